What follows belongs to an exercise in optimizing a design on an open flow for small area, a short achievable clock period and few clock cycles; a production flow would make more cautious choices. Function was checked by simulation only, so behaviour that the tests miss may differ from the original. Runs are listed by start time; runs that overlapped did not see each other's results, and the first one shown may already differ from the original design. Some runs may be left out. An edit can pass the tests and still lose a function that they never use.

===== flow/config.mk =====
export PLATFORM = sky130hd
export DESIGN_NAME = MyDesign
export DESIGN_NICKNAME = MyDesign
export VERILOG_FILES = /design/flow/design.v
export SDC_FILE = /design/flow/constraint.sdc
export NUM_CORES = 8
export LEC_CHECK = 0
export CAP_MARGIN = 20
export CORE_MARGIN = 2
export CORE_UTILIZATION = 20
export PLACE_DENSITY = 0.28
export SLEW_MARGIN = 20

===== flow/constraint.sdc =====
create_clock -name core_clock -period 30.0 [get_ports {clock}]
set_input_delay 6.0000 -clock core_clock [delete_from_list [all_inputs] [get_ports {clock}]]
set_output_delay 6.0000 -clock core_clock [all_outputs]
set_load 0.01 [all_outputs]

===== flow/design.v =====
module fp_mult (a, b, z);
input  [31:0] a;
input  [31:0] b;
output reg [31:0] z;
wire        sa = a[31], sb = b[31];
wire [7:0]  ea = a[30:23], eb = b[30:23];
wire        za = (ea == 8'd0), zb = (eb == 8'd0);
wire        ia = (ea == 8'hff), ib = (eb == 8'hff);
wire        na = ia & (a[22:0] != 23'd0), nb = ib & (b[22:0] != 23'd0);
wire        sz = sa ^ sb;
wire [47:0] p = {1'b1, a[22:0]} * {1'b1, b[22:0]};
wire [23:0] m0 = p[47] ? p[47:24] : p[46:23];
wire        g  = p[47] ? p[23] : p[22];
wire        st = p[47] ? (p[22:0] != 23'd0) : (p[21:0] != 22'd0);
wire        up = g & (st | m0[0]);
wire [24:0] mr = {1'b0, m0} + {24'd0, up};
wire [9:0]  e0 = {2'b0, ea} + {2'b0, eb} - 10'd127 + {9'd0, p[47]} + {9'd0, mr[24]};
wire [22:0] mf = mr[24] ? mr[23:1] : mr[22:0];
always @(*) begin
	if (na | nb | (ia & zb) | (ib & za))
		z = 32'h7fc00000;
	else if (ia | ib)
		z = {sz, 8'hff, 23'd0};
	else if (za | zb)
		z = {sz, 31'd0};
	else if (e0[9])
		z = {sz, 31'd0};
	else if (e0[8] | (e0[7:0] == 8'hff))
		z = {sz, 8'hff, 23'd0};
	else if (e0[7:0] == 8'd0)
		z = {sz, 31'd0};
	else
		z = {sz, e0[7:0], mf};
end
endmodule
module fp_addsub (a, b, op, z);
input  [31:0] a;
input  [31:0] b;
input         op;
output reg [31:0] z;
wire        sa = a[31], sb = b[31] ^ op;
wire [7:0]  ea = a[30:23], eb = b[30:23];
wire        za = (ea == 8'd0), zb = (eb == 8'd0);
wire        ia = (ea == 8'hff), ib = (eb == 8'hff);
wire        na = ia & (a[22:0] != 23'd0), nb = ib & (b[22:0] != 23'd0);
wire        swap = {eb, b[22:0]} > {ea, a[22:0]};
wire        sl = swap ? sb : sa;
wire [7:0]  el = swap ? eb : ea;
wire [7:0]  es = swap ? ea : eb;
wire [23:0] ml = swap ? {1'b1, b[22:0]} : {1'b1, a[22:0]};
wire [23:0] ms = swap ? {1'b1, a[22:0]} : {1'b1, b[22:0]};
wire        sub = sa ^ sb;
wire [7:0]  d  = el - es;
wire [4:0]  dc = (d > 8'd27) ? 5'd27 : d[4:0];
wire [53:0] sh = {ms, 3'b000, 27'd0} >> dc;
wire [26:0] ax = {sh[53:28], sh[27] | (sh[26:0] != 27'd0)};
wire [26:0] lx = {ml, 3'b000};
wire [27:0] sum = sub ? ({1'b0, lx} - {1'b0, ax}) : ({1'b0, lx} + {1'b0, ax});
reg  [4:0]  lz;
integer     i;
always @(*) begin
	lz = 5'd27;
	for (i = 0; i <= 26; i = i + 1)
		if (sum[i]) lz = 26 - i;
end
wire [26:0] nl = sum[26:0] << lz;
wire [26:0] nr = {sum[27:2], sum[1] | sum[0]};
wire [26:0] nm = sum[27] ? nr : nl;
wire [9:0]  e1 = sum[27] ? ({2'b0, el} + 10'd1) : ({2'b0, el} - {5'd0, lz});
wire        up = nm[2] & (nm[1] | nm[0] | nm[3]);
wire [24:0] mr = {1'b0, nm[26:3]} + {24'd0, up};
wire [9:0]  e2 = e1 + {9'd0, mr[24]};
wire [22:0] mf = mr[24] ? mr[23:1] : mr[22:0];
always @(*) begin
	if (na | nb | (ia & ib & (sa ^ sb)))
		z = 32'h7fc00000;
	else if (ia)
		z = {sa, 8'hff, 23'd0};
	else if (ib)
		z = {sb, 8'hff, 23'd0};
	else if (za & zb)
		z = {sa & sb, 31'd0};
	else if (za)
		z = {sb, b[30:0]};
	else if (zb)
		z = a;
	else if (sum == 28'd0)
		z = 32'd0;
	else if (e2[9] | (e2[8:0] == 9'd0))
		z = {sl, 31'd0};
	else if (e2[8] | (e2[7:0] == 8'hff))
		z = {sl, 8'hff, 23'd0};
	else
		z = {sl, e2[7:0], mf};
end
endmodule
module div_step (r_in, d, r_out, q);
input  [25:0] r_in;
input  [23:0] d;
output [25:0] r_out;
output        q;
wire   [26:0] t = {1'b0, r_in} - {3'b000, d};
assign q = ~t[26];
assign r_out = q ? t[25:0] : r_in;
endmodule
module div_pipe (inst_a, inst_b, div_go, z6, overflow, clock);
input  [31:0] inst_a;
input  [31:0] inst_b;
input         div_go;
input         clock;
output [31:0] z6;
output reg    overflow;
reg [25:0] r1, r2, r3, r4, r5;
reg [23:0] d1, d2, d3, d4, d5;
reg [24:0] q1, q2, q3, q4, q5;
reg [9:0]  x1, x2, x3, x4, x5;
reg        s1, s2, s3, s4, s5;
reg [1:0]  c1, c2, c3, c4, c5;
reg [31:0] z6;
wire        sa = inst_a[31], sb = inst_b[31];
wire [7:0]  ea = inst_a[30:23], eb = inst_b[30:23];
wire        za = (ea == 8'd0), zb = (eb == 8'd0);
wire        ia = (ea == 8'hff), ib = (eb == 8'hff);
wire        na = ia & (inst_a[22:0] != 23'd0), nb = ib & (inst_b[22:0] != 23'd0);
wire [23:0] ma = {1'b1, inst_a[22:0]};
wire [23:0] mb = {1'b1, inst_b[22:0]};
wire        lt = ma < mb;
wire [25:0] r0 = lt ? {1'b0, ma, 1'b0} : {2'b00, ma};
wire [9:0]  x0 = {2'b0, ea} - {2'b0, eb} + 10'd127 - {9'd0, lt};
wire [1:0]  c0 = (na | nb | (za & zb) | (ia & ib)) ? 2'd3 :
                 (ia | zb) ? 2'd2 :
                 (za | ib) ? 2'd1 : 2'd0;
wire [25:0] ra0, ra1, ra2;
wire        qa0, qa1, qa2;
div_step sa_0 (r0, mb, ra0, qa0);
div_step sa_1 ({ra0[24:0], 1'b0}, mb, ra1, qa1);
div_step sa_2 ({ra1[24:0], 1'b0}, mb, ra2, qa2);
always @(posedge clock) begin
	r1 <= ra2; d1 <= mb; q1 <= {22'd0, qa0, qa1, qa2};
	x1 <= x0; s1 <= sa ^ sb; c1 <= c0;
	overflow <= div_go & zb;
end
wire [25:0] rb0, rb1, rb2, rb3, rb4;
wire        qb0, qb1, qb2, qb3, qb4;
div_step sb_0 ({r1[24:0], 1'b0}, d1, rb0, qb0);
div_step sb_1 ({rb0[24:0], 1'b0}, d1, rb1, qb1);
div_step sb_2 ({rb1[24:0], 1'b0}, d1, rb2, qb2);
div_step sb_3 ({rb2[24:0], 1'b0}, d1, rb3, qb3);
div_step sb_4 ({rb3[24:0], 1'b0}, d1, rb4, qb4);
always @(posedge clock) begin
	r2 <= rb4; d2 <= d1; q2 <= {q1[19:0], qb0, qb1, qb2, qb3, qb4};
	x2 <= x1; s2 <= s1; c2 <= c1;
end
wire [25:0] rc0, rc1, rc2, rc3, rc4;
wire        qc0, qc1, qc2, qc3, qc4;
div_step sc_0 ({r2[24:0], 1'b0}, d2, rc0, qc0);
div_step sc_1 ({rc0[24:0], 1'b0}, d2, rc1, qc1);
div_step sc_2 ({rc1[24:0], 1'b0}, d2, rc2, qc2);
div_step sc_3 ({rc2[24:0], 1'b0}, d2, rc3, qc3);
div_step sc_4 ({rc3[24:0], 1'b0}, d2, rc4, qc4);
always @(posedge clock) begin
	r3 <= rc4; d3 <= d2; q3 <= {q2[19:0], qc0, qc1, qc2, qc3, qc4};
	x3 <= x2; s3 <= s2; c3 <= c2;
end
wire [25:0] rd0, rd1, rd2, rd3, rd4;
wire        qd0, qd1, qd2, qd3, qd4;
div_step sd_0 ({r3[24:0], 1'b0}, d3, rd0, qd0);
div_step sd_1 ({rd0[24:0], 1'b0}, d3, rd1, qd1);
div_step sd_2 ({rd1[24:0], 1'b0}, d3, rd2, qd2);
div_step sd_3 ({rd2[24:0], 1'b0}, d3, rd3, qd3);
div_step sd_4 ({rd3[24:0], 1'b0}, d3, rd4, qd4);
always @(posedge clock) begin
	r4 <= rd4; d4 <= d3; q4 <= {q3[19:0], qd0, qd1, qd2, qd3, qd4};
	x4 <= x3; s4 <= s3; c4 <= c3;
end
wire [25:0] re0, re1, re2, re3, re4;
wire        qe0, qe1, qe2, qe3, qe4;
div_step se_0 ({r4[24:0], 1'b0}, d4, re0, qe0);
div_step se_1 ({re0[24:0], 1'b0}, d4, re1, qe1);
div_step se_2 ({re1[24:0], 1'b0}, d4, re2, qe2);
div_step se_3 ({re2[24:0], 1'b0}, d4, re3, qe3);
div_step se_4 ({re3[24:0], 1'b0}, d4, re4, qe4);
always @(posedge clock) begin
	r5 <= re4; d5 <= d4; q5 <= {q4[19:0], qe0, qe1, qe2, qe3, qe4};
	x5 <= x4; s5 <= s4; c5 <= c4;
end
wire [25:0] rf0, rf1;
wire        qf0, qf1;
div_step sf_0 ({r5[24:0], 1'b0}, d5, rf0, qf0);
div_step sf_1 ({rf0[24:0], 1'b0}, d5, rf1, qf1);
wire [24:0] q  = {q5[22:0], qf0, qf1};
wire        st = (rf1 != 26'd0);
wire        up = q[0] & (st | q[1]);
wire [24:0] mr = {1'b0, q[24:1]} + {24'd0, up};
wire [9:0]  xr = x5 + {9'd0, mr[24]};
wire [22:0] mf = mr[24] ? mr[23:1] : mr[22:0];
always @(posedge clock) begin
	if (c5 == 2'd3)
		z6 <= 32'h7fc00000;
	else if (c5 == 2'd2)
		z6 <= {s5, 8'hff, 23'd0};
	else if (c5 == 2'd1)
		z6 <= {s5, 31'd0};
	else if (xr[9] | (xr[8:0] == 9'd0))
		z6 <= {s5, 31'd0};
	else if (xr[8] | (xr[7:0] == 8'hff))
		z6 <= {s5, 8'hff, 23'd0};
	else
		z6 <= {s5, xr[7:0], mf};
end
endmodule
module MyDesign (clock, reset,go,rdAddress, wrAddress,WE,readbus,writebus,overflow,finished);
	input 		        clock;
	input				reset; 
    input               go;
	input 	 [31:0] 	readbus;   
  	output 	 [31:0]		writebus;   
	output   [6:0] 		rdAddress;  
	output   [6:0]		wrAddress;  
    output              overflow;
    output				finished;
    output              WE;
	reg [6:0]      	rdAddress;
	reg [6:0]		wrAddress;
	reg [31:0] 		a [9:0];  
	reg [31:0] 		b [8:0];  
	reg [31:0] 		c [8:0];  
	reg [5:0]  		Counter;  
	reg [8:0]		cycle;
	reg 			Enable;
	reg    			finished;
	reg				WE;
	reg [31:0]			mul_1_in1;
	reg [31:0]			mul_1_in2;
	wire [31:0]			mul_1_out;
	reg [31:0]			mul_2_in1;
	reg [31:0]			mul_2_in2;
	wire [31:0]			mul_2_out;
	reg [31:0]			div_in1;
	reg [31:0]			div_in2;
	wire [31:0]			div_out;
	reg [31:0]			sub_in_1;
	reg [31:0]			sub_in_2;
	wire [31:0]			sub_out;
	reg [31:0]			R1_mul1;
	reg [31:0]			R2_mul1;
	reg [31:0]			R1_mul2;
	reg [31:0]			R2_mul2;
	reg [31:0]			BC [6:2];
	reg [31:0]			theta[10:2];
	reg [31:0]			phi[9:2];
	reg [31:0]			T_out;
	reg [31:0]			theta_1_10;
	reg [31:0]			theta_0_10;
	wire 				go;	
    wire    		    overflow;
    wire [31:0] 		readbus;
    wire [31:0] 		writebus;
	reg 				div_go;
	wire	inst_op = 1;
always @(posedge clock) begin
	if(!reset) begin
		Counter <= 7'b001_1100;
		finished <= 1'b0;
		Enable <= 1'b0;
	end
	else begin
		if(go) begin
			Enable <= 1'b1;
			Counter <= 7'b001_1100;
			finished <= 1'b0;
		end
		else begin
			if(Counter == 4'b0000) 
			begin
				if(Counter == 4'b0000) 
				begin
				Enable <= 1'b0;
				Counter <= Counter;
				end
			end
			else 
			begin
				Enable <= Enable;
				Counter <= Counter - 1;
			end
			if(cycle==108)
				finished <= 1;
		end
	end	
end
always@(*) 
begin
	if (!reset)
	begin
    	rdAddress = 7'b0;
	end
	else
	begin
		if(Enable == 1)
		begin
			if(Counter == 28)
			begin	
				rdAddress = 7'd0;
			end
			else if(Counter == 27)
			begin	
				rdAddress = 7'd1;
			end
			else if(Counter == 26)
			begin	
				rdAddress = 7'd2;
			end
			else if(Counter == 25)
				begin
				rdAddress = 7'd3;
				end
			else if(Counter == 24)
				begin
					rdAddress = 7'd4;
				end
			else if(Counter == 23)
				begin		
					rdAddress = 7'd5;
				end
			else if(Counter == 22)
				begin		
					rdAddress = 7'd6;
				end
			else if(Counter == 21)
				begin		
					rdAddress = 7'd7;
				end
			else if(Counter == 20)
				begin		
					rdAddress = 7'd8;
				end
			else if(Counter == 19)
				begin		
					rdAddress = 7'd9;
				end
			else if(Counter == 18)
				begin		
					rdAddress = 7'd10;
				end
			else if(Counter == 17)
				begin		
					rdAddress = 7'd11;
				end
			else if(Counter == 16)
				begin		
					rdAddress = 7'd12;
				end
			else if(Counter == 15)
				begin		
					rdAddress = 7'd13;
				end
			else if(Counter == 14)
				begin		
					rdAddress = 7'd14;
				end
			else if(Counter == 13)
				begin		
					rdAddress = 7'd15;
				end
			else if(Counter == 12)
				begin		
					rdAddress = 7'd16;
				end
			else if(Counter == 11)
				begin		
					rdAddress = 7'd17;
				end
			else if(Counter == 10)
				begin		
					rdAddress = 7'd18;
				end
			else if(Counter == 9)
				begin		
					rdAddress = 7'd19;
				end
			else if(Counter == 8)
				begin		
					rdAddress = 7'd20;
				end
			else if(Counter == 7)
				begin		
					rdAddress = 7'd21;
				end
			else if(Counter == 6)
				begin		
					rdAddress = 7'd22;
				end
			else if(Counter == 5)
				begin		
					rdAddress = 7'd23;
				end
			else if(Counter == 4)
				begin		
					rdAddress = 7'd24;
				end
			else if(Counter == 3)
				begin		
					rdAddress = 7'd25;
				end
			else if(Counter == 2)
				begin		
					rdAddress = 7'd26;
				end
			else if(Counter == 1)
				begin		
					rdAddress = 7'd27;
				end
			else if(Counter == 0)
				begin		
					rdAddress = 7'd28;
				end
			else rdAddress = 7'b0;
		end
		else
		begin
			if(cycle == 1)
			begin
				rdAddress = 7'd27;
			end
			else if(cycle == 2)
			begin
				rdAddress = 7'd21;
			end
			else if(cycle == 4)
			begin
				rdAddress = 7'd18;
			end
			else if(cycle == 9)
			begin
				rdAddress = 7'd27;
			end
			else if(cycle == 13)
			begin
				rdAddress = 7'd27;
			end
			else if(cycle == 15)
			begin
				rdAddress = 7'd27;
			end
			else if(cycle == 18)
			begin
				rdAddress = 7'd27;
			end
			else if(cycle == 22)
			begin
				rdAddress = 7'd27;
			end
			else if(cycle == 23)
			begin
				rdAddress = 7'd15;
			end
			else if(cycle == 24)
			begin
				rdAddress = 7'd17;
			end
			else if(cycle == 27)
			begin
				rdAddress = 7'd27;
			end
			else if(cycle == 31)
			begin
				rdAddress = 7'd27;
			end
			else if(cycle == 32)
			begin
				rdAddress = 7'd12;
			end
			else if(cycle == 33)
			begin
				rdAddress = 7'd14;
			end
			else if(cycle == 34)
			begin
				rdAddress = 7'd17;
			end
			else if(cycle == 37)
			begin
				rdAddress = 7'd27;
			end
			else if(cycle == 42)
			begin
				rdAddress = 7'd27;
			end
			else if(cycle == 43)
			begin
				rdAddress = 7'd9;
			end
			else if(cycle == 44)
			begin
				rdAddress = 7'd11;
			end
			else if(cycle == 45)
			begin
				rdAddress = 7'd14;
			end
			else if(cycle == 46)
			begin
				rdAddress = 7'd17;
			end
			else if(cycle == 49)
			begin
				rdAddress = 7'd27;
			end
			else if(cycle == 55)
			begin
				rdAddress = 7'd27;
			end
			else if(cycle == 56)
			begin
				rdAddress = 7'd6;
			end
			else if(cycle == 57)
			begin
				rdAddress = 7'd8;
			end
			else if(cycle == 58)
			begin
				rdAddress = 7'd11;
			end
			else if(cycle == 59)
			begin
				rdAddress = 7'd14;
			end
			else if(cycle == 60)
			begin
				rdAddress = 7'd17;
			end
			else if(cycle == 63)
			begin
				rdAddress = 7'd27;
			end
			else if(cycle == 70)
			begin
				rdAddress = 7'd27;
			end
			else if(cycle == 71)
			begin
				rdAddress = 7'd3;
			end
			else if(cycle == 72)
			begin
				rdAddress = 7'd5;
			end
			else if(cycle == 73)
			begin
				rdAddress = 7'd8;
			end
			else if(cycle == 74)
			begin
				rdAddress = 7'd11;
			end
			else if(cycle == 75)
			begin
				rdAddress = 7'd14;
			end
			else if(cycle == 76)
			begin
				rdAddress = 7'd17;
			end
			else if(cycle == 79)
			begin
				rdAddress = 7'd27;
			end
			else if(cycle == 87)
			begin
				rdAddress = 7'd27;
			end
			else if(cycle == 89)
			begin
				rdAddress = 7'd2;
			end
			else if(cycle == 90)
			begin
				rdAddress = 7'd5;
			end
			else if(cycle == 91)
			begin
				rdAddress = 7'd8;
			end
			else if(cycle == 92)
			begin
				rdAddress = 7'd11;
			end
			else if(cycle == 93)
			begin
				rdAddress = 7'd14;
			end
			else if(cycle == 94)
			begin
				rdAddress = 7'd17;
			end
			else if(cycle == 97)
			begin
				rdAddress = 7'd27;
			end
			else if(cycle == 106)
			begin
				rdAddress = 7'd27;
			end
			else rdAddress = 7'b0;
		end
	end
end
always@(posedge clock) 
begin
	if (!reset)
	begin
		a[0] <= 32'b0;
	end
	else
	begin
		if(Enable == 1 && Counter == 28)
		begin
			a[0]   <= readbus[31:0];
		end
		else
		begin
			a[0] <= a[0];
		end
	end
end
always@(posedge clock) 
begin
	if (!reset)
	begin
		b[0] <= 32'b0;
	end
	else
	begin
		if(Enable == 1 && Counter == 27)
		begin
			b[0]   <= readbus[31:0];
		end
		else
		begin
			b[0] <= b[0];
		end
	end
end
always@(*)
begin
		sub_in_1 = 32'b0;
		sub_in_2 = 32'b0;
		mul_1_in1 = 32'b0;
		mul_1_in2 = 32'b0;
		mul_2_in1 = 32'b0;
		mul_2_in2 = 32'b0;
		div_in1 = 32'b0;
		div_in2 = 32'b0;
		div_go = 1'b0;
	case ({Enable, Counter, cycle})
	{1'b1, 6'd26, 9'd0}:
		begin	
			mul_1_in1 = readbus[31:0];
			mul_1_in2 = b[0];
		end
	{1'b1, 6'd25, 9'd0}:
		begin
			mul_1_in1 = readbus[31:0];
			mul_1_in2 = a[0];
		end
	{1'b1, 6'd24, 9'd0}:
		begin
			sub_in_1 = R1_mul1;
			sub_in_2 = R2_mul1;
			mul_1_in1 = readbus[31:0];
			mul_1_in2 = a[0];
		end
	{1'b1, 6'd23, 9'd0}:
		begin		
			mul_1_in1 = readbus[31:0];
			mul_1_in2 = R1_mul1;
			mul_2_in1 = readbus[31:0];
			mul_2_in2 = b[1];
		end
	{1'b1, 6'd22, 9'd0}:
		begin		
			mul_1_in1 = readbus[31:0];
			mul_1_in2 = theta[2];
		end
	{1'b1, 6'd21, 9'd0}:
		begin		
			sub_in_1 = R1_mul1;
			sub_in_2 = R2_mul1;
			mul_1_in1 = readbus[31:0];
			mul_1_in2 = theta[2];
		end
	{1'b1, 6'd20, 9'd0}:
		begin		
			mul_1_in1 = readbus[31:0];
			mul_1_in2 = R1_mul1;
			mul_2_in1 = readbus[31:0];
			mul_2_in2 = b[2];
		end
	{1'b1, 6'd19, 9'd0}:
		begin		
			mul_1_in1 = readbus[31:0];
			mul_1_in2 = theta[3];
		end
	{1'b1, 6'd18, 9'd0}:
		begin		
			sub_in_1 = R1_mul1;
			sub_in_2 = R2_mul1;
			mul_1_in1 = readbus[31:0];
			mul_1_in2 = theta[3];
		end
	{1'b1, 6'd17, 9'd0}:
		begin		
			mul_1_in1 = readbus[31:0];
			mul_1_in2 = R1_mul1;
			mul_2_in1 = readbus[31:0];
			mul_2_in2 = b[3];
		end
	{1'b1, 6'd16, 9'd0}:
		begin		
			mul_1_in1 = readbus[31:0];
			mul_1_in2 = theta[4];
		end
	{1'b1, 6'd15, 9'd0}:
		begin		
			sub_in_1 = R1_mul1;
			sub_in_2 = R2_mul1;
			mul_1_in1 = readbus[31:0];
			mul_1_in2 = theta[4];
		end
	{1'b1, 6'd14, 9'd0}:
		begin		
			mul_1_in1 = readbus[31:0];
			mul_1_in2 = R1_mul1;
			mul_2_in1 = readbus[31:0];
			mul_2_in2 = b[4];
		end
	{1'b1, 6'd13, 9'd0}:
		begin		
			mul_1_in1 = readbus[31:0];
			mul_1_in2 = theta[5];
		end
	{1'b1, 6'd12, 9'd0}:
		begin		
			sub_in_1 = R1_mul1;
			sub_in_2 = R2_mul1;
			mul_1_in1 = readbus[31:0];
			mul_1_in2 = theta[5];
		end
	{1'b1, 6'd11, 9'd0}:
		begin		
			mul_1_in1 = readbus[31:0];
			mul_1_in2 = R1_mul1;
			mul_2_in1 = readbus[31:0];
			mul_2_in2 = b[5];
		end
	{1'b1, 6'd10, 9'd0}:
		begin		
			mul_1_in1 = readbus[31:0];
			mul_1_in2 = theta[6];
		end
	{1'b1, 6'd9, 9'd0}:
		begin		
			sub_in_1 = R1_mul1;
			sub_in_2 = R2_mul1;
			mul_1_in1 = readbus[31:0];
			mul_1_in2 = theta[6];
		end
	{1'b1, 6'd8, 9'd0}:
		begin		
			mul_1_in1 = readbus[31:0];
			mul_1_in2 = R1_mul1;
		end
	{1'b1, 6'd7, 9'd0}:
		begin		
			mul_1_in1 = readbus[31:0];
			mul_1_in2 = theta[7];
		end
	{1'b1, 6'd6, 9'd0}:
		begin		
			sub_in_1 = R1_mul1;
			sub_in_2 = R2_mul1;
			mul_1_in1 = readbus[31:0];
			mul_1_in2 = theta[7];
		end
	{1'b1, 6'd5, 9'd0}:
		begin		
			mul_1_in1 = readbus[31:0];
			mul_1_in2 = R1_mul1;
		end
	{1'b1, 6'd4, 9'd0}:
		begin		
			mul_1_in1 = readbus[31:0];
			mul_1_in2 = theta[8];
		end
	{1'b1, 6'd3, 9'd0}:
		begin		
			sub_in_1 = R1_mul1;
			sub_in_2 = R2_mul1;
			mul_1_in1 = readbus[31:0];
			mul_1_in2 = theta[8];
		end
	{1'b1, 6'd2, 9'd0}:
		begin		
			mul_1_in1 = readbus[31:0];
			mul_1_in2 = R1_mul1;
		end
	{1'b1, 6'd1, 9'd0}:
		begin		
			mul_1_in1 = readbus[31:0];
			mul_1_in2 = theta[9];
			mul_2_in1 = a[8];
			mul_2_in2 = readbus[31:0];
		end
	{1'b1, 6'd0, 9'd0}:
		begin		
			sub_in_1 = R1_mul1;
			sub_in_2 = R2_mul1;
			mul_1_in1 = b[8];
			mul_1_in2 = c[8];
			mul_2_in1 = b[7];
			mul_2_in2 = c[7];
		end	
	{1'b0, 6'd0, 9'd1}:
	begin
		div_in1 = theta[9];
		div_in2 = theta[10];
		div_go = 1'b1;
		sub_in_1 = R2_mul2;
		sub_in_2 = R1_mul1;
		mul_1_in1 = b[6];
		mul_1_in2 = c[6];
		mul_2_in1 = R1_mul2;
		mul_2_in2 = readbus[31:0];	
	end
	{1'b0, 6'd0, 9'd2}:
	begin
		div_in1 = theta[8];
		div_in2 = theta[10];
		div_go = 1'b1;
		mul_1_in1 = readbus[31:0];
		mul_1_in2 = phi[9];
	end
	{1'b0, 6'd0, 9'd3}:
	begin
		div_in1 = theta[7];
		div_in2 = theta[10];
		div_go = 1'b1;
		sub_in_1 = R1_mul1;
		sub_in_2 = R2_mul2;
		mul_2_in1 = R2_mul1;
		mul_2_in2 = phi[9];		
	end
	{1'b0, 6'd0, 9'd4}:
	begin
		div_in1 = theta[6];
		div_in2 = theta[10];
		div_go = 1'b1;
		mul_2_in1 = readbus[31:0];
		mul_2_in2 = phi[8];		
	end
	{1'b0, 6'd0, 9'd5}:
	begin
		div_in1 = theta[5];
		div_in2 = theta[10];
		div_go = 1'b1;
		sub_in_1 = R1_mul2;
		sub_in_2 = R2_mul2;
	end
	{1'b0, 6'd0, 9'd6}:
	begin
		div_in1 = theta[4];
		div_in2 = theta[10];
		div_go = 1'b1;
	end
	{1'b0, 6'd0, 9'd7}:
	begin
		div_in1 = theta[3];
		div_in2 = theta[10];
		div_go = 1'b1;
	end
	{1'b0, 6'd0, 9'd8}:
	begin
		div_in1 = theta[2];
		div_in2 = theta[10];
		div_go = 1'b1;
	end
	{1'b0, 6'd0, 9'd9}:
	begin
		div_in1 = a[0];
		div_in2 = theta[10];
		div_go = 1'b1;
		mul_1_in1 = readbus[31:0];
		mul_1_in2 = theta[8];
	end
	{1'b0, 6'd0, 9'd10}:
	begin	
		div_in1 = 32'b0011_1111_1000_0000_0000_0000_0000_0000;
		div_in2 = theta[10];
		div_go = 1'b1;
		mul_1_in1 = c[8];
		mul_1_in2 = theta[8];	
	end
	{1'b0, 6'd0, 9'd11}:
	begin
		mul_1_in1 = b[8];
		mul_1_in2 = theta[8];
	end
	{1'b0, 6'd0, 9'd12}:
	begin
		mul_1_in1 = phi[9];
		mul_1_in2 = theta[7];
		mul_2_in1 = theta[7];
		mul_2_in2 = c[7];
	end
	{1'b0, 6'd0, 9'd13}:
	begin
		mul_1_in1 = readbus[31:0];
		mul_1_in2 = R1_mul2;
	end
	{1'b0, 6'd0, 9'd14}:
	begin
		mul_1_in1 = c[8];
		mul_1_in2 = R2_mul2;
		mul_2_in1 = theta[7];
		mul_2_in2 = b[7];
	end
	{1'b0, 6'd0, 9'd15}:
	begin
		mul_1_in1 = readbus[31:0];
		mul_1_in2 = R1_mul2;
	end
	{1'b0, 6'd0, 9'd16}:
	begin
		mul_1_in1 = b[8];
		mul_1_in2 = R2_mul2;
		mul_2_in1 = phi[9];
		mul_2_in2 = c[6];
	end
	{1'b0, 6'd0, 9'd17}:
	begin
		mul_1_in1 = phi[8];
		mul_1_in2 = theta[6];
		mul_2_in1 = c[7];
		mul_2_in2 = c[6];
	end
	{1'b0, 6'd0, 9'd18}:
	begin
		mul_1_in1 = R2_mul2;
		mul_1_in2 = theta[6];
		mul_2_in1 = readbus[31:0];
		mul_2_in2 = R1_mul2;
	end
	{1'b0, 6'd0, 9'd19}:
	begin
		mul_1_in1 = R1_mul2;
		mul_1_in2 = theta[6];
		mul_2_in1 = R2_mul2;
		mul_2_in2 = c[8];
	end
	{1'b0, 6'd0, 9'd20}:
	begin
		mul_1_in1 = R1_mul2;
		mul_1_in2 = theta[6];
		mul_2_in1 = theta[6];
		mul_2_in2 = b[6];
	end
	{1'b0, 6'd0, 9'd21}:
	begin
		mul_1_in1 = R1_mul2;
		mul_1_in2 = phi[9];
		mul_2_in1 = b[7];
		mul_2_in2 = R1_mul2;
	end
	{1'b0, 6'd0, 9'd22}:
	begin
		mul_1_in1 = R1_mul2;
		mul_1_in2 = readbus[31:0];
		mul_2_in1 = BC[6];
		mul_2_in2 = phi[8];
	end
	{1'b0, 6'd0, 9'd23}:
	begin
		mul_1_in1 = R2_mul2;
		mul_1_in2 = b[8];
		mul_2_in1 = phi[7];
		mul_2_in2 = readbus[31:0];
	end
	{1'b0, 6'd0, 9'd24}:
	begin
		sub_in_1 = R1_mul2;
		sub_in_2 = R2_mul2;
		mul_1_in1 = theta[5];
		mul_1_in2 = phi[7];
		mul_2_in1 = theta[5];
		mul_2_in2 = readbus[31:0];
	end
	{1'b0, 6'd0, 9'd25}:
	begin
		mul_1_in1 = R1_mul2;
		mul_1_in2 = phi[8];
		mul_2_in1 = R1_mul2;
		mul_2_in2 = c[6];
	end
	{1'b0, 6'd0, 9'd26}:
	begin
		mul_1_in1 = R1_mul2;
		mul_1_in2 = phi[9];
		mul_2_in1 = R1_mul2;
		mul_2_in2 = c[7];
	end
	{1'b0, 6'd0, 9'd27}:
	begin
		mul_1_in1 = R1_mul2;
		mul_1_in2 = readbus[31:0];
	end
	{1'b0, 6'd0, 9'd28}:
	begin
		mul_1_in1 = R2_mul2;
		mul_1_in2 = c[8];
		mul_2_in1 = theta[5];
		mul_2_in2 = b[5];
	end
	{1'b0, 6'd0, 9'd29}:
	begin
		mul_1_in1 = R1_mul2;
		mul_1_in2 = phi[8];
		mul_2_in1 = R1_mul2;
		mul_2_in2 = b[6];
	end
	{1'b0, 6'd0, 9'd30}:
	begin
		mul_1_in1 = R1_mul2;
		mul_1_in2 = phi[9];
		mul_2_in1 = R1_mul2;
		mul_2_in2 = b[7];
	end
	{1'b0, 6'd0, 9'd31}:
	begin
		mul_1_in1 = R1_mul2;
		mul_1_in2 = readbus[31:0];
		mul_2_in1 = BC[5];
		mul_2_in2 = phi[7];
	end
	{1'b0, 6'd0, 9'd32}:
	begin
		mul_1_in1 = R2_mul2;
		mul_1_in2 = b[8];
		mul_2_in1 = readbus[31:0];
		mul_2_in2 = theta[6];
	end
	{1'b0, 6'd0, 9'd33}:
	begin
		sub_in_1 = R1_mul2;
		sub_in_2 = R2_mul2;
		mul_1_in1 = theta[4];
		mul_1_in2 = theta[6];
		mul_2_in1 = theta[4];
		mul_2_in2 = readbus[31:0];
	end
	{1'b0, 6'd0, 9'd34}:
	begin
		mul_1_in1 = R1_mul2;
		mul_1_in2 = phi[7];
		mul_2_in1 = R1_mul2;
		mul_2_in2 = readbus[31:0];
	end
	{1'b0, 6'd0, 9'd35}:
	begin
		mul_1_in1 = R1_mul2;
		mul_1_in2 = phi[8];
		mul_2_in1 = R1_mul2;
		mul_2_in2 = c[6];
	end
	{1'b0, 6'd0, 9'd36}:
	begin
		mul_1_in1 = R1_mul2;
		mul_1_in2 = phi[9];
		mul_2_in1 = R1_mul2;
		mul_2_in2 = c[7];
	end
	{1'b0, 6'd0, 9'd37}:
	begin
		mul_1_in1 = R1_mul2;
		mul_1_in2 = readbus[31:0];
	end
	{1'b0, 6'd0, 9'd38}:
	begin
		mul_1_in1 = R2_mul2;
		mul_1_in2 = c[8];
		mul_2_in1 = theta[4];
		mul_2_in2 = b[4];
	end
	{1'b0, 6'd0, 9'd39}:
	begin
		mul_1_in1 = R1_mul2;
		mul_1_in2 = phi[7];
		mul_2_in1 = R1_mul2;
		mul_2_in2 = b[5];
	end
	{1'b0, 6'd0, 9'd40}:
	begin
		mul_1_in1 = R1_mul2;
		mul_1_in2 = phi[8];
		mul_2_in1 = R1_mul2;
		mul_2_in2 = b[6];
	end
	{1'b0, 6'd0, 9'd41}:
	begin
		mul_1_in1 = R1_mul2;
		mul_1_in2 = phi[9];
		mul_2_in1 = R1_mul2;
		mul_2_in2 = b[7];
	end
	{1'b0, 6'd0, 9'd42}:
	begin
		mul_1_in1 = R1_mul2;
		mul_1_in2 = readbus[31:0];
		mul_2_in1 = theta[6];
		mul_2_in2 = BC[4];
	end
	{1'b0, 6'd0, 9'd43}:
	begin
		mul_1_in1 = R2_mul2;
		mul_1_in2 = b[8];
		mul_2_in1 = theta[5];
		mul_2_in2 = readbus[31:0];
	end
	{1'b0, 6'd0, 9'd44}:
	begin
		sub_in_1 = R1_mul2;
		sub_in_2 = R2_mul2;
		mul_1_in1 = theta[3];
		mul_1_in2 = theta[5];
		mul_2_in1 = theta[3];
		mul_2_in2 = readbus[31:0];
	end
	{1'b0, 6'd0, 9'd45}:
	begin
		mul_1_in1 = R1_mul2;
		mul_1_in2 = theta[6];
		mul_2_in1 = R1_mul2;
		mul_2_in2 = readbus[31:0];
	end
	{1'b0, 6'd0, 9'd46}:
	begin
		mul_1_in1 = R1_mul2;
		mul_1_in2 = phi[7];
		mul_2_in1 = R1_mul2;
		mul_2_in2 = readbus[31:0];
	end
	{1'b0, 6'd0, 9'd47}:
	begin
		mul_1_in1 = R1_mul2;
		mul_1_in2 = phi[8];
		mul_2_in1 = R1_mul2;
		mul_2_in2 = c[6];
	end
	{1'b0, 6'd0, 9'd48}:
	begin
		mul_1_in1 = R1_mul2;
		mul_1_in2 = phi[9];
		mul_2_in1 = R1_mul2;
		mul_2_in2 = c[7];
	end
	{1'b0, 6'd0, 9'd49}:
	begin
		mul_1_in1 = R1_mul2;
		mul_1_in2 = readbus[31:0];
	end
	{1'b0, 6'd0, 9'd50}:
	begin
		mul_1_in1 = R2_mul2;
		mul_1_in2 = c[8];
		mul_2_in1 = theta[3];
		mul_2_in2 = b[3];
	end
	{1'b0, 6'd0, 9'd51}:
	begin
		mul_1_in1 = R1_mul2;
		mul_1_in2 = theta[6];
		mul_2_in1 = R1_mul2;
		mul_2_in2 = b[4];
	end
	{1'b0, 6'd0, 9'd52}:
	begin
		mul_1_in1 = R1_mul2;
		mul_1_in2 = phi[7];
		mul_2_in1 = R1_mul2;
		mul_2_in2 = b[5];
	end
	{1'b0, 6'd0, 9'd53}:
	begin
		mul_1_in1 = R1_mul2;
		mul_1_in2 = phi[8];
		mul_2_in1 = R1_mul2;
		mul_2_in2 = b[6];
	end
	{1'b0, 6'd0, 9'd54}:
	begin
		mul_1_in1 = R1_mul2;
		mul_1_in2 = phi[9];
		mul_2_in1 = R1_mul2;
		mul_2_in2 = b[7];
	end
	{1'b0, 6'd0, 9'd55}:
	begin
		mul_1_in1 = R1_mul2;
		mul_1_in2 = readbus[31:0];
		mul_2_in1 = BC[3];
		mul_2_in2 = theta[5];
	end
	{1'b0, 6'd0, 9'd56}:
	begin
		mul_1_in1 = R2_mul2;
		mul_1_in2 = b[8];
		mul_2_in1 = readbus[31:0];
		mul_2_in2 = theta[4];
	end
	{1'b0, 6'd0, 9'd57}:
	begin
		sub_in_1 = R1_mul2;
		sub_in_2 = R2_mul2;
		mul_1_in1 = theta[2];
		mul_1_in2 = theta[4];
		mul_2_in1 = theta[2];
		mul_2_in2 = readbus[31:0];
	end
	{1'b0, 6'd0, 9'd58}:
	begin
		mul_1_in1 = R1_mul2;
		mul_1_in2 = theta[5];
		mul_2_in1 = R1_mul2;
		mul_2_in2 = readbus[31:0];
	end
	{1'b0, 6'd0, 9'd59}:
	begin
		mul_1_in1 = R1_mul2;
		mul_1_in2 = theta[6];
		mul_2_in1 = R1_mul2;
		mul_2_in2 = readbus[31:0];
	end
	{1'b0, 6'd0, 9'd60}:
	begin
		mul_1_in1 = R1_mul2;
		mul_1_in2 = phi[7];
		mul_2_in1 = R1_mul2;
		mul_2_in2 = readbus[31:0];
	end
	{1'b0, 6'd0, 9'd61}:
	begin
		mul_1_in1 = R1_mul2;
		mul_1_in2 = phi[8];
		mul_2_in1 = R1_mul2;
		mul_2_in2 = c[6];
	end
	{1'b0, 6'd0, 9'd62}:
	begin
		mul_1_in1 = R1_mul2;
		mul_1_in2 = phi[9];
		mul_2_in1 = R1_mul2;
		mul_2_in2 = c[7];
	end
	{1'b0, 6'd0, 9'd63}:
	begin
		mul_1_in1 = R1_mul2;
		mul_1_in2 = readbus[31:0];
	end
	{1'b0, 6'd0, 9'd64}:
	begin
		mul_1_in1 = R2_mul2;
		mul_1_in2 = c[8];
		mul_2_in1 = theta[2];
		mul_2_in2 = b[2];
	end
	{1'b0, 6'd0, 9'd65}:
	begin
		mul_1_in1 = R1_mul2;
		mul_1_in2 = theta[5];
		mul_2_in1 = R1_mul2;
		mul_2_in2 = b[3];
	end
	{1'b0, 6'd0, 9'd66}:
	begin
		mul_1_in1 = R1_mul2;
		mul_1_in2 = theta[6];
		mul_2_in1 = R1_mul2;
		mul_2_in2 = b[4];
	end
	{1'b0, 6'd0, 9'd67}:
	begin
		mul_1_in1 = R1_mul2;
		mul_1_in2 = phi[7];
		mul_2_in1 = R1_mul2;
		mul_2_in2 = b[5];
	end
	{1'b0, 6'd0, 9'd68}:
	begin
		mul_1_in1 = R1_mul2;
		mul_1_in2 = phi[8];
		mul_2_in1 = R1_mul2;
		mul_2_in2 = b[6];
	end
	{1'b0, 6'd0, 9'd69}:
	begin
		mul_1_in1 = R1_mul2;
		mul_1_in2 = phi[9];
		mul_2_in1 = R1_mul2;
		mul_2_in2 = b[7];
	end
	{1'b0, 6'd0, 9'd70}:
	begin
		mul_1_in1 = R1_mul2;
		mul_1_in2 = readbus[31:0];
		mul_2_in1 = BC[2];
		mul_2_in2 = theta[4];
	end
	{1'b0, 6'd0, 9'd71}:
	begin
		mul_1_in1 = R2_mul2;
		mul_1_in2 = b[8];
		mul_2_in1 = readbus[31:0];
		mul_2_in2 = theta[3];
	end
	{1'b0, 6'd0, 9'd72}:
	begin
		sub_in_1 = R1_mul2;
		sub_in_2 = R2_mul2;
		mul_1_in1 = theta_1_10;
		mul_1_in2 = theta[3];
		mul_2_in1 = theta_1_10;
		mul_2_in2 = readbus[31:0];
	end
	{1'b0, 6'd0, 9'd73}:
	begin
		mul_1_in1 = R1_mul2;
		mul_1_in2 = theta[4];
		mul_2_in1 = R1_mul2;
		mul_2_in2 = readbus[31:0];
	end
	{1'b0, 6'd0, 9'd74}:
	begin
		mul_1_in1 = R1_mul2;
		mul_1_in2 = theta[5];
		mul_2_in1 = R1_mul2;
		mul_2_in2 = readbus[31:0];
	end
	{1'b0, 6'd0, 9'd75}:
	begin
		mul_1_in1 = R1_mul2;
		mul_1_in2 = theta[6];
		mul_2_in1 = R1_mul2;
		mul_2_in2 = readbus[31:0];
	end
	{1'b0, 6'd0, 9'd76}:
	begin
		mul_1_in1 = R1_mul2;
		mul_1_in2 = phi[7];
		mul_2_in1 = R1_mul2;
		mul_2_in2 = readbus[31:0];
	end
	{1'b0, 6'd0, 9'd77}:
	begin
		mul_1_in1 = R1_mul2;
		mul_1_in2 = phi[8];
		mul_2_in1 = R1_mul2;
		mul_2_in2 = c[6];
	end
	{1'b0, 6'd0, 9'd78}:
	begin
		mul_1_in1 = R1_mul2;
		mul_1_in2 = phi[9];
		mul_2_in1 = R1_mul2;
		mul_2_in2 = c[7];
	end
	{1'b0, 6'd0, 9'd79}:
	begin
		mul_1_in1 = R1_mul2;
		mul_1_in2 = readbus[31:0];
	end
	{1'b0, 6'd0, 9'd80}:
	begin
		mul_1_in1 = R2_mul2;
		mul_1_in2 = c[8];
		mul_2_in1 = theta_1_10;
		mul_2_in2 = b[1];
	end
	{1'b0, 6'd0, 9'd81}:
	begin
		mul_1_in1 = R1_mul2;
		mul_1_in2 = theta[4];
		mul_2_in1 = R1_mul2;
		mul_2_in2 = b[2];
	end
	{1'b0, 6'd0, 9'd82}:
	begin
		mul_1_in1 = R1_mul2;
		mul_1_in2 = theta[5];
		mul_2_in1 = R1_mul2;
		mul_2_in2 = b[3];
	end
	{1'b0, 6'd0, 9'd83}:
	begin
		mul_1_in1 = R1_mul2;
		mul_1_in2 = theta[6];
		mul_2_in1 = R1_mul2;
		mul_2_in2 = b[4];
	end
	{1'b0, 6'd0, 9'd84}:
	begin
		mul_1_in1 = R1_mul2;
		mul_1_in2 = phi[7];
		mul_2_in1 = R1_mul2;
		mul_2_in2 = b[5];
	end
	{1'b0, 6'd0, 9'd85}:
	begin
		mul_1_in1 = R1_mul2;
		mul_1_in2 = phi[8];
		mul_2_in1 = R1_mul2;
		mul_2_in2 = b[6];
	end
	{1'b0, 6'd0, 9'd86}:
	begin
		mul_1_in1 = R1_mul2;
		mul_1_in2 = phi[9];
		mul_2_in1 = R1_mul2;
		mul_2_in2 = b[7];
	end
	{1'b0, 6'd0, 9'd87}:
	begin
		mul_1_in1 = R1_mul2;
		mul_1_in2 = readbus[31:0];
	end
	{1'b0, 6'd0, 9'd88}:
	begin
		mul_1_in1 = R2_mul2;
		mul_1_in2 = b[8];
	end
	{1'b0, 6'd0, 9'd89}:
	begin
		mul_1_in1 = theta_0_10;
		mul_1_in2 = theta[2];
		mul_2_in1 = theta_0_10;
		mul_2_in2 = readbus[31:0];
	end
	{1'b0, 6'd0, 9'd90}:
	begin
		mul_1_in1 = R1_mul2;
		mul_1_in2 = theta[3];
		mul_2_in1 = R1_mul2;
		mul_2_in2 = readbus[31:0];
	end
	{1'b0, 6'd0, 9'd91}:
	begin
		mul_1_in1 = R1_mul2;
		mul_1_in2 = theta[4];
		mul_2_in1 = R1_mul2;
		mul_2_in2 = readbus[31:0];
	end
	{1'b0, 6'd0, 9'd92}:
	begin
		mul_1_in1 = R1_mul2;
		mul_1_in2 = theta[5];
		mul_2_in1 = R1_mul2;
		mul_2_in2 = readbus[31:0];
	end
	{1'b0, 6'd0, 9'd93}:
	begin
		mul_1_in1 = R1_mul2;
		mul_1_in2 = theta[6];
		mul_2_in1 = R1_mul2;
		mul_2_in2 = readbus[31:0];
	end
	{1'b0, 6'd0, 9'd94}:
	begin
		mul_1_in1 = R1_mul2;
		mul_1_in2 = phi[7];
		mul_2_in1 = R1_mul2;
		mul_2_in2 = readbus[31:0];
	end
	{1'b0, 6'd0, 9'd95}:
	begin
		mul_1_in1 = R1_mul2;
		mul_1_in2 = phi[8];
		mul_2_in1 = R1_mul2;
		mul_2_in2 = c[6];
	end
	{1'b0, 6'd0, 9'd96}:
	begin
		mul_1_in1 = R1_mul2;
		mul_1_in2 = phi[9];
		mul_2_in1 = R1_mul2;
		mul_2_in2 = c[7];
	end
	{1'b0, 6'd0, 9'd97}:
	begin
		mul_1_in1 = R1_mul2;
		mul_1_in2 = readbus[31:0];
	end
	{1'b0, 6'd0, 9'd98}:
	begin
		mul_1_in1 = R2_mul2;
		mul_1_in2 = c[8];
		mul_2_in1 = theta_0_10;
		mul_2_in2 = b[0];
	end
	{1'b0, 6'd0, 9'd99}:
	begin
		mul_1_in1 = R1_mul2;
		mul_1_in2 = theta[3];
		mul_2_in1 = R1_mul2;
		mul_2_in2 = b[1];
	end
	{1'b0, 6'd0, 9'd100}:
	begin
		mul_1_in1 = R1_mul2;
		mul_1_in2 = theta[4];
		mul_2_in1 = R1_mul2;
		mul_2_in2 = b[2];
	end
	{1'b0, 6'd0, 9'd101}:
	begin
		mul_1_in1 = R1_mul2;
		mul_1_in2 = theta[5];
		mul_2_in1 = R1_mul2;
		mul_2_in2 = b[3];
	end
	{1'b0, 6'd0, 9'd102}:
	begin
		mul_1_in1 = R1_mul2;
		mul_1_in2 = theta[6];
		mul_2_in1 = R1_mul2;
		mul_2_in2 = b[4];
	end
	{1'b0, 6'd0, 9'd103}:
	begin
		mul_1_in1 = R1_mul2;
		mul_1_in2 = phi[7];
		mul_2_in1 = R1_mul2;
		mul_2_in2 = b[5];
	end
	{1'b0, 6'd0, 9'd104}:
	begin
		mul_1_in1 = R1_mul2;
		mul_1_in2 = phi[8];
		mul_2_in1 = R1_mul2;
		mul_2_in2 = b[6];
	end
	{1'b0, 6'd0, 9'd105}:
	begin
		mul_1_in1 = R1_mul2;
		mul_1_in2 = phi[9];
		mul_2_in1 = R1_mul2;
		mul_2_in2 = b[7];
	end
	{1'b0, 6'd0, 9'd106}:
	begin
		mul_1_in1 = R1_mul2;
		mul_1_in2 = readbus[31:0];
	end
	{1'b0, 6'd0, 9'd107}:
	begin
		mul_1_in1 = R2_mul2;
		mul_1_in2 = b[8];
	end
	default: ;
	endcase
end
always@(posedge clock) 
begin
	case ({Enable, Counter, cycle})
	{1'b1, 6'd26, 9'd0}:
		begin
			R1_mul1 <= mul_1_out;
		end
	{1'b1, 6'd25, 9'd0}:
		begin
			R2_mul1 <= R1_mul1;
			R1_mul1 <= mul_1_out;
		end
	{1'b1, 6'd24, 9'd0}:
		begin		
			theta[2] <= sub_out;
			R2_mul1 <= R1_mul1;
			R1_mul1 <= mul_1_out;
		end
	{1'b1, 6'd23, 9'd0}:
		begin		
			R2_mul1 <= R1_mul1;
			R1_mul1 <= mul_1_out;
			BC[2] <= mul_2_out;
		end
	{1'b1, 6'd22, 9'd0}:
		begin	
			R2_mul1 <= R1_mul1;
			R1_mul1 <= mul_1_out;
		end
	{1'b1, 6'd21, 9'd0}:
		begin	
			theta[3] <= sub_out;
			R2_mul1 <= R1_mul1;
			R1_mul1 <= mul_1_out;
		end
	{1'b1, 6'd20, 9'd0}:
		begin		
			R2_mul1 <= R1_mul1;
			R1_mul1 <= mul_1_out;
			BC[3] <= mul_2_out;
		end
	{1'b1, 6'd19, 9'd0}:
		begin	
			R2_mul1 <= R1_mul1;
			R1_mul1 <= mul_1_out;
		end
	{1'b1, 6'd18, 9'd0}:
		begin	
			theta[4] <= sub_out;
			R2_mul1 <= R1_mul1;
			R1_mul1 <= mul_1_out;
		end
	{1'b1, 6'd17, 9'd0}:
		begin		
			R2_mul1 <= R1_mul1;
			R1_mul1 <= mul_1_out;
			BC[4] <= mul_2_out;
		end
	{1'b1, 6'd16, 9'd0}:
		begin	
			R2_mul1 <= R1_mul1;
			R1_mul1 <= mul_1_out;
		end
	{1'b1, 6'd15, 9'd0}:
		begin	
			theta[5] <= sub_out;
			R2_mul1 <= R1_mul1;
			R1_mul1 <= mul_1_out;
		end
	{1'b1, 6'd14, 9'd0}:
		begin		
			R2_mul1 <= R1_mul1;
			R1_mul1 <= mul_1_out;
			BC[5] <= mul_2_out;
		end
	{1'b1, 6'd13, 9'd0}:
		begin	
			R2_mul1 <= R1_mul1;
			R1_mul1 <= mul_1_out;
		end
	{1'b1, 6'd12, 9'd0}:
		begin	
			theta[6] <= sub_out;
			R2_mul1 <= R1_mul1;
			R1_mul1 <= mul_1_out;
		end
	{1'b1, 6'd11, 9'd0}:
		begin		
			R2_mul1 <= R1_mul1;
			R1_mul1 <= mul_1_out;
			BC[6] <= mul_2_out;
		end
	{1'b1, 6'd10, 9'd0}:
		begin	
			R2_mul1 <= R1_mul1;
			R1_mul1 <= mul_1_out;
		end
	{1'b1, 6'd9, 9'd0}:
		begin	
			theta[7] <= sub_out;
			R2_mul1 <= R1_mul1;
			R1_mul1 <= mul_1_out;
		end
	{1'b1, 6'd8, 9'd0}:
		begin		
			R2_mul1 <= R1_mul1;
			R1_mul1 <= mul_1_out;
		end
	{1'b1, 6'd7, 9'd0}:
		begin	
			R2_mul1 <= R1_mul1;
			R1_mul1 <= mul_1_out;
		end
	{1'b1, 6'd6, 9'd0}:
		begin	
			theta[8] <= sub_out;
			R2_mul1 <= R1_mul1;
			R1_mul1 <= mul_1_out;
		end
	{1'b1, 6'd5, 9'd0}:
		begin		
			R2_mul1 <= R1_mul1;
			R1_mul1 <= mul_1_out;
		end
	{1'b1, 6'd4, 9'd0}:
		begin	
			R2_mul1 <= R1_mul1;
			R1_mul1 <= mul_1_out;
		end
	{1'b1, 6'd3, 9'd0}:
		begin	
			theta[9] <= sub_out;
			R2_mul1 <= R1_mul1;
			R1_mul1 <= mul_1_out;
		end
	{1'b1, 6'd2, 9'd0}:
		begin		
			R2_mul1 <= R1_mul1;
			R1_mul1 <= mul_1_out;
		end
	{1'b1, 6'd1, 9'd0}:
		begin	
			R2_mul1 <= R1_mul1;
			R1_mul1 <= mul_1_out;
			R2_mul2 <= R1_mul2;
			R1_mul2 <= mul_2_out;
		end
	{1'b1, 6'd0, 9'd0}:
		begin	
			theta[10] <= sub_out;
			R2_mul1 <= R1_mul1;
			R1_mul1 <= mul_1_out;
			R2_mul2 <= R1_mul2;
			R1_mul2 <= mul_2_out;
			cycle <= 1;
		end
	{1'b0, 6'd0, 9'd1}:
		begin
			phi[9] <= sub_out;
			R2_mul1 <= R1_mul1;
			R1_mul1 <= mul_1_out;
			R2_mul2 <= R1_mul2;
			R1_mul2 <= mul_2_out;
			cycle <= cycle + 1;
		end
	{1'b0, 6'd0, 9'd2}:
		begin		
			R2_mul1 <= R1_mul1;
			R1_mul1 <= mul_1_out;
			R2_mul2 <= R1_mul2;
			cycle <= cycle + 1;			
		end
	{1'b0, 6'd0, 9'd3}:
		begin
			phi[8] <= sub_out;
			R2_mul1 <= R1_mul1;
			R2_mul2 <= R1_mul2;
			R1_mul2 <= mul_2_out;
			cycle <= cycle + 1;
		end
	{1'b0, 6'd0, 9'd4}:
		begin
			R2_mul1 <= R1_mul1;
			R2_mul2 <= R1_mul2;
			R1_mul2 <= mul_2_out;
			cycle <= cycle + 1;
		end
	{1'b0, 6'd0, 9'd5}:
		begin
			phi[7] <= sub_out;
			cycle <= cycle + 1;
		end
	{1'b0, 6'd0, 9'd6}:
		begin
			cycle <= cycle + 1;
		end
	{1'b0, 6'd0, 9'd7}:
		begin
		theta[9] <= div_out;
		cycle <= cycle + 1;
	end
	{1'b0, 6'd0, 9'd8}:
		begin		
			theta[8] <= div_out;
			cycle <= cycle + 1;
		end
	{1'b0, 6'd0, 9'd9}:
		begin
			WE <= 1;			
			wrAddress <= 127;  
			T_out <= theta[9];
			theta[7] <= div_out;
			R2_mul1 <= R1_mul1;
			R1_mul1 <= mul_1_out;
			cycle <= cycle + 1;
		end
	{1'b0, 6'd0, 9'd10}:
		begin
			WE <= 1;			
			wrAddress <= 116;  
			T_out <= R1_mul1;
			theta[6] <= div_out;
			R2_mul1 <= R1_mul1;
			R1_mul1 <= mul_1_out;
			cycle <= cycle + 1;
		end
	{1'b0, 6'd0, 9'd11}:
		begin
			WE <= 1;			
			wrAddress <= 126;  
			T_out <= {~R1_mul1[31],R1_mul1[30:0]};
			theta[5] <= div_out;
			R2_mul1 <= R1_mul1;
			R1_mul1 <= mul_1_out;
			cycle <= cycle + 1;
		end
	{1'b0, 6'd0, 9'd12}:
		begin
			WE <= 1;			
			wrAddress <= 117;  
			T_out <= {~R1_mul1[31],R1_mul1[30:0]};
			theta[4] <= div_out;
			R2_mul1 <= R1_mul1;
			R1_mul1 <= mul_1_out;
			R1_mul2 <= mul_2_out;
			cycle <= cycle + 1;
		end
	{1'b0, 6'd0, 9'd13}:
		begin
			WE <= 1;			
			wrAddress <= 105;  
			T_out <= R1_mul1;
			theta[3] <= div_out;
			R2_mul1 <= R1_mul1;
			R1_mul1 <= mul_1_out;
			R2_mul2 <= R1_mul2;
			cycle <= cycle + 1;
		end
	{1'b0, 6'd0, 9'd14}:
		begin
			WE <= 1;			
			wrAddress <= 115;  
			T_out <= {~R1_mul1[31],R1_mul1[30:0]};
			theta[2] <= div_out;
			R2_mul1 <= R1_mul1;
			R1_mul1 <= mul_1_out;
			R2_mul2 <= R1_mul2;
			R1_mul2 <= mul_2_out;
			cycle <= cycle + 1;
		end
	{1'b0, 6'd0, 9'd15}:
		begin
			WE <= 1;			
			wrAddress <= 125;  
			theta_1_10 <= div_out;
			T_out <= R1_mul1;
			R2_mul1 <= R1_mul1;
			R1_mul1 <= mul_1_out;
			R2_mul2 <= R1_mul2;
			cycle <= cycle + 1;
		end
	{1'b0, 6'd0, 9'd16}:
		begin
			WE <= 1;			
			wrAddress <= 106;  
			theta_0_10 <= div_out;
			T_out <= {~R1_mul1[31],R1_mul1[30:0]};
			R2_mul1 <= R1_mul1;
			R1_mul1 <= mul_1_out;
			R2_mul2 <= R1_mul2;
			R1_mul2 <= mul_2_out;
			cycle <= cycle + 1;
		end
	{1'b0, 6'd0, 9'd17}:
		begin
			WE <= 1;			
			wrAddress <= 107;  
			T_out <= R1_mul1;
			R2_mul1 <= R1_mul1;
			R1_mul1 <= mul_1_out;
			R2_mul2 <= R1_mul2;
			R1_mul2 <= mul_2_out;
			cycle <= cycle + 1;
		end
	{1'b0, 6'd0, 9'd18}:
		begin
			WE <= 1;			
			wrAddress <= 94;  
			T_out <= R1_mul1;
			R2_mul1 <= R1_mul1;
			R1_mul1 <= mul_1_out;
			R2_mul2 <= R1_mul2;
			R1_mul2 <= mul_2_out;
			cycle <= cycle + 1;
		end
	{1'b0, 6'd0, 9'd19}:
		begin
			WE <= 1;			
			wrAddress <= 104;  
			T_out <= {~R1_mul1[31],R1_mul1[30:0]};			
			R2_mul1 <= R1_mul1;
			R1_mul1 <= mul_1_out;
			R2_mul2 <= R1_mul2;
			R1_mul2 <= mul_2_out;
			cycle <= cycle + 1;
		end
	{1'b0, 6'd0, 9'd20}:
		begin
			WE <= 1;			
			wrAddress <= 114;  
			T_out <= R1_mul1;
			R2_mul1 <= R1_mul1;
			R1_mul1 <= mul_1_out;
			R2_mul2 <= R1_mul2;
			R1_mul2 <= mul_2_out;
			cycle <= cycle + 1;
		end
	{1'b0, 6'd0, 9'd21}:
		begin
			WE <= 1;			
			wrAddress <= 124;  
			T_out <= {~R1_mul1[31],R1_mul1[30:0]};
			R2_mul1 <= R1_mul1;
			R1_mul1 <= mul_1_out;
			R2_mul2 <= R1_mul2;
			R1_mul2 <= mul_2_out;
			cycle <= cycle + 1;
		end
	{1'b0, 6'd0, 9'd22}:
		begin
			WE <= 1;			
			wrAddress <= 95;  
			T_out <= {~R1_mul1[31],R1_mul1[30:0]};
			R2_mul1 <= R1_mul1;
			R1_mul1 <= mul_1_out;
			R2_mul2 <= R1_mul2;
			R1_mul2 <= mul_2_out;
			cycle <= cycle + 1;
		end
	{1'b0, 6'd0, 9'd23}:
		begin
			WE <= 1;			
			wrAddress <= 96;  
			T_out <= R1_mul1;
			R2_mul1 <= R1_mul1;
			R1_mul1 <= mul_1_out;
			R2_mul2 <= R1_mul2;
			R1_mul2 <= mul_2_out;
			cycle <= cycle + 1;
		end
	{1'b0, 6'd0, 9'd24}:
		begin
			WE <= 1;			
			wrAddress <= 97;  
			T_out <= {~R1_mul1[31],R1_mul1[30:0]};
			theta[6] <= sub_out;
			R2_mul1 <= R1_mul1;
			R1_mul1 <= mul_1_out;
			R2_mul2 <= R1_mul2;
			R1_mul2 <= mul_2_out;
			cycle <= cycle + 1;
		end
	{1'b0, 6'd0, 9'd25}:
		begin
			WE <= 1;			
			wrAddress <= 83;  
			T_out <= R1_mul1;
			R2_mul1 <= R1_mul1;
			R1_mul1 <= mul_1_out;
			R2_mul2 <= R1_mul2;
			R1_mul2 <= mul_2_out;
			cycle <= cycle + 1;
		end
	{1'b0, 6'd0, 9'd26}:
		begin
			WE <= 1;			
			wrAddress <= 93;  
			T_out <= {~R1_mul1[31],R1_mul1[30:0]};
			R2_mul1 <= R1_mul1;
			R1_mul1 <= mul_1_out;
			R2_mul2 <= R1_mul2;
			R1_mul2 <= mul_2_out;
			cycle <= cycle + 1;
		end
	{1'b0, 6'd0, 9'd27}:
		begin
			WE <= 1;			
			wrAddress <= 103;  
			T_out <= R1_mul1;
			R2_mul1 <= R1_mul1;
			R1_mul1 <= mul_1_out;
			R2_mul2 <= R1_mul2;
			cycle <= cycle + 1;
		end
	{1'b0, 6'd0, 9'd28}:
		begin
			WE <= 1;			
			wrAddress <= 113;  
			T_out <= {~R1_mul1[31],R1_mul1[30:0]};
			R2_mul1 <= R1_mul1;
			R1_mul1 <= mul_1_out;
			R2_mul2 <= R1_mul2;
			R1_mul2 <= mul_2_out;
			cycle <= cycle + 1;
		end
	{1'b0, 6'd0, 9'd29}:
		begin
			WE <= 1;			
			wrAddress <= 123;  
			T_out <= R1_mul1;
			R2_mul1 <= R1_mul1;
			R1_mul1 <= mul_1_out;
			R2_mul2 <= R1_mul2;
			R1_mul2 <= mul_2_out;
			cycle <= cycle + 1;
		end
	{1'b0, 6'd0, 9'd30}:
		begin
			WE <= 1;			
			wrAddress <= 84;  
			T_out <= {~R1_mul1[31],R1_mul1[30:0]};
			R2_mul1 <= R1_mul1;
			R1_mul1 <= mul_1_out;
			R2_mul2 <= R1_mul2;
			R1_mul2 <= mul_2_out;
			cycle <= cycle + 1;
		end
	{1'b0, 6'd0, 9'd31}:
		begin
			WE <= 1;			
			wrAddress <= 85;  
			T_out <= R1_mul1;
			R2_mul1 <= R1_mul1;
			R1_mul1 <= mul_1_out;
			R2_mul2 <= R1_mul2;
			R1_mul2 <= mul_2_out;
			cycle <= cycle + 1;
		end
	{1'b0, 6'd0, 9'd32}:
		begin
			WE <= 1;			
			wrAddress <= 86;  
			T_out <= {~R1_mul1[31],R1_mul1[30:0]};
			R2_mul1 <= R1_mul1;
			R1_mul1 <= mul_1_out;
			R2_mul2 <= R1_mul2;
			R1_mul2 <= mul_2_out;
			cycle <= cycle + 1;
		end
	{1'b0, 6'd0, 9'd33}:
		begin
			WE <= 1;			
			wrAddress <= 87;  
			T_out <= R1_mul1;
			theta[5] <= sub_out;
			R2_mul1 <= R1_mul1;
			R1_mul1 <= mul_1_out;
			R2_mul2 <= R1_mul2;
			R1_mul2 <= mul_2_out;
			cycle <= cycle + 1;
		end
	{1'b0, 6'd0, 9'd34}:
		begin
			WE <= 1;			
			wrAddress <= 72;  
			T_out <= R1_mul1;
			R2_mul1 <= R1_mul1;
			R1_mul1 <= mul_1_out;
			R2_mul2 <= R1_mul2;
			R1_mul2 <= mul_2_out;
			cycle <= cycle + 1;
		end
	{1'b0, 6'd0, 9'd35}:
		begin
			WE <= 1;			
			wrAddress <= 82;  
			T_out <= {~R1_mul1[31],R1_mul1[30:0]};
			R2_mul1 <= R1_mul1;
			R1_mul1 <= mul_1_out;
			R2_mul2 <= R1_mul2;
			R1_mul2 <= mul_2_out;
			cycle <= cycle + 1;
		end
	{1'b0, 6'd0, 9'd36}:
		begin
			WE <= 1;			
			wrAddress <= 92;  
			T_out <= R1_mul1;
			R2_mul1 <= R1_mul1;
			R1_mul1 <= mul_1_out;
			R2_mul2 <= R1_mul2;
			R1_mul2 <= mul_2_out;
			cycle <= cycle + 1;
		end
	{1'b0, 6'd0, 9'd37}:
		begin
			WE <= 1;			
			wrAddress <= 102;  
			T_out <= {~R1_mul1[31],R1_mul1[30:0]};
			R2_mul1 <= R1_mul1;
			R1_mul1 <= mul_1_out;
			R2_mul2 <= R1_mul2;
			cycle <= cycle + 1;
		end
	{1'b0, 6'd0, 9'd38}:
		begin
			WE <= 1;			
			wrAddress <= 112;  
			T_out <= R1_mul1;
			R2_mul1 <= R1_mul1;
			R1_mul1 <= mul_1_out;
			R2_mul2 <= R1_mul2;
			R1_mul2 <= mul_2_out;
			cycle <= cycle + 1;
		end
	{1'b0, 6'd0, 9'd39}:
		begin
			WE <= 1;			
			wrAddress <= 122;  
			T_out <= {~R1_mul1[31],R1_mul1[30:0]};
			R2_mul1 <= R1_mul1;
			R1_mul1 <= mul_1_out;
			R2_mul2 <= R1_mul2;
			R1_mul2 <= mul_2_out;
			cycle <= cycle + 1;
		end
	{1'b0, 6'd0, 9'd40}:
		begin
			WE <= 1;			
			wrAddress <= 73;  
			T_out <= {~R1_mul1[31],R1_mul1[30:0]};
			R2_mul1 <= R1_mul1;
			R1_mul1 <= mul_1_out;
			R2_mul2 <= R1_mul2;
			R1_mul2 <= mul_2_out;
			cycle <= cycle + 1;
		end
	{1'b0, 6'd0, 9'd41}:
		begin
			WE <= 1;			
			wrAddress <= 74;  
			T_out <= R1_mul1;
			R2_mul1 <= R1_mul1;
			R1_mul1 <= mul_1_out;
			R2_mul2 <= R1_mul2;
			R1_mul2 <= mul_2_out;
			cycle <= cycle + 1;
		end
	{1'b0, 6'd0, 9'd42}:
		begin
			WE <= 1;			
			wrAddress <= 75;  
			T_out <= {~R1_mul1[31],R1_mul1[30:0]};
			R2_mul1 <= R1_mul1;
			R1_mul1 <= mul_1_out;
			R2_mul2 <= R1_mul2;
			R1_mul2 <= mul_2_out;
			cycle <= cycle + 1;
		end
	{1'b0, 6'd0, 9'd43}:
		begin
			WE <= 1;			
			wrAddress <= 76;  
			T_out <= R1_mul1;
			R2_mul1 <= R1_mul1;
			R1_mul1 <= mul_1_out;
			R2_mul2 <= R1_mul2;
			R1_mul2 <= mul_2_out;
			cycle <= cycle + 1;
		end
	{1'b0, 6'd0, 9'd44}:
		begin
			WE <= 1;			
			wrAddress <= 77;  
			T_out <= {~R1_mul1[31],R1_mul1[30:0]};
			theta[4] <= sub_out;
			R2_mul1 <= R1_mul1;
			R1_mul1 <= mul_1_out;
			R2_mul2 <= R1_mul2;
			R1_mul2 <= mul_2_out;
			cycle <= cycle + 1;
		end
	{1'b0, 6'd0, 9'd45}:
		begin
			WE <= 1;			
			wrAddress <= 61;  
			T_out <= R1_mul1;
			R2_mul1 <= R1_mul1;
			R1_mul1 <= mul_1_out;
			R2_mul2 <= R1_mul2;
			R1_mul2 <= mul_2_out;
			cycle <= cycle + 1;
		end
	{1'b0, 6'd0, 9'd46}:
		begin
			WE <= 1;			
			wrAddress <= 71;  
			T_out <= {~R1_mul1[31],R1_mul1[30:0]};
			R2_mul1 <= R1_mul1;
			R1_mul1 <= mul_1_out;
			R2_mul2 <= R1_mul2;
			R1_mul2 <= mul_2_out;
			cycle <= cycle + 1;
		end
	{1'b0, 6'd0, 9'd47}:
		begin
			WE <= 1;			
			wrAddress <= 81;  
			T_out <= R1_mul1;
			R2_mul1 <= R1_mul1;
			R1_mul1 <= mul_1_out;
			R2_mul2 <= R1_mul2;
			R1_mul2 <= mul_2_out;
			cycle <= cycle + 1;
		end
	{1'b0, 6'd0, 9'd48}:
		begin
			WE <= 1;			
			wrAddress <= 91;  
			T_out <= {~R1_mul1[31],R1_mul1[30:0]};
			R2_mul1 <= R1_mul1;
			R1_mul1 <= mul_1_out;
			R2_mul2 <= R1_mul2;
			R1_mul2 <= mul_2_out;
			cycle <= cycle + 1;
		end
	{1'b0, 6'd0, 9'd49}:
		begin
			WE <= 1;			
			wrAddress <= 101;  
			T_out <= R1_mul1;
			R2_mul1 <= R1_mul1;
			R1_mul1 <= mul_1_out;
			R2_mul2 <= R1_mul2;
			cycle <= cycle + 1;
		end
	{1'b0, 6'd0, 9'd50}:
		begin
			WE <= 1;			
			wrAddress <= 111;  
			T_out <= {~R1_mul1[31],R1_mul1[30:0]};
			R2_mul1 <= R1_mul1;
			R1_mul1 <= mul_1_out;
			R2_mul2 <= R1_mul2;
			R1_mul2 <= mul_2_out;
			cycle <= cycle + 1;
		end
	{1'b0, 6'd0, 9'd51}:
		begin
			WE <= 1;			
			wrAddress <= 121;  
			T_out <= R1_mul1;
			R2_mul1 <= R1_mul1;
			R1_mul1 <= mul_1_out;
			R2_mul2 <= R1_mul2;
			R1_mul2 <= mul_2_out;
			cycle <= cycle + 1;
		end
	{1'b0, 6'd0, 9'd52}:
		begin
			WE <= 1;			
			wrAddress <= 62;  
			T_out <= {~R1_mul1[31],R1_mul1[30:0]};
			R2_mul1 <= R1_mul1;
			R1_mul1 <= mul_1_out;
			R2_mul2 <= R1_mul2;
			R1_mul2 <= mul_2_out;
			cycle <= cycle + 1;
		end
	{1'b0, 6'd0, 9'd53}:
		begin
			WE <= 1;			
			wrAddress <= 63;  
			T_out <= R1_mul1;
			R2_mul1 <= R1_mul1;
			R1_mul1 <= mul_1_out;
			R2_mul2 <= R1_mul2;
			R1_mul2 <= mul_2_out;
			cycle <= cycle + 1;
		end
	{1'b0, 6'd0, 9'd54}:
		begin
			WE <= 1;			
			wrAddress <= 64;  
			T_out <= {~R1_mul1[31],R1_mul1[30:0]};
			R2_mul1 <= R1_mul1;
			R1_mul1 <= mul_1_out;
			R2_mul2 <= R1_mul2;
			R1_mul2 <= mul_2_out;
			cycle <= cycle + 1;
		end
	{1'b0, 6'd0, 9'd55}:
		begin
			WE <= 1;			
			wrAddress <= 65;  
			T_out <= R1_mul1;
			R2_mul1 <= R1_mul1;
			R1_mul1 <= mul_1_out;
			R2_mul2 <= R1_mul2;
			R1_mul2 <= mul_2_out;
			cycle <= cycle + 1;
		end
	{1'b0, 6'd0, 9'd56}:
		begin
			WE <= 1;			
			wrAddress <= 66;  
			T_out <= {~R1_mul1[31],R1_mul1[30:0]};
			R2_mul1 <= R1_mul1;
			R1_mul1 <= mul_1_out;
			R2_mul2 <= R1_mul2;
			R1_mul2 <= mul_2_out;
			cycle <= cycle + 1;
		end
	{1'b0, 6'd0, 9'd57}:
		begin
			WE <= 1;			
			wrAddress <= 67;  
			T_out <= R1_mul1;
			theta[3] <= sub_out;
			R2_mul1 <= R1_mul1;
			R1_mul1 <= mul_1_out;
			R2_mul2 <= R1_mul2;
			R1_mul2 <= mul_2_out;
			cycle <= cycle + 1;
		end
	{1'b0, 6'd0, 9'd58}:
		begin
			WE <= 1;			
			wrAddress <= 50;  
			T_out <= R1_mul1;
			R2_mul1 <= R1_mul1;
			R1_mul1 <= mul_1_out;
			R2_mul2 <= R1_mul2;
			R1_mul2 <= mul_2_out;
			cycle <= cycle + 1;
		end
	{1'b0, 6'd0, 9'd59}:
		begin
			WE <= 1;			
			wrAddress <= 60;  
			T_out <= {~R1_mul1[31],R1_mul1[30:0]};
			R2_mul1 <= R1_mul1;
			R1_mul1 <= mul_1_out;
			R2_mul2 <= R1_mul2;
			R1_mul2 <= mul_2_out;
			cycle <= cycle + 1;
		end
	{1'b0, 6'd0, 9'd60}:
		begin
			WE <= 1;			
			wrAddress <= 70;  
			T_out <= R1_mul1;
			R2_mul1 <= R1_mul1;
			R1_mul1 <= mul_1_out;
			R2_mul2 <= R1_mul2;
			R1_mul2 <= mul_2_out;
			cycle <= cycle + 1;
		end
	{1'b0, 6'd0, 9'd61}:
		begin
			WE <= 1;			
			wrAddress <= 80;  
			T_out <= {~R1_mul1[31],R1_mul1[30:0]};
			R2_mul1 <= R1_mul1;
			R1_mul1 <= mul_1_out;
			R2_mul2 <= R1_mul2;
			R1_mul2 <= mul_2_out;
			cycle <= cycle + 1;
		end
	{1'b0, 6'd0, 9'd62}:
		begin
			WE <= 1;			
			wrAddress <= 90;  
			T_out <= R1_mul1;
			R2_mul1 <= R1_mul1;
			R1_mul1 <= mul_1_out;
			R2_mul2 <= R1_mul2;
			R1_mul2 <= mul_2_out;
			cycle <= cycle + 1;
		end
	{1'b0, 6'd0, 9'd63}:
		begin
			WE <= 1;			
			wrAddress <= 100;  
			T_out <= {~R1_mul1[31],R1_mul1[30:0]};
			R2_mul1 <= R1_mul1;
			R1_mul1 <= mul_1_out;
			R2_mul2 <= R1_mul2;
			cycle <= cycle + 1;
		end
	{1'b0, 6'd0, 9'd64}:
		begin
			WE <= 1;			
			wrAddress <= 110;  
			T_out <= R1_mul1;
			R2_mul1 <= R1_mul1;
			R1_mul1 <= mul_1_out;
			R2_mul2 <= R1_mul2;
			R1_mul2 <= mul_2_out;
			cycle <= cycle + 1;
		end
	{1'b0, 6'd0, 9'd65}:
		begin
			WE <= 1;			
			wrAddress <= 120;  
			T_out <= {~R1_mul1[31],R1_mul1[30:0]};
			R2_mul1 <= R1_mul1;
			R1_mul1 <= mul_1_out;
			R2_mul2 <= R1_mul2;
			R1_mul2 <= mul_2_out;
			cycle <= cycle + 1;
		end
	{1'b0, 6'd0, 9'd66}:
		begin
			WE <= 1;			
			wrAddress <= 51;  
			T_out <= {~R1_mul1[31],R1_mul1[30:0]};
			R2_mul1 <= R1_mul1;
			R1_mul1 <= mul_1_out;
			R2_mul2 <= R1_mul2;
			R1_mul2 <= mul_2_out;
			cycle <= cycle + 1;
		end
	{1'b0, 6'd0, 9'd67}:
		begin
			WE <= 1;			
			wrAddress <= 52;  
			T_out <= R1_mul1;
			R2_mul1 <= R1_mul1;
			R1_mul1 <= mul_1_out;
			R2_mul2 <= R1_mul2;
			R1_mul2 <= mul_2_out;
			cycle <= cycle + 1;
		end
	{1'b0, 6'd0, 9'd68}:
		begin
			WE <= 1;			
			wrAddress <= 53;  
			T_out <= {~R1_mul1[31],R1_mul1[30:0]};
			R2_mul1 <= R1_mul1;
			R1_mul1 <= mul_1_out;
			R2_mul2 <= R1_mul2;
			R1_mul2 <= mul_2_out;
			cycle <= cycle + 1;
		end
	{1'b0, 6'd0, 9'd69}:
		begin
			WE <= 1;			
			wrAddress <= 54;  
			T_out <= R1_mul1;
			R2_mul1 <= R1_mul1;
			R1_mul1 <= mul_1_out;
			R2_mul2 <= R1_mul2;
			R1_mul2 <= mul_2_out;
			cycle <= cycle + 1;
		end
	{1'b0, 6'd0, 9'd70}:
		begin
			WE <= 1;			
			wrAddress <= 55;  
			T_out <= {~R1_mul1[31],R1_mul1[30:0]};
			R2_mul1 <= R1_mul1;
			R1_mul1 <= mul_1_out;
			R2_mul2 <= R1_mul2;
			R1_mul2 <= mul_2_out;
			cycle <= cycle + 1;
		end
	{1'b0, 6'd0, 9'd71}:
		begin
			WE <= 1;			
			wrAddress <= 56;  
			T_out <= R1_mul1;
			R2_mul1 <= R1_mul1;
			R1_mul1 <= mul_1_out;
			R2_mul2 <= R1_mul2;
			R1_mul2 <= mul_2_out;
			cycle <= cycle + 1;
		end
	{1'b0, 6'd0, 9'd72}:
		begin
			WE <= 1;			
			wrAddress <= 57;  
			T_out <= {~R1_mul1[31],R1_mul1[30:0]};
			theta[2] <= sub_out;
			R2_mul1 <= R1_mul1;
			R1_mul1 <= mul_1_out;
			R2_mul2 <= R1_mul2;
			R1_mul2 <= mul_2_out;
			cycle <= cycle + 1;
		end
	{1'b0, 6'd0, 9'd73}:
		begin
			WE <= 1;			
			wrAddress <= 39;  
			T_out <= R1_mul1;
			R2_mul1 <= R1_mul1;
			R1_mul1 <= mul_1_out;
			R2_mul2 <= R1_mul2;
			R1_mul2 <= mul_2_out;
			cycle <= cycle + 1;
		end
	{1'b0, 6'd0, 9'd74}:
		begin
			WE <= 1;			
			wrAddress <= 49;  
			T_out <= {~R1_mul1[31],R1_mul1[30:0]};
			R2_mul1 <= R1_mul1;
			R1_mul1 <= mul_1_out;
			R2_mul2 <= R1_mul2;
			R1_mul2 <= mul_2_out;
			cycle <= cycle + 1;
		end
	{1'b0, 6'd0, 9'd75}:
		begin
			WE <= 1;			
			wrAddress <= 59;  
			T_out <= R1_mul1;
			R2_mul1 <= R1_mul1;
			R1_mul1 <= mul_1_out;
			R2_mul2 <= R1_mul2;
			R1_mul2 <= mul_2_out;
			cycle <= cycle + 1;
		end
	{1'b0, 6'd0, 9'd76}:
		begin
			WE <= 1;			
			wrAddress <=  69;  
			T_out <= {~R1_mul1[31],R1_mul1[30:0]};
			R2_mul1 <= R1_mul1;
			R1_mul1 <= mul_1_out;
			R2_mul2 <= R1_mul2;
			R1_mul2 <= mul_2_out;
			cycle <= cycle + 1;
		end
	{1'b0, 6'd0, 9'd77}:
		begin
			WE <= 1;			
			wrAddress <= 79;  
			T_out <= R1_mul1;
			R2_mul1 <= R1_mul1;
			R1_mul1 <= mul_1_out;
			R2_mul2 <= R1_mul2;
			R1_mul2 <= mul_2_out;
			cycle <= cycle + 1;
		end
	{1'b0, 6'd0, 9'd78}:
		begin
			WE <= 1;			
			wrAddress <= 89;  
			T_out <= {~R1_mul1[31],R1_mul1[30:0]};
			R2_mul1 <= R1_mul1;
			R1_mul1 <= mul_1_out;
			R2_mul2 <= R1_mul2;
			R1_mul2 <= mul_2_out;
			cycle <= cycle + 1;
		end
	{1'b0, 6'd0, 9'd79}:
		begin
			WE <= 1;			
			wrAddress <= 99;  
			T_out <= R1_mul1;
			R2_mul1 <= R1_mul1;
			R1_mul1 <= mul_1_out;
			R2_mul2 <= R1_mul2;
			cycle <= cycle + 1;
		end
	{1'b0, 6'd0, 9'd80}:
		begin
			WE <= 1;			
			wrAddress <= 109;  
			T_out <= {~R1_mul1[31],R1_mul1[30:0]};
			R2_mul1 <= R1_mul1;
			R1_mul1 <= mul_1_out;
			R2_mul2 <= R1_mul2;
			R1_mul2 <= mul_2_out;
			cycle <= cycle + 1;
		end
	{1'b0, 6'd0, 9'd81}:
		begin
			WE <= 1;			
			wrAddress <= 119;  
			T_out <= R1_mul1;
			R2_mul1 <= R1_mul1;
			R1_mul1 <= mul_1_out;
			R2_mul2 <= R1_mul2;
			R1_mul2 <= mul_2_out;
			cycle <= cycle + 1;
		end
	{1'b0, 6'd0, 9'd82}:
		begin
			WE <= 1;			
			wrAddress <= 40;  
			T_out <= {~R1_mul1[31],R1_mul1[30:0]};
			R2_mul1 <= R1_mul1;
			R1_mul1 <= mul_1_out;
			R2_mul2 <= R1_mul2;
			R1_mul2 <= mul_2_out;
			cycle <= cycle + 1;
		end
	{1'b0, 6'd0, 9'd83}:
		begin
			WE <= 1;			
			wrAddress <= 41;  
			T_out <= R1_mul1;
			R2_mul1 <= R1_mul1;
			R1_mul1 <= mul_1_out;
			R2_mul2 <= R1_mul2;
			R1_mul2 <= mul_2_out;
			cycle <= cycle + 1;
		end
	{1'b0, 6'd0, 9'd84}:
		begin
			WE <= 1;			
			wrAddress <= 42;  
			T_out <= {~R1_mul1[31],R1_mul1[30:0]};
			R2_mul1 <= R1_mul1;
			R1_mul1 <= mul_1_out;
			R2_mul2 <= R1_mul2;
			R1_mul2 <= mul_2_out;
			cycle <= cycle + 1;
		end
	{1'b0, 6'd0, 9'd85}:
		begin
			WE <= 1;			
			wrAddress <= 43;  
			T_out <= R1_mul1;
			R2_mul1 <= R1_mul1;
			R1_mul1 <= mul_1_out;
			R2_mul2 <= R1_mul2;
			R1_mul2 <= mul_2_out;
			cycle <= cycle + 1;
		end
	{1'b0, 6'd0, 9'd86}:
		begin
			WE <= 1;			
			wrAddress <= 44;  
			T_out <= {~R1_mul1[31],R1_mul1[30:0]};
			R2_mul1 <= R1_mul1;
			R1_mul1 <= mul_1_out;
			R2_mul2 <= R1_mul2;
			R1_mul2 <= mul_2_out;
			cycle <= cycle + 1;
		end
	{1'b0, 6'd0, 9'd87}:
		begin
			WE <= 1;			
			wrAddress <= 45;  
			T_out <= R1_mul1;
			R2_mul1 <= R1_mul1;
			R1_mul1 <= mul_1_out;
			R2_mul2 <= R1_mul2;
			cycle <= cycle + 1;
		end
	{1'b0, 6'd0, 9'd88}:
		begin
			WE <= 1;			
			wrAddress <= 46;  
			T_out <= {~R1_mul1[31],R1_mul1[30:0]};
			R2_mul1 <= R1_mul1;
			R1_mul1 <= mul_1_out;
			R2_mul2 <= R2_mul2;
			cycle <= cycle + 1;
		end
	{1'b0, 6'd0, 9'd89}:
		begin
			WE <= 1;			
			wrAddress <= 47;  
			T_out <= R1_mul1;
			R2_mul1 <= R1_mul1;
			R1_mul1 <= mul_1_out;
			R2_mul2 <= R1_mul2;
			R1_mul2 <= mul_2_out;
			cycle <= cycle + 1;
		end
	{1'b0, 6'd0, 9'd90}:
		begin
			WE <= 1;			
			wrAddress <= 7'b001_1100;  
			T_out <= R1_mul1;
			R2_mul1 <= R1_mul1;
			R1_mul1 <= mul_1_out;
			R2_mul2 <= R1_mul2;
			R1_mul2 <= mul_2_out;
			cycle <= cycle + 1;
		end
	{1'b0, 6'd0, 9'd91}:
		begin
			WE <= 1;			
			wrAddress <= 38;  
			T_out <= {~R1_mul1[31],R1_mul1[30:0]};
			R2_mul1 <= R1_mul1;
			R1_mul1 <= mul_1_out;
			R2_mul2 <= R1_mul2;
			R1_mul2 <= mul_2_out;
			cycle <= cycle + 1;
		end
	{1'b0, 6'd0, 9'd92}:
		begin
			WE <= 1;			
			wrAddress <= 48;  
			T_out <= R1_mul1;
			R2_mul1 <= R1_mul1;
			R1_mul1 <= mul_1_out;
			R2_mul2 <= R1_mul2;
			R1_mul2 <= mul_2_out;
			cycle <= cycle + 1;
		end
	{1'b0, 6'd0, 9'd93}:
		begin
			WE <= 1;			
			wrAddress <= 58;  
			T_out <= {~R1_mul1[31],R1_mul1[30:0]};
			R2_mul1 <= R1_mul1;
			R1_mul1 <= mul_1_out;
			R2_mul2 <= R1_mul2;
			R1_mul2 <= mul_2_out;
			cycle <= cycle + 1;
		end
	{1'b0, 6'd0, 9'd94}:
		begin
			WE <= 1;			
			wrAddress <= 68;  
			T_out <= R1_mul1;
			R2_mul1 <= R1_mul1;
			R1_mul1 <= mul_1_out;
			R2_mul2 <= R1_mul2;
			R1_mul2 <= mul_2_out;
			cycle <= cycle + 1;
		end
	{1'b0, 6'd0, 9'd95}:
		begin
			WE <= 1;			
			wrAddress <= 78;  
			T_out <= {~R1_mul1[31],R1_mul1[30:0]};
			R2_mul1 <= R1_mul1;
			R1_mul1 <= mul_1_out;
			R2_mul2 <= R1_mul2;
			R1_mul2 <= mul_2_out;
			cycle <= cycle + 1;
		end
	{1'b0, 6'd0, 9'd96}:
		begin
			WE <= 1;			
			wrAddress <= 88;  
			T_out <= R1_mul1;
			R2_mul1 <= R1_mul1;
			R1_mul1 <= mul_1_out;
			R2_mul2 <= R1_mul2;
			R1_mul2 <= mul_2_out;
			cycle <= cycle + 1;
		end
	{1'b0, 6'd0, 9'd97}:
		begin
			WE <= 1;			
			wrAddress <= 98;  
			T_out <= {~R1_mul1[31],R1_mul1[30:0]};
			R2_mul1 <= R1_mul1;
			R1_mul1 <= mul_1_out;
			R2_mul2 <= R1_mul2;
			cycle <= cycle + 1;
		end
	{1'b0, 6'd0, 9'd98}:
		begin
			WE <= 1;			
			wrAddress <= 108;  
			T_out <= R1_mul1;
			R2_mul1 <= R1_mul1;
			R1_mul1 <= mul_1_out;
			R2_mul2 <= R1_mul2;
			R1_mul2 <= mul_2_out;
			cycle <= cycle + 1;
		end
	{1'b0, 6'd0, 9'd99}:
		begin
			WE <= 1;			
			wrAddress <= 118;  
			T_out <= {~R1_mul1[31],R1_mul1[30:0]};
			R2_mul1 <= R1_mul1;
			R1_mul1 <= mul_1_out;
			R2_mul2 <= R1_mul2;
			R1_mul2 <= mul_2_out;
			cycle <= cycle + 1;
		end
	{1'b0, 6'd0, 9'd100}:
		begin
			WE <= 1;			
			wrAddress <= 29;  
			T_out <= {~R1_mul1[31],R1_mul1[30:0]};
			R2_mul1 <= R1_mul1;
			R1_mul1 <= mul_1_out;
			R2_mul2 <= R1_mul2;
			R1_mul2 <= mul_2_out;
			cycle <= cycle + 1;
		end
	{1'b0, 6'd0, 9'd101}:
		begin
			WE <= 1;			
			wrAddress <= 30;  
			T_out <= R1_mul1;
			R2_mul1 <= R1_mul1;
			R1_mul1 <= mul_1_out;
			R2_mul2 <= R1_mul2;
			R1_mul2 <= mul_2_out;
			cycle <= cycle + 1;
		end
	{1'b0, 6'd0, 9'd102}:
		begin
			WE <= 1;			
			wrAddress <= 31;  
			T_out <= {~R1_mul1[31],R1_mul1[30:0]};
			R2_mul1 <= R1_mul1;
			R1_mul1 <= mul_1_out;
			R2_mul2 <= R1_mul2;
			R1_mul2 <= mul_2_out;
			cycle <= cycle + 1;
		end
	{1'b0, 6'd0, 9'd103}:
		begin
			WE <= 1;			
			wrAddress <= 32;  
			T_out <= R1_mul1;
			R2_mul1 <= R1_mul1;
			R1_mul1 <= mul_1_out;
			R2_mul2 <= R1_mul2;
			R1_mul2 <= mul_2_out;
			cycle <= cycle + 1;
		end
	{1'b0, 6'd0, 9'd104}:
		begin
			WE <= 1;			
			wrAddress <= 33;  
			T_out <= {~R1_mul1[31],R1_mul1[30:0]};
			R2_mul1 <= R1_mul1;
			R1_mul1 <= mul_1_out;
			R2_mul2 <= R1_mul2;
			R1_mul2 <= mul_2_out;
			cycle <= cycle + 1;
		end
	{1'b0, 6'd0, 9'd105}:
		begin
			WE <= 1;			
			wrAddress <= 34;  
			T_out <= R1_mul1;
			R2_mul1 <= R1_mul1;
			R1_mul1 <= mul_1_out;
			R2_mul2 <= R1_mul2;
			R1_mul2 <= mul_2_out;
			cycle <= cycle + 1;
		end
	{1'b0, 6'd0, 9'd106}:
		begin
			WE <= 1;			
			wrAddress <= 35;  
			T_out <= {~R1_mul1[31],R1_mul1[30:0]};
			R2_mul1 <= R1_mul1;
			R1_mul1 <= mul_1_out;
			R2_mul2 <= R1_mul2;
			cycle <= cycle + 1;
		end
	{1'b0, 6'd0, 9'd107}:
		begin
			WE <= 1;			
			wrAddress <= 36;  
			T_out <= R1_mul1;
			R2_mul1 <= R1_mul1;
			R1_mul1 <= mul_1_out;
			R2_mul2 <= R2_mul2;
			cycle <= cycle + 1;
		end
	{1'b0, 6'd0, 9'd108}:
		begin
			WE <= 1;			
			wrAddress <= 37;  
			T_out <= {~R1_mul1[31],R1_mul1[30:0]};
			cycle <= cycle;
		end
	default: ;
	endcase
	if(!reset || (go == 1))
	begin
		cycle <= 0;
		WE <= 0;
	end
end
always@(posedge clock) 
begin
	if (!reset)
	begin
		b[1] <= 32'b0;
	end
	else
	begin
		if(Enable == 1 && Counter == 24)
		begin
			b[1]  <= readbus[31:0];
		end
		else
		begin
			b[1] <= b[1];
		end
	end
end
always@(posedge clock) 
begin
	if (!reset)
	begin
		b[2] <= 32'b0;
	end
	else
		if(Enable == 1 && Counter == 21)
		begin
			b[2]  <= readbus[31:0];
		end
		else
		begin
			b[2] <= b[2];
		end
end
always@(posedge clock) 
begin
	if (!reset)
	begin
		b[3] <= 32'b0;
	end
	else
		if(Enable == 1 && Counter == 18)
		begin
			b[3]  <= readbus[31:0];
		end
		else
		begin
			b[3] <= b[3];
		end
end
always@(posedge clock) 
begin
	if (!reset)
	begin
		b[4] <= 32'b0;
	end
	else
		if(Enable == 1 && Counter == 15)
		begin
			b[4]  <= readbus[31:0];
		end
		else
		begin
			b[4] <= b[4];
		end
end
always@(posedge clock) 
begin
	if (!reset)
	begin
		b[5] <= 32'b0;
	end
	else
		if(Enable == 1 && Counter == 12)
		begin
			b[5]  <= readbus[31:0];
		end
		else
		begin
			b[5] <= b[5];
		end
end
always@(posedge clock) 
begin
	if (!reset)
	begin
		b[6] <= 32'b0;
	end
	else
		if(Enable == 1 && Counter == 9)
		begin
			b[6]  <= readbus[31:0];
		end
		else
		begin
			b[6] <= b[6];
		end
end
always@(posedge clock) 
begin
	if (!reset)
	begin
		c[6] <= 32'b0;
	end
	else
		if(Enable == 1 && Counter == 8)
		begin
			c[6]   <= readbus[31:0];
		end
		else
		begin
			c[6] <= c[6];
		end
end
always@(posedge clock) 
begin
	if (!reset)
	begin
		b[7] <= 32'b0;
	end
	else
		if(Enable == 1 && Counter == 6)
		begin
			b[7]  <= readbus[31:0];
		end
		else
		begin
			b[7] <= b[7];
		end
end
always@(posedge clock) 
begin
	if (!reset)
	begin
		c[7] <= 32'b0;
	end
	else
		if(Enable == 1 && Counter == 5)
		begin
			c[7]   <= readbus[31:0];
		end
		else
		begin
			c[7] <= c[7];
		end
end
always@(posedge clock) 
begin
	if (!reset)
	begin
		a[8] <= 32'b0;
	end
	else
		if(Enable == 1 && Counter == 4)
		begin
			a[8]   <= readbus[31:0];
		end		
		else
		begin
			a[8] <= a[8];
		end
end
always@(posedge clock) 
begin
	if (!reset)
	begin
		b[8] <= 32'b0;
	end
	else
		if(Enable == 1 && Counter == 3)
		begin
			b[8]  <= readbus[31:0];
		end
		else
		begin
			b[8] <= b[8];
		end
end
always@(posedge clock) 
begin
	if (!reset)
	begin
		c[8] <= 32'b0;
	end
	else
		if(Enable == 1 && Counter == 2)
		begin
			c[8]   <= readbus[31:0];
		end
		else
		begin
			c[8] <= c[8];
		end
end
assign writebus = (WE) ? (T_out) : 32'b0;  
div_pipe U1 (.inst_a(div_in1), .inst_b(div_in2), .div_go(div_go), .z6(div_out) , .overflow(overflow), .clock(clock));
fp_addsub U2 ( .a(sub_in_1), .b(sub_in_2), .op(inst_op), .z(sub_out));
fp_mult U3 (.a(mul_1_in1), .b(mul_1_in2),.z(mul_1_out));
fp_mult U4 (.a(mul_2_in1), .b(mul_2_in2),.z(mul_2_out));
endmodule

===== flow/run.sh =====
#!/bin/bash
# synth_recipe.tcl (not shown) runs the flow's synth.tcl, then flattens the netlist and writes it again
# the make line also repeats each setting of config.mk as NAME=value (left out here)
make -C /OpenROAD-flow-scripts/flow DESIGN_CONFIG=/design/flow/config.mk WORK_HOME=/design/flow/orfs CLKGATE_MAP_FILE= SYNTH_SCRIPT=/design/flow/synth_recipe.tcl finish

==> results.toml, run 1 <==
[outcome]
status = "no timing/DRC/antenna violations"

[drt]
viasPerCell = 5.16
wl_um = 979000
firstDrtPassIters = 14
drtAntennaViolNets = 0
routedWlPerCell_um = 34.4
vias = 146675
drt-initial-drc-count = 16615
route.detailed.drc = 0

[timing]
max_slew_margin = 0.130
rsz0062_at_grt = "false"
drv_slew = 0
fmax_ghz = 0.0362
finalCriticalPeriod_ns = 27.61
tns_ns = 0
tightestPinTransition_ns = 1.30
min_period_over_period = 0.920
hold_viol_final = 0
finalSetupViolCount = 0
finClkSkew_ns = 0.182

[floorplanning]
dieHeight_um = 878
coreArea_um2 = 763000
rows = 321
start_util = 0.200
fp.dieW_um = 878
top_level_ports = 84
dieArea_um2 = 772000

[cells_and_area]
postLayoutCoreUtil = 0.232
drive_gt1_frac = 0.0921
final_cell_mix = "nand2_1 (2927), inv_1 (1658), nor2_1 (1190)"
final_nets = 19973
multiInputGateArea_um2 = 103000
fin_area_um2 = 177000
layout-area-overhead-vs-synth_pct = 15.6
register_area_um2 = 40700
nFillCells = 83779
layout_commonest_cell = "nand2_1"

[synth]
ys_seq_area_frac = 0.266
yosys_warnings = 10
syn_area_per_cell_um2 = 8.49
async_flop_share = 0
synth_ff_type = "dfxtp_1"
netlist_area_um2 = 153000
synth_edf_count = 775
synth.distinct_cells = 133
synthCells = 18004
synth-seq-cells = 1644

[global_routing]
grt_pass1_vias = 144438
grt_use_total = 0.244
grt_pass1_wl_um = 1310000
grt-ovfl-total = 0
antenna_found_initial = 129
grt_max_degree = 177

[run]
max-cap-violations = 0

[worst_setup_path]
critPathSlowestCell = "o211a_1"
crit_fanout = 45
start_kind = "flop"
crit_path_max_incr_delay_ns = 0.79
setup.worst_path.end_class = "flop"
path_class = "flop to flop"
worst_path_most_repeated_cell = "o21a_1"
crit_arrival_ns = 28.42
required_ns = 30.81

[worst_hold_path]
hold_class = "flop to flop"

[placed_design]
place.port_buffers = 81
place_area_um2 = 169000
place_hpwl_um = 726000
place_congestion = 0.925

[clock_network]
postCtsResizedCells = 0
numCtsBuffers = 220
cts.sinks = 1644
h-tree-depth = 4
root_buffer = "clkbuf_16"
clkLatencyLatePin_ns = 1.05
holdBufCountCts = 0
clock_path_buffers = 4
path_clk_slew_ns = 0.06
cts_tree = "done"
post-cts-setup-buffer-count = 0
[synth_stat cells, types with 158 or more instances]
| cell | n | share of area |
|---|---|---|
| nand2_1 | 2948 | 0.072 |
| inv_1 | 1660 | 0.041 |
| nor2_1 | 1239 | 0.030 |
| ha_1 | 1067 | 0.087 |
| fa_1 | 979 | 0.13 |
| clkbuf_1 | 869 | 0.021 |
| dfxtp_1 | 869 | 0.11 |
| edfxtp_1 | 775 | 0.15 |
| a21oi_1 | 773 | 0.025 |
| a21boi_0 | 596 | 0.029 |
| o21ai_0 | 586 | 0.019 |
| a22oi_1 | 521 | 0.026 |
| o21a_1 | 364 | 0.018 |
| xnor2_1 | 320 | 0.018 |
| nor3_1 | 315 | 0.010 |
| a21o_1 | 306 | 0.015 |
| a221oi_1 | 295 | 0.017 |
| nand3_1 | 288 | 0.0094 |
| mux2_2 | 272 | 0.020 |
| a222oi_1 | 247 | 0.016 |
| nand4_1 | 242 | 0.0099 |
| o31ai_1 | 233 | 0.011 |
| and2_1 | 176 | 0.0072 |
| buf_1 | 160 | 0.0039 |
| xor2_1 | 158 | 0.0090 |
[sequential cells by signal, summed over array words and instances, names as in the netlist, 32 cells and up]
name	count
R2_mul2	32
phi	96
theta	288
a	64
c	96
U1.z6	32
R1_mul2	32
theta_1_10	32
R1_mul1	32
T_out	32
b	288
R2_mul1	32
BC	160
theta_0_10	32
[worst max-delay path: cells and delay by family (launching register included)]
kind | cells | cell delay (ns)
AND/OR/NAND/NOR | 7 | 1.35
adder cells (fa/ha/maj) | 5 | 1.83
buffers and inverters | 4 | 1.14
multiplexers | 2 | 0.72
flip-flops | 1 | 0.66
AO/OA/AOI/OAI | 112 | 21.70
[metrics by stage]
step                worst slack (ns)  hold WS (ns)  cells
global route                   0.221         0.318  28365
detailed placement              2.21         0.312  27844
floorplan                       4.34         0.310  18005
global placement                2.39         0.310  27844
CTS                             2.22         0.299  28255
finish                          2.39         0.270  28429
[cell families (layout without fill, tap and decap cells)]
logic type	Yosys count	count (layout)	share of synthesized area
simple gates	5894	5894	0.171
fa+ha+maj	2046	2046	0.215
xor+xnor	483	483	0.0280
compound gates	4801	4801	0.224
other cells	1	176	0.0000245
mux	371	371	0.0267
flops	1644	1644	0.266
buf+inv	2764	2840	0.0687
[cell type report]
type / instances / share of cell area
timing repair buffer: 756 / 0.0345
clock inverter: 105 / 0.00568
clock buffer: 306 / 0.0356
sequential: 1644 / 0.230
tap: 10174 / 0.0720
antenna: 174 / 0.00246
inverter: 1673 / 0.0356
multi-input combinational: 13597 / 0.584
[per-layer routing]
| layer | share of wire | track usage | vias up |
|---|---|---|---|
| met5 | 0.00028 | 0 | - |
| met4 | 0.062 | 0.131 | 34 |
| met3 | 0.071 | 0.0508 | 1912 |
| met2 | 0.45 | 0.387 | 6550 |
| met1 | 0.42 | 0.310 | 74480 |
| li1 | - | - | 63699 |
[worst paths after layout]
path / endpoint / slack, ns / cells after the start / from
worst max-delay path: U1.r3[4] / 2.39 / 130 / U1.d2[0]
worst min register to register: U1.d5[2] / 0.27 / 0 / U1.d4[2]
worst max register to register: U1.r3[4] / 2.39 / 130 / U1.d2[0]
worst min-delay path: U1.d5[2] / 0.27 / 0 / U1.d4[2]
Testbench counts, summed over its fixed seeds: cycles 8,840.
Power of run 1 is not shown: the default activity estimate is doubtful for this run.
==> run 2: too many edits to list; what changed since run 1 <==
flow/design.v: 3074 -> 1764 lines; modules unchanged: 0
  fmul2: new, 43 lines, not shown
  fsub2: new, 67 lines, not shown
  mant_mul_and: new, 1110 lines, not shown
  dstep4: new, 14 lines
  fdiv_it: new, 56 lines, not shown
  MyDesign: edited, 2863 -> 474 lines, not shown
  removed: fp_mult, fp_addsub, div_step, div_pipe
==> module dstep4 as of run 2 <==
module dstep4 (r_in, d1, d2, d3, r_out, q);
input  [23:0] r_in;       
input  [23:0] d1;
input  [24:0] d2;
input  [25:0] d3;
output [23:0] r_out;
output [1:0]  q;
wire   [25:0] x = {r_in, 2'b00};
wire   [26:0] t1 = {1'b0, x} - {3'b000, d1};
wire   [26:0] t2 = {1'b0, x} - {2'b00, d2};
wire   [26:0] t3 = {1'b0, x} - {1'b0, d3};
assign q = ~t3[26] ? 2'd3 : ~t2[26] ? 2'd2 : ~t1[26] ? 2'd1 : 2'd0;
assign r_out = ~t3[26] ? t3[23:0] : ~t2[26] ? t2[23:0] : ~t1[26] ? t1[23:0] : x[23:0];
endmodule
==> run 2 against run 1 <==
- sequential share of layout area increased by 2.6 points
- utilization increased by 0.12 points
- critical path type unchanged
- still clean on timing, DRC and antenna
- non-clock buffer count decreased by 189
- synthesized cell count decreased by 27%
- first-iteration DRC count decreased by 47%
- critical path depth decreased by 88
- via count decreased by 30%
- clock-buffer cell count decreased by 46
- die area decreased by 21%
- design area decreased by 21%
- routed wire length decreased by 32%
==> results.toml, run 2 <==
[timing]
finClkSkew_ns = 0.110
finalSetupViolCount = 0
tightestPinTransition_ns = 1.22
hold_viol_final = 0
rsz0062_at_grt = "false"
fmax_ghz = 0.0862
max_slew_margin = 0.187
finalCriticalPeriod_ns = 11.60
tns_ns = 0
drv_slew = 0
min_period_over_period = 0.387

[global_routing]
antenna_found_initial = 62
gr-usage-met1 = 0.302
grt_pass1_vias = 105915
grt_max_degree = 71
top_usage_layer = "met2"
use_met3 = 0.0258
grt_use_total = 0.213
use_met2 = 0.347
grt_pass1_wl_um = 913000
grt-ovfl-total = 0

[cells_and_area]
reg.largest.list = "u_m1.s1 x47, u_m2.s1 x47"
nFillCells = 65381
register_area_um2 = 35700
drive_gt1_frac = 0.123
layout-area-overhead-vs-synth_pct = 15.9
multiInputGateArea_um2 = 76700
final_cell_mix = "inv_1 (1578), nor2_1 (1513), fa_1 (981)"
layout_commonest_cell = "inv_1"
final_nets = 14579

[synth]
netlist_area_um2 = 120000
synth_ff_type = "edfxtp_1"
synth_edf_count = 853
yosys_warnings = 4
yosys-top-cells-count = "inv_1 (1578), nor2_1 (1531), fa_1 (981)"
synthCells = 13088
synth.distinct_cells = 131
synth_most_common_cell = "inv_1"
async_flop_share = 0
yosysTopAreaCell = "edfxtp_1"
netlist.area_leader.share = 0.213
syn_area_per_cell_um2 = 9.19
synth-seq-cells = 1349
ys_seq_area_frac = 0.296
synthTopCellsByArea = "edfxtp_1 (21%), fa_1 (16%), dfxtp_1 (8.3%)"

[floorplanning]
fp.dieW_um = 779
dieHeight_um = 779
top_level_ports = 84
coreArea_um2 = 599000
dieArea_um2 = 608000
start_util = 0.201
rows = 284

[worst_hold_path]
min_from = "c_wa[1]"
hold_class = "flop to flop"
whs_endpoint = "wrAddress[1]"
min_delay_path_depth = 0

[worst_setup_path]
worst_path_most_repeated_cell = "a21oi_1"
crit_path_max_incr_delay_ns = 0.76
crit_arrival_ns = 12.45
cp.buffers_inverters = 6
setup.worst_path.end_class = "flop"
rrSetupSlack_ns = 18.40
rr_startpoint = "c_sel_S_b[3]"
ff2ff_path_depth = 42
cp_top_family = "compound AO/OA/AOI/OAI gates"
rr_endpoint = "u_s.sum1[25]"
start_kind = "flop"
crit_fanout = 41
critPathSlowestCell = "nand2b_1"
required_ns = 30.86
path_class = "flop to flop"

[placed_design]
place.port_buffers = 81
place_hpwl_um = 485000
place_congestion = 0.908

[run]
max-cap-violations = 0

[drt]
vias = 102749
wl_um = 661000
route.detailed.drc = 0
firstDrtPassIters = 6
drt-initial-drc-count = 8786
drtAntennaViolNets = 0
viasPerCell = 4.83
routedWlPerCell_um = 31.1

[clock_network]
h-tree-depth = 4
numCtsBuffers = 196
holdBufCountCts = 0
clock_path_buffers = 4
path_clk_slew_ns = 0.06
cts_tree = "done"
root_buffer = "clkbuf_16"
postCtsResizedCells = 0
clkLatencyLatePin_ns = 1.00
post-cts-setup-buffer-count = 0
cts.sinks = 1349

[outcome]
status = "no timing/DRC/antenna violations"
run 2: cell types whose count changed after synthesis, sizes merged, moves of 299 or more:
cell    before  now
ha        1067  507
nand2     2948  868
mux2i       96  398
o21a       365   64
dfxtp      869  496
a22oi      522  223
a21boi     596   36
run 2: per-stage QoR:
stage / setup WS, ns / instances / hold WS [ns] / area [um2] / util
floorplan: 21.24 / 13089 / 0.310 / 120000 / -
global placement: 18.58 / 20863 / 0.313 / 133000 / 0.222
detailed placement: 18.62 / 20863 / 0.312 / 133000 / 0.222
CTS: 18.55 / 21229 / 0.327 / 139000 / 0.233
global route: 17.77 / 21257 / 0.335 / 139000 / 0.233
finish: 18.40 / 21267 / 0.326 / 139000 / 0.233
run 2: kinds of logic (layout without fill, tap and decap cells):
group,count (synthesis),after routing,share of synthesized area
buf+inv,2392,2527,0.0762
simple gates,3819,3819,0.148
other cells,1,37,0.0000312
mux,817,817,0.0795
fa+ha+maj,1488,1488,0.216
compound gates,2838,2838,0.156
flops,1349,1349,0.296
xor+xnor,384,384,0.0281
run 2: layout make-up:
class	count	area share
tap	8008	0.0719
sequential	1349	0.256
clock buffer	260	0.0390
multi-input combinational	9348	0.550
timing repair buffer	567	0.0322
antenna	35	0.000628
clock inverter	106	0.00771
inverter	1594	0.0429
run 2: worst max path at each step:
stage / start / to / slack [ns] / cells past startpoint
2_1_floorplan: go / c_en_M1 / 21.24 / 14
3_3_place_gp: c_sel_S_b[3] / u_s.sum1[25] / 18.58 / 43
3_5_place_dp: c_sel_S_b[3] / u_s.sum1[25] / 18.62 / 42
4_1_cts: c_sel_S_b[3] / u_s.sum1[25] / 18.55 / 42
5_1_grt: c_sel_S_b[3] / u_s.sum1[25] / 17.77 / 43
6_report: c_sel_S_b[3] / u_s.sum1[25] / 18.40 / 42
run 2: routing by layer:
metal | wire (um) | vias to the layer above | share of wire
li1 | - | 45401 | -
met1 | 309000 | 53751 | 0.47
met2 | 304000 | 2990 | 0.46
met3 | 32500 | 601 | 0.049
met4 | 15100 | 6 | 0.023
met5 | 36 | - | 0.000054
run 2: worst reg2reg max path: cells and delay by family (launching register included):
family | cells | cell delay [ns]
muxes | 3 | 0.69
and+or+nand+nor | 9 | 2.64
adders and majority gates | 3 | 0.99
buffers and inverters | 6 | 2.19
xor gates and xnor gates | 1 | 0.15
AOI/OAI and AO/OA | 20 | 4.15
DFF | 1 | 0.66
Testbench counts for the RTL of run 2, summed over its fixed seeds: cycles 9,672.
Power of run 2 is not shown: the default activity estimate is doubtful for this run.
==> run 3: too many edits to list; what changed since run 2 <==
flow/design.v: 1764 -> 1812 lines; modules unchanged: 2
  fmul2: edited, 43 -> 54 lines, not shown
  fsub2: edited, 67 -> 75 lines, not shown
  ksadd: new, 26 lines, not shown
  ksinc: new, 22 lines, not shown
  dstep2: new, 10 lines
  fdiv_it: edited, 56 -> 57 lines, not shown
  MyDesign: edited, 474 -> 444 lines, not shown
==> module dstep2 as of run 3 <==
module dstep2 (r_in, d1, r_out, q);
input  [23:0] r_in;       
input  [23:0] d1;
output [23:0] r_out;
output        q;
wire   [24:0] x = {r_in, 1'b0};
wire   [25:0] t1 = {1'b0, x} - {2'b00, d1};
assign q = ~t1[25];
assign r_out = q ? t1[23:0] : x[23:0];
endmodule
--- a/flow/config.mk
+++ b/flow/config.mk
@@ -8,5 +8,5 @@
 export CAP_MARGIN = 20
 export CORE_MARGIN = 2
-export CORE_UTILIZATION = 20
-export PLACE_DENSITY = 0.28
+export CORE_UTILIZATION = 35
+export PLACE_DENSITY = 0.45
 export SLEW_MARGIN = 20
==> run 3 against run 2 <==
- worst setup slack better by 1.6 ns
- largest cell class unchanged
- utilization is 16 points higher
- clock skew down 0.014 ns
- global-route usage is 11 points higher
- design area shrank 18%
- critical endpoint is now u_d.r[1]
- flip-flop and latch count decreased by 249
- critical path depth shrank 4
==> results.toml, run 3 <==
[clock_network]
root_buffer = "clkbuf_16"
cts_tree = "done"
path_clk_slew_ns = 0.05
numCtsBuffers = 151
cts.sinks = 1100
clock_path_buffers = 4
h-tree-depth = 4
post-cts-setup-buffer-count = 0
postCtsResizedCells = 0
clkLatencyLatePin_ns = 0.88
holdBufCountCts = 0

[timing]
hold_viol_final = 0
tightestPinTransition_ns = 1.18
tns_ns = 0
finalSetupViolCount = 0
finClkSkew_ns = 0.0961
fmax_ghz = 0.0999
rsz0062_at_grt = "false"
drv_slew = 0
finalCriticalPeriod_ns = 10.01
min_period_over_period = 0.334
max_slew_margin = 0.194

[drt]
drt-initial-drc-count = 11522
wirelength_met1_um = 195000
wl_um = 485000
vias = 92049
viasPerCell = 6.00
route.detailed.drc = 0
routedWlPerCell_um = 31.6
drtAntennaViolNets = 0
top_layer = "met5"
wl_met2_um = 209000
firstDrtPassIters = 11
wl_met3_um = 49100

[run]
max-cap-violations = 0

[synth]
synth_most_common_cell = "inv_1"
yosys.area_share.simple = 0.142
yosys-top-cells-count = "inv_1 (1677), nor2_1 (1311), fa_1 (982)"
synthCells = 11412
syn_area_per_cell_um2 = 9.01
ys_seq_area_frac = 0.279
async_flop_share = 0
yosys_warnings = 7
synth.distinct_cells = 107
synthTopCellsByArea = "edfxtp_1 (19%), fa_1 (19%), dfxtp_1 (8.6%)"
synth_compound_area_frac = 0.186
netlist.area_leader.share = 0.193
synth-adder-area-share = 0.254
yosysTopAreaCell = "edfxtp_1"
synth_ff_type = "edfxtp_1"
netlist_area_um2 = 103000
synth_top_family_by_area = "adder cells"
synthMuxAreaShare = 0.0147
synth_edf_count = 661
synth_xor_area_frac = 0.0336
synth-seq-cells = 1100

[floorplanning]
dieArea_um2 = 298000
coreArea_um2 = 292000
start_util = 0.352
fp.dieW_um = 546
rows = 198
dieHeight_um = 546
top_level_ports = 84

[global_routing]
grt_pass1_wl_um = 689000
grt_max_degree = 65
grt_use_total = 0.318
grt_pass1_vias = 93081
antenna_found_initial = 38
grt-ovfl-total = 0

[cells_and_area]
postLayoutCoreUtil = 0.391
final_cell_mix = "inv_1 (1677), nor2_1 (1303), fa_1 (982)"
drive_gt1_frac = 0.0762
final_nets = 12818
fin_cells = 15334
layout-area-overhead-vs-synth_pct = 10.9
layout_commonest_cell = "inv_1"
nFillCells = 29268

[worst_setup_path]
start_kind = "flop"
critPathLaunch = "u_d.d3[0]"
required_ns = 30.59
rrSetupSlack_ns = 19.99
path_class = "flop to flop"
worst_path_most_repeated_cell = "o21ai_0"
setup.worst_path.end_class = "flop"
crit_arrival_ns = 10.60
crit_path_max_incr_delay_ns = 0.61
critPathSlowestCell = "edfxtp_1"
rr_startpoint = "u_d.d3[0]"
crit_fanout = 44

[outcome]
status = "no timing/DRC/antenna violations"

[placed_design]
place_hpwl_um = 339000
place_congestion = 0.970
dpl.cell_count = 15028
place.port_buffers = 83

[worst_hold_path]
hold_class = "flop to flop"
min_from = "c_wa[5]"
## run 3: cell count changes after synthesis, sizes merged, moves of 67 or more
cell    delta
nor2     -222
a22oi    +219
a21oi    -164
mux4      -68
edfxtp   -192
mux2     -333
inv       +96
o21ai    -287
a22o     +313
buf       -67
mux2i    -275
nand2    -232
a222oi   +116
## run 3: per-layer routing
metal,vias to the layer above,GRT usage
met1,46530,0.419
met4,24,0.176
met5,-,0
li1,38959,-
met2,5276,0.481
met3,1260,0.0725
## run 3: kinds of logic after synthesis
logic type / Yosys count
buf+inv: 2449
xor+xnor: 393
flops: 1100
simple gates: 3140
mux: 141
compound gates: 2688
fa+ha+maj: 1501
## run 3: area by class of cell
| type | count | area (um2) | share of cell area |
|---|---|---|---|
| antenna | 29 | 72.6 | 0.000637 |
| multi-input combinational | 7863 | 65300 | 0.572 |
| clock buffer | 205 | 4310 | 0.0378 |
| clock inverter | 71 | 649 | 0.00570 |
| timing repair buffer | 470 | 3760 | 0.0330 |
| sequential | 1100 | 28700 | 0.252 |
| tap | 3900 | 4880 | 0.0428 |
| inverter | 1696 | 6370 | 0.0558 |
## run 3: stage by stage
stage / area [um2] / setup slack, ns / hold WS [ns]
detailed placement: 109000 / 20.33 / 0.316
CTS: 114000 / 20.22 / 0.336
floorplan: 103000 / 21.48 / 0.310
global route: 114000 / 19.16 / 0.349
finish: 114000 / 19.99 / 0.334
global placement: 109000 / 20.11 / 0.321
## run 3: worst paths after layout
check        cells past startpoint           end
max reg2reg                     38      u_d.r[1]
min reg2reg                      0  wrAddress[5]
max                             38      u_d.r[1]
min                              0  wrAddress[5]
## run 3: critical path, delay by kind of cell (launching register included)
kind	cells	cell delay [ns]
buffers and inverters	4	1.01
AND/OR/NAND/NOR	5	0.98
AO/OA/AOI/OAI	26	6.24
adder cells (fa/ha/maj)	2	0.55
multiplexers	1	0.32
flip-flops	1	0.61
Testbench counts for the RTL of run 3, summed over its fixed seeds: cycles 9,928.
Power of run 3 is not shown: the default activity estimate is doubtful for this run.
## Run 4: large edit since run 3, in outline
flow/design.v: 1812 -> 1901 lines; modules unchanged: 5
  dstep4: edited, 14 -> 16 lines, not shown
  fdiv_it: edited, 57 -> 61 lines, not shown
  MyDesign: edited, 444 -> 537 lines, not shown
  removed: dstep2
--- a/flow/config.mk
+++ b/flow/config.mk
@@ -6,4 +6,5 @@
 export NUM_CORES = 8
 export LEC_CHECK = 0
+export ABC_AREA = 1
 export CAP_MARGIN = 20
 export CORE_MARGIN = 2
==> run 4 against run 3 <==
- synthesized cell count increased by 32%
- routed wire length increased by 19%
- clock-buffer cell count decreased by 6
- synthesized area increased by 9.3%
- critical path depth increased by 4
- maximum frequency increased by 8.8%
- utilization about the same
- worst setup slack improved by 0.81 ns
- design area increased by 9.2%
- critical path type unchanged
- critical endpoint is now u_d.r[0]
==> results.toml, run 4 <==
[outcome]
status = "no timing/DRC/antenna violations"

[clock_network]
numCtsBuffers = 151
holdBufCountCts = 0
clock_path_buffers = 4
h-tree-depth = 4
cts_tree = "done"
cts.sinks = 1139
postCtsResizedCells = 0
clkLatencyLatePin_ns = 0.93
path_clk_slew_ns = 0.06
root_buffer = "clkbuf_16"
post-cts-setup-buffer-count = 0

[synth]
synth.distinct_cells = 83
netlist.area_leader.share = 0.177
yosys-top-cells-count = "inv_1 (3486), nand2_1 (3129), nor2_1 (1051)"
syn_area_per_cell_um2 = 7.48
ys_seq_area_frac = 0.262
synthTopCellsByArea = "edfxtp_1 (18%), fa_1 (17%), inv_1 (12%)"
netlist_area_um2 = 112000
synthCells = 15021
async_flop_share = 0
synth_ff_type = "edfxtp_1"
yosysTopAreaCell = "edfxtp_1"
synth_edf_count = 661
yosys_warnings = 9
synth-seq-cells = 1139
synth_most_common_cell = "inv_1"

[cells_and_area]
register_area_um2 = 29400
drive_gt1_frac = 0.0563
multiInputGateArea_um2 = 67700
fin_area_um2 = 125000
final_cell_mix = "inv_1 (3472), nand2_1 (3128), nor2_1 (1036)"
nFillCells = 34002
layout-area-overhead-vs-synth_pct = 10.9
final_nets = 16640
layout_commonest_cell = "inv_1"

[placed_design]
place.port_buffers = 83
place_hpwl_um = 447000
place_area_um2 = 119000
place_congestion = 1.05

[global_routing]
antenna_found_initial = 29
grt_use_total = 0.349
grt_pass1_vias = 104380
grt_max_degree = 101
grt_pass1_wl_um = 805000
grt-ovfl-total = 0

[floorplanning]
rows = 207
top_level_ports = 84
coreArea_um2 = 319000
dieArea_um2 = 325000
fp.dieW_um = 570
dieHeight_um = 570
start_util = 0.353

[run]
max-cap-violations = 0

[worst_setup_path]
setup.worst_path.end_class = "flop"
critPathSlowestCell = "edfxtp_1"
crit_fanout = 40
crit_arrival_ns = 9.87
crit_path_max_incr_delay_ns = 0.51
start_kind = "flop"
required_ns = 30.67
rrSetupSlack_ns = 20.80
path_class = "flop to flop"

[timing]
finClkSkew_ns = 0.101
hold_viol_final = 0
fmax_ghz = 0.109
finalCriticalPeriod_ns = 9.20
tightestPinTransition_ns = 1.34
drv_slew = 0
finalSetupViolCount = 0
max_slew_margin = 0.110
min_period_over_period = 0.307
rsz0062_at_grt = "false"
tns_ns = 0

[drt]
routedWlPerCell_um = 29.9
drt-initial-drc-count = 11898
drtAntennaViolNets = 0
wirelength_met1_um = 240000
vias = 106774
top_layer = "met5"
route.detailed.drc = 0
viasPerCell = 5.51
wl_met3_um = 49400
wl_um = 579000
firstDrtPassIters = 7
wl_met2_um = 252000

[worst_hold_path]
hold_class = "flop to flop"
[run 4: worst max-delay path, delay by kind of cell (launching register included)]
family | cells | cell delay (ns)
AO/OA/AOI/OAI | 21 | 4.54
adder cells (fa/ha/maj) | 2 | 0.73
buffers and inverters | 6 | 1.64
flip-flops | 1 | 0.51
AND/OR/NAND/NOR | 13 | 1.57
[run 4: worst paths after layout]
check / from / to / cells past startpoint
worst min register to register: c_wa[4] / wrAddress[4] / 0
worst max register to register: u_d.d3[0] / u_d.r[0] / 42
worst max-delay path: u_d.d3[0] / u_d.r[0] / 42
worst min-delay path: c_wa[4] / wrAddress[4] / 0
[run 4: area by class of cell]
cell class,count,share of cell area
Clock buffer,199,0.0335
Inverter,3544,0.107
Timing Repair Buffer,487,0.0311
Multi-Input combinational cell,9734,0.543
Tap cell,4180,0.0420
Antenna cell,32,0.000643
Sequential cell,1139,0.236
Clock inverter,76,0.00601
[run 4: layer usage]
layer | up-vias | track usage
met1 | 52652 | 0.458
met5 | - | 0
met2 | 4948 | 0.536
met4 | 18 | 0.189
met3 | 1326 | 0.0726
li1 | 47830 | -
[run 4: metrics by stage]
| step | hold slack, ns | setup slack, ns | std cells | util |
|---|---|---|---|---|
| finish | 0.327 | 20.80 | 19391 | 0.391 |
| global route | 0.333 | 20.10 | 19370 | 0.391 |
| CTS | 0.329 | 20.75 | 19357 | 0.390 |
| detailed placement | 0.316 | 20.82 | 19082 | 0.375 |
| global placement | 0.313 | 20.91 | 19081 | 0.375 |
| floorplan | 0.310 | 23.28 | 15021 | - |
[run 4: kinds of logic (layout without fill, tap and decap cells)]
logic type | Yosys count | in the layout | share of synthesized area
flops | 1139 | 1139 | 0.262
fa+ha+maj | 1548 | 1548 | 0.238
buf+inv | 4148 | 4306 | 0.140
xor+xnor | 360 | 360 | 0.0281
other cells | 0 | 32 | 0
compound gates | 2309 | 2309 | 0.124
mux | 12 | 12 | 0.00107
simple gates | 5505 | 5505 | 0.207
Testbench counts for the RTL of run 4, summed over its fixed seeds: cycles 9,672.
Power of run 4 is not shown: the default activity estimate is doubtful for this run.
==> run 5, diff against run 4 <==
--- a/flow/config.mk
+++ b/flow/config.mk
@@ -9,5 +9,5 @@
 export CAP_MARGIN = 20
 export CORE_MARGIN = 2
-export CORE_UTILIZATION = 35
-export PLACE_DENSITY = 0.45
+export CORE_UTILIZATION = 50
+export PLACE_DENSITY = 0.6
 export SLEW_MARGIN = 20
==> run 5 against run 4 <==
- die area is 30% lower
- utilization is 16 points higher
- first-iteration DRC count is 63% higher
- synthesized area stayed put
- maximum frequency is 1.8% higher
- synthesized cell count stayed put
- register-to-register slack better by 0.16 ns
- global-route usage is 13 points higher
- sequential share of layout area is 0.49 points higher
- clock skew is 0.048 ns lower
- critical endpoint is now u_d.r[13]
==> results.toml, run 5 <==
[drt]
wl_um = 560000
routedWlPerCell_um = 31.0
vias = 115044
drt-initial-drc-count = 19371
drtAntennaViolNets = 0
route.detailed.drc = 0
viasPerCell = 6.36
firstDrtPassIters = 22

[timing]
finClkSkew_ns = 0.0532
tightestPinTransition_ns = 1.32
hold_viol_final = 0
min_period_over_period = 0.301
finalSetupViolCount = 0
max_slew_margin = 0.112
drv_slew = 0
fmax_ghz = 0.111
rsz0062_at_grt = "false"
tns_ns = 0
finalCriticalPeriod_ns = 9.04

[floorplanning]
rows = 173
dieHeight_um = 478
dieArea_um2 = 228000
coreArea_um2 = 223000
top_level_ports = 84
start_util = 0.504
fp.dieW_um = 478

[synth]
yosys.area_share.simple = 0.207
ys_seq_area_frac = 0.262
synth_most_common_cell = "inv_1"
synth-seq-cells = 1139
synth_xor_area_frac = 0.0281
synth_top_family_by_area = "adder cells"
yosys-top-cells-count = "inv_1 (3486), nand2_1 (3129), nor2_1 (1051)"
synthTopCellsByArea = "edfxtp_1 (18%), fa_1 (17%), inv_1 (12%)"
netlist_area_um2 = 112000
synthMuxAreaShare = 0.00107
synth_ff_type = "edfxtp_1"
syn_area_per_cell_um2 = 7.48
yosysTopAreaCell = "edfxtp_1"
synthCells = 15021
netlist.area_leader.share = 0.177
synth.distinct_cells = 83
synth-adder-area-share = 0.238
synth_compound_area_frac = 0.124
synth_edf_count = 661
yosys_warnings = 9
async_flop_share = 0

[clock_network]
root_buffer = "clkbuf_16"
cts_tree = "done"
clock_path_buffers = 3
path_clk_slew_ns = 0.06
postCtsResizedCells = 0
numCtsBuffers = 137
holdBufCountCts = 0
post-cts-setup-buffer-count = 0
h-tree-depth = 4
clkLatencyLatePin_ns = 0.85
cts.sinks = 1139

[outcome]
status = "no timing/DRC/antenna violations"

[placed_design]
place_hpwl_um = 426000
place.port_buffers = 83
place_congestion = 1.09

[cells_and_area]
final_nets = 16557
drive_gt1_frac = 0.0511
layout-area-overhead-vs-synth_pct = 8.62
nFillCells = 20000
final_cell_mix = "inv_1 (3470), nand2_1 (3128), nor2_1 (1037)"
layout_commonest_cell = "inv_1"

[global_routing]
antenna_found_initial = 30
grt_max_degree = 100
grt-ovfl-total = 0
grt_pass1_vias = 113500
grt_use_total = 0.476
grt_pass1_wl_um = 787000

[worst_setup_path]
ff2ff_path_depth = 53
setup.worst_path.end_class = "flop"
rrSetupSlack_ns = 20.96
start_kind = "flop"
critPathSlowestCell = "edfxtp_1"
worst_path_most_repeated_cell = "nand2_1"
crit_fanout = 40
crit_arrival_ns = 9.59
crit_path_max_incr_delay_ns = 0.54
rr_startpoint = "u_d.d3[0]"
rr_endpoint = "u_d.r[13]"
required_ns = 30.55
path_class = "flop to flop"

[run]
max-cap-violations = 0

[worst_hold_path]
min_delay_path_depth = 0
min_from = "c_wa[4]"
hold_class = "flop to flop"
whs_endpoint = "wrAddress[4]"
[run 5: cell count changes in the layout (fill, tap and decap cells not counted), moves of 4 or more]
cell and change:
buf_4 -73, clkbuf_16 -14, diode_2 -14, clkinv_1 -8, clkinv_2 -8, o2111ai_2 +6, o2111ai_4 -6, clkbuf_8 +5
o221ai_2 +5, o221ai_4 -5, clkinv_4 -4, clkinvlp_4 +4
[run 5: cell families (layout without fill, tap and decap cells)]
| logic type | after synthesis | after routing |
|---|---|---|
| and+or+nand+nor | 5505 | 5505 |
| buffers and inverters | 4148 | 4215 |
| AOI/OAI and AO/OA | 2309 | 2309 |
| adders and majority gates | 1548 | 1548 |
| DFF | 1139 | 1139 |
| xor gates and xnor gates | 360 | 360 |
| muxes | 12 | 12 |
| other | 0 | 18 |
[run 5: metal layers]
layer / track usage / share of wire / vias up
met3: 0.177 / 0.15 / 2804
met2: 0.682 / 0.41 / 10082
met1: 0.597 / 0.36 / 54506
met5: 0 / 0.00056 / -
li1: - / - / 47640
met4: 0.315 / 0.085 / 12
[run 5: through the flow]
step | util | worst slack [ns] | instance area (um2) | hold slack, ns | std cells
final | 0.548 | 20.96 | 122000 | 0.326 | 18081
after global routing | 0.547 | 20.27 | 122000 | 0.343 | 18064
after CTS | 0.547 | 21.21 | 122000 | 0.329 | 18057
after detailed placement | 0.526 | 21.27 | 117000 | 0.315 | 17804
after global placement | 0.526 | 21.17 | 117000 | 0.312 | 17804
after floorplan | - | 23.28 | 112000 | 0.310 | 15021
[run 5: how the worst max path moves through the flow]
stage / start / endpoint / slack (ns) / cells after the start
2_1_floorplan: c_sel_D_b[0] / u_d.r[23] / 23.28 / 43
3_3_place_gp: u_d.d3[0] / u_d.r[13] / 21.17 / 53
3_5_place_dp: u_d.d3[0] / u_d.r[13] / 21.27 / 53
4_1_cts: u_d.d3[0] / u_d.r[22] / 21.21 / 43
5_1_grt: u_d.d3[0] / u_d.r[13] / 20.27 / 53
6_report: u_d.d3[0] / u_d.r[13] / 20.96 / 53
[run 5: layout make-up]
cell class              count  area, um2  share of cell area
clock inverters            63        668             0.00548
diodes                     18       45.0            0.000369
well taps                2975       3720              0.0305
clock buffers             190       3890              0.0319
flip-flops and latches   1139      29400               0.241
inverters                3544      13300               0.109
repair buffers            418       3390              0.0278
multi-input cells        9734      67500               0.553
[run 5: critical path, delay by kind of cell, from the launching register on]
family | cells | cell delay, ns
compound gates | 19 | 3.49
simple gates | 24 | 2.10
buf+inv | 8 | 1.82
fa+ha+maj | 2 | 0.74
flops | 1 | 0.54
Power of run 5 is not shown: the default activity estimate is doubtful for this run.
==> run 6: too many edits to list; what changed since run 5 <==
flow/design.v: 1901 -> 1499 lines; modules unchanged: 4
  fmul2: edited, 54 -> 54 lines
  mant_mul: new, 789 lines, not shown
  dstep2: new, 10 lines, not shown
  fdiv_it: edited, 61 -> 63 lines, not shown
  MyDesign: edited, 537 -> 444 lines, shown in part
  removed: mant_mul_and
==> module fmul2, changes in run 6 <==
@@ -11,5 +11,5 @@
                   (ia | ib) ? 2'd2 : (za | zb) ? 2'd1 : 2'd0;
 wire [47:0] ps, pc;
-mant_mul_and mm (.a({1'b1, a[22:0]}), .b({1'b1, b[22:0]}), .s(ps), .c(pc));
+mant_mul mm (.a({1'b1, a[22:0]}), .b({1'b1, b[22:0]}), .s(ps), .c(pc));
 wire [21:0] lsum;
 wire        lco;
==> module MyDesign as of run 6, first 15 of 444 lines <==
module MyDesign (clock, reset, go, rdAddress, wrAddress, WE, readbus, writebus, overflow, finished);
input         clock, reset, go;
input  [31:0] readbus;
output [6:0]  rdAddress, wrAddress;
output        WE, overflow, finished;
output [31:0] writebus;
reg  [7:0] t;
reg         run, finished, overflow, WE;
reg  [6:0]  rdAddress, wrAddress;
reg  [31:0] writebus;
wire [7:0] tn = go ? 8'd1 : run ? t + 8'd1 : 8'd0;
reg  [7:0] c_sel_M1_a;
wire [7:0] n_sel_M1_a;
reg  [7:0] c_sel_M1_b;
wire [7:0] n_sel_M1_b;
--- a/flow/config.mk
+++ b/flow/config.mk
@@ -7,7 +7,7 @@
 export LEC_CHECK = 0
 export ABC_AREA = 1
-export CAP_MARGIN = 20
+export CAP_MARGIN = 30
 export CORE_MARGIN = 2
-export CORE_UTILIZATION = 50
-export PLACE_DENSITY = 0.6
-export SLEW_MARGIN = 20
+export CORE_UTILIZATION = 35
+export PLACE_DENSITY = 0.45
+export SLEW_MARGIN = 30
==> run 6 against run 5 <==
- still clean
- via count shrank 15%
- sequential share of layout area grew 2.0 points
- non-clock buffer count grew 33
- clock-buffer cell count shrank 7
- hold slack gained 0.0048 ns
- flip-flop and latch count shrank 33
- critical path type unchanged
- largest cell class unchanged
- highest routed layer unchanged
==> results.toml, run 6 <==
[outcome]
status = "no timing/DRC/antenna violations"

[timing]
finClkSkew_ns = 0.0569
max_slew_margin = 0.232
tightestPinTransition_ns = 1.15
finalCriticalPeriod_ns = 9.38
tns_ns = 0
layout_setup_ws_ns = 20.62
rsz0062_at_grt = "false"
hold_viol_final = 0
fmax_ghz = 0.107
finalSetupViolCount = 0
drv_slew = 0
min_period_over_period = 0.313

[worst_setup_path]
cp_top_family = "adder cells"
setup.worst_path.end_class = "flop"
crit_fanout = 34
path_class = "flop to flop"
crit_path_cell_trace = "buf_4 -> inv_2 -> buf_4 -> buf_4 -> o21ai_0 -> nor4_4 -> buf_4 -> inv_1 -> o21ai_0 -> nand2_1 -> o22ai_1 -> xor2_1 -> fa_1 -> fa_1 -> fa_1 -> fa_1 -> inv_1 -> fa_1 -> ha_1 -> inv_1 -> or2_2 -> a2111oi_0 -> o2111ai_1 -> a221oi_1"
start_kind = "flop"
required_ns = 30.78
critPathSlowestCell = "a2111oi_0"
crit_path_max_incr_delay_ns = 0.68
cp.buffers_inverters = 8
worst_path_most_repeated_cell = "fa_1"
crit_arrival_ns = 10.16

[drt]
wl_um = 532000
drt-initial-drc-count = 13010
drtAntennaViolNets = 0
routedWlPerCell_um = 32.1
vias = 98338
route.detailed.drc = 0
viasPerCell = 5.93
firstDrtPassIters = 8

[synth]
netlist_area_um2 = 98900
synthTopCellsByArea = "edfxtp_1 (20%), fa_1 (10%), dfxtp_1 (9.0%)"
ys_seq_area_frac = 0.291
synth_most_common_cell = "nand2_1"
async_flop_share = 0
netlist.area_leader.share = 0.201
syn_area_per_cell_um2 = 7.75
yosys-top-cells-count = "nand2_1 (2167), inv_1 (2095), o22ai_1 (919)"
synth_edf_count = 661
synth-seq-cells = 1106
yosys_warnings = 9
synth_ff_type = "edfxtp_1"
yosysTopAreaCell = "edfxtp_1"
synthCells = 12771
synth.distinct_cells = 80

[floorplanning]
top_level_ports = 84
fp.dieW_um = 536
coreArea_um2 = 282000
rows = 195
start_util = 0.351
dieArea_um2 = 287000
dieHeight_um = 536

[global_routing]
grt_max_degree = 96
antenna_found_initial = 44
grt-ovfl-total = 0
grt_use_total = 0.361
grt_pass1_wl_um = 738000
grt_pass1_vias = 94952

[clock_network]
cts.sinks = 1106
clkLatencyLatePin_ns = 0.88
h-tree-depth = 4
postCtsResizedCells = 0
post-cts-setup-buffer-count = 0
holdBufCountCts = 0
numCtsBuffers = 147
clock_path_buffers = 4
cts_tree = "done"
path_clk_slew_ns = 0.06
root_buffer = "clkbuf_16"

[worst_hold_path]
hold_class = "flop to flop"

[cells_and_area]
final_cell_mix = "nand2_1 (2165), inv_1 (2089), o22ai_1 (915)"
fin_cells = 16596
layout_commonest_cell = "nand2_1"
final_nets = 13819
layout-area-overhead-vs-synth_pct = 11.6
drive_gt1_frac = 0.0675

[placed_design]
place.port_buffers = 83
place_hpwl_um = 399000
place_congestion = 1.03
dpl.cell_count = 16308
pre_cts_ws_ns = 20.87

[run]
max-cap-violations = 0
[run 6: worst paths after layout]
path / from / end / slack (ns) / cells past startpoint
hold / removal: c_wa[3] / wrAddress[3] / 0.33 / 0
hold reg to reg: c_wa[3] / wrAddress[3] / 0.33 / 0
setup reg to reg: c_sel_M1_b[3] / u_m1.lz1 / 20.62 / 24
setup / recovery: c_sel_M1_b[3] / u_m1.lz1 / 20.62 / 24
[run 6: area by class of cell]
| class | instances | area [um2] |
|---|---|---|
| Tap cell | 3743 | 4680 |
| Antenna cell | 19 | 47.5 |
| Inverter | 2163 | 8120 |
| Multi-Input combinational cell | 8849 | 60100 |
| Sequential cell | 1106 | 28800 |
| Fill cell | 29269 | 171000 |
| Clock inverter | 82 | 967 |
| Clock buffer | 183 | 4030 |
| Timing Repair Buffer | 451 | 3630 |
[run 6: cells by family (layout without fill, tap and decap cells)]
kind of cell	count (synthesis)	in the layout	share of synthesized area
compound gates	2749	2749	0.170
xor+xnor	860	860	0.0762
fa+ha+maj	1066	1066	0.173
buf+inv	2816	2879	0.109
flops	1106	1106	0.291
mux	14	14	0.00142
other cells	0	19	0
simple gates	4160	4160	0.180
[run 6: through the flow]
step                hold WS, ns  cell area (um2)   util
global placement          0.322           105000  0.373
CTS                       0.337           110000  0.391
floorplan                 0.310            98900      -
global route              0.340           110000  0.392
finish                    0.331           110000  0.392
detailed placement        0.317           105000  0.374
[run 6: worst register-to-register path, stage by stage, from the launching register on]
cell and delay (ns):
dfxtp_1 0.30, buf_4 0.28, inv_2 0.50, buf_4 0.41, buf_4 0.51, o21ai_0 0.30, nor4_4 0.28, buf_4 0.34
inv_1 0.45, o21ai_0 0.30, nand2_1 0.56, o22ai_1 0.42, xor2_1 0.25, fa_1 0.47, fa_1 0.53, fa_1 0.43
fa_1 0.52, inv_1 0.06, fa_1 0.52, ha_1 0.37, inv_1 0.06, or2_2 0.26, a2111oi_0 0.68, o2111ai_1 0.24
a221oi_1 0.27
[run 6: routing by layer]
metal  GRT usage  vias to the layer above  routed length, um
met5           0                        -                268
met4       0.194                       38              33500
met3       0.104                     1411              57400
met2       0.532                     5670             222000
met1       0.474                    48275             219000
li1            -                    42944                  -
Testbench counts for the RTL of run 6, summed over its fixed seeds: cycles 9,928.
Power of run 6 is not shown: the default activity estimate is doubtful for this run.
==> run 7, diff against run 6 <==
--- a/flow/design.v
+++ b/flow/design.v
@@ -1,7 +1,8 @@
-module fmul2 (clock, a, b, en2, z);
+module fmul2 (clock, a, b, en2, z, zn);
 input         clock;
 input  [31:0] a, b;
 input         en2;
 output reg [31:0] z;
+output     [31:0] zn;       
 wire [7:0]  ea = a[30:23], eb = b[30:23];
 wire        za = (ea == 8'd0), zb = (eb == 8'd0);
@@ -51,11 +52,13 @@
 	else                                   zr = {sz1, e0[7:0], mf};
 end
+assign zn = zr;
 always @(posedge clock) if (en2) z <= zr;
 endmodule
-module fsub2 (clock, a, b, en2, z);
+module fsub2 (clock, a, b, en2, z, zn);
 input         clock;
 input  [31:0] a, b;
 input         en2;
 output reg [31:0] z;
+output     [31:0] zn;       
 wire        sa = a[31], sb = ~b[31];
 wire [7:0]  ea = a[30:23], eb = b[30:23];
@@ -77,6 +80,9 @@
 wire        big = (d > 8'd26);
 wire [4:0]  dc = d[4:0];
-wire [49:0] shx = {my, 26'd0} >> dc;
-wire [26:0] ay = big ? 27'd1 : {shx[49:24], shx[23:0] != 24'd0};
+wire [26:0] yx = {my, 3'b000};
+wire [26:0] ysh = yx >> dc;
+wire [26:0] ymask = ~(27'h7ffffff << dc);
+wire        ystk = (yx & ymask) != 27'd0;
+wire [26:0] ay = big ? 27'd1 : {ysh[26:1], ysh[0] | ystk};
 wire [26:0] lx = {mx, 3'b000};
 wire [27:0] sumf = sub ? ({1'b0, lx} - {1'b0, ay}) : ({1'b0, lx} + {1'b0, ay});
@@ -126,4 +132,5 @@
 	else                                   zr = {sl1, e2[7:0], mf};
 end
+assign zn = zr;
 always @(posedge clock) if (en2) z <= zr;
 endmodule
@@ -1065,6 +1072,6 @@
 reg  [31:0] writebus;
 wire [7:0] tn = go ? 8'd1 : run ? t + 8'd1 : 8'd0;
-reg  [7:0] c_sel_M1_a;
-wire [7:0] n_sel_M1_a;
+reg  [8:0] c_sel_M1_a;
+wire [8:0] n_sel_M1_a;
 reg  [7:0] c_sel_M1_b;
 wire [7:0] n_sel_M1_b;
@@ -1075,10 +1082,10 @@
 reg  [0:0] c_sel_S_a;
 wire [0:0] n_sel_S_a;
-reg  [1:0] c_sel_S_b;
-wire [1:0] n_sel_S_b;
+reg  [0:0] c_sel_S_b;
+wire [0:0] n_sel_S_b;
 reg  [3:0] c_sel_D_a;
 wire [3:0] n_sel_D_a;
-reg  [1:0] c_sel_D_b;
-wire [1:0] n_sel_D_b;
+reg  [0:0] c_sel_D_b;
+wire [0:0] n_sel_D_b;
 reg  [0:0] c_ld_B9;
 wire [0:0] n_ld_B9;
@@ -1147,16 +1154,17 @@
 reg  [0:0] c_ovck;
 wire [0:0] n_ovck;
-wire [7:0] r_sel_M1_a;
-assign r_sel_M1_a[0] = (t == 8'd50) | (t == 8'd58) | (t == 8'd59) | (t == 8'd67) | (t == 8'd68) | (t == 8'd78) | (t == 8'd79) | (t == 8'd91) | (t == 8'd92) | (t == 8'd106) | (t == 8'd107) | (t == 8'd123) | (t == 8'd124) | (t == 8'd142) | (t == 8'd143) | (t == 8'd147) | (t == 8'd148);
-assign r_sel_M1_a[1] = (t == 8'd49) | (t == 8'd52) | (t == 8'd54) | (t == 8'd60) | (t == 8'd61) | (t == 8'd62) | (t == 8'd63) | (t == 8'd64) | (t == 8'd65) | (t == 8'd69) | (t == 8'd70) | (t == 8'd71) | (t == 8'd72) | (t == 8'd73) | (t == 8'd74) | (t == 8'd75) | (t == 8'd76) | (t == 8'd80) | (t == 8'd81) | (t == 8'd82) | (t == 8'd83) | (t == 8'd84) | (t == 8'd85) | (t == 8'd86) | (t == 8'd87) | (t == 8'd88) | (t == 8'd89) | (t == 8'd93) | (t == 8'd94) | (t == 8'd95) | (t == 8'd96) | (t == 8'd97) | (t == 8'd98) | (t == 8'd99) | (t == 8'd100) | (t == 8'd101) | (t == 8'd102) | (t == 8'd103) | (t == 8'd104) | (t == 8'd108) | (t == 8'd109) | (t == 8'd110) | (t == 8'd111) | (t == 8'd112) | (t == 8'd113) | (t == 8'd114) | (t == 8'd115) | (t == 8'd116) | (t == 8'd117) | (t == 8'd118) | (t == 8'd119) | (t == 8'd120) | (t == 8'd121) | (t == 8'd125) | (t == 8'd126) | (t == 8'd127) | (t == 8'd128) | (t == 8'd129) | (t == 8'd130) | (t == 8'd131) | (t == 8'd132) | (t == 8'd133) | (t == 8'd134) | (t == 8'd135) | (t == 8'd136) | (t == 8'd137) | (t == 8'd138) | (t == 8'd139) | (t == 8'd140) | (t == 8'd144) | (t == 8'd145);
-assign r_sel_M1_a[2] = (t == 8'd51) | (t == 8'd53);
-assign r_sel_M1_a[3] = (t == 8'd41);
-assign r_sel_M1_a[4] = (t == 8'd37);
-assign r_sel_M1_a[5] = (t == 8'd47);
-assign r_sel_M1_a[6] = (t == 8'd3) | (t == 8'd5) | (t == 8'd9) | (t == 8'd13) | (t == 8'd17) | (t == 8'd21) | (t == 8'd25) | (t == 8'd29) | (t == 8'd33);
-assign r_sel_M1_a[7] = (t == 8'd7) | (t == 8'd11) | (t == 8'd15) | (t == 8'd19) | (t == 8'd23) | (t == 8'd27) | (t == 8'd31) | (t == 8'd35);
-assign n_sel_M1_a = run ? r_sel_M1_a : 8'd0;
+wire [8:0] r_sel_M1_a;
+assign r_sel_M1_a[0] = (t == 8'd36);
+assign r_sel_M1_a[1] = (t == 8'd50) | (t == 8'd58) | (t == 8'd59) | (t == 8'd67) | (t == 8'd68) | (t == 8'd78) | (t == 8'd79) | (t == 8'd91) | (t == 8'd92) | (t == 8'd106) | (t == 8'd107) | (t == 8'd123) | (t == 8'd124) | (t == 8'd142) | (t == 8'd143) | (t == 8'd147) | (t == 8'd148);
+assign r_sel_M1_a[2] = (t == 8'd49) | (t == 8'd52) | (t == 8'd54) | (t == 8'd60) | (t == 8'd61) | (t == 8'd62) | (t == 8'd63) | (t == 8'd64) | (t == 8'd65) | (t == 8'd69) | (t == 8'd70) | (t == 8'd71) | (t == 8'd72) | (t == 8'd73) | (t == 8'd74) | (t == 8'd75) | (t == 8'd76) | (t == 8'd80) | (t == 8'd81) | (t == 8'd82) | (t == 8'd83) | (t == 8'd84) | (t == 8'd85) | (t == 8'd86) | (t == 8'd87) | (t == 8'd88) | (t == 8'd89) | (t == 8'd93) | (t == 8'd94) | (t == 8'd95) | (t == 8'd96) | (t == 8'd97) | (t == 8'd98) | (t == 8'd99) | (t == 8'd100) | (t == 8'd101) | (t == 8'd102) | (t == 8'd103) | (t == 8'd104) | (t == 8'd108) | (t == 8'd109) | (t == 8'd110) | (t == 8'd111) | (t == 8'd112) | (t == 8'd113) | (t == 8'd114) | (t == 8'd115) | (t == 8'd116) | (t == 8'd117) | (t == 8'd118) | (t == 8'd119) | (t == 8'd120) | (t == 8'd121) | (t == 8'd125) | (t == 8'd126) | (t == 8'd127) | (t == 8'd128) | (t == 8'd129) | (t == 8'd130) | (t == 8'd131) | (t == 8'd132) | (t == 8'd133) | (t == 8'd134) | (t == 8'd135) | (t == 8'd136) | (t == 8'd137) | (t == 8'd138) | (t == 8'd139) | (t == 8'd140) | (t == 8'd144) | (t == 8'd145);
+assign r_sel_M1_a[3] = (t == 8'd51) | (t == 8'd53);
+assign r_sel_M1_a[4] = (t == 8'd41);
+assign r_sel_M1_a[5] = (t == 8'd37);
+assign r_sel_M1_a[6] = (t == 8'd47);
+assign r_sel_M1_a[7] = (t == 8'd3) | (t == 8'd5) | (t == 8'd9) | (t == 8'd13) | (t == 8'd17) | (t == 8'd21) | (t == 8'd25) | (t == 8'd29) | (t == 8'd33);
+assign r_sel_M1_a[8] = (t == 8'd7) | (t == 8'd11) | (t == 8'd15) | (t == 8'd19) | (t == 8'd23) | (t == 8'd27) | (t == 8'd31) | (t == 8'd35);
+assign n_sel_M1_a = run ? r_sel_M1_a : 9'd0;
 wire [7:0] r_sel_M1_b;
-assign r_sel_M1_b[0] = (t == 8'd54) | (t == 8'd65) | (t == 8'd76) | (t == 8'd89) | (t == 8'd104) | (t == 8'd121) | (t == 8'd140) | (t == 8'd145) | (t == 8'd148);
+assign r_sel_M1_b[0] = (t == 8'd36) | (t == 8'd54) | (t == 8'd65) | (t == 8'd76) | (t == 8'd89) | (t == 8'd104) | (t == 8'd121) | (t == 8'd140) | (t == 8'd145) | (t == 8'd148);
 assign r_sel_M1_b[1] = (t == 8'd64) | (t == 8'd75) | (t == 8'd88) | (t == 8'd103) | (t == 8'd120) | (t == 8'd139) | (t == 8'd144) | (t == 8'd147);
 assign r_sel_M1_b[2] = (t == 8'd49) | (t == 8'd51) | (t == 8'd53);
@@ -1175,5 +1183,5 @@
 assign r_sel_M2_a[5] = (t == 8'd66) | (t == 8'd90);
 assign r_sel_M2_a[6] = (t == 8'd46) | (t == 8'd77);
-assign r_sel_M2_a[7] = (t == 8'd1) | (t == 8'd6) | (t == 8'd7) | (t == 8'd10) | (t == 8'd11) | (t == 8'd14) | (t == 8'd15) | (t == 8'd18) | (t == 8'd19) | (t == 8'd22) | (t == 8'd23) | (t == 8'd26) | (t == 8'd27) | (t == 8'd30) | (t == 8'd31) | (t == 8'd34) | (t == 8'd35) | (t == 8'd36) | (t == 8'd40) | (t == 8'd47) | (t == 8'd53);
+assign r_sel_M2_a[7] = (t == 8'd1) | (t == 8'd6) | (t == 8'd7) | (t == 8'd10) | (t == 8'd11) | (t == 8'd14) | (t == 8'd15) | (t == 8'd18) | (t == 8'd19) | (t == 8'd22) | (t == 8'd23) | (t == 8'd26) | (t == 8'd27) | (t == 8'd30) | (t == 8'd31) | (t == 8'd35) | (t == 8'd36) | (t == 8'd40) | (t == 8'd47) | (t == 8'd53);
 assign r_sel_M2_a[8] = (t == 8'd44) | (t == 8'd67) | (t == 8'd78) | (t == 8'd91) | (t == 8'd106);
 assign n_sel_M2_a = run ? r_sel_M2_a : 9'd0;
@@ -1188,5 +1196,5 @@
 assign r_sel_M2_b[7] = (t == 8'd50) | (t == 8'd60) | (t == 8'd61) | (t == 8'd71) | (t == 8'd72) | (t == 8'd84) | (t == 8'd85) | (t == 8'd99) | (t == 8'd100) | (t == 8'd116) | (t == 8'd117) | (t == 8'd135) | (t == 8'd136);
 assign r_sel_M2_b[8] = (t == 8'd52) | (t == 8'd62) | (t == 8'd63) | (t == 8'd73) | (t == 8'd74) | (t == 8'd86) | (t == 8'd87) | (t == 8'd101) | (t == 8'd102) | (t == 8'd118) | (t == 8'd119) | (t == 8'd137) | (t == 8'd138) | (t == 8'd143);
-assign r_sel_M2_b[9] = (t == 8'd1) | (t == 8'd6) | (t == 8'd10) | (t == 8'd14) | (t == 8'd18) | (t == 8'd22) | (t == 8'd26) | (t == 8'd30) | (t == 8'd34) | (t == 8'd47);
+assign r_sel_M2_b[9] = (t == 8'd1) | (t == 8'd6) | (t == 8'd10) | (t == 8'd14) | (t == 8'd18) | (t == 8'd22) | (t == 8'd26) | (t == 8'd30) | (t == 8'd47);
 assign r_sel_M2_b[10] = (t == 8'd7) | (t == 8'd11) | (t == 8'd15) | (t == 8'd19) | (t == 8'd23) | (t == 8'd27) | (t == 8'd31) | (t == 8'd35) | (t == 8'd40) | (t == 8'd44) | (t == 8'd46) | (t == 8'd53) | (t == 8'd67) | (t == 8'd68) | (t == 8'd78) | (t == 8'd79) | (t == 8'd91) | (t == 8'd92) | (t == 8'd106) | (t == 8'd107) | (t == 8'd124);
 assign n_sel_M2_b = run ? r_sel_M2_b : 11'd0;
@@ -1194,8 +1202,7 @@
 assign r_sel_S_a[0] = (t == 8'd5) | (t == 8'd9) | (t == 8'd13) | (t == 8'd17) | (t == 8'd21) | (t == 8'd25) | (t == 8'd29) | (t == 8'd33) | (t == 8'd37) | (t == 8'd38) | (t == 8'd42) | (t == 8'd46) | (t == 8'd55) | (t == 8'd69) | (t == 8'd80) | (t == 8'd93) | (t == 8'd108);
 assign n_sel_S_a = run ? r_sel_S_a : 1'd0;
-wire [1:0] r_sel_S_b;
-assign r_sel_S_b[0] = (t == 8'd5) | (t == 8'd9) | (t == 8'd13) | (t == 8'd17) | (t == 8'd21) | (t == 8'd25) | (t == 8'd29) | (t == 8'd33) | (t == 8'd37) | (t == 8'd42) | (t == 8'd46);
-assign r_sel_S_b[1] = (t == 8'd38) | (t == 8'd55) | (t == 8'd69) | (t == 8'd80) | (t == 8'd93) | (t == 8'd108);
-assign n_sel_S_b = run ? r_sel_S_b : 2'd0;
+wire [0:0] r_sel_S_b;
+assign r_sel_S_b[0] = (t == 8'd5) | (t == 8'd9) | (t == 8'd13) | (t == 8'd17) | (t == 8'd21) | (t == 8'd25) | (t == 8'd29) | (t == 8'd33) | (t == 8'd37) | (t == 8'd38) | (t == 8'd42) | (t == 8'd46) | (t == 8'd55) | (t == 8'd69) | (t == 8'd80) | (t == 8'd93) | (t == 8'd108);
+assign n_sel_S_b = run ? r_sel_S_b : 1'd0;
 wire [3:0] r_sel_D_a;
 assign r_sel_D_a[0] = (t == 8'd113);
@@ -1204,8 +1211,7 @@
 assign r_sel_D_a[3] = (t == 8'd134) | (t == 8'd143);
 assign n_sel_D_a = run ? r_sel_D_a : 4'd0;
-wire [1:0] r_sel_D_b;
-assign r_sel_D_b[0] = (t == 8'd39);
-assign r_sel_D_b[1] = (t == 8'd48) | (t == 8'd57) | (t == 8'd66) | (t == 8'd77) | (t == 8'd90) | (t == 8'd113) | (t == 8'd123) | (t == 8'd134) | (t == 8'd143);
-assign n_sel_D_b = run ? r_sel_D_b : 2'd0;
+wire [0:0] r_sel_D_b;
+assign r_sel_D_b[0] = (t == 8'd39) | (t == 8'd48) | (t == 8'd57) | (t == 8'd66) | (t == 8'd77) | (t == 8'd90) | (t == 8'd113) | (t == 8'd123) | (t == 8'd134) | (t == 8'd143);
+assign n_sel_D_b = run ? r_sel_D_b : 1'd0;
 wire [0:0] r_ld_B9;
 assign r_ld_B9[0] = (t == 8'd33);
@@ -1277,19 +1283,19 @@
 assign n_ld_PH9 = run ? r_ld_PH9 : 1'd0;
 wire [0:0] r_ld_TH10;
-assign r_ld_TH10[0] = (t == 8'd39);
+assign r_ld_TH10[0] = (t == 8'd38);
 assign n_ld_TH10 = run ? r_ld_TH10 : 1'd0;
 wire [0:0] r_ld_XR;
-assign r_ld_XR[0] = (t == 8'd36) | (t == 8'd39) | (t == 8'd43) | (t == 8'd48) | (t == 8'd68) | (t == 8'd79) | (t == 8'd92) | (t == 8'd107) | (t == 8'd121) | (t == 8'd141);
+assign r_ld_XR[0] = (t == 8'd4) | (t == 8'd8) | (t == 8'd12) | (t == 8'd16) | (t == 8'd20) | (t == 8'd24) | (t == 8'd28) | (t == 8'd32) | (t == 8'd36) | (t == 8'd37) | (t == 8'd38) | (t == 8'd42) | (t == 8'd47) | (t == 8'd67) | (t == 8'd78) | (t == 8'd91) | (t == 8'd106) | (t == 8'd121) | (t == 8'd141);
 assign n_ld_XR = run ? r_ld_XR : 1'd0;
 wire [2:0] r_sel_XR;
-assign r_sel_XR[0] = (t == 8'd39) | (t == 8'd43);
-assign r_sel_XR[1] = (t == 8'd36) | (t == 8'd48) | (t == 8'd68) | (t == 8'd79) | (t == 8'd92) | (t == 8'd107);
+assign r_sel_XR[0] = (t == 8'd4) | (t == 8'd8) | (t == 8'd12) | (t == 8'd16) | (t == 8'd20) | (t == 8'd24) | (t == 8'd28) | (t == 8'd32) | (t == 8'd36) | (t == 8'd37) | (t == 8'd38) | (t == 8'd42);
+assign r_sel_XR[1] = (t == 8'd47) | (t == 8'd67) | (t == 8'd78) | (t == 8'd91) | (t == 8'd106);
 assign r_sel_XR[2] = (t == 8'd121) | (t == 8'd141);
 assign n_sel_XR = run ? r_sel_XR : 3'd0;
 wire [0:0] r_en_M1;
-assign r_en_M1[0] = (t == 8'd4) | (t == 8'd6) | (t == 8'd8) | (t == 8'd10) | (t == 8'd12) | (t == 8'd14) | (t == 8'd16) | (t == 8'd18) | (t == 8'd20) | (t == 8'd22) | (t == 8'd24) | (t == 8'd26) | (t == 8'd28) | (t == 8'd30) | (t == 8'd32) | (t == 8'd34) | (t == 8'd36) | (t == 8'd38) | (t == 8'd42) | (t == 8'd48) | (t == 8'd50) | (t == 8'd51) | (t == 8'd52) | (t == 8'd53) | (t == 8'd54) | (t == 8'd55) | (t == 8'd59) | (t == 8'd60) | (t == 8'd61) | (t == 8'd62) | (t == 8'd63) | (t == 8'd64) | (t == 8'd65) | (t == 8'd66) | (t == 8'd68) | (t == 8'd69) | (t == 8'd70) | (t == 8'd71) | (t == 8'd72) | (t == 8'd73) | (t == 8'd74) | (t == 8'd75) | (t == 8'd76) | (t == 8'd77) | (t == 8'd79) | (t == 8'd80) | (t == 8'd81) | (t == 8'd82) | (t == 8'd83) | (t == 8'd84) | (t == 8'd85) | (t == 8'd86) | (t == 8'd87) | (t == 8'd88) | (t == 8'd89) | (t == 8'd90) | (t == 8'd92) | (t == 8'd93) | (t == 8'd94) | (t == 8'd95) | (t == 8'd96) | (t == 8'd97) | (t == 8'd98) | (t == 8'd99) | (t == 8'd100) | (t == 8'd101) | (t == 8'd102) | (t == 8'd103) | (t == 8'd104) | (t == 8'd105) | (t == 8'd107) | (t == 8'd108) | (t == 8'd109) | (t == 8'd110) | (t == 8'd111) | (t == 8'd112) | (t == 8'd113) | (t == 8'd114) | (t == 8'd115) | (t == 8'd116) | (t == 8'd117) | (t == 8'd118) | (t == 8'd119) | (t == 8'd120) | (t == 8'd121) | (t == 8'd122) | (t == 8'd124) | (t == 8'd125) | (t == 8'd126) | (t == 8'd127) | (t == 8'd128) | (t == 8'd129) | (t == 8'd130) | (t == 8'd131) | (t == 8'd132) | (t == 8'd133) | (t == 8'd134) | (t == 8'd135) | (t == 8'd136) | (t == 8'd137) | (t == 8'd138) | (t == 8'd139) | (t == 8'd140) | (t == 8'd141) | (t == 8'd143) | (t == 8'd144) | (t == 8'd145) | (t == 8'd146) | (t == 8'd148) | (t == 8'd149);
+assign r_en_M1[0] = (t == 8'd4) | (t == 8'd6) | (t == 8'd8) | (t == 8'd10) | (t == 8'd12) | (t == 8'd14) | (t == 8'd16) | (t == 8'd18) | (t == 8'd20) | (t == 8'd22) | (t == 8'd24) | (t == 8'd26) | (t == 8'd28) | (t == 8'd30) | (t == 8'd32) | (t == 8'd34) | (t == 8'd36) | (t == 8'd37) | (t == 8'd38) | (t == 8'd42) | (t == 8'd48) | (t == 8'd50) | (t == 8'd51) | (t == 8'd52) | (t == 8'd53) | (t == 8'd54) | (t == 8'd55) | (t == 8'd59) | (t == 8'd60) | (t == 8'd61) | (t == 8'd62) | (t == 8'd63) | (t == 8'd64) | (t == 8'd65) | (t == 8'd66) | (t == 8'd68) | (t == 8'd69) | (t == 8'd70) | (t == 8'd71) | (t == 8'd72) | (t == 8'd73) | (t == 8'd74) | (t == 8'd75) | (t == 8'd76) | (t == 8'd77) | (t == 8'd79) | (t == 8'd80) | (t == 8'd81) | (t == 8'd82) | (t == 8'd83) | (t == 8'd84) | (t == 8'd85) | (t == 8'd86) | (t == 8'd87) | (t == 8'd88) | (t == 8'd89) | (t == 8'd90) | (t == 8'd92) | (t == 8'd93) | (t == 8'd94) | (t == 8'd95) | (t == 8'd96) | (t == 8'd97) | (t == 8'd98) | (t == 8'd99) | (t == 8'd100) | (t == 8'd101) | (t == 8'd102) | (t == 8'd103) | (t == 8'd104) | (t == 8'd105) | (t == 8'd107) | (t == 8'd108) | (t == 8'd109) | (t == 8'd110) | (t == 8'd111) | (t == 8'd112) | (t == 8'd113) | (t == 8'd114) | (t == 8'd115) | (t == 8'd116) | (t == 8'd117) | (t == 8'd118) | (t == 8'd119) | (t == 8'd120) | (t == 8'd121) | (t == 8'd122) | (t == 8'd124) | (t == 8'd125) | (t == 8'd126) | (t == 8'd127) | (t == 8'd128) | (t == 8'd129) | (t == 8'd130) | (t == 8'd131) | (t == 8'd132) | (t == 8'd133) | (t == 8'd134) | (t == 8'd135) | (t == 8'd136) | (t == 8'd137) | (t == 8'd138) | (t == 8'd139) | (t == 8'd140) | (t == 8'd141) | (t == 8'd143) | (t == 8'd144) | (t == 8'd145) | (t == 8'd146) | (t == 8'd148) | (t == 8'd149);
 assign n_en_M1 = run ? r_en_M1 : 1'd0;
 wire [0:0] r_en_M2;
-assign r_en_M2[0] = (t == 8'd2) | (t == 8'd7) | (t == 8'd8) | (t == 8'd11) | (t == 8'd12) | (t == 8'd15) | (t == 8'd16) | (t == 8'd19) | (t == 8'd20) | (t == 8'd23) | (t == 8'd24) | (t == 8'd27) | (t == 8'd28) | (t == 8'd31) | (t == 8'd32) | (t == 8'd35) | (t == 8'd36) | (t == 8'd37) | (t == 8'd41) | (t == 8'd45) | (t == 8'd47) | (t == 8'd48) | (t == 8'd50) | (t == 8'd51) | (t == 8'd52) | (t == 8'd53) | (t == 8'd54) | (t == 8'd55) | (t == 8'd60) | (t == 8'd61) | (t == 8'd62) | (t == 8'd63) | (t == 8'd64) | (t == 8'd65) | (t == 8'd66) | (t == 8'd67) | (t == 8'd68) | (t == 8'd69) | (t == 8'd70) | (t == 8'd71) | (t == 8'd72) | (t == 8'd73) | (t == 8'd74) | (t == 8'd75) | (t == 8'd76) | (t == 8'd77) | (t == 8'd78) | (t == 8'd79) | (t == 8'd80) | (t == 8'd81) | (t == 8'd82) | (t == 8'd83) | (t == 8'd84) | (t == 8'd85) | (t == 8'd86) | (t == 8'd87) | (t == 8'd88) | (t == 8'd89) | (t == 8'd90) | (t == 8'd91) | (t == 8'd92) | (t == 8'd93) | (t == 8'd94) | (t == 8'd95) | (t == 8'd96) | (t == 8'd97) | (t == 8'd98) | (t == 8'd99) | (t == 8'd100) | (t == 8'd101) | (t == 8'd102) | (t == 8'd103) | (t == 8'd104) | (t == 8'd105) | (t == 8'd106) | (t == 8'd107) | (t == 8'd108) | (t == 8'd109) | (t == 8'd110) | (t == 8'd111) | (t == 8'd112) | (t == 8'd113) | (t == 8'd114) | (t == 8'd115) | (t == 8'd116) | (t == 8'd117) | (t == 8'd118) | (t == 8'd119) | (t == 8'd120) | (t == 8'd121) | (t == 8'd122) | (t == 8'd125) | (t == 8'd126) | (t == 8'd127) | (t == 8'd128) | (t == 8'd129) | (t == 8'd130) | (t == 8'd131) | (t == 8'd132) | (t == 8'd133) | (t == 8'd134) | (t == 8'd135) | (t == 8'd136) | (t == 8'd137) | (t == 8'd138) | (t == 8'd139) | (t == 8'd140) | (t == 8'd141) | (t == 8'd144) | (t == 8'd145) | (t == 8'd146) | (t == 8'd149);
+assign r_en_M2[0] = (t == 8'd2) | (t == 8'd7) | (t == 8'd8) | (t == 8'd11) | (t == 8'd12) | (t == 8'd15) | (t == 8'd16) | (t == 8'd19) | (t == 8'd20) | (t == 8'd23) | (t == 8'd24) | (t == 8'd27) | (t == 8'd28) | (t == 8'd31) | (t == 8'd32) | (t == 8'd36) | (t == 8'd37) | (t == 8'd41) | (t == 8'd45) | (t == 8'd47) | (t == 8'd48) | (t == 8'd50) | (t == 8'd51) | (t == 8'd52) | (t == 8'd53) | (t == 8'd54) | (t == 8'd55) | (t == 8'd60) | (t == 8'd61) | (t == 8'd62) | (t == 8'd63) | (t == 8'd64) | (t == 8'd65) | (t == 8'd66) | (t == 8'd67) | (t == 8'd68) | (t == 8'd69) | (t == 8'd70) | (t == 8'd71) | (t == 8'd72) | (t == 8'd73) | (t == 8'd74) | (t == 8'd75) | (t == 8'd76) | (t == 8'd77) | (t == 8'd78) | (t == 8'd79) | (t == 8'd80) | (t == 8'd81) | (t == 8'd82) | (t == 8'd83) | (t == 8'd84) | (t == 8'd85) | (t == 8'd86) | (t == 8'd87) | (t == 8'd88) | (t == 8'd89) | (t == 8'd90) | (t == 8'd91) | (t == 8'd92) | (t == 8'd93) | (t == 8'd94) | (t == 8'd95) | (t == 8'd96) | (t == 8'd97) | (t == 8'd98) | (t == 8'd99) | (t == 8'd100) | (t == 8'd101) | (t == 8'd102) | (t == 8'd103) | (t == 8'd104) | (t == 8'd105) | (t == 8'd106) | (t == 8'd107) | (t == 8'd108) | (t == 8'd109) | (t == 8'd110) | (t == 8'd111) | (t == 8'd112) | (t == 8'd113) | (t == 8'd114) | (t == 8'd115) | (t == 8'd116) | (t == 8'd117) | (t == 8'd118) | (t == 8'd119) | (t == 8'd120) | (t == 8'd121) | (t == 8'd122) | (t == 8'd125) | (t == 8'd126) | (t == 8'd127) | (t == 8'd128) | (t == 8'd129) | (t == 8'd130) | (t == 8'd131) | (t == 8'd132) | (t == 8'd133) | (t == 8'd134) | (t == 8'd135) | (t == 8'd136) | (t == 8'd137) | (t == 8'd138) | (t == 8'd139) | (t == 8'd140) | (t == 8'd141) | (t == 8'd144) | (t == 8'd145) | (t == 8'd146) | (t == 8'd149);
 assign n_en_M2 = run ? r_en_M2 : 1'd0;
 wire [0:0] r_en_S;
@@ -1337,12 +1343,12 @@
 always @(posedge clock) begin
 	if (!reset_q) begin
-		c_sel_M1_a <= 8'd0;
+		c_sel_M1_a <= 9'd0;
 		c_sel_M1_b <= 8'd0;
 		c_sel_M2_a <= 9'd0;
 		c_sel_M2_b <= 11'd0;
 		c_sel_S_a <= 1'd0;
-		c_sel_S_b <= 2'd0;
+		c_sel_S_b <= 1'd0;
 		c_sel_D_a <= 4'd0;
-		c_sel_D_b <= 2'd0;
+		c_sel_D_b <= 1'd0;
 		c_ld_B9 <= 1'd0;
 		c_ld_C9 <= 1'd0;
@@ -1434,5 +1440,5 @@
 always @(posedge clock) begin RB <= readbus; RB2 <= RB; end
 always @(posedge clock) rdAddress <= reset ? n_rd : 7'd0;
-wire [31:0] M1, M2, S, D;
+wire [31:0] M1, M2, S, D, M1n, M2n, Sn;
 reg  [31:0] in_M1_a;
 reg  [31:0] in_M1_b;
@@ -1458,15 +1464,15 @@
 reg  [31:0] XR;
 wire [31:0] ONE = 32'h3f800000;
-always @(*) in_M1_a = (D & {32{c_sel_M1_a[0]}}) | (M1 & {32{c_sel_M1_a[1]}}) | (M2 & {32{c_sel_M1_a[2]}}) | (PH7 & {32{c_sel_M1_a[3]}}) | (PH8 & {32{c_sel_M1_a[4]}}) | (PH9 & {32{c_sel_M1_a[5]}}) | (RB & {32{c_sel_M1_a[6]}}) | (RB2 & {32{c_sel_M1_a[7]}});
+always @(*) in_M1_a = (C9 & {32{c_sel_M1_a[0]}}) | (D & {32{c_sel_M1_a[1]}}) | (M1 & {32{c_sel_M1_a[2]}}) | (M2 & {32{c_sel_M1_a[3]}}) | (PH7 & {32{c_sel_M1_a[4]}}) | (PH8 & {32{c_sel_M1_a[5]}}) | (PH9 & {32{c_sel_M1_a[6]}}) | (RB & {32{c_sel_M1_a[7]}}) | (RB2 & {32{c_sel_M1_a[8]}});
 always @(*) in_M1_b = (B9 & {32{c_sel_M1_b[0]}}) | (C9 & {32{c_sel_M1_b[1]}}) | (D & {32{c_sel_M1_b[2]}}) | (M1 & {32{c_sel_M1_b[3]}}) | (PH10 & {32{c_sel_M1_b[4]}}) | (RB & {32{c_sel_M1_b[5]}}) | (RB2 & {32{c_sel_M1_b[6]}}) | (S & {32{c_sel_M1_b[7]}});
 always @(*) in_M2_a = (D & {32{c_sel_M2_a[0]}}) | (H & {32{c_sel_M2_a[1]}}) | (M1 & {32{c_sel_M2_a[2]}}) | (M2 & {32{c_sel_M2_a[3]}}) | (PH2 & {32{c_sel_M2_a[4]}}) | (PH5 & {32{c_sel_M2_a[5]}}) | (PH6 & {32{c_sel_M2_a[6]}}) | (RB & {32{c_sel_M2_a[7]}}) | (RB2 & {32{c_sel_M2_a[8]}});
 always @(*) in_M2_b = (C9 & {32{c_sel_M2_b[0]}}) | (PH10 & {32{c_sel_M2_b[1]}}) | (PH3 & {32{c_sel_M2_b[2]}}) | (PH4 & {32{c_sel_M2_b[3]}}) | (PH5 & {32{c_sel_M2_b[4]}}) | (PH6 & {32{c_sel_M2_b[5]}}) | (PH7 & {32{c_sel_M2_b[6]}}) | (PH8 & {32{c_sel_M2_b[7]}}) | (PH9 & {32{c_sel_M2_b[8]}}) | (RB2 & {32{c_sel_M2_b[9]}}) | (S & {32{c_sel_M2_b[10]}});
 always @(*) in_S_a = M2;
-always @(*) in_S_b = (M1 & {32{c_sel_S_b[0]}}) | (XR & {32{c_sel_S_b[1]}});
+always @(*) in_S_b = XR;
 always @(*) in_D_a = (ONE & {32{c_sel_D_a[0]}}) | (RB & {32{c_sel_D_a[1]}}) | (RB2 & {32{c_sel_D_a[2]}}) | (XR & {32{c_sel_D_a[3]}});
-always @(*) in_D_b = (S & {32{c_sel_D_b[0]}}) | (TH10 & {32{c_sel_D_b[1]}});
-fmul2 u_m1 (.clock(clock), .a(in_M1_a), .b(in_M1_b), .en2(c_en_M1), .z(M1));
-fmul2 u_m2 (.clock(clock), .a(in_M2_a), .b(in_M2_b), .en2(c_en_M2), .z(M2));
-fsub2 u_s (.clock(clock), .a(in_S_a), .b(in_S_b), .en2(c_en_S), .z(S));
+always @(*) in_D_b = TH10;
+fmul2 u_m1 (.clock(clock), .a(in_M1_a), .b(in_M1_b), .en2(c_en_M1), .z(M1), .zn(M1n));
+fmul2 u_m2 (.clock(clock), .a(in_M2_a), .b(in_M2_b), .en2(c_en_M2), .z(M2), .zn(M2n));
+fsub2 u_s (.clock(clock), .a(in_S_a), .b(in_S_b), .en2(c_en_S), .z(S), .zn(Sn));
 fdiv_it u_d (.clock(clock), .go(c_dgo), .a(in_D_a), .b(in_D_b), .z(D));
 always @(posedge clock) begin
@@ -1483,6 +1489,6 @@
 	if (c_ld_PH8) PH8 <= (M2 & {32{c_sel_PH8[0]}}) | (S & {32{c_sel_PH8[1]}});
 	if (c_ld_PH9) PH9 <= S;
-	if (c_ld_TH10) TH10 <= S;
-	if (c_ld_XR) XR <= (M1 & {32{c_sel_XR[0]}}) | (M2 & {32{c_sel_XR[1]}}) | (RB & {32{c_sel_XR[2]}});
+	if (c_ld_TH10) TH10 <= Sn;
+	if (c_ld_XR) XR <= (M1n & {32{c_sel_XR[0]}}) | (M2n & {32{c_sel_XR[1]}}) | (RB & {32{c_sel_XR[2]}});
 end
 reg [31:0] wv;
==> run 7 against run 6 <==
- design area decreased by 0.83%
- largest cell class unchanged
- synthesized area decreased by 0.88%
- critical path type unchanged
- sequential share of layout area grew 0.21 points
==> results.toml, run 7 <==
[worst_setup_path]
required_ns = 30.71
rrSetupSlack_ns = 20.75
crit_fanout = 23
setup.worst_path.end_class = "flop"
critPathSlowestCell = "inv_1"
start_kind = "flop"
worst_path_most_repeated_cell = "fa_1"
crit_arrival_ns = 9.96
crit_path_max_incr_delay_ns = 0.70
path_class = "flop to flop"
rr_startpoint = "c_sel_M1_b[6]"
ff2ff_path_depth = 25
rr_endpoint = "u_m1.lz1"

[global_routing]
grt_max_degree = 70
grt_use_total = 0.394
grt_pass1_vias = 95940
top_usage_layer = "met2"
grt_pass1_wl_um = 786000
grt-ovfl-total = 0
use_met2 = 0.582
antenna_found_initial = 53
use_met3 = 0.108
gr-usage-met1 = 0.498

[cells_and_area]
layout-area-overhead-vs-synth_pct = 11.6
final_nets = 13665
final_cell_mix = "nand2_1 (2259), inv_1 (1868), nor2_1 (876)"
nFillCells = 28848
layout_commonest_cell = "nand2_1"
fin_cells = 16467
drive_gt1_frac = 0.0659

[placed_design]
dpl.cell_count = 16138
place_hpwl_um = 434000
place.port_buffers = 83
place_congestion = 1.04
pre_cts_ws_ns = 21.04

[floorplanning]
fp.dieW_um = 533
dieHeight_um = 533
rows = 194
dieArea_um2 = 284000
coreArea_um2 = 279000
top_level_ports = 84
start_util = 0.352

[worst_hold_path]
whs_endpoint = "wrAddress[6]"
hold_class = "flop to flop"
min_delay_path_depth = 0
min_from = "c_wa[6]"

[timing]
finalSetupViolCount = 0
finalCriticalPeriod_ns = 9.25
fmax_ghz = 0.108
max_slew_margin = 0.223
drv_slew = 0
hold_viol_final = 0
tightestPinTransition_ns = 1.17
rsz0062_at_grt = "false"
min_period_over_period = 0.308
finClkSkew_ns = 0.0880
layout_setup_ws_ns = 20.75
tns_ns = 0

[clock_network]
clock_path_buffers = 4
cts.sinks = 1105
post-cts-setup-buffer-count = 0
root_buffer = "clkbuf_16"
holdBufCountCts = 0
clkLatencyLatePin_ns = 0.89
numCtsBuffers = 152
path_clk_slew_ns = 0.06
h-tree-depth = 4
postCtsResizedCells = 0
cts_tree = "done"

[synth]
yosys-top-cells-count = "nand2_1 (2264), inv_1 (1887), nor2_1 (889)"
async_flop_share = 0
yosysTopAreaCell = "edfxtp_1"
synth_most_common_cell = "nand2_1"
synthTopCellsByArea = "edfxtp_1 (20%), fa_1 (10%), dfxtp_1 (9.1%)"
synth_edf_count = 661
syn_area_per_cell_um2 = 7.78
synthCells = 12603
synth-seq-cells = 1105
synth_ff_type = "edfxtp_1"
ys_seq_area_frac = 0.293
synth.distinct_cells = 83
netlist.area_leader.share = 0.202
netlist_area_um2 = 98000
yosys_warnings = 9

[drt]
route.detailed.drc = 0
firstDrtPassIters = 9
vias = 99374
drt-initial-drc-count = 13613
routedWlPerCell_um = 35.1
drtAntennaViolNets = 0
wl_um = 578000
viasPerCell = 6.03

[run]
max-cap-violations = 0

[outcome]
status = "no timing/DRC/antenna violations"
## run 7: stage by stage
step                hold slack, ns  area, um2  utilization
detailed placement           0.313     104000        0.374
floorplan                    0.310      98000            -
finish                       0.323     109000        0.392
global placement             0.318     104000        0.373
CTS                          0.325     109000        0.392
global route                 0.334     109000        0.392
## run 7: kinds of logic (layout without fill, tap and decap cells)
family | count (synthesis) | in the layout | synth area share
AO/OA/AOI/OAI | 2712 | 2712 | 0.169
XOR/XNOR | 871 | 871 | 0.0778
adder cells (fa/ha/maj) | 1061 | 1061 | 0.174
buffers and inverters | 2605 | 2694 | 0.101
flip-flops | 1105 | 1105 | 0.293
multiplexers | 10 | 10 | 0.00102
other | 0 | 51 | 0
AND/OR/NAND/NOR | 4239 | 4239 | 0.184
## run 7: cell type report
class,count,area (um2),share of cell area
antenna,51,128,0.00117
clock buffer,225,4470,0.0408
sequential,1105,28800,0.263
multi-input combinational,8893,59900,0.548
tap,3724,4660,0.0426
timing repair buffer,422,3430,0.0313
inverter,1996,7520,0.0687
clock inverter,51,537,0.00490
## run 7: layer usage
layer,part of all wire,vias to the layer above
met3,0.10,1585
met5,0.00040,-
met4,0.082,34
met1,0.39,49029
li1,-,42535
met2,0.42,6191
## run 7: worst max path at each step
| stage | slack, ns | from | end |
|---|---|---|---|
| 3_3_place_gp | 20.98 | u_s.sum1[1] | TH10[14] |
| 3_5_place_dp | 21.04 | c_sel_M2_a[1] | u_m2.lz1 |
| 6_report | 20.75 | c_sel_M1_b[6] | u_m1.lz1 |
| 2_1_floorplan | 23.29 | PH5[9] | u_m2.lz1 |
| 4_1_cts | 21.02 | c_sel_M2_a[1] | u_m2.lz1 |
| 5_1_grt | 20.52 | c_sel_M2_a[1] | u_m2.lz1 |
## run 7: critical path: cells and delay by family (launching register included)
family,cells,cell delay [ns]
buffers and inverters,8,3.41
xor gates and xnor gates,1,0.24
AOI/OAI and AO/OA,7,1.90
adders and majority gates,6,2.83
and+or+nand+nor,3,0.39
DFF,1,0.31
Testbench counts for the RTL of run 7, summed over its fixed seeds: cycles 9,928.
Power of run 7 is not shown: the default activity estimate is doubtful for this run.
==> run 8, diff against run 7 <==
--- a/flow/design.v
+++ b/flow/design.v
@@ -13,23 +13,22 @@
 wire [47:0] ps, pc;
 mant_mul mm (.a({1'b1, a[22:0]}), .b({1'b1, b[22:0]}), .s(ps), .c(pc));
-wire [21:0] lsum;
-wire        lco;
-ksadd #(.N(22)) lo (.a(ps[21:0]), .b(pc[21:0]), .ci(1'b0), .s(lsum), .co(lco));
-wire [21:0] zx = (ps[21:0] ^ pc[21:0]) ^ {(ps[20:0] | pc[20:0]), 1'b0};
-wire        lz = (zx == 22'd0);
-reg [25:0] s1, c1;
-reg        co1, lz1;
+reg [47:0] s1, c1;
 reg [9:0]  e1;
 reg        sz1;
 reg [1:0]  cl1;
 always @(posedge clock) begin
-	s1 <= ps[47:22]; c1 <= pc[47:22]; co1 <= lco; lz1 <= lz;
+	s1 <= ps; c1 <= pc;
 	e1 <= {2'b0, ea} + {2'b0, eb} - 10'd127;
 	sz1 <= a[31] ^ b[31];
 	cl1 <= cls;
 end
+wire [21:0] lsum;
+wire        co1;
+ksadd #(.N(22)) lo (.a(s1[21:0]), .b(c1[21:0]), .ci(1'b0), .s(lsum), .co(co1));
+wire [21:0] zx = (s1[21:0] ^ c1[21:0]) ^ {(s1[20:0] | c1[20:0]), 1'b0};
+wire        lz1 = (zx == 22'd0);
 wire [25:0] p;
 wire        pco;
-ksadd #(.N(26)) hi (.a(s1), .b(c1), .ci(co1), .s(p), .co(pco));
+ksadd #(.N(26)) hi (.a(s1[47:22]), .b(c1[47:22]), .ci(co1), .s(p), .co(pco));
 wire        n1 = p[25];
 wire [23:0] m0 = n1 ? p[25:2] : p[24:1];
@@ -109,11 +108,27 @@
 	sum1 <= sum; el1 <= el; sl1 <= sl; spf1 <= spf; spv1 <= spv;
 end
-reg  [4:0]  lz;
-integer     i;
-always @(*) begin
-	lz = 5'd27;
-	for (i = 0; i <= 26; i = i + 1)
-		if (sum1[i]) lz = 26 - i;
+wire [31:0] lzx = {sum1[26:0], 1'b1, 4'b0000};
+wire [15:0] z1;  wire [15:0] c1z;           
+wire [7:0]  z2;  wire [15:0] c2z;           
+wire [3:0]  z3;  wire [11:0] c3z;           
+wire [1:0]  z4;  wire [7:0]  c4z;           
+genvar gi;
+generate for (gi = 0; gi < 16; gi = gi + 1) begin : l1
+	assign z1[gi]  = ~(lzx[2*gi+1] | lzx[2*gi]);
+	assign c1z[gi] = ~lzx[2*gi+1];
+end
+for (gi = 0; gi < 8; gi = gi + 1) begin : l2
+	assign z2[gi] = z1[2*gi+1] & z1[2*gi];
+	assign c2z[2*gi+1:2*gi] = z1[2*gi+1] ? {1'b1, c1z[2*gi]} : {1'b0, c1z[2*gi+1]};
+end
+for (gi = 0; gi < 4; gi = gi + 1) begin : l3
+	assign z3[gi] = z2[2*gi+1] & z2[2*gi];
+	assign c3z[3*gi+2:3*gi] = z2[2*gi+1] ? {1'b1, c2z[4*gi+1:4*gi]} : {1'b0, c2z[4*gi+3:4*gi+2]};
 end
+for (gi = 0; gi < 2; gi = gi + 1) begin : l4
+	assign z4[gi] = z3[2*gi+1] & z3[2*gi];
+	assign c4z[4*gi+3:4*gi] = z3[2*gi+1] ? {1'b1, c3z[6*gi+2:6*gi]} : {1'b0, c3z[6*gi+5:6*gi+3]};
+end endgenerate
+wire [4:0]  lz = z4[1] ? {1'b1, c4z[3:0]} : {1'b0, c4z[7:4]};
 wire [26:0] nl = sum1[26:0] << lz;
 wire [26:0] nr = {sum1[27:2], sum1[1] | sum1[0]};
==> run 8 against run 7 <==
- highest routed layer unchanged
- routed wire length shrank 1.0%
- global-route usage decreased by 2.5 points
- die area increased by 5.6%
- maximum frequency rose by 11%
- first-iteration DRC count up 12%
- via count grew 6.5%
==> results.toml, run 8 <==
[worst_setup_path]
crit_path_max_incr_delay_ns = 0.74
crit_arrival_ns = 9.13
required_ns = 30.76
worst_path_most_repeated_cell = "nand2_1"
crit_fanout = 31
critPathSlowestCell = "fa_1"
start_kind = "flop"
setup.worst_path.end_class = "flop"
path_class = "flop to flop"

[timing]
max_slew_margin = 0.234
layout_setup_ws_ns = 21.64
hold_slack_ns = 0.330
rsz0062_at_grt = "false"
min_period_over_period = 0.279
finalCriticalPeriod_ns = 8.36
tightestPinTransition_ns = 1.15
fmax_ghz = 0.120
drv_slew = 0
finClkSkew_ns = 0.0557
hold_viol_final = 0
finalSetupViolCount = 0
tns_ns = 0

[placed_design]
place_area_um2 = 110000
place.port_buffers = 83
place_hpwl_um = 429000
place_congestion = 1.02
pre_cts_ws_ns = 21.70

[outcome]
status = "no timing/DRC/antenna violations"

[run]
max-cap-violations = 0

[global_routing]
grt-ovfl-total = 0
grt_max_degree = 78
grt_use_total = 0.369
grt_pass1_vias = 101756
grt_pass1_wl_um = 792000
antenna_found_initial = 51

[drt]
routedWlPerCell_um = 32.1
drtAntennaViolNets = 0
wl_um = 572000
viasPerCell = 5.95
firstDrtPassIters = 10
drt-initial-drc-count = 15300
route.detailed.drc = 0
vias = 105797

[synth]
synth_edf_count = 661
netlist_area_um2 = 104000
syn_area_per_cell_um2 = 7.53
synthCells = 13757
synth-seq-cells = 1187
synth.distinct_cells = 75
async_flop_share = 0
netlist.area_leader.share = 0.192
synth_ff_type = "edfxtp_1"
ys_seq_area_frac = 0.293
yosys-top-cells-count = "nand2_1 (2897), inv_1 (2075), nor2_1 (984)"
synth_most_common_cell = "nand2_1"
synthTopCellsByArea = "edfxtp_1 (19%), nand2_1 (10%), dfxtp_1 (10%)"
yosysTopAreaCell = "edfxtp_1"
yosys_warnings = 9

[clock_network]
clkLatencyLatePin_ns = 0.91
postCtsResizedCells = 0
cts.sinks = 1187
h-tree-depth = 4
holdBufCountCts = 0
path_clk_slew_ns = 0.06
post-cts-setup-buffer-count = 0
cts_tree = "done"
clock_path_buffers = 4
root_buffer = "clkbuf_16"
numCtsBuffers = 153

[cells_and_area]
fin_area_um2 = 115000
layout-area-overhead-vs-synth_pct = 11.0
final_cell_mix = "nand2_1 (2894), inv_1 (2063), nor2_1 (975)"
final_nets = 14812
nFillCells = 31076
drive_gt1_frac = 0.0614
layout_commonest_cell = "nand2_1"
reg.largest.list = "u_m1.s1 x48, u_m2.s1 x48"

[floorplanning]
rows = 199
top_level_ports = 84
fp.dieW_um = 548
start_util = 0.352
dieArea_um2 = 300000
coreArea_um2 = 294000
dieHeight_um = 548

[worst_hold_path]
hold_class = "flop to flop"
[run 8: routing by layer]
layer | GRT usage | part of all wire | vias up
li1 | - | - | 45979
met1 | 0.486 | 0.40 | 51730
met2 | 0.551 | 0.42 | 6587
met3 | 0.101 | 0.11 | 1481
met4 | 0.190 | 0.062 | 20
met5 | 0 | 0.00024 | -
[run 8: layout make-up]
class | instances | area, um2 | area share
Inverter | 2169 | 8150 | 0.0709
Clock inverter | 77 | 633 | 0.00551
Sequential cell | 1187 | 30500 | 0.265
Clock buffer | 200 | 4290 | 0.0373
Tap cell | 3919 | 4900 | 0.0427
Timing Repair Buffer | 416 | 3360 | 0.0292
Multi-Input combinational cell | 9786 | 63100 | 0.549
Antenna cell | 40 | 100 | 0.000871
[run 8: final timing paths]
path	startpoint	slack [ns]	depth (start not counted)	end
min	c_wa[6]	0.33	0	wrAddress[6]
max reg2reg	u_m2.s1[8]	21.64	38	XR[1]
max	u_m2.s1[8]	21.64	38	XR[1]
min reg2reg	c_wa[6]	0.33	0	wrAddress[6]
[run 8: per-stage QoR]
step	cells	util
2_1_floorplan	13757	-
3_3_place_gp	17470	0.373
3_5_place_dp	17474	0.373
4_1_cts	17751	0.390
5_1_grt	17776	0.390
6_report	17794	0.391
[run 8: cell families after synthesis]
group                      Yosys count  share of synthesized area
muxes                                3                   0.000302
DFF                               1187                      0.293
AOI/OAI and AO/OA                 2581                      0.152
and+or+nand+nor                   5359                      0.222
xor gates and xnor gates           779                     0.0659
adders and majority gates         1064                      0.165
buffers and inverters             2784                      0.102
[run 8: worst max-delay path: cells and delay by family, from the launching register on]
kind	cells	cell delay, ns
buf+inv	5	0.44
flops	1	0.35
fa+ha+maj	4	1.65
simple gates	26	4.87
compound gates	2	0.75
xor+xnor	1	0.18
Testbench counts for the RTL of run 8, summed over its fixed seeds: cycles 9,928.
Power of run 8 is not shown: the default activity estimate is doubtful for this run.
==> run 9, diff against run 8 <==
--- a/flow/design.v
+++ b/flow/design.v
@@ -1103,70 +1103,7 @@
 reg  [0:0] c_sel_D_b;
 wire [0:0] n_sel_D_b;
-reg  [0:0] c_ld_B9;
-wire [0:0] n_ld_B9;
-reg  [0:0] c_ld_C9;
-wire [0:0] n_ld_C9;
-reg  [0:0] c_ld_H;
-wire [0:0] n_ld_H;
-reg  [1:0] c_sel_H;
-wire [1:0] n_sel_H;
-reg  [0:0] c_ld_PH10;
-wire [0:0] n_ld_PH10;
-reg  [0:0] c_ld_PH2;
-wire [0:0] n_ld_PH2;
-reg  [1:0] c_sel_PH2;
-wire [1:0] n_sel_PH2;
-reg  [0:0] c_ld_PH3;
-wire [0:0] n_ld_PH3;
-reg  [1:0] c_sel_PH3;
-wire [1:0] n_sel_PH3;
-reg  [0:0] c_ld_PH4;
-wire [0:0] n_ld_PH4;
-reg  [1:0] c_sel_PH4;
-wire [1:0] n_sel_PH4;
-reg  [0:0] c_ld_PH5;
-wire [0:0] n_ld_PH5;
-reg  [1:0] c_sel_PH5;
-wire [1:0] n_sel_PH5;
-reg  [0:0] c_ld_PH6;
-wire [0:0] n_ld_PH6;
-reg  [1:0] c_sel_PH6;
-wire [1:0] n_sel_PH6;
-reg  [0:0] c_ld_PH7;
-wire [0:0] n_ld_PH7;
-reg  [1:0] c_sel_PH7;
-wire [1:0] n_sel_PH7;
-reg  [0:0] c_ld_PH8;
-wire [0:0] n_ld_PH8;
-reg  [1:0] c_sel_PH8;
-wire [1:0] n_sel_PH8;
-reg  [0:0] c_ld_PH9;
-wire [0:0] n_ld_PH9;
-reg  [0:0] c_ld_TH10;
-wire [0:0] n_ld_TH10;
-reg  [0:0] c_ld_XR;
-wire [0:0] n_ld_XR;
-reg  [2:0] c_sel_XR;
-wire [2:0] n_sel_XR;
-reg  [0:0] c_en_M1;
-wire [0:0] n_en_M1;
-reg  [0:0] c_en_M2;
-wire [0:0] n_en_M2;
-reg  [0:0] c_en_S;
-wire [0:0] n_en_S;
 reg  [0:0] c_dgo;
 wire [0:0] n_dgo;
-reg  [6:0] c_rd;
 wire [6:0] n_rd;
-reg  [0:0] c_we;
-wire [0:0] n_we;
-reg  [6:0] c_wa;
-wire [6:0] n_wa;
-reg  [0:0] c_neg;
-wire [0:0] n_neg;
-reg  [4:0] c_sel_W;
-wire [4:0] n_sel_W;
-reg  [0:0] c_ovck;
-wire [0:0] n_ovck;
 wire [8:0] r_sel_M1_a;
 assign r_sel_M1_a[0] = (t == 8'd36);
@@ -1229,92 +1166,4 @@
 assign r_sel_D_b[0] = (t == 8'd39) | (t == 8'd48) | (t == 8'd57) | (t == 8'd66) | (t == 8'd77) | (t == 8'd90) | (t == 8'd113) | (t == 8'd123) | (t == 8'd134) | (t == 8'd143);
 assign n_sel_D_b = run ? r_sel_D_b : 1'd0;
-wire [0:0] r_ld_B9;
-assign r_ld_B9[0] = (t == 8'd33);
-assign n_ld_B9 = run ? r_ld_B9 : 1'd0;
-wire [0:0] r_ld_C9;
-assign r_ld_C9[0] = (t == 8'd34);
-assign n_ld_C9 = run ? r_ld_C9 : 1'd0;
-wire [0:0] r_ld_H;
-assign r_ld_H[0] = (t == 8'd49) | (t == 8'd66) | (t == 8'd77) | (t == 8'd90) | (t == 8'd105) | (t == 8'd122) | (t == 8'd141) | (t == 8'd146) | (t == 8'd149);
-assign n_ld_H = run ? r_ld_H : 1'd0;
-wire [1:0] r_sel_H;
-assign r_sel_H[0] = (t == 8'd66) | (t == 8'd77) | (t == 8'd90) | (t == 8'd105) | (t == 8'd122) | (t == 8'd141) | (t == 8'd146) | (t == 8'd149);
-assign r_sel_H[1] = (t == 8'd49);
-assign n_sel_H = run ? r_sel_H : 2'd0;
-wire [0:0] r_ld_PH10;
-assign r_ld_PH10[0] = (t == 8'd35);
-assign n_ld_PH10 = run ? r_ld_PH10 : 1'd0;
-wire [0:0] r_ld_PH2;
-assign r_ld_PH2[0] = (t == 8'd8) | (t == 8'd110);
-assign n_ld_PH2 = run ? r_ld_PH2 : 1'd0;
-wire [1:0] r_sel_PH2;
-assign r_sel_PH2[0] = (t == 8'd8);
-assign r_sel_PH2[1] = (t == 8'd110);
-assign n_sel_PH2 = run ? r_sel_PH2 : 2'd0;
-wire [0:0] r_ld_PH3;
-assign r_ld_PH3[0] = (t == 8'd12) | (t == 8'd95);
-assign n_ld_PH3 = run ? r_ld_PH3 : 1'd0;
-wire [1:0] r_sel_PH3;
-assign r_sel_PH3[0] = (t == 8'd12);
-assign r_sel_PH3[1] = (t == 8'd95);
-assign n_sel_PH3 = run ? r_sel_PH3 : 2'd0;
-wire [0:0] r_ld_PH4;
-assign r_ld_PH4[0] = (t == 8'd16) | (t == 8'd82);
-assign n_ld_PH4 = run ? r_ld_PH4 : 1'd0;
-wire [1:0] r_sel_PH4;
-assign r_sel_PH4[0] = (t == 8'd16);
-assign r_sel_PH4[1] = (t == 8'd82);
-assign n_sel_PH4 = run ? r_sel_PH4 : 2'd0;
-wire [0:0] r_ld_PH5;
-assign r_ld_PH5[0] = (t == 8'd20) | (t == 8'd71);
-assign n_ld_PH5 = run ? r_ld_PH5 : 1'd0;
-wire [1:0] r_sel_PH5;
-assign r_sel_PH5[0] = (t == 8'd20);
-assign r_sel_PH5[1] = (t == 8'd71);
-assign n_sel_PH5 = run ? r_sel_PH5 : 2'd0;
-wire [0:0] r_ld_PH6;
-assign r_ld_PH6[0] = (t == 8'd24) | (t == 8'd57);
-assign n_ld_PH6 = run ? r_ld_PH6 : 1'd0;
-wire [1:0] r_sel_PH6;
-assign r_sel_PH6[0] = (t == 8'd24);
-assign r_sel_PH6[1] = (t == 8'd57);
-assign n_sel_PH6 = run ? r_sel_PH6 : 2'd0;
-wire [0:0] r_ld_PH7;
-assign r_ld_PH7[0] = (t == 8'd28) | (t == 8'd48);
-assign n_ld_PH7 = run ? r_ld_PH7 : 1'd0;
-wire [1:0] r_sel_PH7;
-assign r_sel_PH7[0] = (t == 8'd28);
-assign r_sel_PH7[1] = (t == 8'd48);
-assign n_sel_PH7 = run ? r_sel_PH7 : 2'd0;
-wire [0:0] r_ld_PH8;
-assign r_ld_PH8[0] = (t == 8'd32) | (t == 8'd44);
-assign n_ld_PH8 = run ? r_ld_PH8 : 1'd0;
-wire [1:0] r_sel_PH8;
-assign r_sel_PH8[0] = (t == 8'd32);
-assign r_sel_PH8[1] = (t == 8'd44);
-assign n_sel_PH8 = run ? r_sel_PH8 : 2'd0;
-wire [0:0] r_ld_PH9;
-assign r_ld_PH9[0] = (t == 8'd40);
-assign n_ld_PH9 = run ? r_ld_PH9 : 1'd0;
-wire [0:0] r_ld_TH10;
-assign r_ld_TH10[0] = (t == 8'd38);
-assign n_ld_TH10 = run ? r_ld_TH10 : 1'd0;
-wire [0:0] r_ld_XR;
-assign r_ld_XR[0] = (t == 8'd4) | (t == 8'd8) | (t == 8'd12) | (t == 8'd16) | (t == 8'd20) | (t == 8'd24) | (t == 8'd28) | (t == 8'd32) | (t == 8'd36) | (t == 8'd37) | (t == 8'd38) | (t == 8'd42) | (t == 8'd47) | (t == 8'd67) | (t == 8'd78) | (t == 8'd91) | (t == 8'd106) | (t == 8'd121) | (t == 8'd141);
-assign n_ld_XR = run ? r_ld_XR : 1'd0;
-wire [2:0] r_sel_XR;
-assign r_sel_XR[0] = (t == 8'd4) | (t == 8'd8) | (t == 8'd12) | (t == 8'd16) | (t == 8'd20) | (t == 8'd24) | (t == 8'd28) | (t == 8'd32) | (t == 8'd36) | (t == 8'd37) | (t == 8'd38) | (t == 8'd42);
-assign r_sel_XR[1] = (t == 8'd47) | (t == 8'd67) | (t == 8'd78) | (t == 8'd91) | (t == 8'd106);
-assign r_sel_XR[2] = (t == 8'd121) | (t == 8'd141);
-assign n_sel_XR = run ? r_sel_XR : 3'd0;
-wire [0:0] r_en_M1;
-assign r_en_M1[0] = (t == 8'd4) | (t == 8'd6) | (t == 8'd8) | (t == 8'd10) | (t == 8'd12) | (t == 8'd14) | (t == 8'd16) | (t == 8'd18) | (t == 8'd20) | (t == 8'd22) | (t == 8'd24) | (t == 8'd26) | (t == 8'd28) | (t == 8'd30) | (t == 8'd32) | (t == 8'd34) | (t == 8'd36) | (t == 8'd37) | (t == 8'd38) | (t == 8'd42) | (t == 8'd48) | (t == 8'd50) | (t == 8'd51) | (t == 8'd52) | (t == 8'd53) | (t == 8'd54) | (t == 8'd55) | (t == 8'd59) | (t == 8'd60) | (t == 8'd61) | (t == 8'd62) | (t == 8'd63) | (t == 8'd64) | (t == 8'd65) | (t == 8'd66) | (t == 8'd68) | (t == 8'd69) | (t == 8'd70) | (t == 8'd71) | (t == 8'd72) | (t == 8'd73) | (t == 8'd74) | (t == 8'd75) | (t == 8'd76) | (t == 8'd77) | (t == 8'd79) | (t == 8'd80) | (t == 8'd81) | (t == 8'd82) | (t == 8'd83) | (t == 8'd84) | (t == 8'd85) | (t == 8'd86) | (t == 8'd87) | (t == 8'd88) | (t == 8'd89) | (t == 8'd90) | (t == 8'd92) | (t == 8'd93) | (t == 8'd94) | (t == 8'd95) | (t == 8'd96) | (t == 8'd97) | (t == 8'd98) | (t == 8'd99) | (t == 8'd100) | (t == 8'd101) | (t == 8'd102) | (t == 8'd103) | (t == 8'd104) | (t == 8'd105) | (t == 8'd107) | (t == 8'd108) | (t == 8'd109) | (t == 8'd110) | (t == 8'd111) | (t == 8'd112) | (t == 8'd113) | (t == 8'd114) | (t == 8'd115) | (t == 8'd116) | (t == 8'd117) | (t == 8'd118) | (t == 8'd119) | (t == 8'd120) | (t == 8'd121) | (t == 8'd122) | (t == 8'd124) | (t == 8'd125) | (t == 8'd126) | (t == 8'd127) | (t == 8'd128) | (t == 8'd129) | (t == 8'd130) | (t == 8'd131) | (t == 8'd132) | (t == 8'd133) | (t == 8'd134) | (t == 8'd135) | (t == 8'd136) | (t == 8'd137) | (t == 8'd138) | (t == 8'd139) | (t == 8'd140) | (t == 8'd141) | (t == 8'd143) | (t == 8'd144) | (t == 8'd145) | (t == 8'd146) | (t == 8'd148) | (t == 8'd149);
-assign n_en_M1 = run ? r_en_M1 : 1'd0;
-wire [0:0] r_en_M2;
-assign r_en_M2[0] = (t == 8'd2) | (t == 8'd7) | (t == 8'd8) | (t == 8'd11) | (t == 8'd12) | (t == 8'd15) | (t == 8'd16) | (t == 8'd19) | (t == 8'd20) | (t == 8'd23) | (t == 8'd24) | (t == 8'd27) | (t == 8'd28) | (t == 8'd31) | (t == 8'd32) | (t == 8'd36) | (t == 8'd37) | (t == 8'd41) | (t == 8'd45) | (t == 8'd47) | (t == 8'd48) | (t == 8'd50) | (t == 8'd51) | (t == 8'd52) | (t == 8'd53) | (t == 8'd54) | (t == 8'd55) | (t == 8'd60) | (t == 8'd61) | (t == 8'd62) | (t == 8'd63) | (t == 8'd64) | (t == 8'd65) | (t == 8'd66) | (t == 8'd67) | (t == 8'd68) | (t == 8'd69) | (t == 8'd70) | (t == 8'd71) | (t == 8'd72) | (t == 8'd73) | (t == 8'd74) | (t == 8'd75) | (t == 8'd76) | (t == 8'd77) | (t == 8'd78) | (t == 8'd79) | (t == 8'd80) | (t == 8'd81) | (t == 8'd82) | (t == 8'd83) | (t == 8'd84) | (t == 8'd85) | (t == 8'd86) | (t == 8'd87) | (t == 8'd88) | (t == 8'd89) | (t == 8'd90) | (t == 8'd91) | (t == 8'd92) | (t == 8'd93) | (t == 8'd94) | (t == 8'd95) | (t == 8'd96) | (t == 8'd97) | (t == 8'd98) | (t == 8'd99) | (t == 8'd100) | (t == 8'd101) | (t == 8'd102) | (t == 8'd103) | (t == 8'd104) | (t == 8'd105) | (t == 8'd106) | (t == 8'd107) | (t == 8'd108) | (t == 8'd109) | (t == 8'd110) | (t == 8'd111) | (t == 8'd112) | (t == 8'd113) | (t == 8'd114) | (t == 8'd115) | (t == 8'd116) | (t == 8'd117) | (t == 8'd118) | (t == 8'd119) | (t == 8'd120) | (t == 8'd121) | (t == 8'd122) | (t == 8'd125) | (t == 8'd126) | (t == 8'd127) | (t == 8'd128) | (t == 8'd129) | (t == 8'd130) | (t == 8'd131) | (t == 8'd132) | (t == 8'd133) | (t == 8'd134) | (t == 8'd135) | (t == 8'd136) | (t == 8'd137) | (t == 8'd138) | (t == 8'd139) | (t == 8'd140) | (t == 8'd141) | (t == 8'd144) | (t == 8'd145) | (t == 8'd146) | (t == 8'd149);
-assign n_en_M2 = run ? r_en_M2 : 1'd0;
-wire [0:0] r_en_S;
-assign r_en_S[0] = (t == 8'd6) | (t == 8'd10) | (t == 8'd14) | (t == 8'd18) | (t == 8'd22) | (t == 8'd26) | (t == 8'd30) | (t == 8'd34) | (t == 8'd38) | (t == 8'd39) | (t == 8'd43) | (t == 8'd47) | (t == 8'd56) | (t == 8'd70) | (t == 8'd81) | (t == 8'd94) | (t == 8'd109);
-assign n_en_S = run ? r_en_S : 1'd0;
 wire [0:0] r_dgo;
 assign r_dgo[0] = (t == 8'd39) | (t == 8'd48) | (t == 8'd57) | (t == 8'd66) | (t == 8'd77) | (t == 8'd90) | (t == 8'd113) | (t == 8'd123) | (t == 8'd134) | (t == 8'd143);
@@ -1329,29 +1178,86 @@
 assign r_rd[6] = (t == 8'd38) | (t == 8'd47) | (t == 8'd56) | (t == 8'd64) | (t == 8'd75) | (t == 8'd120) | (t == 8'd121) | (t == 8'd140);
 assign n_rd = go ? 7'd3 : run ? r_rd : 7'd0;
-wire [0:0] r_we;
-assign r_we[0] = (t == 8'd7) | (t == 8'd11) | (t == 8'd15) | (t == 8'd19) | (t == 8'd23) | (t == 8'd27) | (t == 8'd31) | (t == 8'd35) | (t == 8'd51) | (t == 8'd52) | (t == 8'd53) | (t == 8'd54) | (t == 8'd55) | (t == 8'd56) | (t == 8'd57) | (t == 8'd61) | (t == 8'd62) | (t == 8'd63) | (t == 8'd64) | (t == 8'd65) | (t == 8'd66) | (t == 8'd67) | (t == 8'd68) | (t == 8'd69) | (t == 8'd70) | (t == 8'd71) | (t == 8'd72) | (t == 8'd73) | (t == 8'd74) | (t == 8'd75) | (t == 8'd76) | (t == 8'd77) | (t == 8'd78) | (t == 8'd79) | (t == 8'd80) | (t == 8'd81) | (t == 8'd82) | (t == 8'd83) | (t == 8'd84) | (t == 8'd85) | (t == 8'd86) | (t == 8'd87) | (t == 8'd88) | (t == 8'd89) | (t == 8'd90) | (t == 8'd91) | (t == 8'd92) | (t == 8'd93) | (t == 8'd94) | (t == 8'd95) | (t == 8'd96) | (t == 8'd97) | (t == 8'd98) | (t == 8'd99) | (t == 8'd100) | (t == 8'd101) | (t == 8'd102) | (t == 8'd103) | (t == 8'd104) | (t == 8'd105) | (t == 8'd106) | (t == 8'd107) | (t == 8'd108) | (t == 8'd109) | (t == 8'd110) | (t == 8'd111) | (t == 8'd112) | (t == 8'd113) | (t == 8'd114) | (t == 8'd115) | (t == 8'd116) | (t == 8'd117) | (t == 8'd118) | (t == 8'd119) | (t == 8'd120) | (t == 8'd121) | (t == 8'd122) | (t == 8'd123) | (t == 8'd124) | (t == 8'd125) | (t == 8'd126) | (t == 8'd127) | (t == 8'd128) | (t == 8'd129) | (t == 8'd130) | (t == 8'd131) | (t == 8'd132) | (t == 8'd133) | (t == 8'd134) | (t == 8'd135) | (t == 8'd136) | (t == 8'd137) | (t == 8'd138) | (t == 8'd139) | (t == 8'd140) | (t == 8'd141) | (t == 8'd142) | (t == 8'd143) | (t == 8'd144) | (t == 8'd145) | (t == 8'd146) | (t == 8'd147) | (t == 8'd148) | (t == 8'd149) | (t == 8'd150) | (t == 8'd151) | (t == 8'd152) | (t == 8'd153);
-assign n_we = run ? r_we : 1'd0;
-wire [6:0] r_wa;
-assign r_wa[0] = (t == 8'd7) | (t == 8'd15) | (t == 8'd19) | (t == 8'd27) | (t == 8'd31) | (t == 8'd54) | (t == 8'd57) | (t == 8'd61) | (t == 8'd62) | (t == 8'd64) | (t == 8'd65) | (t == 8'd66) | (t == 8'd68) | (t == 8'd69) | (t == 8'd72) | (t == 8'd76) | (t == 8'd79) | (t == 8'd81) | (t == 8'd82) | (t == 8'd84) | (t == 8'd85) | (t == 8'd86) | (t == 8'd88) | (t == 8'd89) | (t == 8'd90) | (t == 8'd92) | (t == 8'd93) | (t == 8'd96) | (t == 8'd100) | (t == 8'd104) | (t == 8'd107) | (t == 8'd109) | (t == 8'd110) | (t == 8'd112) | (t == 8'd113) | (t == 8'd114) | (t == 8'd116) | (t == 8'd117) | (t == 8'd118) | (t == 8'd120) | (t == 8'd121) | (t == 8'd122) | (t == 8'd124) | (t == 8'd125) | (t == 8'd128) | (t == 8'd132) | (t == 8'd136) | (t == 8'd140) | (t == 8'd143) | (t == 8'd145) | (t == 8'd146) | (t == 8'd148) | (t == 8'd149) | (t == 8'd151) | (t == 8'd153);
-assign r_wa[1] = (t == 8'd11) | (t == 8'd15) | (t == 8'd19) | (t == 8'd35) | (t == 8'd52) | (t == 8'd53) | (t == 8'd54) | (t == 8'd61) | (t == 8'd64) | (t == 8'd67) | (t == 8'd68) | (t == 8'd69) | (t == 8'd71) | (t == 8'd74) | (t == 8'd75) | (t == 8'd76) | (t == 8'd80) | (t == 8'd82) | (t == 8'd83) | (t == 8'd85) | (t == 8'd86) | (t == 8'd90) | (t == 8'd91) | (t == 8'd92) | (t == 8'd94) | (t == 8'd96) | (t == 8'd97) | (t == 8'd101) | (t == 8'd102) | (t == 8'd104) | (t == 8'd105) | (t == 8'd109) | (t == 8'd112) | (t == 8'd115) | (t == 8'd116) | (t == 8'd117) | (t == 8'd120) | (t == 8'd123) | (t == 8'd124) | (t == 8'd125) | (t == 8'd127) | (t == 8'd130) | (t == 8'd131) | (t == 8'd132) | (t == 8'd135) | (t == 8'd138) | (t == 8'd139) | (t == 8'd140) | (t == 8'd144) | (t == 8'd146) | (t == 8'd147) | (t == 8'd148) | (t == 8'd152) | (t == 8'd153);
-assign r_wa[2] = (t == 8'd23) | (t == 8'd27) | (t == 8'd31) | (t == 8'd35) | (t == 8'd52) | (t == 8'd54) | (t == 8'd55) | (t == 8'd62) | (t == 8'd63) | (t == 8'd64) | (t == 8'd65) | (t == 8'd67) | (t == 8'd68) | (t == 8'd73) | (t == 8'd75) | (t == 8'd78) | (t == 8'd79) | (t == 8'd81) | (t == 8'd82) | (t == 8'd83) | (t == 8'd85) | (t == 8'd88) | (t == 8'd90) | (t == 8'd95) | (t == 8'd97) | (t == 8'd98) | (t == 8'd100) | (t == 8'd102) | (t == 8'd103) | (t == 8'd104) | (t == 8'd105) | (t == 8'd109) | (t == 8'd114) | (t == 8'd116) | (t == 8'd119) | (t == 8'd121) | (t == 8'd122) | (t == 8'd123) | (t == 8'd124) | (t == 8'd125) | (t == 8'd126) | (t == 8'd127) | (t == 8'd128) | (t == 8'd130) | (t == 8'd132) | (t == 8'd133) | (t == 8'd135) | (t == 8'd141) | (t == 8'd142) | (t == 8'd143) | (t == 8'd144) | (t == 8'd149) | (t == 8'd150) | (t == 8'd151) | (t == 8'd152) | (t == 8'd153);
-assign r_wa[3] = (t == 8'd7) | (t == 8'd11) | (t == 8'd15) | (t == 8'd31) | (t == 8'd35) | (t == 8'd51) | (t == 8'd52) | (t == 8'd54) | (t == 8'd55) | (t == 8'd62) | (t == 8'd69) | (t == 8'd70) | (t == 8'd72) | (t == 8'd73) | (t == 8'd74) | (t == 8'd76) | (t == 8'd78) | (t == 8'd79) | (t == 8'd80) | (t == 8'd81) | (t == 8'd83) | (t == 8'd85) | (t == 8'd86) | (t == 8'd90) | (t == 8'd93) | (t == 8'd95) | (t == 8'd101) | (t == 8'd105) | (t == 8'd106) | (t == 8'd107) | (t == 8'd108) | (t == 8'd111) | (t == 8'd112) | (t == 8'd113) | (t == 8'd115) | (t == 8'd116) | (t == 8'd117) | (t == 8'd118) | (t == 8'd119) | (t == 8'd121) | (t == 8'd122) | (t == 8'd123) | (t == 8'd124) | (t == 8'd126) | (t == 8'd128) | (t == 8'd130) | (t == 8'd131) | (t == 8'd132) | (t == 8'd135) | (t == 8'd137) | (t == 8'd141) | (t == 8'd145) | (t == 8'd147) | (t == 8'd148) | (t == 8'd149) | (t == 8'd152) | (t == 8'd153);
-assign r_wa[4] = (t == 8'd19) | (t == 8'd23) | (t == 8'd27) | (t == 8'd31) | (t == 8'd35) | (t == 8'd52) | (t == 8'd53) | (t == 8'd54) | (t == 8'd55) | (t == 8'd61) | (t == 8'd62) | (t == 8'd63) | (t == 8'd65) | (t == 8'd66) | (t == 8'd67) | (t == 8'd68) | (t == 8'd69) | (t == 8'd71) | (t == 8'd73) | (t == 8'd77) | (t == 8'd80) | (t == 8'd81) | (t == 8'd83) | (t == 8'd84) | (t == 8'd85) | (t == 8'd86) | (t == 8'd93) | (t == 8'd94) | (t == 8'd95) | (t == 8'd96) | (t == 8'd98) | (t == 8'd99) | (t == 8'd100) | (t == 8'd101) | (t == 8'd102) | (t == 8'd104) | (t == 8'd106) | (t == 8'd107) | (t == 8'd108) | (t == 8'd110) | (t == 8'd112) | (t == 8'd118) | (t == 8'd125) | (t == 8'd126) | (t == 8'd128) | (t == 8'd129) | (t == 8'd130) | (t == 8'd131) | (t == 8'd132) | (t == 8'd137) | (t == 8'd144) | (t == 8'd146) | (t == 8'd149) | (t == 8'd150) | (t == 8'd151) | (t == 8'd152) | (t == 8'd153);
-assign r_wa[5] = (t == 8'd7) | (t == 8'd11) | (t == 8'd15) | (t == 8'd19) | (t == 8'd23) | (t == 8'd27) | (t == 8'd31) | (t == 8'd35) | (t == 8'd51) | (t == 8'd53) | (t == 8'd55) | (t == 8'd56) | (t == 8'd57) | (t == 8'd64) | (t == 8'd66) | (t == 8'd69) | (t == 8'd75) | (t == 8'd77) | (t == 8'd80) | (t == 8'd81) | (t == 8'd83) | (t == 8'd85) | (t == 8'd88) | (t == 8'd90) | (t == 8'd93) | (t == 8'd94) | (t == 8'd95) | (t == 8'd96) | (t == 8'd98) | (t == 8'd100) | (t == 8'd102) | (t == 8'd103) | (t == 8'd104) | (t == 8'd105) | (t == 8'd106) | (t == 8'd107) | (t == 8'd108) | (t == 8'd109) | (t == 8'd110) | (t == 8'd111) | (t == 8'd112) | (t == 8'd113) | (t == 8'd115) | (t == 8'd117) | (t == 8'd119) | (t == 8'd120) | (t == 8'd121) | (t == 8'd122) | (t == 8'd123) | (t == 8'd124) | (t == 8'd125) | (t == 8'd127) | (t == 8'd129) | (t == 8'd131) | (t == 8'd134) | (t == 8'd136) | (t == 8'd138) | (t == 8'd139) | (t == 8'd140) | (t == 8'd141) | (t == 8'd142) | (t == 8'd143) | (t == 8'd144) | (t == 8'd145) | (t == 8'd146) | (t == 8'd147) | (t == 8'd148) | (t == 8'd149) | (t == 8'd150) | (t == 8'd151) | (t == 8'd152) | (t == 8'd153);
-assign r_wa[6] = (t == 8'd7) | (t == 8'd11) | (t == 8'd15) | (t == 8'd19) | (t == 8'd23) | (t == 8'd27) | (t == 8'd31) | (t == 8'd35) | (t == 8'd51) | (t == 8'd52) | (t == 8'd53) | (t == 8'd54) | (t == 8'd55) | (t == 8'd56) | (t == 8'd57) | (t == 8'd61) | (t == 8'd62) | (t == 8'd63) | (t == 8'd64) | (t == 8'd65) | (t == 8'd66) | (t == 8'd67) | (t == 8'd68) | (t == 8'd69) | (t == 8'd70) | (t == 8'd71) | (t == 8'd72) | (t == 8'd73) | (t == 8'd74) | (t == 8'd75) | (t == 8'd76) | (t == 8'd77) | (t == 8'd78) | (t == 8'd79) | (t == 8'd80) | (t == 8'd82) | (t == 8'd84) | (t == 8'd86) | (t == 8'd87) | (t == 8'd88) | (t == 8'd89) | (t == 8'd90) | (t == 8'd91) | (t == 8'd92) | (t == 8'd93) | (t == 8'd97) | (t == 8'd99) | (t == 8'd101) | (t == 8'd103) | (t == 8'd105) | (t == 8'd108) | (t == 8'd114) | (t == 8'd116) | (t == 8'd118) | (t == 8'd120) | (t == 8'd122) | (t == 8'd125) | (t == 8'd133) | (t == 8'd135) | (t == 8'd137) | (t == 8'd139) | (t == 8'd141) | (t == 8'd144) | (t == 8'd145) | (t == 8'd146) | (t == 8'd147) | (t == 8'd148) | (t == 8'd149) | (t == 8'd150) | (t == 8'd151) | (t == 8'd152) | (t == 8'd153);
-assign n_wa = run ? r_wa : 7'd0;
-wire [0:0] r_neg;
-assign r_neg[0] = (t == 8'd51) | (t == 8'd54) | (t == 8'd55) | (t == 8'd57) | (t == 8'd62) | (t == 8'd63) | (t == 8'd66) | (t == 8'd67) | (t == 8'd71) | (t == 8'd72) | (t == 8'd75) | (t == 8'd76) | (t == 8'd79) | (t == 8'd80) | (t == 8'd82) | (t == 8'd83) | (t == 8'd86) | (t == 8'd87) | (t == 8'd90) | (t == 8'd91) | (t == 8'd95) | (t == 8'd96) | (t == 8'd99) | (t == 8'd100) | (t == 8'd103) | (t == 8'd104) | (t == 8'd107) | (t == 8'd108) | (t == 8'd110) | (t == 8'd111) | (t == 8'd114) | (t == 8'd115) | (t == 8'd118) | (t == 8'd119) | (t == 8'd122) | (t == 8'd123) | (t == 8'd127) | (t == 8'd128) | (t == 8'd131) | (t == 8'd132) | (t == 8'd135) | (t == 8'd136) | (t == 8'd139) | (t == 8'd140) | (t == 8'd143) | (t == 8'd144) | (t == 8'd146) | (t == 8'd147) | (t == 8'd151) | (t == 8'd152);
-assign n_neg = run ? r_neg : 1'd0;
-wire [4:0] r_sel_W;
-assign r_sel_W[0] = (t == 8'd153);
-assign r_sel_W[1] = (t == 8'd69) | (t == 8'd80) | (t == 8'd93) | (t == 8'd108) | (t == 8'd125) | (t == 8'd144) | (t == 8'd149) | (t == 8'd152);
-assign r_sel_W[2] = (t == 8'd51) | (t == 8'd53) | (t == 8'd55) | (t == 8'd57) | (t == 8'd68) | (t == 8'd79) | (t == 8'd92) | (t == 8'd107) | (t == 8'd124) | (t == 8'd143) | (t == 8'd148) | (t == 8'd151);
-assign r_sel_W[3] = (t == 8'd52) | (t == 8'd54) | (t == 8'd56) | (t == 8'd61) | (t == 8'd62) | (t == 8'd63) | (t == 8'd64) | (t == 8'd65) | (t == 8'd66) | (t == 8'd67) | (t == 8'd70) | (t == 8'd71) | (t == 8'd72) | (t == 8'd73) | (t == 8'd74) | (t == 8'd75) | (t == 8'd76) | (t == 8'd77) | (t == 8'd78) | (t == 8'd81) | (t == 8'd82) | (t == 8'd83) | (t == 8'd84) | (t == 8'd85) | (t == 8'd86) | (t == 8'd87) | (t == 8'd88) | (t == 8'd89) | (t == 8'd90) | (t == 8'd91) | (t == 8'd94) | (t == 8'd95) | (t == 8'd96) | (t == 8'd97) | (t == 8'd98) | (t == 8'd99) | (t == 8'd100) | (t == 8'd101) | (t == 8'd102) | (t == 8'd103) | (t == 8'd104) | (t == 8'd105) | (t == 8'd106) | (t == 8'd109) | (t == 8'd110) | (t == 8'd111) | (t == 8'd112) | (t == 8'd113) | (t == 8'd114) | (t == 8'd115) | (t == 8'd116) | (t == 8'd117) | (t == 8'd118) | (t == 8'd119) | (t == 8'd120) | (t == 8'd121) | (t == 8'd122) | (t == 8'd123) | (t == 8'd126) | (t == 8'd127) | (t == 8'd128) | (t == 8'd129) | (t == 8'd130) | (t == 8'd131) | (t == 8'd132) | (t == 8'd133) | (t == 8'd134) | (t == 8'd135) | (t == 8'd136) | (t == 8'd137) | (t == 8'd138) | (t == 8'd139) | (t == 8'd140) | (t == 8'd141) | (t == 8'd142) | (t == 8'd145) | (t == 8'd146) | (t == 8'd147) | (t == 8'd150);
-assign r_sel_W[4] = (t == 8'd7) | (t == 8'd11) | (t == 8'd15) | (t == 8'd19) | (t == 8'd23) | (t == 8'd27) | (t == 8'd31) | (t == 8'd35);
-assign n_sel_W = run ? r_sel_W : 5'd0;
-wire [0:0] r_ovck;
-assign r_ovck[0] = (t == 8'd39);
-assign n_ovck = run ? r_ovck : 1'd0;
+wire [0:0] c_ld_B9;
+assign c_ld_B9[0] = run & ((t == 8'd34));
+wire [0:0] c_ld_C9;
+assign c_ld_C9[0] = run & ((t == 8'd35));
+wire [0:0] c_ld_H;
+assign c_ld_H[0] = run & ((t == 8'd50) | (t == 8'd67) | (t == 8'd78) | (t == 8'd91) | (t == 8'd106) | (t == 8'd123) | (t == 8'd142) | (t == 8'd147) | (t == 8'd150));
+wire [1:0] c_sel_H;
+assign c_sel_H[0] = run & ((t == 8'd67) | (t == 8'd78) | (t == 8'd91) | (t == 8'd106) | (t == 8'd123) | (t == 8'd142) | (t == 8'd147) | (t == 8'd150));
+assign c_sel_H[1] = run & ((t == 8'd50));
+wire [0:0] c_ld_PH10;
+assign c_ld_PH10[0] = run & ((t == 8'd36));
+wire [0:0] c_ld_PH2;
+assign c_ld_PH2[0] = run & ((t == 8'd9) | (t == 8'd111));
+wire [1:0] c_sel_PH2;
+assign c_sel_PH2[0] = run & ((t == 8'd9));
+assign c_sel_PH2[1] = run & ((t == 8'd111));
+wire [0:0] c_ld_PH3;
+assign c_ld_PH3[0] = run & ((t == 8'd13) | (t == 8'd96));
+wire [1:0] c_sel_PH3;
+assign c_sel_PH3[0] = run & ((t == 8'd13));
+assign c_sel_PH3[1] = run & ((t == 8'd96));
+wire [0:0] c_ld_PH4;
+assign c_ld_PH4[0] = run & ((t == 8'd17) | (t == 8'd83));
+wire [1:0] c_sel_PH4;
+assign c_sel_PH4[0] = run & ((t == 8'd17));
+assign c_sel_PH4[1] = run & ((t == 8'd83));
+wire [0:0] c_ld_PH5;
+assign c_ld_PH5[0] = run & ((t == 8'd21) | (t == 8'd72));
+wire [1:0] c_sel_PH5;
+assign c_sel_PH5[0] = run & ((t == 8'd21));
+assign c_sel_PH5[1] = run & ((t == 8'd72));
+wire [0:0] c_ld_PH6;
+assign c_ld_PH6[0] = run & ((t == 8'd25) | (t == 8'd58));
+wire [1:0] c_sel_PH6;
+assign c_sel_PH6[0] = run & ((t == 8'd25));
+assign c_sel_PH6[1] = run & ((t == 8'd58));
+wire [0:0] c_ld_PH7;
+assign c_ld_PH7[0] = run & ((t == 8'd29) | (t == 8'd49));
+wire [1:0] c_sel_PH7;
+assign c_sel_PH7[0] = run & ((t == 8'd29));
+assign c_sel_PH7[1] = run & ((t == 8'd49));
+wire [0:0] c_ld_PH8;
+assign c_ld_PH8[0] = run & ((t == 8'd33) | (t == 8'd45));
+wire [1:0] c_sel_PH8;
+assign c_sel_PH8[0] = run & ((t == 8'd33));
+assign c_sel_PH8[1] = run & ((t == 8'd45));
+wire [0:0] c_ld_PH9;
+assign c_ld_PH9[0] = run & ((t == 8'd41));
+wire [0:0] c_ld_TH10;
+assign c_ld_TH10[0] = run & ((t == 8'd39));
+wire [0:0] c_ld_XR;
+assign c_ld_XR[0] = run & ((t == 8'd5) | (t == 8'd9) | (t == 8'd13) | (t == 8'd17) | (t == 8'd21) | (t == 8'd25) | (t == 8'd29) | (t == 8'd33) | (t == 8'd37) | (t == 8'd38) | (t == 8'd39) | (t == 8'd43) | (t == 8'd48) | (t == 8'd68) | (t == 8'd79) | (t == 8'd92) | (t == 8'd107) | (t == 8'd122) | (t == 8'd142));
+wire [2:0] c_sel_XR;
+assign c_sel_XR[0] = run & ((t == 8'd5) | (t == 8'd9) | (t == 8'd13) | (t == 8'd17) | (t == 8'd21) | (t == 8'd25) | (t == 8'd29) | (t == 8'd33) | (t == 8'd37) | (t == 8'd38) | (t == 8'd39) | (t == 8'd43));
+assign c_sel_XR[1] = run & ((t == 8'd48) | (t == 8'd68) | (t == 8'd79) | (t == 8'd92) | (t == 8'd107));
+assign c_sel_XR[2] = run & ((t == 8'd122) | (t == 8'd142));
+wire [0:0] c_en_M1;
+assign c_en_M1[0] = run & ((t == 8'd5) | (t == 8'd7) | (t == 8'd9) | (t == 8'd11) | (t == 8'd13) | (t == 8'd15) | (t == 8'd17) | (t == 8'd19) | (t == 8'd21) | (t == 8'd23) | (t == 8'd25) | (t == 8'd27) | (t == 8'd29) | (t == 8'd31) | (t == 8'd33) | (t == 8'd35) | (t == 8'd37) | (t == 8'd38) | (t == 8'd39) | (t == 8'd43) | (t == 8'd49) | (t == 8'd51) | (t == 8'd52) | (t == 8'd53) | (t == 8'd54) | (t == 8'd55) | (t == 8'd56) | (t == 8'd60) | (t == 8'd61) | (t == 8'd62) | (t == 8'd63) | (t == 8'd64) | (t == 8'd65) | (t == 8'd66) | (t == 8'd67) | (t == 8'd69) | (t == 8'd70) | (t == 8'd71) | (t == 8'd72) | (t == 8'd73) | (t == 8'd74) | (t == 8'd75) | (t == 8'd76) | (t == 8'd77) | (t == 8'd78) | (t == 8'd80) | (t == 8'd81) | (t == 8'd82) | (t == 8'd83) | (t == 8'd84) | (t == 8'd85) | (t == 8'd86) | (t == 8'd87) | (t == 8'd88) | (t == 8'd89) | (t == 8'd90) | (t == 8'd91) | (t == 8'd93) | (t == 8'd94) | (t == 8'd95) | (t == 8'd96) | (t == 8'd97) | (t == 8'd98) | (t == 8'd99) | (t == 8'd100) | (t == 8'd101) | (t == 8'd102) | (t == 8'd103) | (t == 8'd104) | (t == 8'd105) | (t == 8'd106) | (t == 8'd108) | (t == 8'd109) | (t == 8'd110) | (t == 8'd111) | (t == 8'd112) | (t == 8'd113) | (t == 8'd114) | (t == 8'd115) | (t == 8'd116) | (t == 8'd117) | (t == 8'd118) | (t == 8'd119) | (t == 8'd120) | (t == 8'd121) | (t == 8'd122) | (t == 8'd123) | (t == 8'd125) | (t == 8'd126) | (t == 8'd127) | (t == 8'd128) | (t == 8'd129) | (t == 8'd130) | (t == 8'd131) | (t == 8'd132) | (t == 8'd133) | (t == 8'd134) | (t == 8'd135) | (t == 8'd136) | (t == 8'd137) | (t == 8'd138) | (t == 8'd139) | (t == 8'd140) | (t == 8'd141) | (t == 8'd142) | (t == 8'd144) | (t == 8'd145) | (t == 8'd146) | (t == 8'd147) | (t == 8'd149) | (t == 8'd150));
+wire [0:0] c_en_M2;
+assign c_en_M2[0] = run & ((t == 8'd3) | (t == 8'd8) | (t == 8'd9) | (t == 8'd12) | (t == 8'd13) | (t == 8'd16) | (t == 8'd17) | (t == 8'd20) | (t == 8'd21) | (t == 8'd24) | (t == 8'd25) | (t == 8'd28) | (t == 8'd29) | (t == 8'd32) | (t == 8'd33) | (t == 8'd37) | (t == 8'd38) | (t == 8'd42) | (t == 8'd46) | (t == 8'd48) | (t == 8'd49) | (t == 8'd51) | (t == 8'd52) | (t == 8'd53) | (t == 8'd54) | (t == 8'd55) | (t == 8'd56) | (t == 8'd61) | (t == 8'd62) | (t == 8'd63) | (t == 8'd64) | (t == 8'd65) | (t == 8'd66) | (t == 8'd67) | (t == 8'd68) | (t == 8'd69) | (t == 8'd70) | (t == 8'd71) | (t == 8'd72) | (t == 8'd73) | (t == 8'd74) | (t == 8'd75) | (t == 8'd76) | (t == 8'd77) | (t == 8'd78) | (t == 8'd79) | (t == 8'd80) | (t == 8'd81) | (t == 8'd82) | (t == 8'd83) | (t == 8'd84) | (t == 8'd85) | (t == 8'd86) | (t == 8'd87) | (t == 8'd88) | (t == 8'd89) | (t == 8'd90) | (t == 8'd91) | (t == 8'd92) | (t == 8'd93) | (t == 8'd94) | (t == 8'd95) | (t == 8'd96) | (t == 8'd97) | (t == 8'd98) | (t == 8'd99) | (t == 8'd100) | (t == 8'd101) | (t == 8'd102) | (t == 8'd103) | (t == 8'd104) | (t == 8'd105) | (t == 8'd106) | (t == 8'd107) | (t == 8'd108) | (t == 8'd109) | (t == 8'd110) | (t == 8'd111) | (t == 8'd112) | (t == 8'd113) | (t == 8'd114) | (t == 8'd115) | (t == 8'd116) | (t == 8'd117) | (t == 8'd118) | (t == 8'd119) | (t == 8'd120) | (t == 8'd121) | (t == 8'd122) | (t == 8'd123) | (t == 8'd126) | (t == 8'd127) | (t == 8'd128) | (t == 8'd129) | (t == 8'd130) | (t == 8'd131) | (t == 8'd132) | (t == 8'd133) | (t == 8'd134) | (t == 8'd135) | (t == 8'd136) | (t == 8'd137) | (t == 8'd138) | (t == 8'd139) | (t == 8'd140) | (t == 8'd141) | (t == 8'd142) | (t == 8'd145) | (t == 8'd146) | (t == 8'd147) | (t == 8'd150));
+wire [0:0] c_en_S;
+assign c_en_S[0] = run & ((t == 8'd7) | (t == 8'd11) | (t == 8'd15) | (t == 8'd19) | (t == 8'd23) | (t == 8'd27) | (t == 8'd31) | (t == 8'd35) | (t == 8'd39) | (t == 8'd40) | (t == 8'd44) | (t == 8'd48) | (t == 8'd57) | (t == 8'd71) | (t == 8'd82) | (t == 8'd95) | (t == 8'd110));
+wire [0:0] c_we;
+assign c_we[0] = run & ((t == 8'd8) | (t == 8'd12) | (t == 8'd16) | (t == 8'd20) | (t == 8'd24) | (t == 8'd28) | (t == 8'd32) | (t == 8'd36) | (t == 8'd52) | (t == 8'd53) | (t == 8'd54) | (t == 8'd55) | (t == 8'd56) | (t == 8'd57) | (t == 8'd58) | (t == 8'd62) | (t == 8'd63) | (t == 8'd64) | (t == 8'd65) | (t == 8'd66) | (t == 8'd67) | (t == 8'd68) | (t == 8'd69) | (t == 8'd70) | (t == 8'd71) | (t == 8'd72) | (t == 8'd73) | (t == 8'd74) | (t == 8'd75) | (t == 8'd76) | (t == 8'd77) | (t == 8'd78) | (t == 8'd79) | (t == 8'd80) | (t == 8'd81) | (t == 8'd82) | (t == 8'd83) | (t == 8'd84) | (t == 8'd85) | (t == 8'd86) | (t == 8'd87) | (t == 8'd88) | (t == 8'd89) | (t == 8'd90) | (t == 8'd91) | (t == 8'd92) | (t == 8'd93) | (t == 8'd94) | (t == 8'd95) | (t == 8'd96) | (t == 8'd97) | (t == 8'd98) | (t == 8'd99) | (t == 8'd100) | (t == 8'd101) | (t == 8'd102) | (t == 8'd103) | (t == 8'd104) | (t == 8'd105) | (t == 8'd106) | (t == 8'd107) | (t == 8'd108) | (t == 8'd109) | (t == 8'd110) | (t == 8'd111) | (t == 8'd112) | (t == 8'd113) | (t == 8'd114) | (t == 8'd115) | (t == 8'd116) | (t == 8'd117) | (t == 8'd118) | (t == 8'd119) | (t == 8'd120) | (t == 8'd121) | (t == 8'd122) | (t == 8'd123) | (t == 8'd124) | (t == 8'd125) | (t == 8'd126) | (t == 8'd127) | (t == 8'd128) | (t == 8'd129) | (t == 8'd130) | (t == 8'd131) | (t == 8'd132) | (t == 8'd133) | (t == 8'd134) | (t == 8'd135) | (t == 8'd136) | (t == 8'd137) | (t == 8'd138) | (t == 8'd139) | (t == 8'd140) | (t == 8'd141) | (t == 8'd142) | (t == 8'd143) | (t == 8'd144) | (t == 8'd145) | (t == 8'd146) | (t == 8'd147) | (t == 8'd148) | (t == 8'd149) | (t == 8'd150) | (t == 8'd151) | (t == 8'd152) | (t == 8'd153) | (t == 8'd154));
+wire [6:0] c_wa;
+assign c_wa[0] = run & ((t == 8'd8) | (t == 8'd16) | (t == 8'd20) | (t == 8'd28) | (t == 8'd32) | (t == 8'd55) | (t == 8'd58) | (t == 8'd62) | (t == 8'd63) | (t == 8'd65) | (t == 8'd66) | (t == 8'd67) | (t == 8'd69) | (t == 8'd70) | (t == 8'd73) | (t == 8'd77) | (t == 8'd80) | (t == 8'd82) | (t == 8'd83) | (t == 8'd85) | (t == 8'd86) | (t == 8'd87) | (t == 8'd89) | (t == 8'd90) | (t == 8'd91) | (t == 8'd93) | (t == 8'd94) | (t == 8'd97) | (t == 8'd101) | (t == 8'd105) | (t == 8'd108) | (t == 8'd110) | (t == 8'd111) | (t == 8'd113) | (t == 8'd114) | (t == 8'd115) | (t == 8'd117) | (t == 8'd118) | (t == 8'd119) | (t == 8'd121) | (t == 8'd122) | (t == 8'd123) | (t == 8'd125) | (t == 8'd126) | (t == 8'd129) | (t == 8'd133) | (t == 8'd137) | (t == 8'd141) | (t == 8'd144) | (t == 8'd146) | (t == 8'd147) | (t == 8'd149) | (t == 8'd150) | (t == 8'd152) | (t == 8'd154));
+assign c_wa[1] = run & ((t == 8'd12) | (t == 8'd16) | (t == 8'd20) | (t == 8'd36) | (t == 8'd53) | (t == 8'd54) | (t == 8'd55) | (t == 8'd62) | (t == 8'd65) | (t == 8'd68) | (t == 8'd69) | (t == 8'd70) | (t == 8'd72) | (t == 8'd75) | (t == 8'd76) | (t == 8'd77) | (t == 8'd81) | (t == 8'd83) | (t == 8'd84) | (t == 8'd86) | (t == 8'd87) | (t == 8'd91) | (t == 8'd92) | (t == 8'd93) | (t == 8'd95) | (t == 8'd97) | (t == 8'd98) | (t == 8'd102) | (t == 8'd103) | (t == 8'd105) | (t == 8'd106) | (t == 8'd110) | (t == 8'd113) | (t == 8'd116) | (t == 8'd117) | (t == 8'd118) | (t == 8'd121) | (t == 8'd124) | (t == 8'd125) | (t == 8'd126) | (t == 8'd128) | (t == 8'd131) | (t == 8'd132) | (t == 8'd133) | (t == 8'd136) | (t == 8'd139) | (t == 8'd140) | (t == 8'd141) | (t == 8'd145) | (t == 8'd147) | (t == 8'd148) | (t == 8'd149) | (t == 8'd153) | (t == 8'd154));
+assign c_wa[2] = run & ((t == 8'd24) | (t == 8'd28) | (t == 8'd32) | (t == 8'd36) | (t == 8'd53) | (t == 8'd55) | (t == 8'd56) | (t == 8'd63) | (t == 8'd64) | (t == 8'd65) | (t == 8'd66) | (t == 8'd68) | (t == 8'd69) | (t == 8'd74) | (t == 8'd76) | (t == 8'd79) | (t == 8'd80) | (t == 8'd82) | (t == 8'd83) | (t == 8'd84) | (t == 8'd86) | (t == 8'd89) | (t == 8'd91) | (t == 8'd96) | (t == 8'd98) | (t == 8'd99) | (t == 8'd101) | (t == 8'd103) | (t == 8'd104) | (t == 8'd105) | (t == 8'd106) | (t == 8'd110) | (t == 8'd115) | (t == 8'd117) | (t == 8'd120) | (t == 8'd122) | (t == 8'd123) | (t == 8'd124) | (t == 8'd125) | (t == 8'd126) | (t == 8'd127) | (t == 8'd128) | (t == 8'd129) | (t == 8'd131) | (t == 8'd133) | (t == 8'd134) | (t == 8'd136) | (t == 8'd142) | (t == 8'd143) | (t == 8'd144) | (t == 8'd145) | (t == 8'd150) | (t == 8'd151) | (t == 8'd152) | (t == 8'd153) | (t == 8'd154));
+assign c_wa[3] = run & ((t == 8'd8) | (t == 8'd12) | (t == 8'd16) | (t == 8'd32) | (t == 8'd36) | (t == 8'd52) | (t == 8'd53) | (t == 8'd55) | (t == 8'd56) | (t == 8'd63) | (t == 8'd70) | (t == 8'd71) | (t == 8'd73) | (t == 8'd74) | (t == 8'd75) | (t == 8'd77) | (t == 8'd79) | (t == 8'd80) | (t == 8'd81) | (t == 8'd82) | (t == 8'd84) | (t == 8'd86) | (t == 8'd87) | (t == 8'd91) | (t == 8'd94) | (t == 8'd96) | (t == 8'd102) | (t == 8'd106) | (t == 8'd107) | (t == 8'd108) | (t == 8'd109) | (t == 8'd112) | (t == 8'd113) | (t == 8'd114) | (t == 8'd116) | (t == 8'd117) | (t == 8'd118) | (t == 8'd119) | (t == 8'd120) | (t == 8'd122) | (t == 8'd123) | (t == 8'd124) | (t == 8'd125) | (t == 8'd127) | (t == 8'd129) | (t == 8'd131) | (t == 8'd132) | (t == 8'd133) | (t == 8'd136) | (t == 8'd138) | (t == 8'd142) | (t == 8'd146) | (t == 8'd148) | (t == 8'd149) | (t == 8'd150) | (t == 8'd153) | (t == 8'd154));
+assign c_wa[4] = run & ((t == 8'd20) | (t == 8'd24) | (t == 8'd28) | (t == 8'd32) | (t == 8'd36) | (t == 8'd53) | (t == 8'd54) | (t == 8'd55) | (t == 8'd56) | (t == 8'd62) | (t == 8'd63) | (t == 8'd64) | (t == 8'd66) | (t == 8'd67) | (t == 8'd68) | (t == 8'd69) | (t == 8'd70) | (t == 8'd72) | (t == 8'd74) | (t == 8'd78) | (t == 8'd81) | (t == 8'd82) | (t == 8'd84) | (t == 8'd85) | (t == 8'd86) | (t == 8'd87) | (t == 8'd94) | (t == 8'd95) | (t == 8'd96) | (t == 8'd97) | (t == 8'd99) | (t == 8'd100) | (t == 8'd101) | (t == 8'd102) | (t == 8'd103) | (t == 8'd105) | (t == 8'd107) | (t == 8'd108) | (t == 8'd109) | (t == 8'd111) | (t == 8'd113) | (t == 8'd119) | (t == 8'd126) | (t == 8'd127) | (t == 8'd129) | (t == 8'd130) | (t == 8'd131) | (t == 8'd132) | (t == 8'd133) | (t == 8'd138) | (t == 8'd145) | (t == 8'd147) | (t == 8'd150) | (t == 8'd151) | (t == 8'd152) | (t == 8'd153) | (t == 8'd154));
+assign c_wa[5] = run & ((t == 8'd8) | (t == 8'd12) | (t == 8'd16) | (t == 8'd20) | (t == 8'd24) | (t == 8'd28) | (t == 8'd32) | (t == 8'd36) | (t == 8'd52) | (t == 8'd54) | (t == 8'd56) | (t == 8'd57) | (t == 8'd58) | (t == 8'd65) | (t == 8'd67) | (t == 8'd70) | (t == 8'd76) | (t == 8'd78) | (t == 8'd81) | (t == 8'd82) | (t == 8'd84) | (t == 8'd86) | (t == 8'd89) | (t == 8'd91) | (t == 8'd94) | (t == 8'd95) | (t == 8'd96) | (t == 8'd97) | (t == 8'd99) | (t == 8'd101) | (t == 8'd103) | (t == 8'd104) | (t == 8'd105) | (t == 8'd106) | (t == 8'd107) | (t == 8'd108) | (t == 8'd109) | (t == 8'd110) | (t == 8'd111) | (t == 8'd112) | (t == 8'd113) | (t == 8'd114) | (t == 8'd116) | (t == 8'd118) | (t == 8'd120) | (t == 8'd121) | (t == 8'd122) | (t == 8'd123) | (t == 8'd124) | (t == 8'd125) | (t == 8'd126) | (t == 8'd128) | (t == 8'd130) | (t == 8'd132) | (t == 8'd135) | (t == 8'd137) | (t == 8'd139) | (t == 8'd140) | (t == 8'd141) | (t == 8'd142) | (t == 8'd143) | (t == 8'd144) | (t == 8'd145) | (t == 8'd146) | (t == 8'd147) | (t == 8'd148) | (t == 8'd149) | (t == 8'd150) | (t == 8'd151) | (t == 8'd152) | (t == 8'd153) | (t == 8'd154));
+assign c_wa[6] = run & ((t == 8'd8) | (t == 8'd12) | (t == 8'd16) | (t == 8'd20) | (t == 8'd24) | (t == 8'd28) | (t == 8'd32) | (t == 8'd36) | (t == 8'd52) | (t == 8'd53) | (t == 8'd54) | (t == 8'd55) | (t == 8'd56) | (t == 8'd57) | (t == 8'd58) | (t == 8'd62) | (t == 8'd63) | (t == 8'd64) | (t == 8'd65) | (t == 8'd66) | (t == 8'd67) | (t == 8'd68) | (t == 8'd69) | (t == 8'd70) | (t == 8'd71) | (t == 8'd72) | (t == 8'd73) | (t == 8'd74) | (t == 8'd75) | (t == 8'd76) | (t == 8'd77) | (t == 8'd78) | (t == 8'd79) | (t == 8'd80) | (t == 8'd81) | (t == 8'd83) | (t == 8'd85) | (t == 8'd87) | (t == 8'd88) | (t == 8'd89) | (t == 8'd90) | (t == 8'd91) | (t == 8'd92) | (t == 8'd93) | (t == 8'd94) | (t == 8'd98) | (t == 8'd100) | (t == 8'd102) | (t == 8'd104) | (t == 8'd106) | (t == 8'd109) | (t == 8'd115) | (t == 8'd117) | (t == 8'd119) | (t == 8'd121) | (t == 8'd123) | (t == 8'd126) | (t == 8'd134) | (t == 8'd136) | (t == 8'd138) | (t == 8'd140) | (t == 8'd142) | (t == 8'd145) | (t == 8'd146) | (t == 8'd147) | (t == 8'd148) | (t == 8'd149) | (t == 8'd150) | (t == 8'd151) | (t == 8'd152) | (t == 8'd153) | (t == 8'd154));
+wire [0:0] c_neg;
+assign c_neg[0] = run & ((t == 8'd52) | (t == 8'd55) | (t == 8'd56) | (t == 8'd58) | (t == 8'd63) | (t == 8'd64) | (t == 8'd67) | (t == 8'd68) | (t == 8'd72) | (t == 8'd73) | (t == 8'd76) | (t == 8'd77) | (t == 8'd80) | (t == 8'd81) | (t == 8'd83) | (t == 8'd84) | (t == 8'd87) | (t == 8'd88) | (t == 8'd91) | (t == 8'd92) | (t == 8'd96) | (t == 8'd97) | (t == 8'd100) | (t == 8'd101) | (t == 8'd104) | (t == 8'd105) | (t == 8'd108) | (t == 8'd109) | (t == 8'd111) | (t == 8'd112) | (t == 8'd115) | (t == 8'd116) | (t == 8'd119) | (t == 8'd120) | (t == 8'd123) | (t == 8'd124) | (t == 8'd128) | (t == 8'd129) | (t == 8'd132) | (t == 8'd133) | (t == 8'd136) | (t == 8'd137) | (t == 8'd140) | (t == 8'd141) | (t == 8'd144) | (t == 8'd145) | (t == 8'd147) | (t == 8'd148) | (t == 8'd152) | (t == 8'd153));
+wire [4:0] c_sel_W;
+assign c_sel_W[0] = run & ((t == 8'd154));
+assign c_sel_W[1] = run & ((t == 8'd70) | (t == 8'd81) | (t == 8'd94) | (t == 8'd109) | (t == 8'd126) | (t == 8'd145) | (t == 8'd150) | (t == 8'd153));
+assign c_sel_W[2] = run & ((t == 8'd52) | (t == 8'd54) | (t == 8'd56) | (t == 8'd58) | (t == 8'd69) | (t == 8'd80) | (t == 8'd93) | (t == 8'd108) | (t == 8'd125) | (t == 8'd144) | (t == 8'd149) | (t == 8'd152));
+assign c_sel_W[3] = run & ((t == 8'd53) | (t == 8'd55) | (t == 8'd57) | (t == 8'd62) | (t == 8'd63) | (t == 8'd64) | (t == 8'd65) | (t == 8'd66) | (t == 8'd67) | (t == 8'd68) | (t == 8'd71) | (t == 8'd72) | (t == 8'd73) | (t == 8'd74) | (t == 8'd75) | (t == 8'd76) | (t == 8'd77) | (t == 8'd78) | (t == 8'd79) | (t == 8'd82) | (t == 8'd83) | (t == 8'd84) | (t == 8'd85) | (t == 8'd86) | (t == 8'd87) | (t == 8'd88) | (t == 8'd89) | (t == 8'd90) | (t == 8'd91) | (t == 8'd92) | (t == 8'd95) | (t == 8'd96) | (t == 8'd97) | (t == 8'd98) | (t == 8'd99) | (t == 8'd100) | (t == 8'd101) | (t == 8'd102) | (t == 8'd103) | (t == 8'd104) | (t == 8'd105) | (t == 8'd106) | (t == 8'd107) | (t == 8'd110) | (t == 8'd111) | (t == 8'd112) | (t == 8'd113) | (t == 8'd114) | (t == 8'd115) | (t == 8'd116) | (t == 8'd117) | (t == 8'd118) | (t == 8'd119) | (t == 8'd120) | (t == 8'd121) | (t == 8'd122) | (t == 8'd123) | (t == 8'd124) | (t == 8'd127) | (t == 8'd128) | (t == 8'd129) | (t == 8'd130) | (t == 8'd131) | (t == 8'd132) | (t == 8'd133) | (t == 8'd134) | (t == 8'd135) | (t == 8'd136) | (t == 8'd137) | (t == 8'd138) | (t == 8'd139) | (t == 8'd140) | (t == 8'd141) | (t == 8'd142) | (t == 8'd143) | (t == 8'd146) | (t == 8'd147) | (t == 8'd148) | (t == 8'd151));
+assign c_sel_W[4] = run & ((t == 8'd8) | (t == 8'd12) | (t == 8'd16) | (t == 8'd20) | (t == 8'd24) | (t == 8'd28) | (t == 8'd32) | (t == 8'd36));
+wire [0:0] c_ovck;
+assign c_ovck[0] = run & ((t == 8'd40));
 reg reset_q;
 always @(posedge clock) reset_q <= reset;
@@ -1366,37 +1272,5 @@
 		c_sel_D_a <= 4'd0;
 		c_sel_D_b <= 1'd0;
-		c_ld_B9 <= 1'd0;
-		c_ld_C9 <= 1'd0;
-		c_ld_H <= 1'd0;
-		c_sel_H <= 2'd0;
-		c_ld_PH10 <= 1'd0;
-		c_ld_PH2 <= 1'd0;
-		c_sel_PH2 <= 2'd0;
-		c_ld_PH3 <= 1'd0;
-		c_sel_PH3 <= 2'd0;
-		c_ld_PH4 <= 1'd0;
-		c_sel_PH4 <= 2'd0;
-		c_ld_PH5 <= 1'd0;
-		c_sel_PH5 <= 2'd0;
-		c_ld_PH6 <= 1'd0;
-		c_sel_PH6 <= 2'd0;
-		c_ld_PH7 <= 1'd0;
-		c_sel_PH7 <= 2'd0;
-		c_ld_PH8 <= 1'd0;
-		c_sel_PH8 <= 2'd0;
-		c_ld_PH9 <= 1'd0;
-		c_ld_TH10 <= 1'd0;
-		c_ld_XR <= 1'd0;
-		c_sel_XR <= 3'd0;
-		c_en_M1 <= 1'd0;
-		c_en_M2 <= 1'd0;
-		c_en_S <= 1'd0;
 		c_dgo <= 1'd0;
-		c_rd <= 7'd0;
-		c_we <= 1'd0;
-		c_wa <= 7'd0;
-		c_neg <= 1'd0;
-		c_sel_W <= 5'd0;
-		c_ovck <= 1'd0;
 	end else begin
 		c_sel_M1_a <= n_sel_M1_a;
@@ -1408,37 +1282,5 @@
 		c_sel_D_a <= n_sel_D_a;
 		c_sel_D_b <= n_sel_D_b;
-		c_ld_B9 <= n_ld_B9;
-		c_ld_C9 <= n_ld_C9;
-		c_ld_H <= n_ld_H;
-		c_sel_H <= n_sel_H;
-		c_ld_PH10 <= n_ld_PH10;
-		c_ld_PH2 <= n_ld_PH2;
-		c_sel_PH2 <= n_sel_PH2;
-		c_ld_PH3 <= n_ld_PH3;
-		c_sel_PH3 <= n_sel_PH3;
-		c_ld_PH4 <= n_ld_PH4;
-		c_sel_PH4 <= n_sel_PH4;
-		c_ld_PH5 <= n_ld_PH5;
-		c_sel_PH5 <= n_sel_PH5;
-		c_ld_PH6 <= n_ld_PH6;
-		c_sel_PH6 <= n_sel_PH6;
-		c_ld_PH7 <= n_ld_PH7;
-		c_sel_PH7 <= n_sel_PH7;
-		c_ld_PH8 <= n_ld_PH8;
-		c_sel_PH8 <= n_sel_PH8;
-		c_ld_PH9 <= n_ld_PH9;
-		c_ld_TH10 <= n_ld_TH10;
-		c_ld_XR <= n_ld_XR;
-		c_sel_XR <= n_sel_XR;
-		c_en_M1 <= n_en_M1;
-		c_en_M2 <= n_en_M2;
-		c_en_S <= n_en_S;
 		c_dgo <= n_dgo;
-		c_rd <= n_rd;
-		c_we <= n_we;
-		c_wa <= n_wa;
-		c_neg <= n_neg;
-		c_sel_W <= n_sel_W;
-		c_ovck <= n_ovck;
 	end
 end
==> run 9 against run 8 <==
- clock-buffer cell count is 3 lower
- routed wire length up 3.2%
- hold slack better by 0.13 ns
- design area fell by 1.7%
- sequential share of layout area shrank 0.47 points
- register-to-register slack got worse by 0.40 ns
- non-clock buffer count up 44
- critical path type unchanged
- highest routed layer unchanged
==> results.toml, run 9 <==
[global_routing]
grt_pass1_vias = 101417
grt_max_degree = 73
antenna_found_initial = 57
grt_use_total = 0.389
grt_pass1_wl_um = 810000
grt-ovfl-total = 0

[worst_setup_path]
worst_path_most_repeated_cell = "nand2_1"
path_class = "flop to flop"
critPathLaunch = "u_m2.s1[15]"
crit_path_max_incr_delay_ns = 0.69
crit_arrival_ns = 9.49
critPathSlowestCell = "fa_1"
start_kind = "flop"
required_ns = 30.73
rr_startpoint = "u_m2.s1[15]"
setup.worst_path.end_class = "flop"
rrSetupSlack_ns = 21.23
worstSetupEndpoint = "XR[22]"
ff2ff_path_depth = 37
rr_endpoint = "XR[22]"
crit_fanout = 30

[worst_hold_path]
hold_class = "flop to flop"
min_delay_path_depth = 0

[synth]
synth-seq-cells = 1138
netlist_area_um2 = 102000
synth.distinct_cells = 83
async_flop_share = 0
yosysTopAreaCell = "edfxtp_1"
yosys_warnings = 9
synthTopCellsByArea = "edfxtp_1 (20%), fa_1 (9.9%), nand2_1 (9.7%)"
syn_area_per_cell_um2 = 7.63
yosys-top-cells-count = "nand2_1 (2632), inv_1 (1988), nor2_1 (939)"
netlist.area_leader.share = 0.195
ys_seq_area_frac = 0.289
synth_most_common_cell = "nand2_1"
synthCells = 13315
synth_edf_count = 661
synth_ff_type = "edfxtp_1"

[placed_design]
place_hpwl_um = 437000
place_congestion = 1.05
place.port_buffers = 83

[run]
max-cap-violations = 0

[timing]
drv_slew = 0
tns_ns = 0
rsz0062_at_grt = "false"
min_period_over_period = 0.292
finalSetupViolCount = 0
max_slew_margin = 0.165
hold_viol_final = 0
tightestPinTransition_ns = 1.24
finClkSkew_ns = 0.0556
finalCriticalPeriod_ns = 8.77
fmax_ghz = 0.114

[drt]
wl_met2_um = 249000
routedWlPerCell_um = 34.2
wl_met3_um = 65200
drt-initial-drc-count = 14886
wirelength_met1_um = 233000
viasPerCell = 6.13
wl_um = 590000
vias = 105600
route.detailed.drc = 0
firstDrtPassIters = 7
drtAntennaViolNets = 0
top_layer = "met5"

[floorplanning]
start_util = 0.352
coreArea_um2 = 288000
fp.dieW_um = 543
rows = 197
dieHeight_um = 543
top_level_ports = 84
dieArea_um2 = 294000

[clock_network]
clkLatencyLatePin_ns = 0.88
holdBufCountCts = 0
clock_path_buffers = 4
post-cts-setup-buffer-count = 0
cts_tree = "done"
h-tree-depth = 4
cts.sinks = 1138
numCtsBuffers = 151
postCtsResizedCells = 0
root_buffer = "clkbuf_16"
path_clk_slew_ns = 0.07

[cells_and_area]
final_cell_mix = "nand2_1 (2620), inv_1 (1981), nor2_1 (931)"
reg.largest.list = "u_m1.s1 x48, u_m2.s1 x48"
drive_gt1_frac = 0.0646
final_nets = 14397
layout_commonest_cell = "nand2_1"
layout-area-overhead-vs-synth_pct = 11.3
nFillCells = 30083

[outcome]
status = "no timing/DRC/antenna violations"
## run 9: area by class of cell
class	instances	area, um2	area share
diodes	35	87.6	0.000775
clock buffers	197	4230	0.0374
clock inverters	77	691	0.00611
inverters	2093	7870	0.0696
multi-input cells	9454	62300	0.551
flip-flops and latches	1138	29400	0.260
well taps	3781	4730	0.0419
repair buffers	460	3690	0.0326
## run 9: per-layer routing
metal	up-vias	GRT usage
met1	51857	0.500
met4	42	0.236
li1	44913	-
met3	1775	0.103
met5	-	0.000658
met2	7013	0.580
## run 9: kinds of logic (layout without fill, tap and decap cells)
logic type / count (synthesis) / after routing / share of synthesized area
XOR/XNOR: 788 / 788 / 0.0680
AND/OR/NAND/NOR: 4884 / 4884 / 0.206
multiplexers: 3 / 3 / 0.000308
flip-flops: 1138 / 1138 / 0.289
other: 0 / 35 / 0
adder cells (fa/ha/maj): 1064 / 1064 / 0.168
AO/OA/AOI/OAI: 2715 / 2715 / 0.166
buffers and inverters: 2723 / 2827 / 0.102
## run 9: worst max-delay path: cells and delay by family, from the launching register on
| kind | cells | cell delay [ns] |
|---|---|---|
| simple gates | 23 | 4.28 |
| flops | 1 | 0.33 |
| fa+ha+maj | 4 | 1.91 |
| compound gates | 4 | 1.12 |
| xor+xnor | 1 | 0.17 |
| buf+inv | 5 | 0.81 |
## run 9: per-stage QoR
step	std cells	cell area, um2	hold WS, ns	utilization	worst slack [ns]
finish	17235	113000	0.457	0.392	21.23
global route	17213	113000	0.472	0.392	20.73
CTS	17198	113000	0.457	0.391	21.22
detailed placement	16924	108000	0.444	0.374	21.26
global placement	16920	108000	0.445	0.374	21.24
floorplan	13315	102000	0.391	-	23.30
## run 9: worst min-delay path by stage
stage	from	slack, ns	endpoint
5_1_grt	u_s.z[10]	0.47	PH9[10]
2_1_floorplan	RB[12]	0.39	RB2[12]
6_report	u_s.z[10]	0.46	PH9[10]
3_3_place_gp	u_s.z[31]	0.45	PH9[31]
4_1_cts	overflow	0.46	overflow
3_5_place_dp	overflow	0.44	overflow
Testbench counts for the RTL of run 9, summed over its fixed seeds: cycles 9,928.
Power of run 9 is not shown: the default activity estimate is doubtful for this run.
--- run 10: outline of the changes from run 9 ---
flow/design.v: 1362 -> 1360 lines; modules unchanged: 8
  MyDesign: edited, 285 -> 283 lines, shown in part
==> module MyDesign as of run 10, first 33 of 283 lines <==
module MyDesign (clock, reset, go, rdAddress, wrAddress, WE, readbus, writebus, overflow, finished);
input         clock, reset, go;
input  [31:0] readbus;
output [6:0]  rdAddress, wrAddress;
output        WE, overflow, finished;
output [31:0] writebus;
reg  [7:0] t;
reg         run, finished, overflow, WE;
reg  [6:0]  rdAddress, wrAddress;
reg  [31:0] writebus;
wire [7:0] tn = go ? 8'd1 : run ? t + 8'd1 : 8'd0;
reg  [8:0] c_sel_M1_a;
wire [8:0] n_sel_M1_a;
reg  [7:0] c_sel_M1_b;
wire [7:0] n_sel_M1_b;
reg  [8:0] c_sel_M2_a;
wire [8:0] n_sel_M2_a;
reg  [10:0] c_sel_M2_b;
wire [10:0] n_sel_M2_b;
reg  [0:0] c_sel_S_a;
wire [0:0] n_sel_S_a;
reg  [0:0] c_sel_S_b;
wire [0:0] n_sel_S_b;
reg  [3:0] c_sel_D_a;
wire [3:0] n_sel_D_a;
reg  [0:0] c_sel_D_b;
wire [0:0] n_sel_D_b;
reg  [0:0] c_dgo;
wire [0:0] n_dgo;
wire [6:0] n_rd;
wire [8:0] r_sel_M1_a;
assign r_sel_M1_a[0] = (t == 8'd36);
assign r_sel_M1_a[1] = (t == 8'd49) | (t == 8'd50) | (t == 8'd58) | (t == 8'd59) | (t == 8'd69) | (t == 8'd70) | (t == 8'd82) | (t == 8'd83) | (t == 8'd97) | (t == 8'd98) | (t == 8'd117) | (t == 8'd122) | (t == 8'd123) | (t == 8'd141) | (t == 8'd142) | (t == 8'd146) | (t == 8'd147);
==> run 10 against run 9 <==
- utilization is essentially flat
- critical path type unchanged
- synthesized area is essentially flat
- clock-buffer cell count shrank 7
- die area is essentially flat
- non-clock buffer count shrank 9
- sequential share of layout area is essentially flat
==> results.toml, run 10 <==
[floorplanning]
fp.dieW_um = 542
rows = 197
top_level_ports = 84
dieArea_um2 = 294000
start_util = 0.352
dieHeight_um = 542
coreArea_um2 = 288000

[placed_design]
place.port_buffers = 83
place_hpwl_um = 419000
place_congestion = 1.02

[global_routing]
grt-ovfl-total = 0
grt_use_total = 0.371
grt_pass1_vias = 99807
grt_max_degree = 69
antenna_found_initial = 50
grt_pass1_wl_um = 779000

[cells_and_area]
layout-area-overhead-vs-synth_pct = 11.2
register_area_um2 = 29400
multiInputGateArea_um2 = 62200
drive_gt1_frac = 0.0615
final_nets = 14400
final_cell_mix = "nand2_1 (2609), inv_1 (1990), nor2_1 (944)"
reg.largest.list = "u_m1.s1 x48, u_m2.s1 x48"
layout_commonest_cell = "nand2_1"
nFillCells = 29961

[timing]
rsz0062_at_grt = "false"
max_slew_margin = 0.234
finalSetupViolCount = 0
drv_slew = 0
fmax_ghz = 0.116
hold_viol_final = 0
tns_ns = 0
min_period_over_period = 0.287
finClkSkew_ns = 0.0643
finalCriticalPeriod_ns = 8.60
tightestPinTransition_ns = 1.15

[synth]
synth_edf_count = 661
syn_area_per_cell_um2 = 7.62
netlist.area_leader.share = 0.196
synth_most_common_cell = "nand2_1"
synthCells = 13318
synth_ff_type = "edfxtp_1"
yosys_warnings = 9
ys_seq_area_frac = 0.290
synthTopCellsByArea = "edfxtp_1 (20%), fa_1 (9.9%), nand2_1 (9.7%)"
synth.distinct_cells = 77
yosysTopAreaCell = "edfxtp_1"
netlist_area_um2 = 101000
synth-seq-cells = 1138
async_flop_share = 0
yosys-top-cells-count = "nand2_1 (2618), inv_1 (2006), nor2_1 (958)"

[drt]
firstDrtPassIters = 11
drtAntennaViolNets = 0
drt-initial-drc-count = 14038
viasPerCell = 6.01
routedWlPerCell_um = 32.6
route.detailed.drc = 0
vias = 103439
wl_um = 562000

[worst_setup_path]
start_kind = "flop"
worst_path_most_repeated_cell = "nand2_1"
setup.worst_path.end_class = "flop"
crit_fanout = 30
crit_path_max_incr_delay_ns = 0.72
path_class = "flop to flop"
required_ns = 30.72
crit_arrival_ns = 9.32
critPathSlowestCell = "fa_1"

[clock_network]
numCtsBuffers = 151
postCtsResizedCells = 0
cts_tree = "done"
clock_path_buffers = 4
cts.sinks = 1138
path_clk_slew_ns = 0.06
holdBufCountCts = 0
h-tree-depth = 4
clkLatencyLatePin_ns = 0.87
root_buffer = "clkbuf_16"
post-cts-setup-buffer-count = 0

[outcome]
status = "no timing/DRC/antenna violations"

[run]
max-cap-violations = 0

[worst_hold_path]
hold_class = "flop to flop"
==> run 10: critical path: cells and delay by family, from the launching register on <==
kind | cells | cell delay [ns]
AND/OR/NAND/NOR | 28 | 5.32
adder cells (fa/ha/maj) | 4 | 1.56
buffers and inverters | 6 | 0.72
AO/OA/AOI/OAI | 3 | 0.41
flip-flops | 1 | 0.34
XOR/XNOR | 1 | 0.12
==> run 10: cells by family after synthesis <==
logic type               after synthesis  synth area share
adder cells (fa/ha/maj)             1066             0.168
buffers and inverters               2710             0.102
flip-flops                          1138             0.290
AND/OR/NAND/NOR                     4934             0.209
multiplexers                           2          0.000210
AO/OA/AOI/OAI                       2669             0.161
XOR/XNOR                             799            0.0690
==> run 10: metrics by stage <==
stage / util / std cells / worst slack [ns] / hold slack, ns / area [um2]
global route: 0.392 / 17201 / 20.66 / 0.518 / 113000
finish: 0.392 / 17221 / 21.40 / 0.496 / 113000
floorplan: - / 13318 / 23.30 / 0.391 / 101000
detailed placement: 0.374 / 16925 / 21.55 / 0.483 / 108000
CTS: 0.391 / 17194 / 21.53 / 0.496 / 113000
global placement: 0.374 / 16923 / 21.33 / 0.473 / 108000
==> run 10: routing by layer <==
layer  GRT usage  part of all wire
met1       0.480              0.40
met2       0.560              0.42
met3       0.103              0.11
met4       0.196             0.065
met5           0           0.00049
==> run 10: layout make-up <==
type	instances	area share
multi-input cells	9470	0.551
flip-flops and latches	1138	0.261
inverters	2088	0.0695
well taps	3781	0.0419
clock buffers	190	0.0364
repair buffers	451	0.0320
clock inverters	79	0.00783
diodes	24	0.000532
==> run 10: worst paths after layout <==
path	from	endpoint	slack, ns	depth (start not counted)
hold / removal	u_s.z[11]	PH9[11]	0.50	0
setup reg to reg	u_m1.s1[15]	XR[22]	21.40	42
setup / recovery	u_m1.s1[15]	XR[22]	21.40	42
hold reg to reg	u_s.z[11]	PH9[11]	0.50	0
Testbench counts for the RTL of run 10, summed over its fixed seeds: cycles 9,864.
Power of run 10 is not shown: the default activity estimate is doubtful for this run.
==> run 11, diff against run 10 <==
--- a/flow/design.v
+++ b/flow/design.v
@@ -1037,5 +1037,6 @@
 ksadd #(.N(25)) sub1b (.a({ma, 1'b0}), .b(~{1'b0, mb}), .ci(1'b1), .s(r1b), .co(r1bc));
 wire [24:0] r1 = lt ? r1b : r1a;
-reg [23:0] r, d1;
+reg [23:0] r;
+wire [23:0] d1 = mb;    
 reg [25:0] d3;
 reg [24:0] q;
@@ -1052,5 +1053,5 @@
 always @(posedge clock) begin
 	if (go) begin
-		r <= r1[23:0]; d1 <= mb; d3 <= {1'b0, mb, 1'b0} + {2'b00, mb};
+		r <= r1[23:0]; d3 <= {1'b0, mb, 1'b0} + {2'b00, mb};
 		q <= 25'd1;
 		x <= x0; s <= sa ^ sb; c <= c0;
--- a/flow/config.mk
+++ b/flow/config.mk
@@ -10,4 +10,5 @@
 export CORE_MARGIN = 2
 export CORE_UTILIZATION = 35
+export CTS_BUF_LIST = sky130_fd_sc_hd__clkbuf_8
 export PLACE_DENSITY = 0.45
 export SLEW_MARGIN = 30
==> run 11 against run 10 <==
- non-clock buffer count is 25 higher
- via count about the same
- sequential share of layout area is 0.40 points lower
- die area decreased by 1.0%
- flip-flop and latch count is 22 lower
- utilization up 0.12 points
- critical path depth down 3
- critical path type unchanged
- maximum frequency is 4.7% lower
- first-iteration DRC count fell by 3.2%
- clock-buffer cell count increased by 82
- highest routed layer unchanged
- synthesized area decreased by 1.0%
- register-to-register slack lost 0.43 ns
==> results.toml, run 11 <==
[floorplanning]
start_util = 0.352
dieHeight_um = 540
rows = 196
top_level_ports = 84
dieArea_um2 = 291000
fp.dieW_um = 540
coreArea_um2 = 285000

[cells_and_area]
fin_area_um2 = 112000
multiInputGateArea_um2 = 61900
layout-area-overhead-vs-synth_pct = 11.6
layout_commonest_cell = "nand2_1"
reg.largest.list = "u_m1.s1 x48, u_m2.s1 x48"
nFillCells = 29864
drive_gt1_frac = 0.0753
final_nets = 14338
final_cell_mix = "nand2_1 (2559), inv_1 (2033), nor2_1 (940)"
register_area_um2 = 28700

[drt]
vias = 103378
wl_um = 575000
firstDrtPassIters = 9
viasPerCell = 6.00
drtAntennaViolNets = 0
routedWlPerCell_um = 33.3
drt-initial-drc-count = 13592
route.detailed.drc = 0

[clock_network]
clock_path_buffers = 4
clkLatencyLatePin_ns = 1.10
h-tree-depth = 4
postCtsResizedCells = 0
path_clk_slew_ns = 0.06
post-cts-setup-buffer-count = 0
cts.sinks = 1116
numCtsBuffers = 223
root_buffer = "clkbuf_8"
cts_tree = "done"
holdBufCountCts = 0

[synth]
syn_area_per_cell_um2 = 7.64
yosys.area_share.simple = 0.205
synth_ff_type = "edfxtp_1"
synthTopCellsByArea = "edfxtp_1 (19%), fa_1 (10%), nand2_1 (9.6%)"
synthMuxAreaShare = 0.000399
netlist.area_leader.share = 0.191
synth_xor_area_frac = 0.0707
yosysTopAreaCell = "edfxtp_1"
async_flop_share = 0
synth_edf_count = 639
ys_seq_area_frac = 0.286
synth_compound_area_frac = 0.164
synth-adder-area-share = 0.170
yosys_warnings = 9
yosys-top-cells-count = "nand2_1 (2569), inv_1 (1986), nor2_1 (951)"
synth_top_family_by_area = "simple AND/OR/NAND/NOR gates"
synthCells = 13154
netlist_area_um2 = 100000
synth-seq-cells = 1116
synth.distinct_cells = 76
synth_most_common_cell = "nand2_1"

[placed_design]
place.port_buffers = 83
place_congestion = 1.07
pre_cts_ws_ns = 21.11
place_hpwl_um = 427000
place_area_um2 = 107000

[worst_setup_path]
worst_path_most_repeated_cell = "nand2_1"
ff2ff_path_depth = 39
cp_num_cells = 39
required_ns = 30.95
rr_startpoint = "u_m1.s1[9]"
rrSetupSlack_ns = 20.97
crit_arrival_ns = 9.98
rr_endpoint = "XR[22]"
cp_top_family = "simple AND/OR/NAND/NOR gates"
critPathSlowestCell = "a2111oi_1"
crit_path_max_incr_delay_ns = 0.85
start_kind = "flop"
crit_fanout = 32
cp.buffers_inverters = 4
setup.worst_path.end_class = "flop"
path_class = "flop to flop"

[timing]
finClkSkew_ns = 0.0978
finalSetupViolCount = 0
fmax_ghz = 0.111
min_period_over_period = 0.301
finalCriticalPeriod_ns = 9.03
tns_ns = 0
layout_setup_ws_ns = 20.97
drv_slew = 0
rsz0062_at_grt = "false"
tightestPinTransition_ns = 1.14
hold_viol_final = 0
max_slew_margin = 0.231

[worst_hold_path]
whs_endpoint = "PH9[2]"
min_from = "u_s.z[2]"
min_delay_path_depth = 0
hold_class = "flop to flop"

[run]
max-cap-violations = 0

[global_routing]
grt-ovfl-total = 0
antenna_found_initial = 44
grt_use_total = 0.383
grt_pass1_wl_um = 792000
grt_max_degree = 66
grt_pass1_vias = 99764

[outcome]
status = "no timing/DRC/antenna violations"
[run 11: worst max-delay path by stage]
stage	start	endpoint	slack (ns)
2_1_floorplan	go	t[5]	23.30
3_3_place_gp	u_m1.s1[7]	XR[22]	21.26
3_5_place_dp	u_m1.s1[7]	XR[22]	21.11
4_1_cts	u_m1.s1[7]	XR[22]	21.08
5_1_grt	u_m1.s1[7]	XR[22]	20.32
6_report	u_m1.s1[9]	XR[22]	20.97
[run 11: final cells by class]
| class | count | area share |
|---|---|---|
| clock buffer | 272 | 0.0334 |
| tap | 3762 | 0.0420 |
| timing repair buffer | 476 | 0.0343 |
| inverter | 2074 | 0.0695 |
| multi-input combinational | 9346 | 0.553 |
| antenna | 48 | 0.00107 |
| clock inverter | 145 | 0.0106 |
| sequential | 1116 | 0.257 |
[run 11: per-layer routing]
metal  vias up  part of all wire  global-route usage
met5         -           0.00040             0.00230
met1     50730              0.39               0.482
met4        24             0.079               0.250
met2      6437              0.42               0.568
li1      44535                 -                   -
met3      1652              0.11               0.112
[run 11: kinds of logic (layout without fill, tap and decap cells)]
group	Yosys count	after routing
other	0	48
adder cells (fa/ha/maj)	1066	1066
multiplexers	4	4
AO/OA/AOI/OAI	2676	2676
flip-flops	1116	1116
buffers and inverters	2692	2967
AND/OR/NAND/NOR	4789	4789
XOR/XNOR	811	811
[run 11: per-stage QoR]
stage,utilization,std cells,hold WS (ns)
final,0.393,17239,0.396
after global routing,0.393,17212,0.437
after CTS,0.392,17186,0.430
after detailed placement,0.375,16769,0.443
after global placement,0.374,16766,0.438
after floorplan,-,13154,0.391
Testbench counts for the RTL of run 11, summed over its fixed seeds: cycles 9,864.
Power of run 11 is not shown: the default activity estimate is doubtful for this run.
==> run 12, diff against run 11 <==
--- a/flow/design.v
+++ b/flow/design.v
@@ -28,7 +28,7 @@
 wire [21:0] zx = (s1[21:0] ^ c1[21:0]) ^ {(s1[20:0] | c1[20:0]), 1'b0};
 wire        lz1 = (zx == 22'd0);
-wire [25:0] p;
-wire        pco;
-ksadd #(.N(26)) hi (.a(s1[47:22]), .b(c1[47:22]), .ci(co1), .s(p), .co(pco));
+wire [25:0] p0, p1;
+ksadd2 #(.N(26)) hi (.a(s1[47:22]), .b(c1[47:22]), .s0(p0), .s1(p1));
+wire [25:0] p = co1 ? p1 : p0;
 wire        n1 = p[25];
 wire [23:0] m0 = n1 ? p[25:2] : p[24:1];
@@ -36,7 +36,10 @@
 wire        st = n1 ? (p[0] | ~lz1) : ~lz1;
 wire        up = g & (st | m0[0]);
-wire [23:0] mi;
-wire        mco;
-ksinc #(.N(24)) inc (.a(m0), .ci(up), .s(mi), .co(mco));
+wire [23:0] i2, i1;
+wire        c2, c1i;
+ksinc #(.N(24)) inc2 (.a(p[25:2]), .ci(1'b1), .s(i2), .co(c2));
+ksinc #(.N(24)) inc1 (.a(p[24:1]), .ci(1'b1), .s(i1), .co(c1i));
+wire [23:0] mi = up ? (n1 ? i2 : i1) : m0;
+wire        mco = up & (n1 ? c2 : c1i);
 wire [9:0]  e0 = e1 + {9'd0, n1} + {9'd0, mco};
 wire [22:0] mf = mco ? 23'd0 : mi[22:0];
@@ -198,4 +201,28 @@
 assign co = p[LV][N];
 endmodule
+module ksadd2 (a, b, s0, s1);
+parameter N = 8;
+input  [N-1:0] a, b;
+output [N-1:0] s0, s1;
+localparam LV = 6;     
+wire [N-1:0] g [0:LV];
+wire [N-1:0] p [0:LV];
+assign g[0] = a & b;
+assign p[0] = a ^ b;
+genvar l, i;
+generate for (l = 0; l < LV; l = l + 1) begin : lv
+	for (i = 0; i < N; i = i + 1) begin : bt
+		if (i >= (1 << l)) begin : c
+			assign g[l+1][i] = g[l][i] | (p[l][i] & g[l][i - (1 << l)]);
+			assign p[l+1][i] = p[l][i] & p[l][i - (1 << l)];
+		end else begin : n
+			assign g[l+1][i] = g[l][i];
+			assign p[l+1][i] = p[l][i];
+		end
+	end
+end endgenerate
+assign s0 = (a ^ b) ^ {g[LV][N-2:0], 1'b0};
+assign s1 = (a ^ b) ^ {g[LV][N-2:0] | p[LV][N-2:0], 1'b1};
+endmodule
 module mant_mul (input [23:0] a, input [23:0] b, output [47:0] s, output [47:0] c);
 wire [25:0] bb = {2'b00, b};
--- a/flow/config.mk
+++ b/flow/config.mk
@@ -10,5 +10,4 @@
 export CORE_MARGIN = 2
 export CORE_UTILIZATION = 35
-export CTS_BUF_LIST = sky130_fd_sc_hd__clkbuf_8
 export PLACE_DENSITY = 0.45
 export SLEW_MARGIN = 30
==> run 12 against run 11 <==
- cell count grew 5.9%
- non-clock buffer count shrank 3
- flip-flop and latch count is the same
- design area grew 3.8%
- utilization shrank 0.12 points
- die area grew 4.0%
- still clean on timing, DRC and antenna
- largest cell class unchanged
==> results.toml, run 12 <==
[clock_network]
h-tree-depth = 4
clkLatencyLatePin_ns = 0.91
path_clk_slew_ns = 0.06
postCtsResizedCells = 0
cts.sinks = 1116
post-cts-setup-buffer-count = 0
cts_tree = "done"
holdBufCountCts = 0
clock_path_buffers = 4
numCtsBuffers = 149
root_buffer = "clkbuf_16"

[drt]
viasPerCell = 6.02
wl_um = 596000
drt-initial-drc-count = 14907
firstDrtPassIters = 9
drtAntennaViolNets = 0
routedWlPerCell_um = 32.6
route.detailed.drc = 0
vias = 109930

[synth]
synth.distinct_cells = 80
synth-seq-cells = 1116
yosysTopAreaCell = "edfxtp_1"
synth_xor_area_frac = 0.0654
yosys-top-cells-count = "nand2_1 (2925), inv_1 (2068), nor2_1 (1162)"
yosys.area_share.simple = 0.232
syn_area_per_cell_um2 = 7.36
synth_top_family_by_area = "simple AND/OR/NAND/NOR gates"
synthTopCellsByArea = "edfxtp_1 (18%), nand2_1 (11%), fa_1 (9.6%)"
synth_edf_count = 639
synthMuxAreaShare = 0
ys_seq_area_frac = 0.275
synth_compound_area_frac = 0.161
synth_ff_type = "edfxtp_1"
synth_most_common_cell = "nand2_1"
async_flop_share = 0
synth-adder-area-share = 0.164
synthCells = 14194
netlist_area_um2 = 104000
yosys_warnings = 10
netlist.area_leader.share = 0.184

[floorplanning]
coreArea_um2 = 297000
dieHeight_um = 550
dieArea_um2 = 303000
top_level_ports = 84
fp.dieW_um = 550
rows = 200
start_util = 0.352

[worst_setup_path]
ff2ff_path_depth = 31
worstSetupEndpoint = "XR[18]"
setup.worst_path.end_class = "flop"
crit_fanout = 50
crit_path_max_incr_delay_ns = 0.59
crit_arrival_ns = 9.08
rr_endpoint = "XR[18]"
rrSetupSlack_ns = 21.64
rr_startpoint = "u_m1.s1[15]"
critPathSlowestCell = "a21oi_2"
critPathLaunch = "u_m1.s1[15]"
required_ns = 30.71
start_kind = "flop"
path_class = "flop to flop"

[placed_design]
place_hpwl_um = 445000
place_congestion = 1.05
place.port_buffers = 83

[cells_and_area]
postLayoutCoreUtil = 0.392
layout-area-overhead-vs-synth_pct = 11.4
final_nets = 15275
drive_gt1_frac = 0.0620
nFillCells = 31245
final_cell_mix = "nand2_1 (2917), inv_1 (2060), nor2_1 (1140)"
reg.largest.list = "u_m1.s1 x48, u_m2.s1 x48"
layout_commonest_cell = "nand2_1"

[global_routing]
grt_pass1_wl_um = 821000
grt-ovfl-total = 0
grt_max_degree = 66
grt_pass1_vias = 105658
antenna_found_initial = 48
grt_use_total = 0.381

[timing]
tightestPinTransition_ns = 1.18
drv_slew = 0
finalCriticalPeriod_ns = 8.36
max_slew_margin = 0.213
finClkSkew_ns = 0.0713
min_period_over_period = 0.279
rsz0062_at_grt = "false"
tns_ns = 0
fmax_ghz = 0.120
finalSetupViolCount = 0
hold_viol_final = 0

[outcome]
status = "no timing/DRC/antenna violations"

[run]
max-cap-violations = 0

[worst_hold_path]
hold_class = "flop to flop"
min_from = "u_s.z[7]"
==> run 12: changes by cell type after synthesis, moves of 27 or more <==
cell	before	now
a21oi_1	555	656
clkbuf_1	422	495
inv_1	1986	2068
nand2_1	2569	2925
nand3_1	562	800
nand4_1	211	244
nor2_1	951	1162
o2111ai_1	88	61
o21ai_0	583	629
o22ai_1	814	842
==> run 12: logic make-up after synthesis <==
kind of cell,after synthesis
compound gates,2765
buf+inv,2806
flops,1116
simple gates,5658
xor+xnor,779
fa+ha+maj,1070
==> run 12: worst min-delay path by stage <==
stage	end	slack, ns	cells past startpoint
final	PH9[7]	0.46	0
after global routing	PH9[1]	0.48	0
after CTS	PH9[21]	0.47	0
after detailed placement	PH9[21]	0.45	0
after global placement	PH9[1]	0.44	0
after floorplan	RB2[29]	0.39	0
==> run 12: worst max-delay path, delay by kind of cell (launching register included) <==
| kind | cells | cell delay, ns |
|---|---|---|
| AOI/OAI and AO/OA | 5 | 1.50 |
| xor gates and xnor gates | 1 | 0.18 |
| adders and majority gates | 3 | 1.10 |
| buffers and inverters | 7 | 1.79 |
| DFF | 1 | 0.34 |
| and+or+nand+nor | 15 | 3.21 |
==> run 12: per-layer routing <==
layer | vias up | GRT usage | share of wire
met5 | - | 0.00782 | 0.00081
met4 | 44 | 0.206 | 0.065
met3 | 1684 | 0.128 | 0.12
met2 | 6953 | 0.564 | 0.42
met1 | 53640 | 0.487 | 0.40
li1 | 47609 | - | -
==> run 12: final cells by class <==
cell class,count,area [um2],share of cell area
Antenna cell,25,62.6,0.000538
Clock buffer,203,4280,0.0368
Clock inverter,68,887,0.00762
Inverter,2158,8110,0.0697
Multi-Input combinational cell,10272,65600,0.564
Sequential cell,1116,28700,0.247
Tap cell,3939,4930,0.0424
Timing Repair Buffer,473,3760,0.0323
==> run 12: per-stage QoR <==
step | std cells | hold slack [ns] | setup WS [ns] | instance area (um2)
4_1_cts | 18229 | 0.466 | 21.72 | 116000
3_3_place_gp | 17956 | 0.443 | 21.60 | 111000
3_5_place_dp | 17958 | 0.450 | 21.76 | 111000
5_1_grt | 18234 | 0.478 | 21.06 | 116000
6_report | 18254 | 0.459 | 21.64 | 116000
2_1_floorplan | 14194 | 0.391 | 23.24 | 104000
Testbench counts for the RTL of run 12, summed over its fixed seeds: cycles 9,864.
Power of run 12 is not shown: the default activity estimate is doubtful for this run.
==> run 13, diff against run 12 <==
--- a/flow/design.v
+++ b/flow/design.v
@@ -14,10 +14,16 @@
 mant_mul mm (.a({1'b1, a[22:0]}), .b({1'b1, b[22:0]}), .s(ps), .c(pc));
 reg [47:0] s1, c1;
-reg [9:0]  e1;
+wire [9:0]  ek0 = {2'b0, ea} + {2'b0, eb} - 10'd127;
+wire [9:0]  ek1 = {2'b0, ea} + {2'b0, eb} - 10'd126;
+wire [9:0]  ek2 = {2'b0, ea} + {2'b0, eb} - 10'd125;
+wire [2:0]  zk = {ek2[9] | (~ek2[8] & (ek2[7:0] == 8'd0)), ek1[9] | (~ek1[8] & (ek1[7:0] == 8'd0)), ek0[9] | (~ek0[8] & (ek0[7:0] == 8'd0))};
+wire [2:0]  ik = {~ek2[9] & (ek2[8] | (ek2[7:0] == 8'hff)), ~ek1[9] & (ek1[8] | (ek1[7:0] == 8'hff)), ~ek0[9] & (ek0[8] | (ek0[7:0] == 8'hff))};
+reg [7:0]  x0, x1, x2;
+reg [2:0]  zk1, ik1;
 reg        sz1;
 reg [1:0]  cl1;
 always @(posedge clock) begin
 	s1 <= ps; c1 <= pc;
-	e1 <= {2'b0, ea} + {2'b0, eb} - 10'd127;
+	x0 <= ek0[7:0]; x1 <= ek1[7:0]; x2 <= ek2[7:0]; zk1 <= zk; ik1 <= ik;
 	sz1 <= a[31] ^ b[31];
 	cl1 <= cls;
@@ -28,7 +34,7 @@
 wire [21:0] zx = (s1[21:0] ^ c1[21:0]) ^ {(s1[20:0] | c1[20:0]), 1'b0};
 wire        lz1 = (zx == 22'd0);
-wire [25:0] p0, p1;
-ksadd2 #(.N(26)) hi (.a(s1[47:22]), .b(c1[47:22]), .s0(p0), .s1(p1));
-wire [25:0] p = co1 ? p1 : p0;
+wire [25:0] p;
+wire        pco;
+ksadd #(.N(26)) hi (.a(s1[47:22]), .b(c1[47:22]), .ci(co1), .s(p), .co(pco));
 wire        n1 = p[25];
 wire [23:0] m0 = n1 ? p[25:2] : p[24:1];
@@ -36,12 +42,12 @@
 wire        st = n1 ? (p[0] | ~lz1) : ~lz1;
 wire        up = g & (st | m0[0]);
-wire [23:0] i2, i1;
-wire        c2, c1i;
-ksinc #(.N(24)) inc2 (.a(p[25:2]), .ci(1'b1), .s(i2), .co(c2));
-ksinc #(.N(24)) inc1 (.a(p[24:1]), .ci(1'b1), .s(i1), .co(c1i));
-wire [23:0] mi = up ? (n1 ? i2 : i1) : m0;
-wire        mco = up & (n1 ? c2 : c1i);
-wire [9:0]  e0 = e1 + {9'd0, n1} + {9'd0, mco};
+wire [23:0] mi;
+wire        mco;
+ksinc #(.N(24)) inc (.a(m0), .ci(up), .s(mi), .co(mco));
 wire [22:0] mf = mco ? 23'd0 : mi[22:0];
+wire        k2 = n1 & mco, k0 = ~n1 & ~mco, k1 = ~k2 & ~k0;
+wire        ez = (k0 & zk1[0]) | (k1 & zk1[1]) | (k2 & zk1[2]);
+wire        ei = (k0 & ik1[0]) | (k1 & ik1[1]) | (k2 & ik1[2]);
+wire [7:0]  ex = ({8{k0}} & x0) | ({8{k1}} & x1) | ({8{k2}} & x2);
 reg  [31:0] zr;
 always @(*) begin
@@ -49,8 +55,7 @@
 	else if (cl1 == 2'd2)                  zr = {sz1, 8'hff, 23'd0};
 	else if (cl1 == 2'd1)                  zr = {sz1, 31'd0};
-	else if (e0[9])                        zr = {sz1, 31'd0};
-	else if (e0[8] | (e0[7:0] == 8'hff))   zr = {sz1, 8'hff, 23'd0};
-	else if (e0[7:0] == 8'd0)              zr = {sz1, 31'd0};
-	else                                   zr = {sz1, e0[7:0], mf};
+	else if (ez)                           zr = {sz1, 31'd0};
+	else if (ei)                           zr = {sz1, 8'hff, 23'd0};
+	else                                   zr = {sz1, ex, mf};
 end
 assign zn = zr;
==> run 13 against run 12 <==
- first-iteration DRC count fell by 4.0%
- worst setup slack improved by 0.40 ns
- design area fell by 2.5%
- critical endpoint is now rdAddress[2]
- synthesized area fell by 2.7%
- register-to-register slack improved by 0.72 ns
- non-clock buffer count fell by 7
- cell count fell by 5.2%
- highest routed layer unchanged
- critical path depth fell by 30
==> results.toml, run 13 <==
[global_routing]
grt_max_degree = 61
grt_pass1_wl_um = 775000
grt_pass1_vias = 100778
antenna_found_initial = 41
grt-ovfl-total = 0
grt_use_total = 0.368

[drt]
drtAntennaViolNets = 0
firstDrtPassIters = 9
viasPerCell = 5.97
route.detailed.drc = 0
wl_um = 557000
routedWlPerCell_um = 32.2
vias = 103284
drt-initial-drc-count = 14306

[synth]
yosys-top-cells-count = "nand2_1 (2556), inv_1 (1945), nor2_1 (986)"
synthCells = 13272
netlist_area_um2 = 102000
synth_edf_count = 639
synth_most_common_cell = "nand2_1"
yosysTopAreaCell = "edfxtp_1"
syn_area_per_cell_um2 = 7.66
async_flop_share = 0
netlist.area_leader.share = 0.189
synth-seq-cells = 1154
yosys_warnings = 9
ys_seq_area_frac = 0.290
synth_ff_type = "edfxtp_1"
synth.distinct_cells = 80
synthTopCellsByArea = "edfxtp_1 (19%), dfxtp_1 (10%), fa_1 (9.8%)"

[run]
max-cap-violations = 0

[cells_and_area]
fin_cells = 17301
nFillCells = 29999
layout_commonest_cell = "nand2_1"
final_nets = 14393
drive_gt1_frac = 0.0644
layout-area-overhead-vs-synth_pct = 11.6
postLayoutCoreUtil = 0.393
final_cell_mix = "nand2_1 (2551), inv_1 (1937), nor2_1 (972)"
reg.largest.list = "u_m1.s1 x48, u_m2.s1 x48"

[worst_setup_path]
start_kind = "flop"
critPathSlowestCell = "clkdlybuf4s50_1"
crit_path_max_incr_delay_ns = 0.64
setup.worst_path.end_class = "output pin"
cp_top_family = "buffers and inverters"
crit_fanout = 1
cp.buffers_inverters = 1
crit_path_cell_trace = "clkdlybuf4s50_1"
required_ns = 24.00
path_class = "flop to output pin"
crit_arrival_ns = 1.96

[clock_network]
path_clk_slew_ns = 0.06
clkLatencyLatePin_ns = 0.89
cts_tree = "done"
h-tree-depth = 4
post-cts-setup-buffer-count = 0
cts.sinks = 1154
clock_path_buffers = 4
holdBufCountCts = 0
root_buffer = "clkbuf_16"
numCtsBuffers = 155
postCtsResizedCells = 0

[timing]
min_period_over_period = 0.265
rsz0062_at_grt = "false"
fmax_ghz = 0.126
tightestPinTransition_ns = 1.19
finClkSkew_ns = 0.0769
max_slew_margin = 0.207
drv_slew = 0
hold_viol_final = 0
finalCriticalPeriod_ns = 7.96
tns_ns = 0
finalSetupViolCount = 0

[floorplanning]
dieArea_um2 = 295000
top_level_ports = 84
start_util = 0.352
fp.dieW_um = 543
coreArea_um2 = 289000
dieHeight_um = 543
rows = 197

[placed_design]
place_hpwl_um = 420000
place.port_buffers = 83
dpl.cell_count = 16996
place_congestion = 1.03

[outcome]
status = "no timing/DRC/antenna violations"

[worst_hold_path]
hold_class = "flop to flop"
[run 13: changes by cell type after synthesis, sizes merged, moves of 42 or more]
cell / previous run / this run
nand2: 2965 / 2582
o211ai: 61 / 110
inv: 2100 / 1975
a21oi: 660 / 589
xor2: 654 / 696
nand3: 815 / 575
nor2: 1185 / 1004
[run 13: cells by family (layout without fill, tap and decap cells)]
kind of cell,after synthesis,count (layout),share of synthesized area
xor+xnor,812,812,0.0699
buf+inv,2653,2785,0.0997
flops,1154,1154,0.290
fa+ha+maj,1082,1082,0.170
other cells,0,17,0
simple gates,4812,4812,0.203
mux,6,6,0.000615
compound gates,2753,2753,0.166
[run 13: path summary, 6_finish.rpt]
check / start / end / slack (ns) / depth (start not counted)
max: rdAddress[2] / rdAddress[2] / 22.04 / 1
min: overflow / overflow / 0.47 / 2
max reg2reg: c_sel_M1_b[1] / u_m1.c1[26] / 22.36 / 23
min reg2reg: overflow / overflow / 0.47 / 2
[run 13: metal layers]
layer | vias to the layer above | global-route usage | wire length (um)
met1 | 50583 | 0.475 | 223000
met2 | 6355 | 0.553 | 237000
li1 | 44825 | - | -
met5 | - | 0 | 127
met3 | 1503 | 0.0995 | 60600
met4 | 18 | 0.202 | 36400
[run 13: cell type report]
type                    instances  area [um2]  share of cell area
multi-input cells            9465       62600               0.552
flip-flops and latches       1154       29500               0.260
inverters                    2034        7640              0.0673
well taps                    3880        4850              0.0428
clock buffers                 216        4380              0.0386
repair buffers                466        3730              0.0328
clock inverters                69         692             0.00610
diodes                         17        42.5            0.000375
[run 13: metrics by stage]
stage | setup WS (ns) | area, um2 | hold slack (ns)
final | 22.04 | 113000 | 0.468
after global routing | 21.60 | 113000 | 0.496
after CTS | 21.94 | 113000 | 0.471
after detailed placement | 22.19 | 108000 | 0.452
after global placement | 22.25 | 108000 | 0.457
after floorplan | 23.08 | 102000 | 0.391
Testbench counts for the RTL of run 13, summed over its fixed seeds: cycles 9,864.
Power of run 13 is not shown: the default activity estimate is doubtful for this run.
==> run 14, diff against run 13 <==
--- a/flow/config.mk
+++ b/flow/config.mk
@@ -7,7 +7,7 @@
 export LEC_CHECK = 0
 export ABC_AREA = 1
-export CAP_MARGIN = 30
+export CAP_MARGIN = 20
 export CORE_MARGIN = 2
-export CORE_UTILIZATION = 35
-export PLACE_DENSITY = 0.45
-export SLEW_MARGIN = 30
+export CORE_UTILIZATION = 45
+export PLACE_DENSITY = 0.55
+export SLEW_MARGIN = 20
==> run 14 against run 13 <==
- routed wire length down 4.1%
- still clean
- first-iteration DRC count up 15%
- sequential share of layout area up 0.33 points
- global-route usage up 8.3 points
- non-clock buffer count down 31
- design area down 1.3%
==> results.toml, run 14 <==
[worst_setup_path]
cp.buffers_inverters = 3
critPathSlowestCell = "nor3_1"
required_ns = 30.74
crit_fanout = 32
start_kind = "flop"
rrSetupSlack_ns = 21.44
crit_path_max_incr_delay_ns = 1.17
crit_arrival_ns = 9.31
cp_top_family = "simple AND/OR/NAND/NOR gates"
setup.worst_path.end_class = "flop"
worst_path_most_repeated_cell = "nand2_1"
path_class = "flop to flop"

[cells_and_area]
layout_commonest_cell = "nand2_1"
fin_cells = 16387
drive_gt1_frac = 0.0602
final_nets = 14352
nFillCells = 22164
layout-area-overhead-vs-synth_pct = 10.2
final_cell_mix = "nand2_1 (2549), inv_1 (1944), nor2_1 (973)"
reg.largest.list = "u_m1.s1 x48, u_m2.s1 x48"

[synth]
yosys-top-cells-count = "nand2_1 (2556), inv_1 (1945), nor2_1 (986)"
async_flop_share = 0
synth.distinct_cells = 80
yosysTopAreaCell = "edfxtp_1"
synth_edf_count = 639
synth-adder-area-share = 0.170
synthCells = 13272
ys_seq_area_frac = 0.290
synth_most_common_cell = "nand2_1"
synth_xor_area_frac = 0.0699
synth_top_family_by_area = "simple AND/OR/NAND/NOR gates"
netlist.area_leader.share = 0.189
syn_area_per_cell_um2 = 7.66
yosys.area_share.simple = 0.203
synth_ff_type = "edfxtp_1"
synthTopCellsByArea = "edfxtp_1 (19%), dfxtp_1 (10%), fa_1 (9.8%)"
synth-seq-cells = 1154
yosys_warnings = 9
synthMuxAreaShare = 0.000615
synth_compound_area_frac = 0.166
netlist_area_um2 = 102000

[placed_design]
place_hpwl_um = 387000
pre_cts_ws_ns = 21.92
place_congestion = 1.13
dpl.cell_count = 16078
place.port_buffers = 83

[clock_network]
post-cts-setup-buffer-count = 0
h-tree-depth = 4
clock_path_buffers = 3
postCtsResizedCells = 0
holdBufCountCts = 0
cts.sinks = 1154
numCtsBuffers = 145
root_buffer = "clkbuf_16"
clkLatencyLatePin_ns = 0.90
path_clk_slew_ns = 0.06
cts_tree = "done"

[timing]
finClkSkew_ns = 0.0642
drv_slew = 0
hold_viol_final = 0
rsz0062_at_grt = "false"
hold_slack_ns = 0.458
tns_ns = 0
layout_setup_ws_ns = 21.44
finalSetupViolCount = 0
min_period_over_period = 0.285
tightestPinTransition_ns = 1.37
fmax_ghz = 0.117
max_slew_margin = 0.0791
finalCriticalPeriod_ns = 8.56

[drt]
drt-initial-drc-count = 16468
drtAntennaViolNets = 0
firstDrtPassIters = 17
wl_um = 534000
viasPerCell = 6.51
route.detailed.drc = 0
vias = 106661
routedWlPerCell_um = 32.6

[floorplanning]
fp.dieW_um = 479
rows = 174
start_util = 0.453
dieHeight_um = 479
dieArea_um2 = 230000
top_level_ports = 84
coreArea_um2 = 225000

[global_routing]
grt-ovfl-total = 0
grt_max_degree = 109
grt_pass1_vias = 101577
grt_use_total = 0.451
antenna_found_initial = 47
grt_pass1_wl_um = 746000

[run]
max-cap-violations = 0

[outcome]
status = "no timing/DRC/antenna violations"

[worst_hold_path]
hold_class = "flop to flop"
==> run 14: cell types whose count changed in the layout (fill, tap and decap cells not counted), moves of 6 or more <==
cell and change:
diode_2 +23, clkbuf_1 -10, inv_1 +7, clkinv_2 -7
buf_4 -31, nor4_1 +8, inv_2 -6
==> run 14: final cells by class <==
cell class / instances / area [um2] / share of cell area
multi-input cells: 9465 / 62500 / 0.558
flip-flops and latches: 1154 / 29500 / 0.263
inverters: 2034 / 7640 / 0.0682
clock buffers: 198 / 4180 / 0.0373
well taps: 2992 / 3740 / 0.0334
repair buffers: 435 / 3550 / 0.0316
clock inverters: 69 / 817 / 0.00729
diodes: 40 / 100 / 0.000893
==> run 14: path summary, 6_finish.rpt <==
path / endpoint / startpoint / cells after the start
worst min-delay path: overflow / overflow / 2
worst max register to register: XR[16] / u_m2.c1[9] / 33
worst min register to register: overflow / overflow / 2
worst max-delay path: XR[16] / u_m2.c1[9] / 33
==> run 14: cell families (layout without fill, tap and decap cells) <==
logic type | Yosys count | count (layout)
flip-flops | 1154 | 1154
XOR/XNOR | 812 | 812
adder cells (fa/ha/maj) | 1082 | 1082
buffers and inverters | 2653 | 2736
other | 0 | 40
AO/OA/AOI/OAI | 2753 | 2753
multiplexers | 6 | 6
AND/OR/NAND/NOR | 4812 | 4812
==> run 14: stage by stage <==
stage / util / cell area, um2
after CTS: 0.498 / 112000
after global routing: 0.498 / 112000
final: 0.499 / 112000
after global placement: 0.475 / 107000
after floorplan: - / 102000
after detailed placement: 0.476 / 107000
==> run 14: per-layer routing <==
| metal | vias to the layer above | GRT usage | share of wire |
|---|---|---|---|
| met1 | 50966 | 0.544 | 0.36 |
| met3 | 2386 | 0.190 | 0.14 |
| met2 | 8509 | 0.647 | 0.40 |
| met5 | - | 0.0201 | 0.0015 |
| li1 | 44756 | - | - |
| met4 | 44 | 0.312 | 0.090 |
==> run 14: worst min-delay path: stages (launching register included) <==
cell	delay, ns
dfxtp_1	0.30
inv_1	0.05
a21oi_1	0.05
Power of run 14 is not shown: the default activity estimate is doubtful for this run.
==> run 15, diff against run 14 <==
--- a/flow/design.v
+++ b/flow/design.v
@@ -82,6 +82,9 @@
 wire [7:0]  el = elt ? eb : ea;
 wire [7:0]  d  = elt ? dba : dab[7:0];
-wire [23:0] mx = elt ? {1'b1, b[22:0]} : {1'b1, a[22:0]};
-wire [23:0] my = elt ? {1'b1, a[22:0]} : {1'b1, b[22:0]};
+wire [23:0] ma = za ? 24'd0 : {1'b1, a[22:0]};
+wire [23:0] mb = zb ? 24'd0 : {1'b1, b[22:0]};
+wire [23:0] mx = elt ? mb : ma;
+wire [23:0] my = elt ? ma : mb;
+wire        zy = elt ? za : zb;
 wire        sub = sa ^ sb;
 wire        big = (d > 8'd26);
@@ -91,5 +94,5 @@
 wire [26:0] ymask = ~(27'h7ffffff << dc);
 wire        ystk = (yx & ymask) != 27'd0;
-wire [26:0] ay = big ? 27'd1 : {ysh[26:1], ysh[0] | ystk};
+wire [26:0] ay = big ? {26'd0, ~zy} : {ysh[26:1], ysh[0] | ystk};
 wire [26:0] lx = {mx, 3'b000};
 wire [27:0] sumf = sub ? ({1'b0, lx} - {1'b0, ay}) : ({1'b0, lx} + {1'b0, ay});
@@ -97,22 +100,13 @@
 wire        rev = ~egt & ~elt & sub & mlt;
 wire [27:0] sum = rev ? {1'b0, mdr, 3'b000} : sumf;
-reg  [31:0] spv;
-reg         spf;
-always @(*) begin
-	spf = 1'b1;
-	if (na | nb | (ia & ib & (sa ^ sb))) spv = 32'h7fc00000;
-	else if (ia)        spv = {sa, 8'hff, 23'd0};
-	else if (ib)        spv = {sb, 8'hff, 23'd0};
-	else if (za & zb)   spv = {sa & sb, 31'd0};
-	else if (za)        spv = {sb, b[30:0]};
-	else if (zb)        spv = a;
-	else begin          spv = 32'd0; spf = 1'b0; end
-end
+wire        spn = na | nb | (ia & ib & (sa ^ sb));
+wire        spf = spn | ia | ib | (za & zb);
+wire        spi = ia | ib;
+wire        sps = ia ? sa : ib ? sb : (sa & sb);
 reg [27:0] sum1;
 reg [7:0]  el1;
-reg        sl1, spf1;
-reg [31:0] spv1;
+reg        sl1, spf1, spn1, spi1, sps1;
 always @(posedge clock) begin
-	sum1 <= sum; el1 <= el; sl1 <= sl; spf1 <= spf; spv1 <= spv;
+	sum1 <= sum; el1 <= el; sl1 <= sl; spf1 <= spf; spn1 <= spn; spi1 <= spi; sps1 <= sps;
 end
 wire [31:0] lzx = {sum1[26:0], 1'b1, 4'b0000};
@@ -149,5 +143,5 @@
 reg  [31:0] zr;
 always @(*) begin
-	if (spf1)                              zr = spv1;
+	if (spf1)                              zr = spn1 ? 32'h7fc00000 : {sps1, {8{spi1}}, 23'd0};
 	else if (sum1 == 28'd0)                zr = 32'd0;
 	else if (e2[9] | (e2[8:0] == 9'd0))    zr = {sl1, 31'd0};
--- a/flow/config.mk
+++ b/flow/config.mk
@@ -7,7 +7,7 @@
 export LEC_CHECK = 0
 export ABC_AREA = 1
-export CAP_MARGIN = 20
+export CAP_MARGIN = 30
 export CORE_MARGIN = 2
-export CORE_UTILIZATION = 45
-export PLACE_DENSITY = 0.55
-export SLEW_MARGIN = 20
+export CORE_UTILIZATION = 35
+export PLACE_DENSITY = 0.45
+export SLEW_MARGIN = 30
==> run 15 against run 14 <==
- flip-flop and latch count fell by 29
- critical path depth down 2
- via count shrank 1.5%
- non-clock buffer count grew 24
- worst setup slack gained 0.17 ns
- critical endpoint is now XR[10]
==> results.toml, run 15 <==
[outcome]
status = "no timing/DRC/antenna violations"

[global_routing]
grt_pass1_vias = 101309
antenna_found_initial = 45
grt_max_degree = 72
grt_use_total = 0.379
grt_pass1_wl_um = 793000
grt-ovfl-total = 0

[drt]
routedWlPerCell_um = 33.2
route.detailed.drc = 0
wl_um = 574000
viasPerCell = 6.07
firstDrtPassIters = 9
drtAntennaViolNets = 0
drt-initial-drc-count = 15013
vias = 105016

[floorplanning]
top_level_ports = 84
start_util = 0.352
rows = 197
dieArea_um2 = 295000
dieHeight_um = 543
fp.dieW_um = 543
coreArea_um2 = 288000

[clock_network]
path_clk_slew_ns = 0.06
post-cts-setup-buffer-count = 0
clkLatencyLatePin_ns = 0.89
cts.sinks = 1125
clock_path_buffers = 4
postCtsResizedCells = 0
h-tree-depth = 4
holdBufCountCts = 0
root_buffer = "clkbuf_16"
cts_tree = "done"
numCtsBuffers = 150

[worst_setup_path]
crit_arrival_ns = 9.12
setup.worst_path.end_class = "flop"
rrSetupSlack_ns = 21.61
critPathSlowestCell = "nand2_1"
cp_top_family = "simple AND/OR/NAND/NOR gates"
worst_path_most_repeated_cell = "nand2_1"
crit_fanout = 31
crit_path_max_incr_delay_ns = 0.83
start_kind = "flop"
cp.buffers_inverters = 3
required_ns = 30.72
path_class = "flop to flop"

[worst_hold_path]
hold_class = "flop to flop"

[run]
max-cap-violations = 0

[synth]
syn_area_per_cell_um2 = 7.60
yosys-top-cells-count = "nand2_1 (2622), inv_1 (2014), nor2_1 (1013)"
synthTopCellsByArea = "edfxtp_1 (19%), fa_1 (9.8%), nand2_1 (9.7%)"
netlist_area_um2 = 102000
synthCells = 13371
netlist.area_leader.share = 0.189
yosys_warnings = 9
synth_most_common_cell = "nand2_1"
async_flop_share = 0
ys_seq_area_frac = 0.285
yosysTopAreaCell = "edfxtp_1"
synth.distinct_cells = 79
synth_ff_type = "edfxtp_1"
synth_edf_count = 639
synth-seq-cells = 1125

[cells_and_area]
final_cell_mix = "nand2_1 (2613), inv_1 (2006), nor2_1 (991)"
register_area_um2 = 28900
nFillCells = 29967
final_nets = 14488
drive_gt1_frac = 0.0638
layout_commonest_cell = "nand2_1"
multiInputGateArea_um2 = 62800
postLayoutCoreUtil = 0.393
reg.largest.list = "u_m1.s1 x48, u_m2.s1 x48"
layout-area-overhead-vs-synth_pct = 11.5

[placed_design]
place_congestion = 1.05
place.port_buffers = 83
place_hpwl_um = 441000

[timing]
finClkSkew_ns = 0.0537
drv_slew = 0
min_period_over_period = 0.280
finalCriticalPeriod_ns = 8.39
hold_viol_final = 0
tightestPinTransition_ns = 1.20
fmax_ghz = 0.119
rsz0062_at_grt = "false"
max_slew_margin = 0.192
finalSetupViolCount = 0
tns_ns = 0
run 15: worst reg2reg max path, delay by kind of cell (launching register included):
| kind | cells | cell delay [ns] |
|---|---|---|
| flip-flops | 1 | 0.34 |
| AND/OR/NAND/NOR | 21 | 5.10 |
| adder cells (fa/ha/maj) | 3 | 1.49 |
| AO/OA/AOI/OAI | 4 | 1.11 |
| buffers and inverters | 3 | 0.24 |
run 15: routing by layer:
metal | global-route usage | routed length, um
met1 | 0.509 | 236000
met4 | 0.196 | 36200
met5 | 0 | 445
met2 | 0.557 | 238000
met3 | 0.0965 | 63600
run 15: kinds of logic after synthesis:
| kind of cell | after synthesis | synth area share |
|---|---|---|
| AO/OA/AOI/OAI | 2693 | 0.165 |
| XOR/XNOR | 808 | 0.0697 |
| adder cells (fa/ha/maj) | 1084 | 0.170 |
| buffers and inverters | 2707 | 0.102 |
| flip-flops | 1125 | 0.285 |
| AND/OR/NAND/NOR | 4954 | 0.209 |
run 15: per-stage QoR:
step                      area (um2)  instances  hold WS, ns  setup slack (ns)
after floorplan               102000      13371        0.391             23.24
after global placement        108000      16980        0.446             21.71
after detailed placement      108000      16990        0.453             21.67
after CTS                     113000      17262        0.460             21.62
after global routing          113000      17272        0.473             21.28
final                         113000      17293        0.465             21.61
run 15: final cells by class:
cell class / instances / share of cell area
Tap cell: 3781 / 0.0418
Timing Repair Buffer: 459 / 0.0333
Clock inverter: 59 / 0.00535
Inverter: 2094 / 0.0695
Multi-Input combinational cell: 9539 / 0.555
Clock buffer: 213 / 0.0395
Sequential cell: 1125 / 0.255
Antenna cell: 23 / 0.000508
run 15: worst paths after layout:
check	from	to	cells past startpoint
worst max-delay path	u_m1.s1[19]	XR[10]	31
worst min register to register	overflow	overflow	2
worst max register to register	u_m1.s1[19]	XR[10]	31
worst min-delay path	overflow	overflow	2
Testbench counts for the RTL of run 15, summed over its fixed seeds: cycles 9,864.
Power of run 15 is not shown: the default activity estimate is doubtful for this run.
==> run 16, diff against run 15 <==
--- a/flow/design.v
+++ b/flow/design.v
@@ -34,7 +34,7 @@
 wire [21:0] zx = (s1[21:0] ^ c1[21:0]) ^ {(s1[20:0] | c1[20:0]), 1'b0};
 wire        lz1 = (zx == 22'd0);
-wire [25:0] p;
-wire        pco;
-ksadd #(.N(26)) hi (.a(s1[47:22]), .b(c1[47:22]), .ci(co1), .s(p), .co(pco));
+wire [25:0] p0, p1;
+ksadd2 #(.N(26)) hi (.a(s1[47:22]), .b(c1[47:22]), .s0(p0), .s1(p1));
+wire [25:0] p = co1 ? p1 : p0;
 wire        n1 = p[25];
 wire [23:0] m0 = n1 ? p[25:2] : p[24:1];
==> run 16 against run 15 <==
- maximum frequency is 4.9% higher
- utilization hardly changed
- design area is 0.88% higher
- worst setup slack better by 0.39 ns
==> results.toml, run 16 <==
[outcome]
status = "no timing/DRC/antenna violations"

[clock_network]
cts_tree = "done"
cts.sinks = 1125
post-cts-setup-buffer-count = 0
numCtsBuffers = 153
clkLatencyLatePin_ns = 0.91
h-tree-depth = 4
root_buffer = "clkbuf_16"
holdBufCountCts = 0
clock_path_buffers = 4
path_clk_slew_ns = 0.07
postCtsResizedCells = 0

[worst_setup_path]
worstSetupEndpoint = "XR[14]"
start_kind = "flop"
rr_endpoint = "XR[14]"
rrSetupSlack_ns = 22.00
required_ns = 30.76
worst_path_most_repeated_cell = "nand2_1"
rr_startpoint = "u_m2.c1[19]"
ff2ff_path_depth = 34
setup.worst_path.end_class = "flop"
critPathLaunch = "u_m2.c1[19]"
crit_arrival_ns = 8.76
crit_fanout = 36
critPathSlowestCell = "nor3_2"
path_class = "flop to flop"
crit_path_max_incr_delay_ns = 0.65

[floorplanning]
start_util = 0.352
dieArea_um2 = 297000
fp.dieW_um = 545
coreArea_um2 = 291000
dieHeight_um = 545
top_level_ports = 84
rows = 198

[timing]
finalCriticalPeriod_ns = 8.00
hold_viol_final = 0
min_period_over_period = 0.267
drv_slew = 0
fmax_ghz = 0.125
finalSetupViolCount = 0
tns_ns = 0
layout_setup_ws_ns = 22.00
rsz0062_at_grt = "false"
tightestPinTransition_ns = 1.20
max_slew_margin = 0.193
finClkSkew_ns = 0.101

[placed_design]
place_hpwl_um = 433000
pre_cts_ws_ns = 22.05
place_congestion = 1.05
place_area_um2 = 109000
place.port_buffers = 83

[synth]
synth_ff_type = "edfxtp_1"
yosysTopAreaCell = "edfxtp_1"
ys_seq_area_frac = 0.282
synth.distinct_cells = 76
synth_edf_count = 639
synth-seq-cells = 1125
yosys_warnings = 10
async_flop_share = 0
netlist.area_leader.share = 0.187
synthCells = 13627
syn_area_per_cell_um2 = 7.52
yosys-top-cells-count = "nand2_1 (2780), inv_1 (2072), nor2_1 (1017)"
netlist_area_um2 = 102000
synth_most_common_cell = "nand2_1"
synthTopCellsByArea = "edfxtp_1 (19%), nand2_1 (10%), fa_1 (9.7%)"

[cells_and_area]
register_area_um2 = 28900
final_nets = 14733
postLayoutCoreUtil = 0.392
layout-area-overhead-vs-synth_pct = 11.5
nFillCells = 30397
drive_gt1_frac = 0.0665
fin_area_um2 = 114000
final_cell_mix = "nand2_1 (2753), inv_1 (2061), nor2_1 (1005)"
multiInputGateArea_um2 = 63500
reg.largest.list = "u_m1.s1 x48, u_m2.s1 x48"
layout_commonest_cell = "nand2_1"

[run]
max-cap-violations = 0

[global_routing]
grt_pass1_wl_um = 802000
grt_use_total = 0.382
antenna_found_initial = 48
grt-ovfl-total = 0
grt_max_degree = 84
grt_pass1_vias = 101779

[drt]
viasPerCell = 5.97
routedWlPerCell_um = 32.9
firstDrtPassIters = 9
wl_um = 582000
route.detailed.drc = 0
vias = 105494
drt-initial-drc-count = 13839
drtAntennaViolNets = 0

[worst_hold_path]
hold_class = "flop to flop"
run 16: cell types whose count changed after synthesis, moves of 23 or more:
cell,change
o21ai_1,+23
o211ai_1,-44
clkbuf_1,-41
a21oi_1,+41
o21ai_0,+54
nand2_1,+158
nand3_1,-42
inv_1,+58
o221ai_1,+28
xor2_1,-29
run 16: kinds of logic (layout without fill, tap and decap cells):
logic type                 count (synthesis)  count (layout)  synth area share
and+or+nand+nor                         5122            5122             0.214
buffers and inverters                   2782            2889             0.104
AOI/OAI and AO/OA                       2730            2730             0.163
DFF                                     1125            1125             0.282
adders and majority gates               1085            1085             0.169
xor gates and xnor gates                 780             780            0.0667
muxes                                      3               3          0.000293
other                                      0              40                 0
run 16: how the worst min path moves through the flow:
stage | from | to | slack, ns | depth (start not counted)
after CTS | RB[31] | RB2[31] | 0.45 | 0
after detailed placement | u_s.z[21] | PH9[21] | 0.45 | 0
after global routing | u_s.z[0] | PH9[0] | 0.47 | 0
final | RB[31] | RB2[31] | 0.46 | 0
after floorplan | RB[31] | RB2[31] | 0.39 | 0
after global placement | u_s.z[31] | PH9[31] | 0.44 | 0
run 16: per-layer routing:
| layer | track usage | share of wire |
|---|---|---|
| met1 | 0.466 | 0.38 |
| met2 | 0.590 | 0.43 |
| met3 | 0.107 | 0.11 |
| met4 | 0.250 | 0.080 |
| met5 | 0.00503 | 0.00063 |
run 16: cell type report:
cell class                      instances  share of cell area
Timing Repair Buffer                  444              0.0314
Inverter                             2170              0.0714
Antenna cell                           40            0.000876
Clock buffer                          213              0.0382
Multi-Input combinational cell       9720               0.556
Clock inverter                         62             0.00617
Tap cell                             3900              0.0427
Sequential cell                      1125               0.253
run 16: worst max-delay path: cells and delay by family, from the launching register on:
kind / cells / cell delay, ns
AO/OA/AOI/OAI: 1 / 0.13
adder cells (fa/ha/maj): 2 / 0.86
buffers and inverters: 7 / 1.91
flip-flops: 1 / 0.44
AND/OR/NAND/NOR: 24 / 4.45
run 16: metrics by stage:
stage	instances	hold slack [ns]
2_1_floorplan	13627	0.391
3_3_place_gp	17351	0.442
3_5_place_dp	17356	0.448
4_1_cts	17631	0.454
5_1_grt	17642	0.467
6_report	17674	0.458
Testbench counts for the RTL of run 16, summed over its fixed seeds: cycles 9,864.
Power of run 16 is not shown: the default activity estimate is doubtful for this run.
==> run 17, diff against run 16 <==
--- a/flow/config.mk
+++ b/flow/config.mk
@@ -10,4 +10,6 @@
 export CORE_MARGIN = 2
 export CORE_UTILIZATION = 35
+export CTS_CLUSTER_DIAMETER = 105
+export CTS_CLUSTER_SIZE = 20
 export PLACE_DENSITY = 0.45
 export SLEW_MARGIN = 30
==> run 17 against run 16 <==
- still clean on timing, DRC and antenna
- register-to-register slack better by 0.10 ns
- worst setup slack better by 0.048 ns
- critical path depth is 33 lower
- clock-buffer cell count is 95 lower
- sequential share of layout area is 0.44 points higher
- flip-flop and latch count stayed put
- design area is 1.7% lower
- maximum frequency is 0.60% higher
- die area stayed put
- first-iteration DRC count is 1.1% lower
- utilization is 0.68 points lower
- cell count is 0.68% lower
- critical endpoint is now overflow
==> results.toml, run 17 <==
[synth]
synth-seq-cells = 1125
netlist.area_leader.share = 0.187
synth_edf_count = 639
netlist_area_um2 = 102000
yosys-top-cells-count = "nand2_1 (2780), inv_1 (2072), nor2_1 (1017)"
synthCells = 13627
synth_ff_type = "edfxtp_1"
yosys_warnings = 10
ys_seq_area_frac = 0.282
yosysTopAreaCell = "edfxtp_1"
async_flop_share = 0
synthTopCellsByArea = "edfxtp_1 (19%), nand2_1 (10%), fa_1 (9.7%)"
synth.distinct_cells = 76
synth_most_common_cell = "nand2_1"
syn_area_per_cell_um2 = 7.52

[global_routing]
grt_use_total = 0.381
grt-ovfl-total = 0
antenna_found_initial = 49
grt_pass1_wl_um = 799000
grt_pass1_vias = 101321
grt_max_degree = 84

[clock_network]
cts.sinks = 1125
path_clk_slew_ns = 0.09
clkLatencyLatePin_ns = 0.92
postCtsResizedCells = 0
post-cts-setup-buffer-count = 0
holdBufCountCts = 0
root_buffer = "clkbuf_16"
h-tree-depth = 3
cts_tree = "done"
clock_path_buffers = 4
numCtsBuffers = 92

[cells_and_area]
layout_commonest_cell = "nand2_1"
reg.largest.list = "u_m1.s1 x48, u_m2.s1 x48"
layout-area-overhead-vs-synth_pct = 9.63
drive_gt1_frac = 0.0609
final_cell_mix = "nand2_1 (2753), inv_1 (2060), nor2_1 (1005)"
final_nets = 14670

[timing]
finClkSkew_ns = 0.0886
drv_slew = 0
hold_viol_final = 0
max_slew_margin = 0.208
tns_ns = 0
tightestPinTransition_ns = 1.18
hold_slack_ns = 0.466
min_period_over_period = 0.265
finalSetupViolCount = 0
finalCriticalPeriod_ns = 7.95
rsz0062_at_grt = "false"
fmax_ghz = 0.126

[drt]
firstDrtPassIters = 6
top_layer = "met5"
drtAntennaViolNets = 0
drt-initial-drc-count = 13683
vias = 105116
routedWlPerCell_um = 33.0
route.detailed.drc = 0
wl_met3_um = 60500
wirelength_met1_um = 222000
wl_met2_um = 251000
wl_um = 580000
viasPerCell = 5.99

[worst_setup_path]
start_kind = "flop"
crit_fanout = 2
setup.worst_path.end_class = "output pin"
path_class = "flop to output pin"
crit_path_cell_trace = "clkdlybuf4s50_1"
critPathSlowestCell = "clkdlybuf4s50_1"
crit_arrival_ns = 1.95
crit_path_max_incr_delay_ns = 0.60
cp_top_family = "buffers and inverters"
cp.buffers_inverters = 1
required_ns = 24.00

[placed_design]
place_hpwl_um = 433000
place.port_buffers = 83
place_congestion = 1.05

[floorplanning]
fp.dieW_um = 545
dieArea_um2 = 297000
coreArea_um2 = 291000
start_util = 0.352
dieHeight_um = 545
rows = 198
top_level_ports = 84

[run]
max-cap-violations = 0

[worst_hold_path]
hold_class = "flop to flop"

[outcome]
status = "no timing/DRC/antenna violations"
==> run 17: cell counts after synthesis <==
Identical to the previous run, type by type.
==> run 17: cell type report <==
| cell class | count | area [um2] |
|---|---|---|
| fill | 30546 | 179000 |
| multi-input combinational | 9720 | 63500 |
| sequential | 1125 | 28900 |
| inverter | 2170 | 8150 |
| tap | 3900 | 4880 |
| timing repair buffer | 442 | 3570 |
| clock buffer | 118 | 2510 |
| clock inverter | 46 | 632 |
| antenna | 32 | 80.1 |
==> run 17: metrics by stage <==
| step | util | setup WS [ns] | area [um2] | std cells |
|---|---|---|---|---|
| 3_5_place_dp | 0.374 | 22.05 | 109000 | 17356 |
| 4_1_cts | 0.385 | 21.99 | 112000 | 17520 |
| 2_1_floorplan | - | 23.24 | 102000 | 13627 |
| 5_1_grt | 0.386 | 21.60 | 112000 | 17526 |
| 6_report | 0.386 | 22.05 | 112000 | 17553 |
| 3_3_place_gp | 0.374 | 20.79 | 109000 | 17351 |
==> run 17: cells by family (layout without fill, tap and decap cells) <==
group                    after synthesis  after routing  share of synthesized area
XOR/XNOR                             780            780                     0.0667
flip-flops                          1125           1125                      0.282
other                                  0             32                          0
AND/OR/NAND/NOR                     5122           5122                      0.214
AO/OA/AOI/OAI                       2730           2730                      0.163
buffers and inverters               2782           2776                      0.104
multiplexers                           3              3                   0.000293
adder cells (fa/ha/maj)             1085           1085                      0.169
==> run 17: metal layers <==
layer / global-route usage / up-vias
li1: - / 45541
met1: 0.465 / 51581
met2: 0.588 / 6329
met3: 0.106 / 1631
met4: 0.246 / 34
met5: 0.00455 / -
==> run 17: path summary, 6_finish.rpt <==
kind	start	endpoint	slack (ns)	cells past startpoint
worst max-delay path	overflow	overflow	22.05	1
worst min-delay path	RB[31]	RB2[31]	0.47	0
worst max register to register	u_m2.c1[19]	XR[14]	22.10	34
worst min register to register	RB[31]	RB2[31]	0.47	0
Power of run 17 is not shown: the default activity estimate is doubtful for this run.
==> run 18, diff against run 17 <==
--- a/flow/design.v
+++ b/flow/design.v
@@ -38,11 +38,15 @@
 wire [25:0] p = co1 ? p1 : p0;
 wire        n1 = p[25];
-wire [23:0] m0 = n1 ? p[25:2] : p[24:1];
-wire        g  = n1 ? p[1] : p[0];
-wire        st = n1 ? (p[0] | ~lz1) : ~lz1;
-wire        up = g & (st | m0[0]);
-wire [23:0] mi;
-wire        mco;
-ksinc #(.N(24)) inc (.a(m0), .ci(up), .s(mi), .co(mco));
+wire        up1 = p[0] & (~lz1 | p[1]);                
+wire        up2 = p[1] & (p[0] | ~lz1 | p[2]);         
+wire [23:0] i2, i1;
+wire        c2, c1i;
+ksinc #(.N(24)) inc2 (.a(p[25:2]), .ci(1'b1), .s(i2), .co(c2));
+ksinc #(.N(24)) inc1 (.a(p[24:1]), .ci(1'b1), .s(i1), .co(c1i));
+wire [23:0] r1m = up1 ? i1 : p[24:1];
+wire [23:0] r2m = up2 ? i2 : p[25:2];
+wire        mc1 = up1 & c1i, mc2 = up2 & c2;
+wire [23:0] mi = n1 ? r2m : r1m;
+wire        mco = n1 ? mc2 : mc1;
 wire [22:0] mf = mco ? 23'd0 : mi[22:0];
 wire        k2 = n1 & mco, k0 = ~n1 & ~mco, k1 = ~k2 & ~k0;
==> run 18 against run 17 <==
- still clean on timing, DRC and antenna
- synthesized cell count is 4.2% higher
- critical path depth increased by 34
- clock skew is 0.025 ns lower
- synthesized area rose by 2.7%
==> results.toml, run 18 <==
[worst_setup_path]
rr_endpoint = "u_d.r[17]"
required_ns = 30.59
start_kind = "flop"
cp.buffers_inverters = 7
cp_num_cells = 35
crit_fanout = 26
crit_path_max_incr_delay_ns = 0.64
rr_startpoint = "TH10[0]"
ff2ff_path_depth = 35
crit_arrival_ns = 8.69
cp_top_family = "compound AO/OA/AOI/OAI gates"
rrSetupSlack_ns = 21.90
setup.worst_path.end_class = "flop"
worst_path_most_repeated_cell = "nand2_1"
path_class = "flop to flop"
critPathSlowestCell = "edfxtp_1"

[timing]
fmax_ghz = 0.123
hold_viol_final = 0
drv_slew = 0
tightestPinTransition_ns = 1.22
max_slew_margin = 0.180
min_period_over_period = 0.270
finClkSkew_ns = 0.0636
finalSetupViolCount = 0
finalCriticalPeriod_ns = 8.10
tns_ns = 0
rsz0062_at_grt = "false"

[synth]
netlist_area_um2 = 105000
synthCells = 14195
synth_edf_count = 639
synth-seq-cells = 1125
yosys-top-cells-count = "nand2_1 (2845), inv_1 (2163), nor2_1 (1108)"
netlist.area_leader.share = 0.182
yosys_warnings = 10
yosysTopAreaCell = "edfxtp_1"
synth_ff_type = "edfxtp_1"
async_flop_share = 0
synth.distinct_cells = 79
synthTopCellsByArea = "edfxtp_1 (18%), nand2_1 (10%), fa_1 (9.5%)"
syn_area_per_cell_um2 = 7.41
synth_most_common_cell = "nand2_1"
ys_seq_area_frac = 0.275

[global_routing]
grt_use_total = 0.379
antenna_found_initial = 44
grt_pass1_vias = 104769
grt_pass1_wl_um = 827000
grt-ovfl-total = 0
grt_max_degree = 80

[worst_hold_path]
hold_class = "flop to flop"
min_delay_path_depth = 2
min_from = "overflow"
whs_endpoint = "overflow"

[placed_design]
place.port_buffers = 83
place_congestion = 1.05
place_hpwl_um = 454000

[clock_network]
cts_tree = "done"
holdBufCountCts = 0
clock_path_buffers = 4
h-tree-depth = 3
postCtsResizedCells = 0
clkLatencyLatePin_ns = 0.89
post-cts-setup-buffer-count = 0
cts.sinks = 1125
root_buffer = "clkbuf_16"
numCtsBuffers = 87
path_clk_slew_ns = 0.10

[floorplanning]
fp.dieW_um = 552
top_level_ports = 84
rows = 201
start_util = 0.351
dieHeight_um = 552
coreArea_um2 = 300000
dieArea_um2 = 305000

[cells_and_area]
final_nets = 15240
register_area_um2 = 28900
nFillCells = 31576
final_cell_mix = "nand2_1 (2841), inv_1 (2153), nor2_1 (1095)"
layout_commonest_cell = "nand2_1"
drive_gt1_frac = 0.0632
multiInputGateArea_um2 = 65800
layout-area-overhead-vs-synth_pct = 9.20
reg.largest.list = "u_m1.s1 x48, u_m2.s1 x48"

[drt]
drt-initial-drc-count = 13711
routedWlPerCell_um = 33.0
viasPerCell = 6.03
firstDrtPassIters = 9
vias = 109543
wl_um = 600000
drtAntennaViolNets = 0
route.detailed.drc = 0

[run]
max-cap-violations = 0

[outcome]
status = "no timing/DRC/antenna violations"
run 18: cell types whose count changed after synthesis, sizes merged, moves of 39 or more:
cell,change
nand3,+183
inv,+77
o21ai,+46
clkbuf,+39
nor2,+108
nor3,+40
nand2,+101
nand4,+82
run 18: worst max path at each step:
stage          startpoint   endpoint
2_1_floorplan          go       t[5]
5_1_grt           TH10[0]  u_d.r[23]
3_3_place_gp      TH10[0]  u_d.r[23]
3_5_place_dp      TH10[0]  u_d.r[12]
6_report          TH10[0]  u_d.r[17]
4_1_cts           TH10[0]  u_d.r[17]
run 18: stage by stage:
stage               utilization  instance area, um2  setup WS [ns]  std cells  hold WS, ns
floorplan                     -              105000          23.24      14195        0.391
global placement          0.373              112000          21.54      17985        0.456
detailed placement        0.373              112000          21.71      17986        0.450
CTS                       0.383              115000          21.67      18140        0.467
global route              0.383              115000          21.17      18146        0.499
finish                    0.384              115000          21.90      18171        0.465
run 18: area by class of cell:
cell class,count,share of cell area
well taps,3958,0.0431
flip-flops and latches,1125,0.252
clock inverters,43,0.00452
diodes,27,0.000588
repair buffers,474,0.0334
clock buffers,111,0.0208
inverters,2235,0.0731
multi-input cells,10198,0.573
run 18: kinds of logic after synthesis:
| family | share of synthesized area |
|---|---|
| compound gates | 0.154 |
| xor+xnor | 0.0632 |
| fa+ha+maj | 0.164 |
| buf+inv | 0.105 |
| flops | 0.275 |
| mux | 0.000381 |
| simple gates | 0.239 |
run 18: worst register-to-register path: cells and delay by family (launching register included):
kind	cells	cell delay (ns)
buffers and inverters	7	1.78
AOI/OAI and AO/OA	10	2.60
adders and majority gates	2	0.80
and+or+nand+nor	16	2.01
DFF	1	0.64
run 18: routing by layer:
layer  share of wire  global-route usage  routed length (um)  vias to the layer above
li1                -                   -                   -                    47412
met1            0.39               0.475              234000                    53564
met2            0.43               0.583              259000                     6913
met3            0.10              0.0903               60400                     1624
met4           0.077               0.239               46100                       30
met5         0.00069             0.00547                 411                        -
Testbench counts for the RTL of run 18, summed over its fixed seeds: cycles 9,864.
Power of run 18 is not shown: the default activity estimate is doubtful for this run.
==> run 19, diff against run 18 <==
--- a/flow/config.mk
+++ b/flow/config.mk
@@ -10,6 +10,4 @@
 export CORE_MARGIN = 2
 export CORE_UTILIZATION = 35
-export CTS_CLUSTER_DIAMETER = 105
-export CTS_CLUSTER_SIZE = 20
 export PLACE_DENSITY = 0.45
 export SLEW_MARGIN = 30
==> run 19 against run 18 <==
- register-to-register slack gained 0.04 ns
- global-route usage grew 0.14 points
- critical path depth is the same
- worst setup slack gained 0.040 ns
- critical endpoint is now u_d.r[12]
- cell count grew 0.70%
- clock skew shrank 0.0013 ns
- critical path type unchanged
- non-clock buffer count grew 1
==> results.toml, run 19 <==
[synth]
synthCells = 14195
synth.distinct_cells = 79
async_flop_share = 0
synth-seq-cells = 1125
synth_ff_type = "edfxtp_1"
yosys_warnings = 10
synth_edf_count = 639
yosysTopAreaCell = "edfxtp_1"
yosys-top-cells-count = "nand2_1 (2845), inv_1 (2163), nor2_1 (1108)"
netlist.area_leader.share = 0.182
syn_area_per_cell_um2 = 7.41
synthTopCellsByArea = "edfxtp_1 (18%), nand2_1 (10%), fa_1 (9.5%)"
ys_seq_area_frac = 0.275
synth_most_common_cell = "nand2_1"
netlist_area_um2 = 105000

[drt]
viasPerCell = 6.03
vias = 110256
routedWlPerCell_um = 32.9
firstDrtPassIters = 9
drt-initial-drc-count = 14239
drtAntennaViolNets = 0
wl_um = 602000
route.detailed.drc = 0

[clock_network]
cts_tree = "done"
numCtsBuffers = 151
post-cts-setup-buffer-count = 0
root_buffer = "clkbuf_16"
path_clk_slew_ns = 0.06
cts.sinks = 1125
postCtsResizedCells = 0
clkLatencyLatePin_ns = 0.89
holdBufCountCts = 0
h-tree-depth = 4
clock_path_buffers = 4

[timing]
max_slew_margin = 0.215
fmax_ghz = 0.124
finClkSkew_ns = 0.0623
finalSetupViolCount = 0
hold_viol_final = 0
min_period_over_period = 0.269
drv_slew = 0
rsz0062_at_grt = "false"
tns_ns = 0
finalCriticalPeriod_ns = 8.06
tightestPinTransition_ns = 1.17

[floorplanning]
dieArea_um2 = 305000
coreArea_um2 = 300000
start_util = 0.351
dieHeight_um = 552
fp.dieW_um = 552
rows = 201
top_level_ports = 84

[outcome]
status = "no timing/DRC/antenna violations"

[cells_and_area]
layout-area-overhead-vs-synth_pct = 11.2
final_nets = 15305
nFillCells = 31445
reg.largest.list = "u_m1.s1 x48, u_m2.s1 x48"
layout_commonest_cell = "nand2_1"
multiInputGateArea_um2 = 65800
drive_gt1_frac = 0.0692
final_cell_mix = "nand2_1 (2841), inv_1 (2152), nor2_1 (1096)"
register_area_um2 = 28900
fin_cells = 18299

[worst_setup_path]
rr_startpoint = "TH10[0]"
setup.worst_path.end_class = "flop"
crit_path_max_incr_delay_ns = 0.64
path_class = "flop to flop"
critPathSlowestCell = "clkinv_1"
start_kind = "flop"
rrSetupSlack_ns = 21.94
worst_path_most_repeated_cell = "nand2_1"
required_ns = 30.61
crit_arrival_ns = 8.66
ff2ff_path_depth = 35
rr_endpoint = "u_d.r[12]"
crit_fanout = 26

[global_routing]
grt-ovfl-total = 0
grt_pass1_wl_um = 830000
grt_use_total = 0.380
grt_max_degree = 80
grt_pass1_vias = 105692
antenna_found_initial = 45

[worst_hold_path]
min_from = "overflow"
hold_class = "flop to flop"
min_delay_path_depth = 2
whs_endpoint = "overflow"

[placed_design]
dpl.cell_count = 17986
place_congestion = 1.05
place.port_buffers = 83
place_hpwl_um = 454000

[run]
max-cap-violations = 0
-- run 19: cell counts after synthesis --
Identical to the previous run, type by type.
-- run 19: routing by layer --
layer,share of wire,track usage,vias up
met5,0.00073,0.00297,-
met4,0.078,0.245,24
met3,0.10,0.0951,1719
met2,0.43,0.582,6995
met1,0.39,0.475,53898
li1,-,-,47620
-- run 19: cell families after synthesis --
group | share of synthesized area
multiplexers | 0.000381
flip-flops | 0.275
AO/OA/AOI/OAI | 0.154
buffers and inverters | 0.105
adder cells (fa/ha/maj) | 0.164
AND/OR/NAND/NOR | 0.239
XOR/XNOR | 0.0632
-- run 19: worst max path at each step --
stage	from	end	slack, ns	depth (start not counted)
final	TH10[0]	u_d.r[12]	21.94	35
after global routing	TH10[0]	u_d.r[23]	21.20	35
after CTS	TH10[0]	u_d.r[12]	21.70	35
after detailed placement	TH10[0]	u_d.r[12]	21.71	35
after global placement	TH10[0]	u_d.r[23]	21.54	36
after floorplan	go	t[5]	23.24	5
-- run 19: final cells by class --
cell class,count,share of cell area
sequential,1125,0.247
antenna,35,0.000748
clock buffer,208,0.0362
inverter,2235,0.0718
multi-input combinational,10198,0.562
timing repair buffer,475,0.0329
tap,3958,0.0423
clock inverter,65,0.00659
-- run 19: metrics by stage --
stage               utilization  hold slack [ns]  setup slack, ns  instance area, um2
floorplan                     -            0.391            23.24              105000
global placement          0.373            0.456            21.54              112000
detailed placement        0.373            0.450            21.71              112000
CTS                       0.390            0.464            21.70              117000
global route              0.390            0.495            21.20              117000
finish                    0.391            0.463            21.94              117000
-- run 19: worst max-delay path, delay by kind of cell, from the launching register on --
family / cells / cell delay [ns]
AO/OA/AOI/OAI: 10 / 2.59
adder cells (fa/ha/maj): 2 / 0.80
buffers and inverters: 7 / 1.75
flip-flops: 1 / 0.61
AND/OR/NAND/NOR: 16 / 2.03
Power of run 19 is not shown: the default activity estimate is doubtful for this run.
==> run 20, diff against run 19 <==
--- a/flow/design.v
+++ b/flow/design.v
@@ -11,7 +11,7 @@
 wire [1:0]  cls = (na | nb | (ia & zb) | (ib & za)) ? 2'd3 :
                   (ia | ib) ? 2'd2 : (za | zb) ? 2'd1 : 2'd0;
-wire [47:0] ps, pc;
-mant_mul mm (.a({1'b1, a[22:0]}), .b({1'b1, b[22:0]}), .s(ps), .c(pc));
-reg [47:0] s1, c1;
+wire [47:0] ps, pc, pe;
+mant_mul3 mm (.a({1'b1, a[22:0]}), .b({1'b1, b[22:0]}), .s(ps), .c(pc), .e(pe));
+reg [47:0] s0, c0, e0r;
 wire [9:0]  ek0 = {2'b0, ea} + {2'b0, eb} - 10'd127;
 wire [9:0]  ek1 = {2'b0, ea} + {2'b0, eb} - 10'd126;
@@ -24,9 +24,11 @@
 reg [1:0]  cl1;
 always @(posedge clock) begin
-	s1 <= ps; c1 <= pc;
+	s0 <= ps; c0 <= pc; e0r <= pe;
 	x0 <= ek0[7:0]; x1 <= ek1[7:0]; x2 <= ek2[7:0]; zk1 <= zk; ik1 <= ik;
 	sz1 <= a[31] ^ b[31];
 	cl1 <= cls;
 end
+wire [47:0] s1 = s0 ^ c0 ^ e0r;
+wire [47:0] c1 = {(s0[46:0] & c0[46:0]) | (s0[46:0] & e0r[46:0]) | (c0[46:0] & e0r[46:0]), 1'b0};
 wire [21:0] lsum;
 wire        co1;
@@ -77,6 +79,9 @@
 wire        ia = (ea == 8'hff), ib = (eb == 8'hff);
 wire        na = ia & (a[22:0] != 23'd0), nb = ib & (b[22:0] != 23'd0);
-wire [8:0]  dab = {1'b0, ea} - {1'b0, eb};
-wire [7:0]  dba = eb - ea;
+wire [8:0]  dab;
+wire [7:0]  dba;
+wire        dco, dco2;
+ksadd #(.N(9)) xab (.a({1'b0, ea}), .b(~{1'b0, eb}), .ci(1'b1), .s(dab), .co(dco));
+ksadd #(.N(8)) xba (.a(eb), .b(~ea), .ci(1'b1), .s(dba), .co(dco2));
 wire        egt = ~dab[8] & (dab[7:0] != 8'd0);      
 wire        elt = dab[8];                             
@@ -85,20 +90,23 @@
 wire        sl = swap ? sb : sa;
 wire [7:0]  el = elt ? eb : ea;
-wire [7:0]  d  = elt ? dba : dab[7:0];
 wire [23:0] ma = za ? 24'd0 : {1'b1, a[22:0]};
 wire [23:0] mb = zb ? 24'd0 : {1'b1, b[22:0]};
 wire [23:0] mx = elt ? mb : ma;
-wire [23:0] my = elt ? ma : mb;
-wire        zy = elt ? za : zb;
 wire        sub = sa ^ sb;
-wire        big = (d > 8'd26);
-wire [4:0]  dc = d[4:0];
-wire [26:0] yx = {my, 3'b000};
-wire [26:0] ysh = yx >> dc;
-wire [26:0] ymask = ~(27'h7ffffff << dc);
-wire        ystk = (yx & ymask) != 27'd0;
-wire [26:0] ay = big ? {26'd0, ~zy} : {ysh[26:1], ysh[0] | ystk};
+wire [26:0] bx = {mb, 3'b000};
+wire [26:0] ax = {ma, 3'b000};
+wire [4:0]  dcb = dab[4:0], dca = dba[4:0];
+wire        bigb = (dab[7:0] > 8'd26), biga = (dba > 8'd26);
+wire [26:0] bsh = bx >> dcb;
+wire [26:0] ash = ax >> dca;
+wire        bstk = (bx & ~(27'h7ffffff << dcb)) != 27'd0;
+wire        astk = (ax & ~(27'h7ffffff << dca)) != 27'd0;
+wire [26:0] ayb = bigb ? {26'd0, ~zb} : {bsh[26:1], bsh[0] | bstk};
+wire [26:0] aya = biga ? {26'd0, ~za} : {ash[26:1], ash[0] | astk};
+wire [26:0] ay = elt ? aya : ayb;
 wire [26:0] lx = {mx, 3'b000};
-wire [27:0] sumf = sub ? ({1'b0, lx} - {1'b0, ay}) : ({1'b0, lx} + {1'b0, ay});
+wire [27:0] sumf;
+wire        sco;
+ksadd #(.N(28)) sadd (.a({1'b0, lx}), .b(sub ? ~{1'b0, ay} : {1'b0, ay}), .ci(sub), .s(sumf), .co(sco));
 wire [23:0] mdr = {1'b1, b[22:0]} - {1'b1, a[22:0]};
 wire        rev = ~egt & ~elt & sub & mlt;
@@ -228,5 +236,5 @@
 assign s1 = (a ^ b) ^ {g[LV][N-2:0] | p[LV][N-2:0], 1'b1};
 endmodule
-module mant_mul (input [23:0] a, input [23:0] b, output [47:0] s, output [47:0] c);
+module mant_mul3 (input [23:0] a, input [23:0] b, output [47:0] s, output [47:0] c, output [47:0] e);
 wire [25:0] bb = {2'b00, b};
 wire [26:0] bx = {bb, 1'b0};
@@ -828,192 +836,148 @@
 wire w505 = pp11[24] ^ pp12[22];
 wire w506 = pp11[24] & pp12[22];
-wire w507 = pp0[2] ^ pp1[0];
-wire w508 = pp0[2] & pp1[0];
-wire w509 = pp0[3] ^ pp1[1];
-wire w510 = pp0[3] & pp1[1];
-wire w511 = w421 ^ pp2[0] ^ neg2;
-wire w512 = (w421 & pp2[0]) | (w421 & neg2) | (pp2[0] & neg2);
-wire w513 = w422 ^ w423 ^ pp2[1];
-wire w514 = (w422 & w423) | (w422 & pp2[1]) | (w423 & pp2[1]);
-wire w515 = w424 ^ w425 ^ neg3;
-wire w516 = (w424 & w425) | (w424 & neg3) | (w425 & neg3);
-wire w517 = w426 ^ w427 ^ pp3[1];
-wire w518 = (w426 & w427) | (w426 & pp3[1]) | (w427 & pp3[1]);
-wire w519 = w428 ^ w429 ^ neg4;
-wire w520 = (w428 & w429) | (w428 & neg4) | (w429 & neg4);
-wire w521 = w430 ^ w431 ^ w283;
-wire w522 = (w430 & w431) | (w430 & w283) | (w431 & w283);
-wire w523 = w432 ^ w433 ^ w287;
-wire w524 = (w432 & w433) | (w432 & w287) | (w433 & w287);
-wire w525 = w434 ^ w435 ^ w291;
-wire w526 = (w434 & w435) | (w434 & w291) | (w435 & w291);
-wire w527 = w436 ^ w437 ^ w295;
-wire w528 = (w436 & w437) | (w436 & w295) | (w437 & w295);
-wire w529 = w438 ^ w439 ^ w299;
-wire w530 = (w438 & w439) | (w438 & w299) | (w439 & w299);
-wire w531 = w440 ^ w441 ^ w303;
-wire w532 = (w440 & w441) | (w440 & w303) | (w441 & w303);
-wire w533 = w442 ^ w443 ^ w307;
-wire w534 = (w442 & w443) | (w442 & w307) | (w443 & w307);
-wire w535 = w444 ^ w445 ^ w311;
-wire w536 = (w444 & w445) | (w444 & w311) | (w445 & w311);
-wire w537 = w446 ^ w447 ^ w315;
-wire w538 = (w446 & w447) | (w446 & w315) | (w447 & w315);
-wire w539 = w448 ^ w449 ^ w319;
-wire w540 = (w448 & w449) | (w448 & w319) | (w449 & w319);
-wire w541 = w450 ^ w451 ^ w323;
-wire w542 = (w450 & w451) | (w450 & w323) | (w451 & w323);
-wire w543 = w452 ^ w453 ^ w327;
-wire w544 = (w452 & w453) | (w452 & w327) | (w453 & w327);
-wire w545 = w454 ^ w455 ^ w331;
-wire w546 = (w454 & w455) | (w454 & w331) | (w455 & w331);
-wire w547 = w456 ^ w457 ^ w335;
-wire w548 = (w456 & w457) | (w456 & w335) | (w457 & w335);
-wire w549 = w458 ^ w459 ^ w339;
-wire w550 = (w458 & w459) | (w458 & w339) | (w459 & w339);
-wire w551 = w460 ^ w461 ^ w343;
-wire w552 = (w460 & w461) | (w460 & w343) | (w461 & w343);
-wire w553 = w462 ^ w463 ^ w347;
-wire w554 = (w462 & w463) | (w462 & w347) | (w463 & w347);
-wire w555 = w464 ^ w465 ^ w351;
-wire w556 = (w464 & w465) | (w464 & w351) | (w465 & w351);
-wire w557 = w466 ^ w467 ^ w355;
-wire w558 = (w466 & w467) | (w466 & w355) | (w467 & w355);
-wire w559 = w468 ^ w469 ^ w359;
-wire w560 = (w468 & w469) | (w468 & w359) | (w469 & w359);
-wire w561 = w470 ^ w471 ^ w363;
-wire w562 = (w470 & w471) | (w470 & w363) | (w471 & w363);
-wire w563 = w472 ^ w473 ^ w367;
-wire w564 = (w472 & w473) | (w472 & w367) | (w473 & w367);
-wire w565 = w474 ^ w475 ^ w371;
-wire w566 = (w474 & w475) | (w474 & w371) | (w475 & w371);
-wire w567 = w476 ^ w477 ^ w375;
-wire w568 = (w476 & w477) | (w476 & w375) | (w477 & w375);
-wire w569 = w478 ^ w479 ^ w379;
-wire w570 = (w478 & w479) | (w478 & w379) | (w479 & w379);
-wire w571 = w480 ^ w481 ^ w383;
-wire w572 = (w480 & w481) | (w480 & w383) | (w481 & w383);
-wire w573 = w482 ^ w483 ^ w387;
-wire w574 = (w482 & w483) | (w482 & w387) | (w483 & w387);
-wire w575 = w484 ^ w485 ^ w391;
-wire w576 = (w484 & w485) | (w484 & w391) | (w485 & w391);
-wire w577 = w486 ^ w487 ^ w395;
-wire w578 = (w486 & w487) | (w486 & w395) | (w487 & w395);
-wire w579 = w488 ^ w489 ^ w399;
-wire w580 = (w488 & w489) | (w488 & w399) | (w489 & w399);
-wire w581 = w490 ^ w491 ^ w403;
-wire w582 = (w490 & w491) | (w490 & w403) | (w491 & w403);
-wire w583 = w492 ^ w493 ^ w407;
-wire w584 = (w492 & w493) | (w492 & w407) | (w493 & w407);
-wire w585 = w494 ^ w495 ^ w411;
-wire w586 = (w494 & w495) | (w494 & w411) | (w495 & w411);
-wire w587 = w496 ^ w497 ^ w415;
-wire w588 = (w496 & w497) | (w496 & w415) | (w497 & w415);
-wire w589 = w498 ^ w499 ^ pp12[19];
-wire w590 = (w498 & w499) | (w498 & pp12[19]) | (w499 & pp12[19]);
-wire w591 = w500 ^ w501 ^ 1'b1;
-wire w592 = (w500 & w501) | (w500 & 1'b1) | (w501 & 1'b1);
-wire w593 = w502 ^ w503 ^ pp12[21];
-wire w594 = (w502 & w503) | (w502 & pp12[21]) | (w503 & pp12[21]);
-wire w595 = w504 ^ w505 ^ 1'b1;
-wire w596 = (w504 & w505) | (w504 & 1'b1) | (w505 & 1'b1);
-wire w597 = w506 ^ ~neg11 ^ pp12[23];
-wire w598 = (w506 & ~neg11) | (w506 & pp12[23]) | (~neg11 & pp12[23]);
 assign s[0] = pp0[0];
 assign c[0] = neg0;
+assign e[0] = 1'b0;
 assign s[1] = pp0[1];
 assign c[1] = 1'b0;
-assign s[2] = w507;
-assign c[2] = neg1;
-assign s[3] = w508;
-assign c[3] = w509;
-assign s[4] = w510;
-assign c[4] = w511;
-assign s[5] = w512;
-assign c[5] = w513;
-assign s[6] = w514;
-assign c[6] = w515;
-assign s[7] = w516;
-assign c[7] = w517;
-assign s[8] = w518;
-assign c[8] = w519;
-assign s[9] = w520;
-assign c[9] = w521;
-assign s[10] = w522;
-assign c[10] = w523;
-assign s[11] = w524;
-assign c[11] = w525;
-assign s[12] = w526;
-assign c[12] = w527;
-assign s[13] = w528;
-assign c[13] = w529;
-assign s[14] = w530;
-assign c[14] = w531;
-assign s[15] = w532;
-assign c[15] = w533;
-assign s[16] = w534;
-assign c[16] = w535;
-assign s[17] = w536;
-assign c[17] = w537;
-assign s[18] = w538;
-assign c[18] = w539;
-assign s[19] = w540;
-assign c[19] = w541;
-assign s[20] = w542;
-assign c[20] = w543;
-assign s[21] = w544;
-assign c[21] = w545;
-assign s[22] = w546;
-assign c[22] = w547;
-assign s[23] = w548;
-assign c[23] = w549;
-assign s[24] = w550;
-assign c[24] = w551;
-assign s[25] = w552;
-assign c[25] = w553;
-assign s[26] = w554;
-assign c[26] = w555;
-assign s[27] = w556;
-assign c[27] = w557;
-assign s[28] = w558;
-assign c[28] = w559;
-assign s[29] = w560;
-assign c[29] = w561;
-assign s[30] = w562;
-assign c[30] = w563;
-assign s[31] = w564;
-assign c[31] = w565;
-assign s[32] = w566;
-assign c[32] = w567;
-assign s[33] = w568;
-assign c[33] = w569;
-assign s[34] = w570;
-assign c[34] = w571;
-assign s[35] = w572;
-assign c[35] = w573;
-assign s[36] = w574;
-assign c[36] = w575;
-assign s[37] = w576;
-assign c[37] = w577;
-assign s[38] = w578;
-assign c[38] = w579;
-assign s[39] = w580;
-assign c[39] = w581;
-assign s[40] = w582;
-assign c[40] = w583;
-assign s[41] = w584;
-assign c[41] = w585;
-assign s[42] = w586;
-assign c[42] = w587;
-assign s[43] = w588;
-assign c[43] = w589;
-assign s[44] = w590;
-assign c[44] = w591;
-assign s[45] = w592;
-assign c[45] = w593;
-assign s[46] = w594;
-assign c[46] = w595;
-assign s[47] = w596;
-assign c[47] = w597;
+assign e[1] = 1'b0;
+assign s[2] = pp0[2];
+assign c[2] = pp1[0];
+assign e[2] = neg1;
+assign s[3] = pp0[3];
+assign c[3] = pp1[1];
+assign e[3] = 1'b0;
+assign s[4] = w421;
+assign c[4] = pp2[0];
+assign e[4] = neg2;
+assign s[5] = w422;
+assign c[5] = w423;
+assign e[5] = pp2[1];
+assign s[6] = w424;
+assign c[6] = w425;
+assign e[6] = neg3;
+assign s[7] = w426;
+assign c[7] = w427;
+assign e[7] = pp3[1];
+assign s[8] = w428;
+assign c[8] = w429;
+assign e[8] = neg4;
+assign s[9] = w430;
+assign c[9] = w431;
+assign e[9] = w283;
+assign s[10] = w432;
+assign c[10] = w433;
+assign e[10] = w287;
+assign s[11] = w434;
+assign c[11] = w435;
+assign e[11] = w291;
+assign s[12] = w436;
+assign c[12] = w437;
+assign e[12] = w295;
+assign s[13] = w438;
+assign c[13] = w439;
+assign e[13] = w299;
+assign s[14] = w440;
+assign c[14] = w441;
+assign e[14] = w303;
+assign s[15] = w442;
+assign c[15] = w443;
+assign e[15] = w307;
+assign s[16] = w444;
+assign c[16] = w445;
+assign e[16] = w311;
+assign s[17] = w446;
+assign c[17] = w447;
+assign e[17] = w315;
+assign s[18] = w448;
+assign c[18] = w449;
+assign e[18] = w319;
+assign s[19] = w450;
+assign c[19] = w451;
+assign e[19] = w323;
+assign s[20] = w452;
+assign c[20] = w453;
+assign e[20] = w327;
+assign s[21] = w454;
+assign c[21] = w455;
+assign e[21] = w331;
+assign s[22] = w456;
+assign c[22] = w457;
+assign e[22] = w335;
+assign s[23] = w458;
+assign c[23] = w459;
+assign e[23] = w339;
+assign s[24] = w460;
+assign c[24] = w461;
+assign e[24] = w343;
+assign s[25] = w462;
+assign c[25] = w463;
+assign e[25] = w347;
+assign s[26] = w464;
+assign c[26] = w465;
+assign e[26] = w351;
+assign s[27] = w466;
+assign c[27] = w467;
+assign e[27] = w355;
+assign s[28] = w468;
+assign c[28] = w469;
+assign e[28] = w359;
+assign s[29] = w470;
+assign c[29] = w471;
+assign e[29] = w363;
+assign s[30] = w472;
+assign c[30] = w473;
+assign e[30] = w367;
+assign s[31] = w474;
+assign c[31] = w475;
+assign e[31] = w371;
+assign s[32] = w476;
+assign c[32] = w477;
+assign e[32] = w375;
+assign s[33] = w478;
+assign c[33] = w479;
+assign e[33] = w379;
+assign s[34] = w480;
+assign c[34] = w481;
+assign e[34] = w383;
+assign s[35] = w482;
+assign c[35] = w483;
+assign e[35] = w387;
+assign s[36] = w484;
+assign c[36] = w485;
+assign e[36] = w391;
+assign s[37] = w486;
+assign c[37] = w487;
+assign e[37] = w395;
+assign s[38] = w488;
+assign c[38] = w489;
+assign e[38] = w399;
+assign s[39] = w490;
+assign c[39] = w491;
+assign e[39] = w403;
+assign s[40] = w492;
+assign c[40] = w493;
+assign e[40] = w407;
+assign s[41] = w494;
+assign c[41] = w495;
+assign e[41] = w411;
+assign s[42] = w496;
+assign c[42] = w497;
+assign e[42] = w415;
+assign s[43] = w498;
+assign c[43] = w499;
+assign e[43] = pp12[19];
+assign s[44] = w500;
+assign c[44] = w501;
+assign e[44] = 1'b1;
+assign s[45] = w502;
+assign c[45] = w503;
+assign e[45] = pp12[21];
+assign s[46] = w504;
+assign c[46] = w505;
+assign e[46] = 1'b1;
+assign s[47] = w506;
+assign c[47] = ~neg11;
+assign e[47] = pp12[23];
 endmodule
 module dstep4 (r_in, d1, d2, d3, r_out, q);
@@ -1067,6 +1031,5 @@
 ksadd #(.N(25)) sub1b (.a({ma, 1'b0}), .b(~{1'b0, mb}), .ci(1'b1), .s(r1b), .co(r1bc));
 wire [24:0] r1 = lt ? r1b : r1a;
-reg [23:0] r;
-wire [23:0] d1 = mb;    
+reg [23:0] r, d1;
 reg [25:0] d3;
 reg [24:0] q;
@@ -1083,5 +1046,5 @@
 always @(posedge clock) begin
 	if (go) begin
-		r <= r1[23:0]; d3 <= {1'b0, mb, 1'b0} + {2'b00, mb};
+		r <= r1[23:0]; d1 <= mb; d3 <= {1'b0, mb, 1'b0} + {2'b00, mb};
 		q <= 25'd1;
 		x <= x0; s <= sa ^ sb; c <= c0;
--- a/flow/config.mk
+++ b/flow/config.mk
@@ -10,4 +10,6 @@
 export CORE_MARGIN = 2
 export CORE_UTILIZATION = 35
+export CTS_CLUSTER_DIAMETER = 105
+export CTS_CLUSTER_SIZE = 20
 export PLACE_DENSITY = 0.45
 export SLEW_MARGIN = 30
==> run 20 against run 19 <==
- design area is 0.62% lower
- synthesized area rose by 1.3%
- register-to-register slack worse by 0.73 ns
- worst setup slack worse by 0.73 ns
- critical path depth is 3 lower
- utilization down 0.66 points
- flip-flop and latch count rose by 104
- routed wire length grew 1.9%
- clock skew increased by 0.019 ns
- critical endpoint is now u_d.r[8]
- highest routed layer unchanged
==> results.toml, run 20 <==
[cells_and_area]
drive_gt1_frac = 0.0595
layout-area-overhead-vs-synth_pct = 9.12
layout_commonest_cell = "nand2_1"
final_nets = 15135
postLayoutCoreUtil = 0.384
reg.largest.list = "u_m1.s0 x48, u_m2.s0 x48"
fin_cells = 18117
final_cell_mix = "nand2_1 (2928), inv_1 (1869), nor2_1 (1119)"

[timing]
finClkSkew_ns = 0.0816
tightestPinTransition_ns = 1.17
layout_setup_ws_ns = 21.22
max_slew_margin = 0.219
min_period_over_period = 0.293
fmax_ghz = 0.114
drv_slew = 0
finalSetupViolCount = 0
tns_ns = 0
finalCriticalPeriod_ns = 8.78
hold_viol_final = 0
rsz0062_at_grt = "false"

[worst_setup_path]
crit_arrival_ns = 9.36
start_kind = "flop"
crit_fanout = 26
required_ns = 30.58
crit_path_max_incr_delay_ns = 0.86
worst_path_most_repeated_cell = "nand2_1"
critPathSlowestCell = "nand2_1"
setup.worst_path.end_class = "flop"
ff2ff_path_depth = 32
path_class = "flop to flop"

[drt]
vias = 111086
drt-initial-drc-count = 15558
firstDrtPassIters = 7
routedWlPerCell_um = 33.9
drtAntennaViolNets = 0
wl_um = 614000
viasPerCell = 6.13
route.detailed.drc = 0

[synth]
ys_seq_area_frac = 0.293
synth-seq-cells = 1229
synth_edf_count = 661
async_flop_share = 0
synthCells = 14122
yosysTopAreaCell = "edfxtp_1"
netlist.area_leader.share = 0.186
synth.distinct_cells = 78
netlist_area_um2 = 107000
yosys-top-cells-count = "nand2_1 (2949), inv_1 (1876), nor2_1 (1138)"
yosys_warnings = 13
synth_most_common_cell = "nand2_1"
syn_area_per_cell_um2 = 7.55
synthTopCellsByArea = "edfxtp_1 (19%), dfxtp_1 (11%), nand2_1 (10%)"
synth_ff_type = "edfxtp_1"

[global_routing]
grt_pass1_vias = 106080
grt_use_total = 0.385
grt_pass1_wl_um = 842000
antenna_found_initial = 51
grt_max_degree = 43
grt-ovfl-total = 0

[clock_network]
holdBufCountCts = 0
post-cts-setup-buffer-count = 0
root_buffer = "clkbuf_16"
clock_path_buffers = 4
clkLatencyLatePin_ns = 0.92
numCtsBuffers = 89
postCtsResizedCells = 0
path_clk_slew_ns = 0.09
cts_tree = "done"
h-tree-depth = 3
cts.sinks = 1229

[floorplanning]
fp.dieW_um = 556
top_level_ports = 84
coreArea_um2 = 303000
dieHeight_um = 556
start_util = 0.352
rows = 202
dieArea_um2 = 309000

[placed_design]
place_congestion = 1.03
pre_cts_ws_ns = 20.73
place.port_buffers = 83
place_hpwl_um = 462000
dpl.cell_count = 17923

[worst_hold_path]
min_delay_path_depth = 0
hold_class = "flop to flop"

[outcome]
status = "no timing/DRC/antenna violations"

[run]
max-cap-violations = 0
==> run 20: cell count changes in the layout (fill, tap and decap cells not counted), moves of 26 or more <==
| cell | change |
|---|---|
| nand3_1 | +167 |
| nor3_1 | +28 |
| nand4_1 | -49 |
| a21oi_1 | -47 |
| o21ai_1 | -34 |
| xnor2_1 | +36 |
| buf_4 | -29 |
| nand2_1 | +87 |
| dfxtp_1 | +76 |
| o21ai_0 | -67 |
| inv_1 | -283 |
| clkbuf_16 | -60 |
| ha_1 | -26 |
==> run 20: metal layers <==
metal	GRT usage	vias up	routed length (um)
met4	0.196	34	39100
met1	0.515	54573	252000
met3	0.110	1705	71100
met2	0.562	7220	252000
li1	-	47554	-
met5	0	-	224
==> run 20: cell type report <==
| class | instances | area (um2) |
|---|---|---|
| well taps | 3978 | 4980 |
| clock buffers | 120 | 2470 |
| clock inverters | 37 | 444 |
| flip-flops and latches | 1229 | 31200 |
| fillers | 31735 | 186000 |
| diodes | 33 | 82.6 |
| inverters | 1977 | 7420 |
| repair buffers | 448 | 3620 |
| multi-input cells | 10295 | 66000 |
==> run 20: final timing paths <==
path                    to  slack [ns]       from
setup reg to reg  u_d.r[8]       21.22  u_d.d3[0]
setup / recovery  u_d.r[8]       21.22  u_d.d3[0]
hold / removal     PH9[17]        0.46  u_s.z[17]
hold reg to reg    PH9[17]        0.46  u_s.z[17]
==> run 20: critical path, delay by kind of cell (launching register included) <==
kind | cells | cell delay, ns
flops | 1 | 0.45
buf+inv | 4 | 1.29
simple gates | 14 | 2.94
fa+ha+maj | 2 | 0.70
compound gates | 12 | 3.11
==> run 20: cells by family after synthesis <==
family,after synthesis,share of synthesized area
DFF,1229,0.293
buffers and inverters,2598,0.0932
and+or+nand+nor,5855,0.238
xor gates and xnor gates,804,0.0661
adders and majority gates,1062,0.160
AOI/OAI and AO/OA,2571,0.149
muxes,3,0.000282
==> run 20: metrics by stage <==
step                      hold slack (ns)  area, um2
after floorplan                     0.391     107000
after global placement              0.440     113000
after detailed placement            0.444     113000
after CTS                           0.463     116000
after global routing                0.474     116000
final                               0.462     116000
Testbench counts for the RTL of run 20, summed over its fixed seeds: cycles 9,864.
Power of run 20 is not shown: the default activity estimate is doubtful for this run.
==> run 21, diff against run 20 <==
--- a/flow/config.mk
+++ b/flow/config.mk
@@ -10,6 +10,4 @@
 export CORE_MARGIN = 2
 export CORE_UTILIZATION = 35
-export CTS_CLUSTER_DIAMETER = 105
-export CTS_CLUSTER_SIZE = 20
 export PLACE_DENSITY = 0.45
 export SLEW_MARGIN = 30
==> run 21 against run 20 <==
- still clean on timing, DRC and antenna
- utilization is 0.77 points higher
- synthesized area unchanged
- first-iteration DRC count shrank 0.44%
- via count increased by 0.31%
- routed wire length grew 0.35%
- global-route usage up 0.16 points
- design area rose by 2.0%
- sequential share of layout area decreased by 0.53 points
- clock-buffer cell count increased by 94
- critical path depth unchanged
- critical path type unchanged
- largest cell class unchanged
==> results.toml, run 21 <==
[timing]
finClkSkew_ns = 0.124
fmax_ghz = 0.114
finalCriticalPeriod_ns = 8.81
drv_slew = 0
max_slew_margin = 0.210
tns_ns = 0
min_period_over_period = 0.294
layout_setup_ws_ns = 21.19
finalSetupViolCount = 0
tightestPinTransition_ns = 1.18
hold_viol_final = 0
rsz0062_at_grt = "false"

[drt]
drtAntennaViolNets = 0
drt-initial-drc-count = 15489
routedWlPerCell_um = 33.8
firstDrtPassIters = 9
route.detailed.drc = 0
vias = 111434
wl_um = 616000
viasPerCell = 6.11

[cells_and_area]
nFillCells = 31552
final_cell_mix = "nand2_1 (2928), inv_1 (1869), nor2_1 (1119)"
reg.largest.list = "u_m1.s0 x48, u_m2.s0 x48"
drive_gt1_frac = 0.0662
multiInputGateArea_um2 = 66000
register_area_um2 = 31200
final_nets = 15205
layout-area-overhead-vs-synth_pct = 11.3
layout_commonest_cell = "nand2_1"

[worst_setup_path]
path_class = "flop to flop"
setup.worst_path.end_class = "flop"
worst_path_most_repeated_cell = "nand2_1"
crit_path_max_incr_delay_ns = 0.86
crit_arrival_ns = 9.38
critPathSlowestCell = "nand2_1"
ff2ff_path_depth = 32
start_kind = "flop"
rr_endpoint = "u_d.r[8]"
rr_startpoint = "u_d.d3[0]"
rrSetupSlack_ns = 21.19
required_ns = 30.58
crit_fanout = 26

[synth]
async_flop_share = 0
ys_seq_area_frac = 0.293
yosys-top-cells-count = "nand2_1 (2949), inv_1 (1876), nor2_1 (1138)"
netlist.area_leader.share = 0.186
synthTopCellsByArea = "edfxtp_1 (19%), dfxtp_1 (11%), nand2_1 (10%)"
synth_ff_type = "edfxtp_1"
synth.distinct_cells = 78
synth_most_common_cell = "nand2_1"
synth-seq-cells = 1229
synth_edf_count = 661
yosysTopAreaCell = "edfxtp_1"
yosys_warnings = 13
syn_area_per_cell_um2 = 7.55
synthCells = 14122
netlist_area_um2 = 107000

[placed_design]
place_hpwl_um = 462000
place.port_buffers = 83
pre_cts_ws_ns = 20.73
place_congestion = 1.03

[clock_network]
cts_tree = "done"
root_buffer = "clkbuf_16"
holdBufCountCts = 0
cts.sinks = 1229
path_clk_slew_ns = 0.06
numCtsBuffers = 158
post-cts-setup-buffer-count = 0
postCtsResizedCells = 0
h-tree-depth = 4
clkLatencyLatePin_ns = 0.93
clock_path_buffers = 4

[floorplanning]
rows = 202
fp.dieW_um = 556
top_level_ports = 84
coreArea_um2 = 303000
dieArea_um2 = 309000
dieHeight_um = 556
start_util = 0.352

[global_routing]
grt_pass1_wl_um = 846000
grt_max_degree = 43
grt-ovfl-total = 0
grt_use_total = 0.387
grt_pass1_vias = 106948
antenna_found_initial = 42

[worst_hold_path]
whs_endpoint = "PH9[19]"
hold_class = "flop to flop"
min_delay_path_depth = 0
min_from = "u_s.z[19]"

[run]
max-cap-violations = 0

[outcome]
status = "no timing/DRC/antenna violations"
[run 21: cell counts after synthesis]
No cell type changed its count.
[run 21: logic make-up (layout without fill, tap and decap cells)]
| group | after synthesis | in the layout | synth area share |
|---|---|---|---|
| simple gates | 5855 | 5855 | 0.238 |
| buf+inv | 2598 | 2712 | 0.0932 |
| compound gates | 2571 | 2571 | 0.149 |
| flops | 1229 | 1229 | 0.293 |
| fa+ha+maj | 1062 | 1062 | 0.160 |
| xor+xnor | 804 | 804 | 0.0661 |
| mux | 3 | 3 | 0.000282 |
| other cells | 0 | 33 | 0 |
[run 21: final cells by class]
type                       instances  share of cell area
clock buffer                     214              0.0376
multi-input combinational      10295               0.557
sequential                      1229               0.263
tap                             3978              0.0420
antenna                           33            0.000696
clock inverter                    72             0.00637
timing repair buffer             449              0.0307
inverter                        1977              0.0626
[run 21: through the flow]
step / util / cells / hold WS (ns) / cell area [um2]
2_1_floorplan: - / 14122 / 0.391 / 107000
3_3_place_gp: 0.373 / 17917 / 0.440 / 113000
3_5_place_dp: 0.374 / 17923 / 0.444 / 113000
4_1_cts: 0.391 / 18209 / 0.457 / 118000
5_1_grt: 0.392 / 18219 / 0.472 / 119000
6_report: 0.392 / 18247 / 0.457 / 119000
[run 21: layer usage]
metal  vias up  wire (um)  global-route usage
met5         -        328                   0
met4        30      40000               0.203
met3      1702      71200               0.114
met2      7021     252000               0.564
met1     54934     252000               0.514
li1      47747          -                   -
[run 21: how the worst max path moves through the flow]
stage,startpoint,to,slack [ns],cells after the start
2_1_floorplan,go,t[5],23.31,5
3_3_place_gp,u_d.d3[0],u_d.r[15],20.58,32
3_5_place_dp,u_d.d3[0],u_d.r[8],20.73,32
4_1_cts,u_d.d3[0],u_d.r[8],20.71,32
5_1_grt,u_d.d3[0],u_d.r[8],20.16,32
6_report,u_d.d3[0],u_d.r[8],21.19,32
[run 21: critical path, delay by kind of cell, from the launching register on]
| family | cells | cell delay (ns) |
|---|---|---|
| AND/OR/NAND/NOR | 14 | 2.95 |
| buffers and inverters | 4 | 1.30 |
| adder cells (fa/ha/maj) | 2 | 0.69 |
| AO/OA/AOI/OAI | 12 | 3.14 |
| flip-flops | 1 | 0.43 |
Power of run 21 is not shown: the default activity estimate is doubtful for this run.
==> run 22, diff against run 21 <==
==> flow/design.v: back to that of run 16 <==
--- a/flow/config.mk
+++ b/flow/config.mk
@@ -7,7 +7,9 @@
 export LEC_CHECK = 0
 export ABC_AREA = 1
-export CAP_MARGIN = 30
+export CAP_MARGIN = 50
 export CORE_MARGIN = 2
 export CORE_UTILIZATION = 35
+export CTS_CLUSTER_DIAMETER = 105
+export CTS_CLUSTER_SIZE = 20
 export PLACE_DENSITY = 0.45
-export SLEW_MARGIN = 30
+export SLEW_MARGIN = 80
==> run 22 against run 21 <==
- global-route usage is 0.14 points lower
- largest cell class unchanged
- still clean on timing, DRC and antenna
- synthesized cell count is 3.5% lower
- hold slack worse by 0.031 ns
- utilization is 5.3 points higher
- critical path depth is 10 higher
==> results.toml, run 22 <==
[floorplanning]
fp.dieW_um = 545
dieHeight_um = 545
start_util = 0.352
coreArea_um2 = 291000
top_level_ports = 84
rows = 198
dieArea_um2 = 297000

[worst_setup_path]
start_kind = "flop"
worst_path_most_repeated_cell = "nand2_1"
critPathSlowestCell = "clkdlybuf4s50_1"
path_class = "flop to flop"
crit_fanout = 24
crit_path_max_incr_delay_ns = 0.56
required_ns = 30.81
crit_arrival_ns = 8.92
setup.worst_path.end_class = "flop"

[drt]
vias = 108730
firstDrtPassIters = 10
drtAntennaViolNets = 0
viasPerCell = 5.93
routedWlPerCell_um = 32.0
route.detailed.drc = 0
wl_um = 587000
drt-initial-drc-count = 13667

[clock_network]
path_clk_slew_ns = 0.09
cts.sinks = 1125
cts_tree = "done"
postCtsResizedCells = 0
h-tree-depth = 3
post-cts-setup-buffer-count = 0
root_buffer = "clkbuf_16"
clkLatencyLatePin_ns = 0.97
holdBufCountCts = 0
numCtsBuffers = 90
clock_path_buffers = 4

[global_routing]
grt_pass1_wl_um = 813000
grt_max_degree = 34
antenna_found_initial = 35
grt_use_total = 0.385
grt_pass1_vias = 105881
grt-ovfl-total = 0

[cells_and_area]
final_nets = 15470
reg.largest.list = "u_m1.s1 x48, u_m2.s1 x48"
drive_gt1_frac = 0.180
layout-area-overhead-vs-synth_pct = 26.4
layout_commonest_cell = "nand2_1"
final_cell_mix = "nand2_1 (2717), inv_1 (1915), o22ai_1 (827)"

[synth]
synthTopCellsByArea = "edfxtp_1 (19%), nand2_1 (10%), fa_1 (9.7%)"
netlist.area_leader.share = 0.187
yosys-top-cells-count = "nand2_1 (2780), inv_1 (2072), nor2_1 (1017)"
synth.distinct_cells = 76
synth_ff_type = "edfxtp_1"
synth-seq-cells = 1125
synth_edf_count = 639
syn_area_per_cell_um2 = 7.52
synth_most_common_cell = "nand2_1"
yosys_warnings = 10
synthCells = 13627
netlist_area_um2 = 102000
yosysTopAreaCell = "edfxtp_1"
async_flop_share = 0
ys_seq_area_frac = 0.282

[outcome]
status = "no timing/DRC/antenna violations"

[timing]
min_period_over_period = 0.270
hold_viol_final = 0
drv_slew = 0
hold_slack_ns = 0.426
tightestPinTransition_ns = 0.362
finClkSkew_ns = 0.116
tns_ns = 0
fmax_ghz = 0.123
finalCriticalPeriod_ns = 8.11
finalSetupViolCount = 0
max_slew_margin = 0.758
rsz0062_at_grt = "false"

[placed_design]
place_congestion = 1.05
place.port_buffers = 83
place_hpwl_um = 463000

[run]
max-cap-violations = 0

[worst_hold_path]
hold_class = "flop to flop"
==> run 22: final timing paths <==
path | start | endpoint | slack, ns | cells past startpoint
setup / recovery | u_m2.z[23] | u_s.sum1[25] | 21.89 | 42
hold / removal | RB[31] | RB2[31] | 0.43 | 0
setup reg to reg | u_m2.z[23] | u_s.sum1[25] | 21.89 | 42
hold reg to reg | RB[31] | RB2[31] | 0.43 | 0
==> run 22: logic make-up after synthesis <==
logic type | synth area share
buf+inv | 0.104
flops | 0.282
compound gates | 0.163
simple gates | 0.214
mux | 0.000293
xor+xnor | 0.0667
fa+ha+maj | 0.169
==> run 22: cell type report <==
cell class | instances | area, um2
multi-input cells | 9720 | 71100
diodes | 14 | 35.0
fillers | 29131 | 162000
well taps | 3900 | 4880
clock buffers | 119 | 2420
inverters | 2170 | 8570
flip-flops and latches | 1125 | 29100
repair buffers | 1244 | 12900
clock inverters | 43 | 541
==> run 22: worst max-delay path, delay by kind of cell (launching register included) <==
family	cells	cell delay, ns
and+or+nand+nor	18	2.03
AOI/OAI and AO/OA	8	1.52
DFF	1	0.40
buffers and inverters	13	3.07
adders and majority gates	3	0.91
==> run 22: metal layers <==
| layer | share of wire | track usage | vias up |
|---|---|---|---|
| li1 | - | - | 47193 |
| met1 | 0.38 | 0.472 | 53090 |
| met2 | 0.44 | 0.601 | 6619 |
| met3 | 0.10 | 0.101 | 1800 |
| met4 | 0.079 | 0.241 | 28 |
| met5 | 0.00053 | 0 | - |
==> run 22: metrics by stage <==
stage	worst slack [ns]	util	cell area, um2	std cells
global placement	20.79	0.374	109000	17351
finish	21.89	0.445	129000	18335
global route	21.36	0.445	129000	18322
CTS	22.00	0.439	128000	18267
floorplan	23.24	-	102000	13627
detailed placement	22.12	0.428	125000	18105
Testbench counts for the RTL of run 22, summed over its fixed seeds: cycles 9,864.
Power of run 22 is not shown: the default activity estimate is doubtful for this run.
==> run 23, diff against run 22 <==
--- a/flow/design.v
+++ b/flow/design.v
@@ -38,11 +38,15 @@
 wire [25:0] p = co1 ? p1 : p0;
 wire        n1 = p[25];
-wire [23:0] m0 = n1 ? p[25:2] : p[24:1];
-wire        g  = n1 ? p[1] : p[0];
-wire        st = n1 ? (p[0] | ~lz1) : ~lz1;
-wire        up = g & (st | m0[0]);
-wire [23:0] mi;
-wire        mco;
-ksinc #(.N(24)) inc (.a(m0), .ci(up), .s(mi), .co(mco));
+wire        up1 = p[0] & (~lz1 | p[1]);                
+wire        up2 = p[1] & (p[0] | ~lz1 | p[2]);         
+wire [23:0] i2, i1;
+wire        c2, c1i;
+ksinc #(.N(24)) inc2 (.a(p[25:2]), .ci(1'b1), .s(i2), .co(c2));
+ksinc #(.N(24)) inc1 (.a(p[24:1]), .ci(1'b1), .s(i1), .co(c1i));
+wire [23:0] r1m = up1 ? i1 : p[24:1];
+wire [23:0] r2m = up2 ? i2 : p[25:2];
+wire        mc1 = up1 & c1i, mc2 = up2 & c2;
+wire [23:0] mi = n1 ? r2m : r1m;
+wire        mco = n1 ? mc2 : mc1;
 wire [22:0] mf = mco ? 23'd0 : mi[22:0];
 wire        k2 = n1 & mco, k0 = ~n1 & ~mco, k1 = ~k2 & ~k0;
@@ -73,6 +77,9 @@
 wire        ia = (ea == 8'hff), ib = (eb == 8'hff);
 wire        na = ia & (a[22:0] != 23'd0), nb = ib & (b[22:0] != 23'd0);
-wire [8:0]  dab = {1'b0, ea} - {1'b0, eb};
-wire [7:0]  dba = eb - ea;
+wire [8:0]  dab;
+wire [7:0]  dba;
+wire        dco, dco2;
+ksadd #(.N(9)) xab (.a({1'b0, ea}), .b(~{1'b0, eb}), .ci(1'b1), .s(dab), .co(dco));
+ksadd #(.N(8)) xba (.a(eb), .b(~ea), .ci(1'b1), .s(dba), .co(dco2));
 wire        egt = ~dab[8] & (dab[7:0] != 8'd0);      
 wire        elt = dab[8];                             
@@ -81,20 +88,23 @@
 wire        sl = swap ? sb : sa;
 wire [7:0]  el = elt ? eb : ea;
-wire [7:0]  d  = elt ? dba : dab[7:0];
 wire [23:0] ma = za ? 24'd0 : {1'b1, a[22:0]};
 wire [23:0] mb = zb ? 24'd0 : {1'b1, b[22:0]};
 wire [23:0] mx = elt ? mb : ma;
-wire [23:0] my = elt ? ma : mb;
-wire        zy = elt ? za : zb;
 wire        sub = sa ^ sb;
-wire        big = (d > 8'd26);
-wire [4:0]  dc = d[4:0];
-wire [26:0] yx = {my, 3'b000};
-wire [26:0] ysh = yx >> dc;
-wire [26:0] ymask = ~(27'h7ffffff << dc);
-wire        ystk = (yx & ymask) != 27'd0;
-wire [26:0] ay = big ? {26'd0, ~zy} : {ysh[26:1], ysh[0] | ystk};
+wire [26:0] bx = {mb, 3'b000};
+wire [26:0] ax = {ma, 3'b000};
+wire [4:0]  dcb = dab[4:0], dca = dba[4:0];
+wire        bigb = (dab[7:0] > 8'd26), biga = (dba > 8'd26);
+wire [26:0] bsh = bx >> dcb;
+wire [26:0] ash = ax >> dca;
+wire        bstk = (bx & ~(27'h7ffffff << dcb)) != 27'd0;
+wire        astk = (ax & ~(27'h7ffffff << dca)) != 27'd0;
+wire [26:0] ayb = bigb ? {26'd0, ~zb} : {bsh[26:1], bsh[0] | bstk};
+wire [26:0] aya = biga ? {26'd0, ~za} : {ash[26:1], ash[0] | astk};
+wire [26:0] ay = elt ? aya : ayb;
 wire [26:0] lx = {mx, 3'b000};
-wire [27:0] sumf = sub ? ({1'b0, lx} - {1'b0, ay}) : ({1'b0, lx} + {1'b0, ay});
+wire [27:0] sumf;
+wire        sco;
+ksadd #(.N(28)) sadd (.a({1'b0, lx}), .b(sub ? ~{1'b0, ay} : {1'b0, ay}), .ci(sub), .s(sumf), .co(sco));
 wire [23:0] mdr = {1'b1, b[22:0]} - {1'b1, a[22:0]};
 wire        rev = ~egt & ~elt & sub & mlt;
@@ -1063,6 +1073,5 @@
 ksadd #(.N(25)) sub1b (.a({ma, 1'b0}), .b(~{1'b0, mb}), .ci(1'b1), .s(r1b), .co(r1bc));
 wire [24:0] r1 = lt ? r1b : r1a;
-reg [23:0] r;
-wire [23:0] d1 = mb;    
+reg [23:0] r, d1;
 reg [25:0] d3;
 reg [24:0] q;
@@ -1079,5 +1088,5 @@
 always @(posedge clock) begin
 	if (go) begin
-		r <= r1[23:0]; d3 <= {1'b0, mb, 1'b0} + {2'b00, mb};
+		r <= r1[23:0]; d1 <= mb; d3 <= {1'b0, mb, 1'b0} + {2'b00, mb};
 		q <= 25'd1;
 		x <= x0; s <= sa ^ sb; c <= c0;
==> run 23 against run 22 <==
- cell count grew 4.5%
- maximum frequency up 3.5%
- first-iteration DRC count is 7.3% higher
- register-to-register slack improved by 1.3 ns
- sequential share of layout area decreased by 0.32 points
- clock skew shrank 0.045 ns
- synthesized area grew 3.2%
- routed wire length increased by 6.2%
- synthesized cell count up 4.6%
- utilization rose by 0.24 points
- design area increased by 3.6%
- worst setup slack improved by 0.27 ns
==> results.toml, run 23 <==
[outcome]
status = "no timing/DRC/antenna violations"

[worst_setup_path]
crit_arrival_ns = 1.84
rrSetupSlack_ns = 23.15
ff2ff_path_depth = 35
crit_path_cell_trace = "clkdlybuf4s50_1"
path_class = "flop to output pin"
cp_top_family = "buffers and inverters"
setup.worst_path.end_class = "output pin"
rr_startpoint = "u_s.sum1[12]"
crit_fanout = 2
start_kind = "flop"
rr_endpoint = "u_s.z[17]"
cp.buffers_inverters = 1
crit_path_max_incr_delay_ns = 0.57
critPathSlowestCell = "clkdlybuf4s50_1"
required_ns = 24.00

[cells_and_area]
nFillCells = 30129
final_nets = 16203
drive_gt1_frac = 0.188
reg.largest.list = "u_m1.s1 x48, u_m2.s1 x48"
layout_commonest_cell = "nand2_1"
final_cell_mix = "nand2_1 (2836), inv_1 (1971), nor2_1 (826)"
layout-area-overhead-vs-synth_pct = 26.9

[timing]
min_period_over_period = 0.261
max_slew_margin = 0.755
finalSetupViolCount = 0
rsz0062_at_grt = "false"
tns_ns = 0
drv_slew = 0
tightestPinTransition_ns = 0.368
fmax_ghz = 0.128
finalCriticalPeriod_ns = 7.84
finClkSkew_ns = 0.0711
hold_viol_final = 0

[clock_network]
path_clk_slew_ns = 0.09
clkLatencyLatePin_ns = 0.91
cts.sinks = 1147
postCtsResizedCells = 0
h-tree-depth = 3
post-cts-setup-buffer-count = 0
cts_tree = "done"
numCtsBuffers = 90
holdBufCountCts = 0
root_buffer = "clkbuf_16"
clock_path_buffers = 4

[global_routing]
grt_max_degree = 39
grt_pass1_wl_um = 865000
grt-ovfl-total = 0
antenna_found_initial = 48
grt_pass1_vias = 111199
grt_use_total = 0.395

[worst_hold_path]
hold_class = "flop to flop"
whs_endpoint = "RB2[25]"
min_from = "RB[25]"
min_delay_path_depth = 0

[placed_design]
place_hpwl_um = 495000
place.port_buffers = 83
place_congestion = 1.04

[drt]
drtAntennaViolNets = 0
vias = 114580
viasPerCell = 5.98
routedWlPerCell_um = 32.5
route.detailed.drc = 0
firstDrtPassIters = 9
wl_um = 623000
drt-initial-drc-count = 14671

[synth]
synth_ff_type = "edfxtp_1"
synth_edf_count = 661
async_flop_share = 0
yosys-top-cells-count = "nand2_1 (2934), inv_1 (2068), nor2_1 (1128)"
synthMuxAreaShare = 0.000189
yosys.area_share.simple = 0.237
yosysTopAreaCell = "edfxtp_1"
synth_most_common_cell = "nand2_1"
synthTopCellsByArea = "edfxtp_1 (19%), nand2_1 (10%), fa_1 (9.4%)"
synth-seq-cells = 1147
synthCells = 14251
synth_compound_area_frac = 0.152
synth.distinct_cells = 80
syn_area_per_cell_um2 = 7.42
ys_seq_area_frac = 0.280
synth-adder-area-share = 0.161
netlist.area_leader.share = 0.188
yosys_warnings = 13
synth_xor_area_frac = 0.0675
synth_top_family_by_area = "simple AND/OR/NAND/NOR gates"
netlist_area_um2 = 106000

[floorplanning]
dieArea_um2 = 306000
dieHeight_um = 553
top_level_ports = 84
start_util = 0.352
fp.dieW_um = 553
rows = 201
coreArea_um2 = 300000

[run]
max-cap-violations = 0
run 23: worst max-delay path by stage:
stage          slack, ns    startpoint           end  depth (start not counted)
2_1_floorplan      23.24            go          t[5]                          5
3_3_place_gp       21.91            go  rdAddress[2]                          6
3_5_place_dp       22.46            go          t[5]                          6
4_1_cts            22.06  rdAddress[5]  rdAddress[5]                          1
5_1_grt            22.08  rdAddress[5]  rdAddress[5]                          1
6_report           22.16  rdAddress[5]  rdAddress[5]                          1
run 23: per-layer routing:
metal | global-route usage | wire (um) | part of all wire | vias to the layer above
met4 | 0.261 | 50800 | 0.082 | 36
met2 | 0.603 | 268000 | 0.43 | 7024
li1 | - | - | - | 49600
met3 | 0.0934 | 62600 | 0.10 | 1888
met1 | 0.496 | 242000 | 0.39 | 56032
met5 | 0 | 251 | 0.00040 | -
run 23: cells by family after synthesis:
logic type,count (synthesis)
adder cells (fa/ha/maj),1059
XOR/XNOR,814
AND/OR/NAND/NOR,5763
multiplexers,2
flip-flops,1147
buffers and inverters,2825
AO/OA/AOI/OAI,2641
run 23: stage by stage:
| stage | area, um2 | setup WS (ns) | utilization | hold WS (ns) | std cells |
|---|---|---|---|---|---|
| 5_1_grt | 134000 | 22.08 | 0.447 | 0.434 | 19142 |
| 3_3_place_gp | 112000 | 21.91 | 0.374 | 0.443 | 18052 |
| 3_5_place_dp | 129000 | 22.46 | 0.430 | 0.431 | 18917 |
| 2_1_floorplan | 106000 | 23.24 | - | 0.391 | 14251 |
| 4_1_cts | 132000 | 22.06 | 0.440 | 0.424 | 19078 |
| 6_report | 134000 | 22.16 | 0.447 | 0.435 | 19161 |
run 23: cell type report:
class | count | area, um2 | share of cell area
flip-flops and latches | 1147 | 29700 | 0.221
inverters | 2183 | 8640 | 0.0644
repair buffers | 1409 | 13700 | 0.102
multi-input cells | 10279 | 74000 | 0.552
well taps | 3958 | 4950 | 0.0369
clock buffers | 115 | 2440 | 0.0182
diodes | 24 | 60.1 | 0.000448
clock inverters | 46 | 589 | 0.00439
Testbench counts for the RTL of run 23, summed over its fixed seeds: cycles 9,864.
Power of run 23 is not shown: the default activity estimate is doubtful for this run.
==> run 24, diff against run 23 <==
--- a/flow/config.mk
+++ b/flow/config.mk
@@ -7,5 +7,5 @@
 export LEC_CHECK = 0
 export ABC_AREA = 1
-export CAP_MARGIN = 50
+export CAP_MARGIN = 30
 export CORE_MARGIN = 2
 export CORE_UTILIZATION = 35
@@ -13,3 +13,3 @@
 export CTS_CLUSTER_SIZE = 20
 export PLACE_DENSITY = 0.45
-export SLEW_MARGIN = 80
+export SLEW_MARGIN = 30
==> run 24 against run 23 <==
- non-clock buffer count decreased by 915
- via count decreased by 3.6%
- routed wire length shrank 0.93%
- critical path type is now flop to flop
- cell count shrank 4.7%
- utilization shrank 6.1 points
- register-to-register slack worse by 1.0 ns
- die area did not move
==> results.toml, run 24 <==
[drt]
top_layer = "met5"
viasPerCell = 6.05
vias = 110500
wl_met3_um = 61600
drt-initial-drc-count = 14444
wirelength_met1_um = 241000
wl_met2_um = 262000
firstDrtPassIters = 9
routedWlPerCell_um = 33.8
drtAntennaViolNets = 0
route.detailed.drc = 0
wl_um = 617000

[timing]
min_period_over_period = 0.263
rsz0062_at_grt = "false"
tns_ns = 0
layout_setup_ws_ns = 22.10
hold_viol_final = 0
finClkSkew_ns = 0.0639
finalSetupViolCount = 0
tightestPinTransition_ns = 1.17
max_slew_margin = 0.210
finalCriticalPeriod_ns = 7.90
hold_slack_ns = 0.455
fmax_ghz = 0.127
drv_slew = 0

[worst_hold_path]
hold_class = "flop to flop"

[synth]
yosysTopAreaCell = "edfxtp_1"
synth_most_common_cell = "nand2_1"
synth_ff_type = "edfxtp_1"
synthTopCellsByArea = "edfxtp_1 (19%), nand2_1 (10%), fa_1 (9.4%)"
async_flop_share = 0
yosys-top-cells-count = "nand2_1 (2934), inv_1 (2068), nor2_1 (1128)"
synthCells = 14251
yosys_warnings = 13
synth-adder-area-share = 0.161
synth_edf_count = 661
synth_compound_area_frac = 0.152
synth.distinct_cells = 80
synth_top_family_by_area = "simple AND/OR/NAND/NOR gates"
synthMuxAreaShare = 0.000189
netlist_area_um2 = 106000
netlist.area_leader.share = 0.188
synth-seq-cells = 1147
synth_xor_area_frac = 0.0675
syn_area_per_cell_um2 = 7.42
yosys.area_share.simple = 0.237
ys_seq_area_frac = 0.280

[placed_design]
place_hpwl_um = 469000
place.port_buffers = 83
place_congestion = 1.04
pre_cts_ws_ns = 21.84

[clock_network]
clkLatencyLatePin_ns = 0.91
holdBufCountCts = 0
path_clk_slew_ns = 0.10
h-tree-depth = 3
numCtsBuffers = 93
cts.sinks = 1147
post-cts-setup-buffer-count = 0
clock_path_buffers = 4
cts_tree = "done"
root_buffer = "clkbuf_16"
postCtsResizedCells = 0

[cells_and_area]
drive_gt1_frac = 0.0609
final_cell_mix = "nand2_1 (2924), inv_1 (2066), nor2_1 (1117)"
layout_commonest_cell = "nand2_1"
multiInputGateArea_um2 = 65700
layout-area-overhead-vs-synth_pct = 9.48
nFillCells = 31548
register_area_um2 = 29600
postLayoutCoreUtil = 0.386
final_nets = 15291
reg.largest.list = "u_m1.s1 x48, u_m2.s1 x48"

[run]
max-cap-violations = 0

[floorplanning]
dieArea_um2 = 306000
start_util = 0.352
rows = 201
fp.dieW_um = 553
top_level_ports = 84
coreArea_um2 = 300000
dieHeight_um = 553

[global_routing]
grt_pass1_vias = 105947
grt_max_degree = 53
grt_use_total = 0.390
grt_pass1_wl_um = 848000
antenna_found_initial = 51
grt-ovfl-total = 0

[worst_setup_path]
setup.worst_path.end_class = "flop"
path_class = "flop to flop"
start_kind = "flop"
crit_path_max_incr_delay_ns = 0.66
critPathSlowestCell = "nand2_2"
crit_fanout = 38
crit_arrival_ns = 8.61
required_ns = 30.72

[outcome]
status = "no timing/DRC/antenna violations"
==> run 24: cell count changes in the layout (fill, tap and decap cells not counted), moves of 94 or more <==
| cell | delta |
|---|---|
| nor2_1 | +291 |
| nor2_2 | -129 |
| buf_2 | -265 |
| nor3_1 | +94 |
| buf_8 | -136 |
| o21ai_0 | +219 |
| buf_1 | -199 |
| inv_1 | +95 |
| nor2_4 | -162 |
| buf_4 | +118 |
| buf_6 | -142 |
| o21ai_1 | -129 |
==> run 24: cells by family (layout without fill, tap and decap cells) <==
group | count (synthesis) | count (layout)
compound gates | 2641 | 2641
other cells | 0 | 30
xor+xnor | 814 | 814
flops | 1147 | 1147
fa+ha+maj | 1059 | 1059
buf+inv | 2825 | 2845
mux | 2 | 2
simple gates | 5763 | 5763
==> run 24: stage by stage <==
| step | instances | area (um2) |
|---|---|---|
| floorplan | 14251 | 106000 |
| global placement | 18052 | 112000 |
| detailed placement | 18057 | 112000 |
| CTS | 18225 | 116000 |
| global route | 18235 | 116000 |
| finish | 18259 | 116000 |
==> run 24: worst paths after layout <==
kind,start,endpoint,slack (ns),depth (start not counted)
setup / recovery,u_s.sum1[23],u_s.z[15],22.10,34
hold / removal,u_s.z[17],PH9[17],0.46,0
setup reg to reg,u_s.sum1[23],u_s.z[15],22.10,34
hold reg to reg,u_s.z[17],PH9[17],0.46,0
==> run 24: layout make-up <==
class | count | area share
multi-input combinational | 10279 | 0.568
sequential | 1147 | 0.256
inverter | 2183 | 0.0709
tap | 3958 | 0.0428
timing repair buffer | 494 | 0.0345
clock buffer | 119 | 0.0218
clock inverter | 49 | 0.00540
antenna | 30 | 0.000649
==> run 24: worst max-delay path: cells and delay by family (launching register included) <==
kind	cells	cell delay (ns)
AOI/OAI and AO/OA	1	0.19
xor gates and xnor gates	1	0.19
adders and majority gates	3	0.60
buffers and inverters	4	0.78
DFF	1	0.35
and+or+nand+nor	25	5.60
==> run 24: metal layers <==
metal / vias to the layer above / track usage
met5: - / 0
met4: 30 / 0.273
met3: 1795 / 0.0916
met2: 6743 / 0.591
met1: 54225 / 0.489
li1: 47707 / -
Power of run 24 is not shown: the default activity estimate is doubtful for this run.
==> run 25, diff against run 24 <==
--- a/flow/config.mk
+++ b/flow/config.mk
@@ -10,6 +10,4 @@
 export CORE_MARGIN = 2
 export CORE_UTILIZATION = 35
-export CTS_CLUSTER_DIAMETER = 105
-export CTS_CLUSTER_SIZE = 20
 export PLACE_DENSITY = 0.45
 export SLEW_MARGIN = 30
==> run 25 against run 24 <==
- die area did not move
- maximum frequency is 0.12% lower
- sequential share of layout area shrank 0.44 points
- critical path depth did not move
- clock-buffer cell count grew 88
- design area up 1.7%
- first-iteration DRC count is 3.2% higher
- global-route usage rose by 0.18 points
- routed wire length rose by 0.44%
- via count up 0.32%
==> results.toml, run 25 <==
[outcome]
status = "no timing/DRC/antenna violations"

[synth]
synth_ff_type = "edfxtp_1"
netlist.area_leader.share = 0.188
synth.distinct_cells = 80
yosysTopAreaCell = "edfxtp_1"
yosys_warnings = 13
syn_area_per_cell_um2 = 7.42
async_flop_share = 0
yosys-top-cells-count = "nand2_1 (2934), inv_1 (2068), nor2_1 (1128)"
synth_most_common_cell = "nand2_1"
ys_seq_area_frac = 0.280
synth_edf_count = 661
netlist_area_um2 = 106000
synthTopCellsByArea = "edfxtp_1 (19%), nand2_1 (10%), fa_1 (9.4%)"
synth-seq-cells = 1147
synthCells = 14251

[clock_network]
holdBufCountCts = 0
clock_path_buffers = 4
numCtsBuffers = 155
h-tree-depth = 4
clkLatencyLatePin_ns = 0.90
postCtsResizedCells = 0
path_clk_slew_ns = 0.06
cts.sinks = 1147
cts_tree = "done"
root_buffer = "clkbuf_16"
post-cts-setup-buffer-count = 0

[timing]
min_period_over_period = 0.264
finalSetupViolCount = 0
drv_slew = 0
tns_ns = 0
rsz0062_at_grt = "false"
fmax_ghz = 0.126
hold_viol_final = 0
finClkSkew_ns = 0.0560
max_slew_margin = 0.242
tightestPinTransition_ns = 1.13
finalCriticalPeriod_ns = 7.91

[global_routing]
grt_max_degree = 53
grt_use_total = 0.392
grt_pass1_wl_um = 852000
grt-ovfl-total = 0
grt_pass1_vias = 106491
antenna_found_initial = 53

[worst_setup_path]
rr_endpoint = "TH10[15]"
rrSetupSlack_ns = 22.09
crit_arrival_ns = 8.57
required_ns = 30.67
setup.worst_path.end_class = "flop"
ff2ff_path_depth = 34
path_class = "flop to flop"
start_kind = "flop"
crit_fanout = 38
critPathSlowestCell = "nand2_2"
crit_path_max_incr_delay_ns = 0.67
rr_startpoint = "u_s.sum1[23]"

[worst_hold_path]
min_from = "u_s.z[17]"
whs_endpoint = "PH9[17]"
min_delay_path_depth = 0
hold_class = "flop to flop"

[floorplanning]
start_util = 0.352
coreArea_um2 = 300000
rows = 201
dieArea_um2 = 306000
dieHeight_um = 553
top_level_ports = 84
fp.dieW_um = 553

[drt]
viasPerCell = 6.04
drtAntennaViolNets = 0
routedWlPerCell_um = 33.8
drt-initial-drc-count = 14899
wl_um = 620000
route.detailed.drc = 0
firstDrtPassIters = 7
vias = 110855

[cells_and_area]
layout-area-overhead-vs-synth_pct = 11.4
final_cell_mix = "nand2_1 (2924), inv_1 (2066), nor2_1 (1117)"
final_nets = 15354
layout_commonest_cell = "nand2_1"
reg.largest.list = "u_m1.s1 x48, u_m2.s1 x48"
drive_gt1_frac = 0.0670

[run]
max-cap-violations = 0

[placed_design]
place_congestion = 1.04
place.port_buffers = 83
place_hpwl_um = 469000
[run 25: kinds of logic after synthesis]
group / share of synthesized area
adders and majority gates: 0.161
and+or+nand+nor: 0.237
DFF: 0.280
buffers and inverters: 0.103
xor gates and xnor gates: 0.0675
AOI/OAI and AO/OA: 0.152
muxes: 0.000189
[run 25: worst max path at each step]
stage,endpoint,cells past startpoint,startpoint
floorplan,t[5],5,go
global placement,rdAddress[2],6,go
detailed placement,rdAddress[2],6,go
CTS,rdAddress[5],1,rdAddress[5]
global route,TH10[15],34,u_s.sum1[25]
finish,TH10[15],34,u_s.sum1[23]
[run 25: per-layer routing]
| metal | routed length [um] | GRT usage | share of wire | vias to the layer above |
|---|---|---|---|---|
| met1 | 240000 | 0.489 | 0.39 | 54377 |
| met3 | 64200 | 0.0980 | 0.10 | 1780 |
| met4 | 52400 | 0.271 | 0.085 | 34 |
| met2 | 263000 | 0.594 | 0.42 | 6825 |
| li1 | - | - | - | 47839 |
| met5 | 311 | 0.00156 | 0.00050 | - |
[run 25: worst max-delay path: cells and delay by family (launching register included)]
kind / cells / cell delay (ns)
compound gates: 1 / 0.20
xor+xnor: 1 / 0.20
fa+ha+maj: 3 / 0.60
buf+inv: 4 / 0.79
flops: 1 / 0.35
simple gates: 25 / 5.54
[run 25: cell type report]
class	instances	area, um2
antenna	21	52.6
clock buffer	207	4330
clock inverter	72	803
fill	31389	182000
inverter	2183	8200
multi-input combinational	10279	65800
sequential	1147	29600
tap	3958	4950
timing repair buffer	495	3990
[run 25: through the flow]
stage / cells / hold WS, ns / cell area [um2] / worst slack, ns / util
floorplan: 14251 / 0.391 / 106000 / 23.24 / -
global placement: 18052 / 0.443 / 112000 / 21.91 / 0.374
detailed placement: 18057 / 0.447 / 112000 / 21.84 / 0.375
CTS: 18336 / 0.451 / 118000 / 22.06 / 0.392
global route: 18348 / 0.464 / 118000 / 21.47 / 0.392
finish: 18362 / 0.442 / 118000 / 22.09 / 0.392
Power of run 25 is not shown: the default activity estimate is doubtful for this run.
==> run 26, diff against run 25 <==
==> flow/design.v: back to that of run 13 <==
--- a/flow/config.mk
+++ b/flow/config.mk
@@ -10,4 +10,6 @@
 export CORE_MARGIN = 2
 export CORE_UTILIZATION = 35
+export CTS_CLUSTER_DIAMETER = 105
+export CTS_CLUSTER_SIZE = 20
 export PLACE_DENSITY = 0.45
 export SLEW_MARGIN = 30
==> run 26 against run 25 <==
- still clean
- synthesized area decreased by 3.8%
- die area decreased by 3.7%
- via count decreased by 7.2%
- sequential share of layout area increased by 1.4 points
- clock skew increased by 0.053 ns
- non-clock buffer count decreased by 28
- first-iteration DRC count decreased by 6.6%
- worst setup slack got worse by 0.049 ns
- clock-buffer cell count decreased by 97
- cell count decreased by 6.4%
- critical path type is now flop to output pin
- highest routed layer unchanged
==> results.toml, run 26 <==
[synth]
async_flop_share = 0
syn_area_per_cell_um2 = 7.66
synth_most_common_cell = "nand2_1"
netlist_area_um2 = 102000
synthTopCellsByArea = "edfxtp_1 (19%), dfxtp_1 (10%), fa_1 (9.8%)"
ys_seq_area_frac = 0.290
synth-seq-cells = 1154
netlist.area_leader.share = 0.189
synth_ff_type = "edfxtp_1"
yosys_warnings = 9
synthCells = 13272
synth_edf_count = 639
yosysTopAreaCell = "edfxtp_1"
synth.distinct_cells = 80
yosys-top-cells-count = "nand2_1 (2556), inv_1 (1945), nor2_1 (986)"

[worst_setup_path]
start_kind = "flop"
rr_endpoint = "u_m1.c1[31]"
critPathLaunch = "rdAddress[2]"
crit_arrival_ns = 1.95
setup.worst_path.end_class = "output pin"
cp_num_cells = 1
rr_startpoint = "c_sel_M1_b[7]"
rrSetupSlack_ns = 22.36
cp.buffers_inverters = 1
crit_path_max_incr_delay_ns = 0.64
path_class = "flop to output pin"
critPathSlowestCell = "clkdlybuf4s50_1"
crit_path_cell_trace = "clkdlybuf4s50_1"
crit_fanout = 1
ff2ff_path_depth = 21
required_ns = 24.00
cp_top_family = "buffers and inverters"

[drt]
routedWlPerCell_um = 32.3
viasPerCell = 5.99
route.detailed.drc = 0
vias = 102871
drtAntennaViolNets = 0
firstDrtPassIters = 7
drt-initial-drc-count = 13912
wl_um = 555000

[cells_and_area]
nFillCells = 30115
register_area_um2 = 29500
final_cell_mix = "nand2_1 (2551), inv_1 (1938), nor2_1 (972)"
drive_gt1_frac = 0.0572
multiInputGateArea_um2 = 62600
final_nets = 14327
layout-area-overhead-vs-synth_pct = 9.47
reg.largest.list = "u_m1.s1 x48, u_m2.s1 x48"
layout_commonest_cell = "nand2_1"

[placed_design]
place.port_buffers = 83
place_congestion = 1.03
place_hpwl_um = 420000

[floorplanning]
coreArea_um2 = 289000
dieHeight_um = 543
dieArea_um2 = 295000
start_util = 0.352
fp.dieW_um = 543
rows = 197
top_level_ports = 84

[clock_network]
cts_tree = "done"
root_buffer = "clkbuf_16"
cts.sinks = 1154
postCtsResizedCells = 0
h-tree-depth = 3
numCtsBuffers = 88
clkLatencyLatePin_ns = 0.93
holdBufCountCts = 0
post-cts-setup-buffer-count = 0
clock_path_buffers = 4
path_clk_slew_ns = 0.08

[timing]
fmax_ghz = 0.126
finClkSkew_ns = 0.109
hold_viol_final = 0
tns_ns = 0
max_slew_margin = 0.173
finalSetupViolCount = 0
drv_slew = 0
finalCriticalPeriod_ns = 7.95
tightestPinTransition_ns = 1.23
min_period_over_period = 0.265
rsz0062_at_grt = "false"

[outcome]
status = "no timing/DRC/antenna violations"

[run]
max-cap-violations = 0

[worst_hold_path]
min_from = "overflow"
min_delay_path_depth = 2
whs_endpoint = "overflow"
hold_class = "flop to flop"

[global_routing]
grt_use_total = 0.367
grt_pass1_vias = 99784
grt_pass1_wl_um = 772000
grt_max_degree = 61
grt-ovfl-total = 0
antenna_found_initial = 41
## run 26: metrics by stage
stage | hold slack [ns] | worst slack, ns | instances | utilization | instance area (um2)
floorplan | 0.391 | 23.08 | 13272 | - | 102000
global placement | 0.457 | 22.25 | 16991 | 0.375 | 108000
detailed placement | 0.452 | 22.19 | 16996 | 0.375 | 108000
CTS | 0.472 | 21.97 | 17150 | 0.385 | 111000
global route | 0.521 | 21.62 | 17164 | 0.386 | 111000
finish | 0.469 | 22.05 | 17179 | 0.386 | 111000
## run 26: area by class of cell
| cell class | count | area share |
|---|---|---|
| Tap cell | 3880 | 0.0436 |
| Antenna cell | 25 | 0.000562 |
| Sequential cell | 1154 | 0.265 |
| Inverter | 2034 | 0.0686 |
| Multi-Input combinational cell | 9465 | 0.563 |
| Clock inverter | 44 | 0.00498 |
| Clock buffer | 110 | 0.0211 |
| Timing Repair Buffer | 467 | 0.0335 |
## run 26: routing by layer
layer | routed length [um] | global-route usage | up-vias
li1 | - | - | 44612
met1 | 224000 | 0.476 | 50572
met2 | 235000 | 0.552 | 6225
met3 | 59100 | 0.0945 | 1446
met4 | 36700 | 0.202 | 16
met5 | 304 | 0 | -
## run 26: how the worst max path moves through the flow
stage	endpoint
after floorplan	t[5]
after global placement	t[5]
after detailed placement	t[5]
after CTS	rdAddress[2]
after global routing	u_d.r[12]
final	rdAddress[2]
## run 26: cell families (layout without fill, tap and decap cells)
kind of cell	Yosys count	in the layout	synth area share
XOR/XNOR	812	812	0.0699
AO/OA/AOI/OAI	2753	2753	0.166
AND/OR/NAND/NOR	4812	4812	0.203
flip-flops	1154	1154	0.290
other	0	25	0
adder cells (fa/ha/maj)	1082	1082	0.170
buffers and inverters	2653	2655	0.0997
multiplexers	6	6	0.000615
Testbench counts for the RTL of run 26, summed over its fixed seeds: cycles 9,864.
Power of run 26 is not shown: the default activity estimate is doubtful for this run.
==> run 27, diff against run 26 <==
--- a/flow/design.v
+++ b/flow/design.v
@@ -82,6 +82,9 @@
 wire [7:0]  el = elt ? eb : ea;
 wire [7:0]  d  = elt ? dba : dab[7:0];
-wire [23:0] mx = elt ? {1'b1, b[22:0]} : {1'b1, a[22:0]};
-wire [23:0] my = elt ? {1'b1, a[22:0]} : {1'b1, b[22:0]};
+wire [23:0] ma = za ? 24'd0 : {1'b1, a[22:0]};
+wire [23:0] mb = zb ? 24'd0 : {1'b1, b[22:0]};
+wire [23:0] mx = elt ? mb : ma;
+wire [23:0] my = elt ? ma : mb;
+wire        zy = elt ? za : zb;
 wire        sub = sa ^ sb;
 wire        big = (d > 8'd26);
@@ -91,5 +94,5 @@
 wire [26:0] ymask = ~(27'h7ffffff << dc);
 wire        ystk = (yx & ymask) != 27'd0;
-wire [26:0] ay = big ? 27'd1 : {ysh[26:1], ysh[0] | ystk};
+wire [26:0] ay = big ? {26'd0, ~zy} : {ysh[26:1], ysh[0] | ystk};
 wire [26:0] lx = {mx, 3'b000};
 wire [27:0] sumf = sub ? ({1'b0, lx} - {1'b0, ay}) : ({1'b0, lx} + {1'b0, ay});
@@ -97,22 +100,13 @@
 wire        rev = ~egt & ~elt & sub & mlt;
 wire [27:0] sum = rev ? {1'b0, mdr, 3'b000} : sumf;
-reg  [31:0] spv;
-reg         spf;
-always @(*) begin
-	spf = 1'b1;
-	if (na | nb | (ia & ib & (sa ^ sb))) spv = 32'h7fc00000;
-	else if (ia)        spv = {sa, 8'hff, 23'd0};
-	else if (ib)        spv = {sb, 8'hff, 23'd0};
-	else if (za & zb)   spv = {sa & sb, 31'd0};
-	else if (za)        spv = {sb, b[30:0]};
-	else if (zb)        spv = a;
-	else begin          spv = 32'd0; spf = 1'b0; end
-end
+wire        spn = na | nb | (ia & ib & (sa ^ sb));
+wire        spf = spn | ia | ib | (za & zb);
+wire        spi = ia | ib;
+wire        sps = ia ? sa : ib ? sb : (sa & sb);
 reg [27:0] sum1;
 reg [7:0]  el1;
-reg        sl1, spf1;
-reg [31:0] spv1;
+reg        sl1, spf1, spn1, spi1, sps1;
 always @(posedge clock) begin
-	sum1 <= sum; el1 <= el; sl1 <= sl; spf1 <= spf; spv1 <= spv;
+	sum1 <= sum; el1 <= el; sl1 <= sl; spf1 <= spf; spn1 <= spn; spi1 <= spi; sps1 <= sps;
 end
 wire [31:0] lzx = {sum1[26:0], 1'b1, 4'b0000};
@@ -149,5 +143,5 @@
 reg  [31:0] zr;
 always @(*) begin
-	if (spf1)                              zr = spv1;
+	if (spf1)                              zr = spn1 ? 32'h7fc00000 : {sps1, {8{spi1}}, 23'd0};
 	else if (sum1 == 28'd0)                zr = 32'd0;
 	else if (e2[9] | (e2[8:0] == 9'd0))    zr = {sl1, 31'd0};
==> run 27 against run 26 <==
- first-iteration DRC count rose by 5.4%
- worst setup slack got worse by 0.30 ns
- clock skew shrank 0.0045 ns
- routed wire length up 3.0%
- die area fell by 0.10%
- clock-buffer cell count up 8
- synthesized cell count increased by 0.75%
==> results.toml, run 27 <==
[timing]
finClkSkew_ns = 0.105
drv_slew = 0
max_slew_margin = 0.235
min_period_over_period = 0.275
tns_ns = 0
tightestPinTransition_ns = 1.14
finalCriticalPeriod_ns = 8.25
fmax_ghz = 0.121
hold_viol_final = 0
finalSetupViolCount = 0
rsz0062_at_grt = "false"

[synth]
synthCells = 13371
ys_seq_area_frac = 0.285
yosysTopAreaCell = "edfxtp_1"
async_flop_share = 0
syn_area_per_cell_um2 = 7.60
yosys_warnings = 9
synth_ff_type = "edfxtp_1"
yosys-top-cells-count = "nand2_1 (2622), inv_1 (2014), nor2_1 (1013)"
synth.distinct_cells = 79
synth_edf_count = 639
netlist_area_um2 = 102000
netlist.area_leader.share = 0.189
synthTopCellsByArea = "edfxtp_1 (19%), fa_1 (9.8%), nand2_1 (9.7%)"
synth_most_common_cell = "nand2_1"
synth-seq-cells = 1125

[global_routing]
grt-ovfl-total = 0
grt_use_total = 0.378
grt_pass1_wl_um = 791000
grt_pass1_vias = 100800
grt_max_degree = 72
antenna_found_initial = 43

[cells_and_area]
reg.largest.list = "u_m1.s1 x48, u_m2.s1 x48"
fin_cells = 17173
drive_gt1_frac = 0.0565
final_cell_mix = "nand2_1 (2613), inv_1 (2005), nor2_1 (991)"
final_nets = 14422
layout-area-overhead-vs-synth_pct = 9.42
layout_commonest_cell = "nand2_1"

[placed_design]
place_hpwl_um = 441000
place.port_buffers = 83
dpl.cell_count = 16990
place_congestion = 1.05

[drt]
drtAntennaViolNets = 0
firstDrtPassIters = 7
drt-initial-drc-count = 14657
viasPerCell = 6.09
route.detailed.drc = 0
wl_um = 572000
routedWlPerCell_um = 33.3
vias = 104538

[floorplanning]
rows = 197
coreArea_um2 = 288000
fp.dieW_um = 543
start_util = 0.352
dieArea_um2 = 295000
dieHeight_um = 543
top_level_ports = 84

[clock_network]
h-tree-depth = 3
clkLatencyLatePin_ns = 0.90
numCtsBuffers = 88
holdBufCountCts = 0
path_clk_slew_ns = 0.09
cts_tree = "done"
cts.sinks = 1125
clock_path_buffers = 4
root_buffer = "clkbuf_16"
post-cts-setup-buffer-count = 0
postCtsResizedCells = 0

[worst_hold_path]
min_delay_path_depth = 2
hold_class = "flop to flop"
min_from = "overflow"
whs_endpoint = "overflow"

[worst_setup_path]
cp_top_family = "adder cells"
setup.worst_path.end_class = "flop"
crit_fanout = 23
rr_endpoint = "u_m1.c1[26]"
critPathSlowestCell = "clkinv_1"
crit_path_cell_trace = "buf_4 -> clkinv_1 -> o2111ai_1 -> a221oi_1 -> nand4_1 -> clkinv_1 -> o22ai_1 -> xor2_1 -> fa_1 -> fa_1 -> inv_1 -> fa_1 -> fa_1 -> inv_1 -> fa_1 -> inv_1 -> fa_1"
rrSetupSlack_ns = 21.75
worst_path_most_repeated_cell = "fa_1"
rr_startpoint = "c_sel_M1_a[0]"
start_kind = "flop"
cp.buffers_inverters = 6
crit_path_max_incr_delay_ns = 1.07
path_class = "flop to flop"
crit_arrival_ns = 8.96
required_ns = 30.70
ff2ff_path_depth = 17

[outcome]
status = "no timing/DRC/antenna violations"

[run]
max-cap-violations = 0
run 27: cell type report:
| cell class | instances | area (um2) |
|---|---|---|
| antenna | 20 | 50.0 |
| clock buffer | 118 | 2450 |
| clock inverter | 41 | 591 |
| fill | 30124 | 177000 |
| inverter | 2094 | 7870 |
| multi-input combinational | 9539 | 62800 |
| sequential | 1125 | 28900 |
| tap | 3781 | 4730 |
| timing repair buffer | 455 | 3730 |
run 27: worst max path at each step:
stage	slack, ns	depth (start not counted)	start	to
2_1_floorplan	23.24	5	go	t[5]
3_3_place_gp	21.71	32	u_m2.s1[3]	XR[22]
3_5_place_dp	21.67	32	u_m2.s1[3]	XR[22]
4_1_cts	21.66	32	u_m2.s1[3]	XR[22]
5_1_grt	21.25	31	u_m1.s1[19]	XR[7]
6_report	21.75	17	c_sel_M1_a[0]	u_m1.c1[26]
run 27: worst min-delay path, cell delays in order, from the launching register on:
cell and delay [ns]:
dfxtp_1 0.32, inv_1 0.05, a21oi_1 0.05
run 27: logic make-up after synthesis:
kind of cell / share of synthesized area
compound gates: 0.165
fa+ha+maj: 0.170
simple gates: 0.209
xor+xnor: 0.0697
buf+inv: 0.102
flops: 0.285
run 27: metrics by stage:
step / hold WS, ns / cell area, um2 / utilization / setup WS (ns)
floorplan: 0.391 / 102000 / - / 23.24
global placement: 0.446 / 108000 / 0.374 / 21.71
detailed placement: 0.453 / 108000 / 0.374 / 21.67
CTS: 0.464 / 111000 / 0.385 / 21.66
global route: 0.476 / 111000 / 0.385 / 21.25
finish: 0.462 / 111000 / 0.385 / 21.75
run 27: metal layers:
metal,share of wire,vias to the layer above,global-route usage
met5,0.00068,-,0.00477
met4,0.062,32,0.198
met3,0.11,1338,0.0925
met2,0.41,6656,0.554
met1,0.41,51648,0.509
li1,-,44864,-
Testbench counts for the RTL of run 27, summed over its fixed seeds: cycles 9,864.
Power of run 27 is not shown: the default activity estimate is doubtful for this run.
==> run 28, diff against run 27 <==
--- a/flow/design.v
+++ b/flow/design.v
@@ -82,9 +82,6 @@
 wire [7:0]  el = elt ? eb : ea;
 wire [7:0]  d  = elt ? dba : dab[7:0];
-wire [23:0] ma = za ? 24'd0 : {1'b1, a[22:0]};
-wire [23:0] mb = zb ? 24'd0 : {1'b1, b[22:0]};
-wire [23:0] mx = elt ? mb : ma;
-wire [23:0] my = elt ? ma : mb;
-wire        zy = elt ? za : zb;
+wire [23:0] mx = elt ? {1'b1, b[22:0]} : {1'b1, a[22:0]};
+wire [23:0] my = elt ? {1'b1, a[22:0]} : {1'b1, b[22:0]};
 wire        sub = sa ^ sb;
 wire        big = (d > 8'd26);
@@ -94,5 +91,5 @@
 wire [26:0] ymask = ~(27'h7ffffff << dc);
 wire        ystk = (yx & ymask) != 27'd0;
-wire [26:0] ay = big ? {26'd0, ~zy} : {ysh[26:1], ysh[0] | ystk};
+wire [26:0] ay = big ? 27'd1 : {ysh[26:1], ysh[0] | ystk};
 wire [26:0] lx = {mx, 3'b000};
 wire [27:0] sumf = sub ? ({1'b0, lx} - {1'b0, ay}) : ({1'b0, lx} + {1'b0, ay});
@@ -100,13 +97,22 @@
 wire        rev = ~egt & ~elt & sub & mlt;
 wire [27:0] sum = rev ? {1'b0, mdr, 3'b000} : sumf;
-wire        spn = na | nb | (ia & ib & (sa ^ sb));
-wire        spf = spn | ia | ib | (za & zb);
-wire        spi = ia | ib;
-wire        sps = ia ? sa : ib ? sb : (sa & sb);
+reg  [31:0] spv;
+reg         spf;
+always @(*) begin
+	spf = 1'b1;
+	if (na | nb | (ia & ib & (sa ^ sb))) spv = 32'h7fc00000;
+	else if (ia)        spv = {sa, 8'hff, 23'd0};
+	else if (ib)        spv = {sb, 8'hff, 23'd0};
+	else if (za & zb)   spv = {sa & sb, 31'd0};
+	else if (za)        spv = {sb, b[30:0]};
+	else if (zb)        spv = a;
+	else begin          spv = 32'd0; spf = 1'b0; end
+end
 reg [27:0] sum1;
 reg [7:0]  el1;
-reg        sl1, spf1, spn1, spi1, sps1;
+reg        sl1, spf1;
+reg [31:0] spv1;
 always @(posedge clock) begin
-	sum1 <= sum; el1 <= el; sl1 <= sl; spf1 <= spf; spn1 <= spn; spi1 <= spi; sps1 <= sps;
+	sum1 <= sum; el1 <= el; sl1 <= sl; spf1 <= spf; spv1 <= spv;
 end
 wire [31:0] lzx = {sum1[26:0], 1'b1, 4'b0000};
@@ -143,5 +149,5 @@
 reg  [31:0] zr;
 always @(*) begin
-	if (spf1)                              zr = spn1 ? 32'h7fc00000 : {sps1, {8{spi1}}, 23'd0};
+	if (spf1)                              zr = spv1;
 	else if (sum1 == 28'd0)                zr = 32'd0;
 	else if (e2[9] | (e2[8:0] == 9'd0))    zr = {sl1, 31'd0};
--- a/flow/config.mk
+++ b/flow/config.mk
@@ -11,5 +11,5 @@
 export CORE_UTILIZATION = 35
 export CTS_CLUSTER_DIAMETER = 105
-export CTS_CLUSTER_SIZE = 20
+export CTS_CLUSTER_SIZE = 24
 export PLACE_DENSITY = 0.45
 export SLEW_MARGIN = 30
==> run 28 against run 27 <==
- maximum frequency up 3.9%
- routed wire length down 3.1%
- design area up 0.17%
- critical endpoint is now rdAddress[2]
- largest cell class unchanged
==> results.toml, run 28 <==
[drt]
route.detailed.drc = 0
drt-initial-drc-count = 14162
firstDrtPassIters = 9
wl_um = 555000
routedWlPerCell_um = 32.3
vias = 102849
viasPerCell = 5.99
drtAntennaViolNets = 0

[synth]
syn_area_per_cell_um2 = 7.66
netlist_area_um2 = 102000
ys_seq_area_frac = 0.290
synthTopCellsByArea = "edfxtp_1 (19%), dfxtp_1 (10%), fa_1 (9.8%)"
synth_most_common_cell = "nand2_1"
synth_compound_area_frac = 0.166
async_flop_share = 0
netlist.area_leader.share = 0.189
synthMuxAreaShare = 0.000615
synthCells = 13272
synth_ff_type = "edfxtp_1"
synth_edf_count = 639
synth_xor_area_frac = 0.0699
synth-adder-area-share = 0.170
yosysTopAreaCell = "edfxtp_1"
yosys.area_share.simple = 0.203
synth_top_family_by_area = "simple AND/OR/NAND/NOR gates"
yosys-top-cells-count = "nand2_1 (2556), inv_1 (1945), nor2_1 (986)"
yosys_warnings = 9
synth-seq-cells = 1154
synth.distinct_cells = 80

[floorplanning]
coreArea_um2 = 289000
start_util = 0.352
rows = 197
top_level_ports = 84
dieHeight_um = 543
dieArea_um2 = 295000
fp.dieW_um = 543

[worst_hold_path]
min_delay_path_depth = 2
min_from = "overflow"
whs_endpoint = "overflow"
hold_class = "flop to flop"

[timing]
hold_viol_final = 0
fmax_ghz = 0.126
drv_slew = 0
finalCriticalPeriod_ns = 7.95
max_slew_margin = 0.163
finClkSkew_ns = 0.0944
tns_ns = 0
tightestPinTransition_ns = 1.24
finalSetupViolCount = 0
min_period_over_period = 0.265
rsz0062_at_grt = "false"

[clock_network]
path_clk_slew_ns = 0.09
holdBufCountCts = 0
root_buffer = "clkbuf_16"
post-cts-setup-buffer-count = 0
numCtsBuffers = 85
postCtsResizedCells = 0
h-tree-depth = 3
cts.sinks = 1154
cts_tree = "done"
clkLatencyLatePin_ns = 0.91
clock_path_buffers = 4

[worst_setup_path]
cp_top_family = "buffers and inverters"
crit_fanout = 1
crit_path_max_incr_delay_ns = 0.64
rr_endpoint = "u_m1.c1[27]"
ff2ff_path_depth = 22
setup.worst_path.end_class = "output pin"
crit_path_cell_trace = "clkdlybuf4s50_1"
path_class = "flop to output pin"
cp.buffers_inverters = 1
critPathSlowestCell = "clkdlybuf4s50_1"
crit_arrival_ns = 1.95
rr_startpoint = "c_sel_M1_b[1]"
required_ns = 24.00
start_kind = "flop"
rrSetupSlack_ns = 22.36

[cells_and_area]
final_cell_mix = "nand2_1 (2551), inv_1 (1937), nor2_1 (972)"
layout-area-overhead-vs-synth_pct = 9.49
reg.largest.list = "u_m1.s1 x48, u_m2.s1 x48"
layout_commonest_cell = "nand2_1"
final_nets = 14324
nFillCells = 30116
drive_gt1_frac = 0.0579

[global_routing]
grt_use_total = 0.366
grt_max_degree = 61
grt_pass1_wl_um = 772000
grt-ovfl-total = 0
antenna_found_initial = 46
grt_pass1_vias = 99934

[placed_design]
place.port_buffers = 83
place_hpwl_um = 420000
place_congestion = 1.03

[run]
max-cap-violations = 0

[outcome]
status = "no timing/DRC/antenna violations"
-- run 28: worst max-delay path by stage --
stage	startpoint	end	slack (ns)	depth (start not counted)
after detailed placement	reset	t[5]	22.19	6
after global routing	u_d.r[1]	u_d.r[12]	21.62	37
after CTS	rdAddress[2]	rdAddress[2]	21.97	1
after global placement	reset	t[5]	22.25	6
after floorplan	go	t[5]	23.08	5
final	rdAddress[2]	rdAddress[2]	22.05	1
-- run 28: layout make-up --
class	count	area [um2]	share of cell area
Sequential cell	1154	29500	0.265
Multi-Input combinational cell	9465	62600	0.562
Clock buffer	95	2210	0.0198
Timing Repair Buffer	467	3740	0.0336
Tap cell	3880	4850	0.0436
Clock inverter	57	739	0.00664
Inverter	2034	7640	0.0686
Antenna cell	13	32.5	0.000292
-- run 28: cells by family after synthesis --
group / Yosys count
AND/OR/NAND/NOR: 4812
AO/OA/AOI/OAI: 2753
XOR/XNOR: 812
buffers and inverters: 2653
flip-flops: 1154
adder cells (fa/ha/maj): 1082
multiplexers: 6
-- run 28: through the flow --
step	hold WS, ns	util	area [um2]	setup WS, ns	std cells
global route	0.522	0.386	111000	21.62	17155
finish	0.471	0.386	111000	22.05	17165
global placement	0.457	0.375	108000	22.25	16991
CTS	0.474	0.385	111000	21.97	17148
floorplan	0.391	-	102000	23.08	13272
detailed placement	0.452	0.375	108000	22.19	16996
-- run 28: layer usage --
layer | track usage | part of all wire
met1 | 0.476 | 0.40
met2 | 0.553 | 0.43
met3 | 0.0947 | 0.11
met4 | 0.198 | 0.065
met5 | 0.00296 | 0.00045
Testbench counts for the RTL of run 28, summed over its fixed seeds: cycles 9,864.
Power of run 28 is not shown: the default activity estimate is doubtful for this run.
==> run 29, diff against run 28 <==
--- a/flow/config.mk
+++ b/flow/config.mk
@@ -10,6 +10,6 @@
 export CORE_MARGIN = 2
 export CORE_UTILIZATION = 35
-export CTS_CLUSTER_DIAMETER = 105
-export CTS_CLUSTER_SIZE = 24
+export CTS_CLUSTER_DIAMETER = 150
+export CTS_CLUSTER_SIZE = 20
 export PLACE_DENSITY = 0.45
 export SLEW_MARGIN = 30
==> run 29 against run 28 <==
- register-to-register slack gained 0.03 ns
- clock skew shrank 0.0015 ns
- worst setup slack better by 0.011 ns
- routed wire length about the same
- sequential share of layout area up 0.18 points
- utilization is 0.25 points lower
- critical endpoint unchanged
- flip-flop and latch count unchanged
- clock-buffer cell count grew 23
- via count about the same
==> results.toml, run 29 <==
[outcome]
status = "no timing/DRC/antenna violations"

[global_routing]
top_usage_layer = "met2"
grt_use_total = 0.366
grt_pass1_wl_um = 771000
gr-usage-met1 = 0.475
use_met3 = 0.0978
grt_pass1_vias = 99873
grt_max_degree = 61
antenna_found_initial = 41
grt-ovfl-total = 0
use_met2 = 0.553

[drt]
wl_um = 555000
route.detailed.drc = 0
firstDrtPassIters = 9
drt-initial-drc-count = 14244
vias = 102883
routedWlPerCell_um = 32.4
viasPerCell = 6.00
drtAntennaViolNets = 0

[clock_network]
cts.sinks = 1154
h-tree-depth = 3
cts_tree = "done"
numCtsBuffers = 75
post-cts-setup-buffer-count = 0
postCtsResizedCells = 0
root_buffer = "clkbuf_16"
holdBufCountCts = 0
path_clk_slew_ns = 0.09
clock_path_buffers = 4
clkLatencyLatePin_ns = 0.88

[synth]
netlist_area_um2 = 102000
synthTopCellsByArea = "edfxtp_1 (19%), dfxtp_1 (10%), fa_1 (9.8%)"
yosysTopAreaCell = "edfxtp_1"
yosys_warnings = 9
synth.distinct_cells = 80
synth-seq-cells = 1154
async_flop_share = 0
synth_ff_type = "edfxtp_1"
synth_edf_count = 639
syn_area_per_cell_um2 = 7.66
synthCells = 13272
netlist.area_leader.share = 0.189
synth_most_common_cell = "nand2_1"
yosys-top-cells-count = "nand2_1 (2556), inv_1 (1945), nor2_1 (986)"
ys_seq_area_frac = 0.290

[cells_and_area]
register_area_um2 = 29500
final_nets = 14313
drive_gt1_frac = 0.0540
nFillCells = 30182
layout-area-overhead-vs-synth_pct = 8.77
reg.largest.list = "u_m1.s1 x48, u_m2.s1 x48"
final_cell_mix = "nand2_1 (2551), inv_1 (1937), nor2_1 (972)"
multiInputGateArea_um2 = 62600
layout_commonest_cell = "nand2_1"
postLayoutCoreUtil = 0.383

[worst_setup_path]
cp.buffers_inverters = 1
path_class = "flop to output pin"
setup.worst_path.end_class = "output pin"
crit_arrival_ns = 1.93
required_ns = 24.00
crit_fanout = 1
critPathSlowestCell = "clkdlybuf4s50_1"
crit_path_max_incr_delay_ns = 0.64
crit_path_cell_trace = "clkdlybuf4s50_1"
start_kind = "flop"
cp_top_family = "buffers and inverters"

[timing]
drv_slew = 0
fmax_ghz = 0.126
layout_setup_ws_ns = 22.07
min_period_over_period = 0.264
tns_ns = 0
finalSetupViolCount = 0
finClkSkew_ns = 0.0928
hold_slack_ns = 0.469
finalCriticalPeriod_ns = 7.93
rsz0062_at_grt = "false"
max_slew_margin = 0.231
hold_viol_final = 0
tightestPinTransition_ns = 1.15

[placed_design]
place_congestion = 1.03
place_hpwl_um = 420000
pre_cts_ws_ns = 22.19
place.port_buffers = 83

[floorplanning]
dieHeight_um = 543
fp.dieW_um = 543
start_util = 0.352
coreArea_um2 = 289000
rows = 197
dieArea_um2 = 295000
top_level_ports = 84

[run]
max-cap-violations = 0

[worst_hold_path]
hold_class = "flop to flop"
## run 29: final cells by class
type | count | area share
Timing Repair Buffer | 466 | 0.0337
Sequential cell | 1154 | 0.267
Inverter | 2034 | 0.0691
Clock buffer | 118 | 0.0187
Clock inverter | 12 | 0.00130
Antenna cell | 16 | 0.000362
Multi-Input combinational cell | 9465 | 0.566
Tap cell | 3880 | 0.0439
## run 29: cell families (layout without fill, tap and decap cells)
kind of cell             Yosys count  count (layout)  share of synthesized area
AND/OR/NAND/NOR                 4812            4812                      0.203
AO/OA/AOI/OAI                   2753            2753                      0.166
buffers and inverters           2653            2630                     0.0997
flip-flops                      1154            1154                      0.290
adder cells (fa/ha/maj)         1082            1082                      0.170
XOR/XNOR                         812             812                     0.0699
multiplexers                       6               6                   0.000615
other                              0              16                          0
## run 29: worst paths after layout
| path | slack (ns) | endpoint | start | cells after the start |
|---|---|---|---|---|
| max | 22.07 | rdAddress[2] | rdAddress[2] | 1 |
| min | 0.47 | overflow | overflow | 2 |
| max reg2reg | 22.39 | u_m1.c1[26] | c_sel_M1_b[1] | 22 |
| min reg2reg | 0.47 | overflow | overflow | 2 |
## run 29: stage by stage
stage	cell area (um2)	cells
after floorplan	102000	13272
after global placement	108000	16991
after detailed placement	108000	16996
after CTS	111000	17126
after global routing	111000	17130
final	111000	17145
## run 29: layer usage
metal  wire length (um)  up-vias
met5                257        -
met4              35900       24
met3              60500     1455
met2             236000     6442
met1             223000    50424
li1                   -    44538
## run 29: worst register-to-register path: stages (launching register included)
cell and delay, ns:
dfxtp_1 0.31, buf_4 0.25, inv_2 0.23, buf_4 0.44, o21ai_0 0.18, a221oi_1 0.22
nand4_1 0.36, a21oi_1 0.65, inv_1 0.14, nor2_1 0.28, nor2_1 0.12, inv_1 0.73
o21ai_0 0.26, xor2_1 0.22, fa_1 0.52, fa_1 0.55, inv_1 0.10, fa_1 0.43
fa_1 0.51, inv_1 0.05, fa_1 0.47, inv_1 0.06, fa_1 0.44
Power of run 29 is not shown: the default activity estimate is doubtful for this run.
==> run 30, diff against run 29 <==
--- a/flow/config.mk
+++ b/flow/config.mk
@@ -10,5 +10,5 @@
 export CORE_MARGIN = 2
 export CORE_UTILIZATION = 35
-export CTS_CLUSTER_DIAMETER = 150
+export CTS_CLUSTER_DIAMETER = 200
 export CTS_CLUSTER_SIZE = 20
 export PLACE_DENSITY = 0.45
==> run 30 against run 29 <==
- highest routed layer unchanged
- routed wire length is 0.15% lower
- non-clock buffer count is 2 higher
- worst setup slack better by 0.062 ns
- largest cell class unchanged
==> results.toml, run 30 <==
[global_routing]
grt_pass1_wl_um = 770000
grt_pass1_vias = 99750
grt_max_degree = 61
grt_use_total = 0.366
grt-ovfl-total = 0
antenna_found_initial = 42

[clock_network]
cts.sinks = 1154
clkLatencyLatePin_ns = 0.77
clock_path_buffers = 3
path_clk_slew_ns = 0.09
cts_tree = "done"
root_buffer = "clkbuf_16"
post-cts-setup-buffer-count = 0
numCtsBuffers = 68
holdBufCountCts = 0
h-tree-depth = 3
postCtsResizedCells = 0

[placed_design]
place.port_buffers = 83
place_congestion = 1.03
place_hpwl_um = 420000
place_area_um2 = 108000

[worst_setup_path]
rr_endpoint = "u_m1.c1[31]"
critPathSlowestCell = "clkdlybuf4s50_1"
crit_path_cell_trace = "clkdlybuf4s50_1"
cp.buffers_inverters = 1
path_class = "flop to output pin"
crit_fanout = 1
critPathLaunch = "rdAddress[2]"
setup.worst_path.end_class = "output pin"
cp_num_cells = 1
rrSetupSlack_ns = 22.33
start_kind = "flop"
ff2ff_path_depth = 21
rr_startpoint = "c_sel_M1_b[7]"
crit_arrival_ns = 1.87
crit_path_max_incr_delay_ns = 0.64
cp_top_family = "buffers and inverters"
required_ns = 24.00
worstSetupEndpoint = "rdAddress[2]"

[synth]
ys_seq_area_frac = 0.290
yosysTopAreaCell = "edfxtp_1"
synth_most_common_cell = "nand2_1"
yosys-top-cells-count = "nand2_1 (2556), inv_1 (1945), nor2_1 (986)"
synth.distinct_cells = 80
synthCells = 13272
netlist_area_um2 = 102000
syn_area_per_cell_um2 = 7.66
yosys_warnings = 9
netlist.area_leader.share = 0.189
synth_ff_type = "edfxtp_1"
synth_edf_count = 639
async_flop_share = 0
synthTopCellsByArea = "edfxtp_1 (19%), dfxtp_1 (10%), fa_1 (9.8%)"
synth-seq-cells = 1154

[timing]
finalCriticalPeriod_ns = 7.87
tns_ns = 0
drv_slew = 0
hold_slack_ns = 0.472
finalSetupViolCount = 0
finClkSkew_ns = 0.0532
rsz0062_at_grt = "false"
tightestPinTransition_ns = 1.21
fmax_ghz = 0.127
hold_viol_final = 0
max_slew_margin = 0.189
min_period_over_period = 0.262

[outcome]
status = "no timing/DRC/antenna violations"

[drt]
drt-initial-drc-count = 13838
routedWlPerCell_um = 32.3
wl_um = 554000
viasPerCell = 5.99
firstDrtPassIters = 7
drtAntennaViolNets = 0
route.detailed.drc = 0
vias = 102636

[cells_and_area]
fin_area_um2 = 110000
drive_gt1_frac = 0.0530
final_cell_mix = "nand2_1 (2551), inv_1 (1937), nor2_1 (972)"
reg.largest.list = "u_m1.s1 x48, u_m2.s1 x48"
layout_commonest_cell = "nand2_1"
final_nets = 14308
postLayoutCoreUtil = 0.382
layout-area-overhead-vs-synth_pct = 8.55

[floorplanning]
start_util = 0.352
top_level_ports = 84
rows = 197
fp.dieW_um = 543
coreArea_um2 = 289000
dieArea_um2 = 295000
dieHeight_um = 543

[worst_hold_path]
hold_class = "flop to flop"

[run]
max-cap-violations = 0
## run 30: cell counts after synthesis
No cell type changed its count.
## run 30: metal layers
| layer | global-route usage | wire (um) | vias up | share of wire |
|---|---|---|---|---|
| met3 | 0.0920 | 57600 | 1448 | 0.10 |
| met1 | 0.477 | 224000 | 50308 | 0.41 |
| li1 | - | - | 44549 | - |
| met4 | 0.200 | 36600 | 20 | 0.066 |
| met2 | 0.551 | 235000 | 6311 | 0.42 |
| met5 | 0 | 338 | - | 0.00061 |
## run 30: worst min path at each step
stage	endpoint	from	slack, ns	depth (start not counted)
finish	overflow	overflow	0.47	2
global route	overflow	overflow	0.53	2
CTS	overflow	overflow	0.48	2
detailed placement	overflow	overflow	0.45	2
global placement	overflow	overflow	0.46	2
floorplan	RB2[28]	RB[28]	0.39	0
## run 30: stage by stage
| stage | worst slack (ns) | instances |
|---|---|---|
| floorplan | 23.08 | 13272 |
| global placement | 22.25 | 16991 |
| detailed placement | 22.19 | 16996 |
| CTS | 22.05 | 17113 |
| global route | 21.65 | 17129 |
| finish | 22.13 | 17146 |
## run 30: cell type report
class / count / area (um2)
Multi-Input combinational cell: 9465 / 62600
Tap cell: 3880 / 4850
Sequential cell: 1154 / 29500
Inverter: 2034 / 7640
Fill cell: 30202 / 178000
Clock inverter: 4 / 46.3
Timing Repair Buffer: 468 / 3740
Clock buffer: 113 / 1900
Antenna cell: 28 / 70.1
## run 30: cell families (layout without fill, tap and decap cells)
family | count (synthesis) | in the layout | share of synthesized area
fa+ha+maj | 1082 | 1082 | 0.170
buf+inv | 2653 | 2619 | 0.0997
simple gates | 4812 | 4812 | 0.203
flops | 1154 | 1154 | 0.290
other cells | 0 | 28 | 0
compound gates | 2753 | 2753 | 0.166
mux | 6 | 6 | 0.000615
xor+xnor | 812 | 812 | 0.0699
Power of run 30 is not shown: the default activity estimate is doubtful for this run.
==> run 31, diff against run 30 <==
--- a/flow/config.mk
+++ b/flow/config.mk
@@ -7,9 +7,9 @@
 export LEC_CHECK = 0
 export ABC_AREA = 1
-export CAP_MARGIN = 30
+export CAP_MARGIN = 25
 export CORE_MARGIN = 2
 export CORE_UTILIZATION = 35
-export CTS_CLUSTER_DIAMETER = 200
+export CTS_CLUSTER_DIAMETER = 150
 export CTS_CLUSTER_SIZE = 20
 export PLACE_DENSITY = 0.45
-export SLEW_MARGIN = 30
+export SLEW_MARGIN = 25
==> run 31 against run 30 <==
- the layout now fails its checks (capacitance limit, slew limit)
- worst setup slack worse by 0.055 ns
- utilization is 0.077 points higher
- routed wire length is 0.17% higher
- clock skew is 0.0023 ns higher
- clock-buffer cell count is 4 higher
- maximum frequency is 0.70% lower
- hold slack better by 0.0019 ns
==> results.toml, run 31 <==
[clock_network]
clock_path_buffers = 4
root_buffer = "clkbuf_16"
cts.sinks = 1154
clkLatencyLatePin_ns = 0.86
h-tree-depth = 3
path_clk_slew_ns = 0.07
numCtsBuffers = 76
post-cts-setup-buffer-count = 0
cts_tree = "done"
holdBufCountCts = 0
postCtsResizedCells = 0

[synth]
synth_edf_count = 639
synth_most_common_cell = "nand2_1"
yosys_warnings = 9
synth-seq-cells = 1154
async_flop_share = 0
ys_seq_area_frac = 0.290
synth_ff_type = "edfxtp_1"
syn_area_per_cell_um2 = 7.66
netlist_area_um2 = 102000
netlist.area_leader.share = 0.189
yosysTopAreaCell = "edfxtp_1"
yosys-top-cells-count = "nand2_1 (2556), inv_1 (1945), nor2_1 (986)"
synthTopCellsByArea = "edfxtp_1 (19%), dfxtp_1 (10%), fa_1 (9.8%)"
synthCells = 13272
synth.distinct_cells = 80

[placed_design]
pre_cts_ws_ns = 22.19
place_hpwl_um = 419000
place.port_buffers = 83
place_congestion = 1.03

[timing]
fmax_ghz = 0.126
min_period_over_period = 0.264
max_slew_margin = -0.0475
finalSetupViolCount = 0
finalCriticalPeriod_ns = 7.93
finClkSkew_ns = 0.0554
tightestPinTransition_ns = 1.56
hold_viol_final = 0
layout_setup_ws_ns = 22.07
tns_ns = 0
drv_slew = 13
rsz0062_at_grt = "false"

[worst_hold_path]
min_delay_path_depth = 2
whs_endpoint = "overflow"
hold_class = "flop to flop"
min_from = "overflow"

[worst_setup_path]
ff2ff_path_depth = 29
cp.buffers_inverters = 1
crit_arrival_ns = 1.93
crit_fanout = 1
start_kind = "flop"
rrSetupSlack_ns = 22.28
required_ns = 24.00
crit_path_cell_trace = "clkdlybuf4s50_1"
path_class = "flop to output pin"
cp_num_cells = 1
cp_top_family = "buffers and inverters"
rr_endpoint = "XR[24]"
rr_startpoint = "u_m2.s1[4]"
setup.worst_path.end_class = "output pin"
critPathSlowestCell = "clkdlybuf4s50_1"
crit_path_max_incr_delay_ns = 0.63

[drt]
drtAntennaViolNets = 0
firstDrtPassIters = 8
routedWlPerCell_um = 32.4
vias = 102605
drt-initial-drc-count = 14109
route.detailed.drc = 0
wl_um = 555000
viasPerCell = 5.99

[cells_and_area]
nFillCells = 30132
layout-area-overhead-vs-synth_pct = 8.77
layout_commonest_cell = "nand2_1"
final_nets = 14309
drive_gt1_frac = 0.0529
reg.largest.list = "u_m1.s1 x48, u_m2.s1 x48"
final_cell_mix = "nand2_1 (2555), inv_1 (1941), nor2_1 (972)"

[global_routing]
grt-ovfl-total = 0
grt_pass1_vias = 99597
grt_use_total = 0.366
antenna_found_initial = 44
grt_pass1_wl_um = 771000
grt_max_degree = 61

[outcome]
status = "complete, but fails checks"
so.violations = "capacitance limit, slew limit"

[floorplanning]
coreArea_um2 = 289000
top_level_ports = 84
start_util = 0.352
fp.dieW_um = 543
rows = 197
dieHeight_um = 543
dieArea_um2 = 295000

[run]
max-cap-violations = 1
-- run 31: cell count changes in the layout (fill, tap and decap cells not counted), sizes merged --
cell / before / now
clkbuf: 115 / 117
clkinv: 60 / 61
diode: 28 / 20
buf: 383 / 378
bufinv: 0 / 1
inv: 1978 / 1983
clkinvlp: 0 / 1
-- run 31: worst max-delay path by stage --
stage            startpoint           end  slack (ns)
4_1_cts        rdAddress[2]  rdAddress[2]       21.99
2_1_floorplan            go          t[5]       23.08
3_3_place_gp          reset          t[5]       22.25
3_5_place_dp          reset          t[5]       22.19
6_report       rdAddress[2]  rdAddress[2]       22.07
5_1_grt          u_m2.c1[4]        XR[15]       21.58
-- run 31: stage by stage --
step | instances | utilization | hold slack (ns) | area [um2]
floorplan | 13272 | - | 0.391 | 102000
finish | 17143 | 0.383 | 0.474 | 111000
CTS | 17121 | 0.383 | 0.474 | 110000
global placement | 16991 | 0.375 | 0.457 | 108000
global route | 17137 | 0.383 | 0.506 | 111000
detailed placement | 16992 | 0.375 | 0.455 | 108000
-- run 31: worst min-delay path, delay by kind of cell, from the launching register on --
family,cells,cell delay [ns]
AOI/OAI and AO/OA,1,0.06
DFF,1,0.32
buffers and inverters,1,0.05
-- run 31: cell type report --
type	count	area, um2	share of cell area
antenna	20	50.0	0.000452
clock buffer	117	2080	0.0188
clock inverter	12	189	0.00171
inverter	2034	7640	0.0691
multi-input combinational	9465	62600	0.566
sequential	1154	29500	0.267
tap	3880	4850	0.0439
timing repair buffer	461	3700	0.0335
-- run 31: cells by family (layout without fill, tap and decap cells) --
kind of cell,count (synthesis),in the layout,synth area share
simple gates,4812,4812,0.203
other cells,0,20,0
compound gates,2753,2753,0.166
flops,1154,1154,0.290
xor+xnor,812,812,0.0699
mux,6,6,0.000615
buf+inv,2653,2624,0.0997
fa+ha+maj,1082,1082,0.170
-- run 31: routing by layer --
layer  vias up  GRT usage  wire [um]
met5         -    0.00822        287
met4        18      0.206      37800
met3      1457     0.0925      59700
met2      6212      0.548     234000
met1     50397      0.479     224000
li1      44521          -          -
Power of run 31 is not shown: the default activity estimate is doubtful for this run.
==> run 32, diff against run 31 <==
--- a/flow/design.v
+++ b/flow/design.v
@@ -82,6 +82,9 @@
 wire [7:0]  el = elt ? eb : ea;
 wire [7:0]  d  = elt ? dba : dab[7:0];
-wire [23:0] mx = elt ? {1'b1, b[22:0]} : {1'b1, a[22:0]};
-wire [23:0] my = elt ? {1'b1, a[22:0]} : {1'b1, b[22:0]};
+wire [23:0] ma = za ? 24'd0 : {1'b1, a[22:0]};
+wire [23:0] mb = zb ? 24'd0 : {1'b1, b[22:0]};
+wire [23:0] mx = elt ? mb : ma;
+wire [23:0] my = elt ? ma : mb;
+wire        zy = elt ? za : zb;
 wire        sub = sa ^ sb;
 wire        big = (d > 8'd26);
@@ -91,5 +94,5 @@
 wire [26:0] ymask = ~(27'h7ffffff << dc);
 wire        ystk = (yx & ymask) != 27'd0;
-wire [26:0] ay = big ? 27'd1 : {ysh[26:1], ysh[0] | ystk};
+wire [26:0] ay = big ? {26'd0, ~zy} : {ysh[26:1], ysh[0] | ystk};
 wire [26:0] lx = {mx, 3'b000};
 wire [27:0] sumf = sub ? ({1'b0, lx} - {1'b0, ay}) : ({1'b0, lx} + {1'b0, ay});
@@ -97,22 +100,13 @@
 wire        rev = ~egt & ~elt & sub & mlt;
 wire [27:0] sum = rev ? {1'b0, mdr, 3'b000} : sumf;
-reg  [31:0] spv;
-reg         spf;
-always @(*) begin
-	spf = 1'b1;
-	if (na | nb | (ia & ib & (sa ^ sb))) spv = 32'h7fc00000;
-	else if (ia)        spv = {sa, 8'hff, 23'd0};
-	else if (ib)        spv = {sb, 8'hff, 23'd0};
-	else if (za & zb)   spv = {sa & sb, 31'd0};
-	else if (za)        spv = {sb, b[30:0]};
-	else if (zb)        spv = a;
-	else begin          spv = 32'd0; spf = 1'b0; end
-end
+wire        spn = na | nb | (ia & ib & (sa ^ sb));
+wire        spf = spn | ia | ib | (za & zb);
+wire        spi = ia | ib;
+wire        sps = ia ? sa : ib ? sb : (sa & sb);
 reg [27:0] sum1;
 reg [7:0]  el1;
-reg        sl1, spf1;
-reg [31:0] spv1;
+reg        sl1, spf1, spn1, spi1, sps1;
 always @(posedge clock) begin
-	sum1 <= sum; el1 <= el; sl1 <= sl; spf1 <= spf; spv1 <= spv;
+	sum1 <= sum; el1 <= el; sl1 <= sl; spf1 <= spf; spn1 <= spn; spi1 <= spi; sps1 <= sps;
 end
 wire [31:0] lzx = {sum1[26:0], 1'b1, 4'b0000};
@@ -149,5 +143,5 @@
 reg  [31:0] zr;
 always @(*) begin
-	if (spf1)                              zr = spv1;
+	if (spf1)                              zr = spn1 ? 32'h7fc00000 : {sps1, {8{spi1}}, 23'd0};
 	else if (sum1 == 28'd0)                zr = 32'd0;
 	else if (e2[9] | (e2[8:0] == 9'd0))    zr = {sl1, 31'd0};
--- a/flow/config.mk
+++ b/flow/config.mk
@@ -7,9 +7,9 @@
 export LEC_CHECK = 0
 export ABC_AREA = 1
-export CAP_MARGIN = 25
+export CAP_MARGIN = 30
 export CORE_MARGIN = 2
 export CORE_UTILIZATION = 35
-export CTS_CLUSTER_DIAMETER = 150
+export CTS_CLUSTER_DIAMETER = 200
 export CTS_CLUSTER_SIZE = 20
 export PLACE_DENSITY = 0.45
-export SLEW_MARGIN = 25
+export SLEW_MARGIN = 30
==> run 32 against run 31 <==
- now clean on timing, DRC and antenna
- sequential share of layout area decreased by 0.44 points
- design area decreased by 0.35%
- routed wire length increased by 3.1%
- synthesized area decreased by 0.10%
- register-to-register slack got worse by 0.71 ns
- flip-flop and latch count decreased by 29
- cell count about the same
- non-clock buffer count decreased by 6
- critical endpoint is now XR[16]
- highest routed layer unchanged
==> results.toml, run 32 <==
[timing]
drv_slew = 0
min_period_over_period = 0.281
hold_viol_final = 0
max_slew_margin = 0.226
tns_ns = 0
tightestPinTransition_ns = 1.15
finalSetupViolCount = 0
rsz0062_at_grt = "false"
finalCriticalPeriod_ns = 8.43
fmax_ghz = 0.119
finClkSkew_ns = 0.0590

[clock_network]
cts.sinks = 1125
holdBufCountCts = 0
postCtsResizedCells = 0
path_clk_slew_ns = 0.10
clkLatencyLatePin_ns = 0.87
post-cts-setup-buffer-count = 0
numCtsBuffers = 72
cts_tree = "done"
h-tree-depth = 3
clock_path_buffers = 4
root_buffer = "clkbuf_16"

[worst_setup_path]
critPathSlowestCell = "nand2_1"
setup.worst_path.end_class = "flop"
rr_endpoint = "XR[16]"
rr_startpoint = "u_m1.s1[19]"
rrSetupSlack_ns = 21.57
start_kind = "flop"
required_ns = 30.71
path_class = "flop to flop"
worst_path_most_repeated_cell = "nand2_1"
ff2ff_path_depth = 31
crit_path_max_incr_delay_ns = 0.85
crit_fanout = 31
crit_arrival_ns = 9.14

[drt]
vias = 104440
viasPerCell = 6.09
wl_um = 572000
drtAntennaViolNets = 0
route.detailed.drc = 0
routedWlPerCell_um = 33.4
firstDrtPassIters = 8
drt-initial-drc-count = 14843

[placed_design]
place_congestion = 1.05
place_area_um2 = 108000
place.port_buffers = 83
place_hpwl_um = 441000

[cells_and_area]
layout-area-overhead-vs-synth_pct = 8.50
reg.largest.list = "u_m1.s1 x48, u_m2.s1 x48"
multiInputGateArea_um2 = 62800
layout_commonest_cell = "nand2_1"
fin_area_um2 = 110000
drive_gt1_frac = 0.0524
nFillCells = 30207
register_area_um2 = 28900
final_nets = 14406
final_cell_mix = "nand2_1 (2613), inv_1 (2006), nor2_1 (991)"

[floorplanning]
coreArea_um2 = 288000
fp.dieW_um = 543
rows = 197
dieHeight_um = 543
dieArea_um2 = 295000
start_util = 0.352
top_level_ports = 84

[run]
max-cap-violations = 0

[synth]
yosysTopAreaCell = "edfxtp_1"
synth.distinct_cells = 79
yosys_warnings = 9
synth-seq-cells = 1125
netlist_area_um2 = 102000
synthTopCellsByArea = "edfxtp_1 (19%), fa_1 (9.8%), nand2_1 (9.7%)"
synth_edf_count = 639
async_flop_share = 0
netlist.area_leader.share = 0.189
syn_area_per_cell_um2 = 7.60
synth_ff_type = "edfxtp_1"
synth_most_common_cell = "nand2_1"
ys_seq_area_frac = 0.285
synthCells = 13371
yosys-top-cells-count = "nand2_1 (2622), inv_1 (2014), nor2_1 (1013)"

[global_routing]
grt_max_degree = 72
gr-usage-met1 = 0.512
top_usage_layer = "met2"
use_met2 = 0.556
antenna_found_initial = 51
use_met3 = 0.0901
grt_use_total = 0.378
grt-ovfl-total = 0
grt_pass1_vias = 100500
grt_pass1_wl_um = 790000

[worst_hold_path]
min_delay_path_depth = 2
whs_endpoint = "overflow"
hold_class = "flop to flop"
min_from = "overflow"

[outcome]
status = "no timing/DRC/antenna violations"
[run 32: logic make-up after synthesis]
group / after synthesis / synth area share
xor+xnor: 808 / 0.0697
fa+ha+maj: 1084 / 0.170
compound gates: 2693 / 0.165
flops: 1125 / 0.285
buf+inv: 2707 / 0.102
simple gates: 4954 / 0.209
[run 32: worst max path at each step]
| stage | start | to | slack (ns) | cells after the start |
|---|---|---|---|---|
| after floorplan | go | t[5] | 23.24 | 5 |
| after global placement | u_m2.s1[3] | XR[22] | 21.71 | 32 |
| after detailed placement | u_m2.s1[3] | XR[22] | 21.67 | 32 |
| after CTS | u_m2.s1[3] | XR[22] | 21.68 | 32 |
| after global routing | u_m1.s1[19] | XR[7] | 21.26 | 31 |
| final | u_m1.s1[19] | XR[16] | 21.57 | 31 |
[run 32: worst max-delay path: cells and delay by family (launching register included)]
family	cells	cell delay, ns
adders and majority gates	3	1.49
DFF	1	0.35
buffers and inverters	3	0.24
and+or+nand+nor	21	5.13
AOI/OAI and AO/OA	4	1.07
[run 32: cell type report]
type / instances / area share
clock buffers: 116 / 0.0184
diodes: 25 / 0.000568
inverters: 2094 / 0.0714
multi-input cells: 9539 / 0.570
repair buffers: 455 / 0.0338
well taps: 3781 / 0.0429
clock inverters: 6 / 0.000602
flip-flops and latches: 1125 / 0.262
[run 32: per-layer routing]
layer | vias to the layer above | wire length (um) | share of wire
met5 | - | 229 | 0.00040
met3 | 1344 | 62400 | 0.11
met4 | 36 | 34800 | 0.061
met2 | 6645 | 239000 | 0.42
met1 | 51638 | 236000 | 0.41
li1 | 44777 | - | -
[run 32: per-stage QoR]
stage / hold slack, ns / cells / worst slack, ns / util
finish: 0.466 / 17141 / 21.57 / 0.382
global route: 0.479 / 17119 / 21.26 / 0.382
CTS: 0.466 / 17112 / 21.68 / 0.382
detailed placement: 0.453 / 16990 / 21.67 / 0.374
global placement: 0.446 / 16980 / 21.71 / 0.374
floorplan: 0.391 / 13371 / 23.24 / -
Testbench counts for the RTL of run 32, summed over its fixed seeds: cycles 9,864.
Power of run 32 is not shown: the default activity estimate is doubtful for this run.

[static timing again, ports no longer ideal]
In the flow no input, the clock included, has a driving cell. The finished layouts below were timed again as built, in two steps. Step 1 (the two cells are an assumption about what drives the block):
set clk [get_ports {clock}]
set_driving_cell -lib_cell sky130_fd_sc_hd__clkbuf_16 $clk
set_driving_cell -lib_cell sky130_fd_sc_hd__buf_2 [delete_from_list [all_inputs] $clk]
Step 2 also shifts input and output timing later by t, the mid clock arrival at the registers, as if the neighbouring blocks saw the same clock. Three values: ideal ports, drivers, drivers and shift; two values: the first two.
run | shift t [ns] | setup slack, ns | clock arrival spread, ns | slew at the worst register clock pin (ns) | worst data-port slew with drivers (ns)
run 1 | 1.107 | 2.390 / 2.390 / 2.390 | 0.183 / 0.183 | 0.07 / 0.07 | 0.13
run 2 | 1.072 | 18.402 / 18.402 / 18.402 | 0.114 / 0.114 | 0.07 / 0.07 | 0.08
run 3 | 0.940 | 19.992 / 19.992 / 19.992 | 0.097 / 0.097 | 0.08 / 0.08 | 0.09
run 4 | 0.976 | 20.798 / 20.798 / 20.798 | 0.117 / 0.117 | 0.08 / 0.08 | 0.11
run 5 | 0.940 | 20.962 / 20.962 / 20.962 | 0.059 / 0.058 | 0.08 / 0.08 | 0.15
run 6 | 0.955 | 20.617 / 20.617 / 20.617 | 0.060 / 0.060 | 0.07 / 0.07 | 0.08
run 7 | 0.954 | 20.752 / 20.752 / 20.752 | 0.088 / 0.088 | 0.07 / 0.07 | 0.06
run 8 | 0.989 | 21.638 / 21.638 / 21.638 | 0.057 / 0.056 | 0.07 / 0.07 | 0.07
run 9 | 0.966 | 21.233 / 21.233 / 21.233 | 0.056 / 0.056 | 0.08 / 0.08 | 0.20
run 10 | 0.949 | 21.400 / 21.400 / 21.400 | 0.066 / 0.066 | 0.07 / 0.07 | 0.11
run 11 | 1.160 | 20.973 / 20.973 / 20.973 | 0.108 / 0.107 | 0.08 / 0.08 | 0.08
run 12 | 0.979 | 21.638 / 21.638 / 21.638 | 0.075 / 0.075 | 0.07 / 0.07 | 0.12
run 13 | 0.971 | 22.041 / 21.926 / 22.179 | 0.079 / 0.079 | 0.07 / 0.07 | 0.13
run 14 | 0.968 | 21.436 / 21.436 / 21.436 | 0.065 / 0.065 | 0.07 / 0.07 | 0.23
run 15 | 0.968 | 21.605 / 21.605 / 21.605 | 0.066 / 0.067 | 0.07 / 0.07 | 0.06
run 16 | 0.982 | 21.998 / 21.950 / 21.998 | 0.105 / 0.105 | 0.07 / 0.07 | 0.16
run 17 | 0.984 | 22.046 / 21.935 / 22.055 | 0.089 / 0.089 | 0.11 / 0.11 | 0.16
run 18 | 0.968 | 21.903 / 21.903 / 21.730 | 0.064 / 0.065 | 0.11 / 0.11 | 0.13
run 19 | 0.963 | 21.942 / 21.942 / 21.717 | 0.062 / 0.062 | 0.09 / 0.09 | 0.13
run 20 | 0.972 | 21.216 / 21.216 / 21.216 | 0.082 / 0.082 | 0.10 / 0.10 | 0.07
run 21 | 0.975 | 21.195 / 21.195 / 21.195 | 0.128 / 0.128 | 0.07 / 0.07 | 0.07
run 22 | 1.024 | 21.888 / 21.862 / 21.888 | 0.116 / 0.116 | 0.11 / 0.11 | 0.14
run 23 | 0.988 | 22.159 / 22.046 / 22.478 | 0.071 / 0.071 | 0.10 / 0.10 | 0.20
run 24 | 0.993 | 22.104 / 22.079 / 21.978 | 0.065 / 0.064 | 0.11 / 0.11 | 0.18
run 25 | 0.980 | 22.095 / 22.048 / 21.976 | 0.062 / 0.061 | 0.07 / 0.07 | 0.19
run 26 | 0.982 | 22.046 / 21.934 / 22.169 | 0.114 / 0.114 | 0.11 / 0.11 | 0.13
run 27 | 0.949 | 21.747 / 21.747 / 21.747 | 0.106 / 0.106 | 0.11 / 0.11 | 0.06
run 28 | 0.971 | 22.055 / 21.942 / 22.150 | 0.104 / 0.104 | 0.12 / 0.12 | 0.13
run 29 | 0.946 | 22.066 / 21.958 / 22.150 | 0.092 / 0.092 | 0.11 / 0.11 | 0.13
run 30 | 0.853 | 22.128 / 22.020 / 22.195 | 0.056 / 0.057 | 0.11 / 0.11 | 0.13
run 31 | 0.943 | 22.072 / 21.964 / 22.204 | 0.060 / 0.060 | 0.11 / 0.11 | 0.13
run 32 | 0.952 | 21.568 / 21.568 / 21.568 | 0.062 / 0.062 | 0.11 / 0.11 | 0.06
The setup slack of run 19, which loses most, moves by 0.000 ns with the drivers and by -0.225 ns with both steps.
